From an optimization exercise on the open Yosys and OpenROAD flow, aimed at small area; shortcuts taken in it are not production practice.
At most, simulation tests tie the RTL to the original design; equivalence was not proved.
Runs are listed by start time; runs that overlapped did not see each other's results, and the first one shown may already differ from the original design.
Not every run is shown, and edits may drop behaviour that the tests do not exercise.
The RTL of run 5 was laid out without a check of its function.
No activity file was given, so power comes from the tool's default toggle rates.

[flow/run.sh]
#!/bin/bash
# synth_recipe.tcl (not shown) runs the flow's synth.tcl, then flattens the netlist and writes it again
# the make line also repeats each setting of config.mk as NAME=value (left out here)
make -C /OpenROAD-flow-scripts/flow DESIGN_CONFIG=/design/flow/config.mk WORK_HOME=/design/flow/orfs CLKGATE_MAP_FILE= SYNTH_SCRIPT=/design/flow/synth_recipe.tcl finish
[flow/config.mk]
export PLATFORM = sky130hd
export DESIGN_NAME = Main
export DESIGN_NICKNAME = Main
export VERILOG_FILES = /design/flow/design.v
export SDC_FILE = /design/flow/constraint.sdc
export NUM_CORES = 4
export LEC_CHECK = 0
export CAP_MARGIN = 20
export CORE_MARGIN = 2
export CORE_UTILIZATION = 40
export PLACE_DENSITY = 0.6
export SLEW_MARGIN = 20
[flow/design.v]
`timescale 1ns / 1ps
module hvsync_generator(clk, reset, vga_h_sync, vga_v_sync, inDisplayArea, CounterX, CounterY);
input clk, reset;
output vga_h_sync, vga_v_sync;
output inDisplayArea;
output [9:0] CounterX;
output [8:0] CounterY;
reg [9:0] CounterX;
reg [8:0] CounterY;
wire CounterXmaxed = (CounterX==10'h2FF);
always @(posedge clk)
if(!reset)
	CounterX <= 0;
else if(CounterXmaxed)
	CounterX <= 0;
else
	CounterX <= CounterX + 1;
always @(posedge clk)
if(!reset)
	CounterY <= 0;
else if(CounterXmaxed) CounterY <= CounterY + 1;
reg	vga_HS, vga_VS;
always @(posedge clk)
if(!reset)
begin
	vga_HS <= 0;
	vga_VS <= 0;
end
else
begin
	vga_HS <= (CounterX[9:4]==6'h2D);  
	vga_VS <= (CounterY==500);  
end
reg inDisplayArea;
always @(posedge clk)
if(!reset)
	inDisplayArea <= 0;
else if(inDisplayArea==0)
	inDisplayArea <= (CounterXmaxed) && (CounterY<480);
else
	inDisplayArea <= !(CounterX==639);
assign vga_h_sync = ~vga_HS;
assign vga_v_sync = ~vga_VS;
endmodule
`timescale 1ns / 1ps
module Freq25(tick,clk,reset);
input clk,reset;
output tick;
reg [7:0] count;
assign tick = (count == 8'd127);
always @ (posedge clk)
	if(!reset)
		count <= 8'd0;
	else
		count <= count + 8'd1;
endmodule
`timescale 1ns / 1ps
module slowclock(out,step,clk,reset);
input clk,reset;
output reg out;
output step;   
reg[11:0] count;
assign step = (count == 12'd2441) && !out;
always @ (posedge clk)
	if(!reset)
		begin
		count <= 12'd0;
		out <= 1'b0;
		end
	else if(count == 12'd2441)
		begin
		count <= 12'd0;
		out <= ~out ;
		end
	else
		count <= count + 12'd1;
endmodule
`timescale 1ns / 1ps
module Random(clk,step,reset,data);
  input  clk,step,reset;
  output reg [3:0] data;
wire feedback = data[3] ^ data[0] ;
always @(posedge clk)
    if(!reset)
        data <= 4'b1111;
    else if(step)
        data <= {data[2:0], feedback} ;
endmodule
`timescale 1ns / 1ps
module status(clk,reset,start,dead,status);
input clk,reset,dead,start;
output reg status;
reg start_d,dead_d;
always@(posedge clk)
begin
if (!reset) begin
	status <= 1;
	start_d <= 1;
	dead_d <= 1;
	end
else begin
	start_d <= start;
	dead_d <= dead;
	if ((start_d && !start) || (dead_d && !dead)) begin
		if (!start)
			status <= 1;
		else if (!dead)
			status <= 0;  
		end
	end
end
endmodule
`timescale 1ns / 1ps
module Scene(
	output reg vga_R,vga_G,vga_B,
	input [9:0] CounterX,
	input [8:0] CounterY
	);
	wire G =  (CounterX>=171) && (CounterX<=220) && (CounterY>=120) && (CounterY<=130)
|| (CounterX>=161) &&(CounterX<=180) && (CounterY>=131) && (CounterY<=180)
|| (CounterX>=211) &&(CounterX<=230) && (CounterY>=131) && (CounterY<=140)
|| (CounterX>=201) &&(CounterX<=230) && (CounterY>=151) && (CounterY<=160)
|| (CounterX>=211) &&(CounterX<=230) && (CounterY>=161) && (CounterY<=180)
|| (CounterX>=171) &&(CounterX<=220) && (CounterY>=181) && (CounterY<=190);
wire A =  (CounterX>=261) && (CounterX<=290) && (CounterY>=120) && (CounterY<=130)
|| (CounterX>=251) &&(CounterX<=270) && (CounterY>=131) && (CounterY<=140)
|| (CounterX>=281) &&(CounterX<=300) && (CounterY>=131) && (CounterY<=140)
|| (CounterX>=241) &&(CounterX<=260) && (CounterY>=141) && (CounterY<=150)
|| (CounterX>=291) &&(CounterX<=310) && (CounterY>=141) && (CounterY<=150)
|| (CounterX>=241) &&(CounterX<=260) && (CounterY>=151) && (CounterY<=160)
|| (CounterX>=291) &&(CounterX<=310) && (CounterY>=151) && (CounterY<=160)
|| (CounterX>=241) &&(CounterX<=310) && (CounterY>=161) && (CounterY<=170)
|| (CounterX>=241) &&(CounterX<=260) && (CounterY>=171) && (CounterY<=180)
|| (CounterX>=291) &&(CounterX<=310) && (CounterY>=171) && (CounterY<=180)
|| (CounterX>=241) &&(CounterX<=260) && (CounterY>=181) && (CounterY<=190)
|| (CounterX>=291) &&(CounterX<=310) && (CounterY>=181) && (CounterY<=190);
wire M =  (CounterX>=321) && (CounterX<=330) && (CounterY>=120) && (CounterY<=130)
|| (CounterX>=381) &&(CounterX<=390) && (CounterY>=120) && (CounterY<=130)
|| (CounterX>=321) &&(CounterX<=340) && (CounterY>=131) && (CounterY<=140)
|| (CounterX>=371) &&(CounterX<=390) && (CounterY>=131) && (CounterY<=140)
|| (CounterX>=321) &&(CounterX<=350) && (CounterY>=141) && (CounterY<=150)
|| (CounterX>=361) &&(CounterX<=390) && (CounterY>=141) && (CounterY<=150)
|| (CounterX>=321) &&(CounterX<=390) && (CounterY>=151) && (CounterY<=160)
|| (CounterX>=321) &&(CounterX<=340) && (CounterY>=161) && (CounterY<=170)
|| (CounterX>=351) &&(CounterX<=360) && (CounterY>=161) && (CounterY<=170)
|| (CounterX>=371) &&(CounterX<=390) && (CounterY>=161) && (CounterY<=170)
|| (CounterX>=321) &&(CounterX<=340) && (CounterY>=171) && (CounterY<=180)
|| (CounterX>=371) &&(CounterX<=390) && (CounterY>=171) && (CounterY<=180)
|| (CounterX>=321) &&(CounterX<=340) && (CounterY>=181) && (CounterY<=190)
|| (CounterX>=371) &&(CounterX<=390) && (CounterY>=181) && (CounterY<=190);
wire E =  (CounterX>=401) && (CounterX<=470) && (CounterY>=120) && (CounterY<=130)
|| (CounterX>=401) &&(CounterX<=420) && (CounterY>=131) && (CounterY<=140)
|| (CounterX>=401) &&(CounterX<=420) && (CounterY>=141) && (CounterY<=150)
|| (CounterX>=401) &&(CounterX<=460) && (CounterY>=151) && (CounterY<=160)
|| (CounterX>=401) &&(CounterX<=420) && (CounterY>=161) && (CounterY<=170)
|| (CounterX>=401) &&(CounterX<=420) && (CounterY>=171) && (CounterY<=180)
|| (CounterX>=401) &&(CounterX<=470) && (CounterY>=181) && (CounterY<=190);
wire O =  (CounterX>=171) && (CounterX<=220) && (CounterY>=200) && (CounterY<=210)
|| (CounterX>=161) &&(CounterX<=180) && (CounterY>=211) && (CounterY<=220)
|| (CounterX>=211) &&(CounterX<=230) && (CounterY>=211) && (CounterY<=220)
|| (CounterX>=161) &&(CounterX<=180) && (CounterY>=221) && (CounterY<=230)
|| (CounterX>=211) &&(CounterX<=230) && (CounterY>=221) && (CounterY<=230)
|| (CounterX>=161) &&(CounterX<=180) && (CounterY>=231) && (CounterY<=240)
|| (CounterX>=211) &&(CounterX<=230) && (CounterY>=231) && (CounterY<=240)
|| (CounterX>=161) &&(CounterX<=180) && (CounterY>=241) && (CounterY<=250)
|| (CounterX>=211) &&(CounterX<=230) && (CounterY>=241) && (CounterY<=250)
|| (CounterX>=161) &&(CounterX<=180) && (CounterY>=251) && (CounterY<=260)
|| (CounterX>=211) &&(CounterX<=230) && (CounterY>=251) && (CounterY<=260)
|| (CounterX>=171) &&(CounterX<=220) && (CounterY>=261) && (CounterY<=270);
wire V =  (CounterX>=241) && (CounterX<=260) && (CounterY>=200) && (CounterY<=210)
|| (CounterX>=291) && (CounterX<=310) && (CounterY>=200) && (CounterY<=210)
|| (CounterX>=241) &&(CounterX<=260) && (CounterY>=211) && (CounterY<=220)
|| (CounterX>=291) &&(CounterX<=310) && (CounterY>=211) && (CounterY<=220)
|| (CounterX>=241) &&(CounterX<=260) && (CounterY>=221) && (CounterY<=230)
|| (CounterX>=291) &&(CounterX<=310) && (CounterY>=221) && (CounterY<=230)
|| (CounterX>=241) &&(CounterX<=260) && (CounterY>=231) && (CounterY<=240)
|| (CounterX>=291) &&(CounterX<=310) && (CounterY>=231) && (CounterY<=240)
|| (CounterX>=241) &&(CounterX<=260) && (CounterY>=241) && (CounterY<=250)
|| (CounterX>=291) &&(CounterX<=310) && (CounterY>=241) && (CounterY<=250)
|| (CounterX>=251) &&(CounterX<=270) && (CounterY>=251) && (CounterY<=260)
|| (CounterX>=281) &&(CounterX<=300) && (CounterY>=251) && (CounterY<=260)
|| (CounterX>=261) &&(CounterX<=290) && (CounterY>=261) && (CounterY<=270);
wire EE =  (CounterX>=321) && (CounterX<=390) && (CounterY>=200) && (CounterY<=210)
|| (CounterX>=321) &&(CounterX<=340) && (CounterY>=211) && (CounterY<=220)
|| (CounterX>=321) &&(CounterX<=340) && (CounterY>=221) && (CounterY<=230)
|| (CounterX>=321) &&(CounterX<=380) && (CounterY>=231) && (CounterY<=240)
|| (CounterX>=321) &&(CounterX<=340) && (CounterY>=241) && (CounterY<=250)
|| (CounterX>=321) &&(CounterX<=340) && (CounterY>=251) && (CounterY<=260)
|| (CounterX>=321) &&(CounterX<=390) && (CounterY>=261) && (CounterY<=270);
wire R =  (CounterX>=401) && (CounterX<=460) && (CounterY>=200) && (CounterY<=210)
|| (CounterX>=401) &&(CounterX<=420) && (CounterY>=211) && (CounterY<=220)
|| (CounterX>=451) &&(CounterX<=470) && (CounterY>=211) && (CounterY<=220)
|| (CounterX>=401) &&(CounterX<=420) && (CounterY>=221) && (CounterY<=230)
|| (CounterX>=451) &&(CounterX<=470) && (CounterY>=221) && (CounterY<=230)
|| (CounterX>=401) &&(CounterX<=460) && (CounterY>=231) && (CounterY<=240)
|| (CounterX>=401) &&(CounterX<=420) && (CounterY>=241) && (CounterY<=250)
|| (CounterX>=431) &&(CounterX<=450) && (CounterY>=241) && (CounterY<=250)
|| (CounterX>=401) &&(CounterX<=420) && (CounterY>=251) && (CounterY<=260)
|| (CounterX>=441) &&(CounterX<=460) && (CounterY>=251) && (CounterY<=260)
|| (CounterX>=401) &&(CounterX<=420) && (CounterY>=261) && (CounterY<=270)
|| (CounterX>=451) &&(CounterX<=470) && (CounterY>=261) && (CounterY<=270);
	always @*
	begin
		vga_R = G|A|M|EE|O|V|E|R;
		vga_G = G|A|M|EE|O|V|E|R;
		vga_B = G|A|M|EE|O|V|E|R;
	end
endmodule
module Object(CounterX,CounterY,obj_R,obj_G,obj_B,clk,tick,right,left,check,check1,check2,check3,check4,Oncollision,dead,reset);
input [9:0] CounterX;
input [8:0] CounterY;
input clk,tick,Oncollision,check1,check2,check3,check4;
output reg obj_R,obj_G,obj_B,dead;
output integer check;
input left,reset;
input right;
integer positionx;
localparam integer var0 = 55;
localparam integer Y = 0;
always @( posedge clk )
	if(!reset)
	begin
	dead<=1;
	positionx<=0;
	end
	else if(tick)
	begin
	if(!reset)
	begin  dead<=1;
	end
	else if(Oncollision == 1 && check1==1)begin  
	if(positionx >= -242 && positionx <= -154)
			    dead<=0;
	end
	else if(Oncollision == 1 && check2==1)begin  
	if(positionx >= -130 && positionx <= -29)	 
			    dead<=0;
	end
	else if(Oncollision == 1 && check3==1 )begin   
	if(positionx >= -10 && positionx <= 78)	 
			    dead<=0;
	end
	else if(Oncollision == 1 && check4==1)begin   
	if(positionx >= 80 && positionx <= 135)	 
			   dead<=0;
	end
	 if(right == 0 && positionx <= 135 )  
			positionx <= positionx+2;
	 else if(left == 0 && positionx  >=-255  )
			positionx <= positionx-2;
	end
wire border = (CounterX[9:3]==0) || (CounterX[9:3]==79) || (CounterY[8:3]==0) || (CounterY[8:3]==59);
wire rectangular =  ((CounterX>=285+positionx ) && (CounterX<=365+positionx )&& (CounterY>=350  ) && (CounterY<=460)); 
wire carBorder = (CounterX>=285+positionx+var0)&& (CounterX<=290+positionx+var0) && (CounterY>=375+Y) && (CounterY<=450+Y)
					  || (CounterX>=290+positionx+var0)&& (CounterX<=295+positionx+var0) && (CounterY>=370+Y) && (CounterY<=380+Y)
					  || (CounterX>=295+positionx+var0)&& (CounterX<=300+positionx+var0) && (CounterY>=360+Y) && (CounterY<=375+Y)
					  || (CounterX>=300+positionx+var0)&& (CounterX<=310+positionx+var0) && (CounterY>=355+Y) && (CounterY<=360+Y)
					  || (CounterX>=310+positionx+var0)&& (CounterX<=325+positionx+var0) && (CounterY>=350+Y) && (CounterY<=355+Y)
					  || (CounterX>=325+positionx+var0)&& (CounterX<=340+positionx+var0) && (CounterY>=350+Y) && (CounterY<=355+Y)
					  || (CounterX>=340+positionx+var0)&& (CounterX<=350+positionx+var0) && (CounterY>=355+Y) && (CounterY<=360+Y)
					  || (CounterX>=350+positionx+var0)&& (CounterX<=355+positionx+var0) && (CounterY>=360+Y) && (CounterY<=375+Y)
					  || (CounterX>=355+positionx+var0)&& (CounterX<=360+positionx+var0) && (CounterY>=370+Y) && (CounterY<=380+Y)
					  || (CounterX>=360+positionx+var0)&& (CounterX<=365+positionx+var0) && (CounterY>=375+Y) && (CounterY<=450+Y)
					  || (CounterX>=290+positionx+var0)&& (CounterX<=360+positionx+var0) && (CounterY>=450+Y) && (CounterY<=455+Y)
					  || (CounterX>=310+positionx+var0)&& (CounterX<=325+positionx+var0) && (CounterY>=375+Y) && (CounterY<=380+Y)
					  || (CounterX>=325+positionx+var0)&& (CounterX<=340+positionx+var0) && (CounterY>=375+Y) && (CounterY<=380+Y)
					  || (CounterX>=300+positionx+var0)&& (CounterX<=310+positionx+var0) && (CounterY>=380+Y) && (CounterY<=385+Y)
					  || (CounterX>=340+positionx+var0)&& (CounterX<=350+positionx+var0) && (CounterY>=380+Y) && (CounterY<=385+Y)
				     || (CounterX>=295+positionx+var0)&& (CounterX<=300+positionx+var0) && (CounterY>=385+Y) && (CounterY<=390+Y)
					  || (CounterX>=350+positionx+var0)&& (CounterX<=355+positionx+var0) && (CounterY>=385+Y) && (CounterY<=390+Y)
					  || (CounterX>=290+positionx+var0)&& (CounterX<=295+positionx+var0) && (CounterY>=390+Y) && (CounterY<=395+Y)
					  || (CounterX>=355+positionx+var0)&& (CounterX<=360+positionx+var0) && (CounterY>=390+Y) && (CounterY<=395+Y)
					  || (CounterX>=300+positionx+var0)&& (CounterX<=350+positionx+var0) && (CounterY>=405+Y) && (CounterY<=410+Y)
					  || (CounterX>=295+positionx+var0)&& (CounterX<=300+positionx+var0) && (CounterY>=410+Y) && (CounterY<=415+Y)
					  || (CounterX>=350+positionx+var0)&& (CounterX<=355+positionx+var0) && (CounterY>=410+Y) && (CounterY<=415+Y)
					  || (CounterX>=355+positionx+var0)&& (CounterX<=360+positionx+var0) && (CounterY>=415+Y) && (CounterY<=420+Y)
					  || (CounterX>=290+positionx+var0)&& (CounterX<=295+positionx+var0) && (CounterY>=415+Y) && (CounterY<=420+Y)
					  || (CounterX>=345+positionx+var0)&& (CounterX<=355+positionx+var0) && (CounterY>=450+Y) && (CounterY<=460+Y)
					  || (CounterX>=295+positionx+var0)&& (CounterX<=305+positionx+var0) && (CounterY>=450+Y) && (CounterY<=460+Y);
wire insideCar = ((CounterX>=290+positionx+var0)&& (CounterX<=360+positionx+var0) && (CounterY>=420+Y) && (CounterY<=450+Y)  
            ||(CounterX>=320+positionx+var0) && (CounterX<=330+positionx+var0) && (CounterY>=355+Y) && (CounterY<=360+Y) 
					  || (CounterX>=295+positionx+var0)&& (CounterX<=355+positionx+var0) && (CounterY>=410+Y) && (CounterY<=420+Y) 
					  || (CounterX>=290+positionx+var0)&& (CounterX<=295+positionx+var0) && (CounterY>=385+Y) && (CounterY<=390+Y) 
					  || (CounterX>=355+positionx+var0)&& (CounterX<=360+positionx+var0) && (CounterY>=385+Y) && (CounterY<=390+Y) 
					  || (CounterX>=290+positionx+var0)&& (CounterX<=300+positionx+var0) && (CounterY>=380+Y) && (CounterY<=385+Y) 
					  || (CounterX>=350+positionx+var0)&& (CounterX<=360+positionx+var0) && (CounterY>=380+Y) && (CounterY<=385+Y) 
					  || (CounterX>=290+positionx+var0)&& (CounterX<=360+positionx+var0) && (CounterY>=375+Y) && (CounterY<=380+Y) 
					  || (CounterX>=300+positionx+var0)&& (CounterX<=350+positionx+var0) && (CounterY>=360+Y) && (CounterY<=375)+Y); 
wire mirror = 	((CounterX>=290+positionx+var0)&& (CounterX<=300+positionx+var0) && (CounterY>=405+Y) && (CounterY<=415+Y) 
			        || (CounterX>=355+positionx+var0)&& (CounterX<=360+positionx+var0) && (CounterY>=410+Y) && (CounterY<=420+Y) 
					  || (CounterX>=350+positionx+var0)&& (CounterX<=360+positionx+var0) && (CounterY>=400+Y) && (CounterY<=410+Y) 
					  || (CounterX>=290+positionx+var0)&& (CounterX<=360+positionx+var0) && (CounterY>=390+Y) && (CounterY<=400+Y) 
					  || (CounterX>=290+positionx+var0)&& (CounterX<=360+positionx+var0) && (CounterY>=400+Y) && (CounterY<=405+Y) 
					  || (CounterX>=300+positionx+var0)&& (CounterX<=350+positionx+var0) && (CounterY>=380+Y) && (CounterY<=390+Y));
wire light =   ((CounterX>=310+positionx+var0)&& (CounterX<=320+positionx+var0) && (CounterY>=355+Y) && (CounterY<=360+Y)
					  ||(CounterX>=330+positionx+var0)&& (CounterX<=340+positionx+var0) && (CounterY>=355+Y) && (CounterY<=360+Y) );
always @*
begin
obj_R = 0;
obj_G = 0;
obj_B = 0;
if(carBorder==1)
	begin
			obj_R = 0;
		obj_G = 0;
		obj_B = 0;
		check =1;
	end
else if(insideCar)
	begin
		obj_R = 0;
		obj_G = 1;
		obj_B = 0;
		check=1;
	end
else if(mirror)
	begin
		obj_R = 0;
		obj_G = 0;
		obj_B = 1;
		check=1;
	end
else if(light)
	begin
		obj_R = 1;
		obj_G = 1;
		obj_B = 0;
		check=1;
	end
else
check=0;
end
endmodule
`timescale 1ns / 1ps
module Map(clk,tick,reset,CounterX,CounterY,Map_R,Map_G,Map_B);
input clk,tick,reset;
input [9:0] CounterX;
input [8:0] CounterY;
output reg Map_R,Map_G,Map_B;
reg Ground,Road,Border,block,g1;
reg [5:0] Positiony;
always @ (posedge clk) 
if (!reset) Positiony <= 0;
else if (!tick) Positiony <= Positiony;
else if (Positiony == 480) Positiony <= 0;
else  Positiony <= Positiony + 2; 
always @*
begin
Ground = ((CounterX>=0 && CounterX<=80 && CounterY>=0 && CounterY<=480) ||
			 (CounterX>=560 && CounterX<=640 && CounterY>=0 && CounterY<=480) );
Border = ((CounterX>=80 && CounterX<=81 && CounterY>=0 && CounterY<=480 )
			||  (CounterX>=319 && CounterX<=320 && CounterY>=0 && CounterY<=480)
			||  (CounterX>=320 && CounterX<=321 && CounterY>=0 && CounterY<=480)
			||  (CounterX>=559 && CounterX<=560 && CounterY>=0 && CounterY<=480));
Road   =(  (CounterX>=81 && CounterX <= 196 && CounterY>=0 && CounterY<=480)
			|| (CounterX>=204 && CounterX <= 319 && CounterY>=0 && CounterY<=480)
			|| (CounterX>=321 && CounterX <= 436 && CounterY>=0 && CounterY<=480)
			|| (CounterX>=444 && CounterX <= 559 && CounterY>=0 && CounterY<=480) ) ;
block  = (( (CounterX>=196 && CounterX <= 204 )|| (CounterX>=436 && CounterX <= 444 ) )
			&&(( CounterY>=0+Positiony && CounterY<=20+Positiony)     ||(CounterY>=40+Positiony && CounterY<=60+Positiony)    ||( CounterY>=80+Positiony && CounterY<=100+Positiony)  
			||( CounterY>=120+Positiony &&CounterY<=140+Positiony)   ||( CounterY>=160+Positiony && CounterY<=180+Positiony)  ||( CounterY>=200+Positiony && CounterY<=220+Positiony) 
			||( CounterY>=240+Positiony && CounterY<=260+Positiony)  ||(CounterY>=280+Positiony && CounterY<=300+Positiony)   ||( CounterY>=320+Positiony && CounterY<=340+Positiony)  
			||( CounterY>=360+Positiony && CounterY<=380+Positiony)  ||( CounterY>=400+Positiony &&CounterY<=420+Positiony)   ||( CounterY>=440+Positiony && CounterY<=460+Positiony) ) ) ;
if((CounterX>=0) && (CounterX<=80))
			g1  = ((((CounterX + (CounterY-Positiony/2))% 16 <= 5) ) && (CounterY >=0 ) && (CounterY<=480));
else if((CounterX>=559) && (CounterX<=640))
			g1  = ((((CounterX + (CounterY-Positiony/2))% 16 <= 5) ) && (CounterY>=0) && (CounterY<=480));
else 
			g1=0;
if(block==1)
	begin
	Map_R = 1;
	Map_G = 1;
	Map_B = 1;
	end
else
	begin
	Map_R = ( Road   )& ~Border;
	Map_G = ( Road |g1 )& ~Border ;
	Map_B = ( Road | block  ) & ~Border ;
	end
end
endmodule
`timescale 1ns / 1ps
module Block(CounterX,CounterY,obj_R,obj_G,obj_B,clk,tick,check,var1,check1,check2,check3,check4,Oncollision,CheckPositionY,reset);
input [9:0] CounterX;
input [8:0] CounterY;
input clk,tick;
input check1,check2,check3,check4,reset;
input [8:0]var1;
output reg obj_R,obj_G,obj_B,check,Oncollision,CheckPositionY;
integer Position;
always @ (posedge clk)
begin
 if(!reset)
	begin
   Position<=0;
	CheckPositionY <= 0;
	Oncollision <= 0;
	end
else if (!tick) begin
	end
else if (Position == 480) begin
		Position <= 0;
		CheckPositionY <= 1;
		end
else if(Position>=300 && Position < 470)begin
		Oncollision <= 1;	 
		Position <= Position + 3;
	end	
else  begin
		Oncollision <= 0; 
		Position <= Position + 3;
		CheckPositionY <= 0;
end		
end
		wire Obs = check1 && (((CounterX>=113+0) && (CounterX <= 161+0) && (CounterY >= 302+Position-250) && (CounterY <= 318+Position-250) 
		              || (CounterX>=109+0) && (CounterX <= 113+0) && (CounterY >= 290+Position-250) && (CounterY <= 318+Position-250) 
		              || (CounterX>=161+0) && (CounterX <= 165+0) && (CounterY >= 290+Position-250) && (CounterY <= 318+Position-250) 
		              || (CounterX>=113+0) && (CounterX <= 161+0) && (CounterY >= 282+Position-250) && (CounterY <= 290+Position-250) 
		              || (CounterX>=93+0)  && (CounterX <= 109+0) && (CounterY >= 298+Position-250) && (CounterY <= 306+Position-250) 
		              || (CounterX>=97+0)  && (CounterX <= 109+0) && (CounterY >= 306+Position-250) && (CounterY <= 310+Position-250) 
		              || (CounterX>=101+0) && (CounterX <= 109+0) && (CounterY >= 310+Position-250) && (CounterY <= 314+Position-250) 
		              || (CounterX>=105+0) && (CounterX <= 109+0) && (CounterY >= 314+Position-250) && (CounterY <= 318+Position-250) 
		              || (CounterX>=165+0) && (CounterX <= 181+0) && (CounterY >= 298+Position-250) && (CounterY <= 306+Position-250) 
		              || (CounterX>=165+0) && (CounterX <= 177+0) && (CounterY >= 306+Position-250) && (CounterY <= 310+Position-250) 
		              || (CounterX>=165+0) && (CounterX <= 173+0) && (CounterY >= 310+Position-250) && (CounterY <= 314+Position-250) 
		              || (CounterX>=165+0) && (CounterX <= 169+0) && (CounterY >= 314+Position-250) && (CounterY <= 318+Position-250) 
		              || (CounterX>=105+0) && (CounterX <= 109+0) && (CounterY >= 294+Position-250) && (CounterY <= 298+Position-250) 
		              || (CounterX>=165+0) && (CounterX <= 169+0) && (CounterY >= 314+Position-250) && (CounterY <= 318+Position-250)
		              || (CounterX>=113+0) && (CounterX <= 117+0) && (CounterY >= 298+Position-250) && (CounterY <= 302+Position-250)  
		              || (CounterX>=157+0) && (CounterX <= 161+0) && (CounterY >= 298+Position-250) && (CounterY <= 302+Position-250) 
		              || (CounterX>=117+0) && (CounterX <= 157+0) && (CounterY >= 290+Position-250) && (CounterY <= 294+Position-250) 
		              || (CounterX>=117+0) && (CounterX <= 121+0) && (CounterY >= 274+Position-250) && (CounterY <= 282+Position-250) 
		              || (CounterX>=153+0) && (CounterX <= 157+0) && (CounterY >= 274+Position-250) && (CounterY <= 282+Position-250)
		              || (CounterX>=121+0) && (CounterX <= 125+0) && (CounterY >= 266+Position-250) && (CounterY <= 274+Position-250)
		              || (CounterX>=149+0) && (CounterX <= 153+0) && (CounterY >= 266+Position-250) && (CounterY <= 274+Position-250)
		              || (CounterX>=125+0) && (CounterX <= 149+0) && (CounterY >= 262+Position-250) && (CounterY <= 270+Position-250)
		              || (CounterX>=129+0) && (CounterX <= 145+0) && (CounterY >= 254+Position-250) && (CounterY <= 262+Position-250)
		            || (CounterX>=133+0) && (CounterX <= 141+0) && (CounterY >= 250+Position-250) && (CounterY <= 254+Position-250)));
		wire Obs1 = check2 && (((CounterX>=113+125) && (CounterX <= 161+125) && (CounterY >= 302+Position-250) && (CounterY <= 318+Position-250) 
		              || (CounterX>=109+125) && (CounterX <= 113+125) && (CounterY >= 290+Position-250) && (CounterY <= 318+Position-250) 
		              || (CounterX>=161+125) && (CounterX <= 165+125) && (CounterY >= 290+Position-250) && (CounterY <= 318+Position-250) 
		              || (CounterX>=113+125) && (CounterX <= 161+125) && (CounterY >= 282+Position-250) && (CounterY <= 290+Position-250) 
		              || (CounterX>=93+125)  && (CounterX <= 109+125) && (CounterY >= 298+Position-250) && (CounterY <= 306+Position-250) 
		              || (CounterX>=97+125)  && (CounterX <= 109+125) && (CounterY >= 306+Position-250) && (CounterY <= 310+Position-250) 
		              || (CounterX>=101+125) && (CounterX <= 109+125) && (CounterY >= 310+Position-250) && (CounterY <= 314+Position-250) 
		              || (CounterX>=105+125) && (CounterX <= 109+125) && (CounterY >= 314+Position-250) && (CounterY <= 318+Position-250) 
		              || (CounterX>=165+125) && (CounterX <= 181+125) && (CounterY >= 298+Position-250) && (CounterY <= 306+Position-250) 
		              || (CounterX>=165+125) && (CounterX <= 177+125) && (CounterY >= 306+Position-250) && (CounterY <= 310+Position-250) 
		              || (CounterX>=165+125) && (CounterX <= 173+125) && (CounterY >= 310+Position-250) && (CounterY <= 314+Position-250) 
		              || (CounterX>=165+125) && (CounterX <= 169+125) && (CounterY >= 314+Position-250) && (CounterY <= 318+Position-250) 
		              || (CounterX>=105+125) && (CounterX <= 109+125) && (CounterY >= 294+Position-250) && (CounterY <= 298+Position-250) 
		              || (CounterX>=165+125) && (CounterX <= 169+125) && (CounterY >= 314+Position-250) && (CounterY <= 318+Position-250)
		              || (CounterX>=113+125) && (CounterX <= 117+125) && (CounterY >= 298+Position-250) && (CounterY <= 302+Position-250)  
		              || (CounterX>=157+125) && (CounterX <= 161+125) && (CounterY >= 298+Position-250) && (CounterY <= 302+Position-250) 
		              || (CounterX>=117+125) && (CounterX <= 157+125) && (CounterY >= 290+Position-250) && (CounterY <= 294+Position-250) 
		              || (CounterX>=117+125) && (CounterX <= 121+125) && (CounterY >= 274+Position-250) && (CounterY <= 282+Position-250) 
		              || (CounterX>=153+125) && (CounterX <= 157+125) && (CounterY >= 274+Position-250) && (CounterY <= 282+Position-250)
		              || (CounterX>=121+125) && (CounterX <= 125+125) && (CounterY >= 266+Position-250) && (CounterY <= 274+Position-250)
		              || (CounterX>=149+125) && (CounterX <= 153+125) && (CounterY >= 266+Position-250) && (CounterY <= 274+Position-250)
		              || (CounterX>=125+125) && (CounterX <= 149+125) && (CounterY >= 262+Position-250) && (CounterY <= 270+Position-250)
		              || (CounterX>=129+125) && (CounterX <= 145+125) && (CounterY >= 254+Position-250) && (CounterY <= 262+Position-250)
		            || (CounterX>=133+125) && (CounterX <= 141+125) && (CounterY >= 250+Position-250) && (CounterY <= 254+Position-250)));
		wire Obs2 = check3 && (((CounterX>=113+240) && (CounterX <= 161+240) && (CounterY >= 302+Position-250) && (CounterY <= 318+Position-250) 
		              || (CounterX>=109+240) && (CounterX <= 113+240) && (CounterY >= 290+Position-250) && (CounterY <= 318+Position-250) 
		              || (CounterX>=161+240) && (CounterX <= 165+240) && (CounterY >= 290+Position-250) && (CounterY <= 318+Position-250) 
		              || (CounterX>=113+240) && (CounterX <= 161+240) && (CounterY >= 282+Position-250) && (CounterY <= 290+Position-250) 
		              || (CounterX>=93+240)  && (CounterX <= 109+240) && (CounterY >= 298+Position-250) && (CounterY <= 306+Position-250) 
		              || (CounterX>=97+240)  && (CounterX <= 109+240) && (CounterY >= 306+Position-250) && (CounterY <= 310+Position-250) 
		              || (CounterX>=101+240) && (CounterX <= 109+240) && (CounterY >= 310+Position-250) && (CounterY <= 314+Position-250) 
		              || (CounterX>=105+240) && (CounterX <= 109+240) && (CounterY >= 314+Position-250) && (CounterY <= 318+Position-250) 
		              || (CounterX>=165+240) && (CounterX <= 181+240) && (CounterY >= 298+Position-250) && (CounterY <= 306+Position-250) 
		              || (CounterX>=165+240) && (CounterX <= 177+240) && (CounterY >= 306+Position-250) && (CounterY <= 310+Position-250) 
		              || (CounterX>=165+240) && (CounterX <= 173+240) && (CounterY >= 310+Position-250) && (CounterY <= 314+Position-250) 
		              || (CounterX>=165+240) && (CounterX <= 169+240) && (CounterY >= 314+Position-250) && (CounterY <= 318+Position-250) 
		              || (CounterX>=105+240) && (CounterX <= 109+240) && (CounterY >= 294+Position-250) && (CounterY <= 298+Position-250) 
		              || (CounterX>=165+240) && (CounterX <= 169+240) && (CounterY >= 314+Position-250) && (CounterY <= 318+Position-250)
		              || (CounterX>=113+240) && (CounterX <= 117+240) && (CounterY >= 298+Position-250) && (CounterY <= 302+Position-250)  
		              || (CounterX>=157+240) && (CounterX <= 161+240) && (CounterY >= 298+Position-250) && (CounterY <= 302+Position-250) 
		              || (CounterX>=117+240) && (CounterX <= 157+240) && (CounterY >= 290+Position-250) && (CounterY <= 294+Position-250) 
		              || (CounterX>=117+240) && (CounterX <= 121+240) && (CounterY >= 274+Position-250) && (CounterY <= 282+Position-250) 
		              || (CounterX>=153+240) && (CounterX <= 157+240) && (CounterY >= 274+Position-250) && (CounterY <= 282+Position-250)
		              || (CounterX>=121+240) && (CounterX <= 125+240) && (CounterY >= 266+Position-250) && (CounterY <= 274+Position-250)
		              || (CounterX>=149+240) && (CounterX <= 153+240) && (CounterY >= 266+Position-250) && (CounterY <= 274+Position-250)
		              || (CounterX>=125+240) && (CounterX <= 149+240) && (CounterY >= 262+Position-250) && (CounterY <= 270+Position-250)
		              || (CounterX>=129+240) && (CounterX <= 145+240) && (CounterY >= 254+Position-250) && (CounterY <= 262+Position-250)
		            || (CounterX>=133+240) && (CounterX <= 141+240) && (CounterY >= 250+Position-250) && (CounterY <= 254+Position-250)));				
		wire Obs3 = check4 && (((CounterX>=113+365) && (CounterX <= 161+365) && (CounterY >= 302+Position-250) && (CounterY <= 318+Position-250) 
		              || (CounterX>=109+365) && (CounterX <= 113+365) && (CounterY >= 290+Position-250) && (CounterY <= 318+Position-250) 
		              || (CounterX>=161+365) && (CounterX <= 165+365) && (CounterY >= 290+Position-250) && (CounterY <= 318+Position-250) 
		              || (CounterX>=113+365) && (CounterX <= 161+365) && (CounterY >= 282+Position-250) && (CounterY <= 290+Position-250) 
		              || (CounterX>=93+365)  && (CounterX <= 109+365) && (CounterY >= 298+Position-250) && (CounterY <= 306+Position-250) 
		              || (CounterX>=97+365)  && (CounterX <= 109+365) && (CounterY >= 306+Position-250) && (CounterY <= 310+Position-250) 
		              || (CounterX>=101+365) && (CounterX <= 109+365) && (CounterY >= 310+Position-250) && (CounterY <= 314+Position-250) 
		              || (CounterX>=105+365) && (CounterX <= 109+365) && (CounterY >= 314+Position-250) && (CounterY <= 318+Position-250) 
		              || (CounterX>=165+365) && (CounterX <= 181+365) && (CounterY >= 298+Position-250) && (CounterY <= 306+Position-250) 
		              || (CounterX>=165+365) && (CounterX <= 177+365) && (CounterY >= 306+Position-250) && (CounterY <= 310+Position-250) 
		              || (CounterX>=165+365) && (CounterX <= 173+365) && (CounterY >= 310+Position-250) && (CounterY <= 314+Position-250) 
		              || (CounterX>=165+365) && (CounterX <= 169+365) && (CounterY >= 314+Position-250) && (CounterY <= 318+Position-250) 
		              || (CounterX>=105+365) && (CounterX <= 109+365) && (CounterY >= 294+Position-250) && (CounterY <= 298+Position-250) 
		              || (CounterX>=165+365) && (CounterX <= 169+365) && (CounterY >= 314+Position-250) && (CounterY <= 318+Position-250)
		              || (CounterX>=113+365) && (CounterX <= 117+365) && (CounterY >= 298+Position-250) && (CounterY <= 302+Position-250)  
		              || (CounterX>=157+365) && (CounterX <= 161+365) && (CounterY >= 298+Position-250) && (CounterY <= 302+Position-250) 
		              || (CounterX>=117+365) && (CounterX <= 157+365) && (CounterY >= 290+Position-250) && (CounterY <= 294+Position-250) 
		              || (CounterX>=117+365) && (CounterX <= 121+365) && (CounterY >= 274+Position-250) && (CounterY <= 282+Position-250) 
		              || (CounterX>=153+365) && (CounterX <= 157+365) && (CounterY >= 274+Position-250) && (CounterY <= 282+Position-250)
		              || (CounterX>=121+365) && (CounterX <= 125+365) && (CounterY >= 266+Position-250) && (CounterY <= 274+Position-250)
		              || (CounterX>=149+365) && (CounterX <= 153+365) && (CounterY >= 266+Position-250) && (CounterY <= 274+Position-250)
		              || (CounterX>=125+365) && (CounterX <= 149+365) && (CounterY >= 262+Position-250) && (CounterY <= 270+Position-250)
		              || (CounterX>=129+365) && (CounterX <= 145+365) && (CounterY >= 254+Position-250) && (CounterY <= 262+Position-250)
		              || (CounterX>=133+365) && (CounterX <= 141+365) && (CounterY >= 250+Position-250) && (CounterY <= 254+Position-250)));				
always @*
begin 
		obj_R = Obs2 | Obs | Obs1 | Obs3;
		obj_G = 0;
		obj_B = 0 ;
		check= obj_R|obj_G|obj_B;
end
endmodule
`timescale 1ns / 1ps
module Generate_block(clk,reset,Random,position,check1,check2,check3,check4,ck);
input clk,reset;
input  [1:0] Random;
input ck;
output reg check1,check2,check3,check4;
output reg [8:0]position;
reg ck_d;
always@(posedge clk)
	if(!reset)
	  begin
		check1<=1;check2<=1;check3<=0;check4<=1;
		position<=0;
		ck_d<=0;
	  end
	else
	  begin
	  ck_d<=ck;
	  if(ck && !ck_d)
	  begin
		check1<=1;
		check2<=1;
		check3<=1;
		check4<=1;
		case(Random)
		2'b00:
		begin
			position <= 0;
			check1<=0;
		end
		2'b01:
		begin
			position <= 125;
			check2<=0;
		end
		2'b10:
		begin
			position <= 250;
			check3<=0;
		end
		2'b11:
		begin
			position <= 375;
			check4<=0;
		end
		endcase
	  end
	  end
endmodule
`timescale 1ns / 1ps
module DrawScore(clk,tick,CheckPositionY,CounterX,CounterY,R_Score_on,G_Score_on,B_Score_on,R_Score_off,G_Score_off,B_Score_off,check,reset,dead);
reg [15:0] ScorePositionX;
reg [15:0] ScorePositionY;
input [9:0] CounterX;
input [8:0] CounterY;
input CheckPositionY,reset,dead;
input clk,tick;
output reg R_Score_on,G_Score_on,B_Score_on,R_Score_off,G_Score_off,B_Score_off,check;
integer Ten;
integer Unit;
reg p_y;
reg ZeroBlack,ZeroWhite,OneBlack,OneWhite,TwoBlack,TwoWhite,ThreeBlack,ThreeWhite,FourBlack,FourWhite,FiveBlack,FiveWhite,SixBlack,SixWhite,SevenBlack,SevenWhite,EightBlack,EightWhite,NineBlack,NineWhite;
reg ScoreWhiteUnit,ScoreBlackUnit,ScoreWhiteTen,ScoreBlackTen;
always @ (posedge clk)
if (!reset)
	begin
		ScorePositionX <= 320;
		ScorePositionY <= 50;
		Ten <= 0;
		Unit <= 0;
		p_y <= 1;
	end
else if (tick)
begin
ScorePositionX <= 320;
ScorePositionY <= 20;
if (CheckPositionY == 1 && p_y)
			begin
			if (Unit == 9)
				begin
					Ten <= Ten + 1;
					Unit <= 0;
				end
			else if (Ten == 10)
				begin  Ten <= 0; Unit <= Unit + 1; end
			else
				begin		Unit <= Unit + 1;end
			end
else if(!dead)
	begin
		ScorePositionY <= 380;
		p_y <= 0 ;
end
end
always @*
begin
ScoreBlackTen = 0;
ScoreBlackUnit = 0;
ScoreWhiteUnit = 0;
ScoreWhiteTen = 0;
case (Unit)
0 : begin
ScoreBlackUnit = (CounterX>=ScorePositionX+3+0*3) && (CounterX<=ScorePositionX+3+9*3) && (CounterY>=ScorePositionY+0*3) && (CounterY<=ScorePositionY+1*3)
||          (CounterX>=ScorePositionX+3+0*3) && (CounterX<=ScorePositionX+3+1*3) && (CounterY>=ScorePositionY+1*3) && (CounterY<=ScorePositionY+4*3)
||          (CounterX>=ScorePositionX+3+8*3) && (CounterX<=ScorePositionX+3+9*3) && (CounterY>=ScorePositionY+1*3) && (CounterY<=ScorePositionY+4*3)
||          (CounterX>=ScorePositionX+3+0*3) && (CounterX<=ScorePositionX+3+1*3) && (CounterY>=ScorePositionY+4*3) && (CounterY<=ScorePositionY+10*3)
||          (CounterX>=ScorePositionX+3+4*3) && (CounterX<=ScorePositionX+3+5*3) && (CounterY>=ScorePositionY+4*3) && (CounterY<=ScorePositionY+10*3)
||          (CounterX>=ScorePositionX+3+8*3) && (CounterX<=ScorePositionX+3+9*3) && (CounterY>=ScorePositionY+4*3) && (CounterY<=ScorePositionY+10*3)
||          (CounterX>=ScorePositionX+3+0*3) && (CounterX<=ScorePositionX+3+1*3) && (CounterY>=ScorePositionY+10*3) && (CounterY<=ScorePositionY+13*3)
||          (CounterX>=ScorePositionX+3+8*3) && (CounterX<=ScorePositionX+3+9*3) && (CounterY>=ScorePositionY+10*3) && (CounterY<=ScorePositionY+13*3)
||	    (CounterX>=ScorePositionX+3+0*3) && (CounterX<=ScorePositionX+3+9*3) && (CounterY>=ScorePositionY+13*3) && (CounterY<=ScorePositionY+14*3);
ScoreWhiteUnit =  (CounterX>=ScorePositionX+3+1*3) && (CounterX<=ScorePositionX+3+8*3) && (CounterY>=ScorePositionY+1*3) && (CounterY<=ScorePositionY+4*3)
||	    (CounterX>=ScorePositionX+3+1*3) && (CounterX<=ScorePositionX+3+4*3) && (CounterY>=ScorePositionY+4*3) && (CounterY<=ScorePositionY+10*3)
||	    (CounterX>=ScorePositionX+3+5*3) && (CounterX<=ScorePositionX+3+8*3) && (CounterY>=ScorePositionY+4*3) && (CounterY<=ScorePositionY+10*3)
||	    (CounterX>=ScorePositionX+3+1*3) && (CounterX<=ScorePositionX+3+8*3) && (CounterY>=ScorePositionY+10*3) && (CounterY<=ScorePositionY+13*3);
end
1 : begin
ScoreBlackUnit = (CounterX>=ScorePositionX+3+2*3) && (CounterX<=ScorePositionX+3+8*3) && (CounterY>=ScorePositionY+0*3) && (CounterY<=ScorePositionY+1*3)
||          (CounterX>=ScorePositionX+3+2*3) && (CounterX<=ScorePositionX+3+3*3) && (CounterY>=ScorePositionY+1*3) && (CounterY<=ScorePositionY+4*3)
||          (CounterX>=ScorePositionX+3+7*3) && (CounterX<=ScorePositionX+3+8*3) && (CounterY>=ScorePositionY+1*3) && (CounterY<=ScorePositionY+4*3)
||          (CounterX>=ScorePositionX+3+2*3) && (CounterX<=ScorePositionX+3+4*3) && (CounterY>=ScorePositionY+4*3) && (CounterY<=ScorePositionY+5*3)
||          (CounterX>=ScorePositionX+3+7*3) && (CounterX<=ScorePositionX+3+8*3) && (CounterY>=ScorePositionY+4*3) && (CounterY<=ScorePositionY+5*3)
||          (CounterX>=ScorePositionX+3+3*3) && (CounterX<=ScorePositionX+3+4*3) && (CounterY>=ScorePositionY+5*3) && (CounterY<=ScorePositionY+13*3)
||          (CounterX>=ScorePositionX+3+7*3) && (CounterX<=ScorePositionX+3+8*3) && (CounterY>=ScorePositionY+5*3) && (CounterY<=ScorePositionY+13*3)
||	    (CounterX>=ScorePositionX+3+3*3) && (CounterX<=ScorePositionX+3+8*3) && (CounterY>=ScorePositionY+13*3) && (CounterY<=ScorePositionY+14*3);
ScoreWhiteUnit =  (CounterX>=ScorePositionX+3+3*3) && (CounterX<=ScorePositionX+3+7*3) && (CounterY>=ScorePositionY+1*3) && (CounterY<=ScorePositionY+4*3)
||	    (CounterX>=ScorePositionX+3+4*3) && (CounterX<=ScorePositionX+3+7*3) && (CounterY>=ScorePositionY+4*3) && (CounterY<=ScorePositionY+13*3);
end
2 : begin
ScoreBlackUnit = (CounterX>=ScorePositionX+3+0*3) && (CounterX<=ScorePositionX+3+9*3) && (CounterY>=ScorePositionY+0*3) && (CounterY<=ScorePositionY+1*3)
||          (CounterX>=ScorePositionX+3+0*3) && (CounterX<=ScorePositionX+3+1*3) && (CounterY>=ScorePositionY+1*3) && (CounterY<=ScorePositionY+4*3)
||          (CounterX>=ScorePositionX+3+8*3) && (CounterX<=ScorePositionX+3+9*3) && (CounterY>=ScorePositionY+1*3) && (CounterY<=ScorePositionY+4*3)
||          (CounterX>=ScorePositionX+3+0*3) && (CounterX<=ScorePositionX+3+5*3) && (CounterY>=ScorePositionY+4*3) && (CounterY<=ScorePositionY+5*3)
||          (CounterX>=ScorePositionX+3+8*3) && (CounterX<=ScorePositionX+3+9*3) && (CounterY>=ScorePositionY+4*3) && (CounterY<=ScorePositionY+5*3)
||          (CounterX>=ScorePositionX+3+0*3) && (CounterX<=ScorePositionX+3+1*3) && (CounterY>=ScorePositionY+5*3) && (CounterY<=ScorePositionY+9*3)
||          (CounterX>=ScorePositionX+3+8*3) && (CounterX<=ScorePositionX+3+9*3) && (CounterY>=ScorePositionY+5*3) && (CounterY<=ScorePositionY+9*3)
||          (CounterX>=ScorePositionX+3+0*3) && (CounterX<=ScorePositionX+3+1*3) && (CounterY>=ScorePositionY+9*3) && (CounterY<=ScorePositionY+10*3)
||          (CounterX>=ScorePositionX+3+4*3) && (CounterX<=ScorePositionX+3+9*3) && (CounterY>=ScorePositionY+9*3) && (CounterY<=ScorePositionY+10*3)
||          (CounterX>=ScorePositionX+3+0*3) && (CounterX<=ScorePositionX+3+1*3) && (CounterY>=ScorePositionY+10*3) && (CounterY<=ScorePositionY+13*3)
||          (CounterX>=ScorePositionX+3+8*3) && (CounterX<=ScorePositionX+3+9*3) && (CounterY>=ScorePositionY+10*3) && (CounterY<=ScorePositionY+13*3)
||	    (CounterX>=ScorePositionX+3+0*3) && (CounterX<=ScorePositionX+3+9*3) && (CounterY>=ScorePositionY+13*3) && (CounterY<=ScorePositionY+14*3);
ScoreWhiteUnit = (CounterX>=ScorePositionX+3+1*3) && (CounterX<=ScorePositionX+3+8*3) && (CounterY>=ScorePositionY+1*3) && (CounterY<=ScorePositionY+4*3)
||          (CounterX>=ScorePositionX+3+5*3) && (CounterX<=ScorePositionX+3+8*3) && (CounterY>=ScorePositionY+4*3) && (CounterY<=ScorePositionY+5*3)
||          (CounterX>=ScorePositionX+3+1*3) && (CounterX<=ScorePositionX+3+8*3) && (CounterY>=ScorePositionY+5*3) && (CounterY<=ScorePositionY+9*3)
||          (CounterX>=ScorePositionX+3+1*3) && (CounterX<=ScorePositionX+3+4*3) && (CounterY>=ScorePositionY+9*3) && (CounterY<=ScorePositionY+10*3)
||          (CounterX>=ScorePositionX+3+1*3) && (CounterX<=ScorePositionX+3+8*3) && (CounterY>=ScorePositionY+10*3) && (CounterY<=ScorePositionY+13*3);
end
3 : begin
ScoreBlackUnit = (CounterX>=ScorePositionX+3+0*3) && (CounterX<=ScorePositionX+3+9*3) && (CounterY>=ScorePositionY+0*3) && (CounterY<=ScorePositionY+1*3)
||          (CounterX>=ScorePositionX+3+0*3) && (CounterX<=ScorePositionX+3+1*3) && (CounterY>=ScorePositionY+1*3) && (CounterY<=ScorePositionY+4*3)
||          (CounterX>=ScorePositionX+3+8*3) && (CounterX<=ScorePositionX+3+9*3) && (CounterY>=ScorePositionY+1*3) && (CounterY<=ScorePositionY+4*3)
||          (CounterX>=ScorePositionX+3+0*3) && (CounterX<=ScorePositionX+3+5*3) && (CounterY>=ScorePositionY+4*3) && (CounterY<=ScorePositionY+5*3)
||          (CounterX>=ScorePositionX+3+8*3) && (CounterX<=ScorePositionX+3+9*3) && (CounterY>=ScorePositionY+4*3) && (CounterY<=ScorePositionY+5*3)
||          (CounterX>=ScorePositionX+3+0*3) && (CounterX<=ScorePositionX+3+1*3) && (CounterY>=ScorePositionY+5*3) && (CounterY<=ScorePositionY+9*3)
||          (CounterX>=ScorePositionX+3+8*3) && (CounterX<=ScorePositionX+3+9*3) && (CounterY>=ScorePositionY+5*3) && (CounterY<=ScorePositionY+9*3)
||          (CounterX>=ScorePositionX+3+0*3) && (CounterX<=ScorePositionX+3+5*3) && (CounterY>=ScorePositionY+9*3) && (CounterY<=ScorePositionY+10*3)
||          (CounterX>=ScorePositionX+3+8*3) && (CounterX<=ScorePositionX+3+9*3) && (CounterY>=ScorePositionY+9*3) && (CounterY<=ScorePositionY+10*3)
||          (CounterX>=ScorePositionX+3+0*3) && (CounterX<=ScorePositionX+3+1*3) && (CounterY>=ScorePositionY+10*3) && (CounterY<=ScorePositionY+13*3)
||          (CounterX>=ScorePositionX+3+8*3) && (CounterX<=ScorePositionX+3+9*3) && (CounterY>=ScorePositionY+10*3) && (CounterY<=ScorePositionY+13*3)
||	    (CounterX>=ScorePositionX+3+0*3) && (CounterX<=ScorePositionX+3+9*3) && (CounterY>=ScorePositionY+13*3) && (CounterY<=ScorePositionY+14*3);
ScoreWhiteUnit = (CounterX>=ScorePositionX+3+1*3) && (CounterX<=ScorePositionX+3+8*3) && (CounterY>=ScorePositionY+1*3) && (CounterY<=ScorePositionY+4*3)
||          (CounterX>=ScorePositionX+3+5*3) && (CounterX<=ScorePositionX+3+8*3) && (CounterY>=ScorePositionY+4*3) && (CounterY<=ScorePositionY+5*3)
||          (CounterX>=ScorePositionX+3+1*3) && (CounterX<=ScorePositionX+3+8*3) && (CounterY>=ScorePositionY+5*3) && (CounterY<=ScorePositionY+9*3)
||          (CounterX>=ScorePositionX+3+5*3) && (CounterX<=ScorePositionX+3+8*3) && (CounterY>=ScorePositionY+9*3) && (CounterY<=ScorePositionY+10*3)
||          (CounterX>=ScorePositionX+3+1*3) && (CounterX<=ScorePositionX+3+8*3) && (CounterY>=ScorePositionY+10*3) && (CounterY<=ScorePositionY+13*3);
end
4 : begin
ScoreBlackUnit = (CounterX>=ScorePositionX+3+0*3) && (CounterX<=ScorePositionX+3+9*3) && (CounterY>=ScorePositionY+0*3) && (CounterY<=ScorePositionY+1*3)
||          (CounterX>=ScorePositionX+3+0*3) && (CounterX<=ScorePositionX+3+1*3) && (CounterY>=ScorePositionY+1*3) && (CounterY<=ScorePositionY+9*3)
||          (CounterX>=ScorePositionX+3+4*3) && (CounterX<=ScorePositionX+3+5*3) && (CounterY>=ScorePositionY+1*3) && (CounterY<=ScorePositionY+6*3)
||          (CounterX>=ScorePositionX+3+8*3) && (CounterX<=ScorePositionX+3+9*3) && (CounterY>=ScorePositionY+1*3) && (CounterY<=ScorePositionY+13*3)
||          (CounterX>=ScorePositionX+3+0*3) && (CounterX<=ScorePositionX+3+5*3) && (CounterY>=ScorePositionY+9*3) && (CounterY<=ScorePositionY+10*3)
||          (CounterX>=ScorePositionX+3+4*3) && (CounterX<=ScorePositionX+3+5*3) && (CounterY>=ScorePositionY+10*3) && (CounterY<=ScorePositionY+13*3)
||	    (CounterX>=ScorePositionX+3+4*3) && (CounterX<=ScorePositionX+3+9*3) && (CounterY>=ScorePositionY+13*3) && (CounterY<=ScorePositionY+14*3);
ScoreWhiteUnit = (CounterX>=ScorePositionX+3+1*3) && (CounterX<=ScorePositionX+3+4*3) && (CounterY>=ScorePositionY+1*3) && (CounterY<=ScorePositionY+9*3)
||          (CounterX>=ScorePositionX+3+4*3) && (CounterX<=ScorePositionX+3+5*3) && (CounterY>=ScorePositionY+6*3) && (CounterY<=ScorePositionY+9*3)
||          (CounterX>=ScorePositionX+3+5*3) && (CounterX<=ScorePositionX+3+8*3) && (CounterY>=ScorePositionY+1*3) && (CounterY<=ScorePositionY+13*3);
end
5 : begin
ScoreBlackUnit = (CounterX>=ScorePositionX+3+0*3) && (CounterX<=ScorePositionX+3+9*3) && (CounterY>=ScorePositionY+0*3) && (CounterY<=ScorePositionY+1*3)
||          (CounterX>=ScorePositionX+3+0*3) && (CounterX<=ScorePositionX+3+1*3) && (CounterY>=ScorePositionY+1*3) && (CounterY<=ScorePositionY+13*3)
||          (CounterX>=ScorePositionX+3+8*3) && (CounterX<=ScorePositionX+3+9*3) && (CounterY>=ScorePositionY+1*3) && (CounterY<=ScorePositionY+13*3)
||          (CounterX>=ScorePositionX+3+4*3) && (CounterX<=ScorePositionX+3+8*3) && (CounterY>=ScorePositionY+4*3) && (CounterY<=ScorePositionY+5*3)
||          (CounterX>=ScorePositionX+3+1*3) && (CounterX<=ScorePositionX+3+5*3) && (CounterY>=ScorePositionY+9*3) && (CounterY<=ScorePositionY+10*3)
||	    (CounterX>=ScorePositionX+3+0*3) && (CounterX<=ScorePositionX+3+9*3) && (CounterY>=ScorePositionY+13*3) && (CounterY<=ScorePositionY+14*3);
ScoreWhiteUnit = (CounterX>=ScorePositionX+3+1*3) && (CounterX<=ScorePositionX+3+8*3) && (CounterY>=ScorePositionY+1*3) && (CounterY<=ScorePositionY+4*3)
||          (CounterX>=ScorePositionX+3+1*3) && (CounterX<=ScorePositionX+3+4*3) && (CounterY>=ScorePositionY+4*3) && (CounterY<=ScorePositionY+5*3)
||          (CounterX>=ScorePositionX+3+1*3) && (CounterX<=ScorePositionX+3+8*3) && (CounterY>=ScorePositionY+5*3) && (CounterY<=ScorePositionY+9*3)
||          (CounterX>=ScorePositionX+3+5*3) && (CounterX<=ScorePositionX+3+8*3) && (CounterY>=ScorePositionY+9*3) && (CounterY<=ScorePositionY+10*3)
||          (CounterX>=ScorePositionX+3+1*3) && (CounterX<=ScorePositionX+3+8*3) && (CounterY>=ScorePositionY+10*3) && (CounterY<=ScorePositionY+13*3);
end
6 : begin
ScoreBlackUnit = (CounterX>=ScorePositionX+3+0*3) && (CounterX<=ScorePositionX+3+9*3) && (CounterY>=ScorePositionY+0*3) && (CounterY<=ScorePositionY+1*3)
||          (CounterX>=ScorePositionX+3+0*3) && (CounterX<=ScorePositionX+3+1*3) && (CounterY>=ScorePositionY+1*3) && (CounterY<=ScorePositionY+13*3)
||          (CounterX>=ScorePositionX+3+8*3) && (CounterX<=ScorePositionX+3+9*3) && (CounterY>=ScorePositionY+1*3) && (CounterY<=ScorePositionY+13*3)
||          (CounterX>=ScorePositionX+3+4*3) && (CounterX<=ScorePositionX+3+8*3) && (CounterY>=ScorePositionY+4*3) && (CounterY<=ScorePositionY+5*3)
||          (CounterX>=ScorePositionX+3+4*3) && (CounterX<=ScorePositionX+3+5*3) && (CounterY>=ScorePositionY+9*3) && (CounterY<=ScorePositionY+10*3)
||	    (CounterX>=ScorePositionX+3+0*3) && (CounterX<=ScorePositionX+3+9*3) && (CounterY>=ScorePositionY+13*3) && (CounterY<=ScorePositionY+14*3);
ScoreWhiteUnit = (CounterX>=ScorePositionX+3+1*3) && (CounterX<=ScorePositionX+3+8*3) && (CounterY>=ScorePositionY+1*3) && (CounterY<=ScorePositionY+4*3)
||          (CounterX>=ScorePositionX+3+1*3) && (CounterX<=ScorePositionX+3+4*3) && (CounterY>=ScorePositionY+4*3) && (CounterY<=ScorePositionY+5*3)
||          (CounterX>=ScorePositionX+3+1*3) && (CounterX<=ScorePositionX+3+8*3) && (CounterY>=ScorePositionY+5*3) && (CounterY<=ScorePositionY+9*3)
||          (CounterX>=ScorePositionX+3+1*3) && (CounterX<=ScorePositionX+3+4*3) && (CounterY>=ScorePositionY+9*3) && (CounterY<=ScorePositionY+10*3)
||          (CounterX>=ScorePositionX+3+5*3) && (CounterX<=ScorePositionX+3+8*3) && (CounterY>=ScorePositionY+9*3) && (CounterY<=ScorePositionY+10*3)
||          (CounterX>=ScorePositionX+3+1*3) && (CounterX<=ScorePositionX+3+8*3) && (CounterY>=ScorePositionY+10*3) && (CounterY<=ScorePositionY+13*3);
end
7 : begin
ScoreBlackUnit = (CounterX>=ScorePositionX+3+0*3) && (CounterX<=ScorePositionX+3+9*3) && (CounterY>=ScorePositionY+0*3) && (CounterY<=ScorePositionY+1*3)
||          (CounterX>=ScorePositionX+3+0*3) && (CounterX<=ScorePositionX+3+1*3) && (CounterY>=ScorePositionY+1*3) && (CounterY<=ScorePositionY+4*3)
||          (CounterX>=ScorePositionX+3+0*3) && (CounterX<=ScorePositionX+3+5*3) && (CounterY>=ScorePositionY+4*3) && (CounterY<=ScorePositionY+5*3)
||          (CounterX>=ScorePositionX+3+4*3) && (CounterX<=ScorePositionX+3+5*3) && (CounterY>=ScorePositionY+5*3) && (CounterY<=ScorePositionY+13*3)
||          (CounterX>=ScorePositionX+3+8*3) && (CounterX<=ScorePositionX+3+9*3) && (CounterY>=ScorePositionY+1*3) && (CounterY<=ScorePositionY+13*3)
||	    (CounterX>=ScorePositionX+3+4*3) && (CounterX<=ScorePositionX+3+9*3) && (CounterY>=ScorePositionY+13*3) && (CounterY<=ScorePositionY+14*3);
ScoreWhiteUnit = (CounterX>=ScorePositionX+3+1*3) && (CounterX<=ScorePositionX+3+8*3) && (CounterY>=ScorePositionY+1*3) && (CounterY<=ScorePositionY+4*3)
||          (CounterX>=ScorePositionX+3+5*3) && (CounterX<=ScorePositionX+3+8*3) && (CounterY>=ScorePositionY+4*3) && (CounterY<=ScorePositionY+13*3);
end
8 : begin
ScoreBlackUnit = (CounterX>=ScorePositionX+3+0*3) && (CounterX<=ScorePositionX+3+9*3) && (CounterY>=ScorePositionY+0*3) && (CounterY<=ScorePositionY+1*3)
||          (CounterX>=ScorePositionX+3+0*3) && (CounterX<=ScorePositionX+3+1*3) && (CounterY>=ScorePositionY+1*3) && (CounterY<=ScorePositionY+13*3)
||          (CounterX>=ScorePositionX+3+8*3) && (CounterX<=ScorePositionX+3+9*3) && (CounterY>=ScorePositionY+1*3) && (CounterY<=ScorePositionY+13*3)
||          (CounterX>=ScorePositionX+3+4*3) && (CounterX<=ScorePositionX+3+5*3) && (CounterY>=ScorePositionY+4*3) && (CounterY<=ScorePositionY+5*3)
||          (CounterX>=ScorePositionX+3+4*3) && (CounterX<=ScorePositionX+3+5*3) && (CounterY>=ScorePositionY+9*3) && (CounterY<=ScorePositionY+10*3)
||	    (CounterX>=ScorePositionX+3+0*3) && (CounterX<=ScorePositionX+3+9*3) && (CounterY>=ScorePositionY+13*3) && (CounterY<=ScorePositionY+14*3);
ScoreWhiteUnit = (CounterX>=ScorePositionX+3+1*3) && (CounterX<=ScorePositionX+3+4*3) && (CounterY>=ScorePositionY+1*3) && (CounterY<=ScorePositionY+13*3)
||          (CounterX>=ScorePositionX+3+5*3) && (CounterX<=ScorePositionX+3+8*3) && (CounterY>=ScorePositionY+1*3) && (CounterY<=ScorePositionY+13*3)
||          (CounterX>=ScorePositionX+3+4*3) && (CounterX<=ScorePositionX+3+5*3) && (CounterY>=ScorePositionY+1*3) && (CounterY<=ScorePositionY+4*3)
||          (CounterX>=ScorePositionX+3+4*3) && (CounterX<=ScorePositionX+3+5*3) && (CounterY>=ScorePositionY+5*3) && (CounterY<=ScorePositionY+9*3)
||          (CounterX>=ScorePositionX+3+4*3) && (CounterX<=ScorePositionX+3+5*3) && (CounterY>=ScorePositionY+10*3) && (CounterY<=ScorePositionY+13*3);
end
9 : begin
ScoreBlackUnit = (CounterX>=ScorePositionX+3+0*3) && (CounterX<=ScorePositionX+3+9*3) && (CounterY>=ScorePositionY+0*3) && (CounterY<=ScorePositionY+1*3)
||          (CounterX>=ScorePositionX+3+0*3) && (CounterX<=ScorePositionX+3+1*3) && (CounterY>=ScorePositionY+1*3) && (CounterY<=ScorePositionY+13*3)
||          (CounterX>=ScorePositionX+3+8*3) && (CounterX<=ScorePositionX+3+9*3) && (CounterY>=ScorePositionY+1*3) && (CounterY<=ScorePositionY+13*3)
||          (CounterX>=ScorePositionX+3+4*3) && (CounterX<=ScorePositionX+3+5*3) && (CounterY>=ScorePositionY+4*3) && (CounterY<=ScorePositionY+5*3)
||          (CounterX>=ScorePositionX+3+1*3) && (CounterX<=ScorePositionX+3+5*3) && (CounterY>=ScorePositionY+9*3) && (CounterY<=ScorePositionY+10*3)
||	    (CounterX>=ScorePositionX+3+0*3) && (CounterX<=ScorePositionX+3+9*3) && (CounterY>=ScorePositionY+13*3) && (CounterY<=ScorePositionY+14*3);
ScoreWhiteUnit = (CounterX>=ScorePositionX+3+1*3) && (CounterX<=ScorePositionX+3+4*3) && (CounterY>=ScorePositionY+1*3) && (CounterY<=ScorePositionY+9*3)
||          (CounterX>=ScorePositionX+3+5*3) && (CounterX<=ScorePositionX+3+8*3) && (CounterY>=ScorePositionY+1*3) && (CounterY<=ScorePositionY+13*3)
||          (CounterX>=ScorePositionX+3+1*3) && (CounterX<=ScorePositionX+3+5*3) && (CounterY>=ScorePositionY+10*3) && (CounterY<=ScorePositionY+13*3)
||          (CounterX>=ScorePositionX+3+4*3) && (CounterX<=ScorePositionX+3+5*3) && (CounterY>=ScorePositionY+1*3) && (CounterY<=ScorePositionY+4*3)
||          (CounterX>=ScorePositionX+3+4*3) && (CounterX<=ScorePositionX+3+5*3) && (CounterY>=ScorePositionY+5*3) && (CounterY<=ScorePositionY+9*3);
end
endcase
if (Ten > 0)
case (Ten)
0 : begin
ScoreBlackTen = (CounterX>=ScorePositionX-30+0*3) && (CounterX<=ScorePositionX-30+9*3) && (CounterY>=ScorePositionY+0*3) && (CounterY<=ScorePositionY+1*3)
||          (CounterX>=ScorePositionX-30+0*3) && (CounterX<=ScorePositionX-30+1*3) && (CounterY>=ScorePositionY+1*3) && (CounterY<=ScorePositionY+4*3)
||          (CounterX>=ScorePositionX-30+8*3) && (CounterX<=ScorePositionX-30+9*3) && (CounterY>=ScorePositionY+1*3) && (CounterY<=ScorePositionY+4*3)
||          (CounterX>=ScorePositionX-30+0*3) && (CounterX<=ScorePositionX-30+1*3) && (CounterY>=ScorePositionY+4*3) && (CounterY<=ScorePositionY+10*3)
||          (CounterX>=ScorePositionX-30+4*3) && (CounterX<=ScorePositionX-30+5*3) && (CounterY>=ScorePositionY+4*3) && (CounterY<=ScorePositionY+10*3)
||          (CounterX>=ScorePositionX-30+8*3) && (CounterX<=ScorePositionX-30+9*3) && (CounterY>=ScorePositionY+4*3) && (CounterY<=ScorePositionY+10*3)
||          (CounterX>=ScorePositionX-30+0*3) && (CounterX<=ScorePositionX-30+1*3) && (CounterY>=ScorePositionY+10*3) && (CounterY<=ScorePositionY+13*3)
||          (CounterX>=ScorePositionX-30+8*3) && (CounterX<=ScorePositionX-30+9*3) && (CounterY>=ScorePositionY+10*3) && (CounterY<=ScorePositionY+13*3)
||	    (CounterX>=ScorePositionX-30+0*3) && (CounterX<=ScorePositionX-30+9*3) && (CounterY>=ScorePositionY+13*3) && (CounterY<=ScorePositionY+14*3);
ScoreWhiteTen =  (CounterX>=ScorePositionX-30+1*3) && (CounterX<=ScorePositionX-30+8*3) && (CounterY>=ScorePositionY+1*3) && (CounterY<=ScorePositionY+4*3)
||	    (CounterX>=ScorePositionX-30+1*3) && (CounterX<=ScorePositionX-30+4*3) && (CounterY>=ScorePositionY+4*3) && (CounterY<=ScorePositionY+10*3)
||	    (CounterX>=ScorePositionX-30+5*3) && (CounterX<=ScorePositionX-30+8*3) && (CounterY>=ScorePositionY+4*3) && (CounterY<=ScorePositionY+10*3)
||	    (CounterX>=ScorePositionX-30+1*3) && (CounterX<=ScorePositionX-30+8*3) && (CounterY>=ScorePositionY+10*3) && (CounterY<=ScorePositionY+13*3);
end
1 : begin
ScoreBlackTen = (CounterX>=ScorePositionX-30+2*3) && (CounterX<=ScorePositionX-30+8*3) && (CounterY>=ScorePositionY+0*3) && (CounterY<=ScorePositionY+1*3)
||          (CounterX>=ScorePositionX-30+2*3) && (CounterX<=ScorePositionX-30+3*3) && (CounterY>=ScorePositionY+1*3) && (CounterY<=ScorePositionY+4*3)
||          (CounterX>=ScorePositionX-30+7*3) && (CounterX<=ScorePositionX-30+8*3) && (CounterY>=ScorePositionY+1*3) && (CounterY<=ScorePositionY+4*3)
||          (CounterX>=ScorePositionX-30+2*3) && (CounterX<=ScorePositionX-30+4*3) && (CounterY>=ScorePositionY+4*3) && (CounterY<=ScorePositionY+5*3)
||          (CounterX>=ScorePositionX-30+7*3) && (CounterX<=ScorePositionX-30+8*3) && (CounterY>=ScorePositionY+4*3) && (CounterY<=ScorePositionY+5*3)
||          (CounterX>=ScorePositionX-30+3*3) && (CounterX<=ScorePositionX-30+4*3) && (CounterY>=ScorePositionY+5*3) && (CounterY<=ScorePositionY+13*3)
||          (CounterX>=ScorePositionX-30+7*3) && (CounterX<=ScorePositionX-30+8*3) && (CounterY>=ScorePositionY+5*3) && (CounterY<=ScorePositionY+13*3)
||	    (CounterX>=ScorePositionX-30+3*3) && (CounterX<=ScorePositionX-30+8*3) && (CounterY>=ScorePositionY+13*3) && (CounterY<=ScorePositionY+14*3);
ScoreWhiteTen =  (CounterX>=ScorePositionX-30+3*3) && (CounterX<=ScorePositionX-30+7*3) && (CounterY>=ScorePositionY+1*3) && (CounterY<=ScorePositionY+4*3)
||	    (CounterX>=ScorePositionX-30+4*3) && (CounterX<=ScorePositionX-30+7*3) && (CounterY>=ScorePositionY+4*3) && (CounterY<=ScorePositionY+13*3);
end
2 : begin
ScoreBlackTen = (CounterX>=ScorePositionX-30+0*3) && (CounterX<=ScorePositionX-30+9*3) && (CounterY>=ScorePositionY+0*3) && (CounterY<=ScorePositionY+1*3)
||          (CounterX>=ScorePositionX-30+0*3) && (CounterX<=ScorePositionX-30+1*3) && (CounterY>=ScorePositionY+1*3) && (CounterY<=ScorePositionY+4*3)
||          (CounterX>=ScorePositionX-30+8*3) && (CounterX<=ScorePositionX-30+9*3) && (CounterY>=ScorePositionY+1*3) && (CounterY<=ScorePositionY+4*3)
||          (CounterX>=ScorePositionX-30+0*3) && (CounterX<=ScorePositionX-30+5*3) && (CounterY>=ScorePositionY+4*3) && (CounterY<=ScorePositionY+5*3)
||          (CounterX>=ScorePositionX-30+8*3) && (CounterX<=ScorePositionX-30+9*3) && (CounterY>=ScorePositionY+4*3) && (CounterY<=ScorePositionY+5*3)
||          (CounterX>=ScorePositionX-30+0*3) && (CounterX<=ScorePositionX-30+1*3) && (CounterY>=ScorePositionY+5*3) && (CounterY<=ScorePositionY+9*3)
||          (CounterX>=ScorePositionX-30+8*3) && (CounterX<=ScorePositionX-30+9*3) && (CounterY>=ScorePositionY+5*3) && (CounterY<=ScorePositionY+9*3)
||          (CounterX>=ScorePositionX-30+0*3) && (CounterX<=ScorePositionX-30+1*3) && (CounterY>=ScorePositionY+9*3) && (CounterY<=ScorePositionY+10*3)
||          (CounterX>=ScorePositionX-30+4*3) && (CounterX<=ScorePositionX-30+9*3) && (CounterY>=ScorePositionY+9*3) && (CounterY<=ScorePositionY+10*3)
||          (CounterX>=ScorePositionX-30+0*3) && (CounterX<=ScorePositionX-30+1*3) && (CounterY>=ScorePositionY+10*3) && (CounterY<=ScorePositionY+13*3)
||          (CounterX>=ScorePositionX-30+8*3) && (CounterX<=ScorePositionX-30+9*3) && (CounterY>=ScorePositionY+10*3) && (CounterY<=ScorePositionY+13*3)
||	    (CounterX>=ScorePositionX-30+0*3) && (CounterX<=ScorePositionX-30+9*3) && (CounterY>=ScorePositionY+13*3) && (CounterY<=ScorePositionY+14*3);
ScoreWhiteTen = (CounterX>=ScorePositionX-30+1*3) && (CounterX<=ScorePositionX-30+8*3) && (CounterY>=ScorePositionY+1*3) && (CounterY<=ScorePositionY+4*3)
||          (CounterX>=ScorePositionX-30+5*3) && (CounterX<=ScorePositionX-30+8*3) && (CounterY>=ScorePositionY+4*3) && (CounterY<=ScorePositionY+5*3)
||          (CounterX>=ScorePositionX-30+1*3) && (CounterX<=ScorePositionX-30+8*3) && (CounterY>=ScorePositionY+5*3) && (CounterY<=ScorePositionY+9*3)
||          (CounterX>=ScorePositionX-30+1*3) && (CounterX<=ScorePositionX-30+4*3) && (CounterY>=ScorePositionY+9*3) && (CounterY<=ScorePositionY+10*3)
||          (CounterX>=ScorePositionX-30+1*3) && (CounterX<=ScorePositionX-30+8*3) && (CounterY>=ScorePositionY+10*3) && (CounterY<=ScorePositionY+13*3);
end
3 : begin
ScoreBlackTen = (CounterX>=ScorePositionX-30+0*3) && (CounterX<=ScorePositionX-30+9*3) && (CounterY>=ScorePositionY+0*3) && (CounterY<=ScorePositionY+1*3)
||          (CounterX>=ScorePositionX-30+0*3) && (CounterX<=ScorePositionX-30+1*3) && (CounterY>=ScorePositionY+1*3) && (CounterY<=ScorePositionY+4*3)
||          (CounterX>=ScorePositionX-30+8*3) && (CounterX<=ScorePositionX-30+9*3) && (CounterY>=ScorePositionY+1*3) && (CounterY<=ScorePositionY+4*3)
||          (CounterX>=ScorePositionX-30+0*3) && (CounterX<=ScorePositionX-30+5*3) && (CounterY>=ScorePositionY+4*3) && (CounterY<=ScorePositionY+5*3)
||          (CounterX>=ScorePositionX-30+8*3) && (CounterX<=ScorePositionX-30+9*3) && (CounterY>=ScorePositionY+4*3) && (CounterY<=ScorePositionY+5*3)
||          (CounterX>=ScorePositionX-30+0*3) && (CounterX<=ScorePositionX-30+1*3) && (CounterY>=ScorePositionY+5*3) && (CounterY<=ScorePositionY+9*3)
||          (CounterX>=ScorePositionX-30+8*3) && (CounterX<=ScorePositionX-30+9*3) && (CounterY>=ScorePositionY+5*3) && (CounterY<=ScorePositionY+9*3)
||          (CounterX>=ScorePositionX-30+0*3) && (CounterX<=ScorePositionX-30+5*3) && (CounterY>=ScorePositionY+9*3) && (CounterY<=ScorePositionY+10*3)
||          (CounterX>=ScorePositionX-30+8*3) && (CounterX<=ScorePositionX-30+9*3) && (CounterY>=ScorePositionY+9*3) && (CounterY<=ScorePositionY+10*3)
||          (CounterX>=ScorePositionX-30+0*3) && (CounterX<=ScorePositionX-30+1*3) && (CounterY>=ScorePositionY+10*3) && (CounterY<=ScorePositionY+13*3)
||          (CounterX>=ScorePositionX-30+8*3) && (CounterX<=ScorePositionX-30+9*3) && (CounterY>=ScorePositionY+10*3) && (CounterY<=ScorePositionY+13*3)
||	    (CounterX>=ScorePositionX-30+0*3) && (CounterX<=ScorePositionX-30+9*3) && (CounterY>=ScorePositionY+13*3) && (CounterY<=ScorePositionY+14*3);
ScoreWhiteTen = (CounterX>=ScorePositionX-30+1*3) && (CounterX<=ScorePositionX-30+8*3) && (CounterY>=ScorePositionY+1*3) && (CounterY<=ScorePositionY+4*3)
||          (CounterX>=ScorePositionX-30+5*3) && (CounterX<=ScorePositionX-30+8*3) && (CounterY>=ScorePositionY+4*3) && (CounterY<=ScorePositionY+5*3)
||          (CounterX>=ScorePositionX-30+1*3) && (CounterX<=ScorePositionX-30+8*3) && (CounterY>=ScorePositionY+5*3) && (CounterY<=ScorePositionY+9*3)
||          (CounterX>=ScorePositionX-30+5*3) && (CounterX<=ScorePositionX-30+8*3) && (CounterY>=ScorePositionY+9*3) && (CounterY<=ScorePositionY+10*3)
||          (CounterX>=ScorePositionX-30+1*3) && (CounterX<=ScorePositionX-30+8*3) && (CounterY>=ScorePositionY+10*3) && (CounterY<=ScorePositionY+13*3);
end
4 : begin
ScoreBlackTen = (CounterX>=ScorePositionX-30+0*3) && (CounterX<=ScorePositionX-30+9*3) && (CounterY>=ScorePositionY+0*3) && (CounterY<=ScorePositionY+1*3)
||          (CounterX>=ScorePositionX-30+0*3) && (CounterX<=ScorePositionX-30+1*3) && (CounterY>=ScorePositionY+1*3) && (CounterY<=ScorePositionY+9*3)
||          (CounterX>=ScorePositionX-30+4*3) && (CounterX<=ScorePositionX-30+5*3) && (CounterY>=ScorePositionY+1*3) && (CounterY<=ScorePositionY+6*3)
||          (CounterX>=ScorePositionX-30+8*3) && (CounterX<=ScorePositionX-30+9*3) && (CounterY>=ScorePositionY+1*3) && (CounterY<=ScorePositionY+13*3)
||          (CounterX>=ScorePositionX-30+0*3) && (CounterX<=ScorePositionX-30+5*3) && (CounterY>=ScorePositionY+9*3) && (CounterY<=ScorePositionY+10*3)
||          (CounterX>=ScorePositionX-30+4*3) && (CounterX<=ScorePositionX-30+5*3) && (CounterY>=ScorePositionY+10*3) && (CounterY<=ScorePositionY+13*3)
||	    (CounterX>=ScorePositionX-30+4*3) && (CounterX<=ScorePositionX-30+9*3) && (CounterY>=ScorePositionY+13*3) && (CounterY<=ScorePositionY+14*3);
ScoreWhiteTen = (CounterX>=ScorePositionX-30+1*3) && (CounterX<=ScorePositionX-30+4*3) && (CounterY>=ScorePositionY+1*3) && (CounterY<=ScorePositionY+9*3)
||          (CounterX>=ScorePositionX-30+4*3) && (CounterX<=ScorePositionX-30+5*3) && (CounterY>=ScorePositionY+6*3) && (CounterY<=ScorePositionY+9*3)
||          (CounterX>=ScorePositionX-30+5*3) && (CounterX<=ScorePositionX-30+8*3) && (CounterY>=ScorePositionY+1*3) && (CounterY<=ScorePositionY+13*3);
end
5 : begin
ScoreBlackTen = (CounterX>=ScorePositionX-30+0*3) && (CounterX<=ScorePositionX-30+9*3) && (CounterY>=ScorePositionY+0*3) && (CounterY<=ScorePositionY+1*3)
||          (CounterX>=ScorePositionX-30+0*3) && (CounterX<=ScorePositionX-30+1*3) && (CounterY>=ScorePositionY+1*3) && (CounterY<=ScorePositionY+13*3)
||          (CounterX>=ScorePositionX-30+8*3) && (CounterX<=ScorePositionX-30+9*3) && (CounterY>=ScorePositionY+1*3) && (CounterY<=ScorePositionY+13*3)
||          (CounterX>=ScorePositionX-30+4*3) && (CounterX<=ScorePositionX-30+8*3) && (CounterY>=ScorePositionY+4*3) && (CounterY<=ScorePositionY+5*3)
||          (CounterX>=ScorePositionX-30+1*3) && (CounterX<=ScorePositionX-30+5*3) && (CounterY>=ScorePositionY+9*3) && (CounterY<=ScorePositionY+10*3)
||	    (CounterX>=ScorePositionX-30+0*3) && (CounterX<=ScorePositionX-30+9*3) && (CounterY>=ScorePositionY+13*3) && (CounterY<=ScorePositionY+14*3);
ScoreWhiteTen = (CounterX>=ScorePositionX-30+1*3) && (CounterX<=ScorePositionX-30+8*3) && (CounterY>=ScorePositionY+1*3) && (CounterY<=ScorePositionY+4*3)
||          (CounterX>=ScorePositionX-30+1*3) && (CounterX<=ScorePositionX-30+4*3) && (CounterY>=ScorePositionY+4*3) && (CounterY<=ScorePositionY+5*3)
||          (CounterX>=ScorePositionX-30+1*3) && (CounterX<=ScorePositionX-30+8*3) && (CounterY>=ScorePositionY+5*3) && (CounterY<=ScorePositionY+9*3)
||          (CounterX>=ScorePositionX-30+5*3) && (CounterX<=ScorePositionX-30+8*3) && (CounterY>=ScorePositionY+9*3) && (CounterY<=ScorePositionY+10*3)
||          (CounterX>=ScorePositionX-30+1*3) && (CounterX<=ScorePositionX-30+8*3) && (CounterY>=ScorePositionY+10*3) && (CounterY<=ScorePositionY+13*3);
end
6 : begin
ScoreBlackTen = (CounterX>=ScorePositionX-30+0*3) && (CounterX<=ScorePositionX-30+9*3) && (CounterY>=ScorePositionY+0*3) && (CounterY<=ScorePositionY+1*3)
||          (CounterX>=ScorePositionX-30+0*3) && (CounterX<=ScorePositionX-30+1*3) && (CounterY>=ScorePositionY+1*3) && (CounterY<=ScorePositionY+13*3)
||          (CounterX>=ScorePositionX-30+8*3) && (CounterX<=ScorePositionX-30+9*3) && (CounterY>=ScorePositionY+1*3) && (CounterY<=ScorePositionY+13*3)
||          (CounterX>=ScorePositionX-30+4*3) && (CounterX<=ScorePositionX-30+8*3) && (CounterY>=ScorePositionY+4*3) && (CounterY<=ScorePositionY+5*3)
||          (CounterX>=ScorePositionX-30+4*3) && (CounterX<=ScorePositionX-30+5*3) && (CounterY>=ScorePositionY+9*3) && (CounterY<=ScorePositionY+10*3)
||	    (CounterX>=ScorePositionX-30+0*3) && (CounterX<=ScorePositionX-30+9*3) && (CounterY>=ScorePositionY+13*3) && (CounterY<=ScorePositionY+14*3);
ScoreWhiteTen = (CounterX>=ScorePositionX-30+1*3) && (CounterX<=ScorePositionX-30+8*3) && (CounterY>=ScorePositionY+1*3) && (CounterY<=ScorePositionY+4*3)
||          (CounterX>=ScorePositionX-30+1*3) && (CounterX<=ScorePositionX-30+4*3) && (CounterY>=ScorePositionY+4*3) && (CounterY<=ScorePositionY+5*3)
||          (CounterX>=ScorePositionX-30+1*3) && (CounterX<=ScorePositionX-30+8*3) && (CounterY>=ScorePositionY+5*3) && (CounterY<=ScorePositionY+9*3)
||          (CounterX>=ScorePositionX-30+1*3) && (CounterX<=ScorePositionX-30+4*3) && (CounterY>=ScorePositionY+9*3) && (CounterY<=ScorePositionY+10*3)
||          (CounterX>=ScorePositionX-30+5*3) && (CounterX<=ScorePositionX-30+8*3) && (CounterY>=ScorePositionY+9*3) && (CounterY<=ScorePositionY+10*3)
||          (CounterX>=ScorePositionX-30+1*3) && (CounterX<=ScorePositionX-30+8*3) && (CounterY>=ScorePositionY+10*3) && (CounterY<=ScorePositionY+13*3);
end
7 : begin
ScoreBlackTen = (CounterX>=ScorePositionX-30+0*3) && (CounterX<=ScorePositionX-30+9*3) && (CounterY>=ScorePositionY+0*3) && (CounterY<=ScorePositionY+1*3)
||          (CounterX>=ScorePositionX-30+0*3) && (CounterX<=ScorePositionX-30+1*3) && (CounterY>=ScorePositionY+1*3) && (CounterY<=ScorePositionY+4*3)
||          (CounterX>=ScorePositionX-30+0*3) && (CounterX<=ScorePositionX-30+5*3) && (CounterY>=ScorePositionY+4*3) && (CounterY<=ScorePositionY+5*3)
||          (CounterX>=ScorePositionX-30+4*3) && (CounterX<=ScorePositionX-30+5*3) && (CounterY>=ScorePositionY+5*3) && (CounterY<=ScorePositionY+13*3)
||          (CounterX>=ScorePositionX-30+8*3) && (CounterX<=ScorePositionX-30+9*3) && (CounterY>=ScorePositionY+1*3) && (CounterY<=ScorePositionY+13*3)
||	    (CounterX>=ScorePositionX-30+4*3) && (CounterX<=ScorePositionX-30+9*3) && (CounterY>=ScorePositionY+13*3) && (CounterY<=ScorePositionY+14*3);
ScoreWhiteTen = (CounterX>=ScorePositionX-30+1*3) && (CounterX<=ScorePositionX-30+8*3) && (CounterY>=ScorePositionY+1*3) && (CounterY<=ScorePositionY+4*3)
||          (CounterX>=ScorePositionX-30+5*3) && (CounterX<=ScorePositionX-30+8*3) && (CounterY>=ScorePositionY+4*3) && (CounterY<=ScorePositionY+13*3);
end
8 : begin
ScoreBlackTen = (CounterX>=ScorePositionX-30+0*3) && (CounterX<=ScorePositionX-30+9*3) && (CounterY>=ScorePositionY+0*3) && (CounterY<=ScorePositionY+1*3)
||          (CounterX>=ScorePositionX-30+0*3) && (CounterX<=ScorePositionX-30+1*3) && (CounterY>=ScorePositionY+1*3) && (CounterY<=ScorePositionY+13*3)
||          (CounterX>=ScorePositionX-30+8*3) && (CounterX<=ScorePositionX-30+9*3) && (CounterY>=ScorePositionY+1*3) && (CounterY<=ScorePositionY+13*3)
||          (CounterX>=ScorePositionX-30+4*3) && (CounterX<=ScorePositionX-30+5*3) && (CounterY>=ScorePositionY+4*3) && (CounterY<=ScorePositionY+5*3)
||          (CounterX>=ScorePositionX-30+4*3) && (CounterX<=ScorePositionX-30+5*3) && (CounterY>=ScorePositionY+9*3) && (CounterY<=ScorePositionY+10*3)
||	    (CounterX>=ScorePositionX-30+0*3) && (CounterX<=ScorePositionX-30+9*3) && (CounterY>=ScorePositionY+13*3) && (CounterY<=ScorePositionY+14*3);
ScoreWhiteTen = (CounterX>=ScorePositionX-30+1*3) && (CounterX<=ScorePositionX-30+4*3) && (CounterY>=ScorePositionY+1*3) && (CounterY<=ScorePositionY+13*3)
||          (CounterX>=ScorePositionX-30+5*3) && (CounterX<=ScorePositionX-30+8*3) && (CounterY>=ScorePositionY+1*3) && (CounterY<=ScorePositionY+13*3)
||          (CounterX>=ScorePositionX-30+4*3) && (CounterX<=ScorePositionX-30+5*3) && (CounterY>=ScorePositionY+1*3) && (CounterY<=ScorePositionY+4*3)
||          (CounterX>=ScorePositionX-30+4*3) && (CounterX<=ScorePositionX-30+5*3) && (CounterY>=ScorePositionY+5*3) && (CounterY<=ScorePositionY+9*3)
||          (CounterX>=ScorePositionX-30+4*3) && (CounterX<=ScorePositionX-30+5*3) && (CounterY>=ScorePositionY+10*3) && (CounterY<=ScorePositionY+13*3);
end
9 : begin
ScoreBlackTen = (CounterX>=ScorePositionX-30+0*3) && (CounterX<=ScorePositionX-30+9*3) && (CounterY>=ScorePositionY+0*3) && (CounterY<=ScorePositionY+1*3)
||          (CounterX>=ScorePositionX-30+0*3) && (CounterX<=ScorePositionX-30+1*3) && (CounterY>=ScorePositionY+1*3) && (CounterY<=ScorePositionY+13*3)
||          (CounterX>=ScorePositionX-30+8*3) && (CounterX<=ScorePositionX-30+9*3) && (CounterY>=ScorePositionY+1*3) && (CounterY<=ScorePositionY+13*3)
||          (CounterX>=ScorePositionX-30+4*3) && (CounterX<=ScorePositionX-30+5*3) && (CounterY>=ScorePositionY+4*3) && (CounterY<=ScorePositionY+5*3)
||          (CounterX>=ScorePositionX-30+1*3) && (CounterX<=ScorePositionX-30+5*3) && (CounterY>=ScorePositionY+9*3) && (CounterY<=ScorePositionY+10*3)
||	    (CounterX>=ScorePositionX-30+0*3) && (CounterX<=ScorePositionX-30+9*3) && (CounterY>=ScorePositionY+13*3) && (CounterY<=ScorePositionY+14*3);
ScoreWhiteTen = (CounterX>=ScorePositionX-30+1*3) && (CounterX<=ScorePositionX-30+4*3) && (CounterY>=ScorePositionY+1*3) && (CounterY<=ScorePositionY+9*3)
||          (CounterX>=ScorePositionX-30+5*3) && (CounterX<=ScorePositionX-30+8*3) && (CounterY>=ScorePositionY+1*3) && (CounterY<=ScorePositionY+13*3)
||          (CounterX>=ScorePositionX-30+1*3) && (CounterX<=ScorePositionX-30+5*3) && (CounterY>=ScorePositionY+10*3) && (CounterY<=ScorePositionY+13*3)
||          (CounterX>=ScorePositionX-30+4*3) && (CounterX<=ScorePositionX-30+5*3) && (CounterY>=ScorePositionY+1*3) && (CounterY<=ScorePositionY+4*3)
||          (CounterX>=ScorePositionX-30+4*3) && (CounterX<=ScorePositionX-30+5*3) && (CounterY>=ScorePositionY+5*3) && (CounterY<=ScorePositionY+9*3);
end
endcase
R_Score_on =    ScoreWhiteUnit | ScoreWhiteTen;
G_Score_on =	 0;
B_Score_on =	 ScoreWhiteUnit | ScoreWhiteTen;
R_Score_off =  ScoreBlackUnit | ScoreBlackTen;
G_Score_off =  ScoreBlackUnit | ScoreBlackTen;
B_Score_off =  ScoreBlackUnit | ScoreBlackTen;
check = R_Score_on |G_Score_on|B_Score_on|R_Score_off|G_Score_off|B_Score_off;
end
endmodule
`timescale 1ns / 1ps
module Main(clk, vga_h_sync, vga_v_sync, vga_R, vga_G, vga_B,right,left,reset,start);
	input clk,right,left,reset,start;
	output vga_h_sync, vga_v_sync, vga_R, vga_G, vga_B ;
	wire inDisplayArea;
	wire [9:0] CounterX;
	wire [8:0] CounterY;
	wire Map_R, Map_G, Map_B,objr,objb,objg,block_r,block_g,block_b;
	wire scene_r,scene_g,scene_b;
	wire tick;
	wire slow,step;
	wire Block1,dead,score;
	wire [31:0] check;
	wire [3:0]data;
	wire [8:0]position;
	wire check1,check2,check3,check4,status;
	wire Oncollision,CheckPositionY;
	wire R_Score_on,G_Score_on,B_Score_on,R_Score_off,G_Score_off,B_Score_off;
	hvsync_generator syncgen(clk,reset,vga_h_sync, vga_v_sync,inDisplayArea, CounterX, CounterY);
   Freq25 divider25(tick,clk,reset);
	slowclock divider(slow,step,clk,reset);
	Random rand_gen(clk,step,reset,data);
	status menu(clk,reset,start,dead,status);
	Scene show(scene_r,scene_b,scene_g,CounterX,CounterY);
	Object character(CounterX,CounterY,objr,objg,objb,clk,tick,right,left,check,check1,check2,check3,check4,Oncollision,dead,reset);
	Map map1(clk,tick,reset,CounterX,CounterY,Map_R,Map_G,Map_B);
	Block object_block1(CounterX,CounterY,block_r,block_g,block_b,clk,tick,Block1,position,check1,check2,check3,check4,Oncollision,CheckPositionY,reset);
	Generate_block block(clk,reset,data[1:0],position,check1,check2,check3,check4,CheckPositionY);
	DrawScore Draw(clk,tick,CheckPositionY,CounterX,CounterY,R_Score_on,G_Score_on,B_Score_on,R_Score_off,G_Score_off,B_Score_off,score,reset,dead);
	   reg R;
		reg G;
		reg B;
		always @(posedge clk)
			if(!reset)
			begin
				R <= 0;
				G <= 0;
				B <= 0;
			end
			else if(status)
			begin
				if(check==1)
					begin 
					R <= objr ;
					G <= objg ;	
					B <= objb ;			
					end
				else if(Block1)
					begin
					R <= block_r;
					G <= block_g;	
					B <= block_b;		
					end
				else if(score)
					begin
					R <= R_Score_on|R_Score_off;
					G <= G_Score_on|G_Score_off;	
					B <= B_Score_on|B_Score_off;		
					end	
				else
					begin
					R <= Map_R;
					G <= Map_G;
					B <= Map_B;
					end
				end 
			else 
					begin
						if(score)
						begin
							R <= R_Score_on|R_Score_off;
							G <= G_Score_on|G_Score_off;	
							B <= B_Score_on|B_Score_off;		
						end	
						else
						begin
							R <= scene_r;
							G <= scene_g;
							B <= scene_b;
						end
					end
	reg vga_R, vga_G, vga_B;
		always @(posedge clk)
		if(!reset)
		begin
			 vga_R <= 0;
			 vga_G <= 0;
			 vga_B <= 0;
		end
		else
		begin
			 vga_R <= R & inDisplayArea ;
			 vga_G <= G & inDisplayArea ;
			 vga_B <= B & inDisplayArea ;
		end
endmodule
[flow/constraint.sdc]
create_clock -name core_clock -period 10.0 [get_ports {clk}]
set_input_delay 2.0000 -clock core_clock [delete_from_list [all_inputs] [get_ports {clk}]]
set_output_delay 2.0000 -clock core_clock [all_outputs]
set_load 0.01 [all_outputs]
==> flow_metrics.py, run 1 <==
metrics = {
    "outcome": {
        "outcome": "timing/DRC/antenna clean",
    },
    "synthesis": {
        "yosys_warnings": 12,
        "synth_fp_nets": 6303,
        "synth_seq_area_share": 0.101,
        "synth_area_mm2": 0.0397,
        "synth_ff_type": "dfxtp_1",
        "synthCells": 5876,
        "synthArstFlopShare": 0,
        "ys_seq_elements": 201,
        "synth_area_per_cell_um2": 6.75,
        "yosysUniqueCellTypes": 98,
        "synth_edf_count": 0,
    },
    "grt": {
        "grt_pass1_vias": 45600,
        "grt_use_total": 0.430,
        "grt_max_degree": 64,
        "antenna_found_initial": 8,
        "grt_pass1_wl_mm": 327,
        "grt-ovfl-total": 0,
    },
    "placement": {
        "place_inst": 6928,
        "post-place-ws_ns": 2.72,
        "gp_congestion": 1.11,
        "hpwl_mm": 174,
        "portBuffers": 9,
    },
    "timing": {
        "tightest_slew_ns": 1.39,
        "fin_crit_ns": 7.17,
        "finalSetupViolCount": 0,
        "drv_slew": 0,
        "holdWs_ns": 0.445,
        "max_slew_margin": 0.0633,
        "clock_skew_ns": 0.0216,
        "rsz0062_at_grt": "no",
        "fin_ws_ns": 2.83,
        "timing.fmax_mhz": 139,
        "period_share": 0.717,
        "setup_tns_ns": 0,
        "hold_viol_final": 0,
    },
    "critical_path": {
        "crit_top_cell": "nor2_1",
        "worstPathRequired_ns": 10.50,
        "crit_chain": "buf_4, nor2_1, nand2_1, or4_1, nor3_1, nand3_1, a21oi_1, inv_1, buf_4, ha_1, a21o_1, a2111oi_0, o31ai_1, a211oi_1, or3_1, o21ai_0, o21a_1, a41o_1, o41ai_1, nor2_1, a2111oi_0, xnor2_1, mux2i_1, nor2_1",
        "critPathTopFamily": "compound AO/OA/AOI/OAI gates",
        "cp-start-kind": "flip-flop",
        "ff2ff_setup_slack_ns": 2.83,
        "cp_slowest_cell": "a2111oi_0",
        "crit_type": "reg -> reg",
        "worst-path-max-fanout": 31,
        "worstReg2RegEnd": "character.positionx[30]",
        "worst_r2r_path_depth": 24,
        "crit_buf_inv": 3,
        "reg2reg_from": "character.positionx[29]",
        "critPathArrivalTime_ns": 7.67,
        "cp-end-kind": "flip-flop",
        "slowest_delay_ns": 0.90,
    },
    "cells_and_area": {
        "nets": 6099,
        "instances_no_fill": 6980,
        "most-common-layout-cells": "nor2_1, nand2_1, ha_1",
        "mostFrequentLayoutCell": "nor2_1",
        "diodes": 0,
        "area_delta_synth_final_pct": 6.19,
        "drive_gt1_frac": 0.0611,
    },
    "route": {
        "drt_iter0_markers": 8319,
        "routedWlPerCell_um": 32.9,
        "totalWireLength_mm": 230,
        "drcViolationCount": 0,
        "ant_nets": 0,
        "first_pass_iters": 9,
        "via_count": 49700,
        "vias_per_cell": 7.12,
    },
    "clock_tree": {
        "hold_buffers": 0,
        "cts_tree": "built",
        "clk_path_buf_depth": 3,
        "numCtsBuffers": 29,
        "cts_root_buf": "clkbuf_16",
        "clkSlewWorstSetupHoldPaths_ns": 0.06,
        "cts_setup_buffers": 0,
        "cts.htree.levels": 1,
        "cts.sinks": 201,
        "cts_resized": 0,
        "clk_latency_ns": 0.65,
    },
    "die": {
        "initial_core_util": 0.403,
        "row_count": 115,
        "die_h_um": 319,
        "io_pins": 10,
        "dieWidth_um": 319,
        "coreArea_mm2": 0.0984,
        "die-area_mm2": 0.102,
    },
    "hold_path": {
        "whs_path_depth": 1,
        "hp-start": "divider25.count[0]",
        "holdPathEnd": "divider25.count[0]",
        "min_path_type": "reg -> reg",
    },
    "run": {
        "cap_violations": 0,
    },
}
per-layer routing:
layer  up-vias  share of wire  global-route usage
li1      21500              -                   -
met1     23600           0.39               0.564
met2      3716           0.40               0.622
met3       821           0.14               0.132
met4         8          0.069               0.237
met5         -        0.00020                   0
final cells by class:
cell class | instances | area [um2]
Fill cell | 10600 | 56300
Clock buffer | 36 | 782
Inverter | 186 | 699
Sequential cell | 201 | 4040
Clock inverter | 16 | 199
Timing Repair Buffer | 185 | 1410
Multi-Input combinational cell | 5069 | 33400
Tap cell | 1287 | 1610
worst max path at each step:
stage	startpoint	endpoint	slack, ns	cells past startpoint
2_1_floorplan	right	character.positionx[29]	3.61	16
3_3_place_gp	right	character.positionx[30]	2.67	19
3_5_place_dp	right	character.positionx[30]	2.72	19
4_1_cts	character.positionx[29]	character.positionx[30]	3.05	24
5_1_grt	character.positionx[29]	character.positionx[30]	2.27	24
6_report	character.positionx[29]	character.positionx[30]	2.83	24
flip-flops by register name, indices dropped and copies added (netlist names), 4 cells and up:
| signal | cells |
|---|---|
| map1.Positiony | 5 |
| divider.count | 12 |
| Draw.Unit | 32 |
| rand_gen.data | 4 |
| divider25.count | 8 |
| Draw.ScorePositionY | 4 |
| syncgen.CounterY | 9 |
| object_block1.Position | 32 |
| Draw.Ten | 32 |
| character.positionx | 31 |
| syncgen.CounterX | 10 |
worst reg2reg max path, stage by stage (launching register included):
cell and delay, ns:
dfxtp_1 0.30, buf_4 0.23, nor2_1 0.56, nand2_1 0.09
or4_1 0.43, nor3_1 0.25, nand3_1 0.21, a21oi_1 0.42
inv_1 0.08, buf_4 0.26, ha_1 0.41, a21o_1 0.21
a2111oi_0 0.90, o31ai_1 0.13, a211oi_1 0.31, or3_1 0.16
o21ai_0 0.13, o21a_1 0.24, a41o_1 0.28, o41ai_1 0.36
nor2_1 0.09, a2111oi_0 0.61, xnor2_1 0.15, mux2i_1 0.16
nor2_1 0.05
cell usage after synthesis, types with 20 or more instances:
| master | instances | area share |
|---|---|---|
| nor2_1 | 588 | 0.056 |
| nand2_1 | 521 | 0.049 |
| a21oi_1 | 418 | 0.053 |
| ha_1 | 418 | 0.13 |
| o21ai_0 | 392 | 0.049 |
| clkbuf_1 | 325 | 0.031 |
| xnor2_1 | 318 | 0.070 |
| nand3_1 | 246 | 0.031 |
| nor3_1 | 222 | 0.028 |
| dfxtp_1 | 201 | 0.10 |
| inv_1 | 169 | 0.016 |
| nand4_1 | 162 | 0.026 |
| xor2_1 | 114 | 0.025 |
| nor4_1 | 106 | 0.017 |
| a21o_1 | 91 | 0.017 |
| and3_1 | 90 | 0.014 |
| a31oi_1 | 89 | 0.014 |
| or3_1 | 84 | 0.013 |
| nor2b_1 | 75 | 0.012 |
| a211oi_1 | 72 | 0.014 |
| nand2b_1 | 67 | 0.011 |
| o31ai_1 | 62 | 0.012 |
| buf_1 | 56 | 0.0053 |
| o21a_1 | 53 | 0.010 |
| o22ai_1 | 53 | 0.0084 |
| and4_1 | 48 | 0.011 |
| and2_1 | 44 | 0.0069 |
| mux2i_1 | 44 | 0.011 |
| or4_1 | 42 | 0.0079 |
| o211ai_1 | 41 | 0.0078 |
| a2111oi_0 | 34 | 0.0075 |
| buf_2 | 33 | 0.0042 |
| or2_2 | 33 | 0.0052 |
| a22oi_1 | 31 | 0.0059 |
| o2111ai_1 | 31 | 0.0068 |
| a32oi_1 | 26 | 0.0057 |
| nand4b_1 | 23 | 0.0051 |
| o31a_1 | 23 | 0.0051 |
| a221oi_1 | 22 | 0.0049 |
| o221ai_1 | 20 | 0.0044 |
stage by stage:
stage	instance area [um2]	util
finish	42100	0.428
global route	42100	0.428
CTS	42100	0.428
detailed placement	41100	0.418
global placement	41100	0.418
floorplan	39700	-
kinds of logic (layout without fill, tap and decap cells):
| logic type | count (synthesis) | after routing | share of synthesized area |
|---|---|---|---|
| xor gates and xnor gates | 432 | 432 | 0.0953 |
| and+or+nand+nor | 2439 | 2439 | 0.312 |
| AOI/OAI and AO/OA | 1728 | 1728 | 0.286 |
| DFF | 201 | 201 | 0.101 |
| muxes | 48 | 48 | 0.0122 |
| buffers and inverters | 606 | 423 | 0.0591 |
| adders and majority gates | 422 | 422 | 0.134 |
Power of run 1 is not shown: the default activity estimate is doubtful for this run.
==> inputs of run 2 (changes only) <==
==> flow/design.v (replaced) <==
module Main(clk, vga_h_sync, vga_v_sync, vga_R, vga_G, vga_B, right, left, reset, start);
input clk, right, left, reset, start;
output vga_h_sync, vga_v_sync, vga_R, vga_G, vga_B;
reg vga_R, vga_G, vga_B;
reg [9:0] X;
reg [8:0] Y;
wire xmax = X[9] & (&X[7:0]);           
always @(posedge clk)
  if (!reset) X <= 10'd0;
  else if (xmax) X <= 10'd0;
  else X <= X + 10'd1;
always @(posedge clk)
  if (!reset) Y <= 9'd0;
  else if (xmax) Y <= Y + 9'd1;
reg HS, VS, inD;
always @(posedge clk)
  if (!reset) begin HS <= 1'b0; VS <= 1'b0; inD <= 1'b0; end
  else begin
    HS <= (X[9:4] == 6'h2D);
    VS <= (Y == 9'd500);
    inD <= inD ? !(X == 10'd639) : (xmax && (Y < 9'd480));
  end
assign vga_h_sync = ~HS;
assign vga_v_sync = ~VS;
wire tick  = (X[7:0] == 8'd127);
wire tick1 = (X[7:0] == 8'd128);
reg [10:0] sc;
always @(posedge clk)
  if (!reset) sc <= 11'd0;
  else if (X[1:0] == 2'd3) sc <= (sc == 11'd1220) ? 11'd0 : sc + 11'd1;
wire step = (sc == 11'd610) && (X[1:0] == 2'd1);
reg [3:0] data;
always @(posedge clk)
  if (!reset) data <= 4'b1111;
  else if (step) data <= {data[2:0], data[3] ^ data[0]};
reg [8:0] P;
reg cpy;                  
always @(posedge clk)
  if (!reset) begin P <= 9'd0; cpy <= 1'b0; end
  else if (tick) begin
    cpy <= (P == 9'd480);
    P <= (P == 9'd480) ? 9'd0 : P + 9'd3;
  end
wire onc = (P >= 9'd303) && (P <= 9'd471);
reg [1:0] lane;
always @(posedge clk)
  if (!reset) lane <= 2'd2;
  else if (cpy && tick1) lane <= data[1:0];
reg [7:0] q;
reg dead;                 
always @(posedge clk)
  if (!reset) begin q <= 8'd128; dead <= 1'b1; end
  else if (tick) begin
    if (onc && ((lane != 2'd0) ? (q >= 8'd7 && q <= 8'd51) : (q >= 8'd63 && q <= 8'd113)))
      dead <= 1'b0;
    if (!right && q <= 8'd195) q <= q + 8'd1;
    else if (!left && q >= 8'd1) q <= q - 8'd1;
  end
reg [3:0] Unit, Ten;
reg p_y;
always @(posedge clk)
  if (!reset) begin Unit <= 4'd0; Ten <= 4'd0; p_y <= 1'b1; end
  else if (tick) begin
    if (cpy && p_y) begin
      if (Unit == 4'd9) begin Ten <= Ten + 4'd1; Unit <= 4'd0; end
      else if (Ten == 4'd10) begin Ten <= 4'd0; Unit <= Unit + 4'd1; end
      else Unit <= Unit + 4'd1;
    end else if (!dead) p_y <= 1'b0;
  end
reg status, start_d;
wire dead_fall = !dead && p_y && tick1;
always @(posedge clk)
  if (!reset) begin status <= 1'b1; start_d <= 1'b1; end
  else begin
    start_d <= start;
    if (dead_fall) status <= !start;
    else if (start_d && !start) status <= 1'b1;
  end
wire [10:0] u = {1'b0, X} - {2'b0, q, 1'b0} - 11'd84;
wire ucar = !u[10] && (u <= 11'd80) && (Y >= 9'd350) && (Y <= 9'd460);
wire [6:0] uc = u[6:0];
wire c_carBorder = ucar && (((uc <= 5) && (Y >= 375) && (Y <= 450))
      | ((uc >= 5) && (uc <= 10) && (Y >= 370) && (Y <= 380))
      | ((uc >= 10) && (uc <= 15) && (Y >= 360) && (Y <= 375))
      | ((uc >= 15) && (uc <= 25) && (Y >= 355) && (Y <= 360))
      | ((uc >= 25) && (uc <= 40) && (Y >= 350) && (Y <= 355))
      | ((uc >= 40) && (uc <= 55) && (Y >= 350) && (Y <= 355))
      | ((uc >= 55) && (uc <= 65) && (Y >= 355) && (Y <= 360))
      | ((uc >= 65) && (uc <= 70) && (Y >= 360) && (Y <= 375))
      | ((uc >= 70) && (uc <= 75) && (Y >= 370) && (Y <= 380))
      | ((uc >= 75) && (Y >= 375) && (Y <= 450))
      | ((uc >= 5) && (uc <= 75) && (Y >= 450) && (Y <= 455))
      | ((uc >= 25) && (uc <= 40) && (Y >= 375) && (Y <= 380))
      | ((uc >= 40) && (uc <= 55) && (Y >= 375) && (Y <= 380))
      | ((uc >= 15) && (uc <= 25) && (Y >= 380) && (Y <= 385))
      | ((uc >= 55) && (uc <= 65) && (Y >= 380) && (Y <= 385))
      | ((uc >= 10) && (uc <= 15) && (Y >= 385) && (Y <= 390))
      | ((uc >= 65) && (uc <= 70) && (Y >= 385) && (Y <= 390))
      | ((uc >= 5) && (uc <= 10) && (Y >= 390) && (Y <= 395))
      | ((uc >= 70) && (uc <= 75) && (Y >= 390) && (Y <= 395))
      | ((uc >= 15) && (uc <= 65) && (Y >= 405) && (Y <= 410))
      | ((uc >= 10) && (uc <= 15) && (Y >= 410) && (Y <= 415))
      | ((uc >= 65) && (uc <= 70) && (Y >= 410) && (Y <= 415))
      | ((uc >= 70) && (uc <= 75) && (Y >= 415) && (Y <= 420))
      | ((uc >= 5) && (uc <= 10) && (Y >= 415) && (Y <= 420))
      | ((uc >= 60) && (uc <= 70) && (Y >= 450) && (Y <= 460))
      | ((uc >= 10) && (uc <= 20) && (Y >= 450) && (Y <= 460)));
wire c_insideCar = ucar && (((uc >= 5) && (uc <= 75) && (Y >= 420) && (Y <= 450))
      | ((uc >= 35) && (uc <= 45) && (Y >= 355) && (Y <= 360))
      | ((uc >= 10) && (uc <= 70) && (Y >= 410) && (Y <= 420))
      | ((uc >= 5) && (uc <= 10) && (Y >= 385) && (Y <= 390))
      | ((uc >= 70) && (uc <= 75) && (Y >= 385) && (Y <= 390))
      | ((uc >= 5) && (uc <= 15) && (Y >= 380) && (Y <= 385))
      | ((uc >= 65) && (uc <= 75) && (Y >= 380) && (Y <= 385))
      | ((uc >= 5) && (uc <= 75) && (Y >= 375) && (Y <= 380))
      | ((uc >= 15) && (uc <= 65) && (Y >= 360) && (Y <= 375)));
wire c_mirror = ucar && (((uc >= 5) && (uc <= 15) && (Y >= 405) && (Y <= 415))
      | ((uc >= 70) && (uc <= 75) && (Y >= 410) && (Y <= 420))
      | ((uc >= 65) && (uc <= 75) && (Y >= 400) && (Y <= 410))
      | ((uc >= 5) && (uc <= 75) && (Y >= 390) && (Y <= 400))
      | ((uc >= 5) && (uc <= 75) && (Y >= 400) && (Y <= 405))
      | ((uc >= 15) && (uc <= 65) && (Y >= 380) && (Y <= 390)));
wire c_light = ucar && (((uc >= 25) && (uc <= 35) && (Y >= 355) && (Y <= 360))
      | ((uc >= 45) && (uc <= 55) && (Y >= 355) && (Y <= 360)));
wire car = c_carBorder | c_insideCar | c_mirror | c_light;
wire [2:0] carc = c_carBorder ? 3'b000 : c_insideCar ? 3'b010 : c_mirror ? 3'b001 : 3'b110;
wire [9:0] vv = {1'b0, Y} - {1'b0, P};
wire vok = !vv[9] && (vv[8:0] <= 9'd68);
wire [6:0] v = vv[6:0];
wire in1 = (X >= 10'd93) && (X <= 10'd181);
wire in2 = (X >= 10'd218) && (X <= 10'd306);
wire in3 = (X >= 10'd333) && (X <= 10'd421);
wire in4 = (X >= 10'd458) && (X <= 10'd546);
wire inl = (in1 && lane != 2'd0) || (in2 && lane != 2'd1) || (in3 && lane != 2'd2) || (in4 && lane != 2'd3);
wire [9:0] wb = in1 ? 10'd93 : in2 ? 10'd218 : in3 ? 10'd333 : 10'd458;
wire [9:0] ww = X - wb;
wire [6:0] wo = ww[6:0];
wire obs = inl && vok && (((wo >= 20) && (wo <= 68) && (v >= 52))
      | ((wo >= 16) && (wo <= 20) && (v >= 40))
      | ((wo >= 68) && (wo <= 72) && (v >= 40))
      | ((wo >= 20) && (wo <= 68) && (v >= 32) && (v <= 40))
      | ((wo <= 16) && (v >= 48) && (v <= 56))
      | ((wo >= 4) && (wo <= 16) && (v >= 56) && (v <= 60))
      | ((wo >= 8) && (wo <= 16) && (v >= 60) && (v <= 64))
      | ((wo >= 12) && (wo <= 16) && (v >= 64))
      | ((wo >= 72) && (v >= 48) && (v <= 56))
      | ((wo >= 72) && (wo <= 84) && (v >= 56) && (v <= 60))
      | ((wo >= 72) && (wo <= 80) && (v >= 60) && (v <= 64))
      | ((wo >= 72) && (wo <= 76) && (v >= 64))
      | ((wo >= 12) && (wo <= 16) && (v >= 44) && (v <= 48))
      | ((wo >= 72) && (wo <= 76) && (v >= 64))
      | ((wo >= 20) && (wo <= 24) && (v >= 48) && (v <= 52))
      | ((wo >= 64) && (wo <= 68) && (v >= 48) && (v <= 52))
      | ((wo >= 24) && (wo <= 64) && (v >= 40) && (v <= 44))
      | ((wo >= 24) && (wo <= 28) && (v >= 24) && (v <= 32))
      | ((wo >= 60) && (wo <= 64) && (v >= 24) && (v <= 32))
      | ((wo >= 28) && (wo <= 32) && (v >= 16) && (v <= 24))
      | ((wo >= 56) && (wo <= 60) && (v >= 16) && (v <= 24))
      | ((wo >= 32) && (wo <= 56) && (v >= 12) && (v <= 20))
      | ((wo >= 36) && (wo <= 52) && (v >= 4) && (v <= 12))
      | ((wo >= 40) && (wo <= 48) && (v <= 4)));
wire [9:0] sy = {1'b0, Y} - (p_y ? 10'd20 : 10'd380);
wire syok = !sy[9] && (sy[8:0] <= 9'd42);
wire [5:0] s = sy[5:0];
wire inU = (X >= 10'd323) && (X <= 10'd350);
wire inT = (X >= 10'd290) && (X <= 10'd317) && (Ten != 4'd0) && (Ten != 4'd10);
wire [9:0] xr10 = X - (inU ? 10'd323 : 10'd290);
wire [4:0] xr = xr10[4:0];
wire [3:0] dg = inU ? Unit : Ten;
reg gw, gb;
always @* begin
  gw = 1'b0; gb = 1'b0;
  case (dg)
  4'd0: begin
    gw = ((xr >= 3) && (xr <= 24) && (s >= 3) && (s <= 12))
      | ((xr >= 3) && (xr <= 12) && (s >= 12) && (s <= 30))
      | ((xr >= 15) && (xr <= 24) && (s >= 12) && (s <= 30))
      | ((xr >= 3) && (xr <= 24) && (s >= 30) && (s <= 39));
    gb = (1'b1 && (s <= 3))
      | ((xr <= 3) && (s >= 3) && (s <= 12))
      | ((xr >= 24) && (s >= 3) && (s <= 12))
      | ((xr <= 3) && (s >= 12) && (s <= 30))
      | ((xr >= 12) && (xr <= 15) && (s >= 12) && (s <= 30))
      | ((xr >= 24) && (s >= 12) && (s <= 30))
      | ((xr <= 3) && (s >= 30) && (s <= 39))
      | ((xr >= 24) && (s >= 30) && (s <= 39))
      | (1'b1 && (s >= 39));
  end
  4'd1: begin
    gw = ((xr >= 9) && (xr <= 21) && (s >= 3) && (s <= 12))
      | ((xr >= 12) && (xr <= 21) && (s >= 12) && (s <= 39));
    gb = ((xr >= 6) && (xr <= 24) && (s <= 3))
      | ((xr >= 6) && (xr <= 9) && (s >= 3) && (s <= 12))
      | ((xr >= 21) && (xr <= 24) && (s >= 3) && (s <= 12))
      | ((xr >= 6) && (xr <= 12) && (s >= 12) && (s <= 15))
      | ((xr >= 21) && (xr <= 24) && (s >= 12) && (s <= 15))
      | ((xr >= 9) && (xr <= 12) && (s >= 15) && (s <= 39))
      | ((xr >= 21) && (xr <= 24) && (s >= 15) && (s <= 39))
      | ((xr >= 9) && (xr <= 24) && (s >= 39));
  end
  4'd2: begin
    gw = ((xr >= 3) && (xr <= 24) && (s >= 3) && (s <= 12))
      | ((xr >= 15) && (xr <= 24) && (s >= 12) && (s <= 15))
      | ((xr >= 3) && (xr <= 24) && (s >= 15) && (s <= 27))
      | ((xr >= 3) && (xr <= 12) && (s >= 27) && (s <= 30))
      | ((xr >= 3) && (xr <= 24) && (s >= 30) && (s <= 39));
    gb = (1'b1 && (s <= 3))
      | ((xr <= 3) && (s >= 3) && (s <= 12))
      | ((xr >= 24) && (s >= 3) && (s <= 12))
      | ((xr <= 15) && (s >= 12) && (s <= 15))
      | ((xr >= 24) && (s >= 12) && (s <= 15))
      | ((xr <= 3) && (s >= 15) && (s <= 27))
      | ((xr >= 24) && (s >= 15) && (s <= 27))
      | ((xr <= 3) && (s >= 27) && (s <= 30))
      | ((xr >= 12) && (s >= 27) && (s <= 30))
      | ((xr <= 3) && (s >= 30) && (s <= 39))
      | ((xr >= 24) && (s >= 30) && (s <= 39))
      | (1'b1 && (s >= 39));
  end
  4'd3: begin
    gw = ((xr >= 3) && (xr <= 24) && (s >= 3) && (s <= 12))
      | ((xr >= 15) && (xr <= 24) && (s >= 12) && (s <= 15))
      | ((xr >= 3) && (xr <= 24) && (s >= 15) && (s <= 27))
      | ((xr >= 15) && (xr <= 24) && (s >= 27) && (s <= 30))
      | ((xr >= 3) && (xr <= 24) && (s >= 30) && (s <= 39));
    gb = (1'b1 && (s <= 3))
      | ((xr <= 3) && (s >= 3) && (s <= 12))
      | ((xr >= 24) && (s >= 3) && (s <= 12))
      | ((xr <= 15) && (s >= 12) && (s <= 15))
      | ((xr >= 24) && (s >= 12) && (s <= 15))
      | ((xr <= 3) && (s >= 15) && (s <= 27))
      | ((xr >= 24) && (s >= 15) && (s <= 27))
      | ((xr <= 15) && (s >= 27) && (s <= 30))
      | ((xr >= 24) && (s >= 27) && (s <= 30))
      | ((xr <= 3) && (s >= 30) && (s <= 39))
      | ((xr >= 24) && (s >= 30) && (s <= 39))
      | (1'b1 && (s >= 39));
  end
  4'd4: begin
    gw = ((xr >= 3) && (xr <= 12) && (s >= 3) && (s <= 27))
      | ((xr >= 12) && (xr <= 15) && (s >= 18) && (s <= 27))
      | ((xr >= 15) && (xr <= 24) && (s >= 3) && (s <= 39));
    gb = (1'b1 && (s <= 3))
      | ((xr <= 3) && (s >= 3) && (s <= 27))
      | ((xr >= 12) && (xr <= 15) && (s >= 3) && (s <= 18))
      | ((xr >= 24) && (s >= 3) && (s <= 39))
      | ((xr <= 15) && (s >= 27) && (s <= 30))
      | ((xr >= 12) && (xr <= 15) && (s >= 30) && (s <= 39))
      | ((xr >= 12) && (s >= 39));
  end
  4'd5: begin
    gw = ((xr >= 3) && (xr <= 24) && (s >= 3) && (s <= 12))
      | ((xr >= 3) && (xr <= 12) && (s >= 12) && (s <= 15))
      | ((xr >= 3) && (xr <= 24) && (s >= 15) && (s <= 27))
      | ((xr >= 15) && (xr <= 24) && (s >= 27) && (s <= 30))
      | ((xr >= 3) && (xr <= 24) && (s >= 30) && (s <= 39));
    gb = (1'b1 && (s <= 3))
      | ((xr <= 3) && (s >= 3) && (s <= 39))
      | ((xr >= 24) && (s >= 3) && (s <= 39))
      | ((xr >= 12) && (xr <= 24) && (s >= 12) && (s <= 15))
      | ((xr >= 3) && (xr <= 15) && (s >= 27) && (s <= 30))
      | (1'b1 && (s >= 39));
  end
  4'd6: begin
    gw = ((xr >= 3) && (xr <= 24) && (s >= 3) && (s <= 12))
      | ((xr >= 3) && (xr <= 12) && (s >= 12) && (s <= 15))
      | ((xr >= 3) && (xr <= 24) && (s >= 15) && (s <= 27))
      | ((xr >= 3) && (xr <= 12) && (s >= 27) && (s <= 30))
      | ((xr >= 15) && (xr <= 24) && (s >= 27) && (s <= 30))
      | ((xr >= 3) && (xr <= 24) && (s >= 30) && (s <= 39));
    gb = (1'b1 && (s <= 3))
      | ((xr <= 3) && (s >= 3) && (s <= 39))
      | ((xr >= 24) && (s >= 3) && (s <= 39))
      | ((xr >= 12) && (xr <= 24) && (s >= 12) && (s <= 15))
      | ((xr >= 12) && (xr <= 15) && (s >= 27) && (s <= 30))
      | (1'b1 && (s >= 39));
  end
  4'd7: begin
    gw = ((xr >= 3) && (xr <= 24) && (s >= 3) && (s <= 12))
      | ((xr >= 15) && (xr <= 24) && (s >= 12) && (s <= 39));
    gb = (1'b1 && (s <= 3))
      | ((xr <= 3) && (s >= 3) && (s <= 12))
      | ((xr <= 15) && (s >= 12) && (s <= 15))
      | ((xr >= 12) && (xr <= 15) && (s >= 15) && (s <= 39))
      | ((xr >= 24) && (s >= 3) && (s <= 39))
      | ((xr >= 12) && (s >= 39));
  end
  4'd8: begin
    gw = ((xr >= 3) && (xr <= 12) && (s >= 3) && (s <= 39))
      | ((xr >= 15) && (xr <= 24) && (s >= 3) && (s <= 39))
      | ((xr >= 12) && (xr <= 15) && (s >= 3) && (s <= 12))
      | ((xr >= 12) && (xr <= 15) && (s >= 15) && (s <= 27))
      | ((xr >= 12) && (xr <= 15) && (s >= 30) && (s <= 39));
    gb = (1'b1 && (s <= 3))
      | ((xr <= 3) && (s >= 3) && (s <= 39))
      | ((xr >= 24) && (s >= 3) && (s <= 39))
      | ((xr >= 12) && (xr <= 15) && (s >= 12) && (s <= 15))
      | ((xr >= 12) && (xr <= 15) && (s >= 27) && (s <= 30))
      | (1'b1 && (s >= 39));
  end
  4'd9: begin
    gw = ((xr >= 3) && (xr <= 12) && (s >= 3) && (s <= 27))
      | ((xr >= 15) && (xr <= 24) && (s >= 3) && (s <= 39))
      | ((xr >= 3) && (xr <= 15) && (s >= 30) && (s <= 39))
      | ((xr >= 12) && (xr <= 15) && (s >= 3) && (s <= 12))
      | ((xr >= 12) && (xr <= 15) && (s >= 15) && (s <= 27));
    gb = (1'b1 && (s <= 3))
      | ((xr <= 3) && (s >= 3) && (s <= 39))
      | ((xr >= 24) && (s >= 3) && (s <= 39))
      | ((xr >= 12) && (xr <= 15) && (s >= 12) && (s <= 15))
      | ((xr >= 3) && (xr <= 15) && (s >= 27) && (s <= 30))
      | (1'b1 && (s >= 39));
  end
  default: ;
  endcase
end
wire sc_on = (inU | inT) && syok;
wire score = sc_on && (gw | gb);
wire soff = sc_on && gb;
wire border = (X == 10'd80) || (X == 10'd81) || (X == 10'd319) || (X == 10'd320) || (X == 10'd321) || (X == 10'd559) || (X == 10'd560);
wire road = ((X >= 10'd81) && (X <= 10'd196)) || ((X >= 10'd204) && (X <= 10'd319)) || ((X >= 10'd321) && (X <= 10'd436)) || ((X >= 10'd444) && (X <= 10'd559));
wire mk1 = (X >= 10'd196) && (X <= 10'd204);
wire mk2 = (X >= 10'd436) && (X <= 10'd444);
wire [4:0] m = Y[4:0] + {Y[3:0], 1'b0} + (mk2 ? 5'd2 : 5'd1);
wire [9:0] ry = {1'b0, Y} - {4'b0, m, 1'b0};
wire block = (mk1 || mk2) && !ry[9] && (((ry >= 10'd0) && (ry <= 10'd20)) || ((ry >= 10'd40) && (ry <= 10'd60)) || ((ry >= 10'd80) && (ry <= 10'd100)) || ((ry >= 10'd120) && (ry <= 10'd140)) || ((ry >= 10'd160) && (ry <= 10'd180)) || ((ry >= 10'd200) && (ry <= 10'd220)) || ((ry >= 10'd240) && (ry <= 10'd260)) || ((ry >= 10'd280) && (ry <= 10'd300)) || ((ry >= 10'd320) && (ry <= 10'd340)) || ((ry >= 10'd360) && (ry <= 10'd380)) || ((ry >= 10'd400) && (ry <= 10'd420)) || ((ry >= 10'd440) && (ry <= 10'd460)));
wire gz = (X <= 10'd80) || ((X >= 10'd559) && (X <= 10'd640));
wire [3:0] gm = X[3:0] - {Y[2:0], 1'b0} - ((X >= 10'd384) ? 4'd2 : 4'd0);
wire g1 = gz && (gm <= 4'd5);
wire [2:0] mapc = block ? 3'b111 : {road & !border, (road | g1) & !border, road & !border};
wire letters = ((X >= 171) && (X <= 220) && (Y >= 120) && (Y <= 130))
      | ((X >= 161) && (X <= 180) && (Y >= 131) && (Y <= 180))
      | ((X >= 211) && (X <= 230) && (Y >= 131) && (Y <= 140))
      | ((X >= 201) && (X <= 230) && (Y >= 151) && (Y <= 160))
      | ((X >= 211) && (X <= 230) && (Y >= 161) && (Y <= 180))
      | ((X >= 171) && (X <= 220) && (Y >= 181) && (Y <= 190))
      | ((X >= 261) && (X <= 290) && (Y >= 120) && (Y <= 130))
      | ((X >= 251) && (X <= 270) && (Y >= 131) && (Y <= 140))
      | ((X >= 281) && (X <= 300) && (Y >= 131) && (Y <= 140))
      | ((X >= 241) && (X <= 260) && (Y >= 141) && (Y <= 150))
      | ((X >= 291) && (X <= 310) && (Y >= 141) && (Y <= 150))
      | ((X >= 241) && (X <= 260) && (Y >= 151) && (Y <= 160))
      | ((X >= 291) && (X <= 310) && (Y >= 151) && (Y <= 160))
      | ((X >= 241) && (X <= 310) && (Y >= 161) && (Y <= 170))
      | ((X >= 241) && (X <= 260) && (Y >= 171) && (Y <= 180))
      | ((X >= 291) && (X <= 310) && (Y >= 171) && (Y <= 180))
      | ((X >= 241) && (X <= 260) && (Y >= 181) && (Y <= 190))
      | ((X >= 291) && (X <= 310) && (Y >= 181) && (Y <= 190))
      | ((X >= 321) && (X <= 330) && (Y >= 120) && (Y <= 130))
      | ((X >= 381) && (X <= 390) && (Y >= 120) && (Y <= 130))
      | ((X >= 321) && (X <= 340) && (Y >= 131) && (Y <= 140))
      | ((X >= 371) && (X <= 390) && (Y >= 131) && (Y <= 140))
      | ((X >= 321) && (X <= 350) && (Y >= 141) && (Y <= 150))
      | ((X >= 361) && (X <= 390) && (Y >= 141) && (Y <= 150))
      | ((X >= 321) && (X <= 390) && (Y >= 151) && (Y <= 160))
      | ((X >= 321) && (X <= 340) && (Y >= 161) && (Y <= 170))
      | ((X >= 351) && (X <= 360) && (Y >= 161) && (Y <= 170))
      | ((X >= 371) && (X <= 390) && (Y >= 161) && (Y <= 170))
      | ((X >= 321) && (X <= 340) && (Y >= 171) && (Y <= 180))
      | ((X >= 371) && (X <= 390) && (Y >= 171) && (Y <= 180))
      | ((X >= 321) && (X <= 340) && (Y >= 181) && (Y <= 190))
      | ((X >= 371) && (X <= 390) && (Y >= 181) && (Y <= 190))
      | ((X >= 401) && (X <= 470) && (Y >= 120) && (Y <= 130))
      | ((X >= 401) && (X <= 420) && (Y >= 131) && (Y <= 140))
      | ((X >= 401) && (X <= 420) && (Y >= 141) && (Y <= 150))
      | ((X >= 401) && (X <= 460) && (Y >= 151) && (Y <= 160))
      | ((X >= 401) && (X <= 420) && (Y >= 161) && (Y <= 170))
      | ((X >= 401) && (X <= 420) && (Y >= 171) && (Y <= 180))
      | ((X >= 401) && (X <= 470) && (Y >= 181) && (Y <= 190))
      | ((X >= 171) && (X <= 220) && (Y >= 200) && (Y <= 210))
      | ((X >= 161) && (X <= 180) && (Y >= 211) && (Y <= 220))
      | ((X >= 211) && (X <= 230) && (Y >= 211) && (Y <= 220))
      | ((X >= 161) && (X <= 180) && (Y >= 221) && (Y <= 230))
      | ((X >= 211) && (X <= 230) && (Y >= 221) && (Y <= 230))
      | ((X >= 161) && (X <= 180) && (Y >= 231) && (Y <= 240))
      | ((X >= 211) && (X <= 230) && (Y >= 231) && (Y <= 240))
      | ((X >= 161) && (X <= 180) && (Y >= 241) && (Y <= 250))
      | ((X >= 211) && (X <= 230) && (Y >= 241) && (Y <= 250))
      | ((X >= 161) && (X <= 180) && (Y >= 251) && (Y <= 260))
      | ((X >= 211) && (X <= 230) && (Y >= 251) && (Y <= 260))
      | ((X >= 171) && (X <= 220) && (Y >= 261) && (Y <= 270))
      | ((X >= 241) && (X <= 260) && (Y >= 200) && (Y <= 210))
      | ((X >= 291) && (X <= 310) && (Y >= 200) && (Y <= 210))
      | ((X >= 241) && (X <= 260) && (Y >= 211) && (Y <= 220))
      | ((X >= 291) && (X <= 310) && (Y >= 211) && (Y <= 220))
      | ((X >= 241) && (X <= 260) && (Y >= 221) && (Y <= 230))
      | ((X >= 291) && (X <= 310) && (Y >= 221) && (Y <= 230))
      | ((X >= 241) && (X <= 260) && (Y >= 231) && (Y <= 240))
      | ((X >= 291) && (X <= 310) && (Y >= 231) && (Y <= 240))
      | ((X >= 241) && (X <= 260) && (Y >= 241) && (Y <= 250))
      | ((X >= 291) && (X <= 310) && (Y >= 241) && (Y <= 250))
      | ((X >= 251) && (X <= 270) && (Y >= 251) && (Y <= 260))
      | ((X >= 281) && (X <= 300) && (Y >= 251) && (Y <= 260))
      | ((X >= 261) && (X <= 290) && (Y >= 261) && (Y <= 270))
      | ((X >= 321) && (X <= 390) && (Y >= 200) && (Y <= 210))
      | ((X >= 321) && (X <= 340) && (Y >= 211) && (Y <= 220))
      | ((X >= 321) && (X <= 340) && (Y >= 221) && (Y <= 230))
      | ((X >= 321) && (X <= 380) && (Y >= 231) && (Y <= 240))
      | ((X >= 321) && (X <= 340) && (Y >= 241) && (Y <= 250))
      | ((X >= 321) && (X <= 340) && (Y >= 251) && (Y <= 260))
      | ((X >= 321) && (X <= 390) && (Y >= 261) && (Y <= 270))
      | ((X >= 401) && (X <= 460) && (Y >= 200) && (Y <= 210))
      | ((X >= 401) && (X <= 420) && (Y >= 211) && (Y <= 220))
      | ((X >= 451) && (X <= 470) && (Y >= 211) && (Y <= 220))
      | ((X >= 401) && (X <= 420) && (Y >= 221) && (Y <= 230))
      | ((X >= 451) && (X <= 470) && (Y >= 221) && (Y <= 230))
      | ((X >= 401) && (X <= 460) && (Y >= 231) && (Y <= 240))
      | ((X >= 401) && (X <= 420) && (Y >= 241) && (Y <= 250))
      | ((X >= 431) && (X <= 450) && (Y >= 241) && (Y <= 250))
      | ((X >= 401) && (X <= 420) && (Y >= 251) && (Y <= 260))
      | ((X >= 441) && (X <= 460) && (Y >= 251) && (Y <= 260))
      | ((X >= 401) && (X <= 420) && (Y >= 261) && (Y <= 270))
      | ((X >= 451) && (X <= 470) && (Y >= 261) && (Y <= 270));
reg R, G, B;
always @(posedge clk)
  if (!reset) {R, G, B} <= 3'b000;
  else if (status) begin
    if (car) {R, G, B} <= carc;
    else if (obs) {R, G, B} <= 3'b100;
    else if (score) {R, G, B} <= {1'b1, soff, 1'b1};
    else {R, G, B} <= mapc;
  end else begin
    if (score) {R, G, B} <= {1'b1, soff, 1'b1};
    else {R, G, B} <= {3{letters}};
  end
always @(posedge clk)
  if (!reset) {vga_R, vga_G, vga_B} <= 3'b000;
  else {vga_R, vga_G, vga_B} <= {R & inD, G & inD, B & inD};
endmodule
==> run 2 against run 1 <==
  * Still clean
  * Via count shrank 72%
  * Hold slack improved by 0.035 ns
  * Critical endpoint is now R
  * Non-clock buffer count fell by 151
  * Global-route usage is 15 points lower
  * Design area down 70%
  * Largest cell class unchanged
  * Sequential cell count fell by 126
==> flow_metrics.py, run 2 <==
metrics = {
    "placement": {
        "hpwl_mm": 32.9,
        "place_inst": 2086,
        "portBuffers": 9,
        "gp_congestion": 0.966,
    },
    "synthesis": {
        "synth_top_cells_by_count": "nor2_1, nand2_1, a21oi_1",
        "synth_compound_area_frac": 0.331,
        "synth_area_leaders": "dfxtp_1, ha_1, a21oi_1",
        "yosys_warnings": 1,
        "ys_seq_elements": 75,
        "synth_fp_nets": 1868,
        "yosys.area.top_type_share": 0.124,
        "synth.mux.area_fraction": 0.0232,
        "yosys.area.top_type": "dfxtp_1",
        "synth_ff_type": "dfxtp_1",
        "synthArstFlopShare": 0,
        "yosysUniqueCellTypes": 104,
        "synthXorXnorAreaFrac": 0.0585,
        "synthAdderAreaFrac": 0.107,
        "synthSimpleGateAreaFrac": 0.298,
        "synth_seq_area_share": 0.124,
        "yosysMostFrequentCell": "nor2_1",
        "synth_edf_count": 0,
        "synthCells": 1763,
        "synth_area_mm2": 0.0121,
        "synth_top_family_by_area": "compound AO/OA/AOI/OAI gates",
        "synth_area_per_cell_um2": 6.88,
    },
    "grt": {
        "grt-ovfl-total": 0,
        "antenna_found_initial": 0,
        "grt_pass1_vias": 12600,
        "grt_use_total": 0.279,
        "grt_pass1_wl_mm": 70.4,
        "grt_max_degree": 46,
    },
    "timing": {
        "tightest_slew_ns": 1.11,
        "hold_viol_final": 0,
        "max_slew_margin": 0.261,
        "fin_crit_ns": 6.69,
        "drv_slew": 0,
        "finalSetupViolCount": 0,
        "rsz0062_at_grt": "no",
        "setup_tns_ns": 0,
        "clock_skew_ns": 0.0188,
        "period_share": 0.669,
        "timing.fmax_mhz": 150,
    },
    "clock_tree": {
        "cts.htree.levels": 3,
        "clkSlewWorstSetupHoldPaths_ns": 0.07,
        "cts_setup_buffers": 0,
        "cts_resized": 0,
        "clk_latency_ns": 0.37,
        "cts_root_buf": "clkbuf_16",
        "cts_tree": "built",
        "numCtsBuffers": 9,
        "hold_buffers": 0,
        "cts.sinks": 75,
        "clk_path_buf_depth": 2,
    },
    "cells_and_area": {
        "biggestRegsByFlops": "sc: 11 flops, X: 10 flops",
        "nets": 1812,
        "mostFrequentLayoutCell": "nor2_1",
        "largest_reg_flops": 11,
        "multi_input_area_mm2": 0.00993,
        "drive_gt1_frac": 0.0567,
        "diodes": 0,
        "most-common-layout-cells": "nor2_1, nand2_1, a21oi_1",
        "top_register": "sc",
        "area_delta_synth_final_pct": 5.20,
        "seqCellArea_mm2": 0.00150,
        "instances_no_fill": 2102,
        "nFillCells": 3077,
    },
    "critical_path": {
        "worst-path-max-fanout": 19,
        "cp-start-kind": "flip-flop",
        "crit_type": "reg -> reg",
        "ff2ff_setup_slack_ns": 3.31,
        "worstPathRequired_ns": 10.23,
        "critPathArrivalTime_ns": 6.92,
        "cp-end-kind": "flip-flop",
    },
    "hold_path": {
        "min_path_type": "reg -> reg",
    },
    "die": {
        "row_count": 63,
        "die-area_mm2": 0.0317,
        "die_h_um": 178,
        "dieWidth_um": 178,
        "initial_core_util": 0.408,
        "io_pins": 10,
        "coreArea_mm2": 0.0297,
    },
    "route": {
        "ant_nets": 0,
        "drcViolationCount": 0,
        "met3_length_mm": 3.34,
        "route.met2.wl_mm": 20.4,
        "drt-met1-wl_mm": 19.4,
        "first_pass_iters": 8,
        "drt_iter0_markers": 2038,
        "totalWireLength_mm": 44.9,
        "routedWlPerCell_um": 21.3,
        "via_count": 14000,
        "top_layer": "met4",
        "vias_per_cell": 6.65,
    },
    "power_and_ir_drop": {
        "power_leakage_nw": 4.53,
        "ir_worst_vdd_mv": 0.0710,
        "p_total_w": 0.000836,
        "cellPowerDensity_mw_per_mm2": 65.5,
    },
    "run": {
        "cap_violations": 0,
    },
    "outcome": {
        "outcome": "timing/DRC/antenna clean",
    },
}
run 2: cell count changes after synthesis, sizes merged, moves of 264 or more:
cell   change
nand2    -369
nor2     -405
ha       -325
xnor2    -264
a21oi    -276
o21ai    -285
run 2: path summary, 6_finish.rpt:
path              start    to  cells after the start
setup / recovery   X[0]     R                     22
hold / removal     dead  dead                      2
setup reg to reg   X[0]     R                     22
hold reg to reg    dead  dead                      2
run 2: through the flow:
stage               area (um2)  utilization  hold WS (ns)  setup slack (ns)
CTS                      12800        0.429         0.479              3.36
finish                   12800        0.429         0.479              3.31
global route             12800        0.429         0.503              2.75
detailed placement       12500        0.419         0.464              3.37
global placement         12500        0.419         0.454              3.46
floorplan                12100            -         0.437              4.33
run 2: area by class of cell:
cell class	count	share of cell area
Clock inverter	7	0.00520
Inverter	74	0.0218
Sequential cell	75	0.118
Clock buffer	9	0.0176
Tap cell	390	0.0382
Timing Repair Buffer	34	0.0218
Multi-Input combinational cell	1513	0.778
run 2: cell families (layout without fill, tap and decap cells):
| family | after synthesis | in the layout |
|---|---|---|
| AOI/OAI and AO/OA | 596 | 596 |
| xor gates and xnor gates | 81 | 81 |
| adders and majority gates | 100 | 100 |
| buffers and inverters | 175 | 124 |
| DFF | 75 | 75 |
| muxes | 27 | 27 |
| and+or+nand+nor | 709 | 709 |
run 2: power breakdown:
part           switching [W]  leakage [nW]  internal [W]
Clock               0.000166         0.145      0.000176
Sequential        0.00000210         0.606      0.000300
Combinational       0.000127          3.78     0.0000640
run 2: worst max-delay path, stage by stage (launching register included):
cell	delay [ns]
dfxtp_1	0.74
inv_1	0.41
ha_1	0.51
nand2_1	0.16
o21ai_0	0.09
nand2_1	0.09
a21oi_1	0.14
fa_1	0.53
ha_1	0.17
inv_1	0.05
fa_1	0.37
xor2_1	0.15
ha_1	0.36
o2bb2ai_1	0.39
xor2_1	0.65
o21ai_0	0.19
a31oi_1	0.22
nor3_1	0.07
a32o_1	0.28
o41a_1	0.40
a21o_1	0.23
o311ai_2	0.25
a21oi_1	0.09
run 2: metal layers:
layer	GRT usage	vias to the layer above
met1	0.371	6599
met3	0.0343	144
li1	-	6514
met4	0.105	0
met2	0.461	721
met5	0	-
--- run 3: outline of the changes from run 2 ---
flow/design.v: 429 -> 2743 lines; modules unchanged: 0
  Main: edited, 429 -> 2743 lines, shown in part
==> module Main as of run 3, first 114 of 2743 lines <==
module Main(clk, vga_h_sync, vga_v_sync, vga_R, vga_G, vga_B, right, left, reset, start);
  input clk;
  wire clk;
  output vga_h_sync;
  wire vga_h_sync;
  output vga_v_sync;
  wire vga_v_sync;
  output vga_R;
  reg vga_R;
  output vga_G;
  reg vga_G;
  output vga_B;
  reg vga_B;
  input right;
  wire right;
  input left;
  wire left;
  input reset;
  wire reset;
  input start;
  wire start;
  wire _0000_;
  wire _0001_;
  wire _0002_;
  wire _0003_;
  wire _0004_;
  wire _0005_;
  wire _0006_;
  wire _0007_;
  wire _0008_;
  wire _0009_;
  wire _0010_;
  wire _0011_;
  wire _0012_;
  wire _0013_;
  wire _0014_;
  wire _0015_;
  wire _0016_;
  wire _0017_;
  wire _0018_;
  wire _0019_;
  wire _0020_;
  wire _0021_;
  wire _0022_;
  wire _0023_;
  wire _0024_;
  wire _0025_;
  wire _0026_;
  wire _0027_;
  wire _0028_;
  wire _0029_;
  wire _0030_;
  wire _0031_;
  wire _0032_;
  wire _0033_;
  wire _0034_;
  wire _0035_;
  wire _0036_;
  wire _0037_;
  wire _0038_;
  wire _0039_;
  wire _0040_;
  wire _0041_;
  wire _0042_;
  wire _0043_;
  wire _0044_;
  wire _0045_;
  wire _0046_;
  wire _0047_;
  wire _0048_;
  wire _0049_;
  wire _0050_;
  wire _0051_;
  wire _0052_;
  wire _0053_;
  wire _0054_;
  wire _0055_;
  wire _0056_;
  wire _0057_;
  wire _0058_;
  wire _0059_;
  wire _0060_;
  wire _0061_;
  wire _0062_;
  wire _0063_;
  wire _0064_;
  wire _0065_;
  wire _0066_;
  wire _0067_;
  wire _0068_;
  wire _0069_;
  wire _0070_;
  wire _0071_;
  wire _0072_;
  wire _0073_;
  wire _0074_;
  wire _0075_;
  wire _0076_;
  wire _0077_;
  wire _0078_;
  wire _0079_;
  wire _0080_;
  wire _0081_;
  wire _0082_;
  wire _0083_;
  wire _0084_;
  wire _0085_;
  wire _0086_;
  wire _0087_;
  wire _0088_;
  wire _0089_;
  wire _0090_;
  wire _0091_;
  wire _0092_;
--- a/flow/config.mk
+++ b/flow/config.mk
@@ -7,2 +7,3 @@
 export LEC_CHECK = 0
+export ABC_AREA = 1
 export CAP_MARGIN = 20
==> run 3 against run 2 <==
  * Hold slack got worse by 0.023 ns
  * Design area fell by 39%
  * Register-to-register slack improved by 2.4 ns
  * Clock skew fell by 0.0080 ns
  * Largest power group unchanged
==> flow_metrics.py, run 3 <==
metrics = {
    "cells_and_area": {
        "diodes": 0,
        "drive_gt1_frac": 0.0748,
        "nets": 1274,
        "top_register": "sc",
        "largest_reg_flops": 11,
        "nFillCells": 1961,
        "area_delta_synth_final_pct": 7.65,
        "most-common-layout-cells": "nand2_1, inv_1, nor2_1",
        "final_area_mm2": 0.00783,
        "biggestRegsByFlops": "sc: 11 flops, X: 10 flops",
        "instances_no_fill": 1445,
        "mostFrequentLayoutCell": "nand2_1",
    },
    "route": {
        "totalWireLength_mm": 25.3,
        "vias_per_cell": 5.53,
        "ant_nets": 0,
        "drcViolationCount": 0,
        "drt_iter0_markers": 777,
        "routedWlPerCell_um": 17.5,
        "first_pass_iters": 6,
        "via_count": 7994,
    },
    "synthesis": {
        "synth_seq_area_share": 0.204,
        "synthCells": 1210,
        "synth_area_leaders": "dfxtp_1, nand2_1, inv_1",
        "synth_edf_count": 0,
        "yosysMostFrequentCell": "nand2_1",
        "synthArstFlopShare": 0,
        "yosys.area.top_type": "dfxtp_1",
        "synth_top_cells_by_count": "nand2_1, inv_1, nor2_1",
        "yosysUniqueCellTypes": 61,
        "yosys.area.top_type_share": 0.204,
        "synth_area_mm2": 0.00727,
        "synth_ff_type": "dfxtp_1",
        "synth_fp_nets": 1273,
        "yosys_warnings": 1,
        "synth_area_per_cell_um2": 6.01,
        "ys_seq_elements": 74,
    },
    "clock_tree": {
        "cts_root_buf": "clkbuf_16",
        "clk_latency_ns": 0.35,
        "cts.htree.levels": 3,
        "clkSlewWorstSetupHoldPaths_ns": 0.06,
        "cts_resized": 0,
        "cts_tree": "built",
        "clk_path_buf_depth": 2,
        "cts_setup_buffers": 0,
        "cts.sinks": 74,
        "hold_buffers": 0,
        "numCtsBuffers": 9,
    },
    "grt": {
        "grt_pass1_wl_mm": 40.5,
        "grt-ovfl-total": 0,
        "grt_pass1_vias": 7491,
        "grt_max_degree": 48,
        "grt_use_total": 0.264,
        "antenna_found_initial": 0,
    },
    "critical_path": {
        "cp-start-kind": "flip-flop",
        "cp-end-kind": "flip-flop",
        "worstPathRequired_ns": 10.23,
        "crit_type": "reg -> reg",
        "critPathArrivalTime_ns": 4.48,
        "worst-path-max-fanout": 9,
        "worst_r2r_path_depth": 23,
    },
    "placement": {
        "portBuffers": 9,
        "placed_area_mm2": 0.00754,
        "hpwl_mm": 19.8,
        "post-place-ws_ns": 5.92,
        "gp_congestion": 0.996,
        "place_inst": 1429,
    },
    "timing": {
        "period_share": 0.426,
        "max_slew_margin": 0.458,
        "rsz0062_at_grt": "no",
        "drv_slew": 0,
        "fin_ws_ns": 5.74,
        "holdWs_ns": 0.456,
        "fin_crit_ns": 4.26,
        "hold_viol_final": 0,
        "clock_skew_ns": 0.0109,
        "tightest_slew_ns": 0.810,
        "finalSetupViolCount": 0,
        "timing.fmax_mhz": 235,
        "setup_tns_ns": 0,
    },
    "die": {
        "die-area_mm2": 0.0193,
        "io_pins": 10,
        "row_count": 49,
        "dieWidth_um": 139,
        "coreArea_mm2": 0.0179,
        "initial_core_util": 0.406,
        "die_h_um": 139,
    },
    "power_and_ir_drop": {
        "power_frac_seq": 0.425,
        "power.switching_w": 0.000210,
        "power_switching_share": 0.296,
        "ir_worst_vdd_mv": 0.0934,
        "p_int_w": 0.000497,
        "power_leakage_nw": 3.81,
        "pwr-share-clk": 0.462,
        "cellPowerDensity_mw_per_mm2": 90.3,
        "power_frac_comb": 0.114,
    },
    "hold_path": {
        "whs_path_depth": 2,
        "min_path_type": "reg -> reg",
    },
    "outcome": {
        "outcome": "timing/DRC/antenna clean",
    },
    "run": {
        "cap_violations": 0,
    },
}
run 3: power by group through the flow:
stage               Combinational [W]  Sequential (W)  Clock (W)
CTS                         0.0000783        0.000300   0.000334
floorplan                   0.0000592        0.000304          0
detailed placement          0.0000778        0.000307          0
global route                0.0000885        0.000300   0.000342
global placement            0.0000790        0.000307          0
finish                      0.0000803        0.000300   0.000326
run 3: stage by stage:
stage	util	total power [W]
after floorplan	-	0.000363
after global placement	0.421	0.000386
after detailed placement	0.421	0.000385
after CTS	0.437	0.000712
after global routing	0.437	0.000731
final	0.437	0.000707
run 3: area by class of cell:
class,count,area (um2),share of cell area
multi-input cells,911,4890,0.624
flip-flops and latches,74,1480,0.189
inverters,202,771,0.0984
well taps,229,287,0.0366
clock buffers,10,239,0.0305
repair buffers,13,115,0.0147
clock inverters,6,50.0,0.00639
run 3: worst paths after layout:
| path | slack (ns) | end | from |
|---|---|---|---|
| min reg2reg | 0.46 | vga_R | R |
| min | 0.46 | vga_R | R |
| max reg2reg | 5.74 | B | X[1] |
| max | 5.74 | B | X[1] |
run 3: logic make-up (layout without fill, tap and decap cells):
group                    after synthesis  after routing  synth area share
AO/OA/AOI/OAI                        214            214             0.173
buffers and inverters                225            231             0.124
flip-flops                            74             74             0.204
XOR/XNOR                              10             10            0.0120
adder cells (fa/ha/maj)               58             58             0.105
multiplexers                           1              1           0.00138
AND/OR/NAND/NOR                      628            628             0.381
run 3: routing by layer:
layer | routed length [um] | global-route usage
met1 | 11700 | 0.377
met2 | 10900 | 0.410
met3 | 1800 | 0.0266
met4 | 939 | 0.107
met5 | 0 | 0
run 3: critical path, stage by stage, from the launching register on:
cell and delay, ns:
dfxtp_1 0.59, ha_1 0.47, inv_1 0.16, ha_1 0.26
inv_1 0.16, nor2_1 0.12, nor2_1 0.15, inv_1 0.05
a21oi_1 0.22, nand2_1 0.12, inv_1 0.11, fa_1 0.17
inv_1 0.04, ha_1 0.16, inv_1 0.05, ha_1 0.16
nand2_1 0.06, nand2_1 0.08, nor2_1 0.05, o21ai_0 0.44
o2111a_1 0.27, nand2_1 0.09, nand3_1 0.09, o21ai_1 0.08
==> inputs of run 4 (changes only) <==
==> flow/flow/run.sh (new file) <==
#!/bin/bash
# Layout flow: the standard flow (standard.sh), except that the synthesis
# maps the logic with ABC's area-oriented mapper (flow/abc_map.script) in place
# of ORFS's abc_area.script; everything else, registers included, is as in the
# standard synthesis.
set -euo pipefail
HERE=$(pwd)
{
  cat <<EOT
proc abc {args} {
  set i [lsearch -exact \$args -script]
  if {\$i >= 0} { lset args [expr {\$i + 1}] $HERE/flow/abc_map.script }
  yosys abc {*}\$args
}
EOT
  cat synth_recipe.tcl
} > my_synth.tcl
bash standard.sh SYNTH_SCRIPT=$HERE/my_synth.tcl synth > synth.log 2>&1
bash standard.sh > layout.log 2>&1
==> flow/flow/abc_map.script (new file) <==
strash
dch
amap
topo
==> flow/standard.sh (new file) <==
#!/bin/bash
# synth_recipe.tcl (not shown) runs the flow's synth.tcl, then flattens the netlist and writes it again
# the make line also repeats each setting of config.mk as NAME=value (left out here)
make -C /OpenROAD-flow-scripts/flow DESIGN_CONFIG=/design/flow/config.mk WORK_HOME=/design/flow/orfs CLKGATE_MAP_FILE= SYNTH_SCRIPT=/design/flow/synth_recipe.tcl "${@:-finish}"
removed: flow/run.sh
==> run 4 against run 3 <==
  * Wire length is 11% lower
  * Combinational power shrank 15%
  * Core utilization is 1.2 points higher
  * Sequential share of layout area increased by 2.0 points
  * Fmax decreased by 26%
  * Synthesized cell count shrank 20%
  * Sequential cell count stayed put
  * Count of clock-buffer cells in the layout rose by 1
  * Clock skew down 0.0023 ns
  * Sequential power about the same
  * Critical endpoint is now R
  * Highest routed layer unchanged
==> flow_metrics.py, run 4 <==
metrics = {
    "timing": {
        "max_slew_margin": 0.435,
        "drv_slew": 0,
        "period_share": 0.577,
        "tightest_slew_ns": 0.836,
        "fin_crit_ns": 5.77,
        "fin_ws_ns": 4.23,
        "rsz0062_at_grt": "no",
        "timing.fmax_mhz": 173,
        "hold_viol_final": 0,
        "setup_tns_ns": 0,
        "holdWs_ns": 0.466,
        "finalSetupViolCount": 0,
        "clock_skew_ns": 0.00860,
    },
    "route": {
        "via_count": 7172,
        "drcViolationCount": 0,
        "drt_iter0_markers": 742,
        "first_pass_iters": 8,
        "totalWireLength_mm": 22.5,
        "routedWlPerCell_um": 18.6,
        "vias_per_cell": 5.94,
        "ant_nets": 0,
    },
    "critical_path": {
        "critPathArrivalTime_ns": 6.01,
        "critPathTopFamily": "compound AO/OA/AOI/OAI gates",
        "cp-end-kind": "flip-flop",
        "crit_buf_inv": 3,
        "cp_slowest_cell": "dfxtp_1",
        "cp-start-kind": "flip-flop",
        "crit_chain": "clkinv_1, ha_1, clkinv_1, ha_1, nor2_1, nor2_1, a31oi_1, ha_1, nor3_1, a21oi_1, o21ai_0, clkinv_1, o22ai_1, nand3_1, nand2_1, a31oi_1, a21oi_1, a211oi_1, o311ai_0, o2111ai_1, or2_0, o41ai_1",
        "slowest_delay_ns": 0.77,
        "crit_type": "reg -> reg",
        "critical_path_cell_count": 22,
        "worst-path-max-fanout": 16,
        "worst_r2r_path_depth": 22,
        "worstPathRequired_ns": 10.24,
    },
    "die": {
        "row_count": 46,
        "die_h_um": 130,
        "io_pins": 10,
        "die-area_mm2": 0.0170,
        "dieWidth_um": 130,
        "initial_core_util": 0.406,
        "coreArea_mm2": 0.0158,
    },
    "cells_and_area": {
        "nets": 1050,
        "largest_reg_flops": 11,
        "final_area_mm2": 0.00708,
        "nFillCells": 1695,
        "area_delta_synth_final_pct": 10.7,
        "instances_no_fill": 1207,
        "biggestRegsByFlops": "sc: 11 flops, X: 10 flops",
        "drive_gt1_frac": 0.0182,
        "top_register": "sc",
        "mostFrequentLayoutCell": "nor2_1",
        "diodes": 0,
        "most-common-layout-cells": "nor2_1, clkinv_1, dfxtp_1, nand2_1, nor3_1",
    },
    "placement": {
        "gp_congestion": 1.02,
        "placed_area_mm2": 0.00678,
        "post-place-ws_ns": 4.21,
        "place_inst": 1192,
        "hpwl_mm": 17.4,
        "portBuffers": 9,
    },
    "synthesis": {
        "yosys.area.top_type_share": 0.232,
        "synth_area_mm2": 0.00639,
        "yosysUniqueCellTypes": 50,
        "synth_seq_area_share": 0.232,
        "synthArstFlopShare": 0,
        "synth_edf_count": 0,
        "synth_area_leaders": "dfxtp_1, nor2_1, ha_1",
        "ys_seq_elements": 74,
        "yosysMostFrequentCell": "nor2_1",
        "yosys.area.top_type": "dfxtp_1",
        "synth_fp_nets": 1027,
        "synth_top_cells_by_count": "nor2_1, clkinv_1, dfxtp_1, nand2_1, nor3_1",
        "synthCells": 964,
        "synth_ff_type": "dfxtp_1",
        "synth_area_per_cell_um2": 6.63,
        "yosys_warnings": 1,
    },
    "grt": {
        "antenna_found_initial": 0,
        "grt-ovfl-total": 0,
        "grt_max_degree": 41,
        "grt_pass1_vias": 6557,
        "grt_use_total": 0.274,
        "grt_pass1_wl_mm": 35.8,
    },
    "clock_tree": {
        "numCtsBuffers": 9,
        "clkSlewWorstSetupHoldPaths_ns": 0.06,
        "cts_setup_buffers": 0,
        "cts.sinks": 74,
        "hold_buffers": 0,
        "cts_resized": 0,
        "clk_path_buf_depth": 2,
        "cts_root_buf": "clkbuf_16",
        "cts_tree": "built",
        "clk_latency_ns": 0.35,
        "cts.htree.levels": 3,
    },
    "hold_path": {
        "whs_path_depth": 1,
        "min_path_type": "reg -> reg",
    },
    "outcome": {
        "outcome": "timing/DRC/antenna clean",
    },
    "power_and_ir_drop": {
        "power_leakage_nw": 2.50,
        "cellPowerDensity_mw_per_mm2": 100,
        "ir_worst_vdd_mv": 0.0743,
    },
    "run": {
        "cap_violations": 0,
    },
}
==> run 4: layout make-up <==
| type | instances | area [um2] | share of cell area |
|---|---|---|---|
| Multi-Input combinational cell | 754 | 4400 | 0.622 |
| Sequential cell | 74 | 1480 | 0.209 |
| Inverter | 136 | 510 | 0.0721 |
| Tap cell | 216 | 270 | 0.0382 |
| Clock buffer | 11 | 253 | 0.0357 |
| Timing Repair Buffer | 12 | 113 | 0.0159 |
| Clock inverter | 4 | 51.3 | 0.00724 |
==> run 4: kinds of logic after synthesis <==
group	count (synthesis)	synth area share
flops	74	0.232
fa+ha+maj	58	0.119
compound gates	261	0.270
buf+inv	136	0.0798
simple gates	435	0.299
==> run 4: where the power goes <==
group	switching (W)	internal (W)	leakage (nW)
clock	0.000134	0.000206	0.148
combinational	0.0000477	0.0000209	1.76
sequential	0.00000393	0.000296	0.597
total	0.000186	0.000523	2.50
==> run 4: worst paths after layout <==
check           to  slack [ns]  startpoint
max              R        4.23        X[3]
min          vga_R        0.47           R
max reg2reg      R        4.23        X[3]
min reg2reg  vga_R        0.47           R
==> run 4: layer usage <==
layer / track usage / vias up / wire, um
met3: 0.0497 / 78 / 1690
met5: 0 / - / 0
met4: 0.136 / 0 / 1070
met2: 0.411 / 334 / 9530
li1: - / 3495 / -
met1: 0.378 / 3265 / 10200
==> run 4: stage by stage <==
stage | utilization | total power, W
5_1_grt | 0.449 | 0.000733
3_3_place_gp | 0.430 | 0.000375
3_5_place_dp | 0.430 | 0.000373
6_report | 0.449 | 0.000709
4_1_cts | 0.449 | 0.000714
2_1_floorplan | - | 0.000351
==> run 4: worst reg2reg max path: cells and delay by family, from the launching register on <==
kind	cells	cell delay (ns)
flip-flops	1	0.77
AO/OA/AOI/OAI	10	2.27
buffers and inverters	3	0.85
AND/OR/NAND/NOR	6	0.96
adder cells (fa/ha/maj)	3	0.79
==> run 5: too many edits to list; what changed since run 4 <==
flow/design.v: 2743 -> 2777 lines; modules unchanged: 0
  Main: edited, 2743 -> 2777 lines, shown in part
==> module Main, changes in run 5, first 62 of 2868 lines <==
@@ -1297,2 +1297,19 @@
   wire _1275_;
+  wire _1276_;
+  wire _1277_;
+  wire _1278_;
+  wire _1279_;
+  wire _1280_;
+  wire _1281_;
+  wire _1282_;
+  wire _1283_;
+  wire _1284_;
+  wire _1285_;
+  wire _1286_;
+  wire _1287_;
+  wire _1288_;
+  wire _1289_;
+  wire _1290_;
+  wire _1291_;
+  wire _1292_;
   reg B;
@@ -1318,1414 +1335,1431 @@
   assign vga_h_sync = ~HS;
-  assign _0443_ = ~X[5];
-  assign _0444_ = X[3] & X[4];
-  assign _0445_ = ~_0444_;
-  assign _0446_ = ~X[2];
-  assign _0447_ = X[1] & X[0];
-  assign _0448_ = _0447_ & ~(_0446_);
-  assign _0449_ = _0448_ & ~(_0445_);
-  assign _0450_ = _0449_ & ~(_0443_);
-  assign _0451_ = ~(X[7] & X[6]);
-  assign _0452_ = _0451_ | ~(_0450_);
-  assign _0453_ = ~reset;
-  assign _0454_ = ~X[7];
-  assign _0455_ = ~X[6];
-  assign _0456_ = _0450_ & ~(_0455_);
-  assign _0457_ = _0454_ & ~(_0456_);
-  assign _0458_ = _0457_ | _0453_;
-  assign _0000_ = _0452_ & ~(_0458_);
-  assign _0459_ = X[9] & ~(_0452_);
-  assign _0460_ = reset & ~(_0459_);
-  assign _0461_ = ~X[9];
-  assign _0462_ = X[8] & ~(_0452_);
-  assign _0463_ = _0461_ & ~(_0462_);
-  assign _0001_ = _0460_ & ~(_0463_);
-  assign _0464_ = _0450_ | X[6];
-  assign _0465_ = _0456_ | _0453_;
-  assign _0002_ = _0464_ & ~(_0465_);
-  assign _0466_ = _0449_ ^ X[5];
-  assign _0003_ = _0466_ & ~(_0453_);
-  assign _0467_ = ~X[4];
-  assign _0468_ = ~(X[2] & X[3]);
-  assign _0469_ = _0447_ & ~(_0468_);
-  assign _0470_ = _0467_ & ~(_0469_);
-  assign _0471_ = _0470_ | _0449_;
-  assign _0004_ = _0460_ & ~(_0471_);
-  assign _0472_ = _0448_ | X[3];
-  assign _0473_ = _0469_ | ~(_0472_);
-  assign _0005_ = _0460_ & ~(_0473_);
-  assign _0474_ = ~(X[1] | X[2]);
-  assign _0475_ = _0474_ & ~(X[0]);
-  assign _0476_ = ~(X[3] | X[4]);
==> flow/flow/run.sh (replaced) <==
#!/bin/bash
# Layout flow: the standard flow (standard.sh) with these changes:
#  - synthesis: the logic is mapped with ABC's area-oriented mapper
#    (flow/abc_map.script) in place of ORFS's abc_area.script, and Yosys's
#    extract_fa (full/half adder extraction) is skipped; registers are made
#    exactly as in the standard synthesis;
#  - the port buffers are the smallest buffer;
#  - the clock tree is built from small clock buffers without dummy loads.
set -euo pipefail
HERE=$(pwd)
{
  cat <<EOT
proc abc {args} {
  set i [lsearch -exact \$args -script]
  if {\$i >= 0} { lset args [expr {\$i + 1}] $HERE/flow/abc_map.script }
  yosys abc {*}\$args
}
proc extract_fa {args} { puts "extract_fa skipped" }
EOT
  cat synth_recipe.tcl
} > my_synth.tcl
bash standard.sh SYNTH_SCRIPT=$HERE/my_synth.tcl synth > synth.log 2>&1
bash standard.sh "BUFFER_PORTS_ARGS=-buffer_cell sky130_fd_sc_hd__buf_1" \
  "CTS_ARGS=-sink_clustering_enable -repair_clock_nets -buf_list sky130_fd_sc_hd__clkbuf_8 -root_buf sky130_fd_sc_hd__clkbuf_8 -dont_use_dummy_load" \
  finish > layout.log 2>&1
==> run 5 against run 4 <==
  * Combinational power is 4.5% lower
  * Sequential cell count did not move
  * Fmax down 15%
  * Count of clock-buffer cells in the layout decreased by 2
  * Final cell count is 3.1% lower
  * Register-to-register slack worse by 1.0 ns
  * Synthesized area decreased by 7.2%
  * Critical path depth rose by 3
  * Global-route usage up 1.2 points
==> flow_metrics.py, run 5 <==
metrics = {
    "critical_path": {
        "worstReg2RegEnd": "G",
        "critical_path_cell_count": 25,
        "critPathTopFamily": "compound AO/OA/AOI/OAI gates",
        "cp-start-kind": "flip-flop",
        "worst-path-max-fanout": 21,
        "crit_top_cell": "o21ai_0",
        "crit_buf_inv": 4,
        "slowest_delay_ns": 0.81,
        "cp-end-kind": "flip-flop",
        "cp_slowest_cell": "dfxtp_1",
        "crit_type": "reg -> reg",
        "crit_start": "X[4]",
        "reg2reg_from": "X[4]",
        "worst_r2r_path_depth": 25,
        "critPathArrivalTime_ns": 7.07,
        "worstPathRequired_ns": 10.25,
        "timing.critical_path.to": "G",
        "ff2ff_setup_slack_ns": 3.19,
    },
    "cells_and_area": {
        "diodes": 0,
        "mostFrequentLayoutCell": "nor2_1",
        "area_delta_synth_final_pct": 7.04,
        "nets": 993,
        "biggestRegsByFlops": "sc: 11 flops, X: 10 flops",
        "largest_reg_flops": 11,
        "final_area_mm2": 0.00635,
        "top_register": "sc",
        "drive_gt1_frac": 0.0132,
        "most-common-layout-cells": "nor2_1, clkinv_1, nand2_1",
    },
    "grt": {
        "grt-ovfl-total": 0,
        "grt_pass1_wl_mm": 36.0,
        "grt_use_total": 0.286,
        "grt_pass1_vias": 6544,
        "grt_max_degree": 39,
        "antenna_found_initial": 0,
    },
    "synthesis": {
        "synth.mux.area_fraction": 0,
        "synth_fp_nets": 969,
        "ys_seq_elements": 74,
        "synth_area_per_cell_um2": 6.16,
        "yosys.area.top_type": "dfxtp_1",
        "synthArstFlopShare": 0,
        "synth_top_cells_by_count": "nor2_1, clkinv_1, nand2_1",
        "synthSimpleGateAreaFrac": 0.309,
        "synth_seq_area_share": 0.250,
        "synth_top_family_by_area": "compound AO/OA/AOI/OAI gates",
        "synth_edf_count": 0,
        "yosysUniqueCellTypes": 49,
        "synth_area_leaders": "dfxtp_1, nor2_1, clkinv_1",
        "synth_ff_type": "dfxtp_1",
        "synth_compound_area_frac": 0.357,
        "yosys.area.top_type_share": 0.250,
        "synthAdderAreaFrac": 0,
        "synthCells": 964,
        "synthXorXnorAreaFrac": 0,
        "yosys_warnings": 1,
        "synth_area_mm2": 0.00594,
        "yosysMostFrequentCell": "nor2_1",
    },
    "die": {
        "io_pins": 10,
        "die_h_um": 126,
        "row_count": 44,
        "die-area_mm2": 0.0158,
        "dieWidth_um": 126,
        "coreArea_mm2": 0.0145,
        "initial_core_util": 0.408,
    },
    "placement": {
        "portBuffers": 9,
        "gp_congestion": 1.04,
        "hpwl_mm": 18.0,
        "post-place-ws_ns": 3.53,
        "placed_area_mm2": 0.00623,
    },
    "timing": {
        "fin_crit_ns": 6.81,
        "clock_skew_ns": 0.0278,
        "finalSetupViolCount": 0,
        "period_share": 0.681,
        "max_slew_margin": 0.392,
        "hold_viol_final": 0,
        "tightest_slew_ns": 0.913,
        "rsz0062_at_grt": "no",
        "fin_ws_ns": 3.19,
        "timing.fmax_mhz": 147,
        "setup_tns_ns": 0,
        "drv_slew": 0,
    },
    "power_and_ir_drop": {
        "power_leakage_nw": 2.01,
        "ir_worst_vdd_mv": 0.0612,
        "cellPowerDensity_mw_per_mm2": 87.0,
    },
    "run": {
        "cap_violations": 0,
    },
    "clock_tree": {
        "cts_resized": 0,
        "numCtsBuffers": 9,
        "cts_tree": "built",
        "cts.htree.levels": 3,
        "clk_latency_ns": 0.38,
        "cts_setup_buffers": 0,
        "clk_path_buf_depth": 2,
        "hold_buffers": 0,
        "cts_root_buf": "clkbuf_8",
        "clkSlewWorstSetupHoldPaths_ns": 0.07,
        "cts.sinks": 74,
    },
    "route": {
        "route.met2.wl_mm": 9.83,
        "drcViolationCount": 0,
        "vias_per_cell": 6.20,
        "totalWireLength_mm": 23.0,
        "via_count": 7256,
        "drt-met1-wl_mm": 10.4,
        "ant_nets": 0,
        "top_layer": "met4",
        "first_pass_iters": 5,
        "drt_iter0_markers": 691,
        "met3_length_mm": 1.73,
        "routedWlPerCell_um": 19.6,
    },
    "hold_path": {
        "min_path_type": "reg -> reg",
    },
    "outcome": {
        "outcome": "timing/DRC/antenna clean",
    },
}
run 5: cell count changes in the layout (fill, tap and decap cells not counted), moves of 9 or more:
cell / delta
clkbuf_16: -9
buf_1: +9
nand2_1: +17
nor2_1: +16
a21oi_1: +10
o22ai_1: +11
nor2b_1: -12
ha_1: -53
o21ai_0: +21
clkdlybuf4s50_1: -9
run 5: report_power, final:
group          leakage, nW   total, W  internal (W)  switching [W]
Sequential           0.598   0.000301      0.000297     0.00000349
Clock               0.0647   0.000186     0.0000804       0.000106
Combinational         1.35  0.0000655     0.0000183      0.0000473
run 5: stage by stage:
stage	hold WS, ns	std cells	total power (W)	utilization
6_report	0.450	1170	0.000553	0.437
5_1_grt	0.467	1170	0.000577	0.437
4_1_cts	0.458	1170	0.000558	0.437
3_5_place_dp	0.445	1161	0.000372	0.429
3_3_place_gp	0.440	1161	0.000373	0.429
2_1_floorplan	0.414	964	0.000351	-
run 5: cell type report:
type | instances | area (um2)
multi-input combinational | 755 | 3950
sequential | 74 | 1480
clock buffer | 9 | 124
fill | 1614 | 8180
timing repair buffer | 13 | 63.8
inverter | 135 | 507
tap | 184 | 230
run 5: routing by layer:
layer	vias to the layer above	GRT usage
met1	3303	0.401
met2	329	0.429
met3	66	0.0484
met5	-	0
li1	3558	-
met4	0	0.131
run 5: how the worst min path moves through the flow:
stage               from     to  slack [ns]  cells past startpoint
finish                 R  vga_R        0.45                      1
CTS                    R  vga_R        0.46                      1
floorplan              B  vga_B        0.41                      1
global route           R  vga_R        0.47                      1
global placement       B  vga_B        0.44                      1
detailed placement     R  vga_R        0.45                      1
run 5: kinds of logic (layout without fill, tap and decap cells):
kind of cell	count (synthesis)	after routing
buffers and inverters	135	157
flip-flops	74	74
AND/OR/NAND/NOR	435	435
AO/OA/AOI/OAI	320	320
## Run 6: large edit since run 5, in outline
flow/design.v: 2777 -> 2623 lines; modules unchanged: 0
  Main: edited, 2777 -> 2623 lines, shown in part
==> module Main as of run 6, first 114 of 2623 lines <==
module Main(clk, vga_h_sync, vga_v_sync, vga_R, vga_G, vga_B, right, left, reset, start);
  input clk;
  wire clk;
  output vga_h_sync;
  wire vga_h_sync;
  output vga_v_sync;
  wire vga_v_sync;
  output vga_R;
  reg vga_R;
  output vga_G;
  reg vga_G;
  output vga_B;
  reg vga_B;
  input right;
  wire right;
  input left;
  wire left;
  input reset;
  wire reset;
  input start;
  wire start;
  wire _0000_;
  wire _0001_;
  wire _0002_;
  wire _0003_;
  wire _0004_;
  wire _0005_;
  wire _0006_;
  wire _0007_;
  wire _0008_;
  wire _0009_;
  wire _0010_;
  wire _0011_;
  wire _0012_;
  wire _0013_;
  wire _0014_;
  wire _0015_;
  wire _0016_;
  wire _0017_;
  wire _0018_;
  wire _0019_;
  wire _0020_;
  wire _0021_;
  wire _0022_;
  wire _0023_;
  wire _0024_;
  wire _0025_;
  wire _0026_;
  wire _0027_;
  wire _0028_;
  wire _0029_;
  wire _0030_;
  wire _0031_;
  wire _0032_;
  wire _0033_;
  wire _0034_;
  wire _0035_;
  wire _0036_;
  wire _0037_;
  wire _0038_;
  wire _0039_;
  wire _0040_;
  wire _0041_;
  wire _0042_;
  wire _0043_;
  wire _0044_;
  wire _0045_;
  wire _0046_;
  wire _0047_;
  wire _0048_;
  wire _0049_;
  wire _0050_;
  wire _0051_;
  wire _0052_;
  wire _0053_;
  wire _0054_;
  wire _0055_;
  wire _0056_;
  wire _0057_;
  wire _0058_;
  wire _0059_;
  wire _0060_;
  wire _0061_;
  wire _0062_;
  wire _0063_;
  wire _0064_;
  wire _0065_;
  wire _0066_;
  wire _0067_;
  wire _0068_;
  wire _0069_;
  wire _0070_;
  wire _0071_;
  wire _0072_;
  wire _0073_;
  wire _0074_;
  wire _0075_;
  wire _0076_;
  wire _0077_;
  wire _0078_;
  wire _0079_;
  wire _0080_;
  wire _0081_;
  wire _0082_;
  wire _0083_;
  wire _0084_;
  wire _0085_;
  wire _0086_;
  wire _0087_;
  wire _0088_;
  wire _0089_;
  wire _0090_;
  wire _0091_;
  wire _0092_;
==> flow/flow/abc_map.script (replaced) <==
strash
dc2
dch
amap
topo
==> run 6 against run 5 <==
  * Clock power rose by 3%
  * Via count fell by 0.22%
  * Count of clock-buffer cells in the layout did not move
  * Fmax rose by 18%
  * Design area fell by 2.3%
  * Critical path type unchanged
  * Largest cell class unchanged
  * Highest routed layer unchanged
==> flow_metrics.py, run 6 <==
metrics = {
    "hold_path": {
        "whs_path_depth": 2,
        "min_path_type": "reg -> reg",
    },
    "synthesis": {
        "ys_seq_elements": 74,
        "synth_area_per_cell_um2": 6.19,
        "yosysMostFrequentCell": "nor2_1",
        "synth_ff_type": "dfxtp_1",
        "synthCells": 933,
        "synthArstFlopShare": 0,
        "synth_fp_nets": 938,
        "synth_seq_area_share": 0.256,
        "synth_edf_count": 0,
        "yosys.area.top_type_share": 0.256,
        "yosysUniqueCellTypes": 54,
        "yosys.area.top_type": "dfxtp_1",
        "yosys_warnings": 1,
        "synth_area_mm2": 0.00578,
        "synth_area_leaders": "dfxtp_1, nor2_1, clkinv_1",
        "synth_top_cells_by_count": "nor2_1, clkinv_1, nand2_1",
    },
    "timing": {
        "period_share": 0.576,
        "max_slew_margin": 0.449,
        "setup_tns_ns": 0,
        "finalSetupViolCount": 0,
        "holdWs_ns": 0.454,
        "clock_skew_ns": 0.0211,
        "drv_slew": 0,
        "fin_crit_ns": 5.76,
        "tightest_slew_ns": 0.805,
        "hold_viol_final": 0,
        "rsz0062_at_grt": "no",
        "timing.fmax_mhz": 174,
    },
    "die": {
        "die_h_um": 124,
        "row_count": 43,
        "initial_core_util": 0.413,
        "dieWidth_um": 124,
        "coreArea_mm2": 0.0140,
        "die-area_mm2": 0.0154,
        "io_pins": 10,
    },
    "cells_and_area": {
        "largest_reg_flops": 11,
        "seqCellArea_mm2": 0.00148,
        "mostFrequentLayoutCell": "nor2_1",
        "multi_input_area_mm2": 0.00385,
        "area_delta_synth_final_pct": 7.41,
        "final_util": 0.444,
        "instances_no_fill": 1137,
        "biggestRegsByFlops": "sc: 11 flops, X: 10 flops",
        "diodes": 0,
        "top_register": "sc",
        "nFillCells": 1508,
        "drive_gt1_frac": 0.0157,
        "most-common-layout-cells": "nor2_1, clkinv_1, nand2_1",
        "nets": 964,
    },
    "route": {
        "routedWlPerCell_um": 19.5,
        "drt_iter0_markers": 1032,
        "via_count": 7240,
        "drcViolationCount": 0,
        "ant_nets": 0,
        "vias_per_cell": 6.37,
        "first_pass_iters": 6,
        "totalWireLength_mm": 22.2,
    },
    "clock_tree": {
        "cts_root_buf": "clkbuf_8",
        "cts_resized": 0,
        "clkSlewWorstSetupHoldPaths_ns": 0.09,
        "clk_latency_ns": 0.38,
        "cts_tree": "built",
        "cts_setup_buffers": 0,
        "cts.sinks": 74,
        "numCtsBuffers": 9,
        "cts.htree.levels": 3,
        "hold_buffers": 0,
        "clk_path_buf_depth": 2,
    },
    "power_and_ir_drop": {
        "power_switching_share": 0.277,
        "power_frac_seq": 0.558,
        "ir_worst_vdd_mv": 0.0566,
        "power_leakage_nw": 1.98,
        "power_frac_comb": 0.086,
        "power.switching_w": 0.000150,
        "cellPowerDensity_mw_per_mm2": 87.0,
        "p_int_w": 0.000390,
        "pwr-share-clk": 0.356,
        "p_total_w": 0.000540,
    },
    "placement": {
        "gp_congestion": 1.04,
        "place_inst": 1128,
        "hpwl_mm": 16.7,
        "portBuffers": 9,
    },
    "critical_path": {
        "worst-path-max-fanout": 16,
        "worstPathRequired_ns": 10.27,
        "timing.critical_path.to": "G",
        "worstReg2RegEnd": "G",
        "reg2reg_from": "X[6]",
        "worst_r2r_path_depth": 25,
        "crit_type": "reg -> reg",
        "crit_start": "X[6]",
        "critPathArrivalTime_ns": 6.04,
        "ff2ff_setup_slack_ns": 4.24,
        "cp-start-kind": "flip-flop",
        "cp-end-kind": "flip-flop",
    },
    "grt": {
        "grt_pass1_wl_mm": 34.9,
        "grt_use_total": 0.298,
        "grt-ovfl-total": 0,
        "grt_pass1_vias": 6410,
        "antenna_found_initial": 0,
        "grt_max_degree": 33,
    },
    "run": {
        "cap_violations": 0,
    },
    "outcome": {
        "outcome": "timing/DRC/antenna clean",
    },
}
run 6: cell count changes after synthesis, sizes merged, moves of 7 or more:
cell	change
a21oi	-10
nor3	-12
o21ai	+10
nand3	+7
nor2	-8
clkinv	-16
run 6: cell type report:
type,instances,area share
multi-input cells,740,0.620
flip-flops and latches,74,0.239
inverters,119,0.0720
well taps,180,0.0363
clock buffers,9,0.0200
repair buffers,15,0.0127
run 6: logic make-up after synthesis:
group                  after synthesis  synth area share
AND/OR/NAND/NOR                    436             0.323
AO/OA/AOI/OAI                      304             0.343
buffers and inverters              119            0.0773
flip-flops                          74             0.256
run 6: worst min-delay path by stage:
stage	from	slack, ns	endpoint
after floorplan	B	0.41	vga_B
after global placement	R	0.44	vga_R
after detailed placement	data[3]	0.45	data[0]
after CTS	data[3]	0.46	data[0]
after global routing	R	0.47	vga_R
final	data[3]	0.45	data[0]
run 6: power groups by stage:
stage / Sequential (W) / Clock, W / Combinational, W
after floorplan: 0.000307 / 0 / 0.0000297
after global placement: 0.000308 / 0 / 0.0000450
after detailed placement: 0.000308 / 0 / 0.0000447
after CTS: 0.000301 / 0.000196 / 0.0000449
after global routing: 0.000302 / 0.000206 / 0.0000508
final: 0.000301 / 0.000192 / 0.0000465
run 6: routing by layer:
metal,up-vias,global-route usage,wire length [um]
met1,3268,0.401,9290
met4,0,0.157,1090
li1,3449,-,-
met2,422,0.432,9330
met5,-,0,0
met3,101,0.0806,2450
run 6: worst max-delay path, cell delays in order (launching register included):
cell	delay (ns)
dfxtp_1	0.74
clkinv_1	0.63
nor2_1	0.46
clkinv_1	0.16
a21oi_1	0.19
a31oi_1	0.06
nand3_1	0.18
o211ai_1	0.25
o21ai_0	0.19
o21ai_0	0.17
nor2_1	0.20
clkinv_1	0.11
nor2_1	0.10
a21oi_1	0.06
o21ai_0	0.50
nor2_1	0.11
o32ai_1	0.13
nand2_1	0.09
o221ai_1	0.15
o21a_1	0.15
o22a_1	0.13
a31oi_1	0.05
nor4_1	0.46
nor3_1	0.07
nor3b_1	0.15
a21o_1	0.15
run 6: metrics by stage:
step           area (um2)  setup slack, ns
3_5_place_dp         6080             4.53
5_1_grt              6210             3.74
4_1_cts              6210             4.47
2_1_floorplan        5780             5.68
6_report             6210             4.24
3_3_place_gp         6080             4.73
==> inputs of run 7 (changes only) <==
--- a/flow/config.mk
+++ b/flow/config.mk
@@ -8,3 +8,3 @@
 export ABC_AREA = 1
-export CAP_MARGIN = 20
+export CAP_MARGIN = 0
 export CORE_MARGIN = 2
@@ -12,2 +12,2 @@
 export PLACE_DENSITY = 0.6
-export SLEW_MARGIN = 20
+export SLEW_MARGIN = 0
==> run 7 against run 6 <==
  * Still clean
  * Clock power about the same
  * Global-route usage unchanged
  * Critical path depth unchanged
  * Clock skew unchanged
  * Sequential share of layout area unchanged
  * Design area unchanged
  * Die area unchanged
  * Sequential power about the same
  * Non-clock buffer count unchanged
  * Synthesized cell count unchanged
  * Register-to-register slack about the same
  * Critical path type unchanged
==> flow_metrics.py, run 7 <==
metrics = {
    "outcome": {
        "outcome": "timing/DRC/antenna clean",
    },
    "timing": {
        "clock_skew_ns": 0.0211,
        "tightest_slew_ns": 0.805,
        "drv_slew": 0,
        "setup_tns_ns": 0,
        "max_slew_margin": 0.449,
        "fin_crit_ns": 5.76,
        "finalSetupViolCount": 0,
        "period_share": 0.576,
        "hold_viol_final": 0,
        "rsz0062_at_grt": "no",
        "timing.fmax_mhz": 174,
    },
    "critical_path": {
        "crit_type": "reg -> reg",
        "critPathArrivalTime_ns": 6.04,
        "cp_slowest_cell": "dfxtp_1",
        "worstPathRequired_ns": 10.27,
        "worst_r2r_path_depth": 25,
        "slowest_delay_ns": 0.74,
        "worst-path-max-fanout": 16,
        "reg2reg_from": "X[6]",
        "crit_start": "X[6]",
        "ff2ff_setup_slack_ns": 4.24,
        "cp-start-kind": "flip-flop",
        "cp-end-kind": "flip-flop",
        "worstReg2RegEnd": "G",
        "crit_top_cell": "nor2_1",
        "timing.critical_path.to": "G",
    },
    "grt": {
        "grt_util_met3": 0.0806,
        "grt.busiest_layer": "met2",
        "grtUsageMet2": 0.432,
        "grt_use_total": 0.298,
        "use_met1": 0.401,
        "grt_pass1_wl_mm": 34.9,
        "grt_pass1_vias": 6410,
        "antenna_found_initial": 0,
        "grt_max_degree": 33,
        "grt-ovfl-total": 0,
    },
    "synthesis": {
        "yosys.area.top_type": "dfxtp_1",
        "yosysMostFrequentCell": "nor2_1",
        "yosys_warnings": 1,
        "synth_seq_area_share": 0.256,
        "synth_fp_nets": 938,
        "synthXorXnorAreaFrac": 0,
        "synth_area_leaders": "dfxtp_1, nor2_1, clkinv_1",
        "synthAdderAreaFrac": 0,
        "synth_top_cells_by_count": "nor2_1, clkinv_1, nand2_1",
        "synth.mux.area_fraction": 0,
        "synth_edf_count": 0,
        "synth_top_family_by_area": "compound AO/OA/AOI/OAI gates",
        "synthCells": 933,
        "yosys.area.top_type_share": 0.256,
        "synth_area_mm2": 0.00578,
        "yosysUniqueCellTypes": 54,
        "synth_ff_type": "dfxtp_1",
        "synth_compound_area_frac": 0.343,
        "synthSimpleGateAreaFrac": 0.323,
        "synthArstFlopShare": 0,
        "synth_area_per_cell_um2": 6.19,
        "ys_seq_elements": 74,
    },
    "route": {
        "vias_per_cell": 6.37,
        "drt_iter0_markers": 1032,
        "via_count": 7240,
        "totalWireLength_mm": 22.2,
        "first_pass_iters": 6,
        "drcViolationCount": 0,
        "ant_nets": 0,
        "routedWlPerCell_um": 19.5,
    },
    "clock_tree": {
        "cts.htree.levels": 3,
        "cts_root_buf": "clkbuf_8",
        "cts_setup_buffers": 0,
        "cts_tree": "built",
        "hold_buffers": 0,
        "cts.sinks": 74,
        "clk_path_buf_depth": 2,
        "cts_resized": 0,
        "clk_latency_ns": 0.38,
        "clkSlewWorstSetupHoldPaths_ns": 0.09,
        "numCtsBuffers": 9,
    },
    "run": {
        "cap_violations": 0,
    },
    "cells_and_area": {
        "largest_reg_flops": 11,
        "most-common-layout-cells": "nor2_1, clkinv_1, nand2_1",
        "drive_gt1_frac": 0.0157,
        "biggestRegsByFlops": "sc: 11 flops, X: 10 flops",
        "mostFrequentLayoutCell": "nor2_1",
        "final_util": 0.444,
        "area_delta_synth_final_pct": 7.41,
        "diodes": 0,
        "top_register": "sc",
        "nets": 964,
        "instances_no_fill": 1137,
    },
    "placement": {
        "hpwl_mm": 16.7,
        "place_inst": 1128,
        "gp_congestion": 1.04,
        "portBuffers": 9,
    },
    "die": {
        "coreArea_mm2": 0.0140,
        "initial_core_util": 0.413,
        "die_h_um": 124,
        "dieWidth_um": 124,
        "die-area_mm2": 0.0154,
        "row_count": 43,
        "io_pins": 10,
    },
    "power_and_ir_drop": {
        "power_leakage_nw": 1.98,
        "cellPowerDensity_mw_per_mm2": 87.0,
        "ir_worst_vdd_mv": 0.0566,
    },
    "hold_path": {
        "min_path_type": "reg -> reg",
    },
}
[run 7: final cells by class]
| type | count | area, um2 |
|---|---|---|
| Clock buffer | 9 | 124 |
| Tap cell | 180 | 225 |
| Sequential cell | 74 | 1480 |
| Inverter | 119 | 447 |
| Fill cell | 1508 | 7780 |
| Timing Repair Buffer | 15 | 78.8 |
| Multi-Input combinational cell | 740 | 3850 |
[run 7: layer usage]
| metal | vias to the layer above | wire length [um] |
|---|---|---|
| li1 | 3449 | - |
| met1 | 3268 | 9290 |
| met2 | 422 | 9330 |
| met3 | 101 | 2450 |
| met4 | 0 | 1090 |
| met5 | - | 0 |
[run 7: report_power, final]
part | internal, W | switching (W)
logic | 0.0000124 | 0.0000341
registers | 0.000297 | 0.00000387
clock network | 0.0000805 | 0.000112
total | 0.000390 | 0.000150
[run 7: worst max-delay path, delay by kind of cell, from the launching register on]
kind	cells	cell delay, ns
AOI/OAI and AO/OA	13	2.18
buffers and inverters	3	0.90
DFF	1	0.74
and+or+nand+nor	9	1.82
[run 7: cells by family (layout without fill, tap and decap cells)]
| group | after synthesis | in the layout |
|---|---|---|
| AO/OA/AOI/OAI | 304 | 304 |
| buffers and inverters | 119 | 143 |
| AND/OR/NAND/NOR | 436 | 436 |
| flip-flops | 74 | 74 |
[run 7: how the worst min path moves through the flow]
stage / startpoint / to / slack [ns] / depth (start not counted)
after floorplan: B / vga_B / 0.41 / 1
after global placement: R / vga_R / 0.44 / 1
after detailed placement: data[3] / data[0] / 0.45 / 2
after CTS: data[3] / data[0] / 0.46 / 2
after global routing: R / vga_R / 0.47 / 1
final: data[3] / data[0] / 0.45 / 2
[run 7: through the flow]
step / setup WS, ns / cell area (um2) / hold WS [ns] / total power (W)
final: 4.24 / 6210 / 0.454 / 0.000540
after global routing: 3.74 / 6210 / 0.474 / 0.000559
after CTS: 4.47 / 6210 / 0.456 / 0.000542
after detailed placement: 4.53 / 6080 / 0.445 / 0.000353
after global placement: 4.73 / 6080 / 0.442 / 0.000353
after floorplan: 5.68 / 5780 / 0.414 / 0.000336
==> inputs of run 8 (changes only) <==
--- a/flow/config.mk
+++ b/flow/config.mk
@@ -10,4 +10,4 @@
 export CORE_MARGIN = 2
-export CORE_UTILIZATION = 40
-export PLACE_DENSITY = 0.6
+export CORE_UTILIZATION = 65
+export PLACE_DENSITY = 0.75
 export SLEW_MARGIN = 0
==> run 8 against run 7 <==
  * First-iteration DRC count increased by 22%
  * Fmax decreased by 5.8%
  * Sequential share of layout area increased by 0.41 points
  * Hold slack got worse by 0.0046 ns
  * Clock skew increased by 0.0096 ns
  * Die area decreased by 37%
  * Final cell count decreased by 6.5%
  * Global-route usage increased by 16 points
  * Critical path type unchanged
  * Critical endpoint unchanged
  * Largest cell class unchanged
==> flow_metrics.py, run 8 <==
metrics = {
    "critical_path": {
        "critPathTopFamily": "compound AO/OA/AOI/OAI gates",
        "worst-path-max-fanout": 16,
        "critPathArrivalTime_ns": 6.38,
        "worstPathRequired_ns": 10.27,
        "cp_slowest_cell": "dfxtp_1",
        "slowest_delay_ns": 0.73,
        "crit_type": "reg -> reg",
        "cp-start-kind": "flip-flop",
        "crit_buf_inv": 3,
        "crit_top_cell": "nor2_1",
        "cp-end-kind": "flip-flop",
    },
    "grt": {
        "grt_use_total": 0.463,
        "grt_pass1_wl_mm": 36.0,
        "antenna_found_initial": 0,
        "grt-ovfl-total": 0,
        "grt_max_degree": 33,
        "grt_pass1_vias": 7173,
    },
    "timing": {
        "hold_viol_final": 0,
        "setup_tns_ns": 0,
        "rsz0062_at_grt": "no",
        "drv_slew": 0,
        "tightest_slew_ns": 0.923,
        "max_slew_margin": 0.378,
        "clock_skew_ns": 0.0308,
        "period_share": 0.612,
        "fin_crit_ns": 6.12,
        "finalSetupViolCount": 0,
        "timing.fmax_mhz": 164,
    },
    "synthesis": {
        "synthCells": 933,
        "synthXorXnorAreaFrac": 0,
        "synthAdderAreaFrac": 0,
        "synth_top_family_by_area": "compound AO/OA/AOI/OAI gates",
        "synth_edf_count": 0,
        "synth.mux.area_fraction": 0,
        "synthArstFlopShare": 0,
        "yosysUniqueCellTypes": 54,
        "synth_ff_type": "dfxtp_1",
        "synth_seq_area_share": 0.256,
        "synthSimpleGateAreaFrac": 0.323,
        "synth_compound_area_frac": 0.343,
        "synth_area_per_cell_um2": 6.19,
        "yosys_warnings": 1,
        "synth_fp_nets": 938,
        "yosysMostFrequentCell": "nor2_1",
        "yosys.area.top_type": "dfxtp_1",
        "ys_seq_elements": 74,
        "synth_area_leaders": "dfxtp_1, nor2_1, clkinv_1",
        "synth_top_cells_by_count": "nor2_1, clkinv_1, nand2_1",
        "synth_area_mm2": 0.00578,
        "yosys.area.top_type_share": 0.256,
    },
    "cells_and_area": {
        "area_delta_synth_final_pct": 5.59,
        "final_util": 0.703,
        "largest_reg_flops": 11,
        "biggestRegsByFlops": "sc: 11 flops, X: 10 flops",
        "nets": 962,
        "diodes": 0,
        "drive_gt1_frac": 0.0136,
        "mostFrequentLayoutCell": "nor2_1",
        "most-common-layout-cells": "nor2_1, clkinv_1, nand2_1",
        "top_register": "sc",
        "nFillCells": 742,
    },
    "clock_tree": {
        "hold_buffers": 0,
        "cts_resized": 0,
        "cts_setup_buffers": 0,
        "cts.sinks": 74,
        "cts_root_buf": "clkbuf_8",
        "cts_tree": "built",
        "clk_latency_ns": 0.38,
        "clkSlewWorstSetupHoldPaths_ns": 0.09,
        "clk_path_buf_depth": 2,
        "numCtsBuffers": 9,
        "cts.htree.levels": 3,
    },
    "route": {
        "top_layer": "met4",
        "route.met2.wl_mm": 9.23,
        "totalWireLength_mm": 22.6,
        "ant_nets": 0,
        "first_pass_iters": 9,
        "via_count": 7761,
        "drcViolationCount": 0,
        "drt_iter0_markers": 1261,
        "vias_per_cell": 7.30,
        "met3_length_mm": 3.50,
        "drt-met1-wl_mm": 7.87,
        "routedWlPerCell_um": 21.2,
    },
    "die": {
        "initial_core_util": 0.666,
        "coreArea_mm2": 0.00868,
        "dieWidth_um": 98.3,
        "row_count": 34,
        "die-area_mm2": 0.00966,
        "io_pins": 10,
        "die_h_um": 98.3,
    },
    "run": {
        "cap_violations": 0,
    },
    "power_and_ir_drop": {
        "cellPowerDensity_mw_per_mm2": 89.2,
        "power_leakage_nw": 1.97,
        "ir_worst_vdd_mv": 0.0862,
    },
    "placement": {
        "gp_congestion": 1.18,
        "portBuffers": 9,
        "hpwl_mm": 16.7,
    },
    "outcome": {
        "outcome": "timing/DRC/antenna clean",
    },
    "hold_path": {
        "min_path_type": "reg -> reg",
    },
}
run 8: changes by cell type in the layout (fill, tap and decap cells not counted), sizes merged:
cell and delta:
buf -2
run 8: logic make-up (layout without fill, tap and decap cells):
kind of cell | after synthesis | count (layout)
buf+inv | 119 | 141
compound gates | 304 | 304
simple gates | 436 | 436
flops | 74 | 74
run 8: routing by layer:
layer / vias to the layer above / GRT usage
li1: 3429 / -
met1: 3332 / 0.573
met2: 762 / 0.688
met3: 238 / 0.142
met4: 0 / 0.315
met5: - / 0
run 8: where the power goes:
group	internal, W	switching, W	total (W)
clock network	0.0000806	0.000112	0.000193
logic	0.0000130	0.0000372	0.0000501
registers	0.000297	0.00000386	0.000301
run 8: stage by stage:
| step | power [W] | instances | setup WS (ns) | cell area, um2 | hold slack [ns] |
|---|---|---|---|---|---|
| after CTS | 0.000532 | 1063 | 4.25 | 6100 | 0.461 |
| final | 0.000544 | 1063 | 3.88 | 6100 | 0.450 |
| after detailed placement | 0.000354 | 1054 | 4.27 | 5980 | 0.448 |
| after global routing | 0.000553 | 1063 | 3.53 | 6100 | 0.479 |
| after global placement | 0.000353 | 1054 | 4.58 | 5980 | 0.450 |
| after floorplan | 0.000336 | 933 | 5.68 | 5780 | 0.414 |
run 8: final cells by class:
cell class / instances / area (um2) / area share
Inverter: 119 / 447 / 0.0732
Multi-Input combinational cell: 740 / 3850 / 0.631
Tap cell: 108 / 135 / 0.0221
Timing Repair Buffer: 13 / 63.8 / 0.0105
Sequential cell: 74 / 1480 / 0.243
Clock buffer: 9 / 124 / 0.0203
run 8: worst register-to-register path, stage by stage (launching register included):
cell and delay, ns:
dfxtp_1 0.73, clkinv_1 0.65, nor2_1 0.45, clkinv_1 0.17
a21oi_1 0.20, a31oi_1 0.06, nand3_1 0.21, o211ai_1 0.28
o21ai_0 0.20, o21ai_0 0.17, nor2_1 0.22, clkinv_1 0.12
nor2_1 0.10, a21oi_1 0.06, o21ai_0 0.56, nor2_1 0.12
o32ai_1 0.18, nand2_1 0.10, o221ai_1 0.18, o21a_1 0.16
o22a_1 0.11, a31oi_1 0.04, nor4_1 0.53, nor3_1 0.10
nor3b_1 0.17, a21o_1 0.17
run 8: final timing paths:
check             cells past startpoint  from  endpoint  slack (ns)
setup reg to reg                     25  X[6]         G        3.88
hold / removal                        1     R     vga_R        0.45
hold reg to reg                       1     R     vga_R        0.45
setup / recovery                     25  X[6]         G        3.88
==> inputs of run 9 (changes only) <==
--- a/flow/flow/run.sh
+++ b/flow/flow/run.sh
@@ -23,3 +23,3 @@
 bash standard.sh "BUFFER_PORTS_ARGS=-buffer_cell sky130_fd_sc_hd__buf_1" \
-  "CTS_ARGS=-sink_clustering_enable -repair_clock_nets -buf_list sky130_fd_sc_hd__clkbuf_8 -root_buf sky130_fd_sc_hd__clkbuf_8 -dont_use_dummy_load" \
+  "CTS_ARGS=-sink_clustering_enable -repair_clock_nets -buf_list sky130_fd_sc_hd__clkbuf_4 -root_buf sky130_fd_sc_hd__clkbuf_8 -dont_use_dummy_load -sink_clustering_size 10 -sink_clustering_max_diameter 50 -balance_levels" \
   finish > layout.log 2>&1
--- a/flow/config.mk
+++ b/flow/config.mk
@@ -8,6 +8,6 @@
 export ABC_AREA = 1
-export CAP_MARGIN = 0
+export CAP_MARGIN = 20
 export CORE_MARGIN = 2
-export CORE_UTILIZATION = 65
-export PLACE_DENSITY = 0.75
-export SLEW_MARGIN = 0
+export CORE_UTILIZATION = 40
+export PLACE_DENSITY = 0.6
+export SLEW_MARGIN = 20
==> run 9 against run 8 <==
  * Synthesized area unchanged
  * Sequential share of layout area shrank 0.41 points
  * Count of clock-buffer cells in the layout did not move
  * Core utilization shrank 26 points
  * Worst setup slack improved by 0.35 ns
  * Critical path depth unchanged
  * Die area increased by 60%
  * Highest routed layer unchanged
==> flow_metrics.py, run 9 <==
metrics = {
    "power_and_ir_drop": {
        "ir_worst_vdd_mv": 0.0566,
        "cellPowerDensity_mw_per_mm2": 87.0,
        "power_leakage_nw": 1.98,
    },
    "grt": {
        "antenna_found_initial": 0,
        "grt_max_degree": 33,
        "grt_pass1_wl_mm": 34.9,
        "grt_use_total": 0.298,
        "grt_pass1_vias": 6410,
        "grt-ovfl-total": 0,
    },
    "timing": {
        "finalSetupViolCount": 0,
        "fin_crit_ns": 5.76,
        "rsz0062_at_grt": "no",
        "period_share": 0.576,
        "clock_skew_ns": 0.0211,
        "timing.fmax_mhz": 174,
        "setup_tns_ns": 0,
        "drv_slew": 0,
        "tightest_slew_ns": 0.805,
        "max_slew_margin": 0.449,
        "hold_viol_final": 0,
    },
    "cells_and_area": {
        "biggestRegsByFlops": "sc: 11 flops, X: 10 flops",
        "nFillCells": 1508,
        "drive_gt1_frac": 0.0157,
        "mostFrequentLayoutCell": "nor2_1",
        "largest_reg_flops": 11,
        "instances_no_fill": 1137,
        "diodes": 0,
        "area_delta_synth_final_pct": 7.41,
        "nets": 964,
        "top_register": "sc",
        "most-common-layout-cells": "nor2_1, clkinv_1, nand2_1",
    },
    "critical_path": {
        "critPathTopFamily": "compound AO/OA/AOI/OAI gates",
        "cp-start-kind": "flip-flop",
        "crit_top_cell": "nor2_1",
        "critPathArrivalTime_ns": 6.04,
        "worst-path-max-fanout": 16,
        "crit_type": "reg -> reg",
        "crit_buf_inv": 3,
        "cp_slowest_cell": "dfxtp_1",
        "slowest_delay_ns": 0.74,
        "worstPathRequired_ns": 10.27,
        "ff2ff_setup_slack_ns": 4.24,
        "cp-end-kind": "flip-flop",
    },
    "placement": {
        "gp_congestion": 1.04,
        "portBuffers": 9,
        "hpwl_mm": 16.7,
        "place_inst": 1128,
    },
    "clock_tree": {
        "cts.sinks": 74,
        "clk_latency_ns": 0.38,
        "clkSlewWorstSetupHoldPaths_ns": 0.09,
        "cts_resized": 0,
        "hold_buffers": 0,
        "cts_root_buf": "clkbuf_8",
        "clk_path_buf_depth": 2,
        "cts_tree": "built",
        "cts_setup_buffers": 0,
        "cts.htree.levels": 3,
        "numCtsBuffers": 9,
    },
    "synthesis": {
        "yosysMostFrequentCell": "nor2_1",
        "synth_edf_count": 0,
        "yosys.area.top_type_share": 0.256,
        "synth_fp_nets": 938,
        "synth_top_cells_by_count": "nor2_1, clkinv_1, nand2_1",
        "ys_seq_elements": 74,
        "yosysUniqueCellTypes": 54,
        "synth_ff_type": "dfxtp_1",
        "synth_area_per_cell_um2": 6.19,
        "yosys_warnings": 1,
        "yosys.area.top_type": "dfxtp_1",
        "synthCells": 933,
        "synth_area_mm2": 0.00578,
        "synth_seq_area_share": 0.256,
        "synthArstFlopShare": 0,
        "synth_area_leaders": "dfxtp_1, nor2_1, clkinv_1",
    },
    "route": {
        "ant_nets": 0,
        "vias_per_cell": 6.37,
        "via_count": 7240,
        "drt_iter0_markers": 1032,
        "routedWlPerCell_um": 19.5,
        "first_pass_iters": 6,
        "totalWireLength_mm": 22.2,
        "drcViolationCount": 0,
    },
    "die": {
        "io_pins": 10,
        "row_count": 43,
        "dieWidth_um": 124,
        "initial_core_util": 0.413,
        "coreArea_mm2": 0.0140,
        "die-area_mm2": 0.0154,
        "die_h_um": 124,
    },
    "hold_path": {
        "min_path_type": "reg -> reg",
    },
    "run": {
        "cap_violations": 0,
    },
    "outcome": {
        "outcome": "timing/DRC/antenna clean",
    },
}
-- run 9: cell counts after synthesis --
Identical to the previous run, type by type.
-- run 9: worst register-to-register path: stages, from the launching register on --
cell      delay [ns]
dfxtp_1         0.74
clkinv_1        0.63
nor2_1          0.46
clkinv_1        0.16
a21oi_1         0.19
a31oi_1         0.06
nand3_1         0.18
o211ai_1        0.25
o21ai_0         0.19
o21ai_0         0.17
nor2_1          0.20
clkinv_1        0.11
nor2_1          0.10
a21oi_1         0.06
o21ai_0         0.50
nor2_1          0.11
o32ai_1         0.13
nand2_1         0.09
o221ai_1        0.15
o21a_1          0.15
o22a_1          0.13
a31oi_1         0.05
nor4_1          0.46
nor3_1          0.07
nor3b_1         0.15
a21o_1          0.15
-- run 9: cell type report --
| type | count | area (um2) | share of cell area |
|---|---|---|---|
| repair buffers | 15 | 78.8 | 0.0127 |
| clock buffers | 9 | 124 | 0.0200 |
| inverters | 119 | 447 | 0.0720 |
| well taps | 180 | 225 | 0.0363 |
| flip-flops and latches | 74 | 1480 | 0.239 |
| multi-input cells | 740 | 3850 | 0.620 |
-- run 9: logic make-up after synthesis --
kind of cell    share of synthesized area
simple gates                        0.323
flops                               0.256
compound gates                      0.343
buf+inv                            0.0773
-- run 9: worst paths after layout --
| path | from | endpoint | depth (start not counted) |
|---|---|---|---|
| max | X[6] | G | 25 |
| min | data[3] | data[0] | 2 |
| max reg2reg | X[6] | G | 25 |
| min reg2reg | data[3] | data[0] | 2 |
-- run 9: metrics by stage --
stage / worst slack [ns] / util / hold slack [ns] / power [W] / cell area (um2)
finish: 4.24 / 0.444 / 0.454 / 0.000540 / 6210
global route: 3.74 / 0.444 / 0.474 / 0.000559 / 6210
CTS: 4.47 / 0.444 / 0.456 / 0.000542 / 6210
detailed placement: 4.53 / 0.435 / 0.445 / 0.000353 / 6080
global placement: 4.73 / 0.435 / 0.442 / 0.000353 / 6080
floorplan: 5.68 / - / 0.414 / 0.000336 / 5780
-- run 9: where the power goes --
part / internal, W / leakage [nW] / switching (W)
combinational: 0.0000124 / 1.32 / 0.0000341
clock: 0.0000805 / 0.0647 / 0.000112
sequential: 0.000297 / 0.598 / 0.00000387
total: 0.000390 / 1.98 / 0.000150
-- run 9: metal layers --
layer | vias up | GRT usage | routed length, um
met5 | - | 0 | 0
met4 | 0 | 0.157 | 1090
met3 | 101 | 0.0806 | 2450
met2 | 422 | 0.432 | 9330
met1 | 3268 | 0.401 | 9290
li1 | 3449 | - | -
==> inputs of run 10 (changes only) <==
--- a/flow/flow/run.sh
+++ b/flow/flow/run.sh
@@ -23,3 +23,3 @@
 bash standard.sh "BUFFER_PORTS_ARGS=-buffer_cell sky130_fd_sc_hd__buf_1" \
-  "CTS_ARGS=-sink_clustering_enable -repair_clock_nets -buf_list sky130_fd_sc_hd__clkbuf_4 -root_buf sky130_fd_sc_hd__clkbuf_8 -dont_use_dummy_load -sink_clustering_size 10 -sink_clustering_max_diameter 50 -balance_levels" \
+  "CTS_ARGS=-repair_clock_nets -buf_list sky130_fd_sc_hd__clkbuf_8 -root_buf sky130_fd_sc_hd__clkbuf_8 -dont_use_dummy_load" \
   finish > layout.log 2>&1
==> run 10 against run 9 <==
  * Fmax did not move
  * Global-route usage did not move
  * Sequential cell count did not move
  * Clock power barely moved
  * Hold slack did not move
  * Synthesized cell count did not move
  * Largest cell class unchanged
  * Largest power group unchanged
  * Clock skew did not move
  * Register-to-register slack barely moved
==> flow_metrics.py, run 10 <==
metrics = {
    "outcome": {
        "outcome": "timing/DRC/antenna clean",
    },
    "synthesis": {
        "synth_area_per_cell_um2": 6.19,
        "yosys_warnings": 1,
        "synth_seq_area_share": 0.256,
        "synthCells": 933,
        "synth_fp_nets": 938,
        "yosysMostFrequentCell": "nor2_1",
        "synth_area_mm2": 0.00578,
        "synth_edf_count": 0,
        "yosys.area.top_type_share": 0.256,
        "yosysUniqueCellTypes": 54,
        "yosys.area.top_type": "dfxtp_1",
        "synthArstFlopShare": 0,
        "synth_area_leaders": "dfxtp_1, nor2_1, clkinv_1",
        "synth_ff_type": "dfxtp_1",
        "ys_seq_elements": 74,
        "synth_top_cells_by_count": "nor2_1, clkinv_1, nand2_1",
    },
    "route": {
        "first_pass_iters": 6,
        "vias_per_cell": 6.37,
        "drt_iter0_markers": 1032,
        "via_count": 7240,
        "totalWireLength_mm": 22.2,
        "ant_nets": 0,
        "drcViolationCount": 0,
        "routedWlPerCell_um": 19.5,
    },
    "clock_tree": {
        "numCtsBuffers": 9,
        "cts_setup_buffers": 0,
        "clk_latency_ns": 0.38,
        "clk_path_buf_depth": 2,
        "clkSlewWorstSetupHoldPaths_ns": 0.09,
        "cts.htree.levels": 3,
        "cts_tree": "built",
        "cts.sinks": 74,
        "cts_root_buf": "clkbuf_8",
        "hold_buffers": 0,
        "cts_resized": 0,
    },
    "critical_path": {
        "crit_type": "reg -> reg",
        "critPathTopFamily": "compound AO/OA/AOI/OAI gates",
        "critPathArrivalTime_ns": 6.04,
        "cp_slowest_cell": "dfxtp_1",
        "worst-path-max-fanout": 16,
        "critical_path_cell_count": 25,
        "worstReg2RegEnd": "G",
        "reg2reg_from": "X[6]",
        "slowest_delay_ns": 0.74,
        "crit_top_cell": "nor2_1",
        "worstPathRequired_ns": 10.27,
        "worst_r2r_path_depth": 25,
        "crit_buf_inv": 3,
        "timing.critical_path.to": "G",
        "crit_start": "X[6]",
        "ff2ff_setup_slack_ns": 4.24,
        "cp-start-kind": "flip-flop",
        "cp-end-kind": "flip-flop",
    },
    "power_and_ir_drop": {
        "power_leakage_nw": 1.98,
        "cellPowerDensity_mw_per_mm2": 87.0,
        "ir_worst_vdd_mv": 0.0566,
    },
    "cells_and_area": {
        "final_area_mm2": 0.00621,
        "top_register": "sc",
        "largest_reg_flops": 11,
        "most-common-layout-cells": "nor2_1, clkinv_1, nand2_1",
        "nFillCells": 1508,
        "drive_gt1_frac": 0.0157,
        "seqCellArea_mm2": 0.00148,
        "instances_no_fill": 1137,
        "multi_input_area_mm2": 0.00385,
        "biggestRegsByFlops": "sc: 11 flops, X: 10 flops",
        "diodes": 0,
        "mostFrequentLayoutCell": "nor2_1",
        "nets": 964,
        "area_delta_synth_final_pct": 7.41,
    },
    "grt": {
        "grt_use_total": 0.298,
        "antenna_found_initial": 0,
        "grtUsageMet2": 0.432,
        "grt_max_degree": 33,
        "grt.busiest_layer": "met2",
        "grt_pass1_vias": 6410,
        "grt_pass1_wl_mm": 34.9,
        "grt-ovfl-total": 0,
        "grt_util_met3": 0.0806,
        "use_met1": 0.401,
    },
    "hold_path": {
        "hp-start": "data[3]",
        "min_path_type": "reg -> reg",
    },
    "timing": {
        "setup_tns_ns": 0,
        "drv_slew": 0,
        "hold_viol_final": 0,
        "clock_skew_ns": 0.0211,
        "timing.fmax_mhz": 174,
        "rsz0062_at_grt": "no",
        "fin_crit_ns": 5.76,
        "tightest_slew_ns": 0.805,
        "period_share": 0.576,
        "finalSetupViolCount": 0,
        "max_slew_margin": 0.449,
    },
    "die": {
        "die-area_mm2": 0.0154,
        "io_pins": 10,
        "initial_core_util": 0.413,
        "die_h_um": 124,
        "row_count": 43,
        "dieWidth_um": 124,
        "coreArea_mm2": 0.0140,
    },
    "placement": {
        "gp_congestion": 1.04,
        "portBuffers": 9,
        "place_inst": 1128,
        "hpwl_mm": 16.7,
        "placed_area_mm2": 0.00608,
    },
    "run": {
        "cap_violations": 0,
    },
}
[run 10: through the flow]
step	worst slack, ns	hold slack (ns)	total power [W]	utilization
after CTS	4.47	0.456	0.000542	0.444
after floorplan	5.68	0.414	0.000336	-
after global routing	3.74	0.474	0.000559	0.444
after detailed placement	4.53	0.445	0.000353	0.435
final	4.24	0.454	0.000540	0.444
after global placement	4.73	0.442	0.000353	0.435
[run 10: layer usage]
| metal | vias to the layer above | wire, um | share of wire |
|---|---|---|---|
| met5 | - | 0 | 0 |
| li1 | 3449 | - | - |
| met4 | 0 | 1090 | 0.049 |
| met1 | 3268 | 9290 | 0.42 |
| met2 | 422 | 9330 | 0.42 |
| met3 | 101 | 2450 | 0.11 |
[run 10: power by group]
group          internal (W)  switching, W  leakage, nW  total (W)
logic             0.0000124     0.0000341         1.32  0.0000465
registers          0.000297    0.00000387        0.598   0.000301
clock network     0.0000805      0.000112       0.0647   0.000192
total              0.000390      0.000150         1.98   0.000540
[run 10: worst register-to-register path, delay by kind of cell (launching register included)]
family	cells	cell delay [ns]
AND/OR/NAND/NOR	9	1.82
AO/OA/AOI/OAI	13	2.18
flip-flops	1	0.74
buffers and inverters	3	0.90
[run 10: cell type report]
type	instances	share of cell area
timing repair buffer	15	0.0127
multi-input combinational	740	0.620
inverter	119	0.0720
sequential	74	0.239
clock buffer	9	0.0200
tap	180	0.0363
[run 10: worst min-delay path by stage]
stage               to  slack, ns  depth (start not counted)
2_1_floorplan    vga_B       0.41                          1
3_3_place_gp     vga_R       0.44                          1
3_5_place_dp   data[0]       0.45                          2
4_1_cts        data[0]       0.46                          2
5_1_grt          vga_R       0.47                          1
6_report       data[0]       0.45                          2
[run 10: logic make-up after synthesis]
group / count (synthesis) / share of synthesized area
AOI/OAI and AO/OA: 304 / 0.343
buffers and inverters: 119 / 0.0773
DFF: 74 / 0.256
and+or+nand+nor: 436 / 0.323
==> inputs of run 11 (changes only) <==
--- a/flow/flow/run.sh
+++ b/flow/flow/run.sh
@@ -23,3 +23,3 @@
 bash standard.sh "BUFFER_PORTS_ARGS=-buffer_cell sky130_fd_sc_hd__buf_1" \
-  "CTS_ARGS=-repair_clock_nets -buf_list sky130_fd_sc_hd__clkbuf_8 -root_buf sky130_fd_sc_hd__clkbuf_8 -dont_use_dummy_load" \
+  "CTS_ARGS=-sink_clustering_enable -repair_clock_nets -buf_list sky130_fd_sc_hd__clkbuf_8 -root_buf sky130_fd_sc_hd__clkbuf_8 -dont_use_dummy_load" \
   finish > layout.log 2>&1
--- a/flow/config.mk
+++ b/flow/config.mk
@@ -10,4 +10,4 @@
 export CORE_MARGIN = 2
-export CORE_UTILIZATION = 40
-export PLACE_DENSITY = 0.6
+export CORE_UTILIZATION = 55
+export PLACE_DENSITY = 0.7
 export SLEW_MARGIN = 20
==> run 11 against run 10 <==
  * Largest cell class unchanged
  * Worst setup slack worse by 0.36 ns
  * Critical path depth stayed put
  * Clock power hardly changed
  * Clock skew is 0.0073 ns higher
  * Wire length is 7.2% higher
  * Sequential share of layout area is 0.21 points higher
==> flow_metrics.py, run 11 <==
metrics = {
    "outcome": {
        "outcome": "timing/DRC/antenna clean",
    },
    "synthesis": {
        "synth_top_cells_by_count": "nor2_1, clkinv_1, nand2_1",
        "synth_area_leaders": "dfxtp_1, nor2_1, clkinv_1",
        "yosys.area.top_type": "dfxtp_1",
        "yosys.area.top_type_share": 0.256,
        "yosysMostFrequentCell": "nor2_1",
        "synth_ff_type": "dfxtp_1",
        "synth_area_mm2": 0.00578,
        "synth_edf_count": 0,
        "yosys_warnings": 1,
        "yosysUniqueCellTypes": 54,
        "ys_seq_elements": 74,
        "synthArstFlopShare": 0,
        "synth_area_per_cell_um2": 6.19,
        "synth_fp_nets": 938,
        "synthCells": 933,
        "synth_seq_area_share": 0.256,
    },
    "critical_path": {
        "critPathArrivalTime_ns": 6.37,
        "worst-path-max-fanout": 16,
        "cp-start-kind": "flip-flop",
        "slowest_delay_ns": 0.70,
        "crit_buf_inv": 3,
        "critPathTopFamily": "compound AO/OA/AOI/OAI gates",
        "ff2ff_setup_slack_ns": 3.87,
        "worstPathRequired_ns": 10.25,
        "cp_slowest_cell": "dfxtp_1",
        "cp-end-kind": "flip-flop",
        "crit_type": "reg -> reg",
        "crit_top_cell": "nor2_1",
    },
    "placement": {
        "hpwl_mm": 17.9,
        "gp_congestion": 1.07,
        "portBuffers": 9,
        "placed_area_mm2": 0.00603,
    },
    "timing": {
        "fin_crit_ns": 6.13,
        "setup_tns_ns": 0,
        "tightest_slew_ns": 0.940,
        "finalSetupViolCount": 0,
        "drv_slew": 0,
        "max_slew_margin": 0.365,
        "period_share": 0.613,
        "clock_skew_ns": 0.0285,
        "holdWs_ns": 0.459,
        "timing.fmax_mhz": 163,
        "rsz0062_at_grt": "no",
        "hold_viol_final": 0,
    },
    "clock_tree": {
        "clk_path_buf_depth": 2,
        "hold_buffers": 0,
        "cts_setup_buffers": 0,
        "clkSlewWorstSetupHoldPaths_ns": 0.08,
        "cts_resized": 0,
        "clk_latency_ns": 0.37,
        "numCtsBuffers": 9,
        "cts.htree.levels": 3,
        "cts_root_buf": "clkbuf_8",
        "cts_tree": "built",
        "cts.sinks": 74,
    },
    "cells_and_area": {
        "final_area_mm2": 0.00615,
        "mostFrequentLayoutCell": "nor2_1",
        "drive_gt1_frac": 0.0157,
        "biggestRegsByFlops": "sc: 11 flops, X: 10 flops",
        "largest_reg_flops": 11,
        "area_delta_synth_final_pct": 6.45,
        "most-common-layout-cells": "nor2_1, clkinv_1, nand2_1",
        "nets": 964,
        "nFillCells": 997,
        "top_register": "sc",
        "diodes": 0,
    },
    "power_and_ir_drop": {
        "p_total_w": 0.000546,
        "cellPowerDensity_mw_per_mm2": 88.7,
        "power_leakage_nw": 1.98,
        "ir_worst_vdd_mv": 0.0856,
    },
    "grt": {
        "antenna_found_initial": 0,
        "grt_use_total": 0.424,
        "grt_pass1_vias": 7178,
        "grt-ovfl-total": 0,
        "grt_max_degree": 33,
        "grt_pass1_wl_mm": 37.4,
    },
    "die": {
        "row_count": 37,
        "dieWidth_um": 106,
        "die_h_um": 106,
        "die-area_mm2": 0.0113,
        "coreArea_mm2": 0.0103,
        "io_pins": 10,
        "initial_core_util": 0.562,
    },
    "run": {
        "cap_violations": 0,
    },
    "route": {
        "ant_nets": 0,
        "drt_iter0_markers": 1291,
        "via_count": 7709,
        "vias_per_cell": 7.05,
        "first_pass_iters": 8,
        "drcViolationCount": 0,
        "totalWireLength_mm": 23.8,
        "routedWlPerCell_um": 21.7,
    },
    "hold_path": {
        "min_path_type": "reg -> reg",
    },
}
run 11: report_power, final:
part           switching [W]  total (W)  internal (W)
clock network       0.000113   0.000193     0.0000807
logic              0.0000380  0.0000510     0.0000130
registers         0.00000417   0.000302      0.000297
run 11: cell families (layout without fill, tap and decap cells):
kind of cell / count (synthesis) / in the layout / share of synthesized area
DFF: 74 / 74 / 0.256
AOI/OAI and AO/OA: 304 / 304 / 0.343
buffers and inverters: 119 / 143 / 0.0773
and+or+nand+nor: 436 / 436 / 0.323
run 11: worst register-to-register path, stage by stage (launching register included):
cell      delay (ns)
dfxtp_1         0.70
clkinv_1        0.62
nor2_1          0.46
clkinv_1        0.15
a21oi_1         0.23
a31oi_1         0.09
nand3_1         0.17
o211ai_1        0.24
o21ai_0         0.19
o21ai_0         0.17
nor2_1          0.24
clkinv_1        0.14
nor2_1          0.10
a21oi_1         0.06
o21ai_0         0.54
nor2_1          0.13
o32ai_1         0.17
nand2_1         0.11
o221ai_1        0.16
o21a_1          0.17
o22a_1          0.15
a31oi_1         0.05
nor4_1          0.58
nor3_1          0.08
nor3b_1         0.17
a21o_1          0.16
run 11: path summary, 6_finish.rpt:
path / startpoint / to / depth (start not counted)
setup reg to reg: X[6] / G / 25
hold reg to reg: data[3] / data[0] / 2
setup / recovery: X[6] / G / 25
hold / removal: data[3] / data[0] / 2
run 11: layer usage:
| metal | part of all wire | wire, um | global-route usage |
|---|---|---|---|
| met1 | 0.38 | 8980 | 0.536 |
| met2 | 0.42 | 10000 | 0.666 |
| met3 | 0.13 | 3170 | 0.112 |
| met4 | 0.066 | 1560 | 0.212 |
| met5 | 0 | 0 | 0 |
run 11: metrics by stage:
stage	worst slack (ns)	util	std cells
after detailed placement	4.30	0.586	1084
after global placement	4.67	0.586	1084
after CTS	4.25	0.598	1093
after global routing	3.56	0.598	1093
final	3.87	0.598	1093
after floorplan	5.68	-	933
run 11: cell type report:
type                    instances  area [um2]  share of cell area
inverters                     119         447              0.0726
well taps                     136         170              0.0277
clock buffers                   9         124              0.0201
flip-flops and latches         74        1480               0.241
multi-input cells             740        3850               0.626
repair buffers                 15        78.8              0.0128
## Run 12: large edit since run 11, in outline
flow/design.v: 2623 -> 2583 lines; modules unchanged: 0
  Main: edited, 2623 -> 2583 lines, shown in part
==> module Main as of run 12, first 114 of 2583 lines <==
module Main(clk, vga_h_sync, vga_v_sync, vga_R, vga_G, vga_B, right, left, reset, start);
  input clk;
  wire clk;
  output vga_h_sync;
  reg vga_h_sync;
  output vga_v_sync;
  reg vga_v_sync;
  output vga_R;
  reg vga_R;
  output vga_G;
  reg vga_G;
  output vga_B;
  reg vga_B;
  input right;
  wire right;
  input left;
  wire left;
  input reset;
  wire reset;
  input start;
  wire start;
  wire _0000_;
  wire _0001_;
  wire _0002_;
  wire _0003_;
  wire _0004_;
  wire _0005_;
  wire _0006_;
  wire _0007_;
  wire _0008_;
  wire _0009_;
  wire _0010_;
  wire _0011_;
  wire _0012_;
  wire _0013_;
  wire _0014_;
  wire _0015_;
  wire _0016_;
  wire _0017_;
  wire _0018_;
  wire _0019_;
  wire _0020_;
  wire _0021_;
  wire _0022_;
  wire _0023_;
  wire _0024_;
  wire _0025_;
  wire _0026_;
  wire _0027_;
  wire _0028_;
  wire _0029_;
  wire _0030_;
  wire _0031_;
  wire _0032_;
  wire _0033_;
  wire _0034_;
  wire _0035_;
  wire _0036_;
  wire _0037_;
  wire _0038_;
  wire _0039_;
  wire _0040_;
  wire _0041_;
  wire _0042_;
  wire _0043_;
  wire _0044_;
  wire _0045_;
  wire _0046_;
  wire _0047_;
  wire _0048_;
  wire _0049_;
  wire _0050_;
  wire _0051_;
  wire _0052_;
  wire _0053_;
  wire _0054_;
  wire _0055_;
  wire _0056_;
  wire _0057_;
  wire _0058_;
  wire _0059_;
  wire _0060_;
  wire _0061_;
  wire _0062_;
  wire _0063_;
  wire _0064_;
  wire _0065_;
  wire _0066_;
  wire _0067_;
  wire _0068_;
  wire _0069_;
  wire _0070_;
  wire _0071_;
  wire _0072_;
  wire _0073_;
  wire _0074_;
  wire _0075_;
  wire _0076_;
  wire _0077_;
  wire _0078_;
  wire _0079_;
  wire _0080_;
  wire _0081_;
  wire _0082_;
  wire _0083_;
  wire _0084_;
  wire _0085_;
  wire _0086_;
  wire _0087_;
  wire _0088_;
  wire _0089_;
  wire _0090_;
  wire _0091_;
  wire _0092_;
--- a/flow/config.mk
+++ b/flow/config.mk
@@ -10,4 +10,4 @@
 export CORE_MARGIN = 2
-export CORE_UTILIZATION = 55
-export PLACE_DENSITY = 0.7
+export CORE_UTILIZATION = 40
+export PLACE_DENSITY = 0.6
 export SLEW_MARGIN = 20
==> run 12 against run 11 <==
  * Largest power group unchanged
  * Via count is 8.5% lower
  * Fmax is 6.4% higher
  * Critical endpoint is now B
  * Combinational power is 4% lower
  * Non-clock buffer count is 2 lower
  * Register-to-register slack better by 0.37 ns
  * Global-route usage is 10 points lower
  * Worst setup slack better by 0.37 ns
  * Design area is 0.83% lower
  * Power is 1.4% lower
  * Sequential share of layout area is 0.20 points higher
  * Sequential power hardly changed
  * Final cell count is 1.4% higher
==> flow_metrics.py, run 12 <==
metrics = {
    "die": {
        "die_h_um": 123,
        "io_pins": 10,
        "dieWidth_um": 123,
        "row_count": 43,
        "coreArea_mm2": 0.0139,
        "die-area_mm2": 0.0152,
        "initial_core_util": 0.410,
    },
    "power_and_ir_drop": {
        "ir_worst_vdd_mv": 0.0520,
        "cellPowerDensity_mw_per_mm2": 88.2,
        "p_total_w": 0.000538,
        "power_leakage_nw": 1.91,
    },
    "critical_path": {
        "cp_slowest_cell": "dfxtp_1",
        "worst-path-max-fanout": 17,
        "critPathArrivalTime_ns": 5.97,
        "worstPathRequired_ns": 10.21,
        "slowest_delay_ns": 0.75,
        "crit_top_cell": "nor2_1",
        "cp-end-kind": "flip-flop",
        "cp-start-kind": "flip-flop",
        "crit_type": "reg -> reg",
        "crit_chain": "clkinv_1, nor2_1, nor2_1, clkinv_1, nor2_1, nor3_1, a21oi_1, a31oi_1, a31oi_1, a211oi_1, o2111a_1, or2_0, a2111oi_0, a2111oi_0, o31ai_1, or4_1, nor2_1, or3_1, o22ai_1",
    },
    "synthesis": {
        "yosysUniqueCellTypes": 50,
        "yosys.area.top_type_share": 0.261,
        "synth_top_cells_by_count": "nor2_1, clkinv_1, o21ai_0",
        "synth_edf_count": 0,
        "yosysMostFrequentCell": "nor2_1",
        "synth_area_leaders": "dfxtp_1, nor2_1, clkinv_1",
        "synthArstFlopShare": 0,
        "synth_seq_area_share": 0.261,
        "synth_area_per_cell_um2": 6.28,
        "synthCells": 906,
        "yosys_warnings": 1,
        "ys_seq_elements": 74,
        "yosys.area.top_type": "dfxtp_1",
        "synth_ff_type": "dfxtp_1",
        "synth_area_mm2": 0.00569,
        "synth_fp_nets": 911,
    },
    "run": {
        "cap_violations": 0,
    },
    "clock_tree": {
        "cts_tree": "built",
        "cts.htree.levels": 3,
        "cts_setup_buffers": 0,
        "cts_resized": 0,
        "clk_latency_ns": 0.38,
        "cts_root_buf": "clkbuf_8",
        "cts.sinks": 74,
        "hold_buffers": 0,
        "clkSlewWorstSetupHoldPaths_ns": 0.07,
        "numCtsBuffers": 9,
        "clk_path_buf_depth": 2,
    },
    "timing": {
        "period_share": 0.576,
        "max_slew_margin": 0.368,
        "hold_viol_final": 0,
        "drv_slew": 0,
        "fin_crit_ns": 5.76,
        "rsz0062_at_grt": "no",
        "finalSetupViolCount": 0,
        "tightest_slew_ns": 0.940,
        "timing.fmax_mhz": 174,
        "setup_tns_ns": 0,
        "clock_skew_ns": 0.0220,
    },
    "cells_and_area": {
        "area_delta_synth_final_pct": 7.26,
        "nFillCells": 1548,
        "top_register": "sc",
        "most-common-layout-cells": "nor2_1, clkinv_1, o21ai_0",
        "final_util": 0.439,
        "mostFrequentLayoutCell": "nor2_1",
        "drive_gt1_frac": 0.0140,
        "diodes": 0,
        "nets": 935,
        "final_area_mm2": 0.00610,
        "largest_reg_flops": 11,
        "biggestRegsByFlops": "sc: 11 flops, X: 10 flops",
    },
    "route": {
        "totalWireLength_mm": 23.9,
        "via_count": 7051,
        "routedWlPerCell_um": 21.6,
        "first_pass_iters": 6,
        "ant_nets": 0,
        "drcViolationCount": 0,
        "vias_per_cell": 6.36,
        "drt_iter0_markers": 830,
    },
    "grt": {
        "grt_max_degree": 33,
        "antenna_found_initial": 0,
        "grt_use_total": 0.324,
        "grt-ovfl-total": 0,
        "grt_pass1_vias": 6505,
        "grt_pass1_wl_mm": 36.8,
    },
    "placement": {
        "placed_area_mm2": 0.00598,
        "hpwl_mm": 18.2,
        "portBuffers": 9,
        "gp_congestion": 1.08,
    },
    "hold_path": {
        "min_path_type": "reg -> reg",
    },
    "outcome": {
        "outcome": "timing/DRC/antenna clean",
    },
}
run 12: logic make-up (layout without fill, tap and decap cells):
family,count (synthesis),count (layout),share of synthesized area
and+or+nand+nor,397,397,0.300
AOI/OAI and AO/OA,310,310,0.356
buffers and inverters,124,146,0.0818
DFF,74,74,0.261
xor gates and xnor gates,1,1,0.00154
run 12: per-stage QoR:
stage	instances	hold slack, ns	worst slack, ns
CTS	1108	0.459	4.49
detailed placement	1099	0.441	4.52
floorplan	906	0.414	5.45
global route	1108	0.466	3.92
finish	1108	0.449	4.24
global placement	1099	0.441	4.58
run 12: cell type report:
type                       count  area (um2)  share of cell area
timing repair buffer          13        63.8              0.0105
sequential                    74        1480               0.243
clock buffer                   9         124              0.0203
tap                          180         225              0.0369
multi-input combinational    708        3740               0.613
inverter                     124         465              0.0763
run 12: final timing paths:
check,start,to,cells after the start,slack [ns]
worst min-delay path,R,vga_R,1,0.45
worst max-delay path,X[6],B,19,4.24
worst max register to register,X[6],B,19,4.24
worst min register to register,R,vga_R,1,0.45
run 12: worst max-delay path, delay by kind of cell (launching register included):
family / cells / cell delay [ns]
compound gates: 9 / 2.25
simple gates: 8 / 1.91
flops: 1 / 0.75
buf+inv: 2 / 0.67
run 12: where the power goes:
group	total [W]	internal, W	switching [W]
clock network	0.000189	0.0000804	0.000108
registers	0.000300	0.000297	0.00000293
logic	0.0000491	0.0000127	0.0000363
total	0.000538	0.000390	0.000147
run 12: per-layer routing:
metal,GRT usage,up-vias,wire [um]
li1,-,3363,-
met5,0,-,0
met3,0.0696,92,2000
met4,0.191,0,1510
met2,0.497,357,10300
met1,0.417,3239,10100
==> inputs of run 13 (changes only) <==
--- a/flow/flow/run.sh
+++ b/flow/flow/run.sh
@@ -22,3 +22,3 @@
 bash standard.sh SYNTH_SCRIPT=$HERE/my_synth.tcl synth > synth.log 2>&1
-bash standard.sh "BUFFER_PORTS_ARGS=-buffer_cell sky130_fd_sc_hd__buf_1" \
+bash standard.sh MATCH_CELL_FOOTPRINT=0 "BUFFER_PORTS_ARGS=-buffer_cell sky130_fd_sc_hd__buf_1" \
   "CTS_ARGS=-sink_clustering_enable -repair_clock_nets -buf_list sky130_fd_sc_hd__clkbuf_8 -root_buf sky130_fd_sc_hd__clkbuf_8 -dont_use_dummy_load" \
==> run 13 against run 12 <==
  * Non-clock buffer count unchanged
  * Design area unchanged
  * Sequential power about the same
  * Sequential share of layout area unchanged
  * Critical endpoint unchanged
  * Critical path type unchanged
  * Hold slack unchanged
  * Still clean
  * Largest power group unchanged
  * Core utilization unchanged
  * Clock skew unchanged
==> flow_metrics.py, run 13 <==
metrics = {
    "timing": {
        "drv_slew": 0,
        "hold_viol_final": 0,
        "timing.fmax_mhz": 174,
        "max_slew_margin": 0.368,
        "setup_tns_ns": 0,
        "tightest_slew_ns": 0.940,
        "fin_crit_ns": 5.76,
        "fin_ws_ns": 4.24,
        "clock_skew_ns": 0.0220,
        "period_share": 0.576,
        "finalSetupViolCount": 0,
        "rsz0062_at_grt": "no",
    },
    "cells_and_area": {
        "diodes": 0,
        "drive_gt1_frac": 0.0140,
        "biggestRegsByFlops": "sc: 11 flops, X: 10 flops",
        "area_delta_synth_final_pct": 7.26,
        "mostFrequentLayoutCell": "nor2_1",
        "largest_reg_flops": 11,
        "nets": 935,
        "final_area_mm2": 0.00610,
        "most-common-layout-cells": "nor2_1, clkinv_1, o21ai_0",
        "top_register": "sc",
        "instances_no_fill": 1108,
    },
    "grt": {
        "grt_pass1_vias": 6505,
        "grtUsageMet2": 0.497,
        "grt_use_total": 0.324,
        "grt_max_degree": 33,
        "use_met1": 0.417,
        "grt_pass1_wl_mm": 36.8,
        "antenna_found_initial": 0,
        "grt-ovfl-total": 0,
        "grt.busiest_layer": "met2",
        "grt_util_met3": 0.0696,
    },
    "placement": {
        "post-place-ws_ns": 4.52,
        "hpwl_mm": 18.2,
        "place_inst": 1099,
        "portBuffers": 9,
        "gp_congestion": 1.08,
        "placed_area_mm2": 0.00598,
    },
    "die": {
        "initial_core_util": 0.410,
        "io_pins": 10,
        "coreArea_mm2": 0.0139,
        "dieWidth_um": 123,
        "die-area_mm2": 0.0152,
        "row_count": 43,
        "die_h_um": 123,
    },
    "critical_path": {
        "reg2reg_from": "X[6]",
        "ff2ff_setup_slack_ns": 4.24,
        "worstPathRequired_ns": 10.21,
        "timing.critical_path.to": "B",
        "crit_type": "reg -> reg",
        "worst-path-max-fanout": 17,
        "worst_r2r_path_depth": 19,
        "critPathArrivalTime_ns": 5.97,
        "cp-end-kind": "flip-flop",
        "cp-start-kind": "flip-flop",
        "worstReg2RegEnd": "B",
        "crit_start": "X[6]",
    },
    "synthesis": {
        "synthCells": 906,
        "yosys.area.top_type_share": 0.261,
        "yosys.area.top_type": "dfxtp_1",
        "synth_area_per_cell_um2": 6.28,
        "synth_edf_count": 0,
        "synth_area_leaders": "dfxtp_1, nor2_1, clkinv_1",
        "synth_seq_area_share": 0.261,
        "synth_top_cells_by_count": "nor2_1, clkinv_1, o21ai_0",
        "synth_ff_type": "dfxtp_1",
        "ys_seq_elements": 74,
        "yosys_warnings": 1,
        "synth_area_mm2": 0.00569,
        "yosysMostFrequentCell": "nor2_1",
        "synth_fp_nets": 911,
        "synthArstFlopShare": 0,
        "yosysUniqueCellTypes": 50,
    },
    "clock_tree": {
        "cts_resized": 0,
        "cts_setup_buffers": 0,
        "cts_root_buf": "clkbuf_8",
        "clk_latency_ns": 0.38,
        "clk_path_buf_depth": 2,
        "cts.sinks": 74,
        "numCtsBuffers": 9,
        "hold_buffers": 0,
        "cts_tree": "built",
        "clkSlewWorstSetupHoldPaths_ns": 0.07,
        "cts.htree.levels": 3,
    },
    "power_and_ir_drop": {
        "power_leakage_nw": 1.91,
        "ir_worst_vdd_mv": 0.0520,
        "cellPowerDensity_mw_per_mm2": 88.2,
    },
    "route": {
        "totalWireLength_mm": 23.9,
        "ant_nets": 0,
        "first_pass_iters": 6,
        "via_count": 7051,
        "routedWlPerCell_um": 21.6,
        "drcViolationCount": 0,
        "drt_iter0_markers": 830,
        "vias_per_cell": 6.36,
    },
    "run": {
        "cap_violations": 0,
    },
    "outcome": {
        "outcome": "timing/DRC/antenna clean",
    },
    "hold_path": {
        "whs_path_depth": 1,
        "min_path_type": "reg -> reg",
    },
}
## run 13: cell counts in the layout (fill, tap and decap cells not counted)
No cell type changed its count.
## run 13: worst max-delay path, cell delays in order (launching register included)
cell and delay, ns:
dfxtp_1 0.75, clkinv_1 0.54, nor2_1 0.51, nor2_1 0.21, clkinv_1 0.13, nor2_1 0.07, nor3_1 0.14, a21oi_1 0.06
a31oi_1 0.51, a31oi_1 0.21, a211oi_1 0.48, o2111a_1 0.29, or2_0 0.19, a2111oi_0 0.10, a2111oi_0 0.32, o31ai_1 0.20
or4_1 0.47, nor2_1 0.17, or3_1 0.15, o22ai_1 0.08
## run 13: cells by family after synthesis
kind of cell / share of synthesized area
XOR/XNOR: 0.00154
flip-flops: 0.261
buffers and inverters: 0.0818
AO/OA/AOI/OAI: 0.356
AND/OR/NAND/NOR: 0.300
## run 13: power by group
part           switching (W)  leakage (nW)  internal (W)
sequential        0.00000293         0.598      0.000297
clock               0.000108        0.0647     0.0000804
combinational      0.0000363          1.25     0.0000127
total               0.000147          1.91      0.000390
## run 13: how the worst min path moves through the flow
| stage | start | end | slack [ns] |
|---|---|---|---|
| final | R | vga_R | 0.45 |
| after detailed placement | R | vga_R | 0.44 |
| after global routing | B | vga_B | 0.47 |
| after global placement | G | vga_G | 0.44 |
| after floorplan | B | vga_B | 0.41 |
| after CTS | R | vga_R | 0.46 |
## run 13: metrics by stage
step                 util  total power (W)  hold slack (ns)
floorplan               -         0.000337            0.414
global placement    0.431         0.000356            0.441
detailed placement  0.431         0.000355            0.441
CTS                 0.439         0.000543            0.459
global route        0.439         0.000558            0.466
finish              0.439         0.000538            0.449
## run 13: per-layer routing
layer | routed length [um] | up-vias
met5 | 0 | -
met4 | 1510 | 0
met3 | 2000 | 92
met2 | 10300 | 357
met1 | 10100 | 3239
li1 | - | 3363
## run 13: layout make-up
class                           count  area, um2
Multi-Input combinational cell    708       3740
Timing Repair Buffer               13       63.8
Sequential cell                    74       1480
Tap cell                          180        225
Fill cell                        1548       7780
Clock buffer                        9        124
Inverter                          124        465
==> inputs of run 14 (changes only) <==
==> flow/design.v (replaced) <==
module Main(clk, vga_h_sync, vga_v_sync, vga_R, vga_G, vga_B, right, left, reset, start);
  input clk;
  wire clk;
  output vga_h_sync;
  reg vga_h_sync;
  output vga_v_sync;
  reg vga_v_sync;
  output vga_R;
  reg vga_R;
  output vga_G;
  reg vga_G;
  output vga_B;
  reg vga_B;
  input right;
  wire right;
  input left;
  wire left;
  input reset;
  wire reset;
  input start;
  wire start;
  wire _0074_;
  wire _0075_;
  wire _0076_;
  wire _0077_;
  wire _0078_;
  wire _0079_;
  wire _0080_;
  wire _0081_;
  wire _0082_;
  wire _0083_;
  wire _0084_;
  wire _0085_;
  wire _0086_;
  wire _0087_;
  wire _0088_;
  wire _0089_;
  wire _0090_;
  wire _0091_;
  wire _0092_;
  wire _0093_;
  wire _0094_;
  wire _0095_;
  wire _0096_;
  wire _0097_;
  wire _0098_;
  wire _0099_;
  wire _0100_;
  wire _0101_;
  wire _0102_;
  wire _0103_;
  wire _0104_;
  wire _0105_;
  wire _0106_;
  wire _0107_;
  wire _0108_;
  wire _0109_;
  wire _0110_;
  wire _0111_;
  wire _0112_;
  wire _0113_;
  wire _0114_;
  wire _0115_;
  wire _0116_;
  wire _0117_;
  wire _0118_;
  wire _0119_;
  wire _0120_;
  wire _0121_;
  wire _0122_;
  wire _0123_;
  wire _0124_;
  wire _0125_;
  wire _0126_;
  wire _0127_;
  wire _0128_;
  wire _0129_;
  wire _0130_;
  wire _0131_;
  wire _0132_;
  wire _0133_;
  wire _0134_;
  wire _0135_;
  wire _0136_;
  wire _0137_;
  wire _0138_;
  wire _0139_;
  wire _0140_;
  wire _0141_;
  wire _0142_;
  wire _0143_;
  wire _0144_;
  wire _0145_;
  wire _0146_;
  wire _0147_;
  wire _0148_;
  wire _0149_;
  wire _0150_;
  wire _0151_;
  wire _0152_;
  wire _0153_;
  wire _0154_;
  wire _0155_;
  wire _0156_;
  wire _0157_;
  wire _0158_;
  wire _0159_;
  wire _0160_;
  wire _0161_;
  wire _0162_;
  wire _0163_;
  wire _0164_;
  wire _0165_;
  wire _0166_;
  wire _0167_;
  wire _0168_;
  wire _0169_;
  wire _0170_;
  wire _0171_;
  wire _0172_;
  wire _0173_;
  wire _0174_;
  wire _0175_;
  wire _0176_;
  wire _0177_;
  wire _0178_;
  wire _0179_;
  wire _0180_;
  wire _0181_;
  wire _0182_;
  wire _0183_;
  wire _0184_;
  wire _0185_;
  wire _0186_;
  wire _0187_;
  wire _0188_;
  wire _0189_;
  wire _0190_;
  wire _0191_;
  wire _0192_;
  wire _0193_;
  wire _0194_;
  wire _0195_;
  wire _0196_;
  wire _0197_;
  wire _0198_;
  wire _0199_;
  wire _0200_;
  wire _0201_;
  wire _0202_;
  wire _0203_;
  wire _0204_;
  wire _0205_;
  wire _0206_;
  wire _0207_;
  wire _0208_;
  wire _0209_;
  wire _0210_;
  wire _0211_;
  wire _0212_;
  wire _0213_;
  wire _0214_;
  wire _0215_;
  wire _0216_;
  wire _0217_;
  wire _0218_;
  wire _0219_;
  wire _0220_;
  wire _0221_;
  wire _0222_;
  wire _0223_;
  wire _0224_;
  wire _0225_;
  wire _0226_;
  wire _0227_;
  wire _0228_;
  wire _0229_;
  wire _0230_;
  wire _0231_;
  wire _0232_;
  wire _0233_;
  wire _0234_;
  wire _0235_;
  wire _0236_;
  wire _0237_;
  wire _0238_;
  wire _0239_;
  wire _0240_;
  wire _0241_;
  wire _0242_;
  wire _0243_;
  wire _0244_;
  wire _0245_;
  wire _0246_;
  wire _0247_;
  wire _0248_;
  wire _0249_;
  wire _0250_;
  wire _0251_;
  wire _0252_;
  wire _0253_;
  wire _0254_;
  wire _0255_;
  wire _0256_;
  wire _0257_;
  wire _0258_;
  wire _0259_;
  wire _0260_;
  wire _0261_;
  wire _0262_;
  wire _0263_;
  wire _0264_;
  wire _0265_;
  wire _0266_;
  wire _0267_;
  wire _0268_;
  wire _0269_;
  wire _0270_;
  wire _0271_;
  wire _0272_;
  wire _0273_;
  wire _0274_;
  wire _0275_;
  wire _0276_;
  wire _0277_;
  wire _0278_;
  wire _0279_;
  wire _0280_;
  wire _0281_;
  wire _0282_;
  wire _0283_;
  wire _0284_;
  wire _0285_;
  wire _0286_;
  wire _0287_;
  wire _0288_;
  wire _0289_;
  wire _0290_;
  wire _0291_;
  wire _0292_;
  wire _0293_;
  wire _0294_;
  wire _0295_;
  wire _0296_;
  wire _0297_;
  wire _0298_;
  wire _0299_;
  wire _0300_;
  wire _0301_;
  wire _0302_;
  wire _0303_;
  wire _0304_;
  wire _0305_;
  wire _0306_;
  wire _0307_;
  wire _0308_;
  wire _0309_;
  wire _0310_;
  wire _0311_;
  wire _0312_;
  wire _0313_;
  wire _0314_;
  wire _0315_;
  wire _0316_;
  wire _0317_;
  wire _0318_;
  wire _0319_;
  wire _0320_;
  wire _0321_;
  wire _0322_;
  wire _0323_;
  wire _0324_;
  wire _0325_;
  wire _0326_;
  wire _0327_;
  wire _0328_;
  wire _0329_;
  wire _0330_;
  wire _0331_;
  wire _0332_;
  wire _0333_;
  wire _0334_;
  wire _0335_;
  wire _0336_;
  wire _0337_;
  wire _0338_;
  wire _0339_;
  wire _0340_;
  wire _0341_;
  wire _0342_;
  wire _0343_;
  wire _0344_;
  wire _0345_;
  wire _0346_;
  wire _0347_;
  wire _0348_;
  wire _0349_;
  wire _0350_;
  wire _0351_;
  wire _0352_;
  wire _0353_;
  wire _0354_;
  wire _0355_;
  wire _0356_;
  wire _0357_;
  wire _0358_;
  wire _0359_;
  wire _0360_;
  wire _0361_;
  wire _0362_;
  wire _0363_;
  wire _0364_;
  wire _0365_;
  wire _0366_;
  wire _0367_;
  wire _0368_;
  wire _0369_;
  wire _0370_;
  wire _0371_;
  wire _0372_;
  wire _0373_;
  wire _0374_;
  wire _0375_;
  wire _0376_;
  wire _0377_;
  wire _0378_;
  wire _0379_;
  wire _0380_;
  wire _0381_;
  wire _0382_;
  wire _0383_;
  wire _0384_;
  wire _0385_;
  wire _0386_;
  wire _0387_;
  wire _0388_;
  wire _0389_;
  wire _0390_;
  wire _0391_;
  wire _0392_;
  wire _0393_;
  wire _0394_;
  wire _0395_;
  wire _0396_;
  wire _0397_;
  wire _0398_;
  wire _0399_;
  wire _0400_;
  wire _0401_;
  wire _0402_;
  wire _0403_;
  wire _0404_;
  wire _0405_;
  wire _0406_;
  wire _0407_;
  wire _0408_;
  wire _0409_;
  wire _0410_;
  wire _0411_;
  wire _0412_;
  wire _0413_;
  wire _0414_;
  wire _0415_;
  wire _0416_;
  wire _0417_;
  wire _0418_;
  wire _0419_;
  wire _0420_;
  wire _0421_;
  wire _0422_;
  wire _0423_;
  wire _0424_;
  wire _0425_;
  wire _0426_;
  wire _0427_;
  wire _0428_;
  wire _0429_;
  wire _0430_;
  wire _0431_;
  wire _0432_;
  wire _0433_;
  wire _0434_;
  wire _0435_;
  wire _0436_;
  wire _0437_;
  wire _0438_;
  wire _0439_;
  wire _0440_;
  wire _0441_;
  wire _0442_;
  wire _0443_;
  wire _0444_;
  wire _0445_;
  wire _0446_;
  wire _0447_;
  wire _0448_;
  wire _0449_;
  wire _0450_;
  wire _0451_;
  wire _0452_;
  wire _0453_;
  wire _0454_;
  wire _0455_;
  wire _0456_;
  wire _0457_;
  wire _0458_;
  wire _0459_;
  wire _0460_;
  wire _0461_;
  wire _0462_;
  wire _0463_;
  wire _0464_;
  wire _0465_;
  wire _0466_;
  wire _0467_;
  wire _0468_;
  wire _0469_;
  wire _0470_;
  wire _0471_;
  wire _0472_;
  wire _0473_;
  wire _0474_;
  wire _0475_;
  wire _0476_;
  wire _0477_;
  wire _0478_;
  wire _0479_;
  wire _0480_;
  wire _0481_;
  wire _0482_;
  wire _0483_;
  wire _0484_;
  wire _0485_;
  wire _0486_;
  wire _0487_;
  wire _0488_;
  wire _0489_;
  wire _0490_;
  wire _0491_;
  wire _0492_;
  wire _0493_;
  wire _0494_;
  wire _0495_;
  wire _0496_;
  wire _0497_;
  wire _0498_;
  wire _0499_;
  wire _0500_;
  wire _0501_;
  wire _0502_;
  wire _0503_;
  wire _0504_;
  wire _0505_;
  wire _0506_;
  wire _0507_;
  wire _0508_;
  wire _0509_;
  wire _0510_;
  wire _0511_;
  wire _0512_;
  wire _0513_;
  wire _0514_;
  wire _0515_;
  wire _0516_;
  wire _0517_;
  wire _0518_;
  wire _0519_;
  wire _0520_;
  wire _0521_;
  wire _0522_;
  wire _0523_;
  wire _0524_;
  wire _0525_;
  wire _0526_;
  wire _0527_;
  wire _0528_;
  wire _0529_;
  wire _0530_;
  wire _0531_;
  wire _0532_;
  wire _0533_;
  wire _0534_;
  wire _0535_;
  wire _0536_;
  wire _0537_;
  wire _0538_;
  wire _0539_;
  wire _0540_;
  wire _0541_;
  wire _0542_;
  wire _0543_;
  wire _0544_;
  wire _0545_;
  wire _0546_;
  wire _0547_;
  wire _0548_;
  wire _0549_;
  wire _0550_;
  wire _0551_;
  wire _0552_;
  wire _0553_;
  wire _0554_;
  wire _0555_;
  wire _0556_;
  wire _0557_;
  wire _0558_;
  wire _0559_;
  wire _0560_;
  wire _0561_;
  wire _0562_;
  wire _0563_;
  wire _0564_;
  wire _0565_;
  wire _0566_;
  wire _0567_;
  wire _0568_;
  wire _0569_;
  wire _0570_;
  wire _0571_;
  wire _0572_;
  wire _0573_;
  wire _0574_;
  wire _0575_;
  wire _0576_;
  wire _0577_;
  wire _0578_;
  wire _0579_;
  wire _0580_;
  wire _0581_;
  wire _0582_;
  wire _0583_;
  wire _0584_;
  wire _0585_;
  wire _0586_;
  wire _0587_;
  wire _0588_;
  wire _0589_;
  wire _0590_;
  wire _0591_;
  wire _0592_;
  wire _0593_;
  wire _0594_;
  wire _0595_;
  wire _0596_;
  wire _0597_;
  wire _0598_;
  wire _0599_;
  wire _0600_;
  wire _0601_;
  wire _0602_;
  wire _0603_;
  wire _0604_;
  wire _0605_;
  wire _0606_;
  wire _0607_;
  wire _0608_;
  wire _0609_;
  wire _0610_;
  wire _0611_;
  wire _0612_;
  wire _0613_;
  wire _0614_;
  wire _0615_;
  wire _0616_;
  wire _0617_;
  wire _0618_;
  wire _0619_;
  wire _0620_;
  wire _0621_;
  wire _0622_;
  wire _0623_;
  wire _0624_;
  wire _0625_;
  wire _0626_;
  wire _0627_;
  wire _0628_;
  wire _0629_;
  wire _0630_;
  wire _0631_;
  wire _0632_;
  wire _0633_;
  wire _0634_;
  wire _0635_;
  wire _0636_;
  wire _0637_;
  wire _0638_;
  wire _0639_;
  wire _0640_;
  wire _0641_;
  wire _0642_;
  wire _0643_;
  wire _0644_;
  wire _0645_;
  wire _0646_;
  wire _0647_;
  wire _0648_;
  wire _0649_;
  wire _0650_;
  wire _0651_;
  wire _0652_;
  wire _0653_;
  wire _0654_;
  wire _0655_;
  wire _0656_;
  wire _0657_;
  wire _0658_;
  wire _0659_;
  wire _0660_;
  wire _0661_;
  wire _0662_;
  wire _0663_;
  wire _0664_;
  wire _0665_;
  wire _0666_;
  wire _0667_;
  wire _0668_;
  wire _0669_;
  wire _0670_;
  wire _0671_;
  wire _0672_;
  wire _0673_;
  wire _0674_;
  wire _0675_;
  wire _0676_;
  wire _0677_;
  wire _0678_;
  wire _0679_;
  wire _0680_;
  wire _0681_;
  wire _0682_;
  wire _0683_;
  wire _0684_;
  wire _0685_;
  wire _0686_;
  wire _0687_;
  wire _0688_;
  wire _0689_;
  wire _0690_;
  wire _0691_;
  wire _0692_;
  wire _0693_;
  wire _0694_;
  wire _0695_;
  wire _0696_;
  wire _0697_;
  wire _0698_;
  wire _0699_;
  wire _0700_;
  wire _0701_;
  wire _0702_;
  wire _0703_;
  wire _0704_;
  wire _0705_;
  wire _0706_;
  wire _0707_;
  wire _0708_;
  wire _0709_;
  wire _0710_;
  wire _0711_;
  wire _0712_;
  wire _0713_;
  wire _0714_;
  wire _0715_;
  wire _0716_;
  wire _0717_;
  wire _0718_;
  wire _0719_;
  wire _0720_;
  wire _0721_;
  wire _0722_;
  wire _0723_;
  wire _0724_;
  wire _0725_;
  wire _0726_;
  wire _0727_;
  wire _0728_;
  wire _0729_;
  wire _0730_;
  wire _0731_;
  wire _0732_;
  wire _0733_;
  wire _0734_;
  wire _0735_;
  wire _0736_;
  wire _0737_;
  wire _0738_;
  wire _0739_;
  wire _0740_;
  wire _0741_;
  wire _0742_;
  wire _0743_;
  wire _0744_;
  wire _0745_;
  wire _0746_;
  wire _0747_;
  wire _0748_;
  wire _0749_;
  wire _0750_;
  wire _0751_;
  wire _0752_;
  wire _0753_;
  wire _0754_;
  wire _0755_;
  wire _0756_;
  wire _0757_;
  wire _0758_;
  wire _0759_;
  wire _0760_;
  wire _0761_;
  wire _0762_;
  wire _0763_;
  wire _0764_;
  wire _0765_;
  wire _0766_;
  wire _0767_;
  wire _0768_;
  wire _0769_;
  wire _0770_;
  wire _0771_;
  wire _0772_;
  wire _0773_;
  wire _0774_;
  wire _0775_;
  wire _0776_;
  wire _0777_;
  wire _0778_;
  wire _0779_;
  wire _0780_;
  wire _0781_;
  wire _0782_;
  wire _0783_;
  wire _0784_;
  wire _0785_;
  wire _0786_;
  wire _0787_;
  wire _0788_;
  wire _0789_;
  wire _0790_;
  wire _0791_;
  wire _0792_;
  wire _0793_;
  wire _0794_;
  wire _0795_;
  wire _0796_;
  wire _0797_;
  wire _0798_;
  wire _0799_;
  wire _0800_;
  wire _0801_;
  wire _0802_;
  wire _0803_;
  wire _0804_;
  wire _0805_;
  wire _0806_;
  wire _0807_;
  wire _0808_;
  wire _0809_;
  wire _0810_;
  wire _0811_;
  wire _0812_;
  wire _0813_;
  wire _0814_;
  wire _0815_;
  wire _0816_;
  wire _0817_;
  wire _0818_;
  wire _0819_;
  wire _0820_;
  wire _0821_;
  wire _0822_;
  wire _0823_;
  wire _0824_;
  wire _0825_;
  wire _0826_;
  wire _0827_;
  wire _0828_;
  wire _0829_;
  wire _0830_;
  wire _0831_;
  wire _0832_;
  wire _0833_;
  wire _0834_;
  wire _0835_;
  wire _0836_;
  wire _0837_;
  wire _0838_;
  wire _0839_;
  wire _0840_;
  wire _0841_;
  wire _0842_;
  wire _0843_;
  wire _0844_;
  wire _0845_;
  wire _0846_;
  wire _0847_;
  wire _0848_;
  wire _0849_;
  wire _0850_;
  wire _0851_;
  wire _0852_;
  wire _0853_;
  wire _0854_;
  wire _0855_;
  wire _0856_;
  wire _0857_;
  wire _0858_;
  wire _0859_;
  wire _0860_;
  wire _0861_;
  wire _0862_;
  wire _0863_;
  wire _0864_;
  wire _0865_;
  wire _0866_;
  wire _0867_;
  wire _0868_;
  wire _0869_;
  wire _0870_;
  wire _0871_;
  wire _0872_;
  wire _0873_;
  wire _0874_;
  wire _0875_;
  wire _0876_;
  wire _0877_;
  wire _0878_;
  wire _0879_;
  wire _0880_;
  wire _0881_;
  wire _0882_;
  wire _0883_;
  wire _0884_;
  wire _0885_;
  wire _0886_;
  wire _0887_;
  wire _0888_;
  wire _0889_;
  wire _0890_;
  wire _0891_;
  wire _0892_;
  wire _0893_;
  wire _0894_;
  wire _0895_;
  wire _0896_;
  wire _0897_;
  wire _0898_;
  wire _0899_;
  wire _0900_;
  wire _0901_;
  wire _0902_;
  wire _0903_;
  wire _0904_;
  wire _0905_;
  wire _0906_;
  wire _0907_;
  wire _0908_;
  wire _0909_;
  wire _0910_;
  wire _0911_;
  wire _0912_;
  wire _0913_;
  wire _0914_;
  wire _0915_;
  wire _0916_;
  wire _0917_;
  wire _0918_;
  wire _0919_;
  wire _0920_;
  wire _0921_;
  wire _0922_;
  wire _0923_;
  wire _0924_;
  wire _0925_;
  wire _0926_;
  wire _0927_;
  wire _0928_;
  wire _0929_;
  wire _0930_;
  wire _0931_;
  wire _0932_;
  wire _0933_;
  wire _0934_;
  wire _0935_;
  wire _0936_;
  wire _0937_;
  wire _0938_;
  wire _0939_;
  wire _0940_;
  wire _0941_;
  wire _0942_;
  wire _0943_;
  wire _0944_;
  wire _0945_;
  wire _0946_;
  wire _0947_;
  wire _0948_;
  wire _0949_;
  wire _0950_;
  wire _0951_;
  wire _0952_;
  wire _0953_;
  wire _0954_;
  wire _0955_;
  wire _0956_;
  wire _0957_;
  wire _0958_;
  wire _0959_;
  wire _0960_;
  wire _0961_;
  wire _0962_;
  wire _0963_;
  wire _0964_;
  wire _0965_;
  wire _0966_;
  wire _0967_;
  wire _0968_;
  wire _0969_;
  wire _0970_;
  wire _0971_;
  wire _0972_;
  wire _0973_;
  wire _0974_;
  wire _0975_;
  wire _0976_;
  wire _0977_;
  wire _0978_;
  wire _0979_;
  wire _0980_;
  wire _0981_;
  wire _0982_;
  wire _0983_;
  wire _0984_;
  wire _0985_;
  wire _0986_;
  wire _0987_;
  wire _0988_;
  wire _0989_;
  wire _0990_;
  wire _0991_;
  wire _0992_;
  wire _0993_;
  wire _0994_;
  wire _0995_;
  wire _0996_;
  wire _0997_;
  wire _0998_;
  wire _0999_;
  wire _1000_;
  wire _1001_;
  wire _1002_;
  wire _1003_;
  wire _1004_;
  wire _1005_;
  wire _1006_;
  wire _1007_;
  wire _1008_;
  wire _1009_;
  wire _1010_;
  wire _1011_;
  wire _1012_;
  wire _1013_;
  wire _1014_;
  wire _1015_;
  wire _1016_;
  wire _1017_;
  wire _1018_;
  wire _1019_;
  wire _1020_;
  wire _1021_;
  wire _1022_;
  wire _1023_;
  wire _1024_;
  wire _1025_;
  wire _1026_;
  wire _1027_;
  wire _1028_;
  wire _1029_;
  wire _1030_;
  wire _1031_;
  wire _1032_;
  wire _1033_;
  wire _1034_;
  wire _1035_;
  wire _1036_;
  wire _1037_;
  wire _1038_;
  wire _1039_;
  wire _1040_;
  wire _1041_;
  wire _1042_;
  wire _1043_;
  wire _1044_;
  wire _1045_;
  wire _1046_;
  wire _1047_;
  wire _1048_;
  wire _1049_;
  wire _1050_;
  wire _1051_;
  wire _1052_;
  wire _1053_;
  wire _1054_;
  wire _1055_;
  wire _1056_;
  wire _1057_;
  wire _1058_;
  wire _1059_;
  wire _1060_;
  wire _1061_;
  wire _1062_;
  wire _1063_;
  wire _1064_;
  wire _1065_;
  wire _1066_;
  wire _1067_;
  wire _1068_;
  wire _1069_;
  wire _1070_;
  wire _1071_;
  wire _1072_;
  wire _1073_;
  wire _1074_;
  wire _1075_;
  wire _1076_;
  wire _1077_;
  wire _1078_;
  wire _1079_;
  wire _1080_;
  wire _1081_;
  wire _1082_;
  wire _1083_;
  wire _1084_;
  wire _1085_;
  wire _1086_;
  wire _1087_;
  wire _1088_;
  wire _1089_;
  wire _1090_;
  wire _1091_;
  wire _1092_;
  wire _1093_;
  wire _1094_;
  wire _1095_;
  wire _1096_;
  wire _1097_;
  wire _1098_;
  wire _1099_;
  wire _1100_;
  wire _1101_;
  wire _1102_;
  wire _1103_;
  wire _1104_;
  wire _1105_;
  wire _1106_;
  wire _1107_;
  wire _1108_;
  wire _1109_;
  wire _1110_;
  wire _1111_;
  wire _1112_;
  wire _1113_;
  wire _1114_;
  wire _1115_;
  wire _1116_;
  wire _1117_;
  wire _1118_;
  wire _1119_;
  wire _1120_;
  wire _1121_;
  wire _1122_;
  wire _1123_;
  wire _1124_;
  wire _1125_;
  wire _1126_;
  wire _1127_;
  wire _1128_;
  wire _1129_;
  wire _1130_;
  wire _1131_;
  wire _1132_;
  wire _1133_;
  wire _1134_;
  wire _1135_;
  wire _1136_;
  wire _1137_;
  wire _1138_;
  wire _1139_;
  wire _1140_;
  wire _1141_;
  wire _1142_;
  wire _1143_;
  wire _1144_;
  wire _1145_;
  wire _1146_;
  wire _1147_;
  wire _1148_;
  wire _1149_;
  wire _1150_;
  wire _1151_;
  wire _1152_;
  wire _1153_;
  wire _1154_;
  wire _1155_;
  wire _1156_;
  wire _1157_;
  wire _1158_;
  wire _1159_;
  wire _1160_;
  wire _1161_;
  wire _1162_;
  wire _1163_;
  wire _1164_;
  wire _1165_;
  wire _1166_;
  wire _1167_;
  wire _1168_;
  wire _1169_;
  wire _1170_;
  wire _1171_;
  wire _1172_;
  wire _1173_;
  wire _1174_;
  wire _1175_;
  wire _1176_;
  wire _1177_;
  reg B;
  reg G;
  reg [8:0] P;
  reg R;
  reg [3:0] Ten;
  reg [3:0] Unit;
  reg [9:0] X;
  reg [8:0] Y;
  wire _0000_;
  wire _0001_;
  wire _0002_;
  wire _0003_;
  wire _0004_;
  wire _0005_;
  wire _0006_;
  wire _0007_;
  wire _0008_;
  wire _0009_;
  wire _0010_;
  wire _0011_;
  wire _0012_;
  wire _0013_;
  wire _0014_;
  wire _0015_;
  wire _0016_;
  wire _0017_;
  wire _0018_;
  wire _0019_;
  wire _0020_;
  wire _0021_;
  wire _0022_;
  wire _0023_;
  wire _0024_;
  wire _0025_;
  wire _0026_;
  wire _0027_;
  wire _0028_;
  wire _0029_;
  wire _0030_;
  wire _0031_;
  wire _0032_;
  wire _0033_;
  wire _0034_;
  wire _0035_;
  wire _0036_;
  wire _0037_;
  wire _0038_;
  wire _0039_;
  wire _0040_;
  wire _0041_;
  wire _0042_;
  wire _0043_;
  wire _0044_;
  wire _0045_;
  wire _0046_;
  wire _0047_;
  wire _0048_;
  wire _0049_;
  wire _0050_;
  wire _0051_;
  wire _0052_;
  wire _0053_;
  wire _0054_;
  wire _0055_;
  wire _0056_;
  wire _0057_;
  wire _0058_;
  wire _0059_;
  wire _0060_;
  wire _0061_;
  wire _0062_;
  wire _0063_;
  wire _0064_;
  wire _0065_;
  wire _0066_;
  wire _0067_;
  wire _0068_;
  wire _0069_;
  wire _0070_;
  wire _0071_;
  wire _0072_;
  wire _0073_;
  reg cpy;
  reg [3:0] data;
  reg dead;
  reg [1:0] lane;
  reg p_y;
  reg [7:0] q;
  reg [10:0] sc;
  reg start_d;
  reg status;
  assign _0359_ = ~X[5];
  assign _0360_ = X[1] & X[0];
  assign _0361_ = _0360_ & ~(_0359_);
  assign _0362_ = ~_0361_;
  assign _0363_ = ~(X[1] | X[0]);
  assign _0364_ = X[2] & ~(_0363_);
  assign _0365_ = X[3] & X[4];
  assign _0366_ = ~(_0365_ & X[6]);
  assign _0367_ = _0364_ & ~(_0366_);
  assign _0368_ = _0367_ & ~(_0362_);
  assign _0369_ = _0368_ & ~(X[7]);
  assign _0370_ = _0369_ & ~(P[0]);
  assign _0371_ = ~P[5];
  assign _0372_ = P[4] & P[3];
  assign _0373_ = _0371_ & ~(_0372_);
  assign _0374_ = ~(P[6] & P[7]);
  assign _0375_ = ~(_0374_ | _0373_);
  assign _0376_ = P[1] | ~(P[8]);
  assign _0377_ = P[3] | P[2];
  assign _0378_ = _0377_ | P[4];
  assign _0379_ = ~(_0378_ | _0376_);
  assign _0380_ = ~(_0379_ & _0375_);
  assign _0381_ = _0370_ & ~(_0380_);
  assign _0382_ = reset & ~(_0381_);
  assign _0383_ = ~P[6];
  assign _0384_ = _0370_ & ~(P[1]);
  assign _0385_ = _0369_ & ~(_0384_);
  assign _0386_ = _0385_ & P[2];
  assign _0387_ = _0372_ & _0386_;
  assign _0388_ = _0387_ & ~(_0371_);
  assign _0389_ = _0388_ ^ _0383_;
  assign _0037_ = _0382_ & ~(_0389_);
  assign _0390_ = ~X[9];
  assign _0391_ = ~X[7];
  assign _0392_ = _0368_ & ~(_0391_);
  assign _0393_ = _0392_ & ~(_0390_);
  assign _0394_ = reset & ~(_0393_);
  assign _0395_ = ~X[8];
  assign _0396_ = _0392_ ^ _0395_;
  assign _0066_ = _0394_ & ~(_0396_);
  assign _0397_ = cpy & p_y;
  assign _0398_ = ~(_0397_ & _0369_);
  assign _0399_ = Unit[0] & ~(_0398_);
  assign _0400_ = _0399_ & Unit[1];
  assign _0401_ = _0400_ ^ Unit[2];
  assign _0402_ = Unit[3] & ~(_0401_);
  assign _0403_ = _0399_ & ~(_0402_);
  assign _0404_ = _0403_ | Unit[1];
  assign _0405_ = ~reset;
  assign _0406_ = _0400_ | _0405_;
  assign _0062_ = _0404_ & ~(_0406_);
  assign _0407_ = _0388_ & ~(_0383_);
  assign _0408_ = ~(_0407_ | P[7]);
  assign _0409_ = _0382_ & ~(_0408_);
  assign _0410_ = _0407_ & P[7];
  assign _0036_ = _0409_ & ~(_0410_);
  assign _0411_ = X[0] & ~(X[1]);
  assign _0412_ = ~sc[9];
  assign _0413_ = sc[8] | ~(sc[7]);
  assign _0414_ = _0412_ & ~(_0413_);
  assign _0415_ = ~(sc[5] & sc[6]);
  assign _0416_ = sc[3] | sc[4];
  assign _0417_ = _0416_ | _0415_;
  assign _0418_ = ~(sc[2] & sc[1]);
  assign _0419_ = sc[10] | ~(sc[0]);
  assign _0420_ = _0419_ | _0418_;
  assign _0421_ = _0420_ | _0417_;
  assign _0422_ = _0414_ & ~(_0421_);
  assign _0423_ = ~(_0422_ & _0411_);
  assign _0424_ = data[3] & ~(_0423_);
  assign _0425_ = _0424_ & ~(data[0]);
  assign _0426_ = data[0] & ~(_0424_);
  assign _0427_ = _0426_ | _0405_;
  assign _0035_ = _0427_ | _0425_;
  assign _0428_ = ~P[8];
  assign _0429_ = _0410_ ^ _0428_;
  assign _0067_ = _0382_ & ~(_0429_);
  assign _0430_ = dead | ~(reset);
  assign _0431_ = ~q[2];
  assign _0432_ = q[0] & q[1];
  assign _0433_ = _0432_ & ~(_0431_);
  assign _0434_ = ~(X[1] | X[2]);
  assign _0435_ = _0434_ & ~(X[3]);
  assign _0436_ = _0435_ & _0433_;
  assign _0437_ = q[0] & ~(X[1]);
  assign _0438_ = q[1] & ~(X[2]);
  assign _0439_ = X[2] & ~(q[1]);
  assign _0440_ = _0437_ ? _0438_ : _0439_;
  assign _0441_ = ~(q[2] ^ X[3]);
  assign _0442_ = ~_0441_;
  assign _0443_ = _0442_ | _0440_;
  assign _0444_ = _0434_ & _0432_;
  assign _0445_ = q[2] & ~(X[3]);
  assign _0446_ = _0445_ | _0444_;
  assign _0447_ = _0443_ & ~(_0446_);
  assign _0448_ = _0447_ | _0436_;
  assign _0449_ = q[3] | ~(X[4]);
  assign _0450_ = X[4] | ~(q[3]);
  assign _0451_ = _0450_ & _0449_;
  assign _0452_ = _0451_ ^ _0448_;
  assign _0453_ = ~_0452_;
  assign _0454_ = _0447_ & ~(_0449_);
  assign _0455_ = _0451_ & _0448_;
  assign _0456_ = _0450_ & ~(_0455_);
  assign _0457_ = _0456_ | _0447_;
  assign _0458_ = _0454_ | ~(_0457_);
  assign _0459_ = ~(q[4] ^ X[5]);
  assign _0460_ = _0459_ ^ _0458_;
  assign _0461_ = ~(_0460_ | _0453_);
  assign _0462_ = _0442_ ^ _0440_;
  assign _0463_ = _0462_ & _0461_;
  assign _0464_ = q[4] & ~(X[5]);
  assign _0465_ = _0464_ & _0457_;
  assign _0466_ = _0459_ | _0458_;
  assign _0467_ = _0464_ | _0454_;
  assign _0468_ = _0466_ & ~(_0467_);
  assign _0469_ = _0468_ | _0465_;
  assign _0470_ = ~(_0469_ | _0463_);
  assign _0471_ = ~q[5];
  assign _0472_ = _0432_ | _0431_;
  assign _0473_ = q[3] ^ q[2];
  assign _0474_ = _0473_ | q[6];
  assign _0475_ = _0472_ & ~(_0474_);
  assign _0476_ = _0475_ | _0471_;
  assign _0477_ = ~(_0476_ | _0470_);
  assign _0478_ = ~P[4];
  assign _0479_ = P[1] & P[0];
  assign _0480_ = ~(P[3] & P[2]);
  assign _0481_ = _0479_ & ~(_0480_);
  assign _0482_ = _0478_ & ~(_0481_);
  assign _0483_ = _0482_ | _0371_;
  assign _0484_ = P[6] | P[7];
  assign _0485_ = _0483_ & ~(_0484_);
  assign _0486_ = ~(q[4] & q[3]);
  assign _0487_ = q[5] & ~(_0486_);
  assign _0488_ = _0487_ | q[6];
  assign _0489_ = ~(lane[1] | lane[0]);
  assign _0490_ = _0489_ ^ _0488_;
  assign _0491_ = _0490_ | _0485_;
  assign _0492_ = q[7] | ~(reset);
  assign _0493_ = _0492_ | _0428_;
  assign _0494_ = _0493_ | _0375_;
  assign _0495_ = ~q[6];
  assign _0496_ = q[4] | q[3];
  assign _0497_ = _0496_ | q[5];
  assign _0498_ = _0495_ & ~(_0497_);
  assign _0499_ = _0498_ & ~(_0433_);
  assign _0500_ = ~(_0499_ | _0494_);
  assign _0501_ = ~(_0500_ & _0369_);
  assign _0502_ = ~(_0501_ | _0491_);
  assign _0503_ = _0502_ & ~(_0477_);
  assign _0034_ = _0430_ & ~(_0503_);
  assign _0504_ = _0392_ & ~(_0395_);
  assign _0505_ = _0390_ & ~(_0504_);
  assign _0059_ = _0394_ & ~(_0505_);
  assign _0506_ = X[6] & X[7];
  assign _0507_ = ~(_0506_ & _0359_);
  assign _0508_ = X[8] | ~(X[4]);
  assign _0509_ = ~(X[9] & reset);
  assign _0510_ = _0509_ | _0508_;
  assign _0033_ = _0510_ | _0507_;
  assign _0511_ = ~(q[0] | q[1]);
  assign _0512_ = ~(_0511_ & _0431_);
  assign _0513_ = _0512_ & ~(_0433_);
  assign _0514_ = _0497_ | q[2];
  assign _0515_ = ~(q[7] & q[6]);
  assign _0516_ = _0514_ & ~(_0515_);
  assign _0517_ = ~(_0516_ | right);
  assign _0518_ = _0512_ | q[7];
  assign _0519_ = _0498_ & ~(_0518_);
  assign _0520_ = _0519_ | left;
  assign _0521_ = _0520_ & ~(_0517_);
  assign _0522_ = _0369_ & ~(_0521_);
  assign _0523_ = _0517_ ^ q[0];
  assign _0524_ = _0522_ & ~(_0523_);
  assign _0525_ = _0524_ & ~(_0513_);
  assign _0526_ = ~(_0525_ ^ q[3]);
  assign _0051_ = reset & ~(_0526_);
  assign _0527_ = _0525_ & ~(_0473_);
  assign _0528_ = _0496_ & _0486_;
  assign _0529_ = _0527_ & ~(_0528_);
  assign _0530_ = _0529_ & _0477_;
  assign _0531_ = ~(_0498_ & reset);
  assign _0532_ = _0529_ & ~(_0531_);
  assign _0533_ = _0492_ & ~(_0532_);
  assign _0032_ = _0533_ | _0530_;
  assign _0534_ = _0368_ | X[7];
  assign _0535_ = _0392_ | _0405_;
  assign _0068_ = _0534_ & ~(_0535_);
  assign _0536_ = _0360_ & ~(_0422_);
  assign _0537_ = _0536_ | _0405_;
  assign _0538_ = _0537_ | sc[0];
  assign _0539_ = ~(_0360_ & reset);
  assign _0540_ = _0539_ | _0422_;
  assign _0541_ = sc[8] ^ sc[10];
  assign _0542_ = ~(_0541_ | _0540_);
  assign _0031_ = _0538_ & ~(_0542_);
  assign _0543_ = Unit[0] | ~(_0398_);
  assign _0544_ = _0399_ | _0405_;
  assign _0063_ = _0543_ & ~(_0544_);
  assign _0545_ = _0536_ & sc[0];
  assign _0546_ = sc[1] & ~(_0360_);
  assign _0547_ = _0546_ | _0405_;
  assign _0030_ = _0547_ | _0545_;
  assign _0548_ = _0360_ | _0405_;
  assign _0549_ = sc[2] & ~(_0548_);
  assign _0550_ = sc[1] & ~(_0540_);
  assign _0029_ = _0550_ | _0549_;
  assign _0551_ = _0540_ | sc[2];
  assign _0552_ = ~(_0537_ | sc[3]);
  assign _0028_ = _0551_ & ~(_0552_);
  assign _0553_ = ~Y[7];
  assign _0554_ = ~Y[6];
  assign _0555_ = Y[4] & Y[5];
  assign _0556_ = Y[1] & Y[0];
  assign _0557_ = Y[3] & Y[2];
  assign _0558_ = _0557_ & _0556_;
  assign _0559_ = _0558_ & _0555_;
  assign _0560_ = _0559_ & _0393_;
  assign _0561_ = _0560_ & ~(_0554_);
  assign _0562_ = _0561_ & ~(_0553_);
  assign _0563_ = _0562_ | Y[8];
  assign _0564_ = ~(Y[7] & Y[8]);
  assign _0565_ = _0561_ & ~(_0564_);
  assign _0566_ = _0565_ | _0405_;
  assign _0027_ = _0563_ & ~(_0566_);
  assign _0026_ = G & reset;
  assign _0567_ = sc[3] & ~(_0539_);
  assign _0568_ = sc[4] & ~(_0548_);
  assign _0025_ = _0568_ | _0567_;
  assign _0569_ = dead | cpy;
  assign _0570_ = _0369_ & ~(_0569_);
  assign _0571_ = p_y & ~(_0570_);
  assign _0024_ = _0571_ | _0405_;
  assign _0023_ = B & reset;
  assign _0572_ = ~(_0402_ & _0399_);
  assign _0573_ = _0572_ | Unit[1];
  assign _0574_ = _0573_ & ~(Ten[0]);
  assign _0575_ = ~Ten[1];
  assign _0576_ = Ten[2] | ~(Ten[3]);
  assign _0577_ = _0576_ | _0575_;
  assign _0578_ = _0577_ | _0398_;
  assign _0579_ = _0574_ & ~(_0578_);
  assign _0580_ = reset & ~(_0579_);
  assign _0581_ = Ten[0] & ~(_0573_);
  assign _0582_ = _0581_ & ~(_0575_);
  assign _0583_ = _0582_ & Ten[2];
  assign _0584_ = ~(_0583_ ^ Ten[3]);
  assign _0022_ = _0580_ & ~(_0584_);
  assign _0585_ = cpy & ~(_0369_);
  assign _0586_ = ~(_0585_ | _0381_);
  assign _0069_ = reset & ~(_0586_);
  assign _0587_ = sc[5] & ~(_0548_);
  assign _0588_ = sc[4] & ~(_0539_);
  assign _0021_ = _0588_ | _0587_;
  assign _0589_ = _0536_ & sc[5];
  assign _0590_ = sc[6] & ~(_0360_);
  assign _0591_ = _0590_ | _0405_;
  assign _0020_ = _0591_ | _0589_;
  assign _0592_ = _0536_ & sc[6];
  assign _0593_ = sc[7] & ~(_0360_);
  assign _0594_ = _0593_ | _0405_;
  assign _0019_ = _0594_ | _0592_;
  assign _0018_ = R & reset;
  assign _0595_ = sc[8] & ~(_0537_);
  assign _0596_ = sc[7] & ~(_0540_);
  assign _0017_ = _0596_ | _0595_;
  assign _0070_ = start | ~(reset);
  assign _0597_ = reset & ~(_0581_);
  assign _0058_ = _0597_ & ~(_0574_);
  assign _0598_ = _0539_ | sc[8];
  assign _0599_ = _0412_ & ~(_0548_);
  assign _0016_ = _0598_ & ~(_0599_);
  assign _0600_ = Y[0] & X[9];
  assign _0601_ = ~_0600_;
  assign _0602_ = _0392_ & ~(_0601_);
  assign _0603_ = ~Y[0];
  assign _0604_ = _0603_ & ~(_0393_);
  assign _0605_ = reset & ~(_0604_);
  assign _0015_ = _0605_ & ~(_0602_);
  assign _0606_ = ~Y[2];
  assign _0607_ = _0606_ & ~(_0556_);
  assign _0608_ = ~(Y[5] | Y[3]);
  assign _0609_ = _0608_ & _0607_;
  assign _0610_ = Y[8] | ~(Y[7]);
  assign _0611_ = Y[4] | Y[5];
  assign _0612_ = ~(Y[1] | Y[0]);
  assign _0613_ = _0557_ & ~(_0612_);
  assign _0614_ = _0554_ & ~(_0613_);
  assign _0615_ = ~(_0614_ | _0611_);
  assign _0616_ = _0615_ | _0610_;
  assign _0617_ = _0616_ | _0609_;
  assign _0618_ = Y[4] & ~(Y[6]);
  assign _0619_ = _0618_ | _0617_;
  assign _0620_ = ~Y[3];
  assign _0621_ = Y[2] & ~(_0612_);
  assign _0622_ = _0620_ & ~(_0621_);
  assign _0623_ = Y[5] & ~(_0610_);
  assign _0624_ = _0611_ | Y[6];
  assign _0625_ = Y[7] | ~(Y[8]);
  assign _0626_ = ~(_0625_ | _0624_);
  assign _0627_ = ~(_0626_ | _0623_);
  assign _0628_ = _0622_ & ~(_0627_);
  assign _0629_ = _0619_ & ~(_0628_);
  assign _0630_ = ~X[4];
  assign _0631_ = ~X[3];
  assign _0632_ = ~X[2];
  assign _0633_ = _0360_ & ~(_0632_);
  assign _0634_ = _0631_ & ~(_0633_);
  assign _0635_ = _0634_ | _0391_;
  assign _0636_ = ~X[6];
  assign _0637_ = _0434_ & ~(X[0]);
  assign _0638_ = X[3] & ~(_0637_);
  assign _0639_ = _0638_ | _0636_;
  assign _0640_ = _0635_ & ~(_0639_);
  assign _0641_ = _0434_ | X[6];
  assign _0642_ = X[3] & ~(_0641_);
  assign _0643_ = ~(X[6] | X[7]);
  assign _0644_ = _0643_ & ~(_0634_);
  assign _0645_ = _0644_ | _0642_;
  assign _0646_ = _0645_ | _0640_;
  assign _0647_ = _0646_ | _0630_;
  assign _0648_ = _0632_ & ~(_0360_);
  assign _0649_ = ~(X[3] | X[4]);
  assign _0650_ = _0649_ & _0648_;
  assign _0651_ = _0650_ | _0507_;
  assign _0652_ = _0647_ & ~(_0651_);
  assign _0653_ = X[6] | X[4];
  assign _0654_ = X[3] & ~(_0648_);
  assign _0655_ = _0654_ | _0653_;
  assign _0656_ = X[6] ^ X[5];
  assign _0657_ = X[8] | ~(X[7]);
  assign _0658_ = _0657_ | ~(_0656_);
  assign _0659_ = _0658_ | _0367_;
  assign _0660_ = _0655_ & ~(_0659_);
  assign _0661_ = _0650_ | _0359_;
  assign _0662_ = _0643_ & ~(_0395_);
  assign _0663_ = ~_0662_;
  assign _0664_ = _0631_ & ~(_0364_);
  assign _0665_ = ~(X[4] | X[5]);
  assign _0666_ = ~_0665_;
  assign _0667_ = _0664_ & ~(_0666_);
  assign _0668_ = _0667_ | _0663_;
  assign _0669_ = _0661_ & ~(_0668_);
  assign _0670_ = _0669_ | _0660_;
  assign _0671_ = ~(_0670_ | _0652_);
  assign _0672_ = X[7] | ~(X[8]);
  assign _0673_ = _0672_ | _0636_;
  assign _0674_ = _0435_ & ~(X[0]);
  assign _0675_ = _0674_ & ~(_0666_);
  assign _0676_ = ~(_0675_ | _0673_);
  assign _0677_ = _0649_ & ~(_0633_);
  assign _0678_ = X[6] | X[5];
  assign _0679_ = ~(X[8] ^ X[4]);
  assign _0680_ = _0679_ | _0643_;
  assign _0681_ = _0680_ | _0678_;
  assign _0682_ = _0677_ & ~(_0681_);
  assign _0683_ = ~(_0682_ | _0676_);
  assign _0684_ = _0683_ & _0671_;
  assign _0685_ = _0679_ ^ _0643_;
  assign _0686_ = X[4] & X[5];
  assign _0687_ = ~(_0686_ | _0665_);
  assign _0688_ = X[3] ^ X[5];
  assign _0689_ = _0685_ ? _0687_ : _0688_;
  assign _0690_ = X[1] & X[2];
  assign _0691_ = ~(_0643_ | _0506_);
  assign _0692_ = _0691_ & ~(_0690_);
  assign _0693_ = _0692_ | _0648_;
  assign _0694_ = _0691_ & ~(_0364_);
  assign _0695_ = ~(_0694_ | _0434_);
  assign _0696_ = _0631_ ? _0693_ : _0695_;
  assign _0697_ = _0695_ & _0693_;
  assign _0698_ = _0696_ & ~(_0697_);
  assign _0699_ = ~(_0698_ | _0685_);
  assign _0700_ = _0689_ & ~(_0699_);
  assign _0701_ = X[7] & ~(X[6]);
  assign _0702_ = ~_0701_;
  assign _0703_ = _0690_ & ~(_0631_);
  assign _0704_ = _0691_ ? _0435_ : _0703_;
  assign _0705_ = _0704_ | _0685_;
  assign _0706_ = _0694_ & _0411_;
  assign _0707_ = X[0] | ~(X[1]);
  assign _0708_ = _0707_ | _0691_;
  assign _0709_ = X[2] & ~(_0708_);
  assign _0710_ = _0709_ | _0706_;
  assign _0711_ = ~(_0704_ & _0685_);
  assign _0712_ = ~(_0711_ | _0710_);
  assign _0713_ = _0705_ & ~(_0712_);
  assign _0714_ = _0359_ & ~(_0713_);
  assign _0715_ = ~X[0];
  assign _0716_ = X[2] & X[3];
  assign _0717_ = _0716_ & ~(_0715_);
  assign _0718_ = _0714_ & ~(_0717_);
  assign _0719_ = _0702_ & ~(_0718_);
  assign _0720_ = _0714_ & ~(X[6]);
  assign _0721_ = ~(_0720_ | _0719_);
  assign _0722_ = _0721_ & ~(_0395_);
  assign _0723_ = _0722_ & _0700_;
  assign _0724_ = _0723_ | ~(_0684_);
  assign _0725_ = ~(_0724_ & _0626_);
  assign _0726_ = _0683_ & ~(_0722_);
  assign _0727_ = ~_0674_;
  assign _0728_ = X[4] ? _0664_ : _0727_;
  assign _0729_ = ~(_0728_ & _0359_);
  assign _0730_ = ~(_0648_ & _0631_);
  assign _0731_ = _0686_ & _0730_;
  assign _0732_ = _0731_ | X[7];
  assign _0733_ = _0729_ & ~(_0732_);
  assign _0734_ = _0733_ | _0726_;
  assign _0735_ = _0686_ & ~(_0674_);
  assign _0736_ = _0657_ | ~(_0735_);
  assign _0737_ = _0634_ & ~(_0663_);
  assign _0738_ = _0662_ & ~(_0735_);
  assign _0739_ = _0738_ | _0737_;
  assign _0740_ = _0736_ & ~(_0739_);
  assign _0741_ = ~(_0740_ | _0670_);
  assign _0742_ = _0741_ | _0660_;
  assign _0743_ = _0742_ | _0652_;
  assign _0744_ = _0734_ & ~(_0743_);
  assign _0745_ = _0623_ & ~(_0744_);
  assign _0746_ = _0745_ | ~(_0725_);
  assign _0747_ = _0746_ & ~(_0558_);
  assign _0748_ = _0629_ & ~(_0747_);
  assign _0749_ = Y[3] & ~(_0607_);
  assign _0750_ = Y[5] & ~(_0749_);
  assign _0751_ = _0716_ & _0360_;
  assign _0752_ = _0630_ & ~(_0751_);
  assign _0753_ = ~(_0752_ & _0730_);
  assign _0754_ = _0753_ & _0750_;
  assign _0755_ = ~(_0754_ & _0721_);
  assign _0756_ = ~Y[4];
  assign _0757_ = ~(Y[3] | Y[2]);
  assign _0758_ = _0757_ & _0612_;
  assign _0759_ = _0758_ | _0756_;
  assign _0760_ = _0755_ & ~(_0759_);
  assign _0761_ = _0666_ | _0654_;
  assign _0762_ = ~(_0686_ & X[3]);
  assign _0763_ = _0364_ & ~(_0762_);
  assign _0764_ = _0763_ | _0636_;
  assign _0765_ = _0761_ & ~(_0764_);
  assign _0766_ = ~(_0765_ | _0656_);
  assign _0767_ = _0556_ & ~(_0606_);
  assign _0768_ = ~(Y[4] | Y[3]);
  assign _0769_ = _0768_ & ~(_0767_);
  assign _0770_ = _0769_ | _0554_;
  assign _0771_ = _0770_ | _0766_;
  assign _0772_ = _0771_ | _0726_;
  assign _0773_ = _0772_ | _0760_;
  assign _0774_ = _0611_ & ~(_0555_);
  assign _0775_ = ~(_0774_ | _0750_);
  assign _0776_ = ~(_0752_ & _0702_);
  assign _0777_ = _0638_ & ~(_0630_);
  assign _0778_ = _0776_ & ~(_0777_);
  assign _0779_ = _0778_ | _0395_;
  assign _0780_ = _0775_ & ~(_0779_);
  assign _0781_ = Y[7] & ~(Y[6]);
  assign _0782_ = ~(_0653_ | _0364_);
  assign _0783_ = _0678_ & ~(_0782_);
  assign _0784_ = _0721_ ? _0781_ : _0783_;
  assign _0785_ = _0780_ & ~(_0784_);
  assign _0786_ = _0632_ & ~(_0361_);
  assign _0787_ = _0365_ & ~(_0786_);
  assign _0788_ = _0665_ & ~(_0638_);
  assign _0789_ = _0788_ | _0649_;
  assign _0790_ = _0789_ | _0787_;
  assign _0791_ = _0775_ & ~(_0790_);
  assign _0792_ = _0741_ & ~(_0791_);
  assign _0793_ = _0641_ & ~(_0730_);
  assign _0794_ = X[4] & ~(_0793_);
  assign _0795_ = _0794_ ^ _0359_;
  assign _0796_ = ~_0781_;
  assign _0797_ = _0796_ | _0683_;
  assign _0798_ = _0795_ & ~(_0797_);
  assign _0799_ = _0794_ | X[5];
  assign _0800_ = X[5] & ~(_0677_);
  assign _0801_ = _0657_ | _0636_;
  assign _0802_ = _0801_ | _0800_;
  assign _0803_ = _0799_ & ~(_0802_);
  assign _0804_ = _0803_ | _0629_;
  assign _0805_ = _0804_ | _0798_;
  assign _0806_ = _0805_ | _0792_;
  assign _0807_ = _0806_ | _0785_;
  assign _0808_ = _0723_ & _0687_;
  assign _0809_ = X[5] ? _0658_ : _0673_;
  assign _0810_ = _0728_ & ~(_0809_);
  assign _0811_ = _0810_ | _0808_;
  assign _0812_ = _0811_ | _0807_;
  assign _0813_ = _0773_ & ~(_0812_);
  assign _0814_ = _0813_ | _0748_;
  assign _0815_ = _0685_ | ~(_0646_);
  assign _0816_ = _0751_ & ~(X[5]);
  assign _0817_ = _0816_ | _0683_;
  assign _0818_ = _0815_ & ~(_0817_);
  assign _0819_ = _0741_ | Y[6];
  assign _0820_ = ~(_0819_ | _0818_);
  assign _0821_ = _0807_ & ~(_0820_);
  assign _0822_ = ~(_0802_ | _0788_);
  assign _0823_ = _0726_ & ~(_0822_);
  assign _0824_ = _0620_ & ~(_0767_);
  assign _0825_ = Y[4] & ~(_0824_);
  assign _0826_ = ~(_0758_ & _0756_);
  assign _0827_ = _0826_ & ~(_0825_);
  assign _0828_ = ~(_0827_ | _0823_);
  assign _0829_ = _0391_ & ~(_0684_);
  assign _0830_ = ~(_0829_ | _0737_);
  assign _0831_ = _0750_ & ~(_0758_);
  assign _0832_ = _0831_ & _0820_;
  assign _0833_ = _0832_ & ~(_0830_);
  assign _0834_ = _0833_ | _0811_;
  assign _0835_ = _0834_ | _0828_;
  assign _0836_ = _0835_ | _0821_;
  assign _0837_ = _0742_ | ~(_0726_);
  assign _0838_ = _0837_ & ~(_0828_);
  assign _0839_ = Y[6] & ~(_0838_);
  assign _0840_ = Y[3] & ~(Y[5]);
  assign _0841_ = ~(_0840_ | _0774_);
  assign _0842_ = _0841_ | _0610_;
  assign _0843_ = _0842_ | _0839_;
  assign _0844_ = _0836_ & ~(_0843_);
  assign _0845_ = _0765_ | _0726_;
  assign _0846_ = ~(_0845_ & _0671_);
  assign _0847_ = Y[4] & Y[3];
  assign _0848_ = ~(Y[5] & Y[6]);
  assign _0849_ = _0848_ | ~(_0847_);
  assign _0850_ = ~(Y[7] | Y[8]);
  assign _0851_ = _0849_ | ~(_0850_);
  assign _0852_ = ~(_0609_ & _0756_);
  assign _0853_ = ~(_0852_ | _0616_);
  assign _0854_ = _0851_ & ~(_0853_);
  assign _0855_ = _0846_ & ~(_0854_);
  assign _0856_ = _0633_ & _0365_;
  assign _0857_ = _0856_ | X[5];
  assign _0858_ = _0673_ | _0650_;
  assign _0859_ = ~(_0858_ | _0857_);
  assign _0860_ = _0859_ ? Unit[1] : Ten[1];
  assign _0861_ = _0859_ ? Unit[0] : Ten[0];
  assign _0862_ = ~(_0861_ ^ _0860_);
  assign _0863_ = ~p_y;
  assign _0864_ = _0863_ & ~(_0768_);
  assign _0865_ = _0847_ | ~(_0864_);
  assign _0866_ = p_y & ~(Y[4]);
  assign _0867_ = _0865_ & ~(_0866_);
  assign _0868_ = ~(Y[3] ^ p_y);
  assign _0869_ = ~(_0868_ | _0556_);
  assign _0870_ = ~(_0869_ | _0867_);
  assign _0871_ = _0870_ & ~(_0861_);
  assign _0872_ = _0859_ ? Unit[2] : Ten[2];
  assign _0873_ = _0864_ ^ Y[5];
  assign _0874_ = _0873_ | ~(_0860_);
  assign _0875_ = ~(_0874_ & _0872_);
  assign _0876_ = ~(_0875_ | _0871_);
  assign _0877_ = ~(_0876_ & _0862_);
  assign _0878_ = ~(Y[4] | Y[2]);
  assign _0879_ = ~(_0878_ | _0607_);
  assign _0880_ = ~(_0879_ | _0868_);
  assign _0881_ = _0867_ & ~(_0880_);
  assign _0882_ = ~(_0881_ | _0861_);
  assign _0883_ = ~(X[0] | X[5]);
  assign _0884_ = _0690_ & ~(_0883_);
  assign _0885_ = _0884_ & ~(_0631_);
  assign _0886_ = _0885_ | X[4];
  assign _0887_ = _0868_ | ~(_0878_);
  assign _0888_ = ~(_0887_ & _0873_);
  assign _0889_ = _0888_ | _0886_;
  assign _0890_ = _0889_ | _0882_;
  assign _0891_ = ~(_0890_ | _0877_);
  assign _0892_ = _0630_ & ~(_0435_);
  assign _0893_ = _0892_ | ~(_0713_);
  assign _0894_ = ~(_0662_ & X[5]);
  assign _0895_ = _0893_ & ~(_0894_);
  assign _0896_ = ~(_0895_ | _0859_);
  assign _0897_ = ~Y[8];
  assign _0898_ = Y[5] & ~(_0769_);
  assign _0899_ = _0898_ | _0796_;
  assign _0900_ = Y[2] & ~(_0849_);
  assign _0901_ = _0899_ & ~(_0900_);
  assign _0902_ = _0901_ | _0897_;
  assign _0903_ = Y[4] & ~(_0757_);
  assign _0904_ = _0903_ | Y[5];
  assign _0905_ = _0850_ & ~(Y[6]);
  assign _0906_ = ~(_0905_ & _0904_);
  assign _0907_ = _0906_ | _0559_;
  assign _0908_ = _0863_ ? _0902_ : _0907_;
  assign _0909_ = _0908_ | _0896_;
  assign _0910_ = ~(_0872_ | _0860_);
  assign _0911_ = _0859_ ? Unit[3] : Ten[3];
  assign _0912_ = _0910_ & ~(_0911_);
  assign _0913_ = _0859_ & ~(Unit[0]);
  assign _0914_ = _0889_ | ~(_0786_);
  assign _0915_ = _0859_ | Ten[0];
  assign _0916_ = _0790_ | ~(_0915_);
  assign _0917_ = _0914_ & ~(_0916_);
  assign _0918_ = _0917_ | _0913_;
  assign _0919_ = _0912_ & ~(_0918_);
  assign _0920_ = _0911_ & ~(_0910_);
  assign _0921_ = _0920_ | _0919_;
  assign _0922_ = _0921_ | _0909_;
  assign _0923_ = ~(_0922_ | _0891_);
  assign _0924_ = ~(Y[6] & X[8]);
  assign _0925_ = _0924_ | _0898_;
  assign _0926_ = _0925_ | _0617_;
  assign _0927_ = _0652_ & ~(_0926_);
  assign _0928_ = _0927_ | status;
  assign _0929_ = _0928_ | _0923_;
  assign _0930_ = _0929_ | _0855_;
  assign _0931_ = _0930_ | _0844_;
  assign _0932_ = _0814_ & ~(_0931_);
  assign _0933_ = X[8] | X[7];
  assign _0934_ = ~(_0933_ | _0368_);
  assign _0935_ = X[9] & ~(_0934_);
  assign _0936_ = _0611_ | ~(_0758_);
  assign _0937_ = _0905_ & ~(_0936_);
  assign _0938_ = _0848_ | _0564_;
  assign _0939_ = _0826_ & ~(_0938_);
  assign _0940_ = ~(_0939_ | _0937_);
  assign _0941_ = ~(_0940_ & reset);
  assign _0942_ = _0941_ | _0935_;
  assign _0943_ = _0942_ | _0932_;
  assign _0944_ = ~status;
  assign _0945_ = Y[7] & ~(Y[4]);
  assign _0946_ = _0945_ | ~(_0848_);
  assign _0947_ = X[1] & ~(q[0]);
  assign _0948_ = ~(_0947_ | _0437_);
  assign _0949_ = _0715_ & ~(_0948_);
  assign _0950_ = _0438_ | _0437_;
  assign _0951_ = _0950_ & ~(_0439_);
  assign _0952_ = _0951_ & ~(X[0]);
  assign _0953_ = ~(_0439_ | _0438_);
  assign _0954_ = ~(_0947_ & X[0]);
  assign _0955_ = _0953_ ? _0947_ : _0954_;
  assign _0956_ = ~(_0955_ | _0952_);
  assign _0957_ = _0948_ & ~(X[0]);
  assign _0958_ = _0957_ & ~(_0439_);
  assign _0959_ = _0442_ & ~(_0958_);
  assign _0960_ = _0951_ ? _0441_ : _0959_;
  assign _0961_ = _0960_ & ~(_0956_);
  assign _0962_ = _0961_ & _0461_;
  assign _0963_ = _0962_ & ~(_0949_);
  assign _0964_ = X[6] & ~(q[5]);
  assign _0965_ = q[5] & ~(X[6]);
  assign _0966_ = ~(_0965_ | _0964_);
  assign _0967_ = _0966_ ^ _0469_;
  assign _0968_ = ~(_0967_ ^ _0463_);
  assign _0969_ = _0968_ & ~(_0963_);
  assign _0970_ = ~(Y[2] | Y[1]);
  assign _0971_ = _0970_ | Y[3];
  assign _0972_ = _0971_ | ~(_0960_);
  assign _0973_ = _0972_ & ~(_0969_);
  assign _0974_ = ~(_0960_ | _0956_);
  assign _0975_ = _0974_ & ~(_0949_);
  assign _0976_ = _0461_ & ~(_0975_);
  assign _0977_ = _0976_ | _0607_;
  assign _0978_ = Y[5] & ~(Y[3]);
  assign _0979_ = ~(_0978_ & _0756_);
  assign _0980_ = _0977_ & ~(_0979_);
  assign _0981_ = _0980_ | _0840_;
  assign _0982_ = _0461_ | ~(_0960_);
  assign _0983_ = ~(_0462_ | _0452_);
  assign _0984_ = _0960_ & _0957_;
  assign _0985_ = _0983_ & ~(_0984_);
  assign _0986_ = ~_0985_;
  assign _0987_ = _0460_ ? _0983_ : _0986_;
  assign _0988_ = ~Y[5];
  assign _0989_ = _0988_ & ~(_0621_);
  assign _0990_ = ~(_0989_ & _0987_);
  assign _0991_ = _0982_ & ~(_0990_);
  assign _0992_ = _0981_ & ~(_0991_);
  assign _0993_ = _0992_ | _0973_;
  assign _0994_ = _0825_ | _0609_;
  assign _0995_ = _0993_ & ~(_0994_);
  assign _0996_ = _0946_ & ~(_0995_);
  assign _0997_ = Y[7] | ~(Y[6]);
  assign _0998_ = Y[2] & Y[1];
  assign _0999_ = _0847_ & _0998_;
  assign _1000_ = _0988_ & ~(_0999_);
  assign _1001_ = ~(_1000_ | _0997_);
  assign _1002_ = _1001_ & ~(_0987_);
  assign _1003_ = _1002_ | _0781_;
  assign _1004_ = _1003_ | _0996_;
  assign _1005_ = _0974_ & _0957_;
  assign _1006_ = _0453_ & ~(_1005_);
  assign _1007_ = ~(_1006_ | _0460_);
  assign _1008_ = _0967_ & ~(_1007_);
  assign _1009_ = ~(q[6] ^ X[7]);
  assign _1010_ = q[4] & ~(_0686_);
  assign _1011_ = _0666_ & ~(_1010_);
  assign _1012_ = _1011_ ? _0964_ : _0965_;
  assign _1013_ = _1012_ & ~(_1009_);
  assign _1014_ = _1009_ & ~(_1012_);
  assign _1015_ = _0506_ | _0495_;
  assign _1016_ = _1015_ & ~(_0643_);
  assign _1017_ = ~(X[9] | X[8]);
  assign _1018_ = q[7] ^ X[8];
  assign _1019_ = _1017_ | ~(_1018_);
  assign _1020_ = _1019_ & ~(_1016_);
  assign _1021_ = _0390_ & ~(_1018_);
  assign _1022_ = _1016_ & ~(_1021_);
  assign _1023_ = _1022_ | _0897_;
  assign _1024_ = _1023_ | _1020_;
  assign _1025_ = _1024_ | _1014_;
  assign _1026_ = _1025_ | _1013_;
  assign _1027_ = _1026_ | _1008_;
  assign _1028_ = _1027_ | _0943_;
  assign _1029_ = _1004_ & ~(_1028_);
  assign _1030_ = _1029_ & ~(_0944_);
  assign _1031_ = ~(_1030_ | _0943_);
  assign _1032_ = _0877_ & ~(_0912_);
  assign _1033_ = _1032_ | ~(_0886_);
  assign _1034_ = ~_0767_;
  assign _1035_ = _0868_ ? _1034_ : _0879_;
  assign _1036_ = ~(_1035_ | _0881_);
  assign _1037_ = _1033_ & ~(_1036_);
  assign _1038_ = ~_0860_;
  assign _1039_ = _0878_ & ~(_0872_);
  assign _1040_ = ~(_1039_ | _0862_);
  assign _1041_ = _1040_ | _1038_;
  assign _1042_ = ~(_0872_ | _0861_);
  assign _1043_ = _1042_ | _0878_;
  assign _1044_ = _1038_ & ~(_1043_);
  assign _1045_ = _1044_ | _0886_;
  assign _1046_ = _1041_ & ~(_1045_);
  assign _1047_ = _1040_ & _1043_;
  assign _1048_ = _0794_ & ~(_1047_);
  assign _1049_ = _0912_ & ~(_0882_);
  assign _1050_ = _1049_ | _1048_;
  assign _1051_ = _1050_ | _1046_;
  assign _1052_ = _1051_ | _1037_;
  assign _1053_ = Unit[0] & X[3];
  assign _1054_ = _1053_ | _0830_;
  assign _1055_ = ~(_0363_ & _0359_);
  assign _1056_ = _1055_ & ~(_0873_);
  assign _1057_ = _0362_ & ~(_1056_);
  assign _1058_ = _1057_ | ~(_0716_);
  assign _1059_ = ~(_1058_ & _0912_);
  assign _1060_ = _1054_ & ~(_1059_);
  assign _1061_ = _0649_ & ~(_0884_);
  assign _1062_ = _1061_ | _0365_;
  assign _1063_ = X[1] & ~(_0883_);
  assign _1064_ = _0632_ & ~(_1063_);
  assign _1065_ = _1062_ & ~(_1064_);
  assign _1066_ = p_y & ~(_0847_);
  assign _1067_ = _1066_ ^ Y[5];
  assign _1068_ = _1067_ & ~(_0607_);
  assign _1069_ = ~(_1068_ | _1065_);
  assign _1070_ = ~(_1069_ & _0923_);
  assign _1071_ = _1070_ | _1060_;
  assign _1072_ = _1052_ & ~(_1071_);
  assign _1073_ = P[5] | ~(Y[5]);
  assign _1074_ = Y[5] | ~(P[5]);
  assign _1075_ = _1074_ & _1073_;
  assign _1076_ = P[4] | ~(Y[4]);
  assign _1077_ = ~(Y[4] ^ P[4]);
  assign _1078_ = ~P[3];
  assign _1079_ = P[2] & ~(Y[2]);
  assign _1080_ = P[1] & ~(Y[1]);
  assign _1081_ = P[0] & ~(Y[0]);
  assign _1082_ = _1081_ | _1080_;
  assign _1083_ = Y[1] & ~(P[1]);
  assign _1084_ = _1082_ & ~(_1083_);
  assign _1085_ = ~(Y[2] ^ P[2]);
  assign _1086_ = ~_1085_;
  assign _1087_ = _1084_ & ~(_1086_);
  assign _1088_ = ~(_1087_ | _1079_);
  assign _1089_ = ~(_1088_ & _1078_);
  assign _1090_ = _1088_ ^ _1078_;
  assign _1091_ = _1090_ & ~(_0620_);
  assign _1092_ = _1089_ & ~(_1091_);
  assign _1093_ = _1077_ & ~(_1092_);
  assign _1094_ = _1076_ & ~(_1093_);
  assign _1095_ = ~(_1094_ ^ _1075_);
  assign _1096_ = ~(_0687_ & _0685_);
  assign _1097_ = _1096_ & ~(_0696_);
  assign _1098_ = _0689_ & ~(_1097_);
  assign _1099_ = Y[0] & ~(P[0]);
  assign _1100_ = _1099_ | _1083_;
  assign _1101_ = _1100_ | _1082_;
  assign _1102_ = _1101_ | _1086_;
  assign _1103_ = _1090_ ^ Y[3];
  assign _1104_ = _1103_ & _1102_;
  assign _1105_ = _1104_ | _0696_;
  assign _1106_ = _0708_ | _0696_;
  assign _1107_ = _0685_ ^ _0646_;
  assign _1108_ = _1106_ & ~(_1107_);
  assign _1109_ = ~_1103_;
  assign _1110_ = _0710_ | ~(_0713_);
  assign _1111_ = _1109_ & ~(_1110_);
  assign _1112_ = _1111_ | _1108_;
  assign _1113_ = _1105_ & ~(_1112_);
  assign _1114_ = _1113_ | ~(_1098_);
  assign _1115_ = ~(_1114_ & _1095_);
  assign _1116_ = P[6] & ~(Y[6]);
  assign _1117_ = Y[6] & ~(P[6]);
  assign _1118_ = _1117_ | _1116_;
  assign _1119_ = _1075_ & ~(_1094_);
  assign _1120_ = _1073_ & ~(_1119_);
  assign _1121_ = _1120_ ^ _1118_;
  assign _1122_ = _1121_ | ~(_1115_);
  assign _1123_ = _1085_ ^ _1084_;
  assign _1124_ = _0713_ & ~(_1123_);
  assign _1125_ = _0685_ & ~(_0698_);
  assign _1126_ = _1125_ | _1103_;
  assign _1127_ = _1126_ | _1124_;
  assign _1128_ = _0696_ & ~(_1123_);
  assign _1129_ = ~(_1128_ | _0713_);
  assign _1130_ = _1129_ | _0689_;
  assign _1131_ = _1127_ & ~(_1130_);
  assign _1132_ = ~(_1131_ | _1122_);
  assign _1133_ = _1123_ | _0636_;
  assign _1134_ = _1133_ & ~(_0696_);
  assign _1135_ = _1134_ | ~(_0713_);
  assign _1136_ = _1101_ & ~(_1123_);
  assign _1137_ = _0700_ ? _1135_ : _1136_;
  assign _1138_ = ~(_1137_ & _1104_);
  assign _1139_ = _1122_ & ~(_1138_);
  assign _1140_ = ~(_1092_ ^ _1077_);
  assign _1141_ = _1102_ | ~(_1125_);
  assign _1142_ = ~(_1108_ & _1098_);
  assign _1143_ = _1142_ | ~(_1141_);
  assign _1144_ = ~(_1136_ | _1103_);
  assign _1145_ = _1144_ & _1143_;
  assign _1146_ = _1145_ & ~(_1095_);
  assign _1147_ = _1121_ & ~(_1146_);
  assign _1148_ = _1147_ | _1140_;
  assign _1149_ = _1148_ | _1139_;
  assign _1150_ = ~(_1149_ | _1132_);
  assign _1151_ = ~(_0710_ | _0646_);
  assign _1152_ = _0699_ & ~(_1151_);
  assign _1153_ = _1115_ & ~(_1152_);
  assign _1154_ = ~(_1153_ | _1109_);
  assign _1155_ = _0713_ & ~(_1136_);
  assign _1156_ = ~(_1155_ | _1125_);
  assign _1157_ = ~(_1156_ & _1104_);
  assign _1158_ = ~(_1144_ | _0699_);
  assign _1159_ = _1158_ | _1098_;
  assign _1160_ = _0708_ & ~(_0815_);
  assign _1161_ = _1160_ | _1159_;
  assign _1162_ = _1123_ & ~(_1159_);
  assign _1163_ = _1095_ ? _1162_ : _1161_;
  assign _1164_ = _1157_ & ~(_1163_);
  assign _1165_ = _1164_ | _1154_;
  assign _1166_ = _1121_ | ~(_1140_);
  assign _1167_ = _1165_ & ~(_1166_);
  assign _1168_ = ~(_1167_ | _1150_);
  assign _1169_ = _0656_ & ~(_1098_);
  assign _1170_ = _1074_ & ~(_1116_);
  assign _1171_ = ~(_1170_ | _1117_);
  assign _1172_ = Y[8] & ~(P[8]);
  assign _1173_ = Y[7] & ~(P[7]);
  assign _1174_ = _1173_ | _1172_;
  assign _1175_ = P[7] & ~(Y[7]);
  assign _1176_ = ~(Y[8] ^ P[8]);
  assign _1177_ = ~(_1176_ | _1175_);
  assign _0074_ = _1174_ & ~(_1177_);
  assign _0075_ = _1171_ & ~(_0074_);
  assign _0076_ = ~_1017_;
  assign _0077_ = ~(lane[1] ^ X[8]);
  assign _0078_ = lane[0] & ~(_0077_);
  assign _0079_ = _0076_ & ~(_0078_);
  assign _0080_ = _0643_ & ~(_0079_);
  assign _0081_ = _0080_ | _0075_;
  assign _0082_ = lane[0] ? _0506_ : _0691_;
  assign _0083_ = _0082_ & _0077_;
  assign _0084_ = _1175_ | ~(_1176_);
  assign _0085_ = _0084_ | _1173_;
  assign _0086_ = _0085_ & ~(_1171_);
  assign _0087_ = X[9] & X[6];
  assign _0088_ = _0087_ | _0944_;
  assign _0089_ = _0088_ | _0086_;
  assign _0090_ = _0089_ | _0083_;
  assign _0091_ = _0090_ | _0081_;
  assign _0092_ = _0091_ | _1169_;
  assign _0093_ = ~(_0092_ | _1168_);
  assign _0094_ = _0093_ | _1072_;
  assign _0095_ = Y[4] & Y[2];
  assign _0096_ = ~(_0095_ | _0878_);
  assign _0097_ = ~Y[1];
  assign _0098_ = X[6] & ~(Y[0]);
  assign _0099_ = _0098_ | _0097_;
  assign _0100_ = ~(_0099_ | _0607_);
  assign _0101_ = _0636_ ? _0998_ : _0970_;
  assign _0102_ = _0101_ | _0556_;
  assign _0103_ = ~(_0102_ | _0612_);
  assign _0104_ = _0103_ & ~(_0620_);
  assign _0105_ = ~(_0104_ | _0100_);
  assign _0106_ = _0096_ & ~(_0105_);
  assign _0107_ = _0106_ | _0095_;
  assign _0108_ = _0840_ | _0768_;
  assign _0109_ = ~(_0108_ | _0622_);
  assign _0110_ = _0099_ ^ _0096_;
  assign _0111_ = _0110_ | _0620_;
  assign _0112_ = _0978_ | ~(_0111_);
  assign _0113_ = _0107_ ? _0109_ : _0112_;
  assign _0114_ = _0113_ | Y[6];
  assign _0115_ = _0113_ & ~(_0554_);
  assign _0116_ = _0114_ & ~(_0115_);
  assign _0117_ = _0103_ ^ Y[5];
  assign _0118_ = _0117_ ^ _0107_;
  assign _0119_ = _0103_ & _0096_;
  assign _0120_ = _0111_ & ~(_0119_);
  assign _0121_ = ~(_0120_ | _0104_);
  assign _0122_ = _0121_ | _0850_;
  assign _0123_ = _0118_ & ~(_0122_);
  assign _0124_ = _0123_ ^ _0116_;
  assign _0125_ = _0978_ | Y[4];
  assign _0126_ = _0117_ & ~(_0125_);
  assign _0127_ = _0105_ & ~(_0126_);
  assign _0128_ = ~_0127_;
  assign _0129_ = _0096_ ? _0105_ : _0128_;
  assign _0130_ = _0103_ | Y[5];
  assign _0131_ = _0749_ & ~(_0130_);
  assign _0132_ = _0102_ | ~(_0621_);
  assign _0133_ = _0750_ & ~(_0132_);
  assign _0134_ = _0133_ | _0131_;
  assign _0135_ = ~(_0134_ | _0129_);
  assign _0136_ = ~_0135_;
  assign _0137_ = _0136_ & ~(_0124_);
  assign _0138_ = _0897_ & ~(_0114_);
  assign _0139_ = _0138_ | _0136_;
  assign _0140_ = _0124_ & ~(_0139_);
  assign _0141_ = _0553_ & ~(_0114_);
  assign _0142_ = Y[8] & ~(_0141_);
  assign _0143_ = X[6] & ~(Y[1]);
  assign _0144_ = _0143_ ^ _0606_;
  assign _0145_ = _0603_ ? _0101_ : _0144_;
  assign _0146_ = _0145_ & _0142_;
  assign _0147_ = _0118_ | _0564_;
  assign _0148_ = _0114_ & ~(_0147_);
  assign _0149_ = _0148_ | _0146_;
  assign _0150_ = _0149_ | _0140_;
  assign _0151_ = _0150_ | _0137_;
  assign _0152_ = _0145_ | _0142_;
  assign _0153_ = _0553_ & ~(_0118_);
  assign _0154_ = ~(_0135_ & _0116_);
  assign _0155_ = _0115_ ^ Y[7];
  assign _0156_ = _0121_ & ~(_0155_);
  assign _0157_ = _0154_ & ~(_0156_);
  assign _0158_ = ~(_0157_ | _0153_);
  assign _0159_ = _0781_ | ~(_0997_);
  assign _0160_ = _0159_ & ~(_0121_);
  assign _0161_ = _0118_ & ~(_0160_);
  assign _0162_ = ~(_0161_ | _0135_);
  assign _0163_ = _0162_ & ~(_0116_);
  assign _0164_ = ~(_0163_ | _0158_);
  assign _0165_ = ~(_0164_ & _0152_);
  assign _0166_ = _0151_ & ~(_0165_);
  assign _0167_ = ~(_0164_ | _0142_);
  assign _0168_ = _0850_ & ~(_0114_);
  assign _0169_ = _0168_ | _0167_;
  assign _0170_ = _0169_ | _0166_;
  assign _0171_ = ~(X[6] | X[8]);
  assign _0172_ = _0171_ | _0716_;
  assign _0173_ = _0172_ | _0664_;
  assign _0174_ = _0170_ & ~(_0173_);
  assign _0175_ = _0174_ | _0391_;
  assign _0176_ = _0076_ & ~(_0735_);
  assign _0177_ = X[8] & ~(_0435_);
  assign _0178_ = _0665_ & ~(_0177_);
  assign _0179_ = _0390_ & ~(_0178_);
  assign _0180_ = _0636_ ? _0176_ : _0179_;
  assign _0181_ = _0435_ & ~(_0076_);
  assign _0182_ = _0181_ | X[5];
  assign _0183_ = X[5] & ~(X[9]);
  assign _0184_ = _0183_ | _0752_;
  assign _0185_ = _0182_ & ~(_0184_);
  assign _0186_ = _0180_ & ~(_0185_);
  assign _0187_ = _0662_ & ~(_0751_);
  assign _0188_ = _0187_ | _0944_;
  assign _0189_ = _0188_ | _0186_;
  assign _0190_ = _0175_ & ~(_0189_);
  assign _0191_ = Y[2] ^ X[3];
  assign _0192_ = _0097_ & ~(_0600_);
  assign _0193_ = _0192_ | X[2];
  assign _0194_ = ~(Y[0] | X[9]);
  assign _0195_ = _0690_ & ~(Y[1]);
  assign _0196_ = _0600_ | ~(X[1]);
  assign _0197_ = _0097_ & ~(_0434_);
  assign _0198_ = _0196_ & ~(_0197_);
  assign _0199_ = _0194_ ? _0195_ : _0198_;
  assign _0200_ = _0193_ & ~(_0199_);
  assign _0201_ = _0200_ | _0191_;
  assign _0202_ = _0194_ | _0097_;
  assign _0203_ = _0600_ & ~(X[1]);
  assign _0204_ = X[2] & ~(_0203_);
  assign _0205_ = _0204_ | _0202_;
  assign _0206_ = _0192_ | ~(_0434_);
  assign _0207_ = ~(_0206_ & _0191_);
  assign _0208_ = _0205_ & ~(_0207_);
  assign _0209_ = _0208_ | _0933_;
  assign _0210_ = _0209_ | _0180_;
  assign _0211_ = _0201_ & ~(_0210_);
  assign _0212_ = _0190_ & ~(_0211_);
  assign _0213_ = _0212_ | _0094_;
  assign _0214_ = _1031_ & ~(_0213_);
  assign _0215_ = _0962_ & _0622_;
  assign _0216_ = _0215_ | _0988_;
  assign _0217_ = _0841_ & ~(_0998_);
  assign _0218_ = _0217_ & ~(_0969_);
  assign _0219_ = _0216_ & ~(_0218_);
  assign _0220_ = _0219_ | Y[6];
  assign _0221_ = _0461_ & ~(_1005_);
  assign _0222_ = Y[3] & ~(_0961_);
  assign _0223_ = _0613_ | Y[7];
  assign _0224_ = ~(_0223_ | _0222_);
  assign _0225_ = ~(_0224_ & _0221_);
  assign _0226_ = _0757_ | _0557_;
  assign _0227_ = _0987_ & ~(_0226_);
  assign _0228_ = ~(_0227_ | _0976_);
  assign _0229_ = _0936_ & ~(_0555_);
  assign _0230_ = _0229_ | _0228_;
  assign _0231_ = _0225_ & ~(_0230_);
  assign _0232_ = ~(_0970_ & Y[6]);
  assign _0233_ = _0608_ & ~(_0232_);
  assign _0234_ = ~(_0878_ & _0612_);
  assign _0235_ = _0234_ & ~(_0768_);
  assign _0236_ = _0452_ | _0715_;
  assign _0237_ = _0961_ & ~(_0236_);
  assign _0238_ = _0237_ | _0987_;
  assign _0239_ = _0235_ | ~(_0238_);
  assign _0240_ = _0825_ & ~(Y[7]);
  assign _0241_ = Y[7] & ~(_0749_);
  assign _0242_ = _0553_ & ~(_0757_);
  assign _0243_ = _0756_ & ~(_0242_);
  assign _0244_ = _0243_ | _0241_;
  assign _0245_ = _0244_ | _0240_;
  assign _0246_ = _0245_ | _0221_;
  assign _0247_ = _0239_ & ~(_0246_);
  assign _0248_ = _0247_ | _0233_;
  assign _0249_ = _0248_ | _0231_;
  assign _0250_ = _0220_ & ~(_0249_);
  assign _0251_ = ~(_0968_ | _0962_);
  assign _0252_ = _0251_ | _0250_;
  assign _0253_ = _1030_ & ~(_0252_);
  assign _0014_ = _0253_ | _0214_;
  assign _0254_ = ~(_0423_ & reset);
  assign _0255_ = _0254_ | data[3];
  assign _0256_ = _0423_ | _0405_;
  assign _0257_ = ~(_0256_ | data[2]);
  assign _0071_ = _0255_ & ~(_0257_);
  assign _0258_ = _0633_ & ~(_0762_);
  assign _0259_ = _0258_ | X[6];
  assign _0260_ = _0368_ | _0405_;
  assign _0072_ = _0259_ & ~(_0260_);
  assign _0261_ = _0258_ | _0405_;
  assign _0073_ = _0857_ & ~(_0261_);
  assign _0262_ = _0581_ ^ _0575_;
  assign _0057_ = _0580_ & ~(_0262_);
  assign _0263_ = _0582_ | Ten[2];
  assign _0264_ = _0583_ | _0405_;
  assign _0056_ = _0263_ & ~(_0264_);
  assign _0265_ = _0254_ | data[2];
  assign _0266_ = ~(_0256_ | data[1]);
  assign _0055_ = _0265_ & ~(_0266_);
  assign _0267_ = _0097_ & ~(_0602_);
  assign _0268_ = reset & ~(_0267_);
  assign _0269_ = _0602_ & ~(_0097_);
  assign _0013_ = _0268_ & ~(_0269_);
  assign _0270_ = _0269_ | Y[2];
  assign _0271_ = _0393_ & ~(_1034_);
  assign _0272_ = _0271_ | _0405_;
  assign _0012_ = _0270_ & ~(_0272_);
  assign _0273_ = _0271_ | Y[3];
  assign _0274_ = _0271_ & ~(_0620_);
  assign _0275_ = _0274_ | _0405_;
  assign _0011_ = _0273_ & ~(_0275_);
  assign _0276_ = _0274_ | Y[4];
  assign _0277_ = _0999_ & _0602_;
  assign _0278_ = _0277_ | _0405_;
  assign _0010_ = _0276_ & ~(_0278_);
  assign _0279_ = _0277_ | Y[5];
  assign _0280_ = _0560_ | _0405_;
  assign _0009_ = _0279_ & ~(_0280_);
  assign _0281_ = reset & ~(_0561_);
  assign _0282_ = _0554_ & ~(_0560_);
  assign _0008_ = _0281_ & ~(_0282_);
  assign _0283_ = _0561_ | Y[7];
  assign _0284_ = _0562_ | _0405_;
  assign _0007_ = _0283_ & ~(_0284_);
  assign _0006_ = reset & ~(X[0]);
  assign _0005_ = ~(_0548_ | _0363_);
  assign _0285_ = ~(_0400_ & Unit[2]);
  assign _0286_ = _0285_ & ~(Unit[3]);
  assign _0287_ = _0286_ | _0405_;
  assign _0004_ = _0572_ & ~(_0287_);
  assign _0288_ = _1031_ & ~(_0190_);
  assign _0289_ = _0452_ & ~(_0974_);
  assign _0290_ = ~(_0242_ & _0768_);
  assign _0291_ = _0290_ | _0289_;
  assign _0292_ = _0291_ | _0238_;
  assign _0293_ = _1029_ & ~(_0292_);
  assign _0003_ = _0293_ | _0288_;
  assign _0294_ = ~(_0522_ ^ q[0]);
  assign _0054_ = reset & ~(_0294_);
  assign _0295_ = _0675_ & ~(_0702_);
  assign _0296_ = dead | ~(p_y);
  assign _0297_ = _0295_ & ~(_0296_);
  assign _0298_ = _0297_ | start_d;
  assign _0299_ = _0298_ & ~(start);
  assign _0300_ = status & ~(_0297_);
  assign _0301_ = _0300_ | _0405_;
  assign _0064_ = _0301_ | _0299_;
  assign _0302_ = _0254_ | data[1];
  assign _0303_ = ~(_0256_ | data[0]);
  assign _0060_ = _0302_ & ~(_0303_);
  assign _0304_ = ~(_0524_ ^ q[1]);
  assign _0053_ = reset & ~(_0304_);
  assign _0305_ = ~(_0511_ | _0432_);
  assign _0306_ = _0524_ & ~(_0305_);
  assign _0307_ = ~(_0306_ & q[2]);
  assign _0308_ = _0431_ & ~(_0306_);
  assign _0309_ = _0308_ | _0405_;
  assign _0052_ = _0307_ & ~(_0309_);
  assign _0061_ = _0401_ & ~(_0405_);
  assign _0310_ = ~(_0527_ ^ q[4]);
  assign _0050_ = reset & ~(_0310_);
  assign _0311_ = _0529_ ^ _0471_;
  assign _0049_ = reset & ~(_0311_);
  assign _0312_ = q[5] ? _0486_ : _0496_;
  assign _0313_ = _0527_ & ~(_0312_);
  assign _0314_ = ~(_0313_ & q[6]);
  assign _0315_ = _0495_ & ~(_0313_);
  assign _0316_ = _0315_ | _0405_;
  assign _0048_ = _0314_ & ~(_0316_);
  assign _0317_ = _0095_ & ~(_0405_);
  assign _0318_ = ~(_0317_ & _0622_);
  assign _0047_ = _0318_ | _0940_;
  assign _0319_ = _0295_ & cpy;
  assign _0320_ = _0319_ ? data[0] : lane[0];
  assign _0046_ = _0320_ & ~(_0405_);
  assign _0321_ = ~(_0369_ ^ P[0]);
  assign _0045_ = _0382_ & ~(_0321_);
  assign _0322_ = ~(_0370_ ^ P[1]);
  assign _0044_ = _0382_ & ~(_0322_);
  assign _0323_ = _0385_ | P[2];
  assign _0324_ = _0386_ | _0405_;
  assign _0043_ = _0323_ & ~(_0324_);
  assign _0325_ = _0548_ | sc[10];
  assign _0326_ = _0412_ & ~(_0539_);
  assign _0042_ = _0325_ & ~(_0326_);
  assign _0327_ = _0386_ | P[3];
  assign _0328_ = _0386_ & ~(_1078_);
  assign _0329_ = _0328_ | ~(_0382_);
  assign _0041_ = _0327_ & ~(_0329_);
  assign _0330_ = _0319_ ? data[1] : lane[1];
  assign _0040_ = _0330_ | _0405_;
  assign _0331_ = _0478_ & ~(_0328_);
  assign _0332_ = reset & ~(_0331_);
  assign _0039_ = _0332_ & ~(_0387_);
  assign _0333_ = reset & ~(_0633_);
  assign _0002_ = _0333_ & ~(_0648_);
  assign _0334_ = _0288_ & ~(_0093_);
  assign _0335_ = _0621_ & ~(_0849_);
  assign _0336_ = _0624_ & ~(_0335_);
  assign _0337_ = _0336_ | _0238_;
  assign _0338_ = _0976_ | _0622_;
  assign _0339_ = _0558_ | _0756_;
  assign _0340_ = _0338_ & ~(_0339_);
  assign _0341_ = ~(Y[4] | Y[6]);
  assign _0342_ = _0221_ | _0970_;
  assign _0343_ = ~(_0962_ | _0824_);
  assign _0344_ = _0343_ | _0557_;
  assign _0345_ = _0342_ & ~(_0344_);
  assign _0346_ = _0341_ & ~(_0345_);
  assign _0347_ = _0346_ | _0340_;
  assign _0348_ = _0970_ | ~(_0847_);
  assign _0349_ = _0969_ & ~(_0348_);
  assign _0350_ = _0251_ | Y[5];
  assign _0351_ = _0350_ | _0349_;
  assign _0352_ = _0347_ & ~(_0351_);
  assign _0353_ = _0337_ & ~(_0352_);
  assign _0354_ = _1029_ & ~(_0353_);
  assign _0065_ = _0354_ | _0334_;
  assign _0355_ = reset & ~(_0751_);
  assign _0001_ = _0355_ & ~(_0634_);
  assign _0356_ = _0371_ & ~(_0387_);
  assign _0357_ = _0382_ & ~(_0356_);
  assign _0038_ = _0357_ & ~(_0388_);
  assign _0358_ = reset & ~(_0752_);
  assign _0000_ = _0358_ & ~(_0856_);
  always @(posedge clk)
    data[3] <= _0071_;
  always @(posedge clk)
    data[2] <= _0055_;
  always @(posedge clk)
    data[1] <= _0060_;
  always @(posedge clk)
    data[0] <= _0035_;
  always @(posedge clk)
    cpy <= _0069_;
  always @(posedge clk)
    P[8] <= _0067_;
  always @(posedge clk)
    P[7] <= _0036_;
  always @(posedge clk)
    P[6] <= _0037_;
  always @(posedge clk)
    P[5] <= _0038_;
  always @(posedge clk)
    P[4] <= _0039_;
  always @(posedge clk)
    P[3] <= _0041_;
  always @(posedge clk)
    P[2] <= _0043_;
  always @(posedge clk)
    P[1] <= _0044_;
  always @(posedge clk)
    P[0] <= _0045_;
  always @(posedge clk)
    lane[1] <= _0040_;
  always @(posedge clk)
    lane[0] <= _0046_;
  always @(posedge clk)
    dead <= _0034_;
  always @(posedge clk)
    q[7] <= _0032_;
  always @(posedge clk)
    q[6] <= _0048_;
  always @(posedge clk)
    q[5] <= _0049_;
  always @(posedge clk)
    q[4] <= _0050_;
  always @(posedge clk)
    q[3] <= _0051_;
  always @(posedge clk)
    q[2] <= _0052_;
  always @(posedge clk)
    q[1] <= _0053_;
  always @(posedge clk)
    q[0] <= _0054_;
  always @(posedge clk)
    p_y <= _0024_;
  always @(posedge clk)
    Ten[3] <= _0022_;
  always @(posedge clk)
    Ten[2] <= _0056_;
  always @(posedge clk)
    Ten[1] <= _0057_;
  always @(posedge clk)
    Ten[0] <= _0058_;
  always @(posedge clk)
    Unit[3] <= _0004_;
  always @(posedge clk)
    Unit[2] <= _0061_;
  always @(posedge clk)
    Unit[1] <= _0062_;
  always @(posedge clk)
    Unit[0] <= _0063_;
  always @(posedge clk)
    start_d <= _0070_;
  always @(posedge clk)
    status <= _0064_;
  always @(posedge clk)
    vga_R <= _0018_;
  always @(posedge clk)
    vga_G <= _0026_;
  always @(posedge clk)
    vga_B <= _0023_;
  always @(posedge clk)
    X[9] <= _0059_;
  always @(posedge clk)
    X[8] <= _0066_;
  always @(posedge clk)
    X[7] <= _0068_;
  always @(posedge clk)
    X[6] <= _0072_;
  always @(posedge clk)
    X[5] <= _0073_;
  always @(posedge clk)
    X[4] <= _0000_;
  always @(posedge clk)
    X[3] <= _0001_;
  always @(posedge clk)
    X[2] <= _0002_;
  always @(posedge clk)
    X[1] <= _0005_;
  always @(posedge clk)
    X[0] <= _0006_;
  always @(posedge clk)
    B <= _0065_;
  always @(posedge clk)
    Y[8] <= _0027_;
  always @(posedge clk)
    Y[7] <= _0007_;
  always @(posedge clk)
    Y[6] <= _0008_;
  always @(posedge clk)
    Y[5] <= _0009_;
  always @(posedge clk)
    Y[4] <= _0010_;
  always @(posedge clk)
    Y[3] <= _0011_;
  always @(posedge clk)
    Y[2] <= _0012_;
  always @(posedge clk)
    Y[1] <= _0013_;
  always @(posedge clk)
    Y[0] <= _0015_;
  always @(posedge clk)
    vga_v_sync <= _0047_;
  always @(posedge clk)
    vga_h_sync <= _0033_;
  always @(posedge clk)
    sc[10] <= _0042_;
  always @(posedge clk)
    sc[9] <= _0016_;
  always @(posedge clk)
    sc[8] <= _0017_;
  always @(posedge clk)
    sc[7] <= _0019_;
  always @(posedge clk)
    sc[6] <= _0020_;
  always @(posedge clk)
    sc[5] <= _0021_;
  always @(posedge clk)
    sc[4] <= _0025_;
  always @(posedge clk)
    sc[3] <= _0028_;
  always @(posedge clk)
    sc[2] <= _0029_;
  always @(posedge clk)
    sc[1] <= _0030_;
  always @(posedge clk)
    sc[0] <= _0031_;
  always @(posedge clk)
    R <= _0003_;
  always @(posedge clk)
    G <= _0014_;
endmodule
--- a/flow/flow/run.sh
+++ b/flow/flow/run.sh
@@ -22,3 +22,3 @@
 bash standard.sh SYNTH_SCRIPT=$HERE/my_synth.tcl synth > synth.log 2>&1
-bash standard.sh MATCH_CELL_FOOTPRINT=0 "BUFFER_PORTS_ARGS=-buffer_cell sky130_fd_sc_hd__buf_1" \
+bash standard.sh "BUFFER_PORTS_ARGS=-buffer_cell sky130_fd_sc_hd__buf_1" \
   "CTS_ARGS=-sink_clustering_enable -repair_clock_nets -buf_list sky130_fd_sc_hd__clkbuf_8 -root_buf sky130_fd_sc_hd__clkbuf_8 -dont_use_dummy_load" \
==> run 14 against run 13 <==
  * Register-to-register slack worse by 0.32 ns
  * Wire length decreased by 11%
  * Clock power barely moved
  * Design area shrank 0.45%
  * Count of clock-buffer cells in the layout stayed put
  * Synthesized cell count up 0.66%
  * Sequential share of layout area rose by 0.11 points
==> flow_metrics.py, run 14 <==
metrics = {
    "timing": {
        "period_share": 0.608,
        "finalSetupViolCount": 0,
        "fin_crit_ns": 6.08,
        "timing.fmax_mhz": 165,
        "clock_skew_ns": 0.0193,
        "setup_tns_ns": 0,
        "drv_slew": 0,
        "tightest_slew_ns": 0.809,
        "hold_viol_final": 0,
        "rsz0062_at_grt": "no",
        "max_slew_margin": 0.460,
    },
    "critical_path": {
        "cp-end-kind": "flip-flop",
        "timing.critical_path.to": "B",
        "reg2reg_from": "X[0]",
        "crit_top_cell": "nor2_1",
        "worstReg2RegEnd": "B",
        "worst-path-max-fanout": 11,
        "critPathArrivalTime_ns": 6.31,
        "crit_start": "X[0]",
        "crit_chain": "clkinv_1, nor2_1, clkinv_1, nor2_1, nor2_1, o221a_1, a211oi_1, nor2_1, and2_0, o21ai_0, nand3_1, nor2_1, a2111oi_0, o311a_1, or4b_1, nor3_1, o21ai_0, nor2_1, or3_1, o22ai_1",
        "cp-start-kind": "flip-flop",
        "worstPathRequired_ns": 10.23,
        "slowest_delay_ns": 0.63,
        "worst_r2r_path_depth": 20,
        "ff2ff_setup_slack_ns": 3.92,
        "cp_slowest_cell": "a211oi_1",
        "crit_type": "reg -> reg",
    },
    "clock_tree": {
        "hold_buffers": 0,
        "numCtsBuffers": 9,
        "clk_path_buf_depth": 2,
        "cts.htree.levels": 3,
        "clk_latency_ns": 0.38,
        "cts_tree": "built",
        "cts_resized": 0,
        "cts_setup_buffers": 0,
        "clkSlewWorstSetupHoldPaths_ns": 0.08,
        "cts_root_buf": "clkbuf_8",
        "cts.sinks": 74,
    },
    "cells_and_area": {
        "nFillCells": 1500,
        "most-common-layout-cells": "nor2_1, clkinv_1, dfxtp_1, o21ai_0, nand2_1",
        "largest_reg_flops": 11,
        "seqCellArea_mm2": 0.00148,
        "diodes": 0,
        "top_register": "sc",
        "nets": 941,
        "multi_input_area_mm2": 0.00368,
        "instances_no_fill": 1114,
        "drive_gt1_frac": 0.0139,
        "mostFrequentLayoutCell": "nor2_1",
        "area_delta_synth_final_pct": 7.30,
        "biggestRegsByFlops": "sc: 11 flops, X: 10 flops",
    },
    "grt": {
        "grt-ovfl-total": 0,
        "grt_use_total": 0.288,
        "grt_pass1_vias": 6141,
        "antenna_found_initial": 0,
        "grt_max_degree": 46,
        "grt_pass1_wl_mm": 33.1,
    },
    "placement": {
        "place_inst": 1105,
        "gp_congestion": 1.02,
        "hpwl_mm": 16.3,
        "portBuffers": 9,
    },
    "route": {
        "via_count": 6837,
        "drt_iter0_markers": 833,
        "vias_per_cell": 6.14,
        "drcViolationCount": 0,
        "totalWireLength_mm": 21.2,
        "routedWlPerCell_um": 19.0,
        "first_pass_iters": 6,
        "ant_nets": 0,
    },
    "die": {
        "row_count": 43,
        "die-area_mm2": 0.0151,
        "die_h_um": 123,
        "initial_core_util": 0.409,
        "coreArea_mm2": 0.0138,
        "dieWidth_um": 123,
        "io_pins": 10,
    },
    "synthesis": {
        "synth_area_mm2": 0.00566,
        "synth_edf_count": 0,
        "yosys.area.top_type_share": 0.262,
        "synth_fp_nets": 917,
        "synth_ff_type": "dfxtp_1",
        "yosys.area.top_type": "dfxtp_1",
        "yosys_warnings": 1,
        "synthCells": 912,
        "yosysUniqueCellTypes": 45,
        "synth_seq_area_share": 0.262,
        "yosysMostFrequentCell": "nor2_1",
        "synthArstFlopShare": 0,
        "ys_seq_elements": 74,
        "synth_area_per_cell_um2": 6.21,
        "synth_area_leaders": "dfxtp_1, nor2_1, clkinv_1",
        "synth_top_cells_by_count": "nor2_1, clkinv_1, dfxtp_1, o21ai_0, nand2_1",
    },
    "hold_path": {
        "min_path_type": "reg -> reg",
    },
    "outcome": {
        "outcome": "timing/DRC/antenna clean",
    },
    "run": {
        "cap_violations": 0,
    },
    "power_and_ir_drop": {
        "ir_worst_vdd_mv": 0.0673,
        "power_leakage_nw": 1.90,
        "p_total_w": 0.000539,
        "cellPowerDensity_mw_per_mm2": 88.7,
    },
}
-- run 14: cell type report --
class,instances,area share
inverters,133,0.0822
clock buffers,9,0.0204
flip-flops and latches,74,0.244
well taps,180,0.0371
repair buffers,13,0.0105
multi-input cells,705,0.606
-- run 14: worst min-delay path by stage --
stage          start     to  cells after the start
2_1_floorplan      B  vga_B                      1
3_3_place_gp       B  vga_B                      1
3_5_place_dp       B  vga_B                      1
4_1_cts            B  vga_B                      1
5_1_grt            B  vga_B                      1
6_report           B  vga_B                      1
-- run 14: cells by family after synthesis --
logic type / after synthesis / synth area share
AO/OA/AOI/OAI: 294 / 0.343
AND/OR/NAND/NOR: 410 / 0.306
buffers and inverters: 133 / 0.0882
XOR/XNOR: 1 / 0.00155
flip-flops: 74 / 0.262
-- run 14: metal layers --
metal,share of wire,global-route usage,wire [um]
met1,0.44,0.397,9260
met2,0.43,0.435,9210
met3,0.088,0.0480,1860
met4,0.041,0.142,864
met5,0,0,0
-- run 14: critical path, delay by kind of cell, from the launching register on --
| family | cells | cell delay [ns] |
|---|---|---|
| buffers and inverters | 2 | 0.54 |
| and+or+nand+nor | 11 | 2.59 |
| DFF | 1 | 0.61 |
| AOI/OAI and AO/OA | 7 | 2.21 |
-- run 14: power breakdown --
part           switching [W]  internal (W)  total (W)
registers         0.00000328      0.000297   0.000301
logic              0.0000331     0.0000129  0.0000459
clock network       0.000111     0.0000805   0.000192
-- run 14: metrics by stage --
step | worst slack, ns | cell area, um2 | hold WS (ns) | util
5_1_grt | 3.46 | 6070 | 0.453 | 0.439
3_5_place_dp | 4.22 | 5950 | 0.423 | 0.430
6_report | 3.92 | 6070 | 0.436 | 0.439
2_1_floorplan | 5.40 | 5660 | 0.414 | -
3_3_place_gp | 4.24 | 5950 | 0.416 | 0.430
4_1_cts | 4.12 | 6070 | 0.438 | 0.439
==> inputs of run 15 (changes only) <==
==> flow/design.v (replaced) <==
module Main(clk, vga_h_sync, vga_v_sync, vga_R, vga_G, vga_B, right, left, reset, start);
  input clk;
  wire clk;
  output vga_h_sync;
  reg vga_h_sync;
  output vga_v_sync;
  reg vga_v_sync;
  output vga_R;
  reg vga_R;
  output vga_G;
  reg vga_G;
  output vga_B;
  reg vga_B;
  input right;
  wire right;
  input left;
  wire left;
  input reset;
  wire reset;
  input start;
  wire start;
  wire _0074_;
  wire _0075_;
  wire _0076_;
  wire _0077_;
  wire _0078_;
  wire _0079_;
  wire _0080_;
  wire _0081_;
  wire _0082_;
  wire _0083_;
  wire _0084_;
  wire _0085_;
  wire _0086_;
  wire _0087_;
  wire _0088_;
  wire _0089_;
  wire _0090_;
  wire _0091_;
  wire _0092_;
  wire _0093_;
  wire _0094_;
  wire _0095_;
  wire _0096_;
  wire _0097_;
  wire _0098_;
  wire _0099_;
  wire _0100_;
  wire _0101_;
  wire _0102_;
  wire _0103_;
  wire _0104_;
  wire _0105_;
  wire _0106_;
  wire _0107_;
  wire _0108_;
  wire _0109_;
  wire _0110_;
  wire _0111_;
  wire _0112_;
  wire _0113_;
  wire _0114_;
  wire _0115_;
  wire _0116_;
  wire _0117_;
  wire _0118_;
  wire _0119_;
  wire _0120_;
  wire _0121_;
  wire _0122_;
  wire _0123_;
  wire _0124_;
  wire _0125_;
  wire _0126_;
  wire _0127_;
  wire _0128_;
  wire _0129_;
  wire _0130_;
  wire _0131_;
  wire _0132_;
  wire _0133_;
  wire _0134_;
  wire _0135_;
  wire _0136_;
  wire _0137_;
  wire _0138_;
  wire _0139_;
  wire _0140_;
  wire _0141_;
  wire _0142_;
  wire _0143_;
  wire _0144_;
  wire _0145_;
  wire _0146_;
  wire _0147_;
  wire _0148_;
  wire _0149_;
  wire _0150_;
  wire _0151_;
  wire _0152_;
  wire _0153_;
  wire _0154_;
  wire _0155_;
  wire _0156_;
  wire _0157_;
  wire _0158_;
  wire _0159_;
  wire _0160_;
  wire _0161_;
  wire _0162_;
  wire _0163_;
  wire _0164_;
  wire _0165_;
  wire _0166_;
  wire _0167_;
  wire _0168_;
  wire _0169_;
  wire _0170_;
  wire _0171_;
  wire _0172_;
  wire _0173_;
  wire _0174_;
  wire _0175_;
  wire _0176_;
  wire _0177_;
  wire _0178_;
  wire _0179_;
  wire _0180_;
  wire _0181_;
  wire _0182_;
  wire _0183_;
  wire _0184_;
  wire _0185_;
  wire _0186_;
  wire _0187_;
  wire _0188_;
  wire _0189_;
  wire _0190_;
  wire _0191_;
  wire _0192_;
  wire _0193_;
  wire _0194_;
  wire _0195_;
  wire _0196_;
  wire _0197_;
  wire _0198_;
  wire _0199_;
  wire _0200_;
  wire _0201_;
  wire _0202_;
  wire _0203_;
  wire _0204_;
  wire _0205_;
  wire _0206_;
  wire _0207_;
  wire _0208_;
  wire _0209_;
  wire _0210_;
  wire _0211_;
  wire _0212_;
  wire _0213_;
  wire _0214_;
  wire _0215_;
  wire _0216_;
  wire _0217_;
  wire _0218_;
  wire _0219_;
  wire _0220_;
  wire _0221_;
  wire _0222_;
  wire _0223_;
  wire _0224_;
  wire _0225_;
  wire _0226_;
  wire _0227_;
  wire _0228_;
  wire _0229_;
  wire _0230_;
  wire _0231_;
  wire _0232_;
  wire _0233_;
  wire _0234_;
  wire _0235_;
  wire _0236_;
  wire _0237_;
  wire _0238_;
  wire _0239_;
  wire _0240_;
  wire _0241_;
  wire _0242_;
  wire _0243_;
  wire _0244_;
  wire _0245_;
  wire _0246_;
  wire _0247_;
  wire _0248_;
  wire _0249_;
  wire _0250_;
  wire _0251_;
  wire _0252_;
  wire _0253_;
  wire _0254_;
  wire _0255_;
  wire _0256_;
  wire _0257_;
  wire _0258_;
  wire _0259_;
  wire _0260_;
  wire _0261_;
  wire _0262_;
  wire _0263_;
  wire _0264_;
  wire _0265_;
  wire _0266_;
  wire _0267_;
  wire _0268_;
  wire _0269_;
  wire _0270_;
  wire _0271_;
  wire _0272_;
  wire _0273_;
  wire _0274_;
  wire _0275_;
  wire _0276_;
  wire _0277_;
  wire _0278_;
  wire _0279_;
  wire _0280_;
  wire _0281_;
  wire _0282_;
  wire _0283_;
  wire _0284_;
  wire _0285_;
  wire _0286_;
  wire _0287_;
  wire _0288_;
  wire _0289_;
  wire _0290_;
  wire _0291_;
  wire _0292_;
  wire _0293_;
  wire _0294_;
  wire _0295_;
  wire _0296_;
  wire _0297_;
  wire _0298_;
  wire _0299_;
  wire _0300_;
  wire _0301_;
  wire _0302_;
  wire _0303_;
  wire _0304_;
  wire _0305_;
  wire _0306_;
  wire _0307_;
  wire _0308_;
  wire _0309_;
  wire _0310_;
  wire _0311_;
  wire _0312_;
  wire _0313_;
  wire _0314_;
  wire _0315_;
  wire _0316_;
  wire _0317_;
  wire _0318_;
  wire _0319_;
  wire _0320_;
  wire _0321_;
  wire _0322_;
  wire _0323_;
  wire _0324_;
  wire _0325_;
  wire _0326_;
  wire _0327_;
  wire _0328_;
  wire _0329_;
  wire _0330_;
  wire _0331_;
  wire _0332_;
  wire _0333_;
  wire _0334_;
  wire _0335_;
  wire _0336_;
  wire _0337_;
  wire _0338_;
  wire _0339_;
  wire _0340_;
  wire _0341_;
  wire _0342_;
  wire _0343_;
  wire _0344_;
  wire _0345_;
  wire _0346_;
  wire _0347_;
  wire _0348_;
  wire _0349_;
  wire _0350_;
  wire _0351_;
  wire _0352_;
  wire _0353_;
  wire _0354_;
  wire _0355_;
  wire _0356_;
  wire _0357_;
  wire _0358_;
  wire _0359_;
  wire _0360_;
  wire _0361_;
  wire _0362_;
  wire _0363_;
  wire _0364_;
  wire _0365_;
  wire _0366_;
  wire _0367_;
  wire _0368_;
  wire _0369_;
  wire _0370_;
  wire _0371_;
  wire _0372_;
  wire _0373_;
  wire _0374_;
  wire _0375_;
  wire _0376_;
  wire _0377_;
  wire _0378_;
  wire _0379_;
  wire _0380_;
  wire _0381_;
  wire _0382_;
  wire _0383_;
  wire _0384_;
  wire _0385_;
  wire _0386_;
  wire _0387_;
  wire _0388_;
  wire _0389_;
  wire _0390_;
  wire _0391_;
  wire _0392_;
  wire _0393_;
  wire _0394_;
  wire _0395_;
  wire _0396_;
  wire _0397_;
  wire _0398_;
  wire _0399_;
  wire _0400_;
  wire _0401_;
  wire _0402_;
  wire _0403_;
  wire _0404_;
  wire _0405_;
  wire _0406_;
  wire _0407_;
  wire _0408_;
  wire _0409_;
  wire _0410_;
  wire _0411_;
  wire _0412_;
  wire _0413_;
  wire _0414_;
  wire _0415_;
  wire _0416_;
  wire _0417_;
  wire _0418_;
  wire _0419_;
  wire _0420_;
  wire _0421_;
  wire _0422_;
  wire _0423_;
  wire _0424_;
  wire _0425_;
  wire _0426_;
  wire _0427_;
  wire _0428_;
  wire _0429_;
  wire _0430_;
  wire _0431_;
  wire _0432_;
  wire _0433_;
  wire _0434_;
  wire _0435_;
  wire _0436_;
  wire _0437_;
  wire _0438_;
  wire _0439_;
  wire _0440_;
  wire _0441_;
  wire _0442_;
  wire _0443_;
  wire _0444_;
  wire _0445_;
  wire _0446_;
  wire _0447_;
  wire _0448_;
  wire _0449_;
  wire _0450_;
  wire _0451_;
  wire _0452_;
  wire _0453_;
  wire _0454_;
  wire _0455_;
  wire _0456_;
  wire _0457_;
  wire _0458_;
  wire _0459_;
  wire _0460_;
  wire _0461_;
  wire _0462_;
  wire _0463_;
  wire _0464_;
  wire _0465_;
  wire _0466_;
  wire _0467_;
  wire _0468_;
  wire _0469_;
  wire _0470_;
  wire _0471_;
  wire _0472_;
  wire _0473_;
  wire _0474_;
  wire _0475_;
  wire _0476_;
  wire _0477_;
  wire _0478_;
  wire _0479_;
  wire _0480_;
  wire _0481_;
  wire _0482_;
  wire _0483_;
  wire _0484_;
  wire _0485_;
  wire _0486_;
  wire _0487_;
  wire _0488_;
  wire _0489_;
  wire _0490_;
  wire _0491_;
  wire _0492_;
  wire _0493_;
  wire _0494_;
  wire _0495_;
  wire _0496_;
  wire _0497_;
  wire _0498_;
  wire _0499_;
  wire _0500_;
  wire _0501_;
  wire _0502_;
  wire _0503_;
  wire _0504_;
  wire _0505_;
  wire _0506_;
  wire _0507_;
  wire _0508_;
  wire _0509_;
  wire _0510_;
  wire _0511_;
  wire _0512_;
  wire _0513_;
  wire _0514_;
  wire _0515_;
  wire _0516_;
  wire _0517_;
  wire _0518_;
  wire _0519_;
  wire _0520_;
  wire _0521_;
  wire _0522_;
  wire _0523_;
  wire _0524_;
  wire _0525_;
  wire _0526_;
  wire _0527_;
  wire _0528_;
  wire _0529_;
  wire _0530_;
  wire _0531_;
  wire _0532_;
  wire _0533_;
  wire _0534_;
  wire _0535_;
  wire _0536_;
  wire _0537_;
  wire _0538_;
  wire _0539_;
  wire _0540_;
  wire _0541_;
  wire _0542_;
  wire _0543_;
  wire _0544_;
  wire _0545_;
  wire _0546_;
  wire _0547_;
  wire _0548_;
  wire _0549_;
  wire _0550_;
  wire _0551_;
  wire _0552_;
  wire _0553_;
  wire _0554_;
  wire _0555_;
  wire _0556_;
  wire _0557_;
  wire _0558_;
  wire _0559_;
  wire _0560_;
  wire _0561_;
  wire _0562_;
  wire _0563_;
  wire _0564_;
  wire _0565_;
  wire _0566_;
  wire _0567_;
  wire _0568_;
  wire _0569_;
  wire _0570_;
  wire _0571_;
  wire _0572_;
  wire _0573_;
  wire _0574_;
  wire _0575_;
  wire _0576_;
  wire _0577_;
  wire _0578_;
  wire _0579_;
  wire _0580_;
  wire _0581_;
  wire _0582_;
  wire _0583_;
  wire _0584_;
  wire _0585_;
  wire _0586_;
  wire _0587_;
  wire _0588_;
  wire _0589_;
  wire _0590_;
  wire _0591_;
  wire _0592_;
  wire _0593_;
  wire _0594_;
  wire _0595_;
  wire _0596_;
  wire _0597_;
  wire _0598_;
  wire _0599_;
  wire _0600_;
  wire _0601_;
  wire _0602_;
  wire _0603_;
  wire _0604_;
  wire _0605_;
  wire _0606_;
  wire _0607_;
  wire _0608_;
  wire _0609_;
  wire _0610_;
  wire _0611_;
  wire _0612_;
  wire _0613_;
  wire _0614_;
  wire _0615_;
  wire _0616_;
  wire _0617_;
  wire _0618_;
  wire _0619_;
  wire _0620_;
  wire _0621_;
  wire _0622_;
  wire _0623_;
  wire _0624_;
  wire _0625_;
  wire _0626_;
  wire _0627_;
  wire _0628_;
  wire _0629_;
  wire _0630_;
  wire _0631_;
  wire _0632_;
  wire _0633_;
  wire _0634_;
  wire _0635_;
  wire _0636_;
  wire _0637_;
  wire _0638_;
  wire _0639_;
  wire _0640_;
  wire _0641_;
  wire _0642_;
  wire _0643_;
  wire _0644_;
  wire _0645_;
  wire _0646_;
  wire _0647_;
  wire _0648_;
  wire _0649_;
  wire _0650_;
  wire _0651_;
  wire _0652_;
  wire _0653_;
  wire _0654_;
  wire _0655_;
  wire _0656_;
  wire _0657_;
  wire _0658_;
  wire _0659_;
  wire _0660_;
  wire _0661_;
  wire _0662_;
  wire _0663_;
  wire _0664_;
  wire _0665_;
  wire _0666_;
  wire _0667_;
  wire _0668_;
  wire _0669_;
  wire _0670_;
  wire _0671_;
  wire _0672_;
  wire _0673_;
  wire _0674_;
  wire _0675_;
  wire _0676_;
  wire _0677_;
  wire _0678_;
  wire _0679_;
  wire _0680_;
  wire _0681_;
  wire _0682_;
  wire _0683_;
  wire _0684_;
  wire _0685_;
  wire _0686_;
  wire _0687_;
  wire _0688_;
  wire _0689_;
  wire _0690_;
  wire _0691_;
  wire _0692_;
  wire _0693_;
  wire _0694_;
  wire _0695_;
  wire _0696_;
  wire _0697_;
  wire _0698_;
  wire _0699_;
  wire _0700_;
  wire _0701_;
  wire _0702_;
  wire _0703_;
  wire _0704_;
  wire _0705_;
  wire _0706_;
  wire _0707_;
  wire _0708_;
  wire _0709_;
  wire _0710_;
  wire _0711_;
  wire _0712_;
  wire _0713_;
  wire _0714_;
  wire _0715_;
  wire _0716_;
  wire _0717_;
  wire _0718_;
  wire _0719_;
  wire _0720_;
  wire _0721_;
  wire _0722_;
  wire _0723_;
  wire _0724_;
  wire _0725_;
  wire _0726_;
  wire _0727_;
  wire _0728_;
  wire _0729_;
  wire _0730_;
  wire _0731_;
  wire _0732_;
  wire _0733_;
  wire _0734_;
  wire _0735_;
  wire _0736_;
  wire _0737_;
  wire _0738_;
  wire _0739_;
  wire _0740_;
  wire _0741_;
  wire _0742_;
  wire _0743_;
  wire _0744_;
  wire _0745_;
  wire _0746_;
  wire _0747_;
  wire _0748_;
  wire _0749_;
  wire _0750_;
  wire _0751_;
  wire _0752_;
  wire _0753_;
  wire _0754_;
  wire _0755_;
  wire _0756_;
  wire _0757_;
  wire _0758_;
  wire _0759_;
  wire _0760_;
  wire _0761_;
  wire _0762_;
  wire _0763_;
  wire _0764_;
  wire _0765_;
  wire _0766_;
  wire _0767_;
  wire _0768_;
  wire _0769_;
  wire _0770_;
  wire _0771_;
  wire _0772_;
  wire _0773_;
  wire _0774_;
  wire _0775_;
  wire _0776_;
  wire _0777_;
  wire _0778_;
  wire _0779_;
  wire _0780_;
  wire _0781_;
  wire _0782_;
  wire _0783_;
  wire _0784_;
  wire _0785_;
  wire _0786_;
  wire _0787_;
  wire _0788_;
  wire _0789_;
  wire _0790_;
  wire _0791_;
  wire _0792_;
  wire _0793_;
  wire _0794_;
  wire _0795_;
  wire _0796_;
  wire _0797_;
  wire _0798_;
  wire _0799_;
  wire _0800_;
  wire _0801_;
  wire _0802_;
  wire _0803_;
  wire _0804_;
  wire _0805_;
  wire _0806_;
  wire _0807_;
  wire _0808_;
  wire _0809_;
  wire _0810_;
  wire _0811_;
  wire _0812_;
  wire _0813_;
  wire _0814_;
  wire _0815_;
  wire _0816_;
  wire _0817_;
  wire _0818_;
  wire _0819_;
  wire _0820_;
  wire _0821_;
  wire _0822_;
  wire _0823_;
  wire _0824_;
  wire _0825_;
  wire _0826_;
  wire _0827_;
  wire _0828_;
  wire _0829_;
  wire _0830_;
  wire _0831_;
  wire _0832_;
  wire _0833_;
  wire _0834_;
  wire _0835_;
  wire _0836_;
  wire _0837_;
  wire _0838_;
  wire _0839_;
  wire _0840_;
  wire _0841_;
  wire _0842_;
  wire _0843_;
  wire _0844_;
  wire _0845_;
  wire _0846_;
  wire _0847_;
  wire _0848_;
  wire _0849_;
  wire _0850_;
  wire _0851_;
  wire _0852_;
  wire _0853_;
  wire _0854_;
  wire _0855_;
  wire _0856_;
  wire _0857_;
  wire _0858_;
  wire _0859_;
  wire _0860_;
  wire _0861_;
  wire _0862_;
  wire _0863_;
  wire _0864_;
  wire _0865_;
  wire _0866_;
  wire _0867_;
  wire _0868_;
  wire _0869_;
  wire _0870_;
  wire _0871_;
  wire _0872_;
  wire _0873_;
  wire _0874_;
  wire _0875_;
  wire _0876_;
  wire _0877_;
  wire _0878_;
  wire _0879_;
  wire _0880_;
  wire _0881_;
  wire _0882_;
  wire _0883_;
  wire _0884_;
  wire _0885_;
  wire _0886_;
  wire _0887_;
  wire _0888_;
  wire _0889_;
  wire _0890_;
  wire _0891_;
  wire _0892_;
  wire _0893_;
  wire _0894_;
  wire _0895_;
  wire _0896_;
  wire _0897_;
  wire _0898_;
  wire _0899_;
  wire _0900_;
  wire _0901_;
  wire _0902_;
  wire _0903_;
  wire _0904_;
  wire _0905_;
  wire _0906_;
  wire _0907_;
  wire _0908_;
  wire _0909_;
  wire _0910_;
  wire _0911_;
  wire _0912_;
  wire _0913_;
  wire _0914_;
  wire _0915_;
  wire _0916_;
  wire _0917_;
  wire _0918_;
  wire _0919_;
  wire _0920_;
  wire _0921_;
  wire _0922_;
  wire _0923_;
  wire _0924_;
  wire _0925_;
  wire _0926_;
  wire _0927_;
  wire _0928_;
  wire _0929_;
  wire _0930_;
  wire _0931_;
  wire _0932_;
  wire _0933_;
  wire _0934_;
  wire _0935_;
  wire _0936_;
  wire _0937_;
  wire _0938_;
  wire _0939_;
  wire _0940_;
  wire _0941_;
  wire _0942_;
  wire _0943_;
  wire _0944_;
  wire _0945_;
  wire _0946_;
  wire _0947_;
  wire _0948_;
  wire _0949_;
  wire _0950_;
  wire _0951_;
  wire _0952_;
  wire _0953_;
  wire _0954_;
  wire _0955_;
  wire _0956_;
  wire _0957_;
  wire _0958_;
  wire _0959_;
  wire _0960_;
  wire _0961_;
  wire _0962_;
  wire _0963_;
  wire _0964_;
  wire _0965_;
  wire _0966_;
  wire _0967_;
  wire _0968_;
  wire _0969_;
  wire _0970_;
  wire _0971_;
  wire _0972_;
  wire _0973_;
  wire _0974_;
  wire _0975_;
  wire _0976_;
  wire _0977_;
  wire _0978_;
  wire _0979_;
  wire _0980_;
  wire _0981_;
  wire _0982_;
  wire _0983_;
  wire _0984_;
  wire _0985_;
  wire _0986_;
  wire _0987_;
  wire _0988_;
  wire _0989_;
  wire _0990_;
  wire _0991_;
  wire _0992_;
  wire _0993_;
  wire _0994_;
  wire _0995_;
  wire _0996_;
  wire _0997_;
  wire _0998_;
  wire _0999_;
  wire _1000_;
  wire _1001_;
  wire _1002_;
  wire _1003_;
  wire _1004_;
  wire _1005_;
  wire _1006_;
  wire _1007_;
  wire _1008_;
  wire _1009_;
  wire _1010_;
  wire _1011_;
  wire _1012_;
  wire _1013_;
  wire _1014_;
  wire _1015_;
  wire _1016_;
  wire _1017_;
  wire _1018_;
  wire _1019_;
  wire _1020_;
  wire _1021_;
  wire _1022_;
  wire _1023_;
  wire _1024_;
  wire _1025_;
  wire _1026_;
  wire _1027_;
  wire _1028_;
  wire _1029_;
  wire _1030_;
  wire _1031_;
  wire _1032_;
  wire _1033_;
  wire _1034_;
  wire _1035_;
  wire _1036_;
  wire _1037_;
  wire _1038_;
  wire _1039_;
  wire _1040_;
  wire _1041_;
  wire _1042_;
  wire _1043_;
  wire _1044_;
  wire _1045_;
  wire _1046_;
  wire _1047_;
  wire _1048_;
  wire _1049_;
  wire _1050_;
  wire _1051_;
  wire _1052_;
  wire _1053_;
  wire _1054_;
  wire _1055_;
  wire _1056_;
  wire _1057_;
  wire _1058_;
  wire _1059_;
  wire _1060_;
  wire _1061_;
  wire _1062_;
  wire _1063_;
  wire _1064_;
  wire _1065_;
  wire _1066_;
  wire _1067_;
  wire _1068_;
  wire _1069_;
  wire _1070_;
  wire _1071_;
  wire _1072_;
  wire _1073_;
  wire _1074_;
  wire _1075_;
  wire _1076_;
  wire _1077_;
  wire _1078_;
  wire _1079_;
  wire _1080_;
  wire _1081_;
  wire _1082_;
  wire _1083_;
  wire _1084_;
  wire _1085_;
  wire _1086_;
  wire _1087_;
  wire _1088_;
  wire _1089_;
  wire _1090_;
  wire _1091_;
  wire _1092_;
  wire _1093_;
  wire _1094_;
  wire _1095_;
  wire _1096_;
  wire _1097_;
  wire _1098_;
  wire _1099_;
  wire _1100_;
  wire _1101_;
  wire _1102_;
  wire _1103_;
  wire _1104_;
  wire _1105_;
  wire _1106_;
  wire _1107_;
  wire _1108_;
  wire _1109_;
  wire _1110_;
  wire _1111_;
  wire _1112_;
  wire _1113_;
  wire _1114_;
  wire _1115_;
  wire _1116_;
  wire _1117_;
  wire _1118_;
  wire _1119_;
  wire _1120_;
  wire _1121_;
  wire _1122_;
  wire _1123_;
  wire _1124_;
  wire _1125_;
  wire _1126_;
  wire _1127_;
  wire _1128_;
  wire _1129_;
  wire _1130_;
  wire _1131_;
  wire _1132_;
  wire _1133_;
  wire _1134_;
  wire _1135_;
  wire _1136_;
  wire _1137_;
  wire _1138_;
  wire _1139_;
  wire _1140_;
  wire _1141_;
  wire _1142_;
  wire _1143_;
  wire _1144_;
  wire _1145_;
  wire _1146_;
  wire _1147_;
  wire _1148_;
  wire _1149_;
  wire _1150_;
  wire _1151_;
  wire _1152_;
  wire _1153_;
  wire _1154_;
  wire _1155_;
  wire _1156_;
  wire _1157_;
  wire _1158_;
  wire _1159_;
  wire _1160_;
  wire _1161_;
  wire _1162_;
  wire _1163_;
  wire _1164_;
  wire _1165_;
  wire _1166_;
  wire _1167_;
  wire _1168_;
  wire _1169_;
  wire _1170_;
  wire _1171_;
  wire _1172_;
  wire _1173_;
  wire _1174_;
  wire _1175_;
  wire _1176_;
  wire _1177_;
  wire _1178_;
  wire _1179_;
  wire _1180_;
  wire _1181_;
  wire _1182_;
  wire _1183_;
  wire _1184_;
  wire _1185_;
  wire _1186_;
  wire _1187_;
  wire _1188_;
  wire _1189_;
  wire _1190_;
  wire _1191_;
  wire _1192_;
  wire _1193_;
  wire _1194_;
  wire _1195_;
  wire _1196_;
  wire _1197_;
  wire _1198_;
  wire _1199_;
  reg B;
  reg G;
  reg [8:0] P;
  reg R;
  reg [3:0] Ten;
  reg [3:0] Unit;
  reg [9:0] X;
  reg [8:0] Y;
  wire _0000_;
  wire _0001_;
  wire _0002_;
  wire _0003_;
  wire _0004_;
  wire _0005_;
  wire _0006_;
  wire _0007_;
  wire _0008_;
  wire _0009_;
  wire _0010_;
  wire _0011_;
  wire _0012_;
  wire _0013_;
  wire _0014_;
  wire _0015_;
  wire _0016_;
  wire _0017_;
  wire _0018_;
  wire _0019_;
  wire _0020_;
  wire _0021_;
  wire _0022_;
  wire _0023_;
  wire _0024_;
  wire _0025_;
  wire _0026_;
  wire _0027_;
  wire _0028_;
  wire _0029_;
  wire _0030_;
  wire _0031_;
  wire _0032_;
  wire _0033_;
  wire _0034_;
  wire _0035_;
  wire _0036_;
  wire _0037_;
  wire _0038_;
  wire _0039_;
  wire _0040_;
  wire _0041_;
  wire _0042_;
  wire _0043_;
  wire _0044_;
  wire _0045_;
  wire _0046_;
  wire _0047_;
  wire _0048_;
  wire _0049_;
  wire _0050_;
  wire _0051_;
  wire _0052_;
  wire _0053_;
  wire _0054_;
  wire _0055_;
  wire _0056_;
  wire _0057_;
  wire _0058_;
  wire _0059_;
  wire _0060_;
  wire _0061_;
  wire _0062_;
  wire _0063_;
  wire _0064_;
  wire _0065_;
  wire _0066_;
  wire _0067_;
  wire _0068_;
  wire _0069_;
  wire _0070_;
  wire _0071_;
  wire _0072_;
  wire _0073_;
  reg cpy;
  reg [3:0] data;
  reg dead;
  reg [1:0] lane;
  reg p_y;
  reg [7:0] q;
  reg [10:0] sc;
  reg start_d;
  reg status;
  assign _0392_ = X[0] & X[1];
  assign _0393_ = ~(_0392_ & reset);
  assign _0394_ = sc[3] & ~(_0393_);
  assign _0395_ = reset & ~(_0392_);
  assign _0396_ = _0395_ & sc[4];
  assign _0025_ = _0396_ | _0394_;
  assign _0397_ = ~X[5];
  assign _0398_ = X[7] & X[6];
  assign _0399_ = ~(_0398_ & _0397_);
  assign _0400_ = X[8] | ~(X[4]);
  assign _0401_ = ~(X[9] & reset);
  assign _0402_ = _0401_ | _0400_;
  assign _0033_ = _0402_ | _0399_;
  assign _0403_ = ~reset;
  assign _0404_ = _0392_ & ~(_0397_);
  assign _0405_ = ~(X[0] | X[1]);
  assign _0406_ = X[2] & ~(_0405_);
  assign _0407_ = X[3] & X[4];
  assign _0408_ = ~(_0407_ & X[6]);
  assign _0409_ = _0406_ & ~(_0408_);
  assign _0410_ = _0409_ & _0404_;
  assign _0411_ = _0410_ & ~(X[7]);
  assign _0412_ = dead | cpy;
  assign _0413_ = _0411_ & ~(_0412_);
  assign _0414_ = p_y & ~(_0413_);
  assign _0024_ = _0414_ | _0403_;
  assign _0023_ = B & reset;
  assign _0415_ = ~Ten[2];
  assign _0416_ = ~Ten[0];
  assign _0417_ = ~Unit[1];
  assign _0418_ = ~(p_y & cpy);
  assign _0419_ = _0411_ & ~(_0418_);
  assign _0420_ = _0419_ & Unit[0];
  assign _0421_ = _0420_ & ~(_0417_);
  assign _0422_ = _0421_ ^ Unit[2];
  assign _0423_ = ~(_0420_ & Unit[3]);
  assign _0424_ = _0423_ | _0422_;
  assign _0425_ = _0424_ | Unit[1];
  assign _0426_ = _0425_ | _0416_;
  assign _0427_ = Ten[1] & ~(_0426_);
  assign _0428_ = _0427_ & ~(_0415_);
  assign _0429_ = ~(_0428_ & Ten[3]);
  assign _0430_ = _0428_ | Ten[3];
  assign _0431_ = _0425_ & ~(Ten[0]);
  assign _0432_ = reset & ~(_0431_);
  assign _0433_ = ~Ten[1];
  assign _0434_ = Ten[2] | ~(Ten[3]);
  assign _0435_ = _0434_ | _0433_;
  assign _0436_ = _0419_ & ~(_0435_);
  assign _0437_ = reset & ~(_0436_);
  assign _0438_ = _0437_ | _0432_;
  assign _0439_ = ~(_0438_ & _0430_);
  assign _0022_ = _0429_ & ~(_0439_);
  assign _0440_ = P[3] & P[4];
  assign _0441_ = _0440_ | P[5];
  assign _0442_ = ~(P[6] & P[7]);
  assign _0443_ = _0441_ & ~(_0442_);
  assign _0444_ = P[3] | P[4];
  assign _0445_ = P[2] | ~(P[8]);
  assign _0446_ = _0445_ | _0444_;
  assign _0447_ = _0443_ & ~(_0446_);
  assign _0448_ = ~(P[1] | P[0]);
  assign _0449_ = ~(_0448_ & _0411_);
  assign _0450_ = _0447_ & ~(_0449_);
  assign _0451_ = reset & ~(_0450_);
  assign _0452_ = _0411_ & ~(_0448_);
  assign _0453_ = _0452_ & P[2];
  assign _0454_ = ~(_0453_ ^ P[3]);
  assign _0041_ = _0451_ & ~(_0454_);
  assign _0455_ = _0411_ | ~(cpy);
  assign _0456_ = _0455_ & ~(_0450_);
  assign _0069_ = reset & ~(_0456_);
  assign _0457_ = ~X[9];
  assign _0458_ = ~X[7];
  assign _0459_ = _0410_ & ~(_0458_);
  assign _0460_ = _0459_ & ~(_0457_);
  assign _0461_ = reset & ~(_0460_);
  assign _0462_ = ~(X[7] & X[8]);
  assign _0463_ = _0410_ & ~(_0462_);
  assign _0464_ = _0457_ & ~(_0463_);
  assign _0059_ = _0461_ & ~(_0464_);
  assign _0465_ = sc[4] & ~(_0393_);
  assign _0466_ = _0395_ & sc[5];
  assign _0021_ = _0466_ | _0465_;
  assign _0006_ = reset & ~(X[0]);
  assign _0467_ = ~(sc[6] & sc[5]);
  assign _0468_ = ~(sc[7] & sc[0]);
  assign _0469_ = _0468_ | _0467_;
  assign _0470_ = sc[2] & ~(sc[9]);
  assign _0471_ = ~(_0470_ & sc[1]);
  assign _0472_ = sc[8] | sc[10];
  assign _0473_ = sc[4] | sc[3];
  assign _0474_ = _0473_ | _0472_;
  assign _0475_ = _0474_ | _0471_;
  assign _0476_ = ~(_0475_ | _0469_);
  assign _0477_ = _0476_ | ~(_0392_);
  assign _0478_ = sc[5] & ~(_0477_);
  assign _0479_ = sc[6] & ~(_0392_);
  assign _0480_ = _0479_ | _0403_;
  assign _0020_ = _0480_ | _0478_;
  assign _0481_ = sc[6] & ~(_0477_);
  assign _0482_ = sc[7] & ~(_0392_);
  assign _0483_ = _0482_ | _0403_;
  assign _0019_ = _0483_ | _0481_;
  assign _0018_ = R & reset;
  assign _0484_ = ~(_0477_ & reset);
  assign _0485_ = sc[8] & ~(_0484_);
  assign _0486_ = _0476_ | _0393_;
  assign _0487_ = sc[7] & ~(_0486_);
  assign _0017_ = _0487_ | _0485_;
  assign _0070_ = start | ~(reset);
  assign _0488_ = q[4] | q[3];
  assign _0489_ = _0488_ | q[5];
  assign _0490_ = _0489_ | q[2];
  assign _0491_ = ~(q[7] & q[6]);
  assign _0492_ = _0490_ & ~(_0491_);
  assign _0493_ = ~(_0492_ | right);
  assign _0494_ = ~q[6];
  assign _0495_ = _0494_ & ~(_0489_);
  assign _0496_ = q[0] | q[1];
  assign _0497_ = _0496_ | q[2];
  assign _0498_ = _0497_ | q[7];
  assign _0499_ = _0495_ & ~(_0498_);
  assign _0500_ = _0499_ | left;
  assign _0501_ = _0500_ & ~(_0493_);
  assign _0502_ = _0411_ & ~(_0501_);
  assign _0503_ = _0493_ ^ q[0];
  assign _0504_ = _0502_ & ~(_0503_);
  assign _0505_ = ~q[2];
  assign _0506_ = q[0] & q[1];
  assign _0507_ = _0506_ & ~(_0505_);
  assign _0508_ = _0497_ & ~(_0507_);
  assign _0509_ = _0504_ & ~(_0508_);
  assign _0510_ = ~(_0509_ ^ q[3]);
  assign _0051_ = reset & ~(_0510_);
  assign _0058_ = _0432_ & _0426_;
  assign _0511_ = _0393_ | sc[8];
  assign _0512_ = _0395_ & ~(sc[9]);
  assign _0016_ = _0511_ & ~(_0512_);
  assign _0005_ = _0395_ & ~(_0405_);
  assign _0513_ = _0460_ | Y[0];
  assign _0514_ = Y[0] & X[9];
  assign _0515_ = _0514_ & _0459_;
  assign _0516_ = _0515_ | _0403_;
  assign _0015_ = _0513_ & ~(_0516_);
  assign _0517_ = ~data[0];
  assign _0518_ = _0474_ | _0469_;
  assign _0519_ = _0518_ | _0471_;
  assign _0520_ = X[1] | ~(X[0]);
  assign _0521_ = ~(_0520_ | _0519_);
  assign _0522_ = ~(_0521_ & data[3]);
  assign _0523_ = _0517_ & ~(_0522_);
  assign _0524_ = _0522_ & ~(_0517_);
  assign _0525_ = _0524_ | _0403_;
  assign _0035_ = _0525_ | _0523_;
  assign _0526_ = _0424_ & ~(_0403_);
  assign _0527_ = ~(_0421_ & Unit[2]);
  assign _0528_ = _0527_ & ~(Unit[3]);
  assign _0004_ = _0526_ & ~(_0528_);
  assign _0529_ = Y[4] | Y[6];
  assign _0530_ = _0529_ | Y[5];
  assign _0531_ = Y[7] | ~(Y[8]);
  assign _0532_ = _0531_ | _0530_;
  assign _0533_ = Y[8] | ~(Y[7]);
  assign _0534_ = Y[5] & ~(_0533_);
  assign _0535_ = _0532_ & ~(_0534_);
  assign _0536_ = ~Y[3];
  assign _0537_ = ~(Y[1] | Y[0]);
  assign _0538_ = Y[2] & ~(_0537_);
  assign _0539_ = _0536_ & ~(_0538_);
  assign _0540_ = ~_0539_;
  assign _0541_ = _0540_ | _0535_;
  assign _0542_ = ~(Y[5] | Y[4]);
  assign _0543_ = ~Y[6];
  assign _0544_ = ~(Y[2] & Y[3]);
  assign _0545_ = ~(_0544_ | _0537_);
  assign _0546_ = _0543_ & ~(_0545_);
  assign _0547_ = _0542_ & ~(_0546_);
  assign _0548_ = ~(_0547_ | _0533_);
  assign _0549_ = ~(Y[5] | Y[3]);
  assign _0550_ = ~_0549_;
  assign _0551_ = ~(Y[1] & Y[0]);
  assign _0552_ = _0551_ & ~(Y[2]);
  assign _0553_ = _0552_ & ~(_0550_);
  assign _0554_ = _0548_ & ~(_0553_);
  assign _0555_ = Y[4] & ~(Y[6]);
  assign _0556_ = _0554_ & ~(_0555_);
  assign _0557_ = _0541_ & ~(_0556_);
  assign _0558_ = ~(_0551_ | _0544_);
  assign _0559_ = ~_0558_;
  assign _0560_ = ~X[8];
  assign _0561_ = X[3] & X[2];
  assign _0562_ = ~_0561_;
  assign _0563_ = ~X[1];
  assign _0564_ = ~(X[7] | X[6]);
  assign _0565_ = ~(_0564_ | _0398_);
  assign _0566_ = _0565_ | _0563_;
  assign _0567_ = _0566_ | _0562_;
  assign _0568_ = ~(X[1] | X[2]);
  assign _0569_ = _0568_ & ~(X[3]);
  assign _0570_ = _0569_ & _0565_;
  assign _0571_ = _0567_ & ~(_0570_);
  assign _0572_ = ~(X[4] ^ X[8]);
  assign _0573_ = _0572_ ^ _0564_;
  assign _0574_ = _0573_ | ~(_0571_);
  assign _0575_ = _0565_ & ~(_0406_);
  assign _0576_ = _0575_ & ~(_0520_);
  assign _0577_ = ~X[2];
  assign _0578_ = ~X[0];
  assign _0579_ = _0578_ & ~(_0566_);
  assign _0580_ = _0579_ & ~(_0577_);
  assign _0581_ = ~(_0580_ | _0576_);
  assign _0582_ = _0571_ | ~(_0573_);
  assign _0583_ = _0581_ & ~(_0582_);
  assign _0584_ = _0574_ & ~(_0583_);
  assign _0585_ = _0561_ & ~(_0578_);
  assign _0586_ = _0585_ | X[5];
  assign _0587_ = _0586_ | _0584_;
  assign _0588_ = X[4] & ~(_0587_);
  assign _0589_ = X[7] & ~(X[6]);
  assign _0590_ = ~(X[5] | X[4]);
  assign _0591_ = _0589_ ? _0590_ : _0587_;
  assign _0592_ = _0591_ | _0588_;
  assign _0593_ = _0592_ | _0560_;
  assign _0594_ = ~(_0575_ | _0568_);
  assign _0595_ = _0577_ & ~(_0392_);
  assign _0596_ = X[1] & X[2];
  assign _0597_ = _0565_ & ~(_0596_);
  assign _0598_ = _0597_ | _0595_;
  assign _0599_ = _0598_ & _0594_;
  assign _0600_ = X[3] ? _0594_ : _0598_;
  assign _0601_ = _0600_ & ~(_0599_);
  assign _0602_ = ~(_0601_ | _0573_);
  assign _0603_ = X[5] & X[4];
  assign _0604_ = ~(_0603_ | _0590_);
  assign _0605_ = X[3] ^ X[5];
  assign _0606_ = _0573_ ? _0604_ : _0605_;
  assign _0607_ = _0606_ & ~(_0602_);
  assign _0608_ = _0593_ | ~(_0607_);
  assign _0609_ = X[3] & ~(_0595_);
  assign _0610_ = X[6] | X[4];
  assign _0611_ = _0610_ | _0609_;
  assign _0612_ = X[7] & ~(X[8]);
  assign _0613_ = X[5] ^ X[6];
  assign _0614_ = ~(_0613_ & _0612_);
  assign _0615_ = _0614_ | _0409_;
  assign _0616_ = _0611_ & ~(_0615_);
  assign _0617_ = ~X[3];
  assign _0618_ = _0617_ & ~(_0406_);
  assign _0619_ = ~(_0618_ & _0590_);
  assign _0620_ = ~(X[3] | X[4]);
  assign _0621_ = _0620_ & _0595_;
  assign _0622_ = X[5] & ~(_0621_);
  assign _0623_ = _0564_ & ~(_0560_);
  assign _0624_ = ~_0623_;
  assign _0625_ = _0624_ | _0622_;
  assign _0626_ = _0619_ & ~(_0625_);
  assign _0627_ = ~(_0626_ | _0616_);
  assign _0628_ = _0392_ & ~(_0577_);
  assign _0629_ = _0617_ & ~(_0628_);
  assign _0630_ = ~_0564_;
  assign _0631_ = ~X[6];
  assign _0632_ = _0631_ & ~(_0568_);
  assign _0633_ = _0632_ & ~(_0617_);
  assign _0634_ = _0630_ & ~(_0633_);
  assign _0635_ = _0634_ | _0629_;
  assign _0636_ = _0629_ | _0458_;
  assign _0637_ = _0568_ & ~(X[0]);
  assign _0638_ = _0637_ | _0617_;
  assign _0639_ = ~(_0638_ & X[6]);
  assign _0640_ = _0636_ & ~(_0639_);
  assign _0641_ = _0635_ & ~(_0640_);
  assign _0642_ = ~(_0641_ & X[4]);
  assign _0643_ = _0621_ | _0399_;
  assign _0644_ = _0642_ & ~(_0643_);
  assign _0645_ = _0644_ | ~(_0627_);
  assign _0646_ = X[7] | ~(X[8]);
  assign _0647_ = _0646_ | _0631_;
  assign _0648_ = ~_0590_;
  assign _0649_ = _0569_ & ~(X[0]);
  assign _0650_ = _0649_ & ~(_0648_);
  assign _0651_ = ~(_0650_ | _0647_);
  assign _0652_ = X[1] & X[5];
  assign _0653_ = ~(_0652_ | _0392_);
  assign _0654_ = X[2] & ~(_0653_);
  assign _0655_ = _0620_ & ~(_0654_);
  assign _0656_ = ~(X[5] | X[6]);
  assign _0657_ = _0462_ | ~(_0656_);
  assign _0658_ = _0655_ & ~(_0657_);
  assign _0659_ = _0658_ | _0651_;
  assign _0660_ = ~(_0659_ | _0645_);
  assign _0661_ = _0660_ & _0608_;
  assign _0662_ = _0661_ | _0532_;
  assign _0663_ = _0593_ & ~(_0659_);
  assign _0664_ = ~_0649_;
  assign _0665_ = X[4] ? _0618_ : _0664_;
  assign _0666_ = ~(_0665_ & _0397_);
  assign _0667_ = _0595_ & ~(X[3]);
  assign _0668_ = _0603_ & ~(_0667_);
  assign _0669_ = _0668_ | X[7];
  assign _0670_ = _0666_ & ~(_0669_);
  assign _0671_ = _0670_ | _0663_;
  assign _0672_ = _0603_ & ~(_0649_);
  assign _0673_ = _0672_ | _0624_;
  assign _0674_ = _0672_ & _0612_;
  assign _0675_ = _0629_ & ~(_0624_);
  assign _0676_ = _0675_ | _0674_;
  assign _0677_ = _0673_ & ~(_0676_);
  assign _0678_ = _0627_ & ~(_0677_);
  assign _0679_ = _0678_ | _0616_;
  assign _0680_ = _0679_ | _0644_;
  assign _0681_ = _0671_ & ~(_0680_);
  assign _0682_ = _0534_ & ~(_0681_);
  assign _0683_ = _0662_ & ~(_0682_);
  assign _0684_ = _0559_ & ~(_0683_);
  assign _0685_ = _0684_ | ~(_0557_);
  assign _0686_ = ~Y[5];
  assign _0687_ = Y[3] & ~(_0552_);
  assign _0688_ = _0687_ | _0686_;
  assign _0689_ = ~X[4];
  assign _0690_ = _0561_ & _0392_;
  assign _0691_ = _0689_ & ~(_0690_);
  assign _0692_ = _0691_ & ~(_0667_);
  assign _0693_ = _0692_ | _0688_;
  assign _0694_ = _0693_ | _0592_;
  assign _0695_ = ~Y[4];
  assign _0696_ = ~(Y[2] | Y[3]);
  assign _0697_ = _0696_ & _0537_;
  assign _0698_ = _0697_ | _0695_;
  assign _0699_ = _0694_ & ~(_0698_);
  assign _0700_ = _0609_ | _0648_;
  assign _0701_ = ~(X[3] & X[5]);
  assign _0702_ = _0701_ | _0689_;
  assign _0703_ = _0406_ & ~(_0702_);
  assign _0704_ = _0703_ | _0631_;
  assign _0705_ = _0700_ & ~(_0704_);
  assign _0706_ = ~(_0705_ | _0613_);
  assign _0707_ = Y[2] & ~(_0551_);
  assign _0708_ = ~(Y[3] | Y[4]);
  assign _0709_ = _0708_ & ~(_0707_);
  assign _0710_ = _0709_ | _0543_;
  assign _0711_ = _0710_ | _0706_;
  assign _0712_ = _0711_ | _0663_;
  assign _0713_ = _0712_ | _0699_;
  assign _0714_ = _0604_ & ~(_0608_);
  assign _0715_ = X[5] ? _0614_ : _0647_;
  assign _0716_ = _0665_ & ~(_0715_);
  assign _0717_ = _0716_ | _0714_;
  assign _0718_ = Y[7] & ~(Y[6]);
  assign _0719_ = _0592_ | ~(_0718_);
  assign _0720_ = ~(_0610_ | _0406_);
  assign _0721_ = _0720_ | _0656_;
  assign _0722_ = _0592_ & ~(_0721_);
  assign _0723_ = _0589_ | ~(_0691_);
  assign _0724_ = X[4] & ~(_0638_);
  assign _0725_ = _0723_ & ~(_0724_);
  assign _0726_ = ~(Y[5] & Y[4]);
  assign _0727_ = _0726_ | ~(_0687_);
  assign _0728_ = _0727_ & ~(_0542_);
  assign _0729_ = _0728_ | _0560_;
  assign _0730_ = _0729_ | _0725_;
  assign _0731_ = _0730_ | _0722_;
  assign _0732_ = _0719_ & ~(_0731_);
  assign _0733_ = _0638_ & ~(_0648_);
  assign _0734_ = _0577_ & ~(_0404_);
  assign _0735_ = _0407_ & ~(_0734_);
  assign _0736_ = _0735_ | _0620_;
  assign _0737_ = _0736_ | _0733_;
  assign _0738_ = ~(_0737_ | _0728_);
  assign _0739_ = _0678_ & ~(_0738_);
  assign _0740_ = _0667_ & ~(_0632_);
  assign _0741_ = X[4] & ~(_0740_);
  assign _0742_ = _0741_ ^ _0397_;
  assign _0743_ = ~(_0718_ & _0659_);
  assign _0744_ = _0742_ & ~(_0743_);
  assign _0745_ = _0741_ | X[5];
  assign _0746_ = _0620_ & ~(_0628_);
  assign _0747_ = X[5] & ~(_0746_);
  assign _0748_ = ~(_0612_ & X[6]);
  assign _0749_ = _0748_ | _0747_;
  assign _0750_ = _0745_ & ~(_0749_);
  assign _0751_ = _0750_ | _0744_;
  assign _0752_ = _0751_ | _0557_;
  assign _0753_ = _0752_ | _0739_;
  assign _0754_ = _0753_ | _0732_;
  assign _0755_ = _0754_ | _0717_;
  assign _0756_ = _0713_ & ~(_0755_);
  assign _0757_ = _0685_ & ~(_0756_);
  assign _0758_ = _0641_ | _0573_;
  assign _0759_ = _0690_ & ~(X[5]);
  assign _0760_ = _0759_ | ~(_0659_);
  assign _0761_ = _0758_ & ~(_0760_);
  assign _0762_ = _0678_ | Y[6];
  assign _0763_ = ~(_0762_ | _0761_);
  assign _0764_ = _0754_ & ~(_0763_);
  assign _0765_ = ~(_0749_ | _0733_);
  assign _0766_ = _0663_ & ~(_0765_);
  assign _0767_ = ~_0697_;
  assign _0768_ = _0536_ & ~(_0707_);
  assign _0769_ = _0695_ ? _0767_ : _0768_;
  assign _0770_ = ~(_0769_ | _0766_);
  assign _0771_ = _0458_ & ~(_0660_);
  assign _0772_ = ~(_0771_ | _0675_);
  assign _0773_ = _0767_ & ~(_0688_);
  assign _0774_ = _0773_ & _0763_;
  assign _0775_ = _0774_ & ~(_0772_);
  assign _0776_ = _0775_ | _0717_;
  assign _0777_ = _0776_ | _0770_;
  assign _0778_ = _0777_ | _0764_;
  assign _0779_ = _0679_ | ~(_0663_);
  assign _0780_ = _0779_ & ~(_0770_);
  assign _0781_ = Y[6] & ~(_0780_);
  assign _0782_ = ~_0708_;
  assign _0783_ = Y[5] ? _0695_ : _0782_;
  assign _0784_ = _0533_ | ~(_0783_);
  assign _0785_ = _0784_ | _0781_;
  assign _0786_ = _0778_ & ~(_0785_);
  assign _0787_ = ~(_0705_ | _0663_);
  assign _0788_ = _0787_ | _0645_;
  assign _0789_ = ~(Y[7] | Y[8]);
  assign _0790_ = ~_0789_;
  assign _0791_ = Y[5] & Y[6];
  assign _0792_ = Y[3] & Y[4];
  assign _0793_ = ~(_0792_ & _0791_);
  assign _0794_ = _0793_ | _0790_;
  assign _0795_ = ~(_0553_ & _0695_);
  assign _0796_ = _0548_ & ~(_0795_);
  assign _0797_ = _0794_ & ~(_0796_);
  assign _0798_ = _0788_ & ~(_0797_);
  assign _0799_ = _0690_ & ~(_0689_);
  assign _0800_ = ~_0799_;
  assign _0801_ = _0647_ | X[5];
  assign _0802_ = _0801_ | _0621_;
  assign _0803_ = _0800_ & ~(_0802_);
  assign _0804_ = _0803_ ? Unit[0] : Ten[0];
  assign _0805_ = _0803_ ? _0417_ : _0433_;
  assign _0806_ = ~(_0805_ ^ _0804_);
  assign _0807_ = ~(_0708_ | p_y);
  assign _0808_ = _0807_ ^ _0686_;
  assign _0809_ = _0808_ & ~(_0805_);
  assign _0810_ = ~Unit[2];
  assign _0811_ = _0803_ ? _0810_ : _0415_;
  assign _0812_ = _0807_ & ~(_0792_);
  assign _0813_ = p_y & ~(Y[4]);
  assign _0814_ = ~(_0813_ | _0812_);
  assign _0815_ = Y[3] ^ p_y;
  assign _0816_ = _0815_ & _0551_;
  assign _0817_ = ~(_0816_ | _0814_);
  assign _0818_ = _0817_ & ~(_0804_);
  assign _0819_ = _0818_ | _0811_;
  assign _0820_ = _0819_ | _0809_;
  assign _0821_ = _0820_ | _0806_;
  assign _0822_ = ~(Y[2] | Y[4]);
  assign _0823_ = ~_0822_;
  assign _0824_ = _0823_ & ~(_0552_);
  assign _0825_ = _0815_ & ~(_0824_);
  assign _0826_ = _0814_ & ~(_0825_);
  assign _0827_ = ~(_0826_ | _0804_);
  assign _0828_ = _0561_ & ~(_0653_);
  assign _0829_ = _0828_ | X[4];
  assign _0830_ = _0815_ & _0822_;
  assign _0831_ = _0830_ | _0808_;
  assign _0832_ = _0831_ | _0829_;
  assign _0833_ = _0832_ | _0827_;
  assign _0834_ = ~(_0833_ | _0821_);
  assign _0835_ = _0689_ & ~(_0569_);
  assign _0836_ = _0835_ | ~(_0584_);
  assign _0837_ = ~(_0623_ & X[5]);
  assign _0838_ = _0836_ & ~(_0837_);
  assign _0839_ = ~(_0838_ | _0803_);
  assign _0840_ = _0811_ & _0805_;
  assign _0841_ = _0803_ ? Unit[3] : Ten[3];
  assign _0842_ = _0840_ & ~(_0841_);
  assign _0843_ = _0803_ & ~(Unit[0]);
  assign _0844_ = _0832_ | ~(_0734_);
  assign _0845_ = _0416_ & ~(_0803_);
  assign _0846_ = _0845_ | _0737_;
  assign _0847_ = _0844_ & ~(_0846_);
  assign _0848_ = _0847_ | _0843_;
  assign _0849_ = _0842_ & ~(_0848_);
  assign _0850_ = _0841_ & ~(_0840_);
  assign _0851_ = _0558_ & ~(_0726_);
  assign _0852_ = Y[2] & Y[4];
  assign _0853_ = _0549_ & ~(_0852_);
  assign _0854_ = _0853_ | _0851_;
  assign _0855_ = _0789_ & ~(Y[6]);
  assign _0856_ = ~(_0855_ & p_y);
  assign _0857_ = _0856_ | _0542_;
  assign _0858_ = _0857_ | _0854_;
  assign _0859_ = Y[5] & ~(_0709_);
  assign _0860_ = _0718_ & ~(_0859_);
  assign _0861_ = Y[2] & ~(_0793_);
  assign _0862_ = _0861_ | _0860_;
  assign _0863_ = p_y | ~(Y[8]);
  assign _0864_ = _0862_ & ~(_0863_);
  assign _0865_ = _0858_ & ~(_0864_);
  assign _0866_ = _0865_ | _0850_;
  assign _0867_ = _0866_ | _0849_;
  assign _0868_ = _0867_ | _0839_;
  assign _0869_ = ~(_0868_ | _0834_);
  assign _0870_ = ~(Y[6] & X[8]);
  assign _0871_ = ~(_0870_ | _0859_);
  assign _0872_ = ~(_0871_ & _0554_);
  assign _0873_ = _0644_ & ~(_0872_);
  assign _0874_ = _0873_ | status;
  assign _0875_ = _0874_ | _0869_;
  assign _0876_ = _0875_ | _0798_;
  assign _0877_ = _0876_ | _0786_;
  assign _0878_ = _0877_ | _0757_;
  assign _0879_ = X[7] | X[8];
  assign _0880_ = ~(_0879_ | _0410_);
  assign _0881_ = X[9] & ~(_0880_);
  assign _0882_ = _0697_ & ~(Y[4]);
  assign _0883_ = Y[7] & Y[8];
  assign _0884_ = ~(_0883_ & _0791_);
  assign _0885_ = ~(_0884_ | _0882_);
  assign _0886_ = _0822_ & _0537_;
  assign _0887_ = _0886_ & ~(_0550_);
  assign _0888_ = _0887_ & _0855_;
  assign _0889_ = ~(_0888_ | _0885_);
  assign _0890_ = ~(_0889_ & reset);
  assign _0891_ = _0890_ | _0881_;
  assign _0892_ = _0878_ & ~(_0891_);
  assign _0893_ = ~status;
  assign _0894_ = Y[4] | ~(Y[7]);
  assign _0895_ = _0894_ & ~(_0791_);
  assign _0896_ = q[0] & ~(X[1]);
  assign _0897_ = X[1] & ~(q[0]);
  assign _0898_ = ~(_0897_ | _0896_);
  assign _0899_ = _0898_ | X[0];
  assign _0900_ = q[1] & ~(X[2]);
  assign _0901_ = ~_0900_;
  assign _0902_ = X[2] & ~(q[1]);
  assign _0903_ = ~_0902_;
  assign _0904_ = _0896_ ? _0901_ : _0903_;
  assign _0905_ = ~(q[2] ^ X[3]);
  assign _0906_ = ~(_0905_ & _0904_);
  assign _0907_ = _0568_ & _0506_;
  assign _0908_ = q[2] & ~(X[3]);
  assign _0909_ = _0908_ | _0907_;
  assign _0910_ = _0906_ & ~(_0909_);
  assign _0911_ = q[3] | ~(X[4]);
  assign _0912_ = _0908_ & _0907_;
  assign _0913_ = X[4] | ~(q[3]);
  assign _0914_ = _0913_ & ~(_0912_);
  assign _0915_ = _0914_ | ~(_0911_);
  assign _0916_ = _0910_ ? _0911_ : _0915_;
  assign _0917_ = ~(q[4] ^ X[5]);
  assign _0918_ = ~(_0917_ ^ _0916_);
  assign _0919_ = ~(_0912_ | _0910_);
  assign _0920_ = _0913_ & _0911_;
  assign _0921_ = _0920_ ^ _0919_;
  assign _0922_ = ~(_0921_ | _0918_);
  assign _0923_ = _0896_ & ~(_0902_);
  assign _0924_ = _0901_ & ~(_0923_);
  assign _0925_ = ~_0924_;
  assign _0926_ = _0898_ & ~(X[0]);
  assign _0927_ = _0926_ & ~(_0902_);
  assign _0928_ = _0924_ & ~(_0927_);
  assign _0929_ = _0905_ ? _0925_ : _0928_;
  assign _0930_ = _0924_ | X[0];
  assign _0931_ = ~(_0902_ | _0900_);
  assign _0932_ = ~(_0897_ & X[0]);
  assign _0933_ = _0931_ ? _0897_ : _0932_;
  assign _0934_ = _0930_ & ~(_0933_);
  assign _0935_ = _0929_ & ~(_0934_);
  assign _0936_ = _0935_ & _0922_;
  assign _0937_ = ~(_0936_ & _0899_);
  assign _0938_ = _0905_ ^ _0904_;
  assign _0939_ = _0938_ & _0922_;
  assign _0940_ = X[6] & ~(q[5]);
  assign _0941_ = q[5] & ~(X[6]);
  assign _0942_ = _0941_ | _0940_;
  assign _0943_ = q[4] & ~(X[5]);
  assign _0944_ = _0911_ | ~(_0910_);
  assign _0945_ = _0916_ & ~(_0917_);
  assign _0946_ = _0944_ & ~(_0945_);
  assign _0947_ = ~(_0946_ ^ _0943_);
  assign _0948_ = _0947_ ^ _0942_;
  assign _0949_ = ~(_0948_ ^ _0939_);
  assign _0950_ = ~(_0949_ & _0937_);
  assign _0951_ = ~(Y[1] | Y[2]);
  assign _0952_ = _0951_ | Y[3];
  assign _0953_ = _0929_ & ~(_0952_);
  assign _0954_ = _0950_ & ~(_0953_);
  assign _0955_ = Y[3] & ~(Y[5]);
  assign _0956_ = _0921_ & ~(_0938_);
  assign _0957_ = ~_0956_;
  assign _0958_ = _0929_ & _0926_;
  assign _0959_ = _0956_ & ~(_0958_);
  assign _0960_ = _0918_ ? _0957_ : _0959_;
  assign _0961_ = _0922_ | ~(_0929_);
  assign _0962_ = _0961_ & ~(_0538_);
  assign _0963_ = _0962_ & ~(_0960_);
  assign _0964_ = _0955_ & ~(_0963_);
  assign _0965_ = ~_0552_;
  assign _0966_ = _0934_ | _0929_;
  assign _0967_ = _0899_ & ~(_0966_);
  assign _0968_ = _0922_ & ~(_0967_);
  assign _0969_ = _0968_ | ~(_0965_);
  assign _0970_ = Y[5] & ~(Y[3]);
  assign _0971_ = ~(_0970_ & _0695_);
  assign _0972_ = _0969_ & ~(_0971_);
  assign _0973_ = _0972_ | _0964_;
  assign _0974_ = _0973_ | _0954_;
  assign _0975_ = Y[4] & ~(_0768_);
  assign _0976_ = _0975_ | _0553_;
  assign _0977_ = _0974_ & ~(_0976_);
  assign _0978_ = _0977_ | _0895_;
  assign _0979_ = Y[1] & Y[2];
  assign _0980_ = _0792_ & _0979_;
  assign _0981_ = _0980_ | Y[5];
  assign _0982_ = Y[6] & ~(Y[7]);
  assign _0983_ = ~(_0982_ & _0981_);
  assign _0984_ = _0960_ & ~(_0983_);
  assign _0985_ = _0984_ | _0718_;
  assign _0986_ = _0978_ & ~(_0985_);
  assign _0987_ = _0926_ & ~(_0966_);
  assign _0988_ = _0987_ & ~(_0918_);
  assign _0989_ = _0988_ | _0922_;
  assign _0990_ = _0948_ & ~(_0989_);
  assign _0991_ = q[4] & ~(_0603_);
  assign _0992_ = _0648_ & ~(_0991_);
  assign _0993_ = _0992_ ? _0940_ : _0941_;
  assign _0994_ = q[6] ^ X[7];
  assign _0995_ = _0994_ & _0993_;
  assign _0996_ = ~(_0994_ | _0993_);
  assign _0997_ = q[6] & ~(_0398_);
  assign _0998_ = _0630_ & ~(_0997_);
  assign _0999_ = q[7] ^ X[8];
  assign _1000_ = ~(X[8] | X[9]);
  assign _1001_ = _1000_ | ~(_0999_);
  assign _1002_ = _1001_ & ~(_0998_);
  assign _1003_ = ~Y[8];
  assign _1004_ = _0457_ & ~(_0999_);
  assign _1005_ = _0998_ & ~(_1004_);
  assign _1006_ = _1005_ | _1003_;
  assign _1007_ = _1006_ | _1002_;
  assign _1008_ = _1007_ | _0996_;
  assign _1009_ = _1008_ | _0995_;
  assign _1010_ = _1009_ | _0990_;
  assign _1011_ = _1010_ | _0986_;
  assign _1012_ = _0892_ & ~(_1011_);
  assign _1013_ = _1012_ & ~(_0893_);
  assign _1014_ = _0892_ & ~(_1013_);
  assign _1015_ = ~(_0852_ | _0822_);
  assign _1016_ = _0979_ & ~(X[6]);
  assign _1017_ = _0551_ & ~(_1016_);
  assign _1018_ = _0631_ ? _0979_ : _0951_;
  assign _1019_ = _0551_ & ~(_1018_);
  assign _1020_ = _1019_ & ~(_0537_);
  assign _1021_ = _1020_ & ~(_0536_);
  assign _1022_ = _1017_ & ~(_1021_);
  assign _1023_ = _1020_ ^ Y[5];
  assign _1024_ = _0970_ | Y[4];
  assign _1025_ = _1023_ & ~(_1024_);
  assign _1026_ = _1022_ & ~(_1025_);
  assign _1027_ = ~(_1026_ | _1015_);
  assign _1028_ = _1022_ & _1015_;
  assign _1029_ = ~(_0970_ & _0538_);
  assign _1030_ = _1019_ & ~(_1029_);
  assign _1031_ = _1020_ | Y[5];
  assign _1032_ = _0687_ & ~(_1031_);
  assign _1033_ = _1032_ | _1030_;
  assign _1034_ = _1033_ | _1028_;
  assign _1035_ = _1034_ | _1027_;
  assign _1036_ = _1022_ | _0822_;
  assign _1037_ = _1036_ & ~(_0852_);
  assign _1038_ = _0955_ | _0708_;
  assign _1039_ = ~(_1038_ | _0539_);
  assign _1040_ = X[6] & ~(Y[0]);
  assign _1041_ = Y[1] & ~(_1040_);
  assign _1042_ = _1041_ | _1015_;
  assign _1043_ = _1041_ & _1015_;
  assign _1044_ = _1043_ | _0536_;
  assign _1045_ = _1042_ & ~(_1044_);
  assign _1046_ = ~(_1045_ | _0970_);
  assign _1047_ = ~_1046_;
  assign _1048_ = _1037_ ? _1047_ : _1039_;
  assign _1049_ = _1048_ | Y[6];
  assign _1050_ = _1048_ & ~(_0543_);
  assign _1051_ = _1049_ & ~(_1050_);
  assign _1052_ = ~(_1037_ ^ _1023_);
  assign _1053_ = _1020_ & _1015_;
  assign _1054_ = ~(_1053_ | _1045_);
  assign _1055_ = _1054_ | _1021_;
  assign _1056_ = ~(_1055_ & _0790_);
  assign _1057_ = _1052_ & ~(_1056_);
  assign _1058_ = _1057_ ^ _1051_;
  assign _1059_ = _1035_ & ~(_1058_);
  assign _1060_ = _1003_ & ~(_1049_);
  assign _1061_ = _1060_ | _1035_;
  assign _1062_ = _1058_ & ~(_1061_);
  assign _1063_ = ~Y[7];
  assign _1064_ = _1063_ & ~(_1049_);
  assign _1065_ = Y[8] & ~(_1064_);
  assign _1066_ = X[6] & ~(Y[1]);
  assign _1067_ = ~(_1066_ ^ Y[2]);
  assign _1068_ = Y[0] ? _1067_ : _1018_;
  assign _1069_ = _1068_ & _1065_;
  assign _1070_ = _1052_ | ~(_0883_);
  assign _1071_ = _1049_ & ~(_1070_);
  assign _1072_ = _1071_ | _1069_;
  assign _1073_ = _1072_ | _1062_;
  assign _1074_ = _1073_ | _1059_;
  assign _1075_ = _1063_ & ~(_1052_);
  assign _1076_ = _1035_ | ~(_1051_);
  assign _1077_ = _1050_ | _1063_;
  assign _1078_ = _1048_ & _0982_;
  assign _1079_ = _1078_ | _1055_;
  assign _1080_ = _1077_ & ~(_1079_);
  assign _1081_ = _1076_ & ~(_1080_);
  assign _1082_ = ~(_1081_ | _1075_);
  assign _1083_ = ~(_0982_ | _0718_);
  assign _1084_ = _1055_ & ~(_1083_);
  assign _1085_ = _1052_ & ~(_1084_);
  assign _1086_ = _1035_ & ~(_1085_);
  assign _1087_ = _1086_ & ~(_1051_);
  assign _1088_ = ~(_1087_ | _1082_);
  assign _1089_ = _1068_ | _1065_;
  assign _1090_ = ~(_1089_ & _1088_);
  assign _1091_ = _1074_ & ~(_1090_);
  assign _1092_ = ~(_1088_ | _1065_);
  assign _1093_ = _0789_ & ~(_1049_);
  assign _1094_ = _1093_ | _1092_;
  assign _1095_ = _1094_ | _1091_;
  assign _1096_ = ~(X[6] | X[8]);
  assign _1097_ = _1096_ | _0561_;
  assign _1098_ = _1097_ | _0618_;
  assign _1099_ = _1095_ & ~(_1098_);
  assign _1100_ = _1099_ | _0458_;
  assign _1101_ = _0569_ | _0560_;
  assign _1102_ = ~(_0590_ & X[6]);
  assign _1103_ = _1101_ & ~(_1102_);
  assign _1104_ = ~_1000_;
  assign _1105_ = _1104_ & ~(_0672_);
  assign _1106_ = X[6] ? _0457_ : _1105_;
  assign _1107_ = _1106_ & ~(_1103_);
  assign _1108_ = ~(X[5] & X[9]);
  assign _1109_ = ~(_0569_ & _0397_);
  assign _1110_ = _1000_ & ~(_1109_);
  assign _1111_ = _1110_ | ~(_1108_);
  assign _1112_ = _1111_ & ~(_0691_);
  assign _1113_ = _1107_ & ~(_1112_);
  assign _1114_ = _0623_ & ~(_0690_);
  assign _1115_ = _1114_ | _0893_;
  assign _1116_ = _1115_ | _1113_;
  assign _1117_ = _1100_ & ~(_1116_);
  assign _1118_ = _1014_ & ~(_1117_);
  assign _1119_ = ~(_0921_ & X[0]);
  assign _1120_ = _0935_ & ~(_1119_);
  assign _1121_ = _0960_ & ~(_1120_);
  assign _1122_ = _0966_ & ~(_0921_);
  assign _1123_ = _1063_ & ~(_0696_);
  assign _1124_ = ~(_1123_ & _0708_);
  assign _1125_ = ~(_1124_ | _1122_);
  assign _1126_ = ~(_1125_ & _1121_);
  assign _1127_ = _1012_ & ~(_1126_);
  assign _0003_ = _1127_ | _1118_;
  assign _1128_ = ~(_0502_ ^ q[0]);
  assign _0054_ = reset & ~(_1128_);
  assign _1129_ = reset & ~(_0595_);
  assign _0002_ = _1129_ & ~(_0628_);
  assign _1130_ = _0393_ | sc[9];
  assign _1131_ = _0395_ & ~(sc[10]);
  assign _0042_ = _1130_ & ~(_1131_);
  assign _1132_ = ~_0707_;
  assign _1133_ = _0460_ & ~(_1132_);
  assign _1134_ = _1133_ | Y[3];
  assign _1135_ = _0460_ & ~(_0559_);
  assign _1136_ = _1135_ | _0403_;
  assign _0011_ = _1134_ & ~(_1136_);
  assign _1137_ = _0650_ & _0589_;
  assign _1138_ = dead | ~(p_y);
  assign _1139_ = _1137_ & ~(_1138_);
  assign _1140_ = _1139_ | start_d;
  assign _1141_ = _1140_ & ~(start);
  assign _1142_ = status & ~(_1139_);
  assign _1143_ = _1142_ | _0403_;
  assign _0064_ = _1143_ | _1141_;
  assign _1144_ = _0852_ & ~(_0403_);
  assign _1145_ = ~(_1144_ & _0539_);
  assign _0047_ = _1145_ | _0889_;
  assign _1146_ = _0520_ | ~(_0476_);
  assign _1147_ = ~(_1146_ & reset);
  assign _1148_ = _1147_ | data[1];
  assign _1149_ = _1146_ | _0403_;
  assign _1150_ = _0517_ & ~(_1149_);
  assign _0060_ = _1148_ & ~(_1150_);
  assign _1151_ = ~(_0504_ ^ q[1]);
  assign _0053_ = reset & ~(_1151_);
  assign _1152_ = _0452_ | P[2];
  assign _1153_ = _0453_ | _0403_;
  assign _0043_ = _1152_ & ~(_1153_);
  assign _1154_ = _0496_ & ~(_0506_);
  assign _1155_ = _0504_ & ~(_1154_);
  assign _1156_ = _1155_ | q[2];
  assign _1157_ = _1155_ & ~(_0505_);
  assign _1158_ = _1157_ | _0403_;
  assign _0052_ = _1156_ & ~(_1158_);
  assign _1159_ = ~P[0];
  assign _1160_ = ~(_0411_ & _1159_);
  assign _1161_ = _1160_ ^ P[1];
  assign _0044_ = _0451_ & ~(_1161_);
  assign _1162_ = _0691_ | _0403_;
  assign _0000_ = _0800_ & ~(_1162_);
  assign _0061_ = _0422_ & ~(_0403_);
  assign _1163_ = ~P[6];
  assign _1164_ = ~(_0453_ & _0440_);
  assign _1165_ = P[5] & ~(_1164_);
  assign _1166_ = _1165_ & ~(_1163_);
  assign _1167_ = ~(_1166_ | P[7]);
  assign _1168_ = _0451_ & ~(_1167_);
  assign _1169_ = _1166_ & P[7];
  assign _0036_ = _1168_ & ~(_1169_);
  assign _1170_ = q[2] ^ q[3];
  assign _1171_ = _0509_ & ~(_1170_);
  assign _1172_ = ~q[5];
  assign _1173_ = ~(q[4] & q[3]);
  assign _1174_ = _1172_ ? _0488_ : _1173_;
  assign _1175_ = _1171_ & ~(_1174_);
  assign _1176_ = ~(_1175_ & q[6]);
  assign _1177_ = _0494_ & ~(_1175_);
  assign _1178_ = _1177_ | _0403_;
  assign _0048_ = _1176_ & ~(_1178_);
  assign _1179_ = _1164_ ^ P[5];
  assign _0038_ = _0451_ & ~(_1179_);
  assign _1180_ = ~(_1171_ ^ q[4]);
  assign _0050_ = reset & ~(_1180_);
  assign _1181_ = _1173_ & _0488_;
  assign _1182_ = _1171_ & ~(_1181_);
  assign _1183_ = _1182_ ^ _1172_;
  assign _0049_ = reset & ~(_1183_);
  assign _1184_ = reset & ~(_0690_);
  assign _0001_ = _1184_ & ~(_0629_);
  assign _1185_ = _0411_ ^ _1159_;
  assign _0045_ = _0451_ & ~(_1185_);
  assign _1186_ = P[2] & P[3];
  assign _1187_ = ~(_1186_ & _0452_);
  assign _1188_ = _1187_ & ~(P[4]);
  assign _1189_ = _1188_ | _0403_;
  assign _0039_ = _1164_ & ~(_1189_);
  assign _1190_ = P[5] & ~(Y[5]);
  assign _1191_ = P[5] | ~(Y[5]);
  assign _1192_ = _1191_ & ~(_1190_);
  assign _1193_ = P[4] & ~(Y[4]);
  assign _1194_ = P[4] | ~(Y[4]);
  assign _1195_ = P[3] & ~(Y[3]);
  assign _1196_ = P[3] | ~(Y[3]);
  assign _1197_ = Y[2] | ~(P[2]);
  assign _1198_ = P[0] & ~(Y[0]);
  assign _1199_ = P[1] & ~(Y[1]);
  assign _0074_ = _1199_ | _1198_;
  assign _0075_ = Y[1] & ~(P[1]);
  assign _0076_ = _0074_ & ~(_0075_);
  assign _0077_ = Y[2] & ~(P[2]);
  assign _0078_ = _0076_ & ~(_0077_);
  assign _0079_ = _1197_ & ~(_0078_);
  assign _0080_ = _1196_ & ~(_0079_);
  assign _0081_ = ~(_0080_ | _1195_);
  assign _0082_ = _1194_ & ~(_0081_);
  assign _0083_ = ~(_0082_ | _1193_);
  assign _0084_ = _0083_ ^ _1192_;
  assign _0085_ = ~(_0604_ & _0573_);
  assign _0086_ = _0085_ & ~(_0600_);
  assign _0087_ = _0606_ & ~(_0086_);
  assign _0088_ = ~(_0641_ ^ _0573_);
  assign _0089_ = _0579_ & ~(_0600_);
  assign _0090_ = _0089_ | _0088_;
  assign _0091_ = _0087_ & ~(_0090_);
  assign _0092_ = Y[0] & ~(P[0]);
  assign _0093_ = _0092_ | _0075_;
  assign _0094_ = _0093_ | _0074_;
  assign _0095_ = _1197_ & ~(_0077_);
  assign _0096_ = _0095_ & ~(_0094_);
  assign _0097_ = _1196_ & ~(_1195_);
  assign _0098_ = _0097_ ^ _0079_;
  assign _0099_ = _0098_ & ~(_0096_);
  assign _0100_ = _0099_ | _0600_;
  assign _0101_ = _0098_ | ~(_0581_);
  assign _0102_ = _0584_ & ~(_0101_);
  assign _0103_ = _0100_ & ~(_0102_);
  assign _0104_ = _0087_ & ~(_0103_);
  assign _0105_ = _0104_ | _0091_;
  assign _0106_ = _0084_ & ~(_0105_);
  assign _0107_ = P[6] & ~(Y[6]);
  assign _0108_ = Y[6] & ~(P[6]);
  assign _0109_ = _0108_ | _0107_;
  assign _0110_ = _0083_ & ~(_1190_);
  assign _0111_ = _1191_ & ~(_0110_);
  assign _0112_ = _0111_ ^ _0109_;
  assign _0113_ = _0112_ | _0106_;
  assign _0114_ = _0095_ ^ _0076_;
  assign _0115_ = _0584_ & ~(_0114_);
  assign _0116_ = _0573_ & ~(_0601_);
  assign _0117_ = _0116_ | _0098_;
  assign _0118_ = _0117_ | _0115_;
  assign _0119_ = _0600_ & ~(_0114_);
  assign _0120_ = ~(_0119_ | _0584_);
  assign _0121_ = _0120_ | _0606_;
  assign _0122_ = _0118_ & ~(_0121_);
  assign _0123_ = _0122_ | _0113_;
  assign _0124_ = _0094_ & ~(_0114_);
  assign _0125_ = ~(_0124_ | _0607_);
  assign _0126_ = _0114_ | _0631_;
  assign _0127_ = _0126_ & ~(_0600_);
  assign _0128_ = _0127_ | ~(_0584_);
  assign _0129_ = _0128_ | ~(_0607_);
  assign _0130_ = ~(_0129_ & _0099_);
  assign _0131_ = _0130_ | _0125_;
  assign _0132_ = _0113_ & ~(_0131_);
  assign _0133_ = _1194_ & ~(_1193_);
  assign _0134_ = ~(_0133_ ^ _0081_);
  assign _0135_ = ~(_0116_ & _0096_);
  assign _0136_ = ~(_0135_ & _0091_);
  assign _0137_ = ~(_0124_ | _0098_);
  assign _0138_ = _0084_ | ~(_0137_);
  assign _0139_ = _0136_ & ~(_0138_);
  assign _0140_ = _0139_ | ~(_0112_);
  assign _0141_ = ~(_0140_ & _0134_);
  assign _0142_ = _0141_ | _0132_;
  assign _0143_ = _0123_ & ~(_0142_);
  assign _0144_ = _0641_ & _0581_;
  assign _0145_ = _0144_ | ~(_0602_);
  assign _0146_ = _0145_ & ~(_0106_);
  assign _0147_ = _0098_ & ~(_0146_);
  assign _0148_ = _0584_ & ~(_0124_);
  assign _0149_ = _0116_ | ~(_0099_);
  assign _0150_ = _0149_ | _0148_;
  assign _0151_ = ~(_0137_ | _0602_);
  assign _0152_ = _0151_ | _0087_;
  assign _0153_ = _0114_ & ~(_0152_);
  assign _0154_ = ~(_0758_ | _0579_);
  assign _0155_ = _0154_ | _0152_;
  assign _0156_ = _0084_ ? _0153_ : _0155_;
  assign _0157_ = _0150_ & ~(_0156_);
  assign _0158_ = _0157_ | _0147_;
  assign _0159_ = _0134_ | _0112_;
  assign _0160_ = _0158_ & ~(_0159_);
  assign _0161_ = _0160_ | _0143_;
  assign _0162_ = _0613_ & ~(_0087_);
  assign _0163_ = _1190_ & ~(_0108_);
  assign _0164_ = ~(_0163_ | _0107_);
  assign _0165_ = ~(Y[8] ^ P[8]);
  assign _0166_ = Y[7] & ~(P[7]);
  assign _0167_ = P[7] & ~(Y[7]);
  assign _0168_ = _0167_ | _0166_;
  assign _0169_ = _0165_ & ~(_0168_);
  assign _0170_ = _0164_ & ~(_0169_);
  assign _0171_ = X[6] & X[9];
  assign _0172_ = _0171_ | _0893_;
  assign _0173_ = _0172_ | _0170_;
  assign _0174_ = Y[8] & ~(P[8]);
  assign _0175_ = _0166_ | _0174_;
  assign _0176_ = ~(_0167_ | _0165_);
  assign _0177_ = _0176_ | ~(_0175_);
  assign _0178_ = _0177_ & ~(_0164_);
  assign _0179_ = _0178_ | _0173_;
  assign _0180_ = ~(lane[1] ^ X[8]);
  assign _0181_ = lane[0] ? _0398_ : _0565_;
  assign _0182_ = _0181_ & _0180_;
  assign _0183_ = lane[0] & ~(_0180_);
  assign _0184_ = _1104_ & ~(_0183_);
  assign _0185_ = _0564_ & ~(_0184_);
  assign _0186_ = _0185_ | _0182_;
  assign _0187_ = _0186_ | _0179_;
  assign _0188_ = _0187_ | _0162_;
  assign _0189_ = _0161_ & ~(_0188_);
  assign _0190_ = _1118_ & ~(_0189_);
  assign _0191_ = _0538_ & ~(_0793_);
  assign _0192_ = _0191_ | ~(_0530_);
  assign _0193_ = ~(_0192_ & _1121_);
  assign _0194_ = _0951_ | ~(_0792_);
  assign _0195_ = _0194_ | _0950_;
  assign _0196_ = ~(_0949_ | _0936_);
  assign _0197_ = _0922_ & ~(_0987_);
  assign _0198_ = ~(_0197_ | _0951_);
  assign _0199_ = ~(_0936_ | _0768_);
  assign _0200_ = _0199_ | _0198_;
  assign _0201_ = _0544_ & ~(_0200_);
  assign _0202_ = _0201_ | _0529_;
  assign _0203_ = _0968_ | ~(_0540_);
  assign _0204_ = _0558_ | _0695_;
  assign _0205_ = _0203_ & ~(_0204_);
  assign _0206_ = _0202_ & ~(_0205_);
  assign _0207_ = _0206_ | Y[5];
  assign _0208_ = _0207_ | _0196_;
  assign _0209_ = _0195_ & ~(_0208_);
  assign _0210_ = _0193_ & ~(_0209_);
  assign _0211_ = _1012_ & ~(_0210_);
  assign _0065_ = _0211_ | _0190_;
  assign _0212_ = _1137_ & cpy;
  assign _0213_ = _0212_ ? data[0] : lane[0];
  assign _0046_ = _0213_ & ~(_0403_);
  assign _0214_ = ~(Y[2] ^ X[3]);
  assign _0215_ = ~Y[1];
  assign _0216_ = _0215_ & ~(_0514_);
  assign _0217_ = _0216_ | X[2];
  assign _0218_ = ~(Y[0] | X[9]);
  assign _0219_ = _0596_ & ~(Y[1]);
  assign _0220_ = _0514_ | _0563_;
  assign _0221_ = _0215_ & ~(_0568_);
  assign _0222_ = _0220_ & ~(_0221_);
  assign _0223_ = _0218_ ? _0219_ : _0222_;
  assign _0224_ = _0223_ | ~(_0217_);
  assign _0225_ = ~(_0224_ & _0214_);
  assign _0226_ = X[2] & ~(_0514_);
  assign _0227_ = _0596_ | _0215_;
  assign _0228_ = _0227_ | _0218_;
  assign _0229_ = _0228_ | _0226_;
  assign _0230_ = _0568_ & ~(_0216_);
  assign _0231_ = _0230_ | _0214_;
  assign _0232_ = _0229_ & ~(_0231_);
  assign _0233_ = _0232_ | _0879_;
  assign _0234_ = _0233_ | _1107_;
  assign _0235_ = _0225_ & ~(_0234_);
  assign _0236_ = _1117_ & ~(_0235_);
  assign _0237_ = _0821_ & ~(_0842_);
  assign _0238_ = _0237_ | ~(_0829_);
  assign _0239_ = _0815_ ? _0824_ : _1132_;
  assign _0240_ = ~(_0239_ | _0826_);
  assign _0241_ = _0238_ & ~(_0240_);
  assign _0242_ = _0811_ & ~(_0823_);
  assign _0243_ = _0806_ & ~(_0242_);
  assign _0244_ = _0243_ | _0805_;
  assign _0245_ = _0811_ & ~(_0804_);
  assign _0246_ = ~(_0245_ | _0822_);
  assign _0247_ = _0246_ & _0805_;
  assign _0248_ = _0247_ | _0829_;
  assign _0249_ = _0244_ & ~(_0248_);
  assign _0250_ = _0243_ & ~(_0246_);
  assign _0251_ = _0741_ & ~(_0250_);
  assign _0252_ = _0842_ & ~(_0827_);
  assign _0253_ = _0252_ | _0251_;
  assign _0254_ = _0253_ | _0249_;
  assign _0255_ = _0254_ | _0241_;
  assign _0256_ = Unit[0] & X[3];
  assign _0257_ = _0256_ | _0772_;
  assign _0258_ = _0808_ | _0404_;
  assign _0259_ = _0405_ & ~(X[5]);
  assign _0260_ = _0259_ | _0562_;
  assign _0261_ = _0260_ | ~(_0258_);
  assign _0262_ = ~(_0261_ & _0842_);
  assign _0263_ = _0257_ & ~(_0262_);
  assign _0264_ = _0655_ | _0407_;
  assign _0265_ = _0653_ & ~(X[2]);
  assign _0266_ = _0264_ & ~(_0265_);
  assign _0267_ = p_y & ~(_0792_);
  assign _0268_ = _0267_ ^ _0686_;
  assign _0269_ = _0965_ & ~(_0268_);
  assign _0270_ = ~(_0269_ | _0266_);
  assign _0271_ = ~(_0270_ & _0869_);
  assign _0272_ = _0271_ | _0263_;
  assign _0273_ = _0255_ & ~(_0272_);
  assign _0274_ = _0273_ | _0189_;
  assign _0275_ = _0274_ | _0236_;
  assign _0276_ = _1014_ & ~(_0275_);
  assign _0277_ = _0936_ & ~(_0540_);
  assign _0278_ = _0277_ | _0686_;
  assign _0279_ = _0783_ | _0979_;
  assign _0280_ = _0950_ & ~(_0279_);
  assign _0281_ = _0278_ & ~(_0280_);
  assign _0282_ = _0281_ | Y[6];
  assign _0283_ = ~(_0549_ & Y[6]);
  assign _0284_ = _0951_ & ~(_0283_);
  assign _0285_ = _0544_ & ~(_0696_);
  assign _0286_ = _0285_ & ~(_0960_);
  assign _0287_ = _0286_ | _0968_;
  assign _0288_ = Y[3] & ~(_0935_);
  assign _0289_ = _0545_ | Y[7];
  assign _0290_ = _0289_ | _0288_;
  assign _0291_ = _0197_ & ~(_0290_);
  assign _0292_ = _0726_ & ~(_0887_);
  assign _0293_ = _0292_ | _0291_;
  assign _0294_ = _0287_ & ~(_0293_);
  assign _0295_ = _0782_ & ~(_0886_);
  assign _0296_ = _0295_ | _1121_;
  assign _0297_ = _0975_ & ~(Y[7]);
  assign _0298_ = Y[7] & ~(_0687_);
  assign _0299_ = _0695_ & ~(_1123_);
  assign _0300_ = _0299_ | _0298_;
  assign _0301_ = _0300_ | _0297_;
  assign _0302_ = _0301_ | _0197_;
  assign _0303_ = _0296_ & ~(_0302_);
  assign _0304_ = _0303_ | _0294_;
  assign _0305_ = _0304_ | _0284_;
  assign _0306_ = _0282_ & ~(_0305_);
  assign _0307_ = _0306_ | _0196_;
  assign _0308_ = _1013_ & ~(_0307_);
  assign _0014_ = _0308_ | _0276_;
  assign _0309_ = _0420_ ^ _0417_;
  assign _0062_ = _0526_ & ~(_0309_);
  assign _0310_ = _0459_ ^ _0560_;
  assign _0066_ = _0461_ & ~(_0310_);
  assign _0311_ = _1165_ ^ _1163_;
  assign _0037_ = _0451_ & ~(_0311_);
  assign _0312_ = q[7] | ~(reset);
  assign _0313_ = ~(_0495_ & reset);
  assign _0314_ = _1182_ & ~(_0313_);
  assign _0315_ = _0312_ & ~(_0314_);
  assign _0316_ = _0947_ & ~(_0939_);
  assign _0317_ = ~(q[2] | q[3]);
  assign _0318_ = _0317_ | _0506_;
  assign _0319_ = _1170_ | q[6];
  assign _0320_ = _0318_ & ~(_0319_);
  assign _0321_ = _0320_ | _1172_;
  assign _0322_ = _0321_ | _0316_;
  assign _0323_ = _1182_ & ~(_0322_);
  assign _0032_ = _0323_ | _0315_;
  assign _0324_ = ~(_0980_ & _0515_);
  assign _0325_ = ~(_0324_ & _0686_);
  assign _0326_ = _0851_ & _0460_;
  assign _0327_ = _0326_ | _0403_;
  assign _0009_ = _0325_ & ~(_0327_);
  assign _0328_ = _0460_ & ~(_0551_);
  assign _0329_ = _0328_ | Y[2];
  assign _0330_ = _1133_ | _0403_;
  assign _0012_ = _0329_ & ~(_0330_);
  assign _0331_ = _1135_ | Y[4];
  assign _0332_ = ~(_0324_ & reset);
  assign _0010_ = _0331_ & ~(_0332_);
  assign _0333_ = _0215_ & ~(_0515_);
  assign _0334_ = reset & ~(_0333_);
  assign _0013_ = _0334_ & ~(_0328_);
  assign _0335_ = _0410_ | X[7];
  assign _0336_ = _0459_ | _0403_;
  assign _0068_ = _0335_ & ~(_0336_);
  assign _0337_ = sc[8] ^ sc[10];
  assign _0338_ = _0337_ | _0486_;
  assign _0339_ = ~(_0484_ | sc[0]);
  assign _0031_ = _0338_ & ~(_0339_);
  assign _0340_ = _0419_ | Unit[0];
  assign _0341_ = _0420_ | _0403_;
  assign _0063_ = _0340_ & ~(_0341_);
  assign _0342_ = sc[0] & ~(_0477_);
  assign _0343_ = sc[1] & ~(_0392_);
  assign _0344_ = _0343_ | _0403_;
  assign _0030_ = _0344_ | _0342_;
  assign _0345_ = _0326_ ^ _0543_;
  assign _0008_ = reset & ~(_0345_);
  assign _0346_ = ~P[8];
  assign _0347_ = _1169_ ^ _0346_;
  assign _0067_ = _0451_ & ~(_0347_);
  assign _0348_ = ~sc[2];
  assign _0349_ = _0395_ & ~(_0348_);
  assign _0350_ = sc[1] & ~(_0486_);
  assign _0029_ = _0350_ | _0349_;
  assign _0351_ = _0212_ ? data[1] : lane[1];
  assign _0040_ = _0351_ | _0403_;
  assign _0352_ = _0484_ | sc[3];
  assign _0353_ = _0348_ & ~(_0486_);
  assign _0028_ = _0352_ & ~(_0353_);
  assign _0354_ = _0791_ & ~(_0324_);
  assign _0355_ = _0354_ & ~(_1063_);
  assign _0356_ = _0355_ | Y[8];
  assign _0357_ = _0354_ & _0883_;
  assign _0358_ = _0357_ | _0403_;
  assign _0027_ = _0356_ & ~(_0358_);
  assign _0026_ = G & reset;
  assign _0359_ = _0354_ | Y[7];
  assign _0360_ = _0355_ | _0403_;
  assign _0007_ = _0359_ & ~(_0360_);
  assign _0361_ = dead | ~(reset);
  assign _0362_ = ~(P[1] & P[0]);
  assign _0363_ = _1186_ & ~(_0362_);
  assign _0364_ = _0363_ | P[4];
  assign _0365_ = ~(_0364_ & P[5]);
  assign _0366_ = P[6] | P[7];
  assign _0367_ = _0366_ | ~(_0365_);
  assign _0368_ = ~(_0367_ & _0411_);
  assign _0369_ = q[5] & ~(_1173_);
  assign _0370_ = _0369_ | q[6];
  assign _0371_ = ~(lane[1] | lane[0]);
  assign _0372_ = _0371_ ^ _0370_;
  assign _0373_ = _0312_ | _0346_;
  assign _0374_ = _0373_ | _0443_;
  assign _0375_ = _0495_ & ~(_0507_);
  assign _0376_ = _0375_ | _0374_;
  assign _0377_ = _0376_ | _0372_;
  assign _0378_ = _0377_ | _0368_;
  assign _0379_ = _0322_ & ~(_0378_);
  assign _0034_ = _0361_ & ~(_0379_);
  assign _0380_ = _1147_ | data[3];
  assign _0381_ = ~(_1149_ | data[2]);
  assign _0071_ = _0380_ & ~(_0381_);
  assign _0382_ = _0690_ & _0603_;
  assign _0383_ = _0382_ | X[6];
  assign _0384_ = _0410_ | _0403_;
  assign _0072_ = _0383_ & ~(_0384_);
  assign _0385_ = _0799_ | X[5];
  assign _0386_ = _0382_ | _0403_;
  assign _0073_ = _0385_ & ~(_0386_);
  assign _0387_ = _0426_ ^ Ten[1];
  assign _0057_ = _0438_ & ~(_0387_);
  assign _0388_ = _0427_ | Ten[2];
  assign _0389_ = _0428_ | _0403_;
  assign _0056_ = _0388_ & ~(_0389_);
  assign _0390_ = _1147_ | data[2];
  assign _0391_ = ~(_1149_ | data[1]);
  assign _0055_ = _0390_ & ~(_0391_);
  always @(posedge clk)
    data[3] <= _0071_;
  always @(posedge clk)
    data[2] <= _0055_;
  always @(posedge clk)
    data[1] <= _0060_;
  always @(posedge clk)
    data[0] <= _0035_;
  always @(posedge clk)
    cpy <= _0069_;
  always @(posedge clk)
    P[8] <= _0067_;
  always @(posedge clk)
    P[7] <= _0036_;
  always @(posedge clk)
    P[6] <= _0037_;
  always @(posedge clk)
    P[5] <= _0038_;
  always @(posedge clk)
    P[4] <= _0039_;
  always @(posedge clk)
    P[3] <= _0041_;
  always @(posedge clk)
    P[2] <= _0043_;
  always @(posedge clk)
    P[1] <= _0044_;
  always @(posedge clk)
    P[0] <= _0045_;
  always @(posedge clk)
    lane[1] <= _0040_;
  always @(posedge clk)
    lane[0] <= _0046_;
  always @(posedge clk)
    dead <= _0034_;
  always @(posedge clk)
    q[7] <= _0032_;
  always @(posedge clk)
    q[6] <= _0048_;
  always @(posedge clk)
    q[5] <= _0049_;
  always @(posedge clk)
    q[4] <= _0050_;
  always @(posedge clk)
    q[3] <= _0051_;
  always @(posedge clk)
    q[2] <= _0052_;
  always @(posedge clk)
    q[1] <= _0053_;
  always @(posedge clk)
    q[0] <= _0054_;
  always @(posedge clk)
    p_y <= _0024_;
  always @(posedge clk)
    Ten[3] <= _0022_;
  always @(posedge clk)
    Ten[2] <= _0056_;
  always @(posedge clk)
    Ten[1] <= _0057_;
  always @(posedge clk)
    Ten[0] <= _0058_;
  always @(posedge clk)
    Unit[3] <= _0004_;
  always @(posedge clk)
    Unit[2] <= _0061_;
  always @(posedge clk)
    Unit[1] <= _0062_;
  always @(posedge clk)
    Unit[0] <= _0063_;
  always @(posedge clk)
    start_d <= _0070_;
  always @(posedge clk)
    status <= _0064_;
  always @(posedge clk)
    vga_R <= _0018_;
  always @(posedge clk)
    vga_G <= _0026_;
  always @(posedge clk)
    vga_B <= _0023_;
  always @(posedge clk)
    X[9] <= _0059_;
  always @(posedge clk)
    X[8] <= _0066_;
  always @(posedge clk)
    X[7] <= _0068_;
  always @(posedge clk)
    X[6] <= _0072_;
  always @(posedge clk)
    X[5] <= _0073_;
  always @(posedge clk)
    X[4] <= _0000_;
  always @(posedge clk)
    X[3] <= _0001_;
  always @(posedge clk)
    X[2] <= _0002_;
  always @(posedge clk)
    X[1] <= _0005_;
  always @(posedge clk)
    X[0] <= _0006_;
  always @(posedge clk)
    B <= _0065_;
  always @(posedge clk)
    Y[8] <= _0027_;
  always @(posedge clk)
    Y[7] <= _0007_;
  always @(posedge clk)
    Y[6] <= _0008_;
  always @(posedge clk)
    Y[5] <= _0009_;
  always @(posedge clk)
    Y[4] <= _0010_;
  always @(posedge clk)
    Y[3] <= _0011_;
  always @(posedge clk)
    Y[2] <= _0012_;
  always @(posedge clk)
    Y[1] <= _0013_;
  always @(posedge clk)
    Y[0] <= _0015_;
  always @(posedge clk)
    vga_v_sync <= _0047_;
  always @(posedge clk)
    vga_h_sync <= _0033_;
  always @(posedge clk)
    sc[10] <= _0042_;
  always @(posedge clk)
    sc[9] <= _0016_;
  always @(posedge clk)
    sc[8] <= _0017_;
  always @(posedge clk)
    sc[7] <= _0019_;
  always @(posedge clk)
    sc[6] <= _0020_;
  always @(posedge clk)
    sc[5] <= _0021_;
  always @(posedge clk)
    sc[4] <= _0025_;
  always @(posedge clk)
    sc[3] <= _0028_;
  always @(posedge clk)
    sc[2] <= _0029_;
  always @(posedge clk)
    sc[1] <= _0030_;
  always @(posedge clk)
    sc[0] <= _0031_;
  always @(posedge clk)
    R <= _0003_;
  always @(posedge clk)
    G <= _0014_;
endmodule
==> run 15 against run 14 <==
  * Hold slack better by 0.038 ns
  * Design area down 0.52%
  * Combinational power down 7.8%
  * Wire length up 6.1%
  * Fmax up 1.9%
  * Die area down 0.41%
  * First-iteration DRC count up 25%
  * Synthesized area down 0.42%
  * Via count up 0.39%
  * Count of clock-buffer cells in the layout unchanged
  * Critical endpoint unchanged
  * Largest power group unchanged
==> flow_metrics.py, run 15 <==
metrics = {
    "outcome": {
        "outcome": "timing/DRC/antenna clean",
    },
    "clock_tree": {
        "cts_setup_buffers": 0,
        "cts.htree.levels": 3,
        "cts.sinks": 74,
        "cts_root_buf": "clkbuf_8",
        "cts_tree": "built",
        "cts_resized": 0,
        "clkSlewWorstSetupHoldPaths_ns": 0.09,
        "clk_latency_ns": 0.38,
        "clk_path_buf_depth": 2,
        "numCtsBuffers": 9,
        "hold_buffers": 0,
    },
    "timing": {
        "drv_slew": 0,
        "fin_crit_ns": 5.97,
        "max_slew_margin": 0.485,
        "setup_tns_ns": 0,
        "timing.fmax_mhz": 168,
        "period_share": 0.597,
        "hold_viol_final": 0,
        "tightest_slew_ns": 0.752,
        "rsz0062_at_grt": "no",
        "clock_skew_ns": 0.0249,
        "finalSetupViolCount": 0,
    },
    "critical_path": {
        "crit_top_cell": "nor2_1",
        "crit_chain": "clkinv_1, o22ai_1, nor2_1, a21oi_1, o21ai_0, nor2_1, a31oi_1, o21ai_0, clkinv_1, nor2_1, nand2_1, o21ai_0, o21ai_0, o31ai_1, o311ai_0, a21oi_1, nor2_1, a21oi_1, nand3_1, nor2_1, or3_1, o22ai_1",
        "critPathTopFamily": "compound AO/OA/AOI/OAI gates",
        "crit_buf_inv": 2,
        "critPathArrivalTime_ns": 6.21,
        "crit_type": "reg -> reg",
        "slowest_delay_ns": 0.77,
        "cp-start-kind": "flip-flop",
        "ff2ff_setup_slack_ns": 4.03,
        "cp-end-kind": "flip-flop",
        "cp_slowest_cell": "dfxtp_1",
        "worstPathRequired_ns": 10.24,
        "worst-path-max-fanout": 18,
    },
    "cells_and_area": {
        "largest_reg_flops": 11,
        "drive_gt1_frac": 0.0130,
        "final_util": 0.437,
        "mostFrequentLayoutCell": "nor2_1",
        "area_delta_synth_final_pct": 7.19,
        "diodes": 0,
        "top_register": "sc",
        "biggestRegsByFlops": "sc: 11 flops, X: 10 flops",
        "most-common-layout-cells": "nor2_1, clkinv_1, dfxtp_1",
        "nets": 927,
    },
    "route": {
        "totalWireLength_mm": 22.5,
        "first_pass_iters": 8,
        "ant_nets": 0,
        "drcViolationCount": 0,
        "drt_iter0_markers": 1038,
        "routedWlPerCell_um": 20.4,
        "vias_per_cell": 6.24,
        "via_count": 6864,
    },
    "power_and_ir_drop": {
        "power_leakage_nw": 1.88,
        "ir_worst_vdd_mv": 0.0622,
        "cellPowerDensity_mw_per_mm2": 89.0,
        "p_total_w": 0.000538,
    },
    "run": {
        "cap_violations": 0,
    },
    "die": {
        "io_pins": 10,
        "die-area_mm2": 0.0151,
        "row_count": 43,
        "dieWidth_um": 123,
        "die_h_um": 123,
        "coreArea_mm2": 0.0138,
        "initial_core_util": 0.408,
    },
    "placement": {
        "portBuffers": 9,
        "gp_congestion": 0.998,
        "hpwl_mm": 17.1,
    },
    "hold_path": {
        "min_path_type": "reg -> reg",
    },
    "synthesis": {
        "synth_top_cells_by_count": "nor2_1, clkinv_1, dfxtp_1",
        "synth_ff_type": "dfxtp_1",
        "yosysUniqueCellTypes": 49,
        "synthArstFlopShare": 0,
        "yosys.area.top_type_share": 0.263,
        "synth_area_leaders": "dfxtp_1, nor2_1, clkinv_1",
        "synth_area_mm2": 0.00564,
        "yosysMostFrequentCell": "nor2_1",
        "synth_area_per_cell_um2": 6.27,
        "synth_fp_nets": 904,
        "yosys_warnings": 1,
        "synthCells": 899,
        "synth_seq_area_share": 0.263,
        "yosys.area.top_type": "dfxtp_1",
        "ys_seq_elements": 74,
        "synth_edf_count": 0,
    },
    "grt": {
        "grt_pass1_wl_mm": 34.5,
        "grt-ovfl-total": 0,
        "grt_use_total": 0.304,
        "grt_pass1_vias": 6038,
        "grt_max_degree": 41,
        "antenna_found_initial": 0,
    },
}
-- run 15: cell count changes after synthesis, moves of 4 or more --
cell      previous run  this run
clkinv_1           133       118
a21oi_1             51        65
nor3_1              54        43
o22ai_1             26        37
nand2_1             72        62
nand3_1             12        18
o221ai_1             8         3
a31oi_1             15        19
nor2_1             233       229
o22a_1              12         8
-- run 15: power breakdown --
| group | total (W) | leakage (nW) | internal, W | switching (W) |
|---|---|---|---|---|
| registers | 0.000302 | 0.598 | 0.000297 | 0.00000419 |
| logic | 0.0000423 | 1.22 | 0.0000111 | 0.0000312 |
| clock network | 0.000194 | 0.0647 | 0.0000806 | 0.000113 |
| total | 0.000538 | 1.88 | 0.000389 | 0.000149 |
-- run 15: per-layer routing --
layer | vias to the layer above | GRT usage | share of wire | wire, um
met5 | - | 0 | 0 | 0
met4 | 0 | 0.168 | 0.048 | 1070
met3 | 85 | 0.0539 | 0.085 | 1910
met2 | 357 | 0.451 | 0.43 | 9700
met1 | 3098 | 0.415 | 0.44 | 9800
li1 | 3324 | - | - | -
-- run 15: cell families after synthesis --
family          synth area share
compound gates             0.366
buf+inv                   0.0786
flops                      0.263
simple gates               0.292
-- run 15: final timing paths --
check / endpoint / from / cells after the start
worst max-delay path: B / X[3] / 22
worst min-delay path: vga_G / G / 1
worst max register to register: B / X[3] / 22
worst min register to register: vga_G / G / 1
-- run 15: final cells by class --
type                    instances  area, um2
repair buffers                 12       56.3
clock buffers                   9        124
inverters                     118        443
multi-input cells             707       3710
well taps                     180        225
flip-flops and latches         74       1480
fillers                      1497       7790
-- run 15: stage by stage --
step           area (um2)  hold slack, ns  setup WS [ns]  instances
2_1_floorplan        5640           0.414           5.47        899
3_3_place_gp         5920           0.470           4.22       1091
3_5_place_dp         5920           0.464           4.21       1091
4_1_cts              6040           0.476           4.15       1100
5_1_grt              6040           0.489           3.25       1100
6_report             6040           0.474           4.03       1100
-- run 15: worst register-to-register path, delay by kind of cell (launching register included) --
family / cells / cell delay (ns)
simple gates: 8 / 1.57
flops: 1 / 0.77
compound gates: 12 / 2.75
buf+inv: 2 / 0.73
--- run 16: outline of the changes from run 15 ---
flow/design.v: 2587 -> 2585 lines; modules unchanged: 0
  Main: edited, 2587 -> 2585 lines, shown in part
==> module Main as of run 16, first 114 of 2585 lines <==
module Main(clk, vga_h_sync, vga_v_sync, vga_R, vga_G, vga_B, right, left, reset, start);
  input clk;
  wire clk;
  output vga_h_sync;
  reg vga_h_sync;
  output vga_v_sync;
  reg vga_v_sync;
  output vga_R;
  reg vga_R;
  output vga_G;
  reg vga_G;
  output vga_B;
  reg vga_B;
  input right;
  wire right;
  input left;
  wire left;
  input reset;
  wire reset;
  input start;
  wire start;
  wire _0074_;
  wire _0075_;
  wire _0076_;
  wire _0077_;
  wire _0078_;
  wire _0079_;
  wire _0080_;
  wire _0081_;
  wire _0082_;
  wire _0083_;
  wire _0084_;
  wire _0085_;
  wire _0086_;
  wire _0087_;
  wire _0088_;
  wire _0089_;
  wire _0090_;
  wire _0091_;
  wire _0092_;
  wire _0093_;
  wire _0094_;
  wire _0095_;
  wire _0096_;
  wire _0097_;
  wire _0098_;
  wire _0099_;
  wire _0100_;
  wire _0101_;
  wire _0102_;
  wire _0103_;
  wire _0104_;
  wire _0105_;
  wire _0106_;
  wire _0107_;
  wire _0108_;
  wire _0109_;
  wire _0110_;
  wire _0111_;
  wire _0112_;
  wire _0113_;
  wire _0114_;
  wire _0115_;
  wire _0116_;
  wire _0117_;
  wire _0118_;
  wire _0119_;
  wire _0120_;
  wire _0121_;
  wire _0122_;
  wire _0123_;
  wire _0124_;
  wire _0125_;
  wire _0126_;
  wire _0127_;
  wire _0128_;
  wire _0129_;
  wire _0130_;
  wire _0131_;
  wire _0132_;
  wire _0133_;
  wire _0134_;
  wire _0135_;
  wire _0136_;
  wire _0137_;
  wire _0138_;
  wire _0139_;
  wire _0140_;
  wire _0141_;
  wire _0142_;
  wire _0143_;
  wire _0144_;
  wire _0145_;
  wire _0146_;
  wire _0147_;
  wire _0148_;
  wire _0149_;
  wire _0150_;
  wire _0151_;
  wire _0152_;
  wire _0153_;
  wire _0154_;
  wire _0155_;
  wire _0156_;
  wire _0157_;
  wire _0158_;
  wire _0159_;
  wire _0160_;
  wire _0161_;
  wire _0162_;
  wire _0163_;
  wire _0164_;
  wire _0165_;
  wire _0166_;
==> run 16 against run 15 <==
  * Synthesized area shrank 0.40%
  * Worst setup slack lost 0.099 ns
  * Combinational power grew 21%
  * Final cell count grew 0.18%
  * Hold slack lost 0.036 ns
  * Clock power is essentially flat
  * Synthesized cell count shrank 0.33%
  * Design area grew 0.21%
  * Sequential share of layout area shrank 0.051 points
  * Non-clock buffer count grew 5
  * Wire length grew 0.33%
  * Critical endpoint unchanged
==> flow_metrics.py, run 16 <==
metrics = {
    "outcome": {
        "outcome": "timing/DRC/antenna clean",
    },
    "critical_path": {
        "worstPathRequired_ns": 10.22,
        "cp-end-kind": "flip-flop",
        "worst-path-max-fanout": 17,
        "ff2ff_setup_slack_ns": 3.94,
        "critPathArrivalTime_ns": 6.28,
        "crit_type": "reg -> reg",
        "cp-start-kind": "flip-flop",
    },
    "clock_tree": {
        "clk_latency_ns": 0.38,
        "numCtsBuffers": 9,
        "clk_path_buf_depth": 2,
        "clkSlewWorstSetupHoldPaths_ns": 0.08,
        "cts_resized": 0,
        "cts.sinks": 74,
        "hold_buffers": 0,
        "cts_setup_buffers": 0,
        "cts.htree.levels": 3,
        "cts_tree": "built",
        "cts_root_buf": "clkbuf_8",
    },
    "synthesis": {
        "synth_seq_area_share": 0.264,
        "synth.mux.area_fraction": 0,
        "yosys_warnings": 1,
        "synth_top_cells_by_count": "nor2_1, clkinv_1, nand2_1",
        "yosysUniqueCellTypes": 45,
        "synth_edf_count": 0,
        "synthArstFlopShare": 0,
        "synthXorXnorAreaFrac": 0.00312,
        "synth_area_mm2": 0.00561,
        "synthSimpleGateAreaFrac": 0.312,
        "synth_compound_area_frac": 0.342,
        "synthAdderAreaFrac": 0,
        "synth_area_leaders": "dfxtp_1, nor2_1, clkinv_1",
        "yosysMostFrequentCell": "nor2_1",
        "synth_fp_nets": 901,
        "yosys.area.top_type": "dfxtp_1",
        "synth_top_family_by_area": "compound AO/OA/AOI/OAI gates",
        "synthCells": 896,
        "synth_area_per_cell_um2": 6.26,
        "ys_seq_elements": 74,
        "synth_ff_type": "dfxtp_1",
        "yosys.area.top_type_share": 0.264,
    },
    "timing": {
        "rsz0062_at_grt": "no",
        "timing.fmax_mhz": 165,
        "max_slew_margin": 0.521,
        "fin_crit_ns": 6.06,
        "finalSetupViolCount": 0,
        "hold_viol_final": 0,
        "setup_tns_ns": 0,
        "period_share": 0.606,
        "tightest_slew_ns": 0.709,
        "drv_slew": 0,
        "clock_skew_ns": 0.0192,
    },
    "die": {
        "row_count": 43,
        "die-area_mm2": 0.0150,
        "initial_core_util": 0.408,
        "dieWidth_um": 122,
        "die_h_um": 122,
        "coreArea_mm2": 0.0138,
        "io_pins": 10,
    },
    "route": {
        "drcViolationCount": 0,
        "totalWireLength_mm": 22.6,
        "ant_nets": 0,
        "first_pass_iters": 5,
        "drt_iter0_markers": 811,
        "via_count": 6961,
        "routedWlPerCell_um": 20.5,
        "vias_per_cell": 6.32,
    },
    "grt": {
        "grt_use_total": 0.308,
        "use_met1": 0.420,
        "grt_pass1_wl_mm": 35.2,
        "grt.busiest_layer": "met2",
        "grt_pass1_vias": 6321,
        "grt_max_degree": 28,
        "grt-ovfl-total": 0,
        "antenna_found_initial": 0,
        "grtUsageMet2": 0.476,
        "grt_util_met3": 0.0664,
    },
    "placement": {
        "gp_congestion": 0.997,
        "hpwl_mm": 17.3,
        "place_inst": 1092,
        "portBuffers": 9,
    },
    "cells_and_area": {
        "biggestRegsByFlops": "sc: 11 flops, X: 10 flops",
        "nets": 929,
        "most-common-layout-cells": "nor2_1, clkinv_1, nand2_1",
        "nFillCells": 1510,
        "mostFrequentLayoutCell": "nor2_1",
        "drive_gt1_frac": 0.0184,
        "largest_reg_flops": 11,
        "top_register": "sc",
        "area_delta_synth_final_pct": 7.85,
        "diodes": 0,
        "instances_no_fill": 1102,
    },
    "hold_path": {
        "min_path_type": "reg -> reg",
    },
    "power_and_ir_drop": {
        "power_frac_seq": 0.552,
        "power_switching_share": 0.282,
        "power.switching_w": 0.000154,
        "cellPowerDensity_mw_per_mm2": 90.2,
        "ir_worst_vdd_mv": 0.0668,
        "pwr-share-clk": 0.355,
        "p_int_w": 0.000392,
        "power_leakage_nw": 1.94,
        "power_frac_comb": 0.094,
    },
    "run": {
        "cap_violations": 0,
    },
}
run 16: area by class of cell:
class	count	area, um2	share of cell area
Inverter	118	443	0.0732
Sequential cell	74	1480	0.245
Tap cell	180	225	0.0372
Clock buffer	9	124	0.0205
Multi-Input combinational cell	704	3690	0.609
Timing Repair Buffer	17	91.3	0.0151
run 16: cells by family after synthesis:
logic type	after synthesis
flops	74
buf+inv	118
xor+xnor	2
simple gates	413
compound gates	289
run 16: metal layers:
layer  wire length, um  share of wire
met5                 0              0
met2              9920           0.44
met1              9910           0.44
met4               758          0.034
met3              1970          0.087
run 16: power groups by stage:
stage	Combinational, W	Clock [W]	Sequential (W)
after global placement	0.0000509	0	0.000308
after CTS	0.0000498	0.000198	0.000301
after global routing	0.0000570	0.000208	0.000301
after floorplan	0.0000336	0	0.000306
final	0.0000512	0.000194	0.000301
after detailed placement	0.0000495	0	0.000308
run 16: path summary, 6_finish.rpt:
| check | startpoint | end | depth (start not counted) |
|---|---|---|---|
| max | X[6] | B | 23 |
| min | G | vga_G | 1 |
| min reg2reg | G | vga_G | 1 |
| max reg2reg | X[6] | B | 23 |
run 16: per-stage QoR:
step	setup slack [ns]	area (um2)	hold slack, ns	total power, W	util
after CTS	4.18	6050	0.433	0.000549	0.439
after global placement	4.36	5920	0.417	0.000359	0.430
after global routing	3.46	6050	0.457	0.000567	0.439
after floorplan	5.41	5610	0.414	0.000340	-
after detailed placement	4.23	5920	0.429	0.000357	0.430
final	3.94	6050	0.438	0.000546	0.439
run 16: worst max-delay path, cell delays in order, from the launching register on:
cell and delay, ns:
dfxtp_1 0.74, clkinv_1 0.57, nor2_1 0.40, nor2_1 0.13, o32ai_1 0.39, nand2_1 0.09, o22ai_1 0.27, clkinv_1 0.22
nor2_1 0.16, o21ai_0 0.10, o21ai_0 0.16, nor2_1 0.12, nor2_1 0.29, clkinv_1 0.14, o32ai_1 0.31, a21boi_0 0.22
o211ai_1 0.10, a31oi_1 0.18, clkinv_1 0.08, o2111a_1 0.12, nor3b_1 0.28, o311ai_0 0.31, o21ai_0 0.38, o32ai_1 0.14

==> afterwards: timing with drivers on the ports <==
Ports are ideal in the flow. The routed layouts listed here were re-timed in OpenROAD.
Step 1, drivers: a clkbuf_16 drives clk and a buf_2 each remaining input, both assumed.
Step 2 times the ports against the registers' clock, not the clock port: input delays grow and output delays shrink by t, the midpoint of the rising clock arrivals with the driver on.
Three values: no drivers, after step 1, after step 2; two values: the first two.
run	t (ns)	setup WS [ns]	hold WS [ns]	latest minus earliest clock arrival (ns)	cell pins on the clock port's net
run 1	0.716	2.825 / 2.825 / 2.528	0.445 / 0.445 / 0.445	0.028 / 0.029	1
run 2	0.410	3.312 / 3.312 / 3.312	0.479 / 0.479 / 0.479	0.022 / 0.022	1
run 3	0.395	5.742 / 5.742 / 5.742	0.456 / 0.456 / 0.456	0.011 / 0.011	1
run 4	0.388	4.233 / 4.233 / 4.233	0.466 / 0.466 / 0.466	0.009 / 0.009	1
run 5	0.399	3.186 / 3.186 / 3.186	0.450 / 0.450 / 0.450	0.028 / 0.028	1
run 6	0.411	4.238 / 4.238 / 4.238	0.454 / 0.454 / 0.454	0.021 / 0.021	1
run 7	0.411	4.238 / 4.238 / 4.238	0.454 / 0.454 / 0.454	0.021 / 0.021	1
run 8	0.398	3.884 / 3.884 / 3.884	0.450 / 0.450 / 0.450	0.031 / 0.031	1
run 9	0.411	4.238 / 4.238 / 4.238	0.454 / 0.454 / 0.454	0.021 / 0.021	1
run 10	0.411	4.238 / 4.238 / 4.238	0.454 / 0.454 / 0.454	0.021 / 0.021	1
run 11	0.392	3.874 / 3.874 / 3.874	0.459 / 0.459 / 0.459	0.029 / 0.029	1
run 12	0.407	4.244 / 4.244 / 4.244	0.449 / 0.449 / 0.449	0.023 / 0.023	1
run 13	0.407	4.244 / 4.244 / 4.244	0.449 / 0.449 / 0.449	0.023 / 0.023	1
run 14	0.412	3.924 / 3.924 / 3.924	0.436 / 0.436 / 0.436	0.020 / 0.019	1
run 15	0.405	4.034 / 4.034 / 4.034	0.474 / 0.474 / 0.474	0.025 / 0.025	1
run 16	0.410	3.936 / 3.936 / 3.936	0.438 / 0.438 / 0.438	0.020 / 0.020	1
After both steps every run listed still meets setup and hold. For run 1, which loses most, drivers alone change the setup slack by 0.000 ns; drivers and shift together by -0.297 ns.
